This design comes from an exercise in tuning for small area, a short achievable clock period and few clock cycles on the open sky130 flow, not from production work. RTL that was checked went through simulation tests only; none was proved equivalent to the original. Order is by start time. A run may have started before the one above it ended, and the first run may already hold edits. The series may have gaps, and a smaller design here may also do less where the tests do not look. Function not checked in run 3: the RTL went through the layout flow alone.

File: flow/constraint.sdc
create_clock -name core_clock -period 6.0 [get_ports {clk}]
set_input_delay 1.2000 -clock core_clock [delete_from_list [all_inputs] [get_ports {clk}]]
set_output_delay 1.2000 -clock core_clock [all_outputs]
set_load 0.01 [all_outputs]
File: flow/config.mk
export PLATFORM = sky130hd
export DESIGN_NAME = mvm
export DESIGN_NICKNAME = mvm
export VERILOG_FILES = /design/flow/design.v
export SDC_FILE = /design/flow/constraint.sdc
export NUM_CORES = 4
export LEC_CHECK = 0
export CAP_MARGIN = 20
export CORE_MARGIN = 2
export CORE_UTILIZATION = 45
export PLACE_DENSITY = 0.6
export SLEW_MARGIN = 20
File: flow/run.sh
#!/bin/bash
# synth_recipe.tcl (not shown) runs the flow's synth.tcl, then flattens the netlist and writes it again
# the make line also repeats each setting of config.mk as NAME=value (left out here)
make -C /OpenROAD-flow-scripts/flow DESIGN_CONFIG=/design/flow/config.mk WORK_HOME=/design/flow/orfs CLKGATE_MAP_FILE= SYNTH_SCRIPT=/design/flow/synth_recipe.tcl finish
File: flow/design.v
module MULT_MACRO #(
    parameter DEVICE  = "7SERIES",
    parameter LATENCY = 3,
    parameter WIDTH_A = 18,
    parameter WIDTH_B = 18
)(
    output [WIDTH_A+WIDTH_B-1:0] P,
    input  [WIDTH_A-1:0] A,
    input  [WIDTH_B-1:0] B,
    input  CE,
    input  CLK,
    input  RST
);
logic [LATENCY-1:0][WIDTH_A+WIDTH_B-1:0] pipe;
always_ff @(posedge CLK) begin
    if (RST) begin
        pipe <= '0;
    end else if (CE) begin
        pipe[0] <= $signed(A) * $signed(B);
        for (int k = 1; k < LATENCY; k++) pipe[k] <= pipe[k-1];
    end
end
assign P = pipe[LATENCY-1];
endmodule
module dot8 # (
    parameter IWIDTH = 8,
    parameter OWIDTH = 32
)(
    input clk,
    input rst,
    input signed [8*IWIDTH-1:0] vec0,
    input signed [8*IWIDTH-1:0] vec1,
    input ivalid,
    output signed [OWIDTH-1:0] result,
    output ovalid
);
logic signed [IWIDTH-1:0] a0, a1, a2, a3, a4, a5, a6, a7;
logic signed [IWIDTH-1:0] b0, b1, b2, b3, b4, b5, b6, b7;
logic signed [2*IWIDTH-1:0] r_mul0, r_mul1, r_mul2, r_mul3, r_mul4, r_mul5, r_mul6, r_mul7;
logic signed [2*IWIDTH:0] r0_add0, r0_add1, r0_add2, r0_add3;
logic signed [2*IWIDTH+1:0] r1_add0, r1_add1;
logic signed [2*IWIDTH+2:0] r1p_add0, r1p_add1;
logic signed [OWIDTH-1:0] r2_add0;
logic r_valid0, r_valid1, r_valid2, r_valid3, r_valid4, r_valid5, r_valid6, r_valid7, r_valid8;
always_ff @(posedge clk) begin
    if (rst) begin
        a0 <= 0; a1 <= 0; a2 <= 0; a3 <= 0; 
        a4 <= 0; a5 <= 0; a6 <= 0; a7 <= 0;
        b0 <= 0; b1 <= 0; b2 <= 0; b3 <= 0; 
        b4 <= 0; b5 <= 0; b6 <= 0; b7 <= 0;
        r_valid0 <= 0;
    end else begin
        a0 <= vec0[8*IWIDTH-1:7*IWIDTH];
        a1 <= vec0[7*IWIDTH-1:6*IWIDTH];
        a2 <= vec0[6*IWIDTH-1:5*IWIDTH];
        a3 <= vec0[5*IWIDTH-1:4*IWIDTH];
        a4 <= vec0[4*IWIDTH-1:3*IWIDTH];
        a5 <= vec0[3*IWIDTH-1:2*IWIDTH];
        a6 <= vec0[2*IWIDTH-1:1*IWIDTH];
        a7 <= vec0[1*IWIDTH-1:0];
        b0 <= vec1[8*IWIDTH-1:7*IWIDTH];
        b1 <= vec1[7*IWIDTH-1:6*IWIDTH];
        b2 <= vec1[6*IWIDTH-1:5*IWIDTH];
        b3 <= vec1[5*IWIDTH-1:4*IWIDTH];
        b4 <= vec1[4*IWIDTH-1:3*IWIDTH];
        b5 <= vec1[3*IWIDTH-1:2*IWIDTH];
        b6 <= vec1[2*IWIDTH-1:1*IWIDTH];
        b7 <= vec1[1*IWIDTH-1:0];
        r_valid0 <= ivalid;
    end
end
MULT_MACRO #(
    .DEVICE("7SERIES"),
    .LATENCY(4),
    .WIDTH_A(8),
    .WIDTH_B(8)
) MULT_MACRO_inst0 (
    .P(r_mul0), .A(a0), .B(b0),
    .CE(1'b1), .CLK(clk), .RST(rst)
);
MULT_MACRO #(
    .DEVICE("7SERIES"),
    .LATENCY(4),
    .WIDTH_A(8),
    .WIDTH_B(8)
) MULT_MACRO_inst1 (
    .P(r_mul1), .A(a1), .B(b1),
    .CE(1'b1), .CLK(clk), .RST(rst)
);
MULT_MACRO #(
    .DEVICE("7SERIES"),
    .LATENCY(4),
    .WIDTH_A(8),
    .WIDTH_B(8)
) MULT_MACRO_inst2 (
    .P(r_mul2), .A(a2), .B(b2),
    .CE(1'b1), .CLK(clk), .RST(rst)
);
MULT_MACRO #(
    .DEVICE("7SERIES"),
    .LATENCY(4),
    .WIDTH_A(8),
    .WIDTH_B(8)
) MULT_MACRO_inst3 (
    .P(r_mul3), .A(a3), .B(b3),
    .CE(1'b1), .CLK(clk), .RST(rst)
);
MULT_MACRO #(
    .DEVICE("7SERIES"),
    .LATENCY(4),
    .WIDTH_A(8),
    .WIDTH_B(8)
) MULT_MACRO_inst4 (
    .P(r_mul4), .A(a4), .B(b4),
    .CE(1'b1), .CLK(clk), .RST(rst)
);
MULT_MACRO #(
    .DEVICE("7SERIES"),
    .LATENCY(4),
    .WIDTH_A(8),
    .WIDTH_B(8)
) MULT_MACRO_inst5 (
    .P(r_mul5), .A(a5), .B(b5),
    .CE(1'b1), .CLK(clk), .RST(rst)
);
MULT_MACRO #(
    .DEVICE("7SERIES"),
    .LATENCY(4),
    .WIDTH_A(8),
    .WIDTH_B(8)
) MULT_MACRO_inst6 (
    .P(r_mul6), .A(a6), .B(b6),
    .CE(1'b1), .CLK(clk), .RST(rst)
);
MULT_MACRO #(
    .DEVICE("7SERIES"),
    .LATENCY(4),
    .WIDTH_A(8),
    .WIDTH_B(8)
) MULT_MACRO_inst7 (
    .P(r_mul7), .A(a7), .B(b7),
    .CE(1'b1), .CLK(clk), .RST(rst)
);
always_ff @(posedge clk) begin
    if (rst) begin
        r0_add0 <= 0; r0_add1 <= 0; r0_add2 <= 0; r0_add3 <= 0;
        r1_add0 <= 0; r1_add1 <= 0;
        r1p_add0 <= 0; r1p_add1 <= 0;
        r2_add0 <= 0;
        r_valid1 <= 0; r_valid2 <= 0; r_valid3 <= 0; r_valid4 <= 0; 
        r_valid5 <= 0; r_valid6 <= 0; r_valid7 <= 0; r_valid8 <= 0;
    end else begin
        r_valid1 <= r_valid0;
        r_valid2 <= r_valid1;
        r_valid3 <= r_valid2;
        r_valid4 <= r_valid3;
        r0_add0 <= r_mul0 + r_mul1;
        r0_add1 <= r_mul2 + r_mul3;
        r0_add2 <= r_mul4 + r_mul5;
        r0_add3 <= r_mul6 + r_mul7;
        r_valid5 <= r_valid4;
        r1_add0 <= r0_add0 + r0_add1;
        r1_add1 <= r0_add2 + r0_add3;
        r_valid6 <= r_valid5;
        r1p_add0 <= r1_add0;
        r1p_add1 <= r1_add1;
        r_valid7 <= r_valid6;
        r2_add0 <= r1p_add0 + r1p_add1;
        r_valid8 <= r_valid7;
    end
end
assign result = r2_add0;
assign ovalid = r_valid8;
endmodule
module accum # (
    parameter DATAW = 32,
    parameter ACCUMW = 32
)(
    input  clk,
    input  rst,
    input  signed [DATAW-1:0] data,
    input  ivalid,
    input  first,
    input  last,
    output signed [ACCUMW-1:0] result,
    output ovalid
);
logic signed [ACCUMW-1:0] accum_reg_r;
logic signed [DATAW-1:0] data_r;
logic ivalid_r, first_r, last_r;
logic signed [ACCUMW-1:0] add_result_r;
logic result_valid_r;
logic do_accumulate, do_reset, do_output;
always_ff @(posedge clk) begin
    if (rst) begin
        data_r <= 0;
        ivalid_r <= 0;
        first_r <= 0;
        last_r <= 0;
    end else begin
        data_r <= data;
        ivalid_r <= ivalid;
        first_r <= first;
        last_r <= last;
    end
end
always_comb begin
    do_accumulate = ivalid_r && !first_r;
    do_reset = ivalid_r && first_r;
    do_output = ivalid_r && last_r;
end
always_ff @(posedge clk) begin
    if (rst) begin
        accum_reg_r <= 0;
        add_result_r <= 0;
        result_valid_r <= 0;
    end else begin
        if (do_reset) begin
            accum_reg_r <= {{(ACCUMW-DATAW){data_r[DATAW-1]}}, data_r};
        end else if (do_accumulate) begin
            accum_reg_r <= accum_reg_r + {{(ACCUMW-DATAW){data_r[DATAW-1]}}, data_r};
        end
        if (do_reset) begin
            add_result_r <= {{(ACCUMW-DATAW){data_r[DATAW-1]}}, data_r};
        end else begin
            add_result_r <= accum_reg_r + {{(ACCUMW-DATAW){data_r[DATAW-1]}}, data_r};
        end
        result_valid_r <= do_output;
    end
end
assign result = add_result_r;
assign ovalid = result_valid_r;
endmodule
module ctrl # (
    parameter VEC_ADDRW = 8,
    parameter MAT_ADDRW = 9,
    parameter VEC_SIZEW = VEC_ADDRW + 1,
    parameter MAT_SIZEW = MAT_ADDRW + 1
)(
    input  clk,
    input  rst,
    input  start,
    input  [VEC_ADDRW-1:0] vec_start_addr,
    input  [VEC_SIZEW-1:0] vec_num_words,
    input  [MAT_ADDRW-1:0] mat_start_addr,
    input  [MAT_SIZEW-1:0] mat_num_rows_per_olane,
    output [VEC_ADDRW-1:0] vec_raddr,
    output [MAT_ADDRW-1:0] mat_raddr,
    output accum_first,
    output accum_last,
    output ovalid,
    output busy
);
enum {IDLE, COMPUTE} state, next_state;
logic [VEC_ADDRW-1:0] vec_start_addr_r, vec_raddr_r;
logic [VEC_SIZEW-1:0] vec_num_words_r;
logic [MAT_ADDRW-1:0] mat_start_addr_r, mat_raddr_r;
logic [MAT_SIZEW-1:0] mat_num_rows_per_olane_r;
logic [VEC_SIZEW-1:0] vec_words_remaining;
logic [MAT_SIZEW-1:0] mat_rows_remaining;
logic [VEC_ADDRW-1:0] vec_addr_next;
logic [MAT_ADDRW-1:0] mat_addr_next;
logic [MAT_ADDRW-1:0] mat_row_start_addr;
logic ovalid_r, busy_r;
logic done;
logic [10:0] accum_first_r;
logic [10:0] accum_last_r;
logic ovalid_w, busy_w;
always_ff @(posedge clk) begin
    if (rst) begin
        vec_start_addr_r <= 0;
        vec_num_words_r <= 0;
        mat_start_addr_r <= 0;
        mat_num_rows_per_olane_r <= 0;
        vec_words_remaining <= 0;
        mat_rows_remaining <= 0;
        vec_addr_next <= 0;
        mat_addr_next <= 0;
        mat_row_start_addr <= 0;
        ovalid_r <= 0;
        busy_r <= 0;
        done <= 0;
        vec_raddr_r <= 0;
        mat_raddr_r <= 0;
        state <= IDLE;
        accum_first_r <= '0;
        accum_last_r <= '0;
    end else begin
        state <= next_state;
        if (state == IDLE && start) begin
            vec_start_addr_r <= vec_start_addr;
            mat_start_addr_r <= mat_start_addr;
            vec_num_words_r <= vec_num_words;
            mat_num_rows_per_olane_r <= mat_num_rows_per_olane;
            vec_words_remaining <= vec_num_words;
            mat_rows_remaining <= mat_num_rows_per_olane;
            vec_addr_next <= vec_start_addr;
            mat_addr_next <= mat_start_addr;
            mat_row_start_addr <= mat_start_addr;
        end else if (state == COMPUTE) begin
            if (vec_words_remaining == 1) begin
                vec_words_remaining <= vec_num_words_r;
                vec_addr_next <= vec_start_addr_r;
                if (mat_rows_remaining == 1) begin
                    mat_rows_remaining <= mat_num_rows_per_olane_r;
                    mat_addr_next <= mat_start_addr_r;
                    mat_row_start_addr <= mat_start_addr_r;
                end else begin
                    mat_rows_remaining <= mat_rows_remaining - 1;
                    mat_addr_next <= mat_row_start_addr + vec_num_words_r;
                    mat_row_start_addr <= mat_row_start_addr + vec_num_words_r;
                end
            end else begin
                vec_words_remaining <= vec_words_remaining - 1;
                vec_addr_next <= vec_addr_next + 1;
                mat_addr_next <= mat_addr_next + 1;
            end
        end
        done <= (state == COMPUTE && vec_words_remaining == 1 && mat_rows_remaining == 1);
        vec_raddr_r <= vec_addr_next;
        mat_raddr_r <= mat_addr_next;
        ovalid_r <= ovalid_w;
        busy_r <= busy_w;
        if (state == COMPUTE) begin
            accum_first_r[0] <= (vec_words_remaining == vec_num_words_r);
            accum_last_r[0] <= (vec_words_remaining == 1);
        end else begin
            accum_first_r[0] <= 0;
            accum_last_r[0] <= 0;
        end
        for (int i = 1; i < 11; i++) begin
            accum_first_r[i] <= accum_first_r[i-1];
            accum_last_r[i] <= accum_last_r[i-1];
        end
    end
end
always_comb begin
    case(state)
        IDLE: next_state = start ? COMPUTE : IDLE;
        COMPUTE: next_state = done ? IDLE : COMPUTE;
        default: next_state = IDLE;
    endcase
end
always_comb begin
    ovalid_w = (state == COMPUTE);
    busy_w = (state == COMPUTE);
end
assign vec_raddr = vec_raddr_r;
assign mat_raddr = mat_raddr_r;
assign accum_first = accum_first_r[10];
assign accum_last = accum_last_r[10];
assign ovalid = ovalid_r;
assign busy = busy_w;
endmodule
module mvm # (
    parameter IWIDTH = 8,
    parameter OWIDTH = 32,
    parameter MEM_DATAW = IWIDTH * 8,
    parameter VEC_MEM_DEPTH = 256,
    parameter VEC_ADDRW = $clog2(VEC_MEM_DEPTH),
    parameter MAT_MEM_DEPTH = 512,
    parameter MAT_ADDRW = $clog2(MAT_MEM_DEPTH),
    parameter NUM_OLANES = 8
)(
    input clk,
    input rst,
    output [VEC_ADDRW-1:0] o_vec_raddr,
    input  [MEM_DATAW-1:0] i_vec_rdata,
    output [MAT_ADDRW-1:0] o_mat_raddr,
    input  [NUM_OLANES*MEM_DATAW-1:0] i_mat_rdata,
    input i_start,
    input [VEC_ADDRW-1:0] i_vec_start_addr,
    input [VEC_ADDRW:0] i_vec_num_words,
    input [MAT_ADDRW-1:0] i_mat_start_addr,
    input [MAT_ADDRW:0] i_mat_num_rows_per_olane,
    output o_busy,
    output [NUM_OLANES*OWIDTH-1:0] o_result,
    output o_valid
);
logic [MEM_DATAW-1:0] vec_rdata;
logic [MEM_DATAW-1:0] mat_rdata [NUM_OLANES-1:0];
logic [OWIDTH-1:0] dot8_result [NUM_OLANES-1:0];
logic ovalid_mvm [NUM_OLANES-1:0];
logic [OWIDTH-1:0] accum_result [NUM_OLANES-1:0];
logic ovalid_accum [NUM_OLANES-1:0];
logic [VEC_ADDRW-1:0] vec_raddr;
logic [MAT_ADDRW-1:0] mat_raddr;
logic accum_first, accum_last, ctrl_ovalid;
ctrl # (
    .VEC_ADDRW(VEC_ADDRW), 
    .MAT_ADDRW(MAT_ADDRW), 
    .VEC_SIZEW(VEC_ADDRW+1), 
    .MAT_SIZEW(MAT_ADDRW+1)
) ctrl_inst (
    .clk(clk),
    .rst(rst),
    .start(i_start),
    .vec_start_addr(i_vec_start_addr),
    .vec_num_words(i_vec_num_words),
    .mat_start_addr(i_mat_start_addr),
    .mat_num_rows_per_olane(i_mat_num_rows_per_olane),
    .vec_raddr(vec_raddr),
    .mat_raddr(mat_raddr),
    .accum_first(accum_first),
    .accum_last(accum_last),
    .ovalid(ctrl_ovalid),
    .busy(o_busy) 
);
assign o_vec_raddr = vec_raddr;
assign o_mat_raddr = mat_raddr;
assign vec_rdata = i_vec_rdata;
genvar i;
generate
for (i = 0; i < NUM_OLANES; i = i + 1) begin : compute_lane
    assign mat_rdata[i] = i_mat_rdata[i*MEM_DATAW +: MEM_DATAW];
    dot8 # (
        .IWIDTH(IWIDTH), 
        .OWIDTH(OWIDTH)
    ) dot8_inst (
        .clk(clk),
        .rst(rst),
        .vec0(vec_rdata),
        .vec1(mat_rdata[i]),
        .ivalid(ctrl_ovalid),
        .result(dot8_result[i]),
        .ovalid(ovalid_mvm[i])
    );
    accum # (
        .DATAW(OWIDTH), 
        .ACCUMW(OWIDTH)
    ) accum_inst (
        .clk(clk),
        .rst(rst),
        .data(dot8_result[i]),
        .ivalid(ovalid_mvm[i]),
        .first(accum_first),
        .last(accum_last),
        .result(accum_result[i]),
        .ovalid(ovalid_accum[i])
    );
    assign o_result[i*OWIDTH +: OWIDTH] = accum_result[i];
end
endgenerate
assign o_valid = ovalid_accum[0];
endmodule
==> key figures, run 1 <==
Flow run
  • Max Cap Violations: 0

Setup path
  • Crit Path Class: flip-flop to flip-flop
  • CP Capture Type: flip-flop
  • Required time of the critical path: 7040 ps
  • CP Data Arrival Time: 6340 ps
  • CP Launch Type: flip-flop
  • Reg2Reg Depth: 20
  • Worst-path fanout max: 45

Synth
  • Syn Area/Cell: 9.709 um2
  • Post-synthesis sequential area ratio: roughly a third
  • Synth cell types: 97
  • Synth warnings: 11
  • Ys flop type: dfxtp_1
  • #FFs+latches synth: 6744
  • Synth Cell Area: a little under 400000 um2
  • Ys async rst share: 0%
  • Mapped Cells: 39670
  • Top cells by area, synth: dfxtp_1 35%, fa_1 19%, ha_1 9.9%, nor2b_1 8.4%, inv_1 5.8%
  • Top cell type's share of synthesized area: 35.06%
  • Synth area leader: dfxtp_1
  • EDFF count, synth: 0

Floorplanning
  • Die area: 863200 um2
  • Rows: 339
  • Chip height: 929.1 um
  • Io pins: slightly below 900
  • Core Box Area: 852600 um2
  • Die X: 929.1 um
  • Initial Utilization: between 40% and 50%

Placed design
  • Routability congestion estimate: 0.9052
  • DP Wirelength: 840800 um
  • Dpl cells: between 50000 and 60000
  • DP Area: 406700 um2
  • PortBufs: 889

CTS
  • Clock root buffer: clkbuf_16
  • CTS buffer count: 714
  • Post-CTS Hold Fix Bufs: 0
  • Clk sink count: approximately 6700
  • Maximum clock path buffer count: 4
  • Worst skew pair latency: 1250 ps
  • CTS tree: yes
  • Post-CTS setup buffer count: 0
  • H-tree Lvls: 6
  • CTS clk-pin slew, worst paths: roughly 60 ps
  • Post-CTS Resized: 0

Route
  • DR WL met2: 462800 um
  • # DRC: 0
  • DR vias/cell: 4.935
  • First-pass DRT Iterations: 8
  • Initial DRC count: between 15000 and 20000
  • M1 wire length: 507100 um
  • WL/cell: a little over 20 um
  • Vias: 257400
  • WL final: 1057000 um
  • DR WL met3: 55130 um
  • Top Layer Used: met5
  • DRT antenna net count: 0

Hold path
  • Hold Path Stages: 1
  • Min-Delay Path Class: flip-flop to flip-flop

Global route
  • Initial antenna violation count: 156
  • Vias in the first global route: around 270k
  • GRT overflow: 0
  • First-pass GRT wire length: 1605000 um
  • GRT Overall Usage: 24.21%
  • Largest net degree at the start of global routing: around 210

Timing
  • Pins Over Slew Limit: 0
  • RSZ-0062 raised after global routing: false
  • Hold violation total from the final report: 0
  • Worst-margin pin slew: 1275 ps
  • Hold slack: ~390 ps
  • Slew margin rel.: 14.09%
  • Clock Skew: 78.81 ps
  • Fin crit period: 5304 ps
  • Crit share post-route: between 80 and 90%
  • Fmax: 188.5 MHz
  • Setup Viol. Count Final: 0
  • Final setup TNS: 0 ps

Layout
  • Share of layout cells above drive strength 1: 4.340%
  • Filler cells: 77760
  • Fin nets: 47500
  • Area Overhead vs Synth: 12.22%
  • Post-route insts no fill: 52150
  • Final Instance Area: approximately 430000 um2

Status
  • Run status: finished clean
[metal layers]
layer / up-vias / GRT usage (%)
li1: 123500 / -
met1: 126700 / 35.45
met2: 5809 / 37.80
met3: 1361 / 3.071
met4: 18 / 6.568
met5: - / 0
[cell usage in the layout, fill, tap and decap left out, types with 62 or more instances in the layout]
master | synthesis | final
a31oi_1 | 72 | 72
clkbuf_16 | 0 | 716
nor2_1 | 2334 | 2331
ha_1 | 3046 | 3046
buf_4 | 0 | 253
or3_1 | 70 | 70
nand2b_1 | 307 | 307
clkbuf_1 | 1280 | 100
xnor2_1 | 1321 | 1321
o211ai_1 | 70 | 70
clkinv_2 | 0 | 117
nor3_1 | 563 | 563
nand3_1 | 137 | 137
clkbuf_8 | 0 | 126
and3_1 | 82 | 82
clkdlybuf4s50_1 | 0 | 888
a21boi_0 | 236 | 236
fa_1 | 3585 | 3585
dfxtp_2 | 0 | 62
xor2_1 | 371 | 371
a21o_1 | 332 | 332
o21bai_1 | 324 | 324
nor2b_1 | 5151 | 5144
o21a_1 | 63 | 63
bufinv_16 | 0 | 77
o21ai_0 | 937 | 937
inv_1 | 5967 | 5966
clkinvlp_4 | 0 | 64
a211oi_1 | 255 | 255
buf_12 | 0 | 81
and2_1 | 2756 | 2756
nand2_1 | 1658 | 1657
dfxtp_1 | 6744 | 6681
a21oi_1 | 1243 | 1243
mux2i_1 | 66 | 66
[cell families (layout without fill, tap and decap cells)]
logic type,after synthesis,count (layout),share of synthesized area [%]
AND/OR/NAND/NOR,13250,13250,18.79
other,0,46,0
AO/OA/AOI/OAI,3899,3899,6.292
XOR/XNOR,1692,1692,3.848
flip-flops,6744,6744,35.06
multiplexers,126,126,0.3470
adder cells (fa/ha/maj),6631,6631,28.53
buffers and inverters,7320,8510,7.136
[metrics by stage]
step / util [%] / setup slack (ps)
finish: 50.69 / 695.7
global route: 50.68 / 270.8
global placement: 47.70 / 714.0
CTS: 50.68 / 683.0
floorplan: - / 1299
detailed placement: 47.70 / 736.5
[state kept, by name (all words and copies together), names as in the netlist, 136 cells and up]
register and count:
compute_lane.dot8_inst.MULT_MACRO_inst0.pipe 512, compute_lane.dot8_inst.MULT_MACRO_inst1.pipe 512, compute_lane.dot8_inst.MULT_MACRO_inst2.pipe 512, compute_lane.dot8_inst.MULT_MACRO_inst3.pipe 512, compute_lane.dot8_inst.MULT_MACRO_inst4.pipe 512, compute_lane.dot8_inst.MULT_MACRO_inst5.pipe 512, compute_lane.dot8_inst.MULT_MACRO_inst6.pipe 512, compute_lane.dot8_inst.MULT_MACRO_inst7.pipe 512
compute_lane.accum_inst.accum_reg_r 256, compute_lane.accum_inst.add_result_r 256, compute_lane.accum_inst.data_r 152, compute_lane.dot8_inst.r2_add0 152, compute_lane.dot8_inst.r1_add0 144, compute_lane.dot8_inst.r1_add1 144, compute_lane.dot8_inst.r1p_add0 144, compute_lane.dot8_inst.r1p_add1 144
compute_lane.dot8_inst.r0_add0 136, compute_lane.dot8_inst.r0_add1 136, compute_lane.dot8_inst.r0_add2 136, compute_lane.dot8_inst.r0_add3 136
[cells in the mapped netlist, types with 48 or more instances]
library cell  instances
a211oi_1            255
a21boi_0            236
a21o_1              332
a21oi_1            1243
a311oi_1             52
a31oi_1              72
and2_1             2756
and3_1               82
buf_1                69
clkbuf_1           1280
dfxtp_1            6744
fa_1               3585
ha_1               3046
inv_1              5967
mux2_2               60
mux2i_1              66
nand2_1            1658
nand2b_1            307
nand3_1             137
nor2_1             2334
nor2b_1            5151
nor3_1              563
nor3b_1              48
o211ai_1             70
o21a_1               63
o21ai_0             937
o21bai_1            324
or3_1                70
xnor2_1            1321
xor2_1              371
[final timing paths]
kind	startpoint	end	slack, ps
min reg2reg	flip-flop	flip-flop	390
max reg2reg	compute_lane[5].dot8_inst.a0[0]$_SDFF_PP0_	flip-flop	700
max	compute_lane[5].dot8_inst.a0[0]$_SDFF_PP0_	flip-flop	700
min	flip-flop	flip-flop	390
[final cells by class]
cell class | count | area [um2] | area share, %
Multi-Input combinational cell | 25600 | 222700 | 51.52
Sequential cell | 6744 | 135100 | 31.26
Inverter | 5969 | 22410 | 5.186
Clock buffer | 942 | 20030 | 4.634
Tap cell | 11250 | 14080 | 3.258
Timing Repair Buffer | 1223 | 12440 | 2.878
Clock inverter | 376 | 5345 | 1.237
Antenna cell | 46 | 115.1 | 0.02664
[worst max-delay path, stage by stage, from the launching register on]
cell and delay, ps:
dfxtp_2 1000, nand2b_1 220, fa_1 430, fa_1 490
inv_1 50, fa_1 490, inv_1 60, fa_1 480
inv_1 50, ha_1 280, inv_1 100, o21ai_0 100
a21oi_1 280, o21bai_1 100, a21oi_1 220, o21bai_1 90
a21oi_1 240, o21bai_1 100, a21oi_1 180, xnor2_1 150
nor2_1 60
Testbench counts, summed over its fixed seeds: cycles 29,730.
Power of run 1 is not shown: the default activity estimate is doubtful for this run.
## Run 2: large edit since run 1, in outline
flow/design.v: 445 -> 1899 lines; modules unchanged: 1
  dot8: edited, 150 -> 1722 lines, shown in part
  accum: edited, 59 -> 10 lines
  ctrl: edited, 121 -> 74 lines
  mvm: edited, 91 -> 69 lines
==> module dot8, changes in run 2, first 49 of 1868 lines <==
@@ -1,150 +1,1722 @@
-module dot8 # (
-    parameter IWIDTH = 8,
-    parameter OWIDTH = 32
-)(
+module dot8 (
     input clk,
-    input rst,
-    input signed [8*IWIDTH-1:0] vec0,
-    input signed [8*IWIDTH-1:0] vec1,
-    input ivalid,
-    output signed [OWIDTH-1:0] result,
-    output ovalid
+    input [63:0] v,
+    input [63:0] m,
+    input first,
+    output [26:0] sum_s,
+    output [26:0] sum_c
 );
-logic signed [IWIDTH-1:0] a0, a1, a2, a3, a4, a5, a6, a7;
-logic signed [IWIDTH-1:0] b0, b1, b2, b3, b4, b5, b6, b7;
-logic signed [2*IWIDTH-1:0] r_mul0, r_mul1, r_mul2, r_mul3, r_mul4, r_mul5, r_mul6, r_mul7;
-logic signed [2*IWIDTH:0] r0_add0, r0_add1, r0_add2, r0_add3;
-logic signed [2*IWIDTH+1:0] r1_add0, r1_add1;
-logic signed [2*IWIDTH+2:0] r1p_add0, r1p_add1;
-logic signed [OWIDTH-1:0] r2_add0;
-logic r_valid0, r_valid1, r_valid2, r_valid3, r_valid4, r_valid5, r_valid6, r_valid7, r_valid8;
-always_ff @(posedge clk) begin
-    if (rst) begin
-        a0 <= 0; a1 <= 0; a2 <= 0; a3 <= 0; 
-        a4 <= 0; a5 <= 0; a6 <= 0; a7 <= 0;
-        b0 <= 0; b1 <= 0; b2 <= 0; b3 <= 0; 
-        b4 <= 0; b5 <= 0; b6 <= 0; b7 <= 0;
-        r_valid0 <= 0;
-    end else begin
-        a0 <= vec0[8*IWIDTH-1:7*IWIDTH];
-        a1 <= vec0[7*IWIDTH-1:6*IWIDTH];
-        a2 <= vec0[6*IWIDTH-1:5*IWIDTH];
-        a3 <= vec0[5*IWIDTH-1:4*IWIDTH];
-        a4 <= vec0[4*IWIDTH-1:3*IWIDTH];
-        a5 <= vec0[3*IWIDTH-1:2*IWIDTH];
-        a6 <= vec0[2*IWIDTH-1:1*IWIDTH];
-        a7 <= vec0[1*IWIDTH-1:0];
-        b0 <= vec1[8*IWIDTH-1:7*IWIDTH];
-        b1 <= vec1[7*IWIDTH-1:6*IWIDTH];
-        b2 <= vec1[6*IWIDTH-1:5*IWIDTH];
-        b3 <= vec1[5*IWIDTH-1:4*IWIDTH];
-        b4 <= vec1[4*IWIDTH-1:3*IWIDTH];
-        b5 <= vec1[3*IWIDTH-1:2*IWIDTH];
==> module accum as of run 2 <==
module accum (
    input  clk,
    input  [26:0] sum_s,
    input  [26:0] sum_c,
    output [31:0] result
);
logic [26:0] res_r;
always_ff @(posedge clk) res_r <= sum_s + sum_c;
assign result = {{5{res_r[26]}}, res_r};
endmodule
==> module ctrl as of run 2 <==
module ctrl (
    input  clk,
    input  rst,
    input  start,
    input  [7:0] vec_start_addr,
    input  [8:0] vec_num_words,
    input  [8:0] mat_start_addr,
    input  [9:0] mat_num_rows_per_olane,
    output [7:0] vec_raddr,
    output [8:0] mat_raddr,
    output rd_valid,         
    output rd_first,         
    output rd_last,          
    output busy
);
logic       active, busy_r;
logic [7:0] vaddr, vs_r;
logic [8:0] maddr, w_r, wcnt;
logic [9:0] rcnt;
logic       first_r, wlast_r, rlast_r, w1_r;
wire accept = start && !busy_r;
always_ff @(posedge clk) begin
    if (rst) begin
        active  <= 1'b0;
        busy_r  <= 1'b0;
    end else if (accept) begin
        active  <= 1'b1;
        busy_r  <= !(vec_num_words == 9'd1 && mat_num_rows_per_olane == 10'd1);
    end else if (active) begin
        if (wlast_r && rlast_r) begin
            active <= 1'b0;
            busy_r <= 1'b0;
        end else begin
            busy_r <= !((wlast_r ? w1_r : (wcnt == 9'd2)) &&
                        (wlast_r ? (rcnt == 10'd2) : rlast_r));
        end
    end
end
always_ff @(posedge clk) begin
    if (accept) begin
        vs_r    <= vec_start_addr;
        w_r     <= vec_num_words;
        w1_r    <= (vec_num_words == 9'd1);
        vaddr   <= vec_start_addr;
        maddr   <= mat_start_addr;
        wcnt    <= vec_num_words;
        rcnt    <= mat_num_rows_per_olane;
        first_r <= 1'b1;
        wlast_r <= (vec_num_words == 9'd1);
        rlast_r <= (mat_num_rows_per_olane == 10'd1);
    end else begin
        maddr <= maddr + 9'd1;
        if (wlast_r) begin
            vaddr   <= vs_r;
            wcnt    <= w_r;
            first_r <= 1'b1;
            wlast_r <= w1_r;
            rcnt    <= rcnt - 10'd1;
            rlast_r <= (rcnt == 10'd2);
        end else begin
            vaddr   <= vaddr + 8'd1;
            wcnt    <= wcnt - 9'd1;
            first_r <= 1'b0;
            wlast_r <= (wcnt == 9'd2);
        end
    end
end
assign vec_raddr = vaddr;
assign mat_raddr = maddr;
assign rd_valid  = active;
assign rd_first  = first_r;
assign rd_last   = wlast_r;
assign busy      = busy_r;
endmodule
==> module mvm as of run 2 <==
module mvm #(
    parameter NUM_OLANES = 8
)(
    input clk,
    input rst,
    output [7:0] o_vec_raddr,
    input  [63:0] i_vec_rdata,
    output [8:0] o_mat_raddr,
    input  [NUM_OLANES*64-1:0] i_mat_rdata,
    input i_start,
    input [7:0] i_vec_start_addr,
    input [8:0] i_vec_num_words,
    input [8:0] i_mat_start_addr,
    input [9:0] i_mat_num_rows_per_olane,
    output o_busy,
    output [NUM_OLANES*32-1:0] o_result,
    output o_valid
);
logic rd_valid, rd_first, rd_last;
ctrl ctrl_inst (
    .clk(clk),
    .rst(rst),
    .start(i_start),
    .vec_start_addr(i_vec_start_addr),
    .vec_num_words(i_vec_num_words),
    .mat_start_addr(i_mat_start_addr),
    .mat_num_rows_per_olane(i_mat_num_rows_per_olane),
    .vec_raddr(o_vec_raddr),
    .mat_raddr(o_mat_raddr),
    .rd_valid(rd_valid),
    .rd_first(rd_first),
    .rd_last(rd_last),
    .busy(o_busy)
);
logic [4:0] vl_p;        
logic [2:0] first_p;     
always_ff @(posedge clk) begin
    if (rst) vl_p <= '0;
    else     vl_p <= {vl_p[3:0], rd_valid & rd_last};
end
always_ff @(posedge clk) first_p <= {first_p[1:0], rd_first};
logic [63:0] vec_r;
logic [NUM_OLANES*64-1:0] mat_r;
always_ff @(posedge clk) begin
    vec_r <= i_vec_rdata;
    mat_r <= i_mat_rdata;
end
genvar l;
generate
for (l = 0; l < NUM_OLANES; l = l + 1) begin : lane
    logic [26:0] sum_s, sum_c;
    dot8 dot8_inst (
        .clk(clk),
        .v(vec_r),
        .m(mat_r[l*64 +: 64]),
        .first(first_p[2]),
        .sum_s(sum_s),
        .sum_c(sum_c)
    );
    accum accum_inst (
        .clk(clk),
        .sum_s(sum_s),
        .sum_c(sum_c),
        .result(o_result[l*32 +: 32])
    );
end
endgenerate
assign o_valid = vl_p[4];
endmodule
==> key figures, run 2 <==
CTS
  • CTS buffer count: 275
  • Post-CTS setup buffer count: 0
  • Worst skew pair latency: 980 ps
  • Post-CTS Resized: 0
  • Maximum clock path buffer count: 4
  • Post-CTS Hold Fix Bufs: 0
  • CTS tree: yes
  • Clk sink count: 2211
  • CTS clk-pin slew, worst paths: 60 ps
  • H-tree Lvls: 5
  • Clock root buffer: clkbuf_16

Timing
  • Crit share post-route: a little over two thirds
  • Slew margin rel.: 21.33%
  • Setup Viol. Count Final: 0
  • Worst-margin pin slew: 1180 ps
  • Clock Skew: around 62 ps
  • RSZ-0062 raised after global routing: false
  • Final setup TNS: 0 ps
  • Fin crit period: around 4200 ps
  • Setup slack after layout: 1812 ps
  • Fmax: 238.8 MHz
  • Hold violation total from the final report: 0
  • Pins Over Slew Limit: 0

Floorplanning
  • Rows: 233
  • Core Box Area: roughly 400000 um2
  • Chip height: ~640 um
  • Die X: 639.2 um
  • Initial Utilization: 45.13%
  • Die area: 408600 um2
  • Io pins: approximately 900

Setup path
  • Crit Path Class: flip-flop to flip-flop
  • Worst path bufs/invs: 5
  • Cells along the critical path: buf_4, nor2b_1, fa_1, inv_1, fa_1, inv_1, fa_1, inv_1, fa_1, inv_1, fa_1
  • Worst path max stage delay: 830 ps
  • CP Launch Type: flip-flop
  • Required time of the critical path: between 6000 and 7000 ps
  • Slowest-stage cell, CP: dfxtp_4
  • CP Data Arrival Time: 5020 ps
  • Worst R2R Start: first_p[2]$_DFF_P_
  • Most frequent CP cell: fa_1
  • Delay-heaviest family, CP: adder cells
  • Worst-path fanout max: 45
  • CP Capture Type: flip-flop
  • Crit path launch: first_p[2]$_DFF_P_

Synth
  • #FFs+latches synth: 2211
  • EDFF count, synth: 28
  • Mapped Cells: 17260
  • Synth warnings: 4
  • Synth top cells by count: 4107 x inv_1, 4088 x fa_1, 2399 x and2_1, 2183 x dfxtp_1, 1841 x nand2_1
  • Count leader, synth: inv_1
  • Synth Cell Area: 181600 um2
  • Synth cell types: 82
  • Top cells by area, synth: fa_1 45%, dfxtp_1 24%, inv_1 8.5%, and2_1 8.3%, nand2_1 3.8%
  • Syn Area/Cell: around 11 um2
  • Top cell type's share of synthesized area: 45.08%
  • Ys async rst share: 0%
  • Synth area leader: fa_1
  • Post-synthesis sequential area ratio: about 25%
  • Ys flop type: dfxtp_1

Route
  • DRT antenna net count: 0
  • Initial DRC count: 11980
  • Vias: 122100
  • First-pass DRT Iterations: 5
  • # DRC: 0
  • WL final: between 600000 and 700000 um
  • WL/cell: 27.26 um
  • DR vias/cell: 5.190

Global route
  • GRT overflow: 0
  • Vias in the first global route: 131800
  • Initial antenna violation count: 86
  • Largest net degree at the start of global routing: 69
  • GRT Overall Usage: 31.90%
  • First-pass GRT wire length: 927200 um

Status
  • Run status: finished clean

Placed design
  • PortBufs: 889
  • Pre-CTS WS: 1807 ps
  • DP Wirelength: 496800 um
  • Routability congestion estimate: 0.9539

Layout
  • Fin nets: 23050
  • Commonest non-fill, non-tap cell in the layout: inv_1
  • Filler cells: 36550
  • Area Overhead vs Synth: 13.21%
  • Largest regs: lane.dot8_inst.r0 x920, mat_r x512
  • Max reg flops: 920
  • Top reg by flops: lane.dot8_inst.r0
  • Most frequent cells in the layout: 4106 x inv_1, 4088 x fa_1, 2399 x and2_1
  • Share of layout cells above drive strength 1: approximately 3.6%

Flow run
  • Max Cap Violations: 0

Hold path
  • Critical hold path startpoint: first_p[1]$_DFF_P_
  • Min-Delay Path Class: flip-flop to flip-flop
==> run 2: changes by cell type in the layout (fill, tap and decap cells not counted), moves of 297 or more <==
cell | before | now
inv_1 | 5966 | 4106
xor2_1 | 371 | 68
o21bai_1 | 324 | 27
clkbuf_16 | 716 | 286
a21oi_1 | 1243 | 181
and2_1 | 2756 | 2399
nor2_1 | 2331 | 168
o21ai_0 | 937 | 92
ha_1 | 3046 | 414
xnor2_1 | 1321 | 144
nor2b_1 | 5144 | 150
fa_1 | 3585 | 4088
dfxtp_1 | 6681 | 2118
nor3_1 | 563 | 41
==> run 2: logic make-up after synthesis <==
group,after synthesis,synth area share [%]
mux,7,0.03928
fa+ha+maj,4502,47.93
flops,2211,24.53
compound gates,584,2.098
xor+xnor,212,1.023
simple gates,5042,14.58
buf+inv,4699,9.798
==> run 2: layer usage <==
layer  GRT usage [%]  vias to the layer above  wire length, um
met5         0.07090                        -               81
met4           18.25                       12            43100
met3           8.185                     1739            69560
met2           48.29                     7072           282000
met1           41.68                    62850           246600
li1                -                    50430                -
==> run 2: final timing paths <==
| kind | end | slack, ps | depth (start not counted) |
|---|---|---|---|
| setup / recovery | lane[1].dot8_inst.acc_c[13]$_DFF_P_ | 1810 | 11 |
| hold / removal | first_p[2]$_DFF_P_ | 330 | 0 |
| setup reg to reg | lane[1].dot8_inst.acc_c[13]$_DFF_P_ | 1810 | 11 |
| hold reg to reg | first_p[2]$_DFF_P_ | 330 | 0 |
==> run 2: metrics by stage <==
stage	utilization, %	cell area [um2]	hold WS, ps	cells
2_1_floorplan	-	181600	309.6	17260
3_3_place_gp	48.68	195900	312.7	22940
3_5_place_dp	48.68	195900	312.1	22940
4_1_cts	51.04	205300	325.9	23440
5_1_grt	51.07	205500	338.5	23490
6_report	51.09	205500	325.8	23530
==> run 2: final cells by class <==
| cell class | instances | area (um2) | area share (%) |
|---|---|---|---|
| multi-input combinational | 10350 | 119200 | 58.00 |
| inverter | 4108 | 15420 | 7.502 |
| tap | 5287 | 6615 | 3.218 |
| clock inverter | 135 | 1675 | 0.8151 |
| timing repair buffer | 991 | 9814 | 4.775 |
| antenna | 85 | 212.7 | 0.1035 |
| clock buffer | 362 | 7792 | 3.791 |
| sequential | 2211 | 44790 | 21.79 |
Testbench counts for the RTL of run 2, summed over its fixed seeds: cycles 28,914.
Power of run 2 is not shown: the default activity estimate is doubtful for this run.
==> run 3: too many edits to list; what changed since run 2 <==
flow/design.v: 1899 -> 1339 lines; modules unchanged: 2
  lane_s0: new, 902 lines, shown in part
  lane_s1: new, 98 lines
  lane_acc: new, 147 lines
  fa: new, 4 lines
  ha: new, 4 lines
  lane: new, 25 lines
  mvm: edited, 69 -> 61 lines
  removed: dot8, accum
==> module lane_s0 as of run 3, first 60 of 902 lines <==
module lane_s0 (
    input [63:0] v,
    input [63:0] m,
    output [129:0] y
);
wire [511:0] pp;
wire [763:0] t;
assign pp[0] = ~(v[0] & m[0]);
assign pp[1] = ~(v[0] & m[1]);
assign pp[2] = ~(v[0] & m[2]);
assign pp[3] = ~(v[0] & m[3]);
assign pp[4] = ~(v[0] & m[4]);
assign pp[5] = ~(v[0] & m[5]);
assign pp[6] = ~(v[0] & m[6]);
assign pp[7] = (v[0] & m[7]);
assign pp[8] = ~(v[1] & m[0]);
assign pp[9] = ~(v[1] & m[1]);
assign pp[10] = ~(v[1] & m[2]);
assign pp[11] = ~(v[1] & m[3]);
assign pp[12] = ~(v[1] & m[4]);
assign pp[13] = ~(v[1] & m[5]);
assign pp[14] = ~(v[1] & m[6]);
assign pp[15] = (v[1] & m[7]);
assign pp[16] = ~(v[2] & m[0]);
assign pp[17] = ~(v[2] & m[1]);
assign pp[18] = ~(v[2] & m[2]);
assign pp[19] = ~(v[2] & m[3]);
assign pp[20] = ~(v[2] & m[4]);
assign pp[21] = ~(v[2] & m[5]);
assign pp[22] = ~(v[2] & m[6]);
assign pp[23] = (v[2] & m[7]);
assign pp[24] = ~(v[3] & m[0]);
assign pp[25] = ~(v[3] & m[1]);
assign pp[26] = ~(v[3] & m[2]);
assign pp[27] = ~(v[3] & m[3]);
assign pp[28] = ~(v[3] & m[4]);
assign pp[29] = ~(v[3] & m[5]);
assign pp[30] = ~(v[3] & m[6]);
assign pp[31] = (v[3] & m[7]);
assign pp[32] = ~(v[4] & m[0]);
assign pp[33] = ~(v[4] & m[1]);
assign pp[34] = ~(v[4] & m[2]);
assign pp[35] = ~(v[4] & m[3]);
assign pp[36] = ~(v[4] & m[4]);
assign pp[37] = ~(v[4] & m[5]);
assign pp[38] = ~(v[4] & m[6]);
assign pp[39] = (v[4] & m[7]);
assign pp[40] = ~(v[5] & m[0]);
assign pp[41] = ~(v[5] & m[1]);
assign pp[42] = ~(v[5] & m[2]);
assign pp[43] = ~(v[5] & m[3]);
assign pp[44] = ~(v[5] & m[4]);
assign pp[45] = ~(v[5] & m[5]);
assign pp[46] = ~(v[5] & m[6]);
assign pp[47] = (v[5] & m[7]);
assign pp[48] = ~(v[6] & m[0]);
assign pp[49] = ~(v[6] & m[1]);
assign pp[50] = ~(v[6] & m[2]);
assign pp[51] = ~(v[6] & m[3]);
assign pp[52] = ~(v[6] & m[4]);
==> module lane_s1 as of run 3 <==
module lane_s1 (
    input [129:0] x,
    output [40:0] y
);
wire [177:0] t;
fa u0 (.a(x[3]), .b(x[4]), .c(x[5]), .s(y[3]), .co(t[1]));
fa u1 (.a(x[6]), .b(x[7]), .c(x[8]), .s(y[4]), .co(t[3]));
fa u2 (.a(x[9]), .b(x[10]), .c(t[1]), .s(y[5]), .co(t[5]));
fa u3 (.a(x[11]), .b(x[12]), .c(x[13]), .s(t[6]), .co(t[7]));
fa u4 (.a(x[14]), .b(x[15]), .c(x[16]), .s(t[8]), .co(t[9]));
fa u5 (.a(x[17]), .b(t[3]), .c(t[6]), .s(t[10]), .co(t[11]));
fa u6 (.a(t[8]), .b(t[5]), .c(t[10]), .s(y[6]), .co(t[13]));
fa u7 (.a(x[18]), .b(x[19]), .c(x[20]), .s(t[14]), .co(t[15]));
fa u8 (.a(x[21]), .b(x[22]), .c(x[23]), .s(t[16]), .co(t[17]));
fa u9 (.a(x[24]), .b(x[25]), .c(x[26]), .s(t[18]), .co(t[19]));
fa u10 (.a(t[7]), .b(t[9]), .c(t[14]), .s(t[20]), .co(t[21]));
fa u11 (.a(t[16]), .b(t[18]), .c(t[11]), .s(t[22]), .co(t[23]));
fa u12 (.a(t[20]), .b(t[13]), .c(t[22]), .s(y[7]), .co(y[10]));
fa u13 (.a(x[27]), .b(x[28]), .c(x[29]), .s(t[26]), .co(t[27]));
fa u14 (.a(x[30]), .b(x[31]), .c(x[32]), .s(t[28]), .co(t[29]));
fa u15 (.a(x[33]), .b(x[34]), .c(x[35]), .s(t[30]), .co(t[31]));
fa u16 (.a(x[36]), .b(x[37]), .c(t[15]), .s(t[32]), .co(t[33]));
fa u17 (.a(t[17]), .b(t[19]), .c(t[26]), .s(t[34]), .co(t[35]));
fa u18 (.a(t[28]), .b(t[30]), .c(t[32]), .s(y[8]), .co(t[37]));
fa u19 (.a(t[21]), .b(t[34]), .c(t[23]), .s(y[9]), .co(y[11]));
fa u20 (.a(x[38]), .b(x[39]), .c(x[40]), .s(t[40]), .co(t[41]));
fa u21 (.a(x[41]), .b(x[42]), .c(x[43]), .s(t[42]), .co(t[43]));
fa u22 (.a(x[44]), .b(x[45]), .c(x[46]), .s(t[44]), .co(t[45]));
fa u23 (.a(x[47]), .b(x[48]), .c(x[49]), .s(t[46]), .co(t[47]));
fa u24 (.a(x[50]), .b(t[27]), .c(t[29]), .s(t[48]), .co(t[49]));
fa u25 (.a(t[31]), .b(t[40]), .c(t[42]), .s(t[50]), .co(t[51]));
fa u26 (.a(t[44]), .b(t[46]), .c(t[33]), .s(t[52]), .co(t[53]));
fa u27 (.a(t[35]), .b(t[48]), .c(t[50]), .s(t[54]), .co(y[13]));
fa u28 (.a(t[37]), .b(t[52]), .c(t[54]), .s(y[12]), .co(y[16]));
fa u29 (.a(x[51]), .b(x[52]), .c(x[53]), .s(t[58]), .co(t[59]));
fa u30 (.a(x[54]), .b(x[55]), .c(x[56]), .s(t[60]), .co(t[61]));
fa u31 (.a(x[57]), .b(x[58]), .c(x[59]), .s(t[62]), .co(t[63]));
fa u32 (.a(x[60]), .b(x[61]), .c(x[62]), .s(t[64]), .co(t[65]));
fa u33 (.a(x[63]), .b(t[41]), .c(t[43]), .s(t[66]), .co(t[67]));
fa u34 (.a(t[45]), .b(t[47]), .c(t[58]), .s(t[68]), .co(t[69]));
fa u35 (.a(t[60]), .b(t[62]), .c(t[64]), .s(t[70]), .co(t[71]));
fa u36 (.a(t[49]), .b(t[66]), .c(t[51]), .s(y[14]), .co(t[73]));
fa u37 (.a(t[68]), .b(t[70]), .c(t[53]), .s(y[15]), .co(y[18]));
fa u38 (.a(x[64]), .b(x[65]), .c(x[66]), .s(t[76]), .co(t[77]));
fa u39 (.a(x[67]), .b(x[68]), .c(x[69]), .s(t[78]), .co(t[79]));
fa u40 (.a(x[70]), .b(x[71]), .c(x[72]), .s(t[80]), .co(t[81]));
fa u41 (.a(x[73]), .b(x[74]), .c(x[75]), .s(t[82]), .co(t[83]));
fa u42 (.a(x[76]), .b(x[77]), .c(t[59]), .s(t[84]), .co(t[85]));
fa u43 (.a(t[61]), .b(t[63]), .c(t[65]), .s(t[86]), .co(t[87]));
fa u44 (.a(t[76]), .b(t[78]), .c(t[80]), .s(t[88]), .co(t[89]));
fa u45 (.a(t[82]), .b(t[84]), .c(t[67]), .s(t[90]), .co(t[91]));
fa u46 (.a(t[69]), .b(t[71]), .c(t[86]), .s(y[17]), .co(t[93]));
fa u47 (.a(t[88]), .b(t[90]), .c(t[73]), .s(y[19]), .co(y[21]));
fa u48 (.a(x[78]), .b(x[79]), .c(x[80]), .s(t[96]), .co(t[97]));
fa u49 (.a(x[81]), .b(x[82]), .c(x[83]), .s(t[98]), .co(t[99]));
fa u50 (.a(x[84]), .b(x[85]), .c(x[86]), .s(t[100]), .co(t[101]));
fa u51 (.a(x[87]), .b(x[88]), .c(x[89]), .s(t[102]), .co(t[103]));
fa u52 (.a(x[90]), .b(t[77]), .c(t[79]), .s(t[104]), .co(t[105]));
fa u53 (.a(t[81]), .b(t[83]), .c(t[96]), .s(t[106]), .co(t[107]));
fa u54 (.a(t[98]), .b(t[100]), .c(t[102]), .s(t[108]), .co(t[109]));
fa u55 (.a(t[85]), .b(t[87]), .c(t[104]), .s(t[110]), .co(t[111]));
fa u56 (.a(t[89]), .b(t[106]), .c(t[108]), .s(y[20]), .co(t[113]));
fa u57 (.a(t[91]), .b(t[110]), .c(t[93]), .s(y[22]), .co(y[24]));
fa u58 (.a(x[91]), .b(x[92]), .c(x[93]), .s(t[116]), .co(t[117]));
fa u59 (.a(x[94]), .b(x[95]), .c(x[96]), .s(t[118]), .co(t[119]));
fa u60 (.a(x[97]), .b(x[98]), .c(x[99]), .s(t[120]), .co(t[121]));
fa u61 (.a(x[100]), .b(x[101]), .c(t[97]), .s(t[122]), .co(t[123]));
fa u62 (.a(t[99]), .b(t[101]), .c(t[103]), .s(t[124]), .co(t[125]));
fa u63 (.a(t[116]), .b(t[118]), .c(t[120]), .s(t[126]), .co(t[127]));
fa u64 (.a(t[122]), .b(t[105]), .c(t[107]), .s(t[128]), .co(t[129]));
fa u65 (.a(t[109]), .b(t[124]), .c(t[126]), .s(y[23]), .co(y[27]));
fa u66 (.a(t[111]), .b(t[128]), .c(t[113]), .s(y[25]), .co(y[29]));
fa u67 (.a(x[102]), .b(x[103]), .c(x[104]), .s(t[134]), .co(t[135]));
fa u68 (.a(x[105]), .b(x[106]), .c(x[107]), .s(t[136]), .co(t[137]));
fa u69 (.a(x[108]), .b(x[109]), .c(x[110]), .s(t[138]), .co(t[139]));
fa u70 (.a(t[117]), .b(t[119]), .c(t[121]), .s(t[140]), .co(t[141]));
fa u71 (.a(t[134]), .b(t[136]), .c(t[138]), .s(t[142]), .co(t[143]));
fa u72 (.a(t[123]), .b(t[125]), .c(t[127]), .s(y[26]), .co(t[145]));
fa u73 (.a(t[140]), .b(t[142]), .c(t[129]), .s(y[28]), .co(y[30]));
fa u74 (.a(x[111]), .b(x[112]), .c(x[113]), .s(t[148]), .co(t[149]));
fa u75 (.a(x[114]), .b(x[115]), .c(x[116]), .s(t[150]), .co(t[151]));
fa u76 (.a(x[117]), .b(t[135]), .c(t[137]), .s(t[152]), .co(t[153]));
fa u77 (.a(t[139]), .b(t[148]), .c(t[150]), .s(t[154]), .co(t[155]));
fa u78 (.a(t[141]), .b(t[152]), .c(t[143]), .s(t[156]), .co(y[32]));
fa u79 (.a(t[154]), .b(t[145]), .c(t[156]), .s(y[31]), .co(y[34]));
fa u80 (.a(x[118]), .b(x[119]), .c(x[120]), .s(t[160]), .co(t[161]));
fa u81 (.a(x[121]), .b(x[122]), .c(t[149]), .s(t[162]), .co(t[163]));
fa u82 (.a(t[151]), .b(t[160]), .c(t[162]), .s(t[164]), .co(y[35]));
fa u83 (.a(t[153]), .b(t[155]), .c(t[164]), .s(y[33]), .co(y[37]));
fa u84 (.a(x[123]), .b(x[124]), .c(x[125]), .s(t[168]), .co(t[169]));
fa u85 (.a(x[126]), .b(x[127]), .c(t[161]), .s(t[170]), .co(t[171]));
fa u86 (.a(t[168]), .b(t[163]), .c(t[170]), .s(y[36]), .co(t[173]));
fa u87 (.a(x[128]), .b(x[129]), .c(t[169]), .s(t[174]), .co(y[39]));
fa u88 (.a(t[171]), .b(t[174]), .c(t[173]), .s(y[38]), .co(y[40]));
assign y[0] = x[0];
assign y[1] = x[1];
assign y[2] = x[2];
endmodule
==> module lane_acc as of run 3 <==
module lane_acc (
    input [40:0] x,
    input first,
    input [26:0] acc_s,
    input [26:0] acc_c,
    output [26:0] nxt_s,
    output [26:0] nxt_c
);
wire [185:0] t;
assign t[0] = ~(x[8] ^ x[9]);
assign t[1] = x[8] | x[9];
assign t[2] = ~(x[11] ^ x[12]);
assign t[3] = x[11] | x[12];
fa u0 (.a(x[13]), .b(x[14]), .c(x[15]), .s(t[4]), .co(t[5]));
assign t[6] = ~(x[16] ^ t[3]);
assign t[7] = x[16] | t[3];
fa u1 (.a(x[17]), .b(x[18]), .c(x[19]), .s(t[8]), .co(t[9]));
assign t[10] = ~(t[5] ^ t[8]);
assign t[11] = t[5] | t[8];
fa u2 (.a(x[20]), .b(x[21]), .c(x[22]), .s(t[12]), .co(t[13]));
assign t[14] = ~(t[9] ^ t[12]);
assign t[15] = t[9] | t[12];
ha u3 (.a(x[23]), .b(x[24]), .s(t[16]), .co(t[17]));
fa u4 (.a(x[25]), .b(t[13]), .c(t[16]), .s(t[18]), .co(t[19]));
fa u5 (.a(x[26]), .b(x[27]), .c(x[28]), .s(t[20]), .co(t[21]));
fa u6 (.a(x[29]), .b(t[17]), .c(t[20]), .s(t[22]), .co(t[23]));
fa u7 (.a(x[30]), .b(x[31]), .c(t[21]), .s(t[24]), .co(t[25]));
fa u8 (.a(x[32]), .b(x[33]), .c(x[34]), .s(t[26]), .co(t[27]));
fa u9 (.a(x[35]), .b(x[36]), .c(x[37]), .s(t[28]), .co(t[29]));
fa u10 (.a(x[0]), .b(x[1]), .c(acc_s[0]), .s(t[30]), .co(t[31]));
fa u11 (.a(x[2]), .b(acc_s[1]), .c(acc_c[1]), .s(t[32]), .co(t[33]));
fa u12 (.a(x[3]), .b(acc_s[2]), .c(acc_c[2]), .s(t[34]), .co(t[35]));
fa u13 (.a(x[4]), .b(x[5]), .c(acc_s[3]), .s(t[36]), .co(t[37]));
assign t[38] = ~(acc_c[3] ^ t[35]);
assign t[39] = acc_c[3] | t[35];
fa u14 (.a(x[6]), .b(acc_s[4]), .c(acc_c[4]), .s(t[40]), .co(t[41]));
assign t[42] = ~(t[37] ^ t[40]);
assign t[43] = t[37] | t[40];
fa u15 (.a(x[7]), .b(acc_s[5]), .c(acc_c[5]), .s(t[44]), .co(t[45]));
assign t[46] = ~(t[41] ^ t[44]);
assign t[47] = t[41] | t[44];
fa u16 (.a(x[10]), .b(acc_s[6]), .c(acc_c[6]), .s(t[48]), .co(t[49]));
fa u17 (.a(t[0]), .b(t[45]), .c(t[48]), .s(t[50]), .co(t[51]));
fa u18 (.a(acc_s[7]), .b(acc_c[7]), .c(t[1]), .s(t[52]), .co(t[53]));
fa u19 (.a(t[2]), .b(t[49]), .c(t[52]), .s(t[54]), .co(t[55]));
fa u20 (.a(acc_s[8]), .b(acc_c[8]), .c(t[4]), .s(t[56]), .co(t[57]));
fa u21 (.a(t[6]), .b(t[53]), .c(t[56]), .s(t[58]), .co(t[59]));
fa u22 (.a(acc_s[9]), .b(acc_c[9]), .c(t[7]), .s(t[60]), .co(t[61]));
fa u23 (.a(t[10]), .b(t[57]), .c(t[60]), .s(t[62]), .co(t[63]));
fa u24 (.a(acc_s[10]), .b(acc_c[10]), .c(t[11]), .s(t[64]), .co(t[65]));
fa u25 (.a(t[14]), .b(t[61]), .c(t[64]), .s(t[66]), .co(t[67]));
fa u26 (.a(acc_s[11]), .b(acc_c[11]), .c(t[15]), .s(t[68]), .co(t[69]));
fa u27 (.a(t[18]), .b(t[65]), .c(t[68]), .s(t[70]), .co(t[71]));
fa u28 (.a(acc_s[12]), .b(acc_c[12]), .c(t[19]), .s(t[72]), .co(t[73]));
fa u29 (.a(t[22]), .b(t[69]), .c(t[72]), .s(t[74]), .co(t[75]));
fa u30 (.a(acc_s[13]), .b(acc_c[13]), .c(t[24]), .s(t[76]), .co(t[77]));
fa u31 (.a(t[23]), .b(t[73]), .c(t[76]), .s(t[78]), .co(t[79]));
fa u32 (.a(acc_s[14]), .b(acc_c[14]), .c(t[26]), .s(t[80]), .co(t[81]));
fa u33 (.a(t[25]), .b(t[80]), .c(t[77]), .s(t[82]), .co(t[83]));
fa u34 (.a(acc_s[15]), .b(acc_c[15]), .c(t[27]), .s(t[84]), .co(t[85]));
fa u35 (.a(t[28]), .b(t[84]), .c(t[81]), .s(t[86]), .co(t[87]));
fa u36 (.a(x[38]), .b(acc_s[16]), .c(acc_c[16]), .s(t[88]), .co(t[89]));
fa u37 (.a(t[29]), .b(t[88]), .c(t[85]), .s(t[90]), .co(t[91]));
fa u38 (.a(x[39]), .b(x[40]), .c(acc_s[17]), .s(t[92]), .co(t[93]));
fa u39 (.a(acc_c[17]), .b(t[89]), .c(t[92]), .s(t[94]), .co(t[95]));
ha u40 (.a(acc_s[18]), .b(acc_c[18]), .s(t[96]), .co(t[97]));
assign t[98] = ~(t[93] ^ t[96]);
assign t[99] = t[93] | t[96];
ha u41 (.a(acc_s[19]), .b(acc_c[19]), .s(t[100]), .co(t[101]));
assign t[102] = ~(t[97] ^ t[100]);
assign t[103] = t[97] | t[100];
ha u42 (.a(acc_s[20]), .b(acc_c[20]), .s(t[104]), .co(t[105]));
assign t[106] = ~(t[101] ^ t[104]);
assign t[107] = t[101] | t[104];
ha u43 (.a(acc_s[21]), .b(acc_c[21]), .s(t[108]), .co(t[109]));
assign t[110] = ~(t[105] ^ t[108]);
assign t[111] = t[105] | t[108];
ha u44 (.a(acc_s[22]), .b(acc_c[22]), .s(t[112]), .co(t[113]));
assign t[114] = ~(t[109] ^ t[112]);
assign t[115] = t[109] | t[112];
ha u45 (.a(acc_s[23]), .b(acc_c[23]), .s(t[116]), .co(t[117]));
assign t[118] = ~(t[113] ^ t[116]);
assign t[119] = t[113] | t[116];
ha u46 (.a(acc_s[24]), .b(acc_c[24]), .s(t[120]), .co(t[121]));
assign t[122] = ~(t[117] ^ t[120]);
assign t[123] = t[117] | t[120];
ha u47 (.a(acc_s[25]), .b(acc_c[25]), .s(t[124]), .co(t[125]));
assign t[126] = ~(t[121] ^ t[124]);
assign t[127] = t[121] | t[124];
ha u48 (.a(acc_s[26]), .b(acc_c[26]), .s(t[128]), .co(t[129]));
assign t[130] = ~(t[125] ^ t[128]);
assign t[131] = t[125] | t[128];
assign nxt_s[0] = first ? x[0] : acc_c[0];
assign nxt_c[0] = first ? x[1] : t[30];
assign nxt_s[1] = first ? x[2] : t[31];
assign nxt_c[1] = first ? 1'b1 : t[32];
assign nxt_s[2] = first ? x[3] : t[33];
assign nxt_c[2] = first ? 1'b1 : t[34];
assign nxt_s[3] = first ? x[4] : t[36];
assign nxt_c[3] = first ? x[5] : t[38];
assign nxt_s[4] = first ? x[6] : t[39];
assign nxt_c[4] = first ? 1'b1 : t[42];
assign nxt_s[5] = first ? x[7] : t[43];
assign nxt_c[5] = first ? 1'b1 : t[46];
assign nxt_s[6] = first ? x[10] : t[47];
assign nxt_c[6] = first ? t[0] : t[50];
assign nxt_s[7] = first ? t[1] : t[51];
assign nxt_c[7] = first ? t[2] : t[54];
assign nxt_s[8] = first ? t[4] : t[55];
assign nxt_c[8] = first ? t[6] : t[58];
assign nxt_s[9] = first ? t[7] : t[59];
assign nxt_c[9] = first ? t[10] : t[62];
assign nxt_s[10] = first ? t[11] : t[63];
assign nxt_c[10] = first ? t[14] : t[66];
assign nxt_s[11] = first ? t[15] : t[67];
assign nxt_c[11] = first ? t[18] : t[70];
assign nxt_s[12] = first ? t[19] : t[71];
assign nxt_c[12] = first ? t[22] : t[74];
assign nxt_s[13] = first ? t[24] : t[75];
assign nxt_c[13] = first ? t[23] : t[78];
assign nxt_s[14] = first ? t[26] : t[82];
assign nxt_c[14] = first ? t[25] : t[79];
assign nxt_s[15] = first ? t[27] : t[86];
assign nxt_c[15] = first ? t[28] : t[83];
assign nxt_s[16] = first ? x[38] : t[90];
assign nxt_c[16] = first ? t[29] : t[87];
assign nxt_s[17] = first ? x[39] : t[94];
assign nxt_c[17] = first ? x[40] : t[91];
assign nxt_s[18] = first ? 1'b0 : t[98];
assign nxt_c[18] = first ? 1'b1 : t[95];
assign nxt_s[19] = first ? 1'b0 : t[99];
assign nxt_c[19] = first ? 1'b1 : t[102];
assign nxt_s[20] = first ? 1'b0 : t[103];
assign nxt_c[20] = first ? 1'b1 : t[106];
assign nxt_s[21] = first ? 1'b0 : t[107];
assign nxt_c[21] = first ? 1'b1 : t[110];
assign nxt_s[22] = first ? 1'b0 : t[111];
assign nxt_c[22] = first ? 1'b1 : t[114];
assign nxt_s[23] = first ? 1'b0 : t[115];
assign nxt_c[23] = first ? 1'b1 : t[118];
assign nxt_s[24] = first ? 1'b0 : t[119];
assign nxt_c[24] = first ? 1'b1 : t[122];
assign nxt_s[25] = first ? 1'b0 : t[123];
assign nxt_c[25] = first ? 1'b1 : t[126];
assign nxt_s[26] = first ? 1'b0 : t[127];
assign nxt_c[26] = first ? 1'b1 : t[130];
endmodule
==> module fa as of run 3 <==
module fa (input a, input b, input c, output s, output co);
assign s = a ^ b ^ c;
assign co = (a & b) | (c & (a ^ b));
endmodule
==> module ha as of run 3 <==
module ha (input a, input b, output s, output co);
assign s = a ^ b;
assign co = a & b;
endmodule
==> module lane as of run 3 <==
module lane (
    input clk,
    input [63:0] v,
    input [63:0] m,
    input first,
    output [26:0] sum
);
wire [129:0] y0;
reg  [129:0] r0;
wire [40:0] y1;
reg  [40:0] r1;
wire [26:0] nxt_s, nxt_c;
reg  [26:0] acc_s, acc_c, sum_r;
lane_s0 s0 (.v(v), .m(m), .y(y0));
lane_s1 s1 (.x(r0), .y(y1));
lane_acc sa (.x(r1), .first(first), .acc_s(acc_s), .acc_c(acc_c), .nxt_s(nxt_s), .nxt_c(nxt_c));
always @(posedge clk) begin
    r0 <= y0;
    r1 <= y1;
    acc_s <= nxt_s;
    acc_c <= nxt_c;
    sum_r <= ~(acc_s + acc_c + 1'b1);    
end
assign sum = sum_r;
endmodule
==> module mvm as of run 3 <==
module mvm #(
    parameter NUM_OLANES = 8
)(
    input clk,
    input rst,
    output [7:0] o_vec_raddr,
    input  [63:0] i_vec_rdata,
    output [8:0] o_mat_raddr,
    input  [NUM_OLANES*64-1:0] i_mat_rdata,
    input i_start,
    input [7:0] i_vec_start_addr,
    input [8:0] i_vec_num_words,
    input [8:0] i_mat_start_addr,
    input [9:0] i_mat_num_rows_per_olane,
    output o_busy,
    output [NUM_OLANES*32-1:0] o_result,
    output o_valid
);
localparam NCUT = 2;     
logic rd_valid, rd_first, rd_last;
ctrl ctrl_inst (
    .clk(clk),
    .rst(rst),
    .start(i_start),
    .vec_start_addr(i_vec_start_addr),
    .vec_num_words(i_vec_num_words),
    .mat_start_addr(i_mat_start_addr),
    .mat_num_rows_per_olane(i_mat_num_rows_per_olane),
    .vec_raddr(o_vec_raddr),
    .mat_raddr(o_mat_raddr),
    .rd_valid(rd_valid),
    .rd_first(rd_first),
    .rd_last(rd_last),
    .busy(o_busy)
);
logic [NCUT+2:0] vl_p;       
logic [NCUT:0]   first_p;    
always_ff @(posedge clk) begin
    if (rst) vl_p <= '0;
    else     vl_p <= {vl_p[NCUT+1:0], rd_valid & rd_last};
end
always_ff @(posedge clk) begin
    if (NCUT == 0) first_p <= rd_first;
    else           first_p <= {first_p, rd_first};
end
genvar l;
generate
for (l = 0; l < NUM_OLANES; l = l + 1) begin : lanes
    logic [26:0] sum;
    lane lane_inst (
        .clk(clk),
        .v(i_vec_rdata),
        .m(i_mat_rdata[l*64 +: 64]),
        .first(first_p[NCUT]),
        .sum(sum)
    );
    assign o_result[l*32 +: 32] = {{5{sum[26]}}, sum};
end
endgenerate
assign o_valid = vl_p[NCUT+2];
endmodule
removed: flow/run.sh
==> flow/flow/run.sh (new file) <==
#!/bin/bash
# Layout: the standard flow (standard.sh, unchanged synthesis and steps),
# except that the input and output ports are buffered with plain buffers
# (buf_1, resized later by the flow as timing needs) instead of the delay-type
# buffer the placer picks by default.  make's full output goes to
# standard.log; each ORFS step keeps its own log under orfs/logs/.
set -uo pipefail
export BUFFER_PORTS_ARGS="-buffer_cell sky130_fd_sc_hd__buf_1"
bash standard.sh > standard.log 2>&1
status=$?
tail -n 40 standard.log
exit $status
==> flow/standard.sh (new file) <==
#!/bin/bash
# synth_recipe.tcl (not shown) runs the flow's synth.tcl, then flattens the netlist and writes it again
# the make line also repeats each setting of config.mk as NAME=value (left out here)
make -C /OpenROAD-flow-scripts/flow DESIGN_CONFIG=/design/flow/config.mk WORK_HOME=/design/flow/orfs CLKGATE_MAP_FILE= SYNTH_SCRIPT=/design/flow/synth_recipe.tcl "${@:-finish}"
--- a/flow/config.mk
+++ b/flow/config.mk
@@ -9,4 +9,7 @@
 export CORE_MARGIN = 2
-export CORE_UTILIZATION = 45
-export PLACE_DENSITY = 0.6
+export CORE_UTILIZATION = 65
+export PLACE_DENSITY = 0.75
+export SETUP_SLACK_MARGIN = 3.4
 export SLEW_MARGIN = 20
+export SYNTH_HIERARCHICAL = 1
+export SYNTH_MINIMUM_KEEP_SIZE = 0
==> key figures, run 3 <==
Synth
  • Post-synthesis sequential area ratio: 25.20%
  • EDFF count, synth: 28
  • Synth warnings: 9
  • Ys flop type: dfxtp_1
  • Synth Cell Area: 166600 um2
  • Ys async rst share: 0%
  • Top cells by area, synth: fa_1 49%, dfxtp_1 25%, nand2_1 7.7%, and2_1 3.4%, ha_1 3.2%
  • Synth area leader: fa_1
  • Mapped Cells: between 10000 and 15000
  • Count leader, synth: fa_1
  • Syn Area/Cell: roughly 12 um2
  • #FFs+latches synth: 2083
  • Synth top cells by count: 4088 x fa_1, 3430 x nand2_1, 2055 x dfxtp_1, 904 x and2_1, 552 x buf_4
  • Synth cell types: 68
  • Top cell type's share of synthesized area: between 40% and 50%

Global route
  • GRT Overall Usage: 71.07%
  • Vias in the first global route: 152700
  • First-pass GRT wire length: roughly 1200000 um
  • Largest net degree at the start of global routing: 166
  • GRT overflow: between 90 and 100

Floorplanning
  • Chip height: 510.3 um
  • Initial Utilization: 65.49%
  • Rows: 185
  • Io pins: between 800 and 900
  • Die X: 510.3 um

Placed design
  • DP Wirelength: approximately 460000 um
  • Routability congestion estimate: around 1.0
  • PortBufs: approximately 890

CTS
  • H-tree Lvls: 4
  • Clock root buffer: clkbuf_16
  • Clk sink count: approximately 2100
  • Post-CTS Hold Fix Bufs: 0
  • CTS buffer count: around 230
  • Maximum clock path buffer count: 3

Status
  • Stop Error: [ERROR GRT-0116] Global routing finished with congestion. Check the congestion regions in the DRC Viewer.
  • Stop stage: global routing
  • Run status: did not finish
run 3: cell types whose count changed after synthesis, sizes merged, moves of 33 or more:
| cell | change |
|---|---|
| and2 | -1495 |
| buf | +513 |
| clkbuf | -476 |
| dfxtp | -128 |
| inv | -3690 |
| mux2 | +223 |
| nand2 | +1589 |
| nand2b | -195 |
| nor2 | +51 |
| nor2b | -125 |
| nor3 | +33 |
| o21ai | +47 |
run 3: cell families after synthesis:
logic type      synth area share (%)
fa+ha+maj                      52.30
flops                          25.20
compound gates                 2.871
mux                            1.592
simple gates                   13.29
buf+inv                        3.717
xor+xnor                       1.036
run 3: worst max-delay path by stage:
| stage | startpoint | to | slack, ps | cells after the start |
|---|---|---|---|---|
| 2_1_floorplan | i_mat_rdata[269] | lanes[4].lane_inst.r0[117]$_DFF_P_ | 2640 | 6 |
| 3_3_place_gp | i_vec_rdata[5] | lanes[3].lane_inst.r0[90]$_DFF_P_ | 1260 | 7 |
| 3_5_place_dp | i_vec_rdata[5] | lanes[3].lane_inst.r0[90]$_DFF_P_ | 1250 | 7 |
| 4_1_cts | i_vec_rdata[2] | lanes[4].lane_inst.r0[26]$_DFF_P_ | 3100 | 8 |
run 3: layer usage:
layer / GRT overflow / GRT usage [%]
met3: 2 / 62.19
met2: 52 / 83.98
met1: 2 / 71.49
met5: 0 / 40.59
met4: 41 / 63.44
run 3: timing repair:
item	4_1_cts
cloned	316
setup endpoints to repair	1295
resized for setup	2309
pin swaps	542
setup buffers	451
run 3: Yosys stat by module, one instance, submodules excluded:
module / copies in the design / cell area [um2] / flops+latches / cells
fa: 4080 / 20.02 / 0 / 1
lane_acc: 8 / 869.6 / 0 / 121
lane_s1: 8 / 22.52 / 0 / 3
ctrl: 1 / 2728 / 59 / 276
lane_s0: 8 / 2630 / 0 / 569
mvm: 1 / 505.5 / 8 / 53
lane: 8 / 6563 / 252 / 469
ha: 80 / 12.51 / 0 / 1
run 3: per-stage QoR:
stage / utilization (%) / hold slack [ps] / setup slack (ps) / cell area, um2 / std cells
floorplan: - / 309.6 / 2642 / 181400 / 13790
global placement: 71.99 / 310.8 / 1257 / 183100 / 17550
detailed placement: 72.00 / 311.8 / 1253 / 183200 / 17550
CTS: 82.93 / 290.5 / 3102 / 211000 / 18760
==> run 4, diff against run 3 <==
==> flow/design.v (replaced) <==
module MULT_MACRO #(
    parameter DEVICE  = "7SERIES",
    parameter LATENCY = 3,
    parameter WIDTH_A = 18,
    parameter WIDTH_B = 18
)(
    output [WIDTH_A+WIDTH_B-1:0] P,
    input  [WIDTH_A-1:0] A,
    input  [WIDTH_B-1:0] B,
    input  CE,
    input  CLK,
    input  RST
);
logic [LATENCY-1:0][WIDTH_A+WIDTH_B-1:0] pipe;
always_ff @(posedge CLK) begin
    if (RST) begin
        pipe <= '0;
    end else if (CE) begin
        pipe[0] <= $signed(A) * $signed(B);
        for (int k = 1; k < LATENCY; k++) pipe[k] <= pipe[k-1];
    end
end
assign P = pipe[LATENCY-1];
endmodule
module lane_s0 (
    input [63:0] v,
    input [63:0] m,
    output [143:0] y
);
wire [511:0] pp;
wire [735:0] t;
assign pp[0] = ~(v[0] & m[0]);
assign pp[1] = ~(v[0] & m[1]);
assign pp[2] = ~(v[0] & m[2]);
assign pp[3] = ~(v[0] & m[3]);
assign pp[4] = ~(v[0] & m[4]);
assign pp[5] = ~(v[0] & m[5]);
assign pp[6] = ~(v[0] & m[6]);
assign pp[7] = (v[0] & m[7]);
assign pp[8] = ~(v[1] & m[0]);
assign pp[9] = ~(v[1] & m[1]);
assign pp[10] = ~(v[1] & m[2]);
assign pp[11] = ~(v[1] & m[3]);
assign pp[12] = ~(v[1] & m[4]);
assign pp[13] = ~(v[1] & m[5]);
assign pp[14] = ~(v[1] & m[6]);
assign pp[15] = (v[1] & m[7]);
assign pp[16] = ~(v[2] & m[0]);
assign pp[17] = ~(v[2] & m[1]);
assign pp[18] = ~(v[2] & m[2]);
assign pp[19] = ~(v[2] & m[3]);
assign pp[20] = ~(v[2] & m[4]);
assign pp[21] = ~(v[2] & m[5]);
assign pp[22] = ~(v[2] & m[6]);
assign pp[23] = (v[2] & m[7]);
assign pp[24] = ~(v[3] & m[0]);
assign pp[25] = ~(v[3] & m[1]);
assign pp[26] = ~(v[3] & m[2]);
assign pp[27] = ~(v[3] & m[3]);
assign pp[28] = ~(v[3] & m[4]);
assign pp[29] = ~(v[3] & m[5]);
assign pp[30] = ~(v[3] & m[6]);
assign pp[31] = (v[3] & m[7]);
assign pp[32] = ~(v[4] & m[0]);
assign pp[33] = ~(v[4] & m[1]);
assign pp[34] = ~(v[4] & m[2]);
assign pp[35] = ~(v[4] & m[3]);
assign pp[36] = ~(v[4] & m[4]);
assign pp[37] = ~(v[4] & m[5]);
assign pp[38] = ~(v[4] & m[6]);
assign pp[39] = (v[4] & m[7]);
assign pp[40] = ~(v[5] & m[0]);
assign pp[41] = ~(v[5] & m[1]);
assign pp[42] = ~(v[5] & m[2]);
assign pp[43] = ~(v[5] & m[3]);
assign pp[44] = ~(v[5] & m[4]);
assign pp[45] = ~(v[5] & m[5]);
assign pp[46] = ~(v[5] & m[6]);
assign pp[47] = (v[5] & m[7]);
assign pp[48] = ~(v[6] & m[0]);
assign pp[49] = ~(v[6] & m[1]);
assign pp[50] = ~(v[6] & m[2]);
assign pp[51] = ~(v[6] & m[3]);
assign pp[52] = ~(v[6] & m[4]);
assign pp[53] = ~(v[6] & m[5]);
assign pp[54] = ~(v[6] & m[6]);
assign pp[55] = (v[6] & m[7]);
assign pp[56] = (v[7] & m[0]);
assign pp[57] = (v[7] & m[1]);
assign pp[58] = (v[7] & m[2]);
assign pp[59] = (v[7] & m[3]);
assign pp[60] = (v[7] & m[4]);
assign pp[61] = (v[7] & m[5]);
assign pp[62] = (v[7] & m[6]);
assign pp[63] = ~(v[7] & m[7]);
assign pp[64] = ~(v[8] & m[8]);
assign pp[65] = ~(v[8] & m[9]);
assign pp[66] = ~(v[8] & m[10]);
assign pp[67] = ~(v[8] & m[11]);
assign pp[68] = ~(v[8] & m[12]);
assign pp[69] = ~(v[8] & m[13]);
assign pp[70] = ~(v[8] & m[14]);
assign pp[71] = (v[8] & m[15]);
assign pp[72] = ~(v[9] & m[8]);
assign pp[73] = ~(v[9] & m[9]);
assign pp[74] = ~(v[9] & m[10]);
assign pp[75] = ~(v[9] & m[11]);
assign pp[76] = ~(v[9] & m[12]);
assign pp[77] = ~(v[9] & m[13]);
assign pp[78] = ~(v[9] & m[14]);
assign pp[79] = (v[9] & m[15]);
assign pp[80] = ~(v[10] & m[8]);
assign pp[81] = ~(v[10] & m[9]);
assign pp[82] = ~(v[10] & m[10]);
assign pp[83] = ~(v[10] & m[11]);
assign pp[84] = ~(v[10] & m[12]);
assign pp[85] = ~(v[10] & m[13]);
assign pp[86] = ~(v[10] & m[14]);
assign pp[87] = (v[10] & m[15]);
assign pp[88] = ~(v[11] & m[8]);
assign pp[89] = ~(v[11] & m[9]);
assign pp[90] = ~(v[11] & m[10]);
assign pp[91] = ~(v[11] & m[11]);
assign pp[92] = ~(v[11] & m[12]);
assign pp[93] = ~(v[11] & m[13]);
assign pp[94] = ~(v[11] & m[14]);
assign pp[95] = (v[11] & m[15]);
assign pp[96] = ~(v[12] & m[8]);
assign pp[97] = ~(v[12] & m[9]);
assign pp[98] = ~(v[12] & m[10]);
assign pp[99] = ~(v[12] & m[11]);
assign pp[100] = ~(v[12] & m[12]);
assign pp[101] = ~(v[12] & m[13]);
assign pp[102] = ~(v[12] & m[14]);
assign pp[103] = (v[12] & m[15]);
assign pp[104] = ~(v[13] & m[8]);
assign pp[105] = ~(v[13] & m[9]);
assign pp[106] = ~(v[13] & m[10]);
assign pp[107] = ~(v[13] & m[11]);
assign pp[108] = ~(v[13] & m[12]);
assign pp[109] = ~(v[13] & m[13]);
assign pp[110] = ~(v[13] & m[14]);
assign pp[111] = (v[13] & m[15]);
assign pp[112] = ~(v[14] & m[8]);
assign pp[113] = ~(v[14] & m[9]);
assign pp[114] = ~(v[14] & m[10]);
assign pp[115] = ~(v[14] & m[11]);
assign pp[116] = ~(v[14] & m[12]);
assign pp[117] = ~(v[14] & m[13]);
assign pp[118] = ~(v[14] & m[14]);
assign pp[119] = (v[14] & m[15]);
assign pp[120] = (v[15] & m[8]);
assign pp[121] = (v[15] & m[9]);
assign pp[122] = (v[15] & m[10]);
assign pp[123] = (v[15] & m[11]);
assign pp[124] = (v[15] & m[12]);
assign pp[125] = (v[15] & m[13]);
assign pp[126] = (v[15] & m[14]);
assign pp[127] = ~(v[15] & m[15]);
assign pp[128] = ~(v[16] & m[16]);
assign pp[129] = ~(v[16] & m[17]);
assign pp[130] = ~(v[16] & m[18]);
assign pp[131] = ~(v[16] & m[19]);
assign pp[132] = ~(v[16] & m[20]);
assign pp[133] = ~(v[16] & m[21]);
assign pp[134] = ~(v[16] & m[22]);
assign pp[135] = (v[16] & m[23]);
assign pp[136] = ~(v[17] & m[16]);
assign pp[137] = ~(v[17] & m[17]);
assign pp[138] = ~(v[17] & m[18]);
assign pp[139] = ~(v[17] & m[19]);
assign pp[140] = ~(v[17] & m[20]);
assign pp[141] = ~(v[17] & m[21]);
assign pp[142] = ~(v[17] & m[22]);
assign pp[143] = (v[17] & m[23]);
assign pp[144] = ~(v[18] & m[16]);
assign pp[145] = ~(v[18] & m[17]);
assign pp[146] = ~(v[18] & m[18]);
assign pp[147] = ~(v[18] & m[19]);
assign pp[148] = ~(v[18] & m[20]);
assign pp[149] = ~(v[18] & m[21]);
assign pp[150] = ~(v[18] & m[22]);
assign pp[151] = (v[18] & m[23]);
assign pp[152] = ~(v[19] & m[16]);
assign pp[153] = ~(v[19] & m[17]);
assign pp[154] = ~(v[19] & m[18]);
assign pp[155] = ~(v[19] & m[19]);
assign pp[156] = ~(v[19] & m[20]);
assign pp[157] = ~(v[19] & m[21]);
assign pp[158] = ~(v[19] & m[22]);
assign pp[159] = (v[19] & m[23]);
assign pp[160] = ~(v[20] & m[16]);
assign pp[161] = ~(v[20] & m[17]);
assign pp[162] = ~(v[20] & m[18]);
assign pp[163] = ~(v[20] & m[19]);
assign pp[164] = ~(v[20] & m[20]);
assign pp[165] = ~(v[20] & m[21]);
assign pp[166] = ~(v[20] & m[22]);
assign pp[167] = (v[20] & m[23]);
assign pp[168] = ~(v[21] & m[16]);
assign pp[169] = ~(v[21] & m[17]);
assign pp[170] = ~(v[21] & m[18]);
assign pp[171] = ~(v[21] & m[19]);
assign pp[172] = ~(v[21] & m[20]);
assign pp[173] = ~(v[21] & m[21]);
assign pp[174] = ~(v[21] & m[22]);
assign pp[175] = (v[21] & m[23]);
assign pp[176] = ~(v[22] & m[16]);
assign pp[177] = ~(v[22] & m[17]);
assign pp[178] = ~(v[22] & m[18]);
assign pp[179] = ~(v[22] & m[19]);
assign pp[180] = ~(v[22] & m[20]);
assign pp[181] = ~(v[22] & m[21]);
assign pp[182] = ~(v[22] & m[22]);
assign pp[183] = (v[22] & m[23]);
assign pp[184] = (v[23] & m[16]);
assign pp[185] = (v[23] & m[17]);
assign pp[186] = (v[23] & m[18]);
assign pp[187] = (v[23] & m[19]);
assign pp[188] = (v[23] & m[20]);
assign pp[189] = (v[23] & m[21]);
assign pp[190] = (v[23] & m[22]);
assign pp[191] = ~(v[23] & m[23]);
assign pp[192] = ~(v[24] & m[24]);
assign pp[193] = ~(v[24] & m[25]);
assign pp[194] = ~(v[24] & m[26]);
assign pp[195] = ~(v[24] & m[27]);
assign pp[196] = ~(v[24] & m[28]);
assign pp[197] = ~(v[24] & m[29]);
assign pp[198] = ~(v[24] & m[30]);
assign pp[199] = (v[24] & m[31]);
assign pp[200] = ~(v[25] & m[24]);
assign pp[201] = ~(v[25] & m[25]);
assign pp[202] = ~(v[25] & m[26]);
assign pp[203] = ~(v[25] & m[27]);
assign pp[204] = ~(v[25] & m[28]);
assign pp[205] = ~(v[25] & m[29]);
assign pp[206] = ~(v[25] & m[30]);
assign pp[207] = (v[25] & m[31]);
assign pp[208] = ~(v[26] & m[24]);
assign pp[209] = ~(v[26] & m[25]);
assign pp[210] = ~(v[26] & m[26]);
assign pp[211] = ~(v[26] & m[27]);
assign pp[212] = ~(v[26] & m[28]);
assign pp[213] = ~(v[26] & m[29]);
assign pp[214] = ~(v[26] & m[30]);
assign pp[215] = (v[26] & m[31]);
assign pp[216] = ~(v[27] & m[24]);
assign pp[217] = ~(v[27] & m[25]);
assign pp[218] = ~(v[27] & m[26]);
assign pp[219] = ~(v[27] & m[27]);
assign pp[220] = ~(v[27] & m[28]);
assign pp[221] = ~(v[27] & m[29]);
assign pp[222] = ~(v[27] & m[30]);
assign pp[223] = (v[27] & m[31]);
assign pp[224] = ~(v[28] & m[24]);
assign pp[225] = ~(v[28] & m[25]);
assign pp[226] = ~(v[28] & m[26]);
assign pp[227] = ~(v[28] & m[27]);
assign pp[228] = ~(v[28] & m[28]);
assign pp[229] = ~(v[28] & m[29]);
assign pp[230] = ~(v[28] & m[30]);
assign pp[231] = (v[28] & m[31]);
assign pp[232] = ~(v[29] & m[24]);
assign pp[233] = ~(v[29] & m[25]);
assign pp[234] = ~(v[29] & m[26]);
assign pp[235] = ~(v[29] & m[27]);
assign pp[236] = ~(v[29] & m[28]);
assign pp[237] = ~(v[29] & m[29]);
assign pp[238] = ~(v[29] & m[30]);
assign pp[239] = (v[29] & m[31]);
assign pp[240] = ~(v[30] & m[24]);
assign pp[241] = ~(v[30] & m[25]);
assign pp[242] = ~(v[30] & m[26]);
assign pp[243] = ~(v[30] & m[27]);
assign pp[244] = ~(v[30] & m[28]);
assign pp[245] = ~(v[30] & m[29]);
assign pp[246] = ~(v[30] & m[30]);
assign pp[247] = (v[30] & m[31]);
assign pp[248] = (v[31] & m[24]);
assign pp[249] = (v[31] & m[25]);
assign pp[250] = (v[31] & m[26]);
assign pp[251] = (v[31] & m[27]);
assign pp[252] = (v[31] & m[28]);
assign pp[253] = (v[31] & m[29]);
assign pp[254] = (v[31] & m[30]);
assign pp[255] = ~(v[31] & m[31]);
assign pp[256] = ~(v[32] & m[32]);
assign pp[257] = ~(v[32] & m[33]);
assign pp[258] = ~(v[32] & m[34]);
assign pp[259] = ~(v[32] & m[35]);
assign pp[260] = ~(v[32] & m[36]);
assign pp[261] = ~(v[32] & m[37]);
assign pp[262] = ~(v[32] & m[38]);
assign pp[263] = (v[32] & m[39]);
assign pp[264] = ~(v[33] & m[32]);
assign pp[265] = ~(v[33] & m[33]);
assign pp[266] = ~(v[33] & m[34]);
assign pp[267] = ~(v[33] & m[35]);
assign pp[268] = ~(v[33] & m[36]);
assign pp[269] = ~(v[33] & m[37]);
assign pp[270] = ~(v[33] & m[38]);
assign pp[271] = (v[33] & m[39]);
assign pp[272] = ~(v[34] & m[32]);
assign pp[273] = ~(v[34] & m[33]);
assign pp[274] = ~(v[34] & m[34]);
assign pp[275] = ~(v[34] & m[35]);
assign pp[276] = ~(v[34] & m[36]);
assign pp[277] = ~(v[34] & m[37]);
assign pp[278] = ~(v[34] & m[38]);
assign pp[279] = (v[34] & m[39]);
assign pp[280] = ~(v[35] & m[32]);
assign pp[281] = ~(v[35] & m[33]);
assign pp[282] = ~(v[35] & m[34]);
assign pp[283] = ~(v[35] & m[35]);
assign pp[284] = ~(v[35] & m[36]);
assign pp[285] = ~(v[35] & m[37]);
assign pp[286] = ~(v[35] & m[38]);
assign pp[287] = (v[35] & m[39]);
assign pp[288] = ~(v[36] & m[32]);
assign pp[289] = ~(v[36] & m[33]);
assign pp[290] = ~(v[36] & m[34]);
assign pp[291] = ~(v[36] & m[35]);
assign pp[292] = ~(v[36] & m[36]);
assign pp[293] = ~(v[36] & m[37]);
assign pp[294] = ~(v[36] & m[38]);
assign pp[295] = (v[36] & m[39]);
assign pp[296] = ~(v[37] & m[32]);
assign pp[297] = ~(v[37] & m[33]);
assign pp[298] = ~(v[37] & m[34]);
assign pp[299] = ~(v[37] & m[35]);
assign pp[300] = ~(v[37] & m[36]);
assign pp[301] = ~(v[37] & m[37]);
assign pp[302] = ~(v[37] & m[38]);
assign pp[303] = (v[37] & m[39]);
assign pp[304] = ~(v[38] & m[32]);
assign pp[305] = ~(v[38] & m[33]);
assign pp[306] = ~(v[38] & m[34]);
assign pp[307] = ~(v[38] & m[35]);
assign pp[308] = ~(v[38] & m[36]);
assign pp[309] = ~(v[38] & m[37]);
assign pp[310] = ~(v[38] & m[38]);
assign pp[311] = (v[38] & m[39]);
assign pp[312] = (v[39] & m[32]);
assign pp[313] = (v[39] & m[33]);
assign pp[314] = (v[39] & m[34]);
assign pp[315] = (v[39] & m[35]);
assign pp[316] = (v[39] & m[36]);
assign pp[317] = (v[39] & m[37]);
assign pp[318] = (v[39] & m[38]);
assign pp[319] = ~(v[39] & m[39]);
assign pp[320] = ~(v[40] & m[40]);
assign pp[321] = ~(v[40] & m[41]);
assign pp[322] = ~(v[40] & m[42]);
assign pp[323] = ~(v[40] & m[43]);
assign pp[324] = ~(v[40] & m[44]);
assign pp[325] = ~(v[40] & m[45]);
assign pp[326] = ~(v[40] & m[46]);
assign pp[327] = (v[40] & m[47]);
assign pp[328] = ~(v[41] & m[40]);
assign pp[329] = ~(v[41] & m[41]);
assign pp[330] = ~(v[41] & m[42]);
assign pp[331] = ~(v[41] & m[43]);
assign pp[332] = ~(v[41] & m[44]);
assign pp[333] = ~(v[41] & m[45]);
assign pp[334] = ~(v[41] & m[46]);
assign pp[335] = (v[41] & m[47]);
assign pp[336] = ~(v[42] & m[40]);
assign pp[337] = ~(v[42] & m[41]);
assign pp[338] = ~(v[42] & m[42]);
assign pp[339] = ~(v[42] & m[43]);
assign pp[340] = ~(v[42] & m[44]);
assign pp[341] = ~(v[42] & m[45]);
assign pp[342] = ~(v[42] & m[46]);
assign pp[343] = (v[42] & m[47]);
assign pp[344] = ~(v[43] & m[40]);
assign pp[345] = ~(v[43] & m[41]);
assign pp[346] = ~(v[43] & m[42]);
assign pp[347] = ~(v[43] & m[43]);
assign pp[348] = ~(v[43] & m[44]);
assign pp[349] = ~(v[43] & m[45]);
assign pp[350] = ~(v[43] & m[46]);
assign pp[351] = (v[43] & m[47]);
assign pp[352] = ~(v[44] & m[40]);
assign pp[353] = ~(v[44] & m[41]);
assign pp[354] = ~(v[44] & m[42]);
assign pp[355] = ~(v[44] & m[43]);
assign pp[356] = ~(v[44] & m[44]);
assign pp[357] = ~(v[44] & m[45]);
assign pp[358] = ~(v[44] & m[46]);
assign pp[359] = (v[44] & m[47]);
assign pp[360] = ~(v[45] & m[40]);
assign pp[361] = ~(v[45] & m[41]);
assign pp[362] = ~(v[45] & m[42]);
assign pp[363] = ~(v[45] & m[43]);
assign pp[364] = ~(v[45] & m[44]);
assign pp[365] = ~(v[45] & m[45]);
assign pp[366] = ~(v[45] & m[46]);
assign pp[367] = (v[45] & m[47]);
assign pp[368] = ~(v[46] & m[40]);
assign pp[369] = ~(v[46] & m[41]);
assign pp[370] = ~(v[46] & m[42]);
assign pp[371] = ~(v[46] & m[43]);
assign pp[372] = ~(v[46] & m[44]);
assign pp[373] = ~(v[46] & m[45]);
assign pp[374] = ~(v[46] & m[46]);
assign pp[375] = (v[46] & m[47]);
assign pp[376] = (v[47] & m[40]);
assign pp[377] = (v[47] & m[41]);
assign pp[378] = (v[47] & m[42]);
assign pp[379] = (v[47] & m[43]);
assign pp[380] = (v[47] & m[44]);
assign pp[381] = (v[47] & m[45]);
assign pp[382] = (v[47] & m[46]);
assign pp[383] = ~(v[47] & m[47]);
assign pp[384] = ~(v[48] & m[48]);
assign pp[385] = ~(v[48] & m[49]);
assign pp[386] = ~(v[48] & m[50]);
assign pp[387] = ~(v[48] & m[51]);
assign pp[388] = ~(v[48] & m[52]);
assign pp[389] = ~(v[48] & m[53]);
assign pp[390] = ~(v[48] & m[54]);
assign pp[391] = (v[48] & m[55]);
assign pp[392] = ~(v[49] & m[48]);
assign pp[393] = ~(v[49] & m[49]);
assign pp[394] = ~(v[49] & m[50]);
assign pp[395] = ~(v[49] & m[51]);
assign pp[396] = ~(v[49] & m[52]);
assign pp[397] = ~(v[49] & m[53]);
assign pp[398] = ~(v[49] & m[54]);
assign pp[399] = (v[49] & m[55]);
assign pp[400] = ~(v[50] & m[48]);
assign pp[401] = ~(v[50] & m[49]);
assign pp[402] = ~(v[50] & m[50]);
assign pp[403] = ~(v[50] & m[51]);
assign pp[404] = ~(v[50] & m[52]);
assign pp[405] = ~(v[50] & m[53]);
assign pp[406] = ~(v[50] & m[54]);
assign pp[407] = (v[50] & m[55]);
assign pp[408] = ~(v[51] & m[48]);
assign pp[409] = ~(v[51] & m[49]);
assign pp[410] = ~(v[51] & m[50]);
assign pp[411] = ~(v[51] & m[51]);
assign pp[412] = ~(v[51] & m[52]);
assign pp[413] = ~(v[51] & m[53]);
assign pp[414] = ~(v[51] & m[54]);
assign pp[415] = (v[51] & m[55]);
assign pp[416] = ~(v[52] & m[48]);
assign pp[417] = ~(v[52] & m[49]);
assign pp[418] = ~(v[52] & m[50]);
assign pp[419] = ~(v[52] & m[51]);
assign pp[420] = ~(v[52] & m[52]);
assign pp[421] = ~(v[52] & m[53]);
assign pp[422] = ~(v[52] & m[54]);
assign pp[423] = (v[52] & m[55]);
assign pp[424] = ~(v[53] & m[48]);
assign pp[425] = ~(v[53] & m[49]);
assign pp[426] = ~(v[53] & m[50]);
assign pp[427] = ~(v[53] & m[51]);
assign pp[428] = ~(v[53] & m[52]);
assign pp[429] = ~(v[53] & m[53]);
assign pp[430] = ~(v[53] & m[54]);
assign pp[431] = (v[53] & m[55]);
assign pp[432] = ~(v[54] & m[48]);
assign pp[433] = ~(v[54] & m[49]);
assign pp[434] = ~(v[54] & m[50]);
assign pp[435] = ~(v[54] & m[51]);
assign pp[436] = ~(v[54] & m[52]);
assign pp[437] = ~(v[54] & m[53]);
assign pp[438] = ~(v[54] & m[54]);
assign pp[439] = (v[54] & m[55]);
assign pp[440] = (v[55] & m[48]);
assign pp[441] = (v[55] & m[49]);
assign pp[442] = (v[55] & m[50]);
assign pp[443] = (v[55] & m[51]);
assign pp[444] = (v[55] & m[52]);
assign pp[445] = (v[55] & m[53]);
assign pp[446] = (v[55] & m[54]);
assign pp[447] = ~(v[55] & m[55]);
assign pp[448] = ~(v[56] & m[56]);
assign pp[449] = ~(v[56] & m[57]);
assign pp[450] = ~(v[56] & m[58]);
assign pp[451] = ~(v[56] & m[59]);
assign pp[452] = ~(v[56] & m[60]);
assign pp[453] = ~(v[56] & m[61]);
assign pp[454] = ~(v[56] & m[62]);
assign pp[455] = (v[56] & m[63]);
assign pp[456] = ~(v[57] & m[56]);
assign pp[457] = ~(v[57] & m[57]);
assign pp[458] = ~(v[57] & m[58]);
assign pp[459] = ~(v[57] & m[59]);
assign pp[460] = ~(v[57] & m[60]);
assign pp[461] = ~(v[57] & m[61]);
assign pp[462] = ~(v[57] & m[62]);
assign pp[463] = (v[57] & m[63]);
assign pp[464] = ~(v[58] & m[56]);
assign pp[465] = ~(v[58] & m[57]);
assign pp[466] = ~(v[58] & m[58]);
assign pp[467] = ~(v[58] & m[59]);
assign pp[468] = ~(v[58] & m[60]);
assign pp[469] = ~(v[58] & m[61]);
assign pp[470] = ~(v[58] & m[62]);
assign pp[471] = (v[58] & m[63]);
assign pp[472] = ~(v[59] & m[56]);
assign pp[473] = ~(v[59] & m[57]);
assign pp[474] = ~(v[59] & m[58]);
assign pp[475] = ~(v[59] & m[59]);
assign pp[476] = ~(v[59] & m[60]);
assign pp[477] = ~(v[59] & m[61]);
assign pp[478] = ~(v[59] & m[62]);
assign pp[479] = (v[59] & m[63]);
assign pp[480] = ~(v[60] & m[56]);
assign pp[481] = ~(v[60] & m[57]);
assign pp[482] = ~(v[60] & m[58]);
assign pp[483] = ~(v[60] & m[59]);
assign pp[484] = ~(v[60] & m[60]);
assign pp[485] = ~(v[60] & m[61]);
assign pp[486] = ~(v[60] & m[62]);
assign pp[487] = (v[60] & m[63]);
assign pp[488] = ~(v[61] & m[56]);
assign pp[489] = ~(v[61] & m[57]);
assign pp[490] = ~(v[61] & m[58]);
assign pp[491] = ~(v[61] & m[59]);
assign pp[492] = ~(v[61] & m[60]);
assign pp[493] = ~(v[61] & m[61]);
assign pp[494] = ~(v[61] & m[62]);
assign pp[495] = (v[61] & m[63]);
assign pp[496] = ~(v[62] & m[56]);
assign pp[497] = ~(v[62] & m[57]);
assign pp[498] = ~(v[62] & m[58]);
assign pp[499] = ~(v[62] & m[59]);
assign pp[500] = ~(v[62] & m[60]);
assign pp[501] = ~(v[62] & m[61]);
assign pp[502] = ~(v[62] & m[62]);
assign pp[503] = (v[62] & m[63]);
assign pp[504] = (v[63] & m[56]);
assign pp[505] = (v[63] & m[57]);
assign pp[506] = (v[63] & m[58]);
assign pp[507] = (v[63] & m[59]);
assign pp[508] = (v[63] & m[60]);
assign pp[509] = (v[63] & m[61]);
assign pp[510] = (v[63] & m[62]);
assign pp[511] = ~(v[63] & m[63]);
fa u0 (.a(pp[0]), .b(pp[64]), .c(pp[128]), .s(t[0]), .co(t[1]));
fa u1 (.a(pp[192]), .b(pp[256]), .c(pp[320]), .s(y[0]), .co(t[3]));
fa u2 (.a(pp[384]), .b(pp[448]), .c(t[0]), .s(y[1]), .co(t[5]));
fa u3 (.a(pp[1]), .b(pp[8]), .c(pp[65]), .s(t[6]), .co(t[7]));
fa u4 (.a(pp[72]), .b(pp[129]), .c(pp[136]), .s(t[8]), .co(t[9]));
fa u5 (.a(pp[193]), .b(pp[200]), .c(pp[257]), .s(t[10]), .co(t[11]));
fa u6 (.a(pp[264]), .b(pp[321]), .c(pp[328]), .s(t[12]), .co(t[13]));
fa u7 (.a(pp[385]), .b(pp[392]), .c(pp[449]), .s(t[14]), .co(t[15]));
fa u8 (.a(pp[456]), .b(t[1]), .c(t[3]), .s(t[16]), .co(t[17]));
fa u9 (.a(t[6]), .b(t[8]), .c(t[10]), .s(t[18]), .co(t[19]));
fa u10 (.a(t[12]), .b(t[14]), .c(t[16]), .s(t[20]), .co(t[21]));
fa u11 (.a(t[5]), .b(t[18]), .c(t[20]), .s(y[2]), .co(y[4]));
fa u12 (.a(pp[2]), .b(pp[9]), .c(pp[16]), .s(t[24]), .co(t[25]));
fa u13 (.a(pp[66]), .b(pp[73]), .c(pp[80]), .s(t[26]), .co(t[27]));
fa u14 (.a(pp[130]), .b(pp[137]), .c(pp[144]), .s(t[28]), .co(t[29]));
fa u15 (.a(pp[194]), .b(pp[201]), .c(pp[208]), .s(t[30]), .co(t[31]));
fa u16 (.a(pp[258]), .b(pp[265]), .c(pp[272]), .s(t[32]), .co(t[33]));
fa u17 (.a(pp[322]), .b(pp[329]), .c(pp[336]), .s(t[34]), .co(t[35]));
fa u18 (.a(pp[386]), .b(pp[393]), .c(pp[400]), .s(t[36]), .co(t[37]));
fa u19 (.a(pp[450]), .b(pp[457]), .c(pp[464]), .s(t[38]), .co(t[39]));
fa u20 (.a(t[7]), .b(t[9]), .c(t[11]), .s(t[40]), .co(t[41]));
fa u21 (.a(t[13]), .b(t[15]), .c(t[24]), .s(t[42]), .co(t[43]));
fa u22 (.a(t[26]), .b(t[28]), .c(t[30]), .s(t[44]), .co(t[45]));
fa u23 (.a(t[32]), .b(t[34]), .c(t[36]), .s(t[46]), .co(t[47]));
fa u24 (.a(t[38]), .b(t[17]), .c(t[19]), .s(t[48]), .co(t[49]));
fa u25 (.a(t[40]), .b(t[42]), .c(t[44]), .s(y[3]), .co(y[6]));
fa u26 (.a(t[46]), .b(t[21]), .c(t[48]), .s(y[5]), .co(y[9]));
fa u27 (.a(pp[3]), .b(pp[10]), .c(pp[17]), .s(t[54]), .co(t[55]));
fa u28 (.a(pp[24]), .b(pp[67]), .c(pp[74]), .s(t[56]), .co(t[57]));
fa u29 (.a(pp[81]), .b(pp[88]), .c(pp[131]), .s(t[58]), .co(t[59]));
fa u30 (.a(pp[138]), .b(pp[145]), .c(pp[152]), .s(t[60]), .co(t[61]));
fa u31 (.a(pp[195]), .b(pp[202]), .c(pp[209]), .s(t[62]), .co(t[63]));
fa u32 (.a(pp[216]), .b(pp[259]), .c(pp[266]), .s(t[64]), .co(t[65]));
fa u33 (.a(pp[273]), .b(pp[280]), .c(pp[323]), .s(t[66]), .co(t[67]));
fa u34 (.a(pp[330]), .b(pp[337]), .c(pp[344]), .s(t[68]), .co(t[69]));
fa u35 (.a(pp[387]), .b(pp[394]), .c(pp[401]), .s(t[70]), .co(t[71]));
fa u36 (.a(pp[408]), .b(pp[451]), .c(pp[458]), .s(t[72]), .co(t[73]));
fa u37 (.a(pp[465]), .b(pp[472]), .c(t[25]), .s(t[74]), .co(t[75]));
fa u38 (.a(t[27]), .b(t[29]), .c(t[31]), .s(t[76]), .co(t[77]));
fa u39 (.a(t[33]), .b(t[35]), .c(t[37]), .s(t[78]), .co(t[79]));
fa u40 (.a(t[39]), .b(t[54]), .c(t[56]), .s(t[80]), .co(t[81]));
fa u41 (.a(t[58]), .b(t[60]), .c(t[62]), .s(t[82]), .co(t[83]));
fa u42 (.a(t[64]), .b(t[66]), .c(t[68]), .s(t[84]), .co(t[85]));
fa u43 (.a(t[70]), .b(t[72]), .c(t[74]), .s(t[86]), .co(t[87]));
fa u44 (.a(t[41]), .b(t[43]), .c(t[45]), .s(t[88]), .co(y[11]));
fa u45 (.a(t[47]), .b(t[76]), .c(t[78]), .s(y[7]), .co(y[13]));
fa u46 (.a(t[80]), .b(t[82]), .c(t[84]), .s(y[8]), .co(y[15]));
fa u47 (.a(t[86]), .b(t[49]), .c(t[88]), .s(y[10]), .co(y[19]));
fa u48 (.a(pp[4]), .b(pp[11]), .c(pp[18]), .s(t[96]), .co(t[97]));
fa u49 (.a(pp[25]), .b(pp[32]), .c(pp[68]), .s(t[98]), .co(t[99]));
fa u50 (.a(pp[75]), .b(pp[82]), .c(pp[89]), .s(t[100]), .co(t[101]));
fa u51 (.a(pp[96]), .b(pp[132]), .c(pp[139]), .s(t[102]), .co(t[103]));
fa u52 (.a(pp[146]), .b(pp[153]), .c(pp[160]), .s(t[104]), .co(t[105]));
fa u53 (.a(pp[196]), .b(pp[203]), .c(pp[210]), .s(t[106]), .co(t[107]));
fa u54 (.a(pp[217]), .b(pp[224]), .c(pp[260]), .s(t[108]), .co(t[109]));
fa u55 (.a(pp[267]), .b(pp[274]), .c(pp[281]), .s(t[110]), .co(t[111]));
fa u56 (.a(pp[288]), .b(pp[324]), .c(pp[331]), .s(t[112]), .co(t[113]));
fa u57 (.a(pp[338]), .b(pp[345]), .c(pp[352]), .s(t[114]), .co(t[115]));
fa u58 (.a(pp[388]), .b(pp[395]), .c(pp[402]), .s(t[116]), .co(t[117]));
fa u59 (.a(pp[409]), .b(pp[416]), .c(pp[452]), .s(t[118]), .co(t[119]));
fa u60 (.a(pp[459]), .b(pp[466]), .c(pp[473]), .s(t[120]), .co(t[121]));
fa u61 (.a(pp[480]), .b(t[55]), .c(t[57]), .s(t[122]), .co(t[123]));
fa u62 (.a(t[59]), .b(t[61]), .c(t[63]), .s(t[124]), .co(t[125]));
fa u63 (.a(t[65]), .b(t[67]), .c(t[69]), .s(t[126]), .co(t[127]));
fa u64 (.a(t[71]), .b(t[73]), .c(t[96]), .s(t[128]), .co(t[129]));
fa u65 (.a(t[98]), .b(t[100]), .c(t[102]), .s(t[130]), .co(t[131]));
fa u66 (.a(t[104]), .b(t[106]), .c(t[108]), .s(t[132]), .co(t[133]));
fa u67 (.a(t[110]), .b(t[112]), .c(t[114]), .s(t[134]), .co(t[135]));
fa u68 (.a(t[116]), .b(t[118]), .c(t[120]), .s(t[136]), .co(t[137]));
fa u69 (.a(t[75]), .b(t[77]), .c(t[79]), .s(y[12]), .co(t[139]));
fa u70 (.a(t[122]), .b(t[81]), .c(t[83]), .s(y[14]), .co(y[20]));
fa u71 (.a(t[85]), .b(t[124]), .c(t[126]), .s(y[16]), .co(y[21]));
fa u72 (.a(t[128]), .b(t[130]), .c(t[132]), .s(y[17]), .co(y[23]));
fa u73 (.a(t[134]), .b(t[136]), .c(t[87]), .s(y[18]), .co(y[27]));
fa u74 (.a(pp[5]), .b(pp[12]), .c(pp[19]), .s(t[148]), .co(t[149]));
fa u75 (.a(pp[26]), .b(pp[33]), .c(pp[40]), .s(t[150]), .co(t[151]));
fa u76 (.a(pp[69]), .b(pp[76]), .c(pp[83]), .s(t[152]), .co(t[153]));
fa u77 (.a(pp[90]), .b(pp[97]), .c(pp[104]), .s(t[154]), .co(t[155]));
fa u78 (.a(pp[133]), .b(pp[140]), .c(pp[147]), .s(t[156]), .co(t[157]));
fa u79 (.a(pp[154]), .b(pp[161]), .c(pp[168]), .s(t[158]), .co(t[159]));
fa u80 (.a(pp[197]), .b(pp[204]), .c(pp[211]), .s(t[160]), .co(t[161]));
fa u81 (.a(pp[218]), .b(pp[225]), .c(pp[232]), .s(t[162]), .co(t[163]));
fa u82 (.a(pp[261]), .b(pp[268]), .c(pp[275]), .s(t[164]), .co(t[165]));
fa u83 (.a(pp[282]), .b(pp[289]), .c(pp[296]), .s(t[166]), .co(t[167]));
fa u84 (.a(pp[325]), .b(pp[332]), .c(pp[339]), .s(t[168]), .co(t[169]));
fa u85 (.a(pp[346]), .b(pp[353]), .c(pp[360]), .s(t[170]), .co(t[171]));
fa u86 (.a(pp[389]), .b(pp[396]), .c(pp[403]), .s(t[172]), .co(t[173]));
fa u87 (.a(pp[410]), .b(pp[417]), .c(pp[424]), .s(t[174]), .co(t[175]));
fa u88 (.a(pp[453]), .b(pp[460]), .c(pp[467]), .s(t[176]), .co(t[177]));
fa u89 (.a(pp[474]), .b(pp[481]), .c(pp[488]), .s(t[178]), .co(t[179]));
fa u90 (.a(t[97]), .b(t[99]), .c(t[101]), .s(t[180]), .co(t[181]));
fa u91 (.a(t[103]), .b(t[105]), .c(t[107]), .s(t[182]), .co(t[183]));
fa u92 (.a(t[109]), .b(t[111]), .c(t[113]), .s(t[184]), .co(t[185]));
fa u93 (.a(t[115]), .b(t[117]), .c(t[119]), .s(t[186]), .co(t[187]));
fa u94 (.a(t[121]), .b(t[148]), .c(t[150]), .s(t[188]), .co(t[189]));
fa u95 (.a(t[152]), .b(t[154]), .c(t[156]), .s(t[190]), .co(t[191]));
fa u96 (.a(t[158]), .b(t[160]), .c(t[162]), .s(t[192]), .co(t[193]));
fa u97 (.a(t[164]), .b(t[166]), .c(t[168]), .s(t[194]), .co(t[195]));
fa u98 (.a(t[170]), .b(t[172]), .c(t[174]), .s(t[196]), .co(t[197]));
fa u99 (.a(t[176]), .b(t[178]), .c(t[123]), .s(t[198]), .co(t[199]));
fa u100 (.a(t[125]), .b(t[127]), .c(t[129]), .s(y[22]), .co(t[201]));
fa u101 (.a(t[131]), .b(t[133]), .c(t[135]), .s(y[24]), .co(y[30]));
fa u102 (.a(t[137]), .b(t[180]), .c(t[182]), .s(y[25]), .co(y[31]));
fa u103 (.a(t[184]), .b(t[186]), .c(t[188]), .s(y[26]), .co(y[32]));
fa u104 (.a(t[190]), .b(t[192]), .c(t[194]), .s(y[28]), .co(y[34]));
fa u105 (.a(t[196]), .b(t[198]), .c(t[139]), .s(y[29]), .co(y[38]));
fa u106 (.a(pp[6]), .b(pp[13]), .c(pp[20]), .s(t[212]), .co(t[213]));
fa u107 (.a(pp[27]), .b(pp[34]), .c(pp[41]), .s(t[214]), .co(t[215]));
fa u108 (.a(pp[48]), .b(pp[70]), .c(pp[77]), .s(t[216]), .co(t[217]));
fa u109 (.a(pp[84]), .b(pp[91]), .c(pp[98]), .s(t[218]), .co(t[219]));
fa u110 (.a(pp[105]), .b(pp[112]), .c(pp[134]), .s(t[220]), .co(t[221]));
fa u111 (.a(pp[141]), .b(pp[148]), .c(pp[155]), .s(t[222]), .co(t[223]));
fa u112 (.a(pp[162]), .b(pp[169]), .c(pp[176]), .s(t[224]), .co(t[225]));
fa u113 (.a(pp[198]), .b(pp[205]), .c(pp[212]), .s(t[226]), .co(t[227]));
fa u114 (.a(pp[219]), .b(pp[226]), .c(pp[233]), .s(t[228]), .co(t[229]));
fa u115 (.a(pp[240]), .b(pp[262]), .c(pp[269]), .s(t[230]), .co(t[231]));
fa u116 (.a(pp[276]), .b(pp[283]), .c(pp[290]), .s(t[232]), .co(t[233]));
fa u117 (.a(pp[297]), .b(pp[304]), .c(pp[326]), .s(t[234]), .co(t[235]));
fa u118 (.a(pp[333]), .b(pp[340]), .c(pp[347]), .s(t[236]), .co(t[237]));
fa u119 (.a(pp[354]), .b(pp[361]), .c(pp[368]), .s(t[238]), .co(t[239]));
fa u120 (.a(pp[390]), .b(pp[397]), .c(pp[404]), .s(t[240]), .co(t[241]));
fa u121 (.a(pp[411]), .b(pp[418]), .c(pp[425]), .s(t[242]), .co(t[243]));
fa u122 (.a(pp[432]), .b(pp[454]), .c(pp[461]), .s(t[244]), .co(t[245]));
fa u123 (.a(pp[468]), .b(pp[475]), .c(pp[482]), .s(t[246]), .co(t[247]));
fa u124 (.a(pp[489]), .b(pp[496]), .c(t[149]), .s(t[248]), .co(t[249]));
fa u125 (.a(t[151]), .b(t[153]), .c(t[155]), .s(t[250]), .co(t[251]));
fa u126 (.a(t[157]), .b(t[159]), .c(t[161]), .s(t[252]), .co(t[253]));
fa u127 (.a(t[163]), .b(t[165]), .c(t[167]), .s(t[254]), .co(t[255]));
fa u128 (.a(t[169]), .b(t[171]), .c(t[173]), .s(t[256]), .co(t[257]));
fa u129 (.a(t[175]), .b(t[177]), .c(t[179]), .s(t[258]), .co(t[259]));
fa u130 (.a(t[212]), .b(t[214]), .c(t[216]), .s(t[260]), .co(t[261]));
fa u131 (.a(t[218]), .b(t[220]), .c(t[222]), .s(t[262]), .co(t[263]));
fa u132 (.a(t[224]), .b(t[226]), .c(t[228]), .s(t[264]), .co(t[265]));
fa u133 (.a(t[230]), .b(t[232]), .c(t[234]), .s(t[266]), .co(t[267]));
fa u134 (.a(t[236]), .b(t[238]), .c(t[240]), .s(t[268]), .co(t[269]));
fa u135 (.a(t[242]), .b(t[244]), .c(t[246]), .s(t[270]), .co(t[271]));
fa u136 (.a(t[248]), .b(t[181]), .c(t[183]), .s(t[272]), .co(t[273]));
fa u137 (.a(t[185]), .b(t[187]), .c(t[189]), .s(y[33]), .co(t[275]));
fa u138 (.a(t[191]), .b(t[193]), .c(t[195]), .s(y[35]), .co(t[277]));
fa u139 (.a(t[197]), .b(t[250]), .c(t[252]), .s(y[36]), .co(y[42]));
fa u140 (.a(t[254]), .b(t[256]), .c(t[258]), .s(y[37]), .co(y[43]));
fa u141 (.a(t[260]), .b(t[262]), .c(t[264]), .s(y[39]), .co(y[46]));
fa u142 (.a(t[266]), .b(t[268]), .c(t[270]), .s(y[40]), .co(y[47]));
fa u143 (.a(t[199]), .b(t[201]), .c(t[272]), .s(y[41]), .co(y[54]));
fa u144 (.a(pp[7]), .b(pp[14]), .c(pp[21]), .s(t[288]), .co(t[289]));
fa u145 (.a(pp[28]), .b(pp[35]), .c(pp[42]), .s(t[290]), .co(t[291]));
fa u146 (.a(pp[49]), .b(pp[56]), .c(pp[71]), .s(t[292]), .co(t[293]));
fa u147 (.a(pp[78]), .b(pp[85]), .c(pp[92]), .s(t[294]), .co(t[295]));
fa u148 (.a(pp[99]), .b(pp[106]), .c(pp[113]), .s(t[296]), .co(t[297]));
fa u149 (.a(pp[120]), .b(pp[135]), .c(pp[142]), .s(t[298]), .co(t[299]));
fa u150 (.a(pp[149]), .b(pp[156]), .c(pp[163]), .s(t[300]), .co(t[301]));
fa u151 (.a(pp[170]), .b(pp[177]), .c(pp[184]), .s(t[302]), .co(t[303]));
fa u152 (.a(pp[199]), .b(pp[206]), .c(pp[213]), .s(t[304]), .co(t[305]));
fa u153 (.a(pp[220]), .b(pp[227]), .c(pp[234]), .s(t[306]), .co(t[307]));
fa u154 (.a(pp[241]), .b(pp[248]), .c(pp[263]), .s(t[308]), .co(t[309]));
fa u155 (.a(pp[270]), .b(pp[277]), .c(pp[284]), .s(t[310]), .co(t[311]));
fa u156 (.a(pp[291]), .b(pp[298]), .c(pp[305]), .s(t[312]), .co(t[313]));
fa u157 (.a(pp[312]), .b(pp[327]), .c(pp[334]), .s(t[314]), .co(t[315]));
fa u158 (.a(pp[341]), .b(pp[348]), .c(pp[355]), .s(t[316]), .co(t[317]));
fa u159 (.a(pp[362]), .b(pp[369]), .c(pp[376]), .s(t[318]), .co(t[319]));
fa u160 (.a(pp[391]), .b(pp[398]), .c(pp[405]), .s(t[320]), .co(t[321]));
fa u161 (.a(pp[412]), .b(pp[419]), .c(pp[426]), .s(t[322]), .co(t[323]));
fa u162 (.a(pp[433]), .b(pp[440]), .c(pp[455]), .s(t[324]), .co(t[325]));
fa u163 (.a(pp[462]), .b(pp[469]), .c(pp[476]), .s(t[326]), .co(t[327]));
fa u164 (.a(pp[483]), .b(pp[490]), .c(pp[497]), .s(t[328]), .co(t[329]));
fa u165 (.a(pp[504]), .b(t[213]), .c(t[215]), .s(t[330]), .co(t[331]));
fa u166 (.a(t[217]), .b(t[219]), .c(t[221]), .s(t[332]), .co(t[333]));
fa u167 (.a(t[223]), .b(t[225]), .c(t[227]), .s(t[334]), .co(t[335]));
fa u168 (.a(t[229]), .b(t[231]), .c(t[233]), .s(t[336]), .co(t[337]));
fa u169 (.a(t[235]), .b(t[237]), .c(t[239]), .s(t[338]), .co(t[339]));
fa u170 (.a(t[241]), .b(t[243]), .c(t[245]), .s(t[340]), .co(t[341]));
fa u171 (.a(t[247]), .b(t[288]), .c(t[290]), .s(t[342]), .co(t[343]));
fa u172 (.a(t[292]), .b(t[294]), .c(t[296]), .s(t[344]), .co(t[345]));
fa u173 (.a(t[298]), .b(t[300]), .c(t[302]), .s(t[346]), .co(t[347]));
fa u174 (.a(t[304]), .b(t[306]), .c(t[308]), .s(t[348]), .co(t[349]));
fa u175 (.a(t[310]), .b(t[312]), .c(t[314]), .s(t[350]), .co(t[351]));
fa u176 (.a(t[316]), .b(t[318]), .c(t[320]), .s(t[352]), .co(t[353]));
fa u177 (.a(t[322]), .b(t[324]), .c(t[326]), .s(t[354]), .co(t[355]));
fa u178 (.a(t[328]), .b(t[249]), .c(t[251]), .s(t[356]), .co(t[357]));
fa u179 (.a(t[253]), .b(t[255]), .c(t[257]), .s(y[44]), .co(t[359]));
fa u180 (.a(t[259]), .b(t[330]), .c(t[261]), .s(y[45]), .co(t[361]));
fa u181 (.a(t[263]), .b(t[265]), .c(t[267]), .s(y[48]), .co(y[56]));
fa u182 (.a(t[269]), .b(t[271]), .c(t[332]), .s(y[49]), .co(y[57]));
fa u183 (.a(t[334]), .b(t[336]), .c(t[338]), .s(y[50]), .co(y[58]));
fa u184 (.a(t[340]), .b(t[342]), .c(t[344]), .s(y[51]), .co(y[60]));
fa u185 (.a(t[346]), .b(t[348]), .c(t[350]), .s(y[52]), .co(y[62]));
fa u186 (.a(t[352]), .b(t[354]), .c(t[273]), .s(y[53]), .co(y[67]));
fa u187 (.a(t[356]), .b(t[275]), .c(t[277]), .s(y[55]), .co(y[70]));
fa u188 (.a(pp[15]), .b(pp[22]), .c(pp[29]), .s(t[376]), .co(t[377]));
fa u189 (.a(pp[36]), .b(pp[43]), .c(pp[50]), .s(t[378]), .co(t[379]));
fa u190 (.a(pp[57]), .b(pp[79]), .c(pp[86]), .s(t[380]), .co(t[381]));
fa u191 (.a(pp[93]), .b(pp[100]), .c(pp[107]), .s(t[382]), .co(t[383]));
fa u192 (.a(pp[114]), .b(pp[121]), .c(pp[143]), .s(t[384]), .co(t[385]));
fa u193 (.a(pp[150]), .b(pp[157]), .c(pp[164]), .s(t[386]), .co(t[387]));
fa u194 (.a(pp[171]), .b(pp[178]), .c(pp[185]), .s(t[388]), .co(t[389]));
fa u195 (.a(pp[207]), .b(pp[214]), .c(pp[221]), .s(t[390]), .co(t[391]));
fa u196 (.a(pp[228]), .b(pp[235]), .c(pp[242]), .s(t[392]), .co(t[393]));
fa u197 (.a(pp[249]), .b(pp[271]), .c(pp[278]), .s(t[394]), .co(t[395]));
fa u198 (.a(pp[285]), .b(pp[292]), .c(pp[299]), .s(t[396]), .co(t[397]));
fa u199 (.a(pp[306]), .b(pp[313]), .c(pp[335]), .s(t[398]), .co(t[399]));
fa u200 (.a(pp[342]), .b(pp[349]), .c(pp[356]), .s(t[400]), .co(t[401]));
fa u201 (.a(pp[363]), .b(pp[370]), .c(pp[377]), .s(t[402]), .co(t[403]));
fa u202 (.a(pp[399]), .b(pp[406]), .c(pp[413]), .s(t[404]), .co(t[405]));
fa u203 (.a(pp[420]), .b(pp[427]), .c(pp[434]), .s(t[406]), .co(t[407]));
fa u204 (.a(pp[441]), .b(pp[463]), .c(pp[470]), .s(t[408]), .co(t[409]));
fa u205 (.a(pp[477]), .b(pp[484]), .c(pp[491]), .s(t[410]), .co(t[411]));
fa u206 (.a(pp[498]), .b(pp[505]), .c(t[289]), .s(t[412]), .co(t[413]));
fa u207 (.a(t[291]), .b(t[293]), .c(t[295]), .s(t[414]), .co(t[415]));
fa u208 (.a(t[297]), .b(t[299]), .c(t[301]), .s(t[416]), .co(t[417]));
fa u209 (.a(t[303]), .b(t[305]), .c(t[307]), .s(t[418]), .co(t[419]));
fa u210 (.a(t[309]), .b(t[311]), .c(t[313]), .s(t[420]), .co(t[421]));
fa u211 (.a(t[315]), .b(t[317]), .c(t[319]), .s(t[422]), .co(t[423]));
fa u212 (.a(t[321]), .b(t[323]), .c(t[325]), .s(t[424]), .co(t[425]));
fa u213 (.a(t[327]), .b(t[329]), .c(t[376]), .s(t[426]), .co(t[427]));
fa u214 (.a(t[378]), .b(t[380]), .c(t[382]), .s(t[428]), .co(t[429]));
fa u215 (.a(t[384]), .b(t[386]), .c(t[388]), .s(t[430]), .co(t[431]));
fa u216 (.a(t[390]), .b(t[392]), .c(t[394]), .s(t[432]), .co(t[433]));
fa u217 (.a(t[396]), .b(t[398]), .c(t[400]), .s(t[434]), .co(t[435]));
fa u218 (.a(t[402]), .b(t[404]), .c(t[406]), .s(t[436]), .co(t[437]));
fa u219 (.a(t[408]), .b(t[410]), .c(t[331]), .s(t[438]), .co(t[439]));
fa u220 (.a(t[412]), .b(t[333]), .c(t[335]), .s(t[440]), .co(t[441]));
fa u221 (.a(t[337]), .b(t[339]), .c(t[341]), .s(y[59]), .co(t[443]));
fa u222 (.a(t[343]), .b(t[345]), .c(t[347]), .s(y[61]), .co(t[445]));
fa u223 (.a(t[349]), .b(t[351]), .c(t[353]), .s(y[63]), .co(y[72]));
fa u224 (.a(t[355]), .b(t[414]), .c(t[416]), .s(y[64]), .co(y[73]));
fa u225 (.a(t[418]), .b(t[420]), .c(t[422]), .s(y[65]), .co(y[74]));
fa u226 (.a(t[424]), .b(t[426]), .c(t[428]), .s(y[66]), .co(y[77]));
fa u227 (.a(t[430]), .b(t[432]), .c(t[434]), .s(y[68]), .co(y[78]));
fa u228 (.a(t[436]), .b(t[357]), .c(t[438]), .s(y[69]), .co(y[83]));
fa u229 (.a(t[359]), .b(t[361]), .c(t[440]), .s(y[71]), .co(y[86]));
fa u230 (.a(pp[23]), .b(pp[30]), .c(pp[37]), .s(t[460]), .co(t[461]));
fa u231 (.a(pp[44]), .b(pp[51]), .c(pp[58]), .s(t[462]), .co(t[463]));
fa u232 (.a(pp[87]), .b(pp[94]), .c(pp[101]), .s(t[464]), .co(t[465]));
fa u233 (.a(pp[108]), .b(pp[115]), .c(pp[122]), .s(t[466]), .co(t[467]));
fa u234 (.a(pp[151]), .b(pp[158]), .c(pp[165]), .s(t[468]), .co(t[469]));
fa u235 (.a(pp[172]), .b(pp[179]), .c(pp[186]), .s(t[470]), .co(t[471]));
fa u236 (.a(pp[215]), .b(pp[222]), .c(pp[229]), .s(t[472]), .co(t[473]));
fa u237 (.a(pp[236]), .b(pp[243]), .c(pp[250]), .s(t[474]), .co(t[475]));
fa u238 (.a(pp[279]), .b(pp[286]), .c(pp[293]), .s(t[476]), .co(t[477]));
fa u239 (.a(pp[300]), .b(pp[307]), .c(pp[314]), .s(t[478]), .co(t[479]));
fa u240 (.a(pp[343]), .b(pp[350]), .c(pp[357]), .s(t[480]), .co(t[481]));
fa u241 (.a(pp[364]), .b(pp[371]), .c(pp[378]), .s(t[482]), .co(t[483]));
fa u242 (.a(pp[407]), .b(pp[414]), .c(pp[421]), .s(t[484]), .co(t[485]));
fa u243 (.a(pp[428]), .b(pp[435]), .c(pp[442]), .s(t[486]), .co(t[487]));
fa u244 (.a(pp[471]), .b(pp[478]), .c(pp[485]), .s(t[488]), .co(t[489]));
fa u245 (.a(pp[492]), .b(pp[499]), .c(pp[506]), .s(t[490]), .co(t[491]));
fa u246 (.a(t[377]), .b(t[379]), .c(t[381]), .s(t[492]), .co(t[493]));
fa u247 (.a(t[383]), .b(t[385]), .c(t[387]), .s(t[494]), .co(t[495]));
fa u248 (.a(t[389]), .b(t[391]), .c(t[393]), .s(t[496]), .co(t[497]));
fa u249 (.a(t[395]), .b(t[397]), .c(t[399]), .s(t[498]), .co(t[499]));
fa u250 (.a(t[401]), .b(t[403]), .c(t[405]), .s(t[500]), .co(t[501]));
fa u251 (.a(t[407]), .b(t[409]), .c(t[411]), .s(t[502]), .co(t[503]));
fa u252 (.a(t[460]), .b(t[462]), .c(t[464]), .s(t[504]), .co(t[505]));
fa u253 (.a(t[466]), .b(t[468]), .c(t[470]), .s(t[506]), .co(t[507]));
fa u254 (.a(t[472]), .b(t[474]), .c(t[476]), .s(t[508]), .co(t[509]));
fa u255 (.a(t[478]), .b(t[480]), .c(t[482]), .s(t[510]), .co(t[511]));
fa u256 (.a(t[484]), .b(t[486]), .c(t[488]), .s(t[512]), .co(t[513]));
fa u257 (.a(t[490]), .b(t[413]), .c(t[415]), .s(t[514]), .co(t[515]));
fa u258 (.a(t[417]), .b(t[419]), .c(t[421]), .s(y[75]), .co(t[517]));
fa u259 (.a(t[423]), .b(t[425]), .c(t[427]), .s(y[76]), .co(t[519]));
fa u260 (.a(t[429]), .b(t[431]), .c(t[433]), .s(y[79]), .co(y[88]));
fa u261 (.a(t[435]), .b(t[437]), .c(t[492]), .s(y[80]), .co(y[89]));
fa u262 (.a(t[494]), .b(t[496]), .c(t[498]), .s(y[81]), .co(y[90]));
fa u263 (.a(t[500]), .b(t[502]), .c(t[504]), .s(y[82]), .co(y[94]));
fa u264 (.a(t[506]), .b(t[508]), .c(t[510]), .s(y[84]), .co(y[95]));
fa u265 (.a(t[512]), .b(t[439]), .c(t[441]), .s(y[85]), .co(y[99]));
fa u266 (.a(t[514]), .b(t[443]), .c(t[445]), .s(y[87]), .co(y[101]));
fa u267 (.a(pp[31]), .b(pp[38]), .c(pp[45]), .s(t[534]), .co(t[535]));
fa u268 (.a(pp[52]), .b(pp[59]), .c(pp[95]), .s(t[536]), .co(t[537]));
fa u269 (.a(pp[102]), .b(pp[109]), .c(pp[116]), .s(t[538]), .co(t[539]));
fa u270 (.a(pp[123]), .b(pp[159]), .c(pp[166]), .s(t[540]), .co(t[541]));
fa u271 (.a(pp[173]), .b(pp[180]), .c(pp[187]), .s(t[542]), .co(t[543]));
fa u272 (.a(pp[223]), .b(pp[230]), .c(pp[237]), .s(t[544]), .co(t[545]));
fa u273 (.a(pp[244]), .b(pp[251]), .c(pp[287]), .s(t[546]), .co(t[547]));
fa u274 (.a(pp[294]), .b(pp[301]), .c(pp[308]), .s(t[548]), .co(t[549]));
fa u275 (.a(pp[315]), .b(pp[351]), .c(pp[358]), .s(t[550]), .co(t[551]));
fa u276 (.a(pp[365]), .b(pp[372]), .c(pp[379]), .s(t[552]), .co(t[553]));
fa u277 (.a(pp[415]), .b(pp[422]), .c(pp[429]), .s(t[554]), .co(t[555]));
fa u278 (.a(pp[436]), .b(pp[443]), .c(pp[479]), .s(t[556]), .co(t[557]));
fa u279 (.a(pp[486]), .b(pp[493]), .c(pp[500]), .s(t[558]), .co(t[559]));
fa u280 (.a(pp[507]), .b(t[461]), .c(t[463]), .s(t[560]), .co(t[561]));
fa u281 (.a(t[465]), .b(t[467]), .c(t[469]), .s(t[562]), .co(t[563]));
fa u282 (.a(t[471]), .b(t[473]), .c(t[475]), .s(t[564]), .co(t[565]));
fa u283 (.a(t[477]), .b(t[479]), .c(t[481]), .s(t[566]), .co(t[567]));
fa u284 (.a(t[483]), .b(t[485]), .c(t[487]), .s(t[568]), .co(t[569]));
fa u285 (.a(t[489]), .b(t[491]), .c(t[534]), .s(t[570]), .co(t[571]));
fa u286 (.a(t[536]), .b(t[538]), .c(t[540]), .s(t[572]), .co(t[573]));
fa u287 (.a(t[542]), .b(t[544]), .c(t[546]), .s(t[574]), .co(t[575]));
fa u288 (.a(t[548]), .b(t[550]), .c(t[552]), .s(t[576]), .co(t[577]));
fa u289 (.a(t[554]), .b(t[556]), .c(t[558]), .s(t[578]), .co(t[579]));
fa u290 (.a(t[493]), .b(t[495]), .c(t[497]), .s(y[91]), .co(t[581]));
fa u291 (.a(t[499]), .b(t[501]), .c(t[503]), .s(y[92]), .co(t[583]));
fa u292 (.a(t[560]), .b(t[505]), .c(t[507]), .s(y[93]), .co(t[585]));
fa u293 (.a(t[509]), .b(t[511]), .c(t[513]), .s(y[96]), .co(t[587]));
fa u294 (.a(t[562]), .b(t[564]), .c(t[566]), .s(y[97]), .co(y[103]));
fa u295 (.a(t[568]), .b(t[570]), .c(t[572]), .s(y[98]), .co(y[106]));
fa u296 (.a(t[574]), .b(t[576]), .c(t[578]), .s(y[100]), .co(y[107]));
fa u297 (.a(t[515]), .b(t[517]), .c(t[519]), .s(y[102]), .co(y[111]));
fa u298 (.a(pp[39]), .b(pp[46]), .c(pp[53]), .s(t[596]), .co(t[597]));
fa u299 (.a(pp[60]), .b(pp[103]), .c(pp[110]), .s(t[598]), .co(t[599]));
fa u300 (.a(pp[117]), .b(pp[124]), .c(pp[167]), .s(t[600]), .co(t[601]));
fa u301 (.a(pp[174]), .b(pp[181]), .c(pp[188]), .s(t[602]), .co(t[603]));
fa u302 (.a(pp[231]), .b(pp[238]), .c(pp[245]), .s(t[604]), .co(t[605]));
fa u303 (.a(pp[252]), .b(pp[295]), .c(pp[302]), .s(t[606]), .co(t[607]));
fa u304 (.a(pp[309]), .b(pp[316]), .c(pp[359]), .s(t[608]), .co(t[609]));
fa u305 (.a(pp[366]), .b(pp[373]), .c(pp[380]), .s(t[610]), .co(t[611]));
fa u306 (.a(pp[423]), .b(pp[430]), .c(pp[437]), .s(t[612]), .co(t[613]));
fa u307 (.a(pp[444]), .b(pp[487]), .c(pp[494]), .s(t[614]), .co(t[615]));
fa u308 (.a(pp[501]), .b(pp[508]), .c(t[535]), .s(t[616]), .co(t[617]));
fa u309 (.a(t[537]), .b(t[539]), .c(t[541]), .s(t[618]), .co(t[619]));
fa u310 (.a(t[543]), .b(t[545]), .c(t[547]), .s(t[620]), .co(t[621]));
fa u311 (.a(t[549]), .b(t[551]), .c(t[553]), .s(t[622]), .co(t[623]));
fa u312 (.a(t[555]), .b(t[557]), .c(t[559]), .s(t[624]), .co(t[625]));
fa u313 (.a(t[596]), .b(t[598]), .c(t[600]), .s(t[626]), .co(t[627]));
fa u314 (.a(t[602]), .b(t[604]), .c(t[606]), .s(t[628]), .co(t[629]));
fa u315 (.a(t[608]), .b(t[610]), .c(t[612]), .s(t[630]), .co(t[631]));
fa u316 (.a(t[614]), .b(t[561]), .c(t[616]), .s(t[632]), .co(t[633]));
fa u317 (.a(t[563]), .b(t[565]), .c(t[567]), .s(y[104]), .co(t[635]));
fa u318 (.a(t[569]), .b(t[571]), .c(t[573]), .s(y[105]), .co(t[637]));
fa u319 (.a(t[575]), .b(t[577]), .c(t[579]), .s(y[108]), .co(y[114]));
fa u320 (.a(t[618]), .b(t[620]), .c(t[622]), .s(y[109]), .co(y[115]));
fa u321 (.a(t[624]), .b(t[626]), .c(t[628]), .s(y[110]), .co(y[117]));
fa u322 (.a(t[630]), .b(t[581]), .c(t[583]), .s(y[112]), .co(y[121]));
fa u323 (.a(t[632]), .b(t[585]), .c(t[587]), .s(y[113]), .co(y[122]));
fa u324 (.a(pp[47]), .b(pp[54]), .c(pp[61]), .s(t[648]), .co(t[649]));
fa u325 (.a(pp[111]), .b(pp[118]), .c(pp[125]), .s(t[650]), .co(t[651]));
fa u326 (.a(pp[175]), .b(pp[182]), .c(pp[189]), .s(t[652]), .co(t[653]));
fa u327 (.a(pp[239]), .b(pp[246]), .c(pp[253]), .s(t[654]), .co(t[655]));
fa u328 (.a(pp[303]), .b(pp[310]), .c(pp[317]), .s(t[656]), .co(t[657]));
fa u329 (.a(pp[367]), .b(pp[374]), .c(pp[381]), .s(t[658]), .co(t[659]));
fa u330 (.a(pp[431]), .b(pp[438]), .c(pp[445]), .s(t[660]), .co(t[661]));
fa u331 (.a(pp[495]), .b(pp[502]), .c(pp[509]), .s(t[662]), .co(t[663]));
fa u332 (.a(t[597]), .b(t[599]), .c(t[601]), .s(t[664]), .co(t[665]));
fa u333 (.a(t[603]), .b(t[605]), .c(t[607]), .s(t[666]), .co(t[667]));
fa u334 (.a(t[609]), .b(t[611]), .c(t[613]), .s(t[668]), .co(t[669]));
fa u335 (.a(t[615]), .b(t[648]), .c(t[650]), .s(t[670]), .co(t[671]));
fa u336 (.a(t[652]), .b(t[654]), .c(t[656]), .s(t[672]), .co(t[673]));
fa u337 (.a(t[658]), .b(t[660]), .c(t[662]), .s(t[674]), .co(t[675]));
fa u338 (.a(t[617]), .b(t[619]), .c(t[621]), .s(t[676]), .co(t[677]));
fa u339 (.a(t[623]), .b(t[625]), .c(t[627]), .s(y[116]), .co(t[679]));
fa u340 (.a(t[629]), .b(t[631]), .c(t[664]), .s(y[118]), .co(y[124]));
fa u341 (.a(t[666]), .b(t[668]), .c(t[670]), .s(y[119]), .co(y[125]));
fa u342 (.a(t[672]), .b(t[674]), .c(t[633]), .s(y[120]), .co(y[129]));
fa u343 (.a(t[635]), .b(t[637]), .c(t[676]), .s(y[123]), .co(y[130]));
fa u344 (.a(pp[55]), .b(pp[62]), .c(pp[119]), .s(t[688]), .co(t[689]));
fa u345 (.a(pp[126]), .b(pp[183]), .c(pp[190]), .s(t[690]), .co(t[691]));
fa u346 (.a(pp[247]), .b(pp[254]), .c(pp[311]), .s(t[692]), .co(t[693]));
fa u347 (.a(pp[318]), .b(pp[375]), .c(pp[382]), .s(t[694]), .co(t[695]));
fa u348 (.a(pp[439]), .b(pp[446]), .c(pp[503]), .s(t[696]), .co(t[697]));
fa u349 (.a(pp[510]), .b(t[649]), .c(t[651]), .s(t[698]), .co(t[699]));
fa u350 (.a(t[653]), .b(t[655]), .c(t[657]), .s(t[700]), .co(t[701]));
fa u351 (.a(t[659]), .b(t[661]), .c(t[663]), .s(t[702]), .co(t[703]));
fa u352 (.a(t[688]), .b(t[690]), .c(t[692]), .s(t[704]), .co(t[705]));
fa u353 (.a(t[694]), .b(t[696]), .c(t[665]), .s(t[706]), .co(t[707]));
fa u354 (.a(t[667]), .b(t[669]), .c(t[698]), .s(y[126]), .co(t[709]));
fa u355 (.a(t[671]), .b(t[673]), .c(t[675]), .s(y[127]), .co(y[132]));
fa u356 (.a(t[700]), .b(t[702]), .c(t[704]), .s(y[128]), .co(y[135]));
fa u357 (.a(t[677]), .b(t[706]), .c(t[679]), .s(y[131]), .co(y[136]));
fa u358 (.a(pp[63]), .b(pp[127]), .c(pp[191]), .s(t[716]), .co(t[717]));
fa u359 (.a(pp[255]), .b(pp[319]), .c(pp[383]), .s(t[718]), .co(t[719]));
fa u360 (.a(pp[447]), .b(pp[511]), .c(t[689]), .s(t[720]), .co(t[721]));
fa u361 (.a(t[691]), .b(t[693]), .c(t[695]), .s(t[722]), .co(t[723]));
fa u362 (.a(t[697]), .b(t[716]), .c(t[718]), .s(t[724]), .co(t[725]));
fa u363 (.a(t[699]), .b(t[720]), .c(t[701]), .s(y[133]), .co(y[138]));
fa u364 (.a(t[703]), .b(t[705]), .c(t[722]), .s(y[134]), .co(y[139]));
fa u365 (.a(t[724]), .b(t[707]), .c(t[709]), .s(y[137]), .co(y[141]));
fa u366 (.a(t[717]), .b(t[719]), .c(t[721]), .s(t[732]), .co(y[142]));
fa u367 (.a(t[723]), .b(t[725]), .c(t[732]), .s(y[140]), .co(y[143]));
endmodule
module lane_s1 (
    input [143:0] x,
    output [42:0] y
);
wire [201:0] t;
fa u0 (.a(x[3]), .b(x[4]), .c(x[5]), .s(y[3]), .co(t[1]));
fa u1 (.a(x[6]), .b(x[7]), .c(x[8]), .s(y[4]), .co(t[3]));
fa u2 (.a(x[9]), .b(x[10]), .c(t[1]), .s(y[5]), .co(t[5]));
fa u3 (.a(x[11]), .b(x[12]), .c(x[13]), .s(t[6]), .co(t[7]));
fa u4 (.a(x[14]), .b(x[15]), .c(x[16]), .s(t[8]), .co(t[9]));
fa u5 (.a(x[17]), .b(x[18]), .c(x[19]), .s(t[10]), .co(t[11]));
fa u6 (.a(t[3]), .b(t[6]), .c(t[8]), .s(t[12]), .co(t[13]));
fa u7 (.a(t[10]), .b(t[5]), .c(t[12]), .s(y[6]), .co(t[15]));
fa u8 (.a(x[20]), .b(x[21]), .c(x[22]), .s(t[16]), .co(t[17]));
fa u9 (.a(x[23]), .b(x[24]), .c(x[25]), .s(t[18]), .co(t[19]));
fa u10 (.a(x[26]), .b(x[27]), .c(x[28]), .s(t[20]), .co(t[21]));
fa u11 (.a(x[29]), .b(t[7]), .c(t[9]), .s(t[22]), .co(t[23]));
fa u12 (.a(t[11]), .b(t[16]), .c(t[18]), .s(t[24]), .co(t[25]));
fa u13 (.a(t[20]), .b(t[22]), .c(t[13]), .s(t[26]), .co(t[27]));
fa u14 (.a(t[24]), .b(t[26]), .c(t[15]), .s(y[7]), .co(y[10]));
fa u15 (.a(x[30]), .b(x[31]), .c(x[32]), .s(t[30]), .co(t[31]));
fa u16 (.a(x[33]), .b(x[34]), .c(x[35]), .s(t[32]), .co(t[33]));
fa u17 (.a(x[36]), .b(x[37]), .c(x[38]), .s(t[34]), .co(t[35]));
fa u18 (.a(x[39]), .b(x[40]), .c(x[41]), .s(t[36]), .co(t[37]));
fa u19 (.a(t[17]), .b(t[19]), .c(t[21]), .s(t[38]), .co(t[39]));
fa u20 (.a(t[30]), .b(t[32]), .c(t[34]), .s(t[40]), .co(t[41]));
fa u21 (.a(t[36]), .b(t[23]), .c(t[25]), .s(y[8]), .co(t[43]));
fa u22 (.a(t[38]), .b(t[40]), .c(t[27]), .s(y[9]), .co(y[11]));
fa u23 (.a(x[42]), .b(x[43]), .c(x[44]), .s(t[46]), .co(t[47]));
fa u24 (.a(x[45]), .b(x[46]), .c(x[47]), .s(t[48]), .co(t[49]));
fa u25 (.a(x[48]), .b(x[49]), .c(x[50]), .s(t[50]), .co(t[51]));
fa u26 (.a(x[51]), .b(x[52]), .c(x[53]), .s(t[52]), .co(t[53]));
fa u27 (.a(x[54]), .b(x[55]), .c(t[31]), .s(t[54]), .co(t[55]));
fa u28 (.a(t[33]), .b(t[35]), .c(t[37]), .s(t[56]), .co(t[57]));
fa u29 (.a(t[46]), .b(t[48]), .c(t[50]), .s(t[58]), .co(t[59]));
fa u30 (.a(t[52]), .b(t[54]), .c(t[39]), .s(t[60]), .co(t[61]));
fa u31 (.a(t[41]), .b(t[56]), .c(t[58]), .s(t[62]), .co(y[14]));
fa u32 (.a(t[43]), .b(t[60]), .c(t[62]), .s(y[12]), .co(y[16]));
fa u33 (.a(x[56]), .b(x[57]), .c(x[58]), .s(t[66]), .co(t[67]));
fa u34 (.a(x[59]), .b(x[60]), .c(x[61]), .s(t[68]), .co(t[69]));
fa u35 (.a(x[62]), .b(x[63]), .c(x[64]), .s(t[70]), .co(t[71]));
fa u36 (.a(x[65]), .b(x[66]), .c(x[67]), .s(t[72]), .co(t[73]));
fa u37 (.a(x[68]), .b(x[69]), .c(x[70]), .s(t[74]), .co(t[75]));
fa u38 (.a(x[71]), .b(t[47]), .c(t[49]), .s(t[76]), .co(t[77]));
fa u39 (.a(t[51]), .b(t[53]), .c(t[66]), .s(t[78]), .co(t[79]));
fa u40 (.a(t[68]), .b(t[70]), .c(t[72]), .s(t[80]), .co(t[81]));
fa u41 (.a(t[74]), .b(t[55]), .c(t[57]), .s(t[82]), .co(t[83]));
fa u42 (.a(t[76]), .b(t[59]), .c(t[78]), .s(y[13]), .co(t[85]));
fa u43 (.a(t[80]), .b(t[61]), .c(t[82]), .s(y[15]), .co(y[18]));
fa u44 (.a(x[72]), .b(x[73]), .c(x[74]), .s(t[88]), .co(t[89]));
fa u45 (.a(x[75]), .b(x[76]), .c(x[77]), .s(t[90]), .co(t[91]));
fa u46 (.a(x[78]), .b(x[79]), .c(x[80]), .s(t[92]), .co(t[93]));
fa u47 (.a(x[81]), .b(x[82]), .c(x[83]), .s(t[94]), .co(t[95]));
fa u48 (.a(x[84]), .b(x[85]), .c(x[86]), .s(t[96]), .co(t[97]));
fa u49 (.a(x[87]), .b(t[67]), .c(t[69]), .s(t[98]), .co(t[99]));
fa u50 (.a(t[71]), .b(t[73]), .c(t[75]), .s(t[100]), .co(t[101]));
fa u51 (.a(t[88]), .b(t[90]), .c(t[92]), .s(t[102]), .co(t[103]));
fa u52 (.a(t[94]), .b(t[96]), .c(t[77]), .s(t[104]), .co(t[105]));
fa u53 (.a(t[98]), .b(t[79]), .c(t[81]), .s(t[106]), .co(t[107]));
fa u54 (.a(t[100]), .b(t[102]), .c(t[83]), .s(y[17]), .co(t[109]));
fa u55 (.a(t[104]), .b(t[85]), .c(t[106]), .s(y[19]), .co(y[21]));
fa u56 (.a(x[88]), .b(x[89]), .c(x[90]), .s(t[112]), .co(t[113]));
fa u57 (.a(x[91]), .b(x[92]), .c(x[93]), .s(t[114]), .co(t[115]));
fa u58 (.a(x[94]), .b(x[95]), .c(x[96]), .s(t[116]), .co(t[117]));
fa u59 (.a(x[97]), .b(x[98]), .c(x[99]), .s(t[118]), .co(t[119]));
fa u60 (.a(x[100]), .b(x[101]), .c(x[102]), .s(t[120]), .co(t[121]));
fa u61 (.a(t[89]), .b(t[91]), .c(t[93]), .s(t[122]), .co(t[123]));
fa u62 (.a(t[95]), .b(t[97]), .c(t[112]), .s(t[124]), .co(t[125]));
fa u63 (.a(t[114]), .b(t[116]), .c(t[118]), .s(t[126]), .co(t[127]));
fa u64 (.a(t[120]), .b(t[99]), .c(t[101]), .s(t[128]), .co(t[129]));
fa u65 (.a(t[103]), .b(t[122]), .c(t[124]), .s(t[130]), .co(y[23]));
fa u66 (.a(t[126]), .b(t[105]), .c(t[128]), .s(y[20]), .co(y[25]));
fa u67 (.a(t[107]), .b(t[130]), .c(t[109]), .s(y[22]), .co(y[27]));
fa u68 (.a(x[103]), .b(x[104]), .c(x[105]), .s(t[136]), .co(t[137]));
fa u69 (.a(x[106]), .b(x[107]), .c(x[108]), .s(t[138]), .co(t[139]));
fa u70 (.a(x[109]), .b(x[110]), .c(x[111]), .s(t[140]), .co(t[141]));
fa u71 (.a(x[112]), .b(x[113]), .c(t[113]), .s(t[142]), .co(t[143]));
fa u72 (.a(t[115]), .b(t[117]), .c(t[119]), .s(t[144]), .co(t[145]));
fa u73 (.a(t[121]), .b(t[136]), .c(t[138]), .s(t[146]), .co(t[147]));
fa u74 (.a(t[140]), .b(t[142]), .c(t[123]), .s(t[148]), .co(t[149]));
fa u75 (.a(t[125]), .b(t[127]), .c(t[144]), .s(y[24]), .co(t[151]));
fa u76 (.a(t[146]), .b(t[129]), .c(t[148]), .s(y[26]), .co(y[29]));
fa u77 (.a(x[114]), .b(x[115]), .c(x[116]), .s(t[154]), .co(t[155]));
fa u78 (.a(x[117]), .b(x[118]), .c(x[119]), .s(t[156]), .co(t[157]));
fa u79 (.a(x[120]), .b(x[121]), .c(x[122]), .s(t[158]), .co(t[159]));
fa u80 (.a(x[123]), .b(t[137]), .c(t[139]), .s(t[160]), .co(t[161]));
fa u81 (.a(t[141]), .b(t[154]), .c(t[156]), .s(t[162]), .co(t[163]));
fa u82 (.a(t[158]), .b(t[143]), .c(t[145]), .s(t[164]), .co(t[165]));
fa u83 (.a(t[160]), .b(t[147]), .c(t[162]), .s(y[28]), .co(y[32]));
fa u84 (.a(t[149]), .b(t[164]), .c(t[151]), .s(y[30]), .co(y[34]));
fa u85 (.a(x[124]), .b(x[125]), .c(x[126]), .s(t[170]), .co(t[171]));
fa u86 (.a(x[127]), .b(x[128]), .c(x[129]), .s(t[172]), .co(t[173]));
fa u87 (.a(x[130]), .b(x[131]), .c(t[155]), .s(t[174]), .co(t[175]));
fa u88 (.a(t[157]), .b(t[159]), .c(t[170]), .s(t[176]), .co(t[177]));
fa u89 (.a(t[172]), .b(t[161]), .c(t[174]), .s(y[31]), .co(t[179]));
fa u90 (.a(t[163]), .b(t[176]), .c(t[165]), .s(y[33]), .co(y[35]));
fa u91 (.a(x[132]), .b(x[133]), .c(x[134]), .s(t[182]), .co(t[183]));
fa u92 (.a(x[135]), .b(x[136]), .c(x[137]), .s(t[184]), .co(t[185]));
fa u93 (.a(t[171]), .b(t[173]), .c(t[182]), .s(t[186]), .co(t[187]));
fa u94 (.a(t[184]), .b(t[175]), .c(t[177]), .s(t[188]), .co(y[37]));
fa u95 (.a(t[186]), .b(t[179]), .c(t[188]), .s(y[36]), .co(y[39]));
fa u96 (.a(x[138]), .b(x[139]), .c(x[140]), .s(t[192]), .co(t[193]));
fa u97 (.a(x[141]), .b(t[183]), .c(t[185]), .s(t[194]), .co(t[195]));
fa u98 (.a(t[192]), .b(t[194]), .c(t[187]), .s(y[38]), .co(t[197]));
fa u99 (.a(x[142]), .b(x[143]), .c(t[193]), .s(t[198]), .co(y[41]));
fa u100 (.a(t[195]), .b(t[198]), .c(t[197]), .s(y[40]), .co(y[42]));
assign y[0] = x[0];
assign y[1] = x[1];
assign y[2] = x[2];
endmodule
module lane_s2 (
    input [42:0] x,
    output [40:0] y
);
wire [33:0] t;
assign y[9] = ~(x[8] ^ x[9]);
assign y[10] = x[8] | x[9];
assign y[11] = ~(x[11] ^ x[12]);
assign t[3] = x[11] | x[12];
fa u0 (.a(x[13]), .b(x[14]), .c(x[15]), .s(y[12]), .co(t[5]));
assign y[13] = ~(x[16] ^ t[3]);
assign y[14] = x[16] | t[3];
fa u1 (.a(x[17]), .b(x[18]), .c(x[19]), .s(t[8]), .co(t[9]));
assign y[15] = ~(t[5] ^ t[8]);
assign y[16] = t[5] | t[8];
fa u2 (.a(x[20]), .b(x[21]), .c(x[22]), .s(t[12]), .co(t[13]));
assign y[17] = ~(t[9] ^ t[12]);
assign y[18] = t[9] | t[12];
ha u3 (.a(x[23]), .b(x[24]), .s(t[16]), .co(t[17]));
fa u4 (.a(x[25]), .b(x[26]), .c(x[27]), .s(t[18]), .co(t[19]));
fa u5 (.a(t[13]), .b(t[16]), .c(t[18]), .s(y[19]), .co(y[20]));
fa u6 (.a(x[28]), .b(x[29]), .c(x[30]), .s(t[22]), .co(t[23]));
fa u7 (.a(t[17]), .b(t[19]), .c(t[22]), .s(y[21]), .co(y[22]));
fa u8 (.a(x[31]), .b(x[32]), .c(x[33]), .s(t[26]), .co(t[27]));
fa u9 (.a(x[34]), .b(t[23]), .c(t[26]), .s(y[23]), .co(y[25]));
fa u10 (.a(x[35]), .b(x[36]), .c(t[27]), .s(y[24]), .co(y[27]));
fa u11 (.a(x[37]), .b(x[38]), .c(x[39]), .s(y[26]), .co(y[29]));
assign y[0] = x[0];
assign y[1] = x[1];
assign y[2] = x[2];
assign y[3] = x[3];
assign y[4] = x[4];
assign y[5] = x[5];
assign y[6] = x[6];
assign y[7] = x[7];
assign y[8] = x[10];
assign y[28] = x[40];
assign y[30] = x[41];
assign y[31] = x[42];
assign y[32] = 1'b0;
assign y[33] = 1'b0;
assign y[34] = 1'b0;
assign y[35] = 1'b0;
assign y[36] = 1'b0;
assign y[37] = 1'b0;
assign y[38] = 1'b0;
assign y[39] = 1'b0;
assign y[40] = 1'b0;
endmodule
module lane_acc (
    input [40:0] x,
    input first,
    input [26:0] acc,
    output [26:0] nxt
);
wire [80:0] t;
assign t[0] = first | ~acc[0];
fa u0 (.a(x[0]), .b(x[1]), .c(t[0]), .s(t[1]), .co(t[2]));
assign t[3] = first | ~acc[1];
assign t[4] = ~(x[2] ^ t[3]);
assign t[5] = x[2] | t[3];
assign t[6] = first | ~acc[2];
assign t[7] = ~(x[3] ^ t[6]);
assign t[8] = x[3] | t[6];
assign t[9] = first | ~acc[3];
fa u1 (.a(x[4]), .b(x[5]), .c(t[9]), .s(t[10]), .co(t[11]));
assign t[12] = first | ~acc[4];
assign t[13] = ~(x[6] ^ t[12]);
assign t[14] = x[6] | t[12];
assign t[15] = first | ~acc[5];
assign t[16] = ~(x[7] ^ t[15]);
assign t[17] = x[7] | t[15];
assign t[18] = first | ~acc[6];
fa u2 (.a(x[8]), .b(x[9]), .c(t[18]), .s(t[19]), .co(t[20]));
assign t[21] = first | ~acc[7];
fa u3 (.a(x[10]), .b(x[11]), .c(t[21]), .s(t[22]), .co(t[23]));
assign t[24] = first | ~acc[8];
fa u4 (.a(x[12]), .b(x[13]), .c(t[24]), .s(t[25]), .co(t[26]));
assign t[27] = first | ~acc[9];
fa u5 (.a(x[14]), .b(x[15]), .c(t[27]), .s(t[28]), .co(t[29]));
assign t[30] = first | ~acc[10];
fa u6 (.a(x[16]), .b(x[17]), .c(t[30]), .s(t[31]), .co(t[32]));
assign t[33] = first | ~acc[11];
fa u7 (.a(x[18]), .b(x[19]), .c(t[33]), .s(t[34]), .co(t[35]));
assign t[36] = first | ~acc[12];
fa u8 (.a(x[20]), .b(x[21]), .c(t[36]), .s(t[37]), .co(t[38]));
assign t[39] = first | ~acc[13];
fa u9 (.a(x[22]), .b(x[23]), .c(t[39]), .s(t[40]), .co(t[41]));
assign t[42] = first | ~acc[14];
fa u10 (.a(x[24]), .b(x[25]), .c(t[42]), .s(t[43]), .co(t[44]));
assign t[45] = first | ~acc[15];
fa u11 (.a(x[26]), .b(x[27]), .c(t[45]), .s(t[46]), .co(t[47]));
assign t[48] = first | ~acc[16];
fa u12 (.a(x[28]), .b(x[29]), .c(t[48]), .s(t[49]), .co(t[50]));
assign t[51] = first | ~acc[17];
fa u13 (.a(x[30]), .b(x[31]), .c(t[51]), .s(t[52]), .co(t[53]));
assign t[54] = first | ~acc[18];
assign t[55] = ~(x[32] ^ t[54]);
assign t[56] = x[32] | t[54];
assign t[57] = first | ~acc[19];
assign t[58] = ~(x[33] ^ t[57]);
assign t[59] = x[33] | t[57];
assign t[60] = first | ~acc[20];
assign t[61] = ~(x[34] ^ t[60]);
assign t[62] = x[34] | t[60];
assign t[63] = first | ~acc[21];
assign t[64] = ~(x[35] ^ t[63]);
assign t[65] = x[35] | t[63];
assign t[66] = first | ~acc[22];
assign t[67] = ~(x[36] ^ t[66]);
assign t[68] = x[36] | t[66];
assign t[69] = first | ~acc[23];
assign t[70] = ~(x[37] ^ t[69]);
assign t[71] = x[37] | t[69];
assign t[72] = first | ~acc[24];
assign t[73] = ~(x[38] ^ t[72]);
assign t[74] = x[38] | t[72];
assign t[75] = first | ~acc[25];
assign t[76] = ~(x[39] ^ t[75]);
assign t[77] = x[39] | t[75];
assign t[78] = first | ~acc[26];
assign t[79] = ~(x[40] ^ t[78]);
assign t[80] = x[40] | t[78];
wire [26:0] s = {t[79], t[76], t[73], t[70], t[67], t[64], t[61], t[58], t[55], t[52], t[49], t[46], t[43], t[40], t[37], t[34], t[31], t[28], t[25], t[22], t[19], t[16], t[13], t[10], t[7], t[4], t[1]};
wire [26:0] c = {t[77], t[74], t[71], t[68], t[65], t[62], t[59], t[56], t[53], t[50], t[47], t[44], t[41], t[38], t[35], t[32], t[29], t[26], t[23], t[20], t[17], t[14], t[11], t[8], t[5], t[2], 1'b1};
wire [27:0] sum_p = {s, 1'b1} + {c, 1'b1};    
assign nxt = ~sum_p[27:1];
endmodule
module fa (input a, input b, input c, output s, output co);
assign s = a ^ b ^ c;
assign co = (a & b) | (c & (a ^ b));
endmodule
module ha (input a, input b, output s, output co);
assign s = a ^ b;
assign co = a & b;
endmodule
module lane (
    input clk,
    input [63:0] vin,
    input [63:0] m,
    input first_in,
    output [26:0] sum
);
reg  [63:0] v;
reg  first;
wire [143:0] y0;
reg  [143:0] r0;
wire [42:0] y1;
reg  [42:0] r1;
wire [40:0] y2;
reg  [40:0] r2;
wire [26:0] nxt;
reg  [26:0] acc;
lane_s0 s0 (.v(v), .m(m), .y(y0));
lane_s1 s1 (.x(r0), .y(y1));
lane_s2 s2 (.x(r1), .y(y2));
lane_acc sa (.x(r2), .first(first), .acc(acc), .nxt(nxt));
always @(posedge clk) begin
    v <= vin;
    first <= first_in;
    r0 <= y0;
    r1 <= y1;
    r2 <= y2;
    acc <= nxt;
end
assign sum = acc;
endmodule
module ctrl (
    input  clk,
    input  rst,
    input  start,
    input  [7:0] vec_start_addr,
    input  [8:0] vec_num_words,
    input  [8:0] mat_start_addr,
    input  [9:0] mat_num_rows_per_olane,
    output [7:0] vec_raddr,
    output [8:0] mat_raddr,
    output rd_valid,         
    output rd_first,         
    output rd_last,          
    output busy
);
logic       active, busy_r;
logic [7:0] vaddr, vs_r;
logic [8:0] maddr, w_r, wcnt;
logic [9:0] rcnt;
logic       first_r, wlast_r, rlast_r, w1_r;
wire accept = start && !busy_r;
always_ff @(posedge clk) begin
    if (rst) begin
        active  <= 1'b0;
        busy_r  <= 1'b0;
    end else if (accept) begin
        active  <= 1'b1;
        busy_r  <= !(vec_num_words == 9'd1 && mat_num_rows_per_olane == 10'd1);
    end else if (active) begin
        if (wlast_r && rlast_r) begin
            active <= 1'b0;
            busy_r <= 1'b0;
        end else begin
            busy_r <= !((wlast_r ? w1_r : (wcnt == 9'd2)) &&
                        (wlast_r ? (rcnt == 10'd2) : rlast_r));
        end
    end
end
always_ff @(posedge clk) begin
    if (accept) begin
        vs_r    <= vec_start_addr;
        w_r     <= vec_num_words;
        w1_r    <= (vec_num_words == 9'd1);
        vaddr   <= vec_start_addr;
        maddr   <= mat_start_addr;
        wcnt    <= vec_num_words;
        rcnt    <= mat_num_rows_per_olane;
        first_r <= 1'b1;
        wlast_r <= (vec_num_words == 9'd1);
        rlast_r <= (mat_num_rows_per_olane == 10'd1);
    end else begin
        maddr <= maddr + 9'd1;
        if (wlast_r) begin
            vaddr   <= vs_r;
            wcnt    <= w_r;
            first_r <= 1'b1;
            wlast_r <= w1_r;
            rcnt    <= rcnt - 10'd1;
            rlast_r <= (rcnt == 10'd2);
        end else begin
            vaddr   <= vaddr + 8'd1;
            wcnt    <= wcnt - 9'd1;
            first_r <= 1'b0;
            wlast_r <= (wcnt == 9'd2);
        end
    end
end
assign vec_raddr = vaddr;
assign mat_raddr = maddr;
assign rd_valid  = active;
assign rd_first  = first_r;
assign rd_last   = wlast_r;
assign busy      = busy_r;
endmodule
module mvm #(
    parameter NUM_OLANES = 8
)(
    input clk,
    input rst,
    output [7:0] o_vec_raddr,
    input  [63:0] i_vec_rdata,
    output [8:0] o_mat_raddr,
    input  [NUM_OLANES*64-1:0] i_mat_rdata,
    input i_start,
    input [7:0] i_vec_start_addr,
    input [8:0] i_vec_num_words,
    input [8:0] i_mat_start_addr,
    input [9:0] i_mat_num_rows_per_olane,
    output o_busy,
    output [NUM_OLANES*32-1:0] o_result,
    output o_valid
);
localparam NCUT = 3;     
logic rd_valid, rd_first, rd_last;
logic [8:0] mat_raddr;
ctrl ctrl_inst (
    .clk(clk),
    .rst(rst),
    .start(i_start),
    .vec_start_addr(i_vec_start_addr),
    .vec_num_words(i_vec_num_words),
    .mat_start_addr(i_mat_start_addr),
    .mat_num_rows_per_olane(i_mat_num_rows_per_olane),
    .vec_raddr(o_vec_raddr),
    .mat_raddr(mat_raddr),
    .rd_valid(rd_valid),
    .rd_first(rd_first),
    .rd_last(rd_last),
    .busy(o_busy)
);
logic [8:0] mat_raddr_r;
always_ff @(posedge clk) mat_raddr_r <= mat_raddr;
assign o_mat_raddr = mat_raddr_r;
logic [NCUT+2:0] vl_p;       
logic [NCUT:0]   first_p;    
always_ff @(posedge clk) begin
    if (rst) vl_p <= '0;
    else     vl_p <= {vl_p[NCUT+1:0], rd_valid & rd_last};
end
always_ff @(posedge clk) first_p <= {first_p[NCUT-1:0], rd_first};
genvar l;
generate
for (l = 0; l < NUM_OLANES; l = l + 1) begin : lanes
    logic [26:0] sum;
    lane lane_inst (
        .clk(clk),
        .vin(i_vec_rdata),
        .m(i_mat_rdata[l*64 +: 64]),
        .first_in(first_p[NCUT]),    
        .sum(sum)
    );
    assign o_result[l*32 +: 32] = {{5{sum[26]}}, sum};
end
endgenerate
assign o_valid = vl_p[NCUT+2];
endmodule
--- a/flow/config.mk
+++ b/flow/config.mk
@@ -9,5 +9,5 @@
 export CORE_MARGIN = 2
-export CORE_UTILIZATION = 65
-export PLACE_DENSITY = 0.75
-export SETUP_SLACK_MARGIN = 3.4
+export CORE_UTILIZATION = 50
+export PLACE_DENSITY = 0.65
+export SETUP_SLACK_MARGIN = 3.3
 export SLEW_MARGIN = 20
==> key figures, run 4 <==
Status
  • Run status: finished clean

Global route
  • GRT overflow: 0
  • GRT Overall Usage: 35.85%
  • Largest net degree at the start of global routing: 76
  • Vias in the first global route: 120800
  • Initial antenna violation count: 224
  • First-pass GRT wire length: 872700 um
  • Routing usage on met1: 43.83%
  • M2 GR Usage: 55.10%
  • Gr busiest metal: met2
  • Met3 GRT Util: 10.68%

Timing
  • Slew margin rel.: 15.19%
  • Fmax: 324.7 MHz
  • Pins Over Slew Limit: 0
  • Final setup TNS: 0 ps
  • Hold violation total from the final report: 0
  • Worst-margin pin slew: 1272 ps
  • RSZ-0062 raised after global routing: true
  • Crit share post-route: approximately half
  • Fin crit period: 3080 ps
  • Clock Skew: 42.03 ps
  • Setup Viol. Count Final: 0

Floorplanning
  • Rows: 215
  • Die X: 590.6 um
  • Io pins: 890
  • Initial Utilization: between 50% and 60%
  • Core Box Area: 342700 um2
  • Chip height: between 500 and 600 um
  • Die area: 348800 um2

Setup path
  • Slowest-stage cell, CP: fa_1
  • Required time of the critical path: 6820 ps
  • CP Data Arrival Time: between 3000 and 4000 ps
  • Crit Path Class: flip-flop to flip-flop
  • Crit path launch: lanes[1].lane_inst.first$_DFF_P_
  • Worst-path fanout max: 4
  • CP Capture Type: flip-flop
  • R2R setup slack: about 2900 ps
  • RR Endpoint: lanes[1].lane_inst.acc[21]$_DFF_P_
  • Setup crit end: lanes[1].lane_inst.acc[21]$_DFF_P_
  • CP Launch Type: flip-flop
  • Worst R2R Start: lanes[1].lane_inst.first$_DFF_P_
  • Reg2Reg Depth: 11
  • Worst path max stage delay: 480 ps
  • Cells along the critical path: buf_8, nand2b_4, fa_1, ha_4, a21oi_2, o211ai_1, nand2_2, buf_6, a211oi_4, nor4_1, a211o_1

Layout
  • Commonest non-fill, non-tap cell in the layout: fa_2
  • Max reg flops: about 1200
  • Largest regs: lanes.lane_inst.r0 x1152, lanes.lane_inst.v x512, lanes.lane_inst.r1 x344
  • Fin nets: 19590
  • Area Overhead vs Synth: 19.76%
  • Share of layout cells above drive strength 1: 42.34%
  • Most frequent cells in the layout: 2553 x fa_2, 2396 x nand2_1, 2105 x dfxtp_1
  • Top reg by flops: lanes.lane_inst.r0

CTS
  • CTS buffer count: 306
  • CTS tree: yes
  • Post-CTS Hold Fix Bufs: 0
  • Clk sink count: 2638
  • Worst skew pair latency: 960 ps
  • Maximum clock path buffer count: 4
  • H-tree Lvls: 5
  • Clock root buffer: clkbuf_16
  • CTS clk-pin slew, worst paths: around 60 ps

Synth
  • Ys async rst share: 0%
  • Top cell type's share of synthesized area: 46.08%
  • #FFs+latches synth: 2638
  • Ys flop type: dfxtp_1
  • Syn Area/Cell: ~12 um2
  • Count leader, synth: fa_1
  • Synth area leader: fa_1
  • Top cells by area, synth: fa_1 46%, dfxtp_1 30%, nand2_1 7.4%, and2_1 3.3%, buf_4 3.0%
  • Mapped Cells: 13940
  • Post-synthesis sequential area ratio: 30.86%
  • EDFF count, synth: 28
  • Synth top cells by count: 3960 x fa_1, 3374 x nand2_1, 2610 x dfxtp_1, 920 x and2_1, 688 x buf_4
  • Synth Cell Area: 172000 um2
  • Synth warnings: 9
  • Synth cell types: 66

Route
  • Vias: 111700
  • Initial DRC count: 9701
  • WL/cell: 31.40 um
  • WL final: 620100 um
  • DRT antenna net count: 0
  • DR vias/cell: 5.657
  • First-pass DRT Iterations: 6
  • # DRC: 0

Placed design
  • PortBufs: between 800 and 900
  • DP Wirelength: 493800 um
  • Routability congestion estimate: ~1

Flow run
  • Max Cap Violations: 0

Hold path
  • Min-Delay Path Class: flip-flop to flip-flop
  • Hold Path Stages: 0
[run 4: cell types whose count changed after synthesis, moves of 56 or more]
cell	delta
nor2_1	-120
inv_1	+80
nor2b_1	+96
buf_4	+136
dfxtp_1	+555
nand2_1	-56
fa_1	-128
ha_1	-64
mux2_2	-224
[run 4: kinds of logic (layout without fill, tap and decap cells)]
logic type	after synthesis	count (layout)	synth area share, %
compound gates	639	639	2.466
xor+xnor	213	213	1.084
fa+ha+maj	4318	4318	48.69
buf+inv	1245	2150	4.234
flops	2638	2638	30.86
mux	5	5	0.02909
other cells	8	353	0.01746
simple gates	4875	4875	12.62
[run 4: final cells by class]
cell class	count	area, um2
well taps	4557	5702
inverters	497	1866
diodes	281	703.2
flip-flops and latches	2638	53840
clock inverters	138	1815
clock buffers	419	8666
multi-input cells	10120	126600
repair buffers	1096	6854
fillers	27310	136700
[run 4: layer usage]
metal	vias to the layer above	wire (um)
li1	44430	-
met1	58600	223900
met2	6734	284500
met3	1826	64090
met4	118	46820
met5	-	743
[run 4: Yosys stat by module (local to each module, per instance)]
module,area (um2),flops+latches,times used,cells
ha,12.51,0,8,1
mvm,734.5,19,1,65
fa,20.02,0,3952,1
lane,6406,320,8,320
ctrl,2728,59,1,276
lane_s0,2630,0,8,569
lane_s2,291.5,0,8,45
lane_s1,22.52,0,8,3
lane_acc,1818,0,8,268
[run 4: worst min-delay path by stage]
stage,start,endpoint,slack (ps)
floorplan,ctrl_inst.first_r$_SDFF_PP1_,first_p[0]$_DFF_P_,310
global placement,lanes[6].lane_inst.r1[0]$_DFF_P_,lanes[6].lane_inst.r2[0]$_DFF_P_,310
detailed placement,lanes[7].lane_inst.r1[7]$_DFF_P_,lanes[7].lane_inst.r2[7]$_DFF_P_,310
CTS,lanes[6].lane_inst.r1[10]$_DFF_P_,lanes[6].lane_inst.r2[8]$_DFF_P_,320
global route,lanes[1].lane_inst.r1[7]$_DFF_P_,lanes[1].lane_inst.r2[7]$_DFF_P_,330
finish,lanes[1].lane_inst.r1[4]$_DFF_P_,lanes[1].lane_inst.r2[4]$_DFF_P_,320
[run 4: through the flow]
stage	hold slack [ps]	setup WS [ps]	utilization (%)	instance area, um2	std cells
final	321.1	2920	60.11	206000	19750
after global placement	309.7	1762	54.79	187800	18740
after CTS	324.9	3021	59.15	202700	19380
after floorplan	309.6	2672	-	187400	14010
after global routing	327.1	2924	60.01	205700	19610
after detailed placement	312.1	1782	54.79	187800	18740
[run 4: critical path, delay by kind of cell (launching register included)]
| kind | cells | cell delay (ps) |
|---|---|---|
| buf+inv | 2 | 320 |
| fa+ha+maj | 2 | 780 |
| compound gates | 4 | 1050 |
| simple gates | 3 | 430 |
| flops | 1 | 360 |
[run 4: timing repair]
action                      CTS  global route
setup endpoints to repair   687           281
pin swaps                   118           220
cloned                        0             1
buffers inserted             92            81
gates resized for setup    1519           674
Testbench counts for the RTL of run 4, summed over its fixed seeds: cycles 28,922.
Power of run 4 is not shown: the default activity estimate is doubtful for this run.
==> run 5: too many edits to list; what changed since run 4 <==
flow/design.v: 1325 -> 1340 lines; modules unchanged: 4
  lane_s0: edited, 888 -> 902 lines, shown in part
  lane_s1: edited, 110 -> 98 lines
  lane_acc: edited, 79 -> 147 lines
  lane: edited, 31 -> 26 lines
  mvm: edited, 62 -> 61 lines
  removed: lane_s2
==> module lane_s0, changes in run 5, first 36 of 647 lines <==
@@ -3,6 +3,6 @@
     input [63:0] m,
-    output [143:0] y
+    output [129:0] y
 );
 wire [511:0] pp;
-wire [735:0] t;
+wire [763:0] t;
 assign pp[0] = ~(v[0] & m[0]);
@@ -529,4 +529,4 @@
 fa u9 (.a(t[6]), .b(t[8]), .c(t[10]), .s(t[18]), .co(t[19]));
-fa u10 (.a(t[12]), .b(t[14]), .c(t[16]), .s(t[20]), .co(t[21]));
-fa u11 (.a(t[5]), .b(t[18]), .c(t[20]), .s(y[2]), .co(y[4]));
+fa u10 (.a(t[12]), .b(t[14]), .c(t[5]), .s(t[20]), .co(t[21]));
+fa u11 (.a(t[16]), .b(t[18]), .c(t[20]), .s(y[2]), .co(y[4]));
 fa u12 (.a(pp[2]), .b(pp[9]), .c(pp[16]), .s(t[24]), .co(t[25]));
@@ -544,3 +544,3 @@
 fa u24 (.a(t[38]), .b(t[17]), .c(t[19]), .s(t[48]), .co(t[49]));
-fa u25 (.a(t[40]), .b(t[42]), .c(t[44]), .s(y[3]), .co(y[6]));
+fa u25 (.a(t[40]), .b(t[42]), .c(t[44]), .s(y[3]), .co(t[51]));
 fa u26 (.a(t[46]), .b(t[21]), .c(t[48]), .s(y[5]), .co(y[9]));
@@ -563,6 +563,6 @@
 fa u43 (.a(t[70]), .b(t[72]), .c(t[74]), .s(t[86]), .co(t[87]));
-fa u44 (.a(t[41]), .b(t[43]), .c(t[45]), .s(t[88]), .co(y[11]));
-fa u45 (.a(t[47]), .b(t[76]), .c(t[78]), .s(y[7]), .co(y[13]));
-fa u46 (.a(t[80]), .b(t[82]), .c(t[84]), .s(y[8]), .co(y[15]));
-fa u47 (.a(t[86]), .b(t[49]), .c(t[88]), .s(y[10]), .co(y[19]));
+fa u44 (.a(t[41]), .b(t[43]), .c(t[45]), .s(y[6]), .co(t[89]));
+fa u45 (.a(t[47]), .b(t[76]), .c(t[78]), .s(y[7]), .co(t[91]));
+fa u46 (.a(t[80]), .b(t[82]), .c(t[84]), .s(y[8]), .co(y[12]));
+fa u47 (.a(t[86]), .b(t[49]), .c(t[51]), .s(y[10]), .co(y[16]));
 fa u48 (.a(pp[4]), .b(pp[11]), .c(pp[18]), .s(t[96]), .co(t[97]));
@@ -588,301 +588,315 @@
 fa u68 (.a(t[116]), .b(t[118]), .c(t[120]), .s(t[136]), .co(t[137]));
-fa u69 (.a(t[75]), .b(t[77]), .c(t[79]), .s(y[12]), .co(t[139]));
-fa u70 (.a(t[122]), .b(t[81]), .c(t[83]), .s(y[14]), .co(y[20]));
==> module lane_s1 as of run 5 <==
module lane_s1 (
    input [129:0] x,
    output [40:0] y
);
wire [177:0] t;
fa u0 (.a(x[3]), .b(x[4]), .c(x[5]), .s(y[3]), .co(t[1]));
fa u1 (.a(x[6]), .b(x[7]), .c(x[8]), .s(y[4]), .co(t[3]));
fa u2 (.a(x[9]), .b(x[10]), .c(t[1]), .s(y[5]), .co(t[5]));
fa u3 (.a(x[11]), .b(x[12]), .c(x[13]), .s(t[6]), .co(t[7]));
fa u4 (.a(x[14]), .b(x[15]), .c(x[16]), .s(t[8]), .co(t[9]));
fa u5 (.a(x[17]), .b(t[3]), .c(t[6]), .s(t[10]), .co(t[11]));
fa u6 (.a(t[8]), .b(t[5]), .c(t[10]), .s(y[6]), .co(t[13]));
fa u7 (.a(x[18]), .b(x[19]), .c(x[20]), .s(t[14]), .co(t[15]));
fa u8 (.a(x[21]), .b(x[22]), .c(x[23]), .s(t[16]), .co(t[17]));
fa u9 (.a(x[24]), .b(x[25]), .c(x[26]), .s(t[18]), .co(t[19]));
fa u10 (.a(t[7]), .b(t[9]), .c(t[14]), .s(t[20]), .co(t[21]));
fa u11 (.a(t[16]), .b(t[18]), .c(t[11]), .s(t[22]), .co(t[23]));
fa u12 (.a(t[20]), .b(t[13]), .c(t[22]), .s(y[7]), .co(y[10]));
fa u13 (.a(x[27]), .b(x[28]), .c(x[29]), .s(t[26]), .co(t[27]));
fa u14 (.a(x[30]), .b(x[31]), .c(x[32]), .s(t[28]), .co(t[29]));
fa u15 (.a(x[33]), .b(x[34]), .c(x[35]), .s(t[30]), .co(t[31]));
fa u16 (.a(x[36]), .b(x[37]), .c(t[15]), .s(t[32]), .co(t[33]));
fa u17 (.a(t[17]), .b(t[19]), .c(t[26]), .s(t[34]), .co(t[35]));
fa u18 (.a(t[28]), .b(t[30]), .c(t[32]), .s(y[8]), .co(t[37]));
fa u19 (.a(t[21]), .b(t[34]), .c(t[23]), .s(y[9]), .co(y[11]));
fa u20 (.a(x[38]), .b(x[39]), .c(x[40]), .s(t[40]), .co(t[41]));
fa u21 (.a(x[41]), .b(x[42]), .c(x[43]), .s(t[42]), .co(t[43]));
fa u22 (.a(x[44]), .b(x[45]), .c(x[46]), .s(t[44]), .co(t[45]));
fa u23 (.a(x[47]), .b(x[48]), .c(x[49]), .s(t[46]), .co(t[47]));
fa u24 (.a(x[50]), .b(t[27]), .c(t[29]), .s(t[48]), .co(t[49]));
fa u25 (.a(t[31]), .b(t[40]), .c(t[42]), .s(t[50]), .co(t[51]));
fa u26 (.a(t[44]), .b(t[46]), .c(t[33]), .s(t[52]), .co(t[53]));
fa u27 (.a(t[35]), .b(t[48]), .c(t[50]), .s(t[54]), .co(y[13]));
fa u28 (.a(t[37]), .b(t[52]), .c(t[54]), .s(y[12]), .co(y[16]));
fa u29 (.a(x[51]), .b(x[52]), .c(x[53]), .s(t[58]), .co(t[59]));
fa u30 (.a(x[54]), .b(x[55]), .c(x[56]), .s(t[60]), .co(t[61]));
fa u31 (.a(x[57]), .b(x[58]), .c(x[59]), .s(t[62]), .co(t[63]));
fa u32 (.a(x[60]), .b(x[61]), .c(x[62]), .s(t[64]), .co(t[65]));
fa u33 (.a(x[63]), .b(t[41]), .c(t[43]), .s(t[66]), .co(t[67]));
fa u34 (.a(t[45]), .b(t[47]), .c(t[58]), .s(t[68]), .co(t[69]));
fa u35 (.a(t[60]), .b(t[62]), .c(t[64]), .s(t[70]), .co(t[71]));
fa u36 (.a(t[49]), .b(t[66]), .c(t[51]), .s(y[14]), .co(t[73]));
fa u37 (.a(t[68]), .b(t[70]), .c(t[53]), .s(y[15]), .co(y[18]));
fa u38 (.a(x[64]), .b(x[65]), .c(x[66]), .s(t[76]), .co(t[77]));
fa u39 (.a(x[67]), .b(x[68]), .c(x[69]), .s(t[78]), .co(t[79]));
fa u40 (.a(x[70]), .b(x[71]), .c(x[72]), .s(t[80]), .co(t[81]));
fa u41 (.a(x[73]), .b(x[74]), .c(x[75]), .s(t[82]), .co(t[83]));
fa u42 (.a(x[76]), .b(x[77]), .c(t[59]), .s(t[84]), .co(t[85]));
fa u43 (.a(t[61]), .b(t[63]), .c(t[65]), .s(t[86]), .co(t[87]));
fa u44 (.a(t[76]), .b(t[78]), .c(t[80]), .s(t[88]), .co(t[89]));
fa u45 (.a(t[82]), .b(t[84]), .c(t[67]), .s(t[90]), .co(t[91]));
fa u46 (.a(t[69]), .b(t[71]), .c(t[86]), .s(y[17]), .co(t[93]));
fa u47 (.a(t[88]), .b(t[90]), .c(t[73]), .s(y[19]), .co(y[21]));
fa u48 (.a(x[78]), .b(x[79]), .c(x[80]), .s(t[96]), .co(t[97]));
fa u49 (.a(x[81]), .b(x[82]), .c(x[83]), .s(t[98]), .co(t[99]));
fa u50 (.a(x[84]), .b(x[85]), .c(x[86]), .s(t[100]), .co(t[101]));
fa u51 (.a(x[87]), .b(x[88]), .c(x[89]), .s(t[102]), .co(t[103]));
fa u52 (.a(x[90]), .b(t[77]), .c(t[79]), .s(t[104]), .co(t[105]));
fa u53 (.a(t[81]), .b(t[83]), .c(t[96]), .s(t[106]), .co(t[107]));
fa u54 (.a(t[98]), .b(t[100]), .c(t[102]), .s(t[108]), .co(t[109]));
fa u55 (.a(t[85]), .b(t[87]), .c(t[104]), .s(t[110]), .co(t[111]));
fa u56 (.a(t[89]), .b(t[106]), .c(t[108]), .s(y[20]), .co(t[113]));
fa u57 (.a(t[91]), .b(t[110]), .c(t[93]), .s(y[22]), .co(y[24]));
fa u58 (.a(x[91]), .b(x[92]), .c(x[93]), .s(t[116]), .co(t[117]));
fa u59 (.a(x[94]), .b(x[95]), .c(x[96]), .s(t[118]), .co(t[119]));
fa u60 (.a(x[97]), .b(x[98]), .c(x[99]), .s(t[120]), .co(t[121]));
fa u61 (.a(x[100]), .b(x[101]), .c(t[97]), .s(t[122]), .co(t[123]));
fa u62 (.a(t[99]), .b(t[101]), .c(t[103]), .s(t[124]), .co(t[125]));
fa u63 (.a(t[116]), .b(t[118]), .c(t[120]), .s(t[126]), .co(t[127]));
fa u64 (.a(t[122]), .b(t[105]), .c(t[107]), .s(t[128]), .co(t[129]));
fa u65 (.a(t[109]), .b(t[124]), .c(t[126]), .s(y[23]), .co(y[27]));
fa u66 (.a(t[111]), .b(t[128]), .c(t[113]), .s(y[25]), .co(y[29]));
fa u67 (.a(x[102]), .b(x[103]), .c(x[104]), .s(t[134]), .co(t[135]));
fa u68 (.a(x[105]), .b(x[106]), .c(x[107]), .s(t[136]), .co(t[137]));
fa u69 (.a(x[108]), .b(x[109]), .c(x[110]), .s(t[138]), .co(t[139]));
fa u70 (.a(t[117]), .b(t[119]), .c(t[121]), .s(t[140]), .co(t[141]));
fa u71 (.a(t[134]), .b(t[136]), .c(t[138]), .s(t[142]), .co(t[143]));
fa u72 (.a(t[123]), .b(t[125]), .c(t[127]), .s(y[26]), .co(t[145]));
fa u73 (.a(t[140]), .b(t[142]), .c(t[129]), .s(y[28]), .co(y[30]));
fa u74 (.a(x[111]), .b(x[112]), .c(x[113]), .s(t[148]), .co(t[149]));
fa u75 (.a(x[114]), .b(x[115]), .c(x[116]), .s(t[150]), .co(t[151]));
fa u76 (.a(x[117]), .b(t[135]), .c(t[137]), .s(t[152]), .co(t[153]));
fa u77 (.a(t[139]), .b(t[148]), .c(t[150]), .s(t[154]), .co(t[155]));
fa u78 (.a(t[141]), .b(t[152]), .c(t[143]), .s(t[156]), .co(y[32]));
fa u79 (.a(t[154]), .b(t[145]), .c(t[156]), .s(y[31]), .co(y[34]));
fa u80 (.a(x[118]), .b(x[119]), .c(x[120]), .s(t[160]), .co(t[161]));
fa u81 (.a(x[121]), .b(x[122]), .c(t[149]), .s(t[162]), .co(t[163]));
fa u82 (.a(t[151]), .b(t[160]), .c(t[162]), .s(t[164]), .co(y[35]));
fa u83 (.a(t[153]), .b(t[155]), .c(t[164]), .s(y[33]), .co(y[37]));
fa u84 (.a(x[123]), .b(x[124]), .c(x[125]), .s(t[168]), .co(t[169]));
fa u85 (.a(x[126]), .b(x[127]), .c(t[161]), .s(t[170]), .co(t[171]));
fa u86 (.a(t[168]), .b(t[163]), .c(t[170]), .s(y[36]), .co(t[173]));
fa u87 (.a(x[128]), .b(x[129]), .c(t[169]), .s(t[174]), .co(y[39]));
fa u88 (.a(t[171]), .b(t[174]), .c(t[173]), .s(y[38]), .co(y[40]));
assign y[0] = x[0];
assign y[1] = x[1];
assign y[2] = x[2];
endmodule
==> module lane_acc as of run 5 <==
module lane_acc (
    input [40:0] x,
    input first,
    input [26:0] acc_s,
    input [26:0] acc_c,
    output [26:0] nxt_s,
    output [26:0] nxt_c
);
wire [185:0] t;
assign t[0] = ~(x[8] ^ x[9]);
assign t[1] = x[8] | x[9];
assign t[2] = ~(x[11] ^ x[12]);
assign t[3] = x[11] | x[12];
fa u0 (.a(x[13]), .b(x[14]), .c(x[15]), .s(t[4]), .co(t[5]));
assign t[6] = ~(x[16] ^ t[3]);
assign t[7] = x[16] | t[3];
fa u1 (.a(x[17]), .b(x[18]), .c(x[19]), .s(t[8]), .co(t[9]));
assign t[10] = ~(t[5] ^ t[8]);
assign t[11] = t[5] | t[8];
fa u2 (.a(x[20]), .b(x[21]), .c(x[22]), .s(t[12]), .co(t[13]));
assign t[14] = ~(t[9] ^ t[12]);
assign t[15] = t[9] | t[12];
ha u3 (.a(x[23]), .b(x[24]), .s(t[16]), .co(t[17]));
fa u4 (.a(x[25]), .b(t[13]), .c(t[16]), .s(t[18]), .co(t[19]));
fa u5 (.a(x[26]), .b(x[27]), .c(x[28]), .s(t[20]), .co(t[21]));
fa u6 (.a(x[29]), .b(t[17]), .c(t[20]), .s(t[22]), .co(t[23]));
fa u7 (.a(x[30]), .b(x[31]), .c(t[21]), .s(t[24]), .co(t[25]));
fa u8 (.a(x[32]), .b(x[33]), .c(x[34]), .s(t[26]), .co(t[27]));
fa u9 (.a(x[35]), .b(x[36]), .c(x[37]), .s(t[28]), .co(t[29]));
fa u10 (.a(x[0]), .b(x[1]), .c(acc_s[0]), .s(t[30]), .co(t[31]));
fa u11 (.a(x[2]), .b(acc_s[1]), .c(acc_c[1]), .s(t[32]), .co(t[33]));
fa u12 (.a(x[3]), .b(acc_s[2]), .c(acc_c[2]), .s(t[34]), .co(t[35]));
fa u13 (.a(x[4]), .b(x[5]), .c(acc_s[3]), .s(t[36]), .co(t[37]));
assign t[38] = ~(acc_c[3] ^ t[35]);
assign t[39] = acc_c[3] | t[35];
fa u14 (.a(x[6]), .b(acc_s[4]), .c(acc_c[4]), .s(t[40]), .co(t[41]));
assign t[42] = ~(t[37] ^ t[40]);
assign t[43] = t[37] | t[40];
fa u15 (.a(x[7]), .b(acc_s[5]), .c(acc_c[5]), .s(t[44]), .co(t[45]));
assign t[46] = ~(t[41] ^ t[44]);
assign t[47] = t[41] | t[44];
fa u16 (.a(x[10]), .b(acc_s[6]), .c(acc_c[6]), .s(t[48]), .co(t[49]));
fa u17 (.a(t[0]), .b(t[45]), .c(t[48]), .s(t[50]), .co(t[51]));
fa u18 (.a(acc_s[7]), .b(acc_c[7]), .c(t[1]), .s(t[52]), .co(t[53]));
fa u19 (.a(t[2]), .b(t[49]), .c(t[52]), .s(t[54]), .co(t[55]));
fa u20 (.a(acc_s[8]), .b(acc_c[8]), .c(t[4]), .s(t[56]), .co(t[57]));
fa u21 (.a(t[6]), .b(t[53]), .c(t[56]), .s(t[58]), .co(t[59]));
fa u22 (.a(acc_s[9]), .b(acc_c[9]), .c(t[7]), .s(t[60]), .co(t[61]));
fa u23 (.a(t[10]), .b(t[57]), .c(t[60]), .s(t[62]), .co(t[63]));
fa u24 (.a(acc_s[10]), .b(acc_c[10]), .c(t[11]), .s(t[64]), .co(t[65]));
fa u25 (.a(t[14]), .b(t[61]), .c(t[64]), .s(t[66]), .co(t[67]));
fa u26 (.a(acc_s[11]), .b(acc_c[11]), .c(t[15]), .s(t[68]), .co(t[69]));
fa u27 (.a(t[18]), .b(t[65]), .c(t[68]), .s(t[70]), .co(t[71]));
fa u28 (.a(acc_s[12]), .b(acc_c[12]), .c(t[19]), .s(t[72]), .co(t[73]));
fa u29 (.a(t[22]), .b(t[69]), .c(t[72]), .s(t[74]), .co(t[75]));
fa u30 (.a(acc_s[13]), .b(acc_c[13]), .c(t[24]), .s(t[76]), .co(t[77]));
fa u31 (.a(t[23]), .b(t[73]), .c(t[76]), .s(t[78]), .co(t[79]));
fa u32 (.a(acc_s[14]), .b(acc_c[14]), .c(t[26]), .s(t[80]), .co(t[81]));
fa u33 (.a(t[25]), .b(t[80]), .c(t[77]), .s(t[82]), .co(t[83]));
fa u34 (.a(acc_s[15]), .b(acc_c[15]), .c(t[27]), .s(t[84]), .co(t[85]));
fa u35 (.a(t[28]), .b(t[84]), .c(t[81]), .s(t[86]), .co(t[87]));
fa u36 (.a(x[38]), .b(acc_s[16]), .c(acc_c[16]), .s(t[88]), .co(t[89]));
fa u37 (.a(t[29]), .b(t[88]), .c(t[85]), .s(t[90]), .co(t[91]));
fa u38 (.a(x[39]), .b(x[40]), .c(acc_s[17]), .s(t[92]), .co(t[93]));
fa u39 (.a(acc_c[17]), .b(t[89]), .c(t[92]), .s(t[94]), .co(t[95]));
ha u40 (.a(acc_s[18]), .b(acc_c[18]), .s(t[96]), .co(t[97]));
assign t[98] = ~(t[93] ^ t[96]);
assign t[99] = t[93] | t[96];
ha u41 (.a(acc_s[19]), .b(acc_c[19]), .s(t[100]), .co(t[101]));
assign t[102] = ~(t[97] ^ t[100]);
assign t[103] = t[97] | t[100];
ha u42 (.a(acc_s[20]), .b(acc_c[20]), .s(t[104]), .co(t[105]));
assign t[106] = ~(t[101] ^ t[104]);
assign t[107] = t[101] | t[104];
ha u43 (.a(acc_s[21]), .b(acc_c[21]), .s(t[108]), .co(t[109]));
assign t[110] = ~(t[105] ^ t[108]);
assign t[111] = t[105] | t[108];
ha u44 (.a(acc_s[22]), .b(acc_c[22]), .s(t[112]), .co(t[113]));
assign t[114] = ~(t[109] ^ t[112]);
assign t[115] = t[109] | t[112];
ha u45 (.a(acc_s[23]), .b(acc_c[23]), .s(t[116]), .co(t[117]));
assign t[118] = ~(t[113] ^ t[116]);
assign t[119] = t[113] | t[116];
ha u46 (.a(acc_s[24]), .b(acc_c[24]), .s(t[120]), .co(t[121]));
assign t[122] = ~(t[117] ^ t[120]);
assign t[123] = t[117] | t[120];
ha u47 (.a(acc_s[25]), .b(acc_c[25]), .s(t[124]), .co(t[125]));
assign t[126] = ~(t[121] ^ t[124]);
assign t[127] = t[121] | t[124];
ha u48 (.a(acc_s[26]), .b(acc_c[26]), .s(t[128]), .co(t[129]));
assign t[130] = ~(t[125] ^ t[128]);
assign t[131] = t[125] | t[128];
assign nxt_s[0] = first ? x[0] : acc_c[0];
assign nxt_c[0] = first ? x[1] : t[30];
assign nxt_s[1] = first ? x[2] : t[31];
assign nxt_c[1] = first ? 1'b1 : t[32];
assign nxt_s[2] = first ? x[3] : t[33];
assign nxt_c[2] = first ? 1'b1 : t[34];
assign nxt_s[3] = first ? x[4] : t[36];
assign nxt_c[3] = first ? x[5] : t[38];
assign nxt_s[4] = first ? x[6] : t[39];
assign nxt_c[4] = first ? 1'b1 : t[42];
assign nxt_s[5] = first ? x[7] : t[43];
assign nxt_c[5] = first ? 1'b1 : t[46];
assign nxt_s[6] = first ? x[10] : t[47];
assign nxt_c[6] = first ? t[0] : t[50];
assign nxt_s[7] = first ? t[1] : t[51];
assign nxt_c[7] = first ? t[2] : t[54];
assign nxt_s[8] = first ? t[4] : t[55];
assign nxt_c[8] = first ? t[6] : t[58];
assign nxt_s[9] = first ? t[7] : t[59];
assign nxt_c[9] = first ? t[10] : t[62];
assign nxt_s[10] = first ? t[11] : t[63];
assign nxt_c[10] = first ? t[14] : t[66];
assign nxt_s[11] = first ? t[15] : t[67];
assign nxt_c[11] = first ? t[18] : t[70];
assign nxt_s[12] = first ? t[19] : t[71];
assign nxt_c[12] = first ? t[22] : t[74];
assign nxt_s[13] = first ? t[24] : t[75];
assign nxt_c[13] = first ? t[23] : t[78];
assign nxt_s[14] = first ? t[26] : t[82];
assign nxt_c[14] = first ? t[25] : t[79];
assign nxt_s[15] = first ? t[27] : t[86];
assign nxt_c[15] = first ? t[28] : t[83];
assign nxt_s[16] = first ? x[38] : t[90];
assign nxt_c[16] = first ? t[29] : t[87];
assign nxt_s[17] = first ? x[39] : t[94];
assign nxt_c[17] = first ? x[40] : t[91];
assign nxt_s[18] = first ? 1'b0 : t[98];
assign nxt_c[18] = first ? 1'b1 : t[95];
assign nxt_s[19] = first ? 1'b0 : t[99];
assign nxt_c[19] = first ? 1'b1 : t[102];
assign nxt_s[20] = first ? 1'b0 : t[103];
assign nxt_c[20] = first ? 1'b1 : t[106];
assign nxt_s[21] = first ? 1'b0 : t[107];
assign nxt_c[21] = first ? 1'b1 : t[110];
assign nxt_s[22] = first ? 1'b0 : t[111];
assign nxt_c[22] = first ? 1'b1 : t[114];
assign nxt_s[23] = first ? 1'b0 : t[115];
assign nxt_c[23] = first ? 1'b1 : t[118];
assign nxt_s[24] = first ? 1'b0 : t[119];
assign nxt_c[24] = first ? 1'b1 : t[122];
assign nxt_s[25] = first ? 1'b0 : t[123];
assign nxt_c[25] = first ? 1'b1 : t[126];
assign nxt_s[26] = first ? 1'b0 : t[127];
assign nxt_c[26] = first ? 1'b1 : t[130];
endmodule
==> module lane as of run 5 <==
module lane (
    input clk,
    input [63:0] v,
    input [63:0] m,
    input first,
    output [26:0] sum
);
wire [129:0] y0;
reg  [129:0] r0;
wire [40:0] y1;
reg  [40:0] r1;
wire [26:0] nxt_s, nxt_c;
wire [27:0] sum_p = {acc_s, 1'b1} + {acc_c, 1'b1};
reg  [26:0] acc_s, acc_c, sum_r;
lane_s0 s0 (.v(v), .m(m), .y(y0));
lane_s1 s1 (.x(r0), .y(y1));
lane_acc sa (.x(r1), .first(first), .acc_s(acc_s), .acc_c(acc_c), .nxt_s(nxt_s), .nxt_c(nxt_c));
always @(posedge clk) begin
    r0 <= y0;
    r1 <= y1;
    acc_s <= nxt_s;
    acc_c <= nxt_c;
    sum_r <= ~sum_p[27:1];
end
assign sum = sum_r;
endmodule
==> module mvm, changes in run 5 <==
@@ -18,5 +18,4 @@
 );
-localparam NCUT = 3;     
+localparam NCUT = 2;     
 logic rd_valid, rd_first, rd_last;
-logic [8:0] mat_raddr;
 ctrl ctrl_inst (
@@ -30,3 +29,3 @@
     .vec_raddr(o_vec_raddr),
-    .mat_raddr(mat_raddr),
+    .mat_raddr(o_mat_raddr),
     .rd_valid(rd_valid),
@@ -36,5 +35,2 @@
 );
-logic [8:0] mat_raddr_r;
-always_ff @(posedge clk) mat_raddr_r <= mat_raddr;
-assign o_mat_raddr = mat_raddr_r;
 logic [NCUT+2:0] vl_p;       
@@ -45,3 +41,6 @@
 end
-always_ff @(posedge clk) first_p <= {first_p[NCUT-1:0], rd_first};
+always_ff @(posedge clk) begin
+    if (NCUT == 0) first_p <= rd_first;
+    else           first_p <= {first_p, rd_first};
+end
 genvar l;
@@ -52,5 +51,5 @@
         .clk(clk),
-        .vin(i_vec_rdata),
+        .v(i_vec_rdata),
         .m(i_mat_rdata[l*64 +: 64]),
-        .first_in(first_p[NCUT]),    
+        .first(first_p[NCUT]),
         .sum(sum)
--- a/flow/config.mk
+++ b/flow/config.mk
@@ -11,3 +11,3 @@
 export PLACE_DENSITY = 0.65
-export SETUP_SLACK_MARGIN = 3.3
+export SETUP_SLACK_MARGIN = 3.15
 export SLEW_MARGIN = 20
==> key figures, run 5 <==
Route
  • Initial DRC count: roughly 15000
  • WL/cell: 39.39 um
  • First-pass DRT Iterations: 11
  • # DRC: 0
  • Vias: 125500
  • DRT antenna net count: 0
  • DR vias/cell: 6.343
  • WL final: 779500 um

Synth
  • Top cell type's share of synthesized area: 49.13%
  • Synth cell types: 68
  • Synth warnings: 9
  • Syn Area/Cell: 12.08 um2
  • Post-synthesis sequential area ratio: 25.20%
  • Count leader, synth: fa_1
  • EDFF count, synth: 28
  • Synth Cell Area: 166600 um2
  • Ys flop type: dfxtp_1
  • Synth top cells by count: 4088 x fa_1, 3430 x nand2_1, 2055 x dfxtp_1, 904 x and2_1, 552 x buf_4
  • #FFs+latches synth: 2083
  • Synth area leader: fa_1
  • Mapped Cells: approximately 14000
  • Top cells by area, synth: fa_1 49%, dfxtp_1 25%, nand2_1 7.7%, and2_1 3.4%, ha_1 3.2%
  • Ys async rst share: 0%

Setup path
  • Required time of the critical path: 6960 ps
  • CP Capture Type: flip-flop
  • CP Launch Type: input port
  • Worst path bufs/invs: 1
  • Most frequent CP cell: fa_2
  • Cells along the critical path: clkdlybuf4s15_2, nand2_1, fa_2, fa_2, fa_2, fa_2
  • CP Data Arrival Time: 3970 ps
  • Slowest-stage cell, CP: clkdlybuf4s15_2
  • Crit Path Class: input port to flip-flop
  • Worst path max stage delay: 560 ps
  • Worst-path fanout max: 8
  • Delay-heaviest family, CP: adder cells

Global route
  • Routing usage on met1: 48.74%
  • Initial antenna violation count: 294
  • Met3 GRT Util: 22.63%
  • Vias in the first global route: 128900
  • First-pass GRT wire length: 1011000 um
  • Largest net degree at the start of global routing: roughly 130
  • M2 GR Usage: 61.08%
  • Gr busiest metal: met2
  • GRT overflow: 0
  • GRT Overall Usage: ~44%

Timing
  • Setup slack after layout: 2995 ps
  • Pins Over Slew Limit: 0
  • RSZ-0062 raised after global routing: true
  • Worst-margin pin slew: 857.2 ps
  • Hold violation total from the final report: 0
  • Fmax: 332.8 MHz
  • Slew margin rel.: 42.85%
  • Clock Skew: 63.27 ps
  • Final setup TNS: 0 ps
  • Setup Viol. Count Final: 0
  • Crit share post-route: 50.08%
  • Fin crit period: 3005 ps

Placed design
  • Routability congestion estimate: 0.9886
  • Pre-CTS WS: 1350 ps
  • Dpl cells: 18570
  • PortBufs: between 800 and 900
  • DP Wirelength: 480200 um

Flow run
  • Max Cap Violations: 0

Hold path
  • Min-Delay Path Class: flip-flop to flip-flop

Layout
  • Top reg by flops: lanes.lane_inst.r0
  • Largest regs: lanes.lane_inst.r0 x1040, lanes.lane_inst.r1 x328
  • Most frequent cells in the layout: 2581 x fa_2, 2504 x nand2_1, 2027 x dfxtp_1
  • Post-route insts no fill: just under 20000
  • Filler cells: 25710
  • Share of layout cells above drive strength 1: 37.63%
  • Fin nets: 20020
  • Area Overhead vs Synth: 23.14%
  • Commonest non-fill, non-tap cell in the layout: fa_2
  • Max reg flops: 1040

Floorplanning
  • Die area: 337800 um2
  • Chip height: 581.2 um
  • Initial Utilization: 50.32%
  • Die X: 581.2 um
  • Io pins: a little under 900
  • Core Box Area: 331100 um2
  • Rows: 211

CTS
  • Post-CTS Hold Fix Bufs: 0
  • Maximum clock path buffer count: 4
  • CTS clk-pin slew, worst paths: 60 ps
  • Clk sink count: about 2100
  • Clock root buffer: clkbuf_16
  • Worst skew pair latency: 1040 ps
  • CTS buffer count: between 200 and 250
  • H-tree Lvls: 4
  • CTS tree: yes

Status
  • Run status: finished clean
## run 5: cell types whose count changed after synthesis, sizes merged, moves of 48 or more
cell   change
dfxtp    -555
ha        +64
nand3     -48
nor2b     -96
nand2     +56
inv       -80
mux2     +224
nor2     +120
buf      -120
fa       +128
## run 5: per-module statistics from Yosys, one instance, submodules excluded, a selection
module	flops+latches	area, um2
ctrl	59	2728
ha	0	12.51
lane	252	6563
lane_s0	0	2630
lane_s1	0	22.52
mvm	8	505.5
## run 5: cell families after synthesis
group           count (synthesis)  synth area share (%)
xor+xnor                      197                 1.036
buf+inv                      1045                 3.717
compound gates                711                 2.871
simple gates                 5002                 13.29
flops                        2083                 25.20
mux                           237                 1.592
fa+ha+maj                    4510                 52.30
## run 5: timing repair
action | 4_1_cts | 5_1_grt
pin swaps | 21 | 144
setup endpoints to repair | 1030 | 194
gates resized for setup | 875 | 256
cloned | 138 | 61
setup buffers | 113 | 134
## run 5: per-stage QoR
| step | hold slack [ps] | cell area [um2] | utilization (%) |
|---|---|---|---|
| after floorplan | 309.6 | 180600 | - |
| after global placement | 309.7 | 184100 | 55.61 |
| after detailed placement | 312.1 | 184100 | 55.62 |
| after CTS | 325.5 | 201100 | 60.75 |
| after global routing | 329.4 | 204700 | 61.84 |
| final | 323.5 | 205100 | 61.96 |
## run 5: final cells by class
type	count	area, um2	share of cell area (%)
diodes	318	795.8	0.3879
flip-flops and latches	2083	42050	20.50
well taps	4366	5463	2.663
inverters	417	1565	0.7630
multi-input cells	10660	129700	63.23
clock buffers	331	6987	3.406
repair buffers	1496	16790	8.184
clock inverters	121	1777	0.8661
## run 5: routing by layer
layer	part of all wire, %	vias to the layer above
met5	0.29	-
met4	12	124
met3	16	4390
met2	40	11950
met1	31	63450
li1	-	45610
## run 5: path summary, 6_finish.rpt
kind | slack, ps | cells after the start | startpoint | to
min reg2reg | 320 | 0 | lanes[3].lane_inst.r0[2]$_DFF_P_ | lanes[3].lane_inst.r1[2]$_DFF_P_
max reg2reg | 3150 | 10 | lanes[4].lane_inst.acc_s[0]$_DFF_P_ | lanes[4].lane_inst.sum_r[18]$_DFF_P_
min | 320 | 0 | lanes[3].lane_inst.r0[2]$_DFF_P_ | lanes[3].lane_inst.r1[2]$_DFF_P_
max | 3000 | 6 | i_mat_rdata[170] | lanes[2].lane_inst.r0[26]$_DFF_P_
Testbench counts for the RTL of run 5, summed over its fixed seeds: cycles 28,914.
Power of run 5 is not shown: the default activity estimate is doubtful for this run.
==> run 6, diff against run 5 <==
==> flow/design.v (replaced) <==
module MULT_MACRO #(
    parameter DEVICE  = "7SERIES",
    parameter LATENCY = 3,
    parameter WIDTH_A = 18,
    parameter WIDTH_B = 18
)(
    output [WIDTH_A+WIDTH_B-1:0] P,
    input  [WIDTH_A-1:0] A,
    input  [WIDTH_B-1:0] B,
    input  CE,
    input  CLK,
    input  RST
);
logic [LATENCY-1:0][WIDTH_A+WIDTH_B-1:0] pipe;
always_ff @(posedge CLK) begin
    if (RST) begin
        pipe <= '0;
    end else if (CE) begin
        pipe[0] <= $signed(A) * $signed(B);
        for (int k = 1; k < LATENCY; k++) pipe[k] <= pipe[k-1];
    end
end
assign P = pipe[LATENCY-1];
endmodule
module lane_s0 (
    input [63:0] v,
    input [63:0] m,
    output [143:0] y
);
wire [511:0] pp;
wire [735:0] t;
assign pp[0] = ~(v[0] & m[0]);
assign pp[1] = ~(v[0] & m[1]);
assign pp[2] = ~(v[0] & m[2]);
assign pp[3] = ~(v[0] & m[3]);
assign pp[4] = ~(v[0] & m[4]);
assign pp[5] = ~(v[0] & m[5]);
assign pp[6] = ~(v[0] & m[6]);
assign pp[7] = (v[0] & m[7]);
assign pp[8] = ~(v[1] & m[0]);
assign pp[9] = ~(v[1] & m[1]);
assign pp[10] = ~(v[1] & m[2]);
assign pp[11] = ~(v[1] & m[3]);
assign pp[12] = ~(v[1] & m[4]);
assign pp[13] = ~(v[1] & m[5]);
assign pp[14] = ~(v[1] & m[6]);
assign pp[15] = (v[1] & m[7]);
assign pp[16] = ~(v[2] & m[0]);
assign pp[17] = ~(v[2] & m[1]);
assign pp[18] = ~(v[2] & m[2]);
assign pp[19] = ~(v[2] & m[3]);
assign pp[20] = ~(v[2] & m[4]);
assign pp[21] = ~(v[2] & m[5]);
assign pp[22] = ~(v[2] & m[6]);
assign pp[23] = (v[2] & m[7]);
assign pp[24] = ~(v[3] & m[0]);
assign pp[25] = ~(v[3] & m[1]);
assign pp[26] = ~(v[3] & m[2]);
assign pp[27] = ~(v[3] & m[3]);
assign pp[28] = ~(v[3] & m[4]);
assign pp[29] = ~(v[3] & m[5]);
assign pp[30] = ~(v[3] & m[6]);
assign pp[31] = (v[3] & m[7]);
assign pp[32] = ~(v[4] & m[0]);
assign pp[33] = ~(v[4] & m[1]);
assign pp[34] = ~(v[4] & m[2]);
assign pp[35] = ~(v[4] & m[3]);
assign pp[36] = ~(v[4] & m[4]);
assign pp[37] = ~(v[4] & m[5]);
assign pp[38] = ~(v[4] & m[6]);
assign pp[39] = (v[4] & m[7]);
assign pp[40] = ~(v[5] & m[0]);
assign pp[41] = ~(v[5] & m[1]);
assign pp[42] = ~(v[5] & m[2]);
assign pp[43] = ~(v[5] & m[3]);
assign pp[44] = ~(v[5] & m[4]);
assign pp[45] = ~(v[5] & m[5]);
assign pp[46] = ~(v[5] & m[6]);
assign pp[47] = (v[5] & m[7]);
assign pp[48] = ~(v[6] & m[0]);
assign pp[49] = ~(v[6] & m[1]);
assign pp[50] = ~(v[6] & m[2]);
assign pp[51] = ~(v[6] & m[3]);
assign pp[52] = ~(v[6] & m[4]);
assign pp[53] = ~(v[6] & m[5]);
assign pp[54] = ~(v[6] & m[6]);
assign pp[55] = (v[6] & m[7]);
assign pp[56] = (v[7] & m[0]);
assign pp[57] = (v[7] & m[1]);
assign pp[58] = (v[7] & m[2]);
assign pp[59] = (v[7] & m[3]);
assign pp[60] = (v[7] & m[4]);
assign pp[61] = (v[7] & m[5]);
assign pp[62] = (v[7] & m[6]);
assign pp[63] = ~(v[7] & m[7]);
assign pp[64] = ~(v[8] & m[8]);
assign pp[65] = ~(v[8] & m[9]);
assign pp[66] = ~(v[8] & m[10]);
assign pp[67] = ~(v[8] & m[11]);
assign pp[68] = ~(v[8] & m[12]);
assign pp[69] = ~(v[8] & m[13]);
assign pp[70] = ~(v[8] & m[14]);
assign pp[71] = (v[8] & m[15]);
assign pp[72] = ~(v[9] & m[8]);
assign pp[73] = ~(v[9] & m[9]);
assign pp[74] = ~(v[9] & m[10]);
assign pp[75] = ~(v[9] & m[11]);
assign pp[76] = ~(v[9] & m[12]);
assign pp[77] = ~(v[9] & m[13]);
assign pp[78] = ~(v[9] & m[14]);
assign pp[79] = (v[9] & m[15]);
assign pp[80] = ~(v[10] & m[8]);
assign pp[81] = ~(v[10] & m[9]);
assign pp[82] = ~(v[10] & m[10]);
assign pp[83] = ~(v[10] & m[11]);
assign pp[84] = ~(v[10] & m[12]);
assign pp[85] = ~(v[10] & m[13]);
assign pp[86] = ~(v[10] & m[14]);
assign pp[87] = (v[10] & m[15]);
assign pp[88] = ~(v[11] & m[8]);
assign pp[89] = ~(v[11] & m[9]);
assign pp[90] = ~(v[11] & m[10]);
assign pp[91] = ~(v[11] & m[11]);
assign pp[92] = ~(v[11] & m[12]);
assign pp[93] = ~(v[11] & m[13]);
assign pp[94] = ~(v[11] & m[14]);
assign pp[95] = (v[11] & m[15]);
assign pp[96] = ~(v[12] & m[8]);
assign pp[97] = ~(v[12] & m[9]);
assign pp[98] = ~(v[12] & m[10]);
assign pp[99] = ~(v[12] & m[11]);
assign pp[100] = ~(v[12] & m[12]);
assign pp[101] = ~(v[12] & m[13]);
assign pp[102] = ~(v[12] & m[14]);
assign pp[103] = (v[12] & m[15]);
assign pp[104] = ~(v[13] & m[8]);
assign pp[105] = ~(v[13] & m[9]);
assign pp[106] = ~(v[13] & m[10]);
assign pp[107] = ~(v[13] & m[11]);
assign pp[108] = ~(v[13] & m[12]);
assign pp[109] = ~(v[13] & m[13]);
assign pp[110] = ~(v[13] & m[14]);
assign pp[111] = (v[13] & m[15]);
assign pp[112] = ~(v[14] & m[8]);
assign pp[113] = ~(v[14] & m[9]);
assign pp[114] = ~(v[14] & m[10]);
assign pp[115] = ~(v[14] & m[11]);
assign pp[116] = ~(v[14] & m[12]);
assign pp[117] = ~(v[14] & m[13]);
assign pp[118] = ~(v[14] & m[14]);
assign pp[119] = (v[14] & m[15]);
assign pp[120] = (v[15] & m[8]);
assign pp[121] = (v[15] & m[9]);
assign pp[122] = (v[15] & m[10]);
assign pp[123] = (v[15] & m[11]);
assign pp[124] = (v[15] & m[12]);
assign pp[125] = (v[15] & m[13]);
assign pp[126] = (v[15] & m[14]);
assign pp[127] = ~(v[15] & m[15]);
assign pp[128] = ~(v[16] & m[16]);
assign pp[129] = ~(v[16] & m[17]);
assign pp[130] = ~(v[16] & m[18]);
assign pp[131] = ~(v[16] & m[19]);
assign pp[132] = ~(v[16] & m[20]);
assign pp[133] = ~(v[16] & m[21]);
assign pp[134] = ~(v[16] & m[22]);
assign pp[135] = (v[16] & m[23]);
assign pp[136] = ~(v[17] & m[16]);
assign pp[137] = ~(v[17] & m[17]);
assign pp[138] = ~(v[17] & m[18]);
assign pp[139] = ~(v[17] & m[19]);
assign pp[140] = ~(v[17] & m[20]);
assign pp[141] = ~(v[17] & m[21]);
assign pp[142] = ~(v[17] & m[22]);
assign pp[143] = (v[17] & m[23]);
assign pp[144] = ~(v[18] & m[16]);
assign pp[145] = ~(v[18] & m[17]);
assign pp[146] = ~(v[18] & m[18]);
assign pp[147] = ~(v[18] & m[19]);
assign pp[148] = ~(v[18] & m[20]);
assign pp[149] = ~(v[18] & m[21]);
assign pp[150] = ~(v[18] & m[22]);
assign pp[151] = (v[18] & m[23]);
assign pp[152] = ~(v[19] & m[16]);
assign pp[153] = ~(v[19] & m[17]);
assign pp[154] = ~(v[19] & m[18]);
assign pp[155] = ~(v[19] & m[19]);
assign pp[156] = ~(v[19] & m[20]);
assign pp[157] = ~(v[19] & m[21]);
assign pp[158] = ~(v[19] & m[22]);
assign pp[159] = (v[19] & m[23]);
assign pp[160] = ~(v[20] & m[16]);
assign pp[161] = ~(v[20] & m[17]);
assign pp[162] = ~(v[20] & m[18]);
assign pp[163] = ~(v[20] & m[19]);
assign pp[164] = ~(v[20] & m[20]);
assign pp[165] = ~(v[20] & m[21]);
assign pp[166] = ~(v[20] & m[22]);
assign pp[167] = (v[20] & m[23]);
assign pp[168] = ~(v[21] & m[16]);
assign pp[169] = ~(v[21] & m[17]);
assign pp[170] = ~(v[21] & m[18]);
assign pp[171] = ~(v[21] & m[19]);
assign pp[172] = ~(v[21] & m[20]);
assign pp[173] = ~(v[21] & m[21]);
assign pp[174] = ~(v[21] & m[22]);
assign pp[175] = (v[21] & m[23]);
assign pp[176] = ~(v[22] & m[16]);
assign pp[177] = ~(v[22] & m[17]);
assign pp[178] = ~(v[22] & m[18]);
assign pp[179] = ~(v[22] & m[19]);
assign pp[180] = ~(v[22] & m[20]);
assign pp[181] = ~(v[22] & m[21]);
assign pp[182] = ~(v[22] & m[22]);
assign pp[183] = (v[22] & m[23]);
assign pp[184] = (v[23] & m[16]);
assign pp[185] = (v[23] & m[17]);
assign pp[186] = (v[23] & m[18]);
assign pp[187] = (v[23] & m[19]);
assign pp[188] = (v[23] & m[20]);
assign pp[189] = (v[23] & m[21]);
assign pp[190] = (v[23] & m[22]);
assign pp[191] = ~(v[23] & m[23]);
assign pp[192] = ~(v[24] & m[24]);
assign pp[193] = ~(v[24] & m[25]);
assign pp[194] = ~(v[24] & m[26]);
assign pp[195] = ~(v[24] & m[27]);
assign pp[196] = ~(v[24] & m[28]);
assign pp[197] = ~(v[24] & m[29]);
assign pp[198] = ~(v[24] & m[30]);
assign pp[199] = (v[24] & m[31]);
assign pp[200] = ~(v[25] & m[24]);
assign pp[201] = ~(v[25] & m[25]);
assign pp[202] = ~(v[25] & m[26]);
assign pp[203] = ~(v[25] & m[27]);
assign pp[204] = ~(v[25] & m[28]);
assign pp[205] = ~(v[25] & m[29]);
assign pp[206] = ~(v[25] & m[30]);
assign pp[207] = (v[25] & m[31]);
assign pp[208] = ~(v[26] & m[24]);
assign pp[209] = ~(v[26] & m[25]);
assign pp[210] = ~(v[26] & m[26]);
assign pp[211] = ~(v[26] & m[27]);
assign pp[212] = ~(v[26] & m[28]);
assign pp[213] = ~(v[26] & m[29]);
assign pp[214] = ~(v[26] & m[30]);
assign pp[215] = (v[26] & m[31]);
assign pp[216] = ~(v[27] & m[24]);
assign pp[217] = ~(v[27] & m[25]);
assign pp[218] = ~(v[27] & m[26]);
assign pp[219] = ~(v[27] & m[27]);
assign pp[220] = ~(v[27] & m[28]);
assign pp[221] = ~(v[27] & m[29]);
assign pp[222] = ~(v[27] & m[30]);
assign pp[223] = (v[27] & m[31]);
assign pp[224] = ~(v[28] & m[24]);
assign pp[225] = ~(v[28] & m[25]);
assign pp[226] = ~(v[28] & m[26]);
assign pp[227] = ~(v[28] & m[27]);
assign pp[228] = ~(v[28] & m[28]);
assign pp[229] = ~(v[28] & m[29]);
assign pp[230] = ~(v[28] & m[30]);
assign pp[231] = (v[28] & m[31]);
assign pp[232] = ~(v[29] & m[24]);
assign pp[233] = ~(v[29] & m[25]);
assign pp[234] = ~(v[29] & m[26]);
assign pp[235] = ~(v[29] & m[27]);
assign pp[236] = ~(v[29] & m[28]);
assign pp[237] = ~(v[29] & m[29]);
assign pp[238] = ~(v[29] & m[30]);
assign pp[239] = (v[29] & m[31]);
assign pp[240] = ~(v[30] & m[24]);
assign pp[241] = ~(v[30] & m[25]);
assign pp[242] = ~(v[30] & m[26]);
assign pp[243] = ~(v[30] & m[27]);
assign pp[244] = ~(v[30] & m[28]);
assign pp[245] = ~(v[30] & m[29]);
assign pp[246] = ~(v[30] & m[30]);
assign pp[247] = (v[30] & m[31]);
assign pp[248] = (v[31] & m[24]);
assign pp[249] = (v[31] & m[25]);
assign pp[250] = (v[31] & m[26]);
assign pp[251] = (v[31] & m[27]);
assign pp[252] = (v[31] & m[28]);
assign pp[253] = (v[31] & m[29]);
assign pp[254] = (v[31] & m[30]);
assign pp[255] = ~(v[31] & m[31]);
assign pp[256] = ~(v[32] & m[32]);
assign pp[257] = ~(v[32] & m[33]);
assign pp[258] = ~(v[32] & m[34]);
assign pp[259] = ~(v[32] & m[35]);
assign pp[260] = ~(v[32] & m[36]);
assign pp[261] = ~(v[32] & m[37]);
assign pp[262] = ~(v[32] & m[38]);
assign pp[263] = (v[32] & m[39]);
assign pp[264] = ~(v[33] & m[32]);
assign pp[265] = ~(v[33] & m[33]);
assign pp[266] = ~(v[33] & m[34]);
assign pp[267] = ~(v[33] & m[35]);
assign pp[268] = ~(v[33] & m[36]);
assign pp[269] = ~(v[33] & m[37]);
assign pp[270] = ~(v[33] & m[38]);
assign pp[271] = (v[33] & m[39]);
assign pp[272] = ~(v[34] & m[32]);
assign pp[273] = ~(v[34] & m[33]);
assign pp[274] = ~(v[34] & m[34]);
assign pp[275] = ~(v[34] & m[35]);
assign pp[276] = ~(v[34] & m[36]);
assign pp[277] = ~(v[34] & m[37]);
assign pp[278] = ~(v[34] & m[38]);
assign pp[279] = (v[34] & m[39]);
assign pp[280] = ~(v[35] & m[32]);
assign pp[281] = ~(v[35] & m[33]);
assign pp[282] = ~(v[35] & m[34]);
assign pp[283] = ~(v[35] & m[35]);
assign pp[284] = ~(v[35] & m[36]);
assign pp[285] = ~(v[35] & m[37]);
assign pp[286] = ~(v[35] & m[38]);
assign pp[287] = (v[35] & m[39]);
assign pp[288] = ~(v[36] & m[32]);
assign pp[289] = ~(v[36] & m[33]);
assign pp[290] = ~(v[36] & m[34]);
assign pp[291] = ~(v[36] & m[35]);
assign pp[292] = ~(v[36] & m[36]);
assign pp[293] = ~(v[36] & m[37]);
assign pp[294] = ~(v[36] & m[38]);
assign pp[295] = (v[36] & m[39]);
assign pp[296] = ~(v[37] & m[32]);
assign pp[297] = ~(v[37] & m[33]);
assign pp[298] = ~(v[37] & m[34]);
assign pp[299] = ~(v[37] & m[35]);
assign pp[300] = ~(v[37] & m[36]);
assign pp[301] = ~(v[37] & m[37]);
assign pp[302] = ~(v[37] & m[38]);
assign pp[303] = (v[37] & m[39]);
assign pp[304] = ~(v[38] & m[32]);
assign pp[305] = ~(v[38] & m[33]);
assign pp[306] = ~(v[38] & m[34]);
assign pp[307] = ~(v[38] & m[35]);
assign pp[308] = ~(v[38] & m[36]);
assign pp[309] = ~(v[38] & m[37]);
assign pp[310] = ~(v[38] & m[38]);
assign pp[311] = (v[38] & m[39]);
assign pp[312] = (v[39] & m[32]);
assign pp[313] = (v[39] & m[33]);
assign pp[314] = (v[39] & m[34]);
assign pp[315] = (v[39] & m[35]);
assign pp[316] = (v[39] & m[36]);
assign pp[317] = (v[39] & m[37]);
assign pp[318] = (v[39] & m[38]);
assign pp[319] = ~(v[39] & m[39]);
assign pp[320] = ~(v[40] & m[40]);
assign pp[321] = ~(v[40] & m[41]);
assign pp[322] = ~(v[40] & m[42]);
assign pp[323] = ~(v[40] & m[43]);
assign pp[324] = ~(v[40] & m[44]);
assign pp[325] = ~(v[40] & m[45]);
assign pp[326] = ~(v[40] & m[46]);
assign pp[327] = (v[40] & m[47]);
assign pp[328] = ~(v[41] & m[40]);
assign pp[329] = ~(v[41] & m[41]);
assign pp[330] = ~(v[41] & m[42]);
assign pp[331] = ~(v[41] & m[43]);
assign pp[332] = ~(v[41] & m[44]);
assign pp[333] = ~(v[41] & m[45]);
assign pp[334] = ~(v[41] & m[46]);
assign pp[335] = (v[41] & m[47]);
assign pp[336] = ~(v[42] & m[40]);
assign pp[337] = ~(v[42] & m[41]);
assign pp[338] = ~(v[42] & m[42]);
assign pp[339] = ~(v[42] & m[43]);
assign pp[340] = ~(v[42] & m[44]);
assign pp[341] = ~(v[42] & m[45]);
assign pp[342] = ~(v[42] & m[46]);
assign pp[343] = (v[42] & m[47]);
assign pp[344] = ~(v[43] & m[40]);
assign pp[345] = ~(v[43] & m[41]);
assign pp[346] = ~(v[43] & m[42]);
assign pp[347] = ~(v[43] & m[43]);
assign pp[348] = ~(v[43] & m[44]);
assign pp[349] = ~(v[43] & m[45]);
assign pp[350] = ~(v[43] & m[46]);
assign pp[351] = (v[43] & m[47]);
assign pp[352] = ~(v[44] & m[40]);
assign pp[353] = ~(v[44] & m[41]);
assign pp[354] = ~(v[44] & m[42]);
assign pp[355] = ~(v[44] & m[43]);
assign pp[356] = ~(v[44] & m[44]);
assign pp[357] = ~(v[44] & m[45]);
assign pp[358] = ~(v[44] & m[46]);
assign pp[359] = (v[44] & m[47]);
assign pp[360] = ~(v[45] & m[40]);
assign pp[361] = ~(v[45] & m[41]);
assign pp[362] = ~(v[45] & m[42]);
assign pp[363] = ~(v[45] & m[43]);
assign pp[364] = ~(v[45] & m[44]);
assign pp[365] = ~(v[45] & m[45]);
assign pp[366] = ~(v[45] & m[46]);
assign pp[367] = (v[45] & m[47]);
assign pp[368] = ~(v[46] & m[40]);
assign pp[369] = ~(v[46] & m[41]);
assign pp[370] = ~(v[46] & m[42]);
assign pp[371] = ~(v[46] & m[43]);
assign pp[372] = ~(v[46] & m[44]);
assign pp[373] = ~(v[46] & m[45]);
assign pp[374] = ~(v[46] & m[46]);
assign pp[375] = (v[46] & m[47]);
assign pp[376] = (v[47] & m[40]);
assign pp[377] = (v[47] & m[41]);
assign pp[378] = (v[47] & m[42]);
assign pp[379] = (v[47] & m[43]);
assign pp[380] = (v[47] & m[44]);
assign pp[381] = (v[47] & m[45]);
assign pp[382] = (v[47] & m[46]);
assign pp[383] = ~(v[47] & m[47]);
assign pp[384] = ~(v[48] & m[48]);
assign pp[385] = ~(v[48] & m[49]);
assign pp[386] = ~(v[48] & m[50]);
assign pp[387] = ~(v[48] & m[51]);
assign pp[388] = ~(v[48] & m[52]);
assign pp[389] = ~(v[48] & m[53]);
assign pp[390] = ~(v[48] & m[54]);
assign pp[391] = (v[48] & m[55]);
assign pp[392] = ~(v[49] & m[48]);
assign pp[393] = ~(v[49] & m[49]);
assign pp[394] = ~(v[49] & m[50]);
assign pp[395] = ~(v[49] & m[51]);
assign pp[396] = ~(v[49] & m[52]);
assign pp[397] = ~(v[49] & m[53]);
assign pp[398] = ~(v[49] & m[54]);
assign pp[399] = (v[49] & m[55]);
assign pp[400] = ~(v[50] & m[48]);
assign pp[401] = ~(v[50] & m[49]);
assign pp[402] = ~(v[50] & m[50]);
assign pp[403] = ~(v[50] & m[51]);
assign pp[404] = ~(v[50] & m[52]);
assign pp[405] = ~(v[50] & m[53]);
assign pp[406] = ~(v[50] & m[54]);
assign pp[407] = (v[50] & m[55]);
assign pp[408] = ~(v[51] & m[48]);
assign pp[409] = ~(v[51] & m[49]);
assign pp[410] = ~(v[51] & m[50]);
assign pp[411] = ~(v[51] & m[51]);
assign pp[412] = ~(v[51] & m[52]);
assign pp[413] = ~(v[51] & m[53]);
assign pp[414] = ~(v[51] & m[54]);
assign pp[415] = (v[51] & m[55]);
assign pp[416] = ~(v[52] & m[48]);
assign pp[417] = ~(v[52] & m[49]);
assign pp[418] = ~(v[52] & m[50]);
assign pp[419] = ~(v[52] & m[51]);
assign pp[420] = ~(v[52] & m[52]);
assign pp[421] = ~(v[52] & m[53]);
assign pp[422] = ~(v[52] & m[54]);
assign pp[423] = (v[52] & m[55]);
assign pp[424] = ~(v[53] & m[48]);
assign pp[425] = ~(v[53] & m[49]);
assign pp[426] = ~(v[53] & m[50]);
assign pp[427] = ~(v[53] & m[51]);
assign pp[428] = ~(v[53] & m[52]);
assign pp[429] = ~(v[53] & m[53]);
assign pp[430] = ~(v[53] & m[54]);
assign pp[431] = (v[53] & m[55]);
assign pp[432] = ~(v[54] & m[48]);
assign pp[433] = ~(v[54] & m[49]);
assign pp[434] = ~(v[54] & m[50]);
assign pp[435] = ~(v[54] & m[51]);
assign pp[436] = ~(v[54] & m[52]);
assign pp[437] = ~(v[54] & m[53]);
assign pp[438] = ~(v[54] & m[54]);
assign pp[439] = (v[54] & m[55]);
assign pp[440] = (v[55] & m[48]);
assign pp[441] = (v[55] & m[49]);
assign pp[442] = (v[55] & m[50]);
assign pp[443] = (v[55] & m[51]);
assign pp[444] = (v[55] & m[52]);
assign pp[445] = (v[55] & m[53]);
assign pp[446] = (v[55] & m[54]);
assign pp[447] = ~(v[55] & m[55]);
assign pp[448] = ~(v[56] & m[56]);
assign pp[449] = ~(v[56] & m[57]);
assign pp[450] = ~(v[56] & m[58]);
assign pp[451] = ~(v[56] & m[59]);
assign pp[452] = ~(v[56] & m[60]);
assign pp[453] = ~(v[56] & m[61]);
assign pp[454] = ~(v[56] & m[62]);
assign pp[455] = (v[56] & m[63]);
assign pp[456] = ~(v[57] & m[56]);
assign pp[457] = ~(v[57] & m[57]);
assign pp[458] = ~(v[57] & m[58]);
assign pp[459] = ~(v[57] & m[59]);
assign pp[460] = ~(v[57] & m[60]);
assign pp[461] = ~(v[57] & m[61]);
assign pp[462] = ~(v[57] & m[62]);
assign pp[463] = (v[57] & m[63]);
assign pp[464] = ~(v[58] & m[56]);
assign pp[465] = ~(v[58] & m[57]);
assign pp[466] = ~(v[58] & m[58]);
assign pp[467] = ~(v[58] & m[59]);
assign pp[468] = ~(v[58] & m[60]);
assign pp[469] = ~(v[58] & m[61]);
assign pp[470] = ~(v[58] & m[62]);
assign pp[471] = (v[58] & m[63]);
assign pp[472] = ~(v[59] & m[56]);
assign pp[473] = ~(v[59] & m[57]);
assign pp[474] = ~(v[59] & m[58]);
assign pp[475] = ~(v[59] & m[59]);
assign pp[476] = ~(v[59] & m[60]);
assign pp[477] = ~(v[59] & m[61]);
assign pp[478] = ~(v[59] & m[62]);
assign pp[479] = (v[59] & m[63]);
assign pp[480] = ~(v[60] & m[56]);
assign pp[481] = ~(v[60] & m[57]);
assign pp[482] = ~(v[60] & m[58]);
assign pp[483] = ~(v[60] & m[59]);
assign pp[484] = ~(v[60] & m[60]);
assign pp[485] = ~(v[60] & m[61]);
assign pp[486] = ~(v[60] & m[62]);
assign pp[487] = (v[60] & m[63]);
assign pp[488] = ~(v[61] & m[56]);
assign pp[489] = ~(v[61] & m[57]);
assign pp[490] = ~(v[61] & m[58]);
assign pp[491] = ~(v[61] & m[59]);
assign pp[492] = ~(v[61] & m[60]);
assign pp[493] = ~(v[61] & m[61]);
assign pp[494] = ~(v[61] & m[62]);
assign pp[495] = (v[61] & m[63]);
assign pp[496] = ~(v[62] & m[56]);
assign pp[497] = ~(v[62] & m[57]);
assign pp[498] = ~(v[62] & m[58]);
assign pp[499] = ~(v[62] & m[59]);
assign pp[500] = ~(v[62] & m[60]);
assign pp[501] = ~(v[62] & m[61]);
assign pp[502] = ~(v[62] & m[62]);
assign pp[503] = (v[62] & m[63]);
assign pp[504] = (v[63] & m[56]);
assign pp[505] = (v[63] & m[57]);
assign pp[506] = (v[63] & m[58]);
assign pp[507] = (v[63] & m[59]);
assign pp[508] = (v[63] & m[60]);
assign pp[509] = (v[63] & m[61]);
assign pp[510] = (v[63] & m[62]);
assign pp[511] = ~(v[63] & m[63]);
fa u0 (.a(pp[0]), .b(pp[64]), .c(pp[128]), .s(t[0]), .co(t[1]));
fa u1 (.a(pp[192]), .b(pp[256]), .c(pp[320]), .s(y[0]), .co(t[3]));
fa u2 (.a(pp[384]), .b(pp[448]), .c(t[0]), .s(y[1]), .co(t[5]));
fa u3 (.a(pp[1]), .b(pp[8]), .c(pp[65]), .s(t[6]), .co(t[7]));
fa u4 (.a(pp[72]), .b(pp[129]), .c(pp[136]), .s(t[8]), .co(t[9]));
fa u5 (.a(pp[193]), .b(pp[200]), .c(pp[257]), .s(t[10]), .co(t[11]));
fa u6 (.a(pp[264]), .b(pp[321]), .c(pp[328]), .s(t[12]), .co(t[13]));
fa u7 (.a(pp[385]), .b(pp[392]), .c(pp[449]), .s(t[14]), .co(t[15]));
fa u8 (.a(pp[456]), .b(t[1]), .c(t[3]), .s(t[16]), .co(t[17]));
fa u9 (.a(t[6]), .b(t[8]), .c(t[10]), .s(t[18]), .co(t[19]));
fa u10 (.a(t[12]), .b(t[14]), .c(t[16]), .s(t[20]), .co(t[21]));
fa u11 (.a(t[5]), .b(t[18]), .c(t[20]), .s(y[2]), .co(y[4]));
fa u12 (.a(pp[2]), .b(pp[9]), .c(pp[16]), .s(t[24]), .co(t[25]));
fa u13 (.a(pp[66]), .b(pp[73]), .c(pp[80]), .s(t[26]), .co(t[27]));
fa u14 (.a(pp[130]), .b(pp[137]), .c(pp[144]), .s(t[28]), .co(t[29]));
fa u15 (.a(pp[194]), .b(pp[201]), .c(pp[208]), .s(t[30]), .co(t[31]));
fa u16 (.a(pp[258]), .b(pp[265]), .c(pp[272]), .s(t[32]), .co(t[33]));
fa u17 (.a(pp[322]), .b(pp[329]), .c(pp[336]), .s(t[34]), .co(t[35]));
fa u18 (.a(pp[386]), .b(pp[393]), .c(pp[400]), .s(t[36]), .co(t[37]));
fa u19 (.a(pp[450]), .b(pp[457]), .c(pp[464]), .s(t[38]), .co(t[39]));
fa u20 (.a(t[7]), .b(t[9]), .c(t[11]), .s(t[40]), .co(t[41]));
fa u21 (.a(t[13]), .b(t[15]), .c(t[24]), .s(t[42]), .co(t[43]));
fa u22 (.a(t[26]), .b(t[28]), .c(t[30]), .s(t[44]), .co(t[45]));
fa u23 (.a(t[32]), .b(t[34]), .c(t[36]), .s(t[46]), .co(t[47]));
fa u24 (.a(t[38]), .b(t[17]), .c(t[19]), .s(t[48]), .co(t[49]));
fa u25 (.a(t[40]), .b(t[42]), .c(t[44]), .s(y[3]), .co(y[6]));
fa u26 (.a(t[46]), .b(t[21]), .c(t[48]), .s(y[5]), .co(y[9]));
fa u27 (.a(pp[3]), .b(pp[10]), .c(pp[17]), .s(t[54]), .co(t[55]));
fa u28 (.a(pp[24]), .b(pp[67]), .c(pp[74]), .s(t[56]), .co(t[57]));
fa u29 (.a(pp[81]), .b(pp[88]), .c(pp[131]), .s(t[58]), .co(t[59]));
fa u30 (.a(pp[138]), .b(pp[145]), .c(pp[152]), .s(t[60]), .co(t[61]));
fa u31 (.a(pp[195]), .b(pp[202]), .c(pp[209]), .s(t[62]), .co(t[63]));
fa u32 (.a(pp[216]), .b(pp[259]), .c(pp[266]), .s(t[64]), .co(t[65]));
fa u33 (.a(pp[273]), .b(pp[280]), .c(pp[323]), .s(t[66]), .co(t[67]));
fa u34 (.a(pp[330]), .b(pp[337]), .c(pp[344]), .s(t[68]), .co(t[69]));
fa u35 (.a(pp[387]), .b(pp[394]), .c(pp[401]), .s(t[70]), .co(t[71]));
fa u36 (.a(pp[408]), .b(pp[451]), .c(pp[458]), .s(t[72]), .co(t[73]));
fa u37 (.a(pp[465]), .b(pp[472]), .c(t[25]), .s(t[74]), .co(t[75]));
fa u38 (.a(t[27]), .b(t[29]), .c(t[31]), .s(t[76]), .co(t[77]));
fa u39 (.a(t[33]), .b(t[35]), .c(t[37]), .s(t[78]), .co(t[79]));
fa u40 (.a(t[39]), .b(t[54]), .c(t[56]), .s(t[80]), .co(t[81]));
fa u41 (.a(t[58]), .b(t[60]), .c(t[62]), .s(t[82]), .co(t[83]));
fa u42 (.a(t[64]), .b(t[66]), .c(t[68]), .s(t[84]), .co(t[85]));
fa u43 (.a(t[70]), .b(t[72]), .c(t[74]), .s(t[86]), .co(t[87]));
fa u44 (.a(t[41]), .b(t[43]), .c(t[45]), .s(t[88]), .co(y[11]));
fa u45 (.a(t[47]), .b(t[76]), .c(t[78]), .s(y[7]), .co(y[13]));
fa u46 (.a(t[80]), .b(t[82]), .c(t[84]), .s(y[8]), .co(y[15]));
fa u47 (.a(t[86]), .b(t[49]), .c(t[88]), .s(y[10]), .co(y[19]));
fa u48 (.a(pp[4]), .b(pp[11]), .c(pp[18]), .s(t[96]), .co(t[97]));
fa u49 (.a(pp[25]), .b(pp[32]), .c(pp[68]), .s(t[98]), .co(t[99]));
fa u50 (.a(pp[75]), .b(pp[82]), .c(pp[89]), .s(t[100]), .co(t[101]));
fa u51 (.a(pp[96]), .b(pp[132]), .c(pp[139]), .s(t[102]), .co(t[103]));
fa u52 (.a(pp[146]), .b(pp[153]), .c(pp[160]), .s(t[104]), .co(t[105]));
fa u53 (.a(pp[196]), .b(pp[203]), .c(pp[210]), .s(t[106]), .co(t[107]));
fa u54 (.a(pp[217]), .b(pp[224]), .c(pp[260]), .s(t[108]), .co(t[109]));
fa u55 (.a(pp[267]), .b(pp[274]), .c(pp[281]), .s(t[110]), .co(t[111]));
fa u56 (.a(pp[288]), .b(pp[324]), .c(pp[331]), .s(t[112]), .co(t[113]));
fa u57 (.a(pp[338]), .b(pp[345]), .c(pp[352]), .s(t[114]), .co(t[115]));
fa u58 (.a(pp[388]), .b(pp[395]), .c(pp[402]), .s(t[116]), .co(t[117]));
fa u59 (.a(pp[409]), .b(pp[416]), .c(pp[452]), .s(t[118]), .co(t[119]));
fa u60 (.a(pp[459]), .b(pp[466]), .c(pp[473]), .s(t[120]), .co(t[121]));
fa u61 (.a(pp[480]), .b(t[55]), .c(t[57]), .s(t[122]), .co(t[123]));
fa u62 (.a(t[59]), .b(t[61]), .c(t[63]), .s(t[124]), .co(t[125]));
fa u63 (.a(t[65]), .b(t[67]), .c(t[69]), .s(t[126]), .co(t[127]));
fa u64 (.a(t[71]), .b(t[73]), .c(t[96]), .s(t[128]), .co(t[129]));
fa u65 (.a(t[98]), .b(t[100]), .c(t[102]), .s(t[130]), .co(t[131]));
fa u66 (.a(t[104]), .b(t[106]), .c(t[108]), .s(t[132]), .co(t[133]));
fa u67 (.a(t[110]), .b(t[112]), .c(t[114]), .s(t[134]), .co(t[135]));
fa u68 (.a(t[116]), .b(t[118]), .c(t[120]), .s(t[136]), .co(t[137]));
fa u69 (.a(t[75]), .b(t[77]), .c(t[79]), .s(y[12]), .co(t[139]));
fa u70 (.a(t[122]), .b(t[81]), .c(t[83]), .s(y[14]), .co(y[20]));
fa u71 (.a(t[85]), .b(t[124]), .c(t[126]), .s(y[16]), .co(y[21]));
fa u72 (.a(t[128]), .b(t[130]), .c(t[132]), .s(y[17]), .co(y[23]));
fa u73 (.a(t[134]), .b(t[136]), .c(t[87]), .s(y[18]), .co(y[27]));
fa u74 (.a(pp[5]), .b(pp[12]), .c(pp[19]), .s(t[148]), .co(t[149]));
fa u75 (.a(pp[26]), .b(pp[33]), .c(pp[40]), .s(t[150]), .co(t[151]));
fa u76 (.a(pp[69]), .b(pp[76]), .c(pp[83]), .s(t[152]), .co(t[153]));
fa u77 (.a(pp[90]), .b(pp[97]), .c(pp[104]), .s(t[154]), .co(t[155]));
fa u78 (.a(pp[133]), .b(pp[140]), .c(pp[147]), .s(t[156]), .co(t[157]));
fa u79 (.a(pp[154]), .b(pp[161]), .c(pp[168]), .s(t[158]), .co(t[159]));
fa u80 (.a(pp[197]), .b(pp[204]), .c(pp[211]), .s(t[160]), .co(t[161]));
fa u81 (.a(pp[218]), .b(pp[225]), .c(pp[232]), .s(t[162]), .co(t[163]));
fa u82 (.a(pp[261]), .b(pp[268]), .c(pp[275]), .s(t[164]), .co(t[165]));
fa u83 (.a(pp[282]), .b(pp[289]), .c(pp[296]), .s(t[166]), .co(t[167]));
fa u84 (.a(pp[325]), .b(pp[332]), .c(pp[339]), .s(t[168]), .co(t[169]));
fa u85 (.a(pp[346]), .b(pp[353]), .c(pp[360]), .s(t[170]), .co(t[171]));
fa u86 (.a(pp[389]), .b(pp[396]), .c(pp[403]), .s(t[172]), .co(t[173]));
fa u87 (.a(pp[410]), .b(pp[417]), .c(pp[424]), .s(t[174]), .co(t[175]));
fa u88 (.a(pp[453]), .b(pp[460]), .c(pp[467]), .s(t[176]), .co(t[177]));
fa u89 (.a(pp[474]), .b(pp[481]), .c(pp[488]), .s(t[178]), .co(t[179]));
fa u90 (.a(t[97]), .b(t[99]), .c(t[101]), .s(t[180]), .co(t[181]));
fa u91 (.a(t[103]), .b(t[105]), .c(t[107]), .s(t[182]), .co(t[183]));
fa u92 (.a(t[109]), .b(t[111]), .c(t[113]), .s(t[184]), .co(t[185]));
fa u93 (.a(t[115]), .b(t[117]), .c(t[119]), .s(t[186]), .co(t[187]));
fa u94 (.a(t[121]), .b(t[148]), .c(t[150]), .s(t[188]), .co(t[189]));
fa u95 (.a(t[152]), .b(t[154]), .c(t[156]), .s(t[190]), .co(t[191]));
fa u96 (.a(t[158]), .b(t[160]), .c(t[162]), .s(t[192]), .co(t[193]));
fa u97 (.a(t[164]), .b(t[166]), .c(t[168]), .s(t[194]), .co(t[195]));
fa u98 (.a(t[170]), .b(t[172]), .c(t[174]), .s(t[196]), .co(t[197]));
fa u99 (.a(t[176]), .b(t[178]), .c(t[123]), .s(t[198]), .co(t[199]));
fa u100 (.a(t[125]), .b(t[127]), .c(t[129]), .s(y[22]), .co(t[201]));
fa u101 (.a(t[131]), .b(t[133]), .c(t[135]), .s(y[24]), .co(y[30]));
fa u102 (.a(t[137]), .b(t[180]), .c(t[182]), .s(y[25]), .co(y[31]));
fa u103 (.a(t[184]), .b(t[186]), .c(t[188]), .s(y[26]), .co(y[32]));
fa u104 (.a(t[190]), .b(t[192]), .c(t[194]), .s(y[28]), .co(y[34]));
fa u105 (.a(t[196]), .b(t[198]), .c(t[139]), .s(y[29]), .co(y[38]));
fa u106 (.a(pp[6]), .b(pp[13]), .c(pp[20]), .s(t[212]), .co(t[213]));
fa u107 (.a(pp[27]), .b(pp[34]), .c(pp[41]), .s(t[214]), .co(t[215]));
fa u108 (.a(pp[48]), .b(pp[70]), .c(pp[77]), .s(t[216]), .co(t[217]));
fa u109 (.a(pp[84]), .b(pp[91]), .c(pp[98]), .s(t[218]), .co(t[219]));
fa u110 (.a(pp[105]), .b(pp[112]), .c(pp[134]), .s(t[220]), .co(t[221]));
fa u111 (.a(pp[141]), .b(pp[148]), .c(pp[155]), .s(t[222]), .co(t[223]));
fa u112 (.a(pp[162]), .b(pp[169]), .c(pp[176]), .s(t[224]), .co(t[225]));
fa u113 (.a(pp[198]), .b(pp[205]), .c(pp[212]), .s(t[226]), .co(t[227]));
fa u114 (.a(pp[219]), .b(pp[226]), .c(pp[233]), .s(t[228]), .co(t[229]));
fa u115 (.a(pp[240]), .b(pp[262]), .c(pp[269]), .s(t[230]), .co(t[231]));
fa u116 (.a(pp[276]), .b(pp[283]), .c(pp[290]), .s(t[232]), .co(t[233]));
fa u117 (.a(pp[297]), .b(pp[304]), .c(pp[326]), .s(t[234]), .co(t[235]));
fa u118 (.a(pp[333]), .b(pp[340]), .c(pp[347]), .s(t[236]), .co(t[237]));
fa u119 (.a(pp[354]), .b(pp[361]), .c(pp[368]), .s(t[238]), .co(t[239]));
fa u120 (.a(pp[390]), .b(pp[397]), .c(pp[404]), .s(t[240]), .co(t[241]));
fa u121 (.a(pp[411]), .b(pp[418]), .c(pp[425]), .s(t[242]), .co(t[243]));
fa u122 (.a(pp[432]), .b(pp[454]), .c(pp[461]), .s(t[244]), .co(t[245]));
fa u123 (.a(pp[468]), .b(pp[475]), .c(pp[482]), .s(t[246]), .co(t[247]));
fa u124 (.a(pp[489]), .b(pp[496]), .c(t[149]), .s(t[248]), .co(t[249]));
fa u125 (.a(t[151]), .b(t[153]), .c(t[155]), .s(t[250]), .co(t[251]));
fa u126 (.a(t[157]), .b(t[159]), .c(t[161]), .s(t[252]), .co(t[253]));
fa u127 (.a(t[163]), .b(t[165]), .c(t[167]), .s(t[254]), .co(t[255]));
fa u128 (.a(t[169]), .b(t[171]), .c(t[173]), .s(t[256]), .co(t[257]));
fa u129 (.a(t[175]), .b(t[177]), .c(t[179]), .s(t[258]), .co(t[259]));
fa u130 (.a(t[212]), .b(t[214]), .c(t[216]), .s(t[260]), .co(t[261]));
fa u131 (.a(t[218]), .b(t[220]), .c(t[222]), .s(t[262]), .co(t[263]));
fa u132 (.a(t[224]), .b(t[226]), .c(t[228]), .s(t[264]), .co(t[265]));
fa u133 (.a(t[230]), .b(t[232]), .c(t[234]), .s(t[266]), .co(t[267]));
fa u134 (.a(t[236]), .b(t[238]), .c(t[240]), .s(t[268]), .co(t[269]));
fa u135 (.a(t[242]), .b(t[244]), .c(t[246]), .s(t[270]), .co(t[271]));
fa u136 (.a(t[248]), .b(t[181]), .c(t[183]), .s(t[272]), .co(t[273]));
fa u137 (.a(t[185]), .b(t[187]), .c(t[189]), .s(y[33]), .co(t[275]));
fa u138 (.a(t[191]), .b(t[193]), .c(t[195]), .s(y[35]), .co(t[277]));
fa u139 (.a(t[197]), .b(t[250]), .c(t[252]), .s(y[36]), .co(y[42]));
fa u140 (.a(t[254]), .b(t[256]), .c(t[258]), .s(y[37]), .co(y[43]));
fa u141 (.a(t[260]), .b(t[262]), .c(t[264]), .s(y[39]), .co(y[46]));
fa u142 (.a(t[266]), .b(t[268]), .c(t[270]), .s(y[40]), .co(y[47]));
fa u143 (.a(t[199]), .b(t[201]), .c(t[272]), .s(y[41]), .co(y[54]));
fa u144 (.a(pp[7]), .b(pp[14]), .c(pp[21]), .s(t[288]), .co(t[289]));
fa u145 (.a(pp[28]), .b(pp[35]), .c(pp[42]), .s(t[290]), .co(t[291]));
fa u146 (.a(pp[49]), .b(pp[56]), .c(pp[71]), .s(t[292]), .co(t[293]));
fa u147 (.a(pp[78]), .b(pp[85]), .c(pp[92]), .s(t[294]), .co(t[295]));
fa u148 (.a(pp[99]), .b(pp[106]), .c(pp[113]), .s(t[296]), .co(t[297]));
fa u149 (.a(pp[120]), .b(pp[135]), .c(pp[142]), .s(t[298]), .co(t[299]));
fa u150 (.a(pp[149]), .b(pp[156]), .c(pp[163]), .s(t[300]), .co(t[301]));
fa u151 (.a(pp[170]), .b(pp[177]), .c(pp[184]), .s(t[302]), .co(t[303]));
fa u152 (.a(pp[199]), .b(pp[206]), .c(pp[213]), .s(t[304]), .co(t[305]));
fa u153 (.a(pp[220]), .b(pp[227]), .c(pp[234]), .s(t[306]), .co(t[307]));
fa u154 (.a(pp[241]), .b(pp[248]), .c(pp[263]), .s(t[308]), .co(t[309]));
fa u155 (.a(pp[270]), .b(pp[277]), .c(pp[284]), .s(t[310]), .co(t[311]));
fa u156 (.a(pp[291]), .b(pp[298]), .c(pp[305]), .s(t[312]), .co(t[313]));
fa u157 (.a(pp[312]), .b(pp[327]), .c(pp[334]), .s(t[314]), .co(t[315]));
fa u158 (.a(pp[341]), .b(pp[348]), .c(pp[355]), .s(t[316]), .co(t[317]));
fa u159 (.a(pp[362]), .b(pp[369]), .c(pp[376]), .s(t[318]), .co(t[319]));
fa u160 (.a(pp[391]), .b(pp[398]), .c(pp[405]), .s(t[320]), .co(t[321]));
fa u161 (.a(pp[412]), .b(pp[419]), .c(pp[426]), .s(t[322]), .co(t[323]));
fa u162 (.a(pp[433]), .b(pp[440]), .c(pp[455]), .s(t[324]), .co(t[325]));
fa u163 (.a(pp[462]), .b(pp[469]), .c(pp[476]), .s(t[326]), .co(t[327]));
fa u164 (.a(pp[483]), .b(pp[490]), .c(pp[497]), .s(t[328]), .co(t[329]));
fa u165 (.a(pp[504]), .b(t[213]), .c(t[215]), .s(t[330]), .co(t[331]));
fa u166 (.a(t[217]), .b(t[219]), .c(t[221]), .s(t[332]), .co(t[333]));
fa u167 (.a(t[223]), .b(t[225]), .c(t[227]), .s(t[334]), .co(t[335]));
fa u168 (.a(t[229]), .b(t[231]), .c(t[233]), .s(t[336]), .co(t[337]));
fa u169 (.a(t[235]), .b(t[237]), .c(t[239]), .s(t[338]), .co(t[339]));
fa u170 (.a(t[241]), .b(t[243]), .c(t[245]), .s(t[340]), .co(t[341]));
fa u171 (.a(t[247]), .b(t[288]), .c(t[290]), .s(t[342]), .co(t[343]));
fa u172 (.a(t[292]), .b(t[294]), .c(t[296]), .s(t[344]), .co(t[345]));
fa u173 (.a(t[298]), .b(t[300]), .c(t[302]), .s(t[346]), .co(t[347]));
fa u174 (.a(t[304]), .b(t[306]), .c(t[308]), .s(t[348]), .co(t[349]));
fa u175 (.a(t[310]), .b(t[312]), .c(t[314]), .s(t[350]), .co(t[351]));
fa u176 (.a(t[316]), .b(t[318]), .c(t[320]), .s(t[352]), .co(t[353]));
fa u177 (.a(t[322]), .b(t[324]), .c(t[326]), .s(t[354]), .co(t[355]));
fa u178 (.a(t[328]), .b(t[249]), .c(t[251]), .s(t[356]), .co(t[357]));
fa u179 (.a(t[253]), .b(t[255]), .c(t[257]), .s(y[44]), .co(t[359]));
fa u180 (.a(t[259]), .b(t[330]), .c(t[261]), .s(y[45]), .co(t[361]));
fa u181 (.a(t[263]), .b(t[265]), .c(t[267]), .s(y[48]), .co(y[56]));
fa u182 (.a(t[269]), .b(t[271]), .c(t[332]), .s(y[49]), .co(y[57]));
fa u183 (.a(t[334]), .b(t[336]), .c(t[338]), .s(y[50]), .co(y[58]));
fa u184 (.a(t[340]), .b(t[342]), .c(t[344]), .s(y[51]), .co(y[60]));
fa u185 (.a(t[346]), .b(t[348]), .c(t[350]), .s(y[52]), .co(y[62]));
fa u186 (.a(t[352]), .b(t[354]), .c(t[273]), .s(y[53]), .co(y[67]));
fa u187 (.a(t[356]), .b(t[275]), .c(t[277]), .s(y[55]), .co(y[70]));
fa u188 (.a(pp[15]), .b(pp[22]), .c(pp[29]), .s(t[376]), .co(t[377]));
fa u189 (.a(pp[36]), .b(pp[43]), .c(pp[50]), .s(t[378]), .co(t[379]));
fa u190 (.a(pp[57]), .b(pp[79]), .c(pp[86]), .s(t[380]), .co(t[381]));
fa u191 (.a(pp[93]), .b(pp[100]), .c(pp[107]), .s(t[382]), .co(t[383]));
fa u192 (.a(pp[114]), .b(pp[121]), .c(pp[143]), .s(t[384]), .co(t[385]));
fa u193 (.a(pp[150]), .b(pp[157]), .c(pp[164]), .s(t[386]), .co(t[387]));
fa u194 (.a(pp[171]), .b(pp[178]), .c(pp[185]), .s(t[388]), .co(t[389]));
fa u195 (.a(pp[207]), .b(pp[214]), .c(pp[221]), .s(t[390]), .co(t[391]));
fa u196 (.a(pp[228]), .b(pp[235]), .c(pp[242]), .s(t[392]), .co(t[393]));
fa u197 (.a(pp[249]), .b(pp[271]), .c(pp[278]), .s(t[394]), .co(t[395]));
fa u198 (.a(pp[285]), .b(pp[292]), .c(pp[299]), .s(t[396]), .co(t[397]));
fa u199 (.a(pp[306]), .b(pp[313]), .c(pp[335]), .s(t[398]), .co(t[399]));
fa u200 (.a(pp[342]), .b(pp[349]), .c(pp[356]), .s(t[400]), .co(t[401]));
fa u201 (.a(pp[363]), .b(pp[370]), .c(pp[377]), .s(t[402]), .co(t[403]));
fa u202 (.a(pp[399]), .b(pp[406]), .c(pp[413]), .s(t[404]), .co(t[405]));
fa u203 (.a(pp[420]), .b(pp[427]), .c(pp[434]), .s(t[406]), .co(t[407]));
fa u204 (.a(pp[441]), .b(pp[463]), .c(pp[470]), .s(t[408]), .co(t[409]));
fa u205 (.a(pp[477]), .b(pp[484]), .c(pp[491]), .s(t[410]), .co(t[411]));
fa u206 (.a(pp[498]), .b(pp[505]), .c(t[289]), .s(t[412]), .co(t[413]));
fa u207 (.a(t[291]), .b(t[293]), .c(t[295]), .s(t[414]), .co(t[415]));
fa u208 (.a(t[297]), .b(t[299]), .c(t[301]), .s(t[416]), .co(t[417]));
fa u209 (.a(t[303]), .b(t[305]), .c(t[307]), .s(t[418]), .co(t[419]));
fa u210 (.a(t[309]), .b(t[311]), .c(t[313]), .s(t[420]), .co(t[421]));
fa u211 (.a(t[315]), .b(t[317]), .c(t[319]), .s(t[422]), .co(t[423]));
fa u212 (.a(t[321]), .b(t[323]), .c(t[325]), .s(t[424]), .co(t[425]));
fa u213 (.a(t[327]), .b(t[329]), .c(t[376]), .s(t[426]), .co(t[427]));
fa u214 (.a(t[378]), .b(t[380]), .c(t[382]), .s(t[428]), .co(t[429]));
fa u215 (.a(t[384]), .b(t[386]), .c(t[388]), .s(t[430]), .co(t[431]));
fa u216 (.a(t[390]), .b(t[392]), .c(t[394]), .s(t[432]), .co(t[433]));
fa u217 (.a(t[396]), .b(t[398]), .c(t[400]), .s(t[434]), .co(t[435]));
fa u218 (.a(t[402]), .b(t[404]), .c(t[406]), .s(t[436]), .co(t[437]));
fa u219 (.a(t[408]), .b(t[410]), .c(t[331]), .s(t[438]), .co(t[439]));
fa u220 (.a(t[412]), .b(t[333]), .c(t[335]), .s(t[440]), .co(t[441]));
fa u221 (.a(t[337]), .b(t[339]), .c(t[341]), .s(y[59]), .co(t[443]));
fa u222 (.a(t[343]), .b(t[345]), .c(t[347]), .s(y[61]), .co(t[445]));
fa u223 (.a(t[349]), .b(t[351]), .c(t[353]), .s(y[63]), .co(y[72]));
fa u224 (.a(t[355]), .b(t[414]), .c(t[416]), .s(y[64]), .co(y[73]));
fa u225 (.a(t[418]), .b(t[420]), .c(t[422]), .s(y[65]), .co(y[74]));
fa u226 (.a(t[424]), .b(t[426]), .c(t[428]), .s(y[66]), .co(y[77]));
fa u227 (.a(t[430]), .b(t[432]), .c(t[434]), .s(y[68]), .co(y[78]));
fa u228 (.a(t[436]), .b(t[357]), .c(t[438]), .s(y[69]), .co(y[83]));
fa u229 (.a(t[359]), .b(t[361]), .c(t[440]), .s(y[71]), .co(y[86]));
fa u230 (.a(pp[23]), .b(pp[30]), .c(pp[37]), .s(t[460]), .co(t[461]));
fa u231 (.a(pp[44]), .b(pp[51]), .c(pp[58]), .s(t[462]), .co(t[463]));
fa u232 (.a(pp[87]), .b(pp[94]), .c(pp[101]), .s(t[464]), .co(t[465]));
fa u233 (.a(pp[108]), .b(pp[115]), .c(pp[122]), .s(t[466]), .co(t[467]));
fa u234 (.a(pp[151]), .b(pp[158]), .c(pp[165]), .s(t[468]), .co(t[469]));
fa u235 (.a(pp[172]), .b(pp[179]), .c(pp[186]), .s(t[470]), .co(t[471]));
fa u236 (.a(pp[215]), .b(pp[222]), .c(pp[229]), .s(t[472]), .co(t[473]));
fa u237 (.a(pp[236]), .b(pp[243]), .c(pp[250]), .s(t[474]), .co(t[475]));
fa u238 (.a(pp[279]), .b(pp[286]), .c(pp[293]), .s(t[476]), .co(t[477]));
fa u239 (.a(pp[300]), .b(pp[307]), .c(pp[314]), .s(t[478]), .co(t[479]));
fa u240 (.a(pp[343]), .b(pp[350]), .c(pp[357]), .s(t[480]), .co(t[481]));
fa u241 (.a(pp[364]), .b(pp[371]), .c(pp[378]), .s(t[482]), .co(t[483]));
fa u242 (.a(pp[407]), .b(pp[414]), .c(pp[421]), .s(t[484]), .co(t[485]));
fa u243 (.a(pp[428]), .b(pp[435]), .c(pp[442]), .s(t[486]), .co(t[487]));
fa u244 (.a(pp[471]), .b(pp[478]), .c(pp[485]), .s(t[488]), .co(t[489]));
fa u245 (.a(pp[492]), .b(pp[499]), .c(pp[506]), .s(t[490]), .co(t[491]));
fa u246 (.a(t[377]), .b(t[379]), .c(t[381]), .s(t[492]), .co(t[493]));
fa u247 (.a(t[383]), .b(t[385]), .c(t[387]), .s(t[494]), .co(t[495]));
fa u248 (.a(t[389]), .b(t[391]), .c(t[393]), .s(t[496]), .co(t[497]));
fa u249 (.a(t[395]), .b(t[397]), .c(t[399]), .s(t[498]), .co(t[499]));
fa u250 (.a(t[401]), .b(t[403]), .c(t[405]), .s(t[500]), .co(t[501]));
fa u251 (.a(t[407]), .b(t[409]), .c(t[411]), .s(t[502]), .co(t[503]));
fa u252 (.a(t[460]), .b(t[462]), .c(t[464]), .s(t[504]), .co(t[505]));
fa u253 (.a(t[466]), .b(t[468]), .c(t[470]), .s(t[506]), .co(t[507]));
fa u254 (.a(t[472]), .b(t[474]), .c(t[476]), .s(t[508]), .co(t[509]));
fa u255 (.a(t[478]), .b(t[480]), .c(t[482]), .s(t[510]), .co(t[511]));
fa u256 (.a(t[484]), .b(t[486]), .c(t[488]), .s(t[512]), .co(t[513]));
fa u257 (.a(t[490]), .b(t[413]), .c(t[415]), .s(t[514]), .co(t[515]));
fa u258 (.a(t[417]), .b(t[419]), .c(t[421]), .s(y[75]), .co(t[517]));
fa u259 (.a(t[423]), .b(t[425]), .c(t[427]), .s(y[76]), .co(t[519]));
fa u260 (.a(t[429]), .b(t[431]), .c(t[433]), .s(y[79]), .co(y[88]));
fa u261 (.a(t[435]), .b(t[437]), .c(t[492]), .s(y[80]), .co(y[89]));
fa u262 (.a(t[494]), .b(t[496]), .c(t[498]), .s(y[81]), .co(y[90]));
fa u263 (.a(t[500]), .b(t[502]), .c(t[504]), .s(y[82]), .co(y[94]));
fa u264 (.a(t[506]), .b(t[508]), .c(t[510]), .s(y[84]), .co(y[95]));
fa u265 (.a(t[512]), .b(t[439]), .c(t[441]), .s(y[85]), .co(y[99]));
fa u266 (.a(t[514]), .b(t[443]), .c(t[445]), .s(y[87]), .co(y[101]));
fa u267 (.a(pp[31]), .b(pp[38]), .c(pp[45]), .s(t[534]), .co(t[535]));
fa u268 (.a(pp[52]), .b(pp[59]), .c(pp[95]), .s(t[536]), .co(t[537]));
fa u269 (.a(pp[102]), .b(pp[109]), .c(pp[116]), .s(t[538]), .co(t[539]));
fa u270 (.a(pp[123]), .b(pp[159]), .c(pp[166]), .s(t[540]), .co(t[541]));
fa u271 (.a(pp[173]), .b(pp[180]), .c(pp[187]), .s(t[542]), .co(t[543]));
fa u272 (.a(pp[223]), .b(pp[230]), .c(pp[237]), .s(t[544]), .co(t[545]));
fa u273 (.a(pp[244]), .b(pp[251]), .c(pp[287]), .s(t[546]), .co(t[547]));
fa u274 (.a(pp[294]), .b(pp[301]), .c(pp[308]), .s(t[548]), .co(t[549]));
fa u275 (.a(pp[315]), .b(pp[351]), .c(pp[358]), .s(t[550]), .co(t[551]));
fa u276 (.a(pp[365]), .b(pp[372]), .c(pp[379]), .s(t[552]), .co(t[553]));
fa u277 (.a(pp[415]), .b(pp[422]), .c(pp[429]), .s(t[554]), .co(t[555]));
fa u278 (.a(pp[436]), .b(pp[443]), .c(pp[479]), .s(t[556]), .co(t[557]));
fa u279 (.a(pp[486]), .b(pp[493]), .c(pp[500]), .s(t[558]), .co(t[559]));
fa u280 (.a(pp[507]), .b(t[461]), .c(t[463]), .s(t[560]), .co(t[561]));
fa u281 (.a(t[465]), .b(t[467]), .c(t[469]), .s(t[562]), .co(t[563]));
fa u282 (.a(t[471]), .b(t[473]), .c(t[475]), .s(t[564]), .co(t[565]));
fa u283 (.a(t[477]), .b(t[479]), .c(t[481]), .s(t[566]), .co(t[567]));
fa u284 (.a(t[483]), .b(t[485]), .c(t[487]), .s(t[568]), .co(t[569]));
fa u285 (.a(t[489]), .b(t[491]), .c(t[534]), .s(t[570]), .co(t[571]));
fa u286 (.a(t[536]), .b(t[538]), .c(t[540]), .s(t[572]), .co(t[573]));
fa u287 (.a(t[542]), .b(t[544]), .c(t[546]), .s(t[574]), .co(t[575]));
fa u288 (.a(t[548]), .b(t[550]), .c(t[552]), .s(t[576]), .co(t[577]));
fa u289 (.a(t[554]), .b(t[556]), .c(t[558]), .s(t[578]), .co(t[579]));
fa u290 (.a(t[493]), .b(t[495]), .c(t[497]), .s(y[91]), .co(t[581]));
fa u291 (.a(t[499]), .b(t[501]), .c(t[503]), .s(y[92]), .co(t[583]));
fa u292 (.a(t[560]), .b(t[505]), .c(t[507]), .s(y[93]), .co(t[585]));
fa u293 (.a(t[509]), .b(t[511]), .c(t[513]), .s(y[96]), .co(t[587]));
fa u294 (.a(t[562]), .b(t[564]), .c(t[566]), .s(y[97]), .co(y[103]));
fa u295 (.a(t[568]), .b(t[570]), .c(t[572]), .s(y[98]), .co(y[106]));
fa u296 (.a(t[574]), .b(t[576]), .c(t[578]), .s(y[100]), .co(y[107]));
fa u297 (.a(t[515]), .b(t[517]), .c(t[519]), .s(y[102]), .co(y[111]));
fa u298 (.a(pp[39]), .b(pp[46]), .c(pp[53]), .s(t[596]), .co(t[597]));
fa u299 (.a(pp[60]), .b(pp[103]), .c(pp[110]), .s(t[598]), .co(t[599]));
fa u300 (.a(pp[117]), .b(pp[124]), .c(pp[167]), .s(t[600]), .co(t[601]));
fa u301 (.a(pp[174]), .b(pp[181]), .c(pp[188]), .s(t[602]), .co(t[603]));
fa u302 (.a(pp[231]), .b(pp[238]), .c(pp[245]), .s(t[604]), .co(t[605]));
fa u303 (.a(pp[252]), .b(pp[295]), .c(pp[302]), .s(t[606]), .co(t[607]));
fa u304 (.a(pp[309]), .b(pp[316]), .c(pp[359]), .s(t[608]), .co(t[609]));
fa u305 (.a(pp[366]), .b(pp[373]), .c(pp[380]), .s(t[610]), .co(t[611]));
fa u306 (.a(pp[423]), .b(pp[430]), .c(pp[437]), .s(t[612]), .co(t[613]));
fa u307 (.a(pp[444]), .b(pp[487]), .c(pp[494]), .s(t[614]), .co(t[615]));
fa u308 (.a(pp[501]), .b(pp[508]), .c(t[535]), .s(t[616]), .co(t[617]));
fa u309 (.a(t[537]), .b(t[539]), .c(t[541]), .s(t[618]), .co(t[619]));
fa u310 (.a(t[543]), .b(t[545]), .c(t[547]), .s(t[620]), .co(t[621]));
fa u311 (.a(t[549]), .b(t[551]), .c(t[553]), .s(t[622]), .co(t[623]));
fa u312 (.a(t[555]), .b(t[557]), .c(t[559]), .s(t[624]), .co(t[625]));
fa u313 (.a(t[596]), .b(t[598]), .c(t[600]), .s(t[626]), .co(t[627]));
fa u314 (.a(t[602]), .b(t[604]), .c(t[606]), .s(t[628]), .co(t[629]));
fa u315 (.a(t[608]), .b(t[610]), .c(t[612]), .s(t[630]), .co(t[631]));
fa u316 (.a(t[614]), .b(t[561]), .c(t[616]), .s(t[632]), .co(t[633]));
fa u317 (.a(t[563]), .b(t[565]), .c(t[567]), .s(y[104]), .co(t[635]));
fa u318 (.a(t[569]), .b(t[571]), .c(t[573]), .s(y[105]), .co(t[637]));
fa u319 (.a(t[575]), .b(t[577]), .c(t[579]), .s(y[108]), .co(y[114]));
fa u320 (.a(t[618]), .b(t[620]), .c(t[622]), .s(y[109]), .co(y[115]));
fa u321 (.a(t[624]), .b(t[626]), .c(t[628]), .s(y[110]), .co(y[117]));
fa u322 (.a(t[630]), .b(t[581]), .c(t[583]), .s(y[112]), .co(y[121]));
fa u323 (.a(t[632]), .b(t[585]), .c(t[587]), .s(y[113]), .co(y[122]));
fa u324 (.a(pp[47]), .b(pp[54]), .c(pp[61]), .s(t[648]), .co(t[649]));
fa u325 (.a(pp[111]), .b(pp[118]), .c(pp[125]), .s(t[650]), .co(t[651]));
fa u326 (.a(pp[175]), .b(pp[182]), .c(pp[189]), .s(t[652]), .co(t[653]));
fa u327 (.a(pp[239]), .b(pp[246]), .c(pp[253]), .s(t[654]), .co(t[655]));
fa u328 (.a(pp[303]), .b(pp[310]), .c(pp[317]), .s(t[656]), .co(t[657]));
fa u329 (.a(pp[367]), .b(pp[374]), .c(pp[381]), .s(t[658]), .co(t[659]));
fa u330 (.a(pp[431]), .b(pp[438]), .c(pp[445]), .s(t[660]), .co(t[661]));
fa u331 (.a(pp[495]), .b(pp[502]), .c(pp[509]), .s(t[662]), .co(t[663]));
fa u332 (.a(t[597]), .b(t[599]), .c(t[601]), .s(t[664]), .co(t[665]));
fa u333 (.a(t[603]), .b(t[605]), .c(t[607]), .s(t[666]), .co(t[667]));
fa u334 (.a(t[609]), .b(t[611]), .c(t[613]), .s(t[668]), .co(t[669]));
fa u335 (.a(t[615]), .b(t[648]), .c(t[650]), .s(t[670]), .co(t[671]));
fa u336 (.a(t[652]), .b(t[654]), .c(t[656]), .s(t[672]), .co(t[673]));
fa u337 (.a(t[658]), .b(t[660]), .c(t[662]), .s(t[674]), .co(t[675]));
fa u338 (.a(t[617]), .b(t[619]), .c(t[621]), .s(t[676]), .co(t[677]));
fa u339 (.a(t[623]), .b(t[625]), .c(t[627]), .s(y[116]), .co(t[679]));
fa u340 (.a(t[629]), .b(t[631]), .c(t[664]), .s(y[118]), .co(y[124]));
fa u341 (.a(t[666]), .b(t[668]), .c(t[670]), .s(y[119]), .co(y[125]));
fa u342 (.a(t[672]), .b(t[674]), .c(t[633]), .s(y[120]), .co(y[129]));
fa u343 (.a(t[635]), .b(t[637]), .c(t[676]), .s(y[123]), .co(y[130]));
fa u344 (.a(pp[55]), .b(pp[62]), .c(pp[119]), .s(t[688]), .co(t[689]));
fa u345 (.a(pp[126]), .b(pp[183]), .c(pp[190]), .s(t[690]), .co(t[691]));
fa u346 (.a(pp[247]), .b(pp[254]), .c(pp[311]), .s(t[692]), .co(t[693]));
fa u347 (.a(pp[318]), .b(pp[375]), .c(pp[382]), .s(t[694]), .co(t[695]));
fa u348 (.a(pp[439]), .b(pp[446]), .c(pp[503]), .s(t[696]), .co(t[697]));
fa u349 (.a(pp[510]), .b(t[649]), .c(t[651]), .s(t[698]), .co(t[699]));
fa u350 (.a(t[653]), .b(t[655]), .c(t[657]), .s(t[700]), .co(t[701]));
fa u351 (.a(t[659]), .b(t[661]), .c(t[663]), .s(t[702]), .co(t[703]));
fa u352 (.a(t[688]), .b(t[690]), .c(t[692]), .s(t[704]), .co(t[705]));
fa u353 (.a(t[694]), .b(t[696]), .c(t[665]), .s(t[706]), .co(t[707]));
fa u354 (.a(t[667]), .b(t[669]), .c(t[698]), .s(y[126]), .co(t[709]));
fa u355 (.a(t[671]), .b(t[673]), .c(t[675]), .s(y[127]), .co(y[132]));
fa u356 (.a(t[700]), .b(t[702]), .c(t[704]), .s(y[128]), .co(y[135]));
fa u357 (.a(t[677]), .b(t[706]), .c(t[679]), .s(y[131]), .co(y[136]));
fa u358 (.a(pp[63]), .b(pp[127]), .c(pp[191]), .s(t[716]), .co(t[717]));
fa u359 (.a(pp[255]), .b(pp[319]), .c(pp[383]), .s(t[718]), .co(t[719]));
fa u360 (.a(pp[447]), .b(pp[511]), .c(t[689]), .s(t[720]), .co(t[721]));
fa u361 (.a(t[691]), .b(t[693]), .c(t[695]), .s(t[722]), .co(t[723]));
fa u362 (.a(t[697]), .b(t[716]), .c(t[718]), .s(t[724]), .co(t[725]));
fa u363 (.a(t[699]), .b(t[720]), .c(t[701]), .s(y[133]), .co(y[138]));
fa u364 (.a(t[703]), .b(t[705]), .c(t[722]), .s(y[134]), .co(y[139]));
fa u365 (.a(t[724]), .b(t[707]), .c(t[709]), .s(y[137]), .co(y[141]));
fa u366 (.a(t[717]), .b(t[719]), .c(t[721]), .s(t[732]), .co(y[142]));
fa u367 (.a(t[723]), .b(t[725]), .c(t[732]), .s(y[140]), .co(y[143]));
endmodule
module lane_s1 (
    input [143:0] x,
    output [42:0] y
);
wire [201:0] t;
fa u0 (.a(x[3]), .b(x[4]), .c(x[5]), .s(y[3]), .co(t[1]));
fa u1 (.a(x[6]), .b(x[7]), .c(x[8]), .s(y[4]), .co(t[3]));
fa u2 (.a(x[9]), .b(x[10]), .c(t[1]), .s(y[5]), .co(t[5]));
fa u3 (.a(x[11]), .b(x[12]), .c(x[13]), .s(t[6]), .co(t[7]));
fa u4 (.a(x[14]), .b(x[15]), .c(x[16]), .s(t[8]), .co(t[9]));
fa u5 (.a(x[17]), .b(x[18]), .c(x[19]), .s(t[10]), .co(t[11]));
fa u6 (.a(t[3]), .b(t[6]), .c(t[8]), .s(t[12]), .co(t[13]));
fa u7 (.a(t[10]), .b(t[5]), .c(t[12]), .s(y[6]), .co(t[15]));
fa u8 (.a(x[20]), .b(x[21]), .c(x[22]), .s(t[16]), .co(t[17]));
fa u9 (.a(x[23]), .b(x[24]), .c(x[25]), .s(t[18]), .co(t[19]));
fa u10 (.a(x[26]), .b(x[27]), .c(x[28]), .s(t[20]), .co(t[21]));
fa u11 (.a(x[29]), .b(t[7]), .c(t[9]), .s(t[22]), .co(t[23]));
fa u12 (.a(t[11]), .b(t[16]), .c(t[18]), .s(t[24]), .co(t[25]));
fa u13 (.a(t[20]), .b(t[22]), .c(t[13]), .s(t[26]), .co(t[27]));
fa u14 (.a(t[24]), .b(t[26]), .c(t[15]), .s(y[7]), .co(y[10]));
fa u15 (.a(x[30]), .b(x[31]), .c(x[32]), .s(t[30]), .co(t[31]));
fa u16 (.a(x[33]), .b(x[34]), .c(x[35]), .s(t[32]), .co(t[33]));
fa u17 (.a(x[36]), .b(x[37]), .c(x[38]), .s(t[34]), .co(t[35]));
fa u18 (.a(x[39]), .b(x[40]), .c(x[41]), .s(t[36]), .co(t[37]));
fa u19 (.a(t[17]), .b(t[19]), .c(t[21]), .s(t[38]), .co(t[39]));
fa u20 (.a(t[30]), .b(t[32]), .c(t[34]), .s(t[40]), .co(t[41]));
fa u21 (.a(t[36]), .b(t[23]), .c(t[25]), .s(y[8]), .co(t[43]));
fa u22 (.a(t[38]), .b(t[40]), .c(t[27]), .s(y[9]), .co(y[11]));
fa u23 (.a(x[42]), .b(x[43]), .c(x[44]), .s(t[46]), .co(t[47]));
fa u24 (.a(x[45]), .b(x[46]), .c(x[47]), .s(t[48]), .co(t[49]));
fa u25 (.a(x[48]), .b(x[49]), .c(x[50]), .s(t[50]), .co(t[51]));
fa u26 (.a(x[51]), .b(x[52]), .c(x[53]), .s(t[52]), .co(t[53]));
fa u27 (.a(x[54]), .b(x[55]), .c(t[31]), .s(t[54]), .co(t[55]));
fa u28 (.a(t[33]), .b(t[35]), .c(t[37]), .s(t[56]), .co(t[57]));
fa u29 (.a(t[46]), .b(t[48]), .c(t[50]), .s(t[58]), .co(t[59]));
fa u30 (.a(t[52]), .b(t[54]), .c(t[39]), .s(t[60]), .co(t[61]));
fa u31 (.a(t[41]), .b(t[56]), .c(t[58]), .s(t[62]), .co(y[14]));
fa u32 (.a(t[43]), .b(t[60]), .c(t[62]), .s(y[12]), .co(y[16]));
fa u33 (.a(x[56]), .b(x[57]), .c(x[58]), .s(t[66]), .co(t[67]));
fa u34 (.a(x[59]), .b(x[60]), .c(x[61]), .s(t[68]), .co(t[69]));
fa u35 (.a(x[62]), .b(x[63]), .c(x[64]), .s(t[70]), .co(t[71]));
fa u36 (.a(x[65]), .b(x[66]), .c(x[67]), .s(t[72]), .co(t[73]));
fa u37 (.a(x[68]), .b(x[69]), .c(x[70]), .s(t[74]), .co(t[75]));
fa u38 (.a(x[71]), .b(t[47]), .c(t[49]), .s(t[76]), .co(t[77]));
fa u39 (.a(t[51]), .b(t[53]), .c(t[66]), .s(t[78]), .co(t[79]));
fa u40 (.a(t[68]), .b(t[70]), .c(t[72]), .s(t[80]), .co(t[81]));
fa u41 (.a(t[74]), .b(t[55]), .c(t[57]), .s(t[82]), .co(t[83]));
fa u42 (.a(t[76]), .b(t[59]), .c(t[78]), .s(y[13]), .co(t[85]));
fa u43 (.a(t[80]), .b(t[61]), .c(t[82]), .s(y[15]), .co(y[18]));
fa u44 (.a(x[72]), .b(x[73]), .c(x[74]), .s(t[88]), .co(t[89]));
fa u45 (.a(x[75]), .b(x[76]), .c(x[77]), .s(t[90]), .co(t[91]));
fa u46 (.a(x[78]), .b(x[79]), .c(x[80]), .s(t[92]), .co(t[93]));
fa u47 (.a(x[81]), .b(x[82]), .c(x[83]), .s(t[94]), .co(t[95]));
fa u48 (.a(x[84]), .b(x[85]), .c(x[86]), .s(t[96]), .co(t[97]));
fa u49 (.a(x[87]), .b(t[67]), .c(t[69]), .s(t[98]), .co(t[99]));
fa u50 (.a(t[71]), .b(t[73]), .c(t[75]), .s(t[100]), .co(t[101]));
fa u51 (.a(t[88]), .b(t[90]), .c(t[92]), .s(t[102]), .co(t[103]));
fa u52 (.a(t[94]), .b(t[96]), .c(t[77]), .s(t[104]), .co(t[105]));
fa u53 (.a(t[98]), .b(t[79]), .c(t[81]), .s(t[106]), .co(t[107]));
fa u54 (.a(t[100]), .b(t[102]), .c(t[83]), .s(y[17]), .co(t[109]));
fa u55 (.a(t[104]), .b(t[85]), .c(t[106]), .s(y[19]), .co(y[21]));
fa u56 (.a(x[88]), .b(x[89]), .c(x[90]), .s(t[112]), .co(t[113]));
fa u57 (.a(x[91]), .b(x[92]), .c(x[93]), .s(t[114]), .co(t[115]));
fa u58 (.a(x[94]), .b(x[95]), .c(x[96]), .s(t[116]), .co(t[117]));
fa u59 (.a(x[97]), .b(x[98]), .c(x[99]), .s(t[118]), .co(t[119]));
fa u60 (.a(x[100]), .b(x[101]), .c(x[102]), .s(t[120]), .co(t[121]));
fa u61 (.a(t[89]), .b(t[91]), .c(t[93]), .s(t[122]), .co(t[123]));
fa u62 (.a(t[95]), .b(t[97]), .c(t[112]), .s(t[124]), .co(t[125]));
fa u63 (.a(t[114]), .b(t[116]), .c(t[118]), .s(t[126]), .co(t[127]));
fa u64 (.a(t[120]), .b(t[99]), .c(t[101]), .s(t[128]), .co(t[129]));
fa u65 (.a(t[103]), .b(t[122]), .c(t[124]), .s(t[130]), .co(y[23]));
fa u66 (.a(t[126]), .b(t[105]), .c(t[128]), .s(y[20]), .co(y[25]));
fa u67 (.a(t[107]), .b(t[130]), .c(t[109]), .s(y[22]), .co(y[27]));
fa u68 (.a(x[103]), .b(x[104]), .c(x[105]), .s(t[136]), .co(t[137]));
fa u69 (.a(x[106]), .b(x[107]), .c(x[108]), .s(t[138]), .co(t[139]));
fa u70 (.a(x[109]), .b(x[110]), .c(x[111]), .s(t[140]), .co(t[141]));
fa u71 (.a(x[112]), .b(x[113]), .c(t[113]), .s(t[142]), .co(t[143]));
fa u72 (.a(t[115]), .b(t[117]), .c(t[119]), .s(t[144]), .co(t[145]));
fa u73 (.a(t[121]), .b(t[136]), .c(t[138]), .s(t[146]), .co(t[147]));
fa u74 (.a(t[140]), .b(t[142]), .c(t[123]), .s(t[148]), .co(t[149]));
fa u75 (.a(t[125]), .b(t[127]), .c(t[144]), .s(y[24]), .co(t[151]));
fa u76 (.a(t[146]), .b(t[129]), .c(t[148]), .s(y[26]), .co(y[29]));
fa u77 (.a(x[114]), .b(x[115]), .c(x[116]), .s(t[154]), .co(t[155]));
fa u78 (.a(x[117]), .b(x[118]), .c(x[119]), .s(t[156]), .co(t[157]));
fa u79 (.a(x[120]), .b(x[121]), .c(x[122]), .s(t[158]), .co(t[159]));
fa u80 (.a(x[123]), .b(t[137]), .c(t[139]), .s(t[160]), .co(t[161]));
fa u81 (.a(t[141]), .b(t[154]), .c(t[156]), .s(t[162]), .co(t[163]));
fa u82 (.a(t[158]), .b(t[143]), .c(t[145]), .s(t[164]), .co(t[165]));
fa u83 (.a(t[160]), .b(t[147]), .c(t[162]), .s(y[28]), .co(y[32]));
fa u84 (.a(t[149]), .b(t[164]), .c(t[151]), .s(y[30]), .co(y[34]));
fa u85 (.a(x[124]), .b(x[125]), .c(x[126]), .s(t[170]), .co(t[171]));
fa u86 (.a(x[127]), .b(x[128]), .c(x[129]), .s(t[172]), .co(t[173]));
fa u87 (.a(x[130]), .b(x[131]), .c(t[155]), .s(t[174]), .co(t[175]));
fa u88 (.a(t[157]), .b(t[159]), .c(t[170]), .s(t[176]), .co(t[177]));
fa u89 (.a(t[172]), .b(t[161]), .c(t[174]), .s(y[31]), .co(t[179]));
fa u90 (.a(t[163]), .b(t[176]), .c(t[165]), .s(y[33]), .co(y[35]));
fa u91 (.a(x[132]), .b(x[133]), .c(x[134]), .s(t[182]), .co(t[183]));
fa u92 (.a(x[135]), .b(x[136]), .c(x[137]), .s(t[184]), .co(t[185]));
fa u93 (.a(t[171]), .b(t[173]), .c(t[182]), .s(t[186]), .co(t[187]));
fa u94 (.a(t[184]), .b(t[175]), .c(t[177]), .s(t[188]), .co(y[37]));
fa u95 (.a(t[186]), .b(t[179]), .c(t[188]), .s(y[36]), .co(y[39]));
fa u96 (.a(x[138]), .b(x[139]), .c(x[140]), .s(t[192]), .co(t[193]));
fa u97 (.a(x[141]), .b(t[183]), .c(t[185]), .s(t[194]), .co(t[195]));
fa u98 (.a(t[192]), .b(t[194]), .c(t[187]), .s(y[38]), .co(t[197]));
fa u99 (.a(x[142]), .b(x[143]), .c(t[193]), .s(t[198]), .co(y[41]));
fa u100 (.a(t[195]), .b(t[198]), .c(t[197]), .s(y[40]), .co(y[42]));
assign y[0] = x[0];
assign y[1] = x[1];
assign y[2] = x[2];
endmodule
module lane_s2 (
    input [42:0] x,
    output [40:0] y
);
wire [33:0] t;
assign y[9] = ~(x[8] ^ x[9]);
assign y[10] = x[8] | x[9];
assign y[11] = ~(x[11] ^ x[12]);
assign t[3] = x[11] | x[12];
fa u0 (.a(x[13]), .b(x[14]), .c(x[15]), .s(y[12]), .co(t[5]));
assign y[13] = ~(x[16] ^ t[3]);
assign y[14] = x[16] | t[3];
fa u1 (.a(x[17]), .b(x[18]), .c(x[19]), .s(t[8]), .co(t[9]));
assign y[15] = ~(t[5] ^ t[8]);
assign y[16] = t[5] | t[8];
fa u2 (.a(x[20]), .b(x[21]), .c(x[22]), .s(t[12]), .co(t[13]));
assign y[17] = ~(t[9] ^ t[12]);
assign y[18] = t[9] | t[12];
ha u3 (.a(x[23]), .b(x[24]), .s(t[16]), .co(t[17]));
fa u4 (.a(x[25]), .b(x[26]), .c(x[27]), .s(t[18]), .co(t[19]));
fa u5 (.a(t[13]), .b(t[16]), .c(t[18]), .s(y[19]), .co(y[20]));
fa u6 (.a(x[28]), .b(x[29]), .c(x[30]), .s(t[22]), .co(t[23]));
fa u7 (.a(t[17]), .b(t[19]), .c(t[22]), .s(y[21]), .co(y[22]));
fa u8 (.a(x[31]), .b(x[32]), .c(x[33]), .s(t[26]), .co(t[27]));
fa u9 (.a(x[34]), .b(t[23]), .c(t[26]), .s(y[23]), .co(y[25]));
fa u10 (.a(x[35]), .b(x[36]), .c(t[27]), .s(y[24]), .co(y[27]));
fa u11 (.a(x[37]), .b(x[38]), .c(x[39]), .s(y[26]), .co(y[29]));
assign y[0] = x[0];
assign y[1] = x[1];
assign y[2] = x[2];
assign y[3] = x[3];
assign y[4] = x[4];
assign y[5] = x[5];
assign y[6] = x[6];
assign y[7] = x[7];
assign y[8] = x[10];
assign y[28] = x[40];
assign y[30] = x[41];
assign y[31] = x[42];
assign y[32] = 1'b0;
assign y[33] = 1'b0;
assign y[34] = 1'b0;
assign y[35] = 1'b0;
assign y[36] = 1'b0;
assign y[37] = 1'b0;
assign y[38] = 1'b0;
assign y[39] = 1'b0;
assign y[40] = 1'b0;
endmodule
module lane_acc (
    input [40:0] x,
    input first_nx,
    input [26:0] fb,
    output [26:0] nxt,
    output [26:0] fb_nxt
);
wire [53:0] t;
fa u0 (.a(x[0]), .b(x[1]), .c(fb[0]), .s(t[0]), .co(t[1]));
assign t[2] = ~(x[2] ^ fb[1]);
assign t[3] = x[2] | fb[1];
assign t[4] = ~(x[3] ^ fb[2]);
assign t[5] = x[3] | fb[2];
fa u1 (.a(x[4]), .b(x[5]), .c(fb[3]), .s(t[6]), .co(t[7]));
assign t[8] = ~(x[6] ^ fb[4]);
assign t[9] = x[6] | fb[4];
assign t[10] = ~(x[7] ^ fb[5]);
assign t[11] = x[7] | fb[5];
fa u2 (.a(x[8]), .b(x[9]), .c(fb[6]), .s(t[12]), .co(t[13]));
fa u3 (.a(x[10]), .b(x[11]), .c(fb[7]), .s(t[14]), .co(t[15]));
fa u4 (.a(x[12]), .b(x[13]), .c(fb[8]), .s(t[16]), .co(t[17]));
fa u5 (.a(x[14]), .b(x[15]), .c(fb[9]), .s(t[18]), .co(t[19]));
fa u6 (.a(x[16]), .b(x[17]), .c(fb[10]), .s(t[20]), .co(t[21]));
fa u7 (.a(x[18]), .b(x[19]), .c(fb[11]), .s(t[22]), .co(t[23]));
fa u8 (.a(x[20]), .b(x[21]), .c(fb[12]), .s(t[24]), .co(t[25]));
fa u9 (.a(x[22]), .b(x[23]), .c(fb[13]), .s(t[26]), .co(t[27]));
fa u10 (.a(x[24]), .b(x[25]), .c(fb[14]), .s(t[28]), .co(t[29]));
fa u11 (.a(x[26]), .b(x[27]), .c(fb[15]), .s(t[30]), .co(t[31]));
fa u12 (.a(x[28]), .b(x[29]), .c(fb[16]), .s(t[32]), .co(t[33]));
fa u13 (.a(x[30]), .b(x[31]), .c(fb[17]), .s(t[34]), .co(t[35]));
assign t[36] = ~(x[32] ^ fb[18]);
assign t[37] = x[32] | fb[18];
assign t[38] = ~(x[33] ^ fb[19]);
assign t[39] = x[33] | fb[19];
assign t[40] = ~(x[34] ^ fb[20]);
assign t[41] = x[34] | fb[20];
assign t[42] = ~(x[35] ^ fb[21]);
assign t[43] = x[35] | fb[21];
assign t[44] = ~(x[36] ^ fb[22]);
assign t[45] = x[36] | fb[22];
assign t[46] = ~(x[37] ^ fb[23]);
assign t[47] = x[37] | fb[23];
assign t[48] = ~(x[38] ^ fb[24]);
assign t[49] = x[38] | fb[24];
assign t[50] = ~(x[39] ^ fb[25]);
assign t[51] = x[39] | fb[25];
assign t[52] = ~(x[40] ^ fb[26]);
assign t[53] = x[40] | fb[26];
wire [26:0] s = {t[52], t[50], t[48], t[46], t[44], t[42], t[40], t[38], t[36], t[34], t[32], t[30], t[28], t[26], t[24], t[22], t[20], t[18], t[16], t[14], t[12], t[10], t[8], t[6], t[4], t[2], t[0]};
wire [26:0] c = {t[51], t[49], t[47], t[45], t[43], t[41], t[39], t[37], t[35], t[33], t[31], t[29], t[27], t[25], t[23], t[21], t[19], t[17], t[15], t[13], t[11], t[9], t[7], t[5], t[3], t[1], 1'b1};
wire [27:0] sum_p = {s, 1'b1} + {c, 1'b1};    
assign nxt = ~sum_p[27:1];
assign fb_nxt = sum_p[27:1] | {27{first_nx}};
endmodule
module fa (input a, input b, input c, output s, output co);
assign s = a ^ b ^ c;
assign co = (a & b) | (c & (a ^ b));
endmodule
module ha (input a, input b, output s, output co);
assign s = a ^ b;
assign co = a & b;
endmodule
module lane (
    input clk,
    input [63:0] vin,
    input [63:0] m,
    input first_in,
    output [26:0] sum
);
reg  [63:0] v;
wire [143:0] y0;
reg  [143:0] r0;
wire [42:0] y1;
reg  [42:0] r1;
wire [40:0] y2;
reg  [40:0] r2;
wire [26:0] nxt, fb_nxt;
reg  [26:0] fb;      
reg  [26:0] acc;
lane_s0 s0 (.v(v), .m(m), .y(y0));
lane_s1 s1 (.x(r0), .y(y1));
lane_s2 s2 (.x(r1), .y(y2));
lane_acc sa (.x(r2), .first_nx(first_in), .fb(fb), .nxt(nxt), .fb_nxt(fb_nxt));
always @(posedge clk) begin
    v <= vin;
    r0 <= y0;
    r1 <= y1;
    r2 <= y2;
    acc <= nxt;
    fb <= fb_nxt;
end
assign sum = acc;
endmodule
module ctrl (
    input  clk,
    input  rst,
    input  start,
    input  [7:0] vec_start_addr,
    input  [8:0] vec_num_words,
    input  [8:0] mat_start_addr,
    input  [9:0] mat_num_rows_per_olane,
    output [7:0] vec_raddr,
    output [8:0] mat_raddr,
    output rd_valid,         
    output rd_first,         
    output rd_last,          
    output busy
);
logic       active, busy_r;
logic [7:0] vaddr, vs_r;
logic [8:0] maddr, w_r, wcnt;
logic [9:0] rcnt;
logic       first_r, wlast_r, rlast_r, w1_r;
wire accept = start && !busy_r;
always_ff @(posedge clk) begin
    if (rst) begin
        active  <= 1'b0;
        busy_r  <= 1'b0;
    end else if (accept) begin
        active  <= 1'b1;
        busy_r  <= !(vec_num_words == 9'd1 && mat_num_rows_per_olane == 10'd1);
    end else if (active) begin
        if (wlast_r && rlast_r) begin
            active <= 1'b0;
            busy_r <= 1'b0;
        end else begin
            busy_r <= !((wlast_r ? w1_r : (wcnt == 9'd2)) &&
                        (wlast_r ? (rcnt == 10'd2) : rlast_r));
        end
    end
end
always_ff @(posedge clk) begin
    if (accept) begin
        vs_r    <= vec_start_addr;
        w_r     <= vec_num_words;
        w1_r    <= (vec_num_words == 9'd1);
        vaddr   <= vec_start_addr;
        maddr   <= mat_start_addr;
        wcnt    <= vec_num_words;
        rcnt    <= mat_num_rows_per_olane;
        first_r <= 1'b1;
        wlast_r <= (vec_num_words == 9'd1);
        rlast_r <= (mat_num_rows_per_olane == 10'd1);
    end else begin
        maddr <= maddr + 9'd1;
        if (wlast_r) begin
            vaddr   <= vs_r;
            wcnt    <= w_r;
            first_r <= 1'b1;
            wlast_r <= w1_r;
            rcnt    <= rcnt - 10'd1;
            rlast_r <= (rcnt == 10'd2);
        end else begin
            vaddr   <= vaddr + 8'd1;
            wcnt    <= wcnt - 9'd1;
            first_r <= 1'b0;
            wlast_r <= (wcnt == 9'd2);
        end
    end
end
assign vec_raddr = vaddr;
assign mat_raddr = maddr;
assign rd_valid  = active;
assign rd_first  = first_r;
assign rd_last   = wlast_r;
assign busy      = busy_r;
endmodule
module mvm #(
    parameter NUM_OLANES = 8
)(
    input clk,
    input rst,
    output [7:0] o_vec_raddr,
    input  [63:0] i_vec_rdata,
    output [8:0] o_mat_raddr,
    input  [NUM_OLANES*64-1:0] i_mat_rdata,
    input i_start,
    input [7:0] i_vec_start_addr,
    input [8:0] i_vec_num_words,
    input [8:0] i_mat_start_addr,
    input [9:0] i_mat_num_rows_per_olane,
    output o_busy,
    output [NUM_OLANES*32-1:0] o_result,
    output o_valid
);
localparam NCUT = 3;     
logic rd_valid, rd_first, rd_last;
logic [8:0] mat_raddr;
ctrl ctrl_inst (
    .clk(clk),
    .rst(rst),
    .start(i_start),
    .vec_start_addr(i_vec_start_addr),
    .vec_num_words(i_vec_num_words),
    .mat_start_addr(i_mat_start_addr),
    .mat_num_rows_per_olane(i_mat_num_rows_per_olane),
    .vec_raddr(o_vec_raddr),
    .mat_raddr(mat_raddr),
    .rd_valid(rd_valid),
    .rd_first(rd_first),
    .rd_last(rd_last),
    .busy(o_busy)
);
logic [8:0] mat_raddr_r;
always_ff @(posedge clk) mat_raddr_r <= mat_raddr;
assign o_mat_raddr = mat_raddr_r;
logic [NCUT+2:0] vl_p;       
logic [NCUT:0]   first_p;    
always_ff @(posedge clk) begin
    if (rst) vl_p <= '0;
    else     vl_p <= {vl_p[NCUT+1:0], rd_valid & rd_last};
end
always_ff @(posedge clk) first_p <= {first_p[NCUT-1:0], rd_first};
genvar l;
generate
for (l = 0; l < NUM_OLANES; l = l + 1) begin : lanes
    logic [26:0] sum;
    lane lane_inst (
        .clk(clk),
        .vin(i_vec_rdata),
        .m(i_mat_rdata[l*64 +: 64]),
        .first_in(first_p[NCUT]),    
        .sum(sum)
    );
    assign o_result[l*32 +: 32] = {{5{sum[26]}}, sum};
end
endgenerate
assign o_valid = vl_p[NCUT+2];
endmodule
--- a/flow/config.mk
+++ b/flow/config.mk
@@ -11,3 +11,3 @@
 export PLACE_DENSITY = 0.65
-export SETUP_SLACK_MARGIN = 3.15
+export SETUP_SLACK_MARGIN = 3.3
 export SLEW_MARGIN = 20
==> key figures, run 6 <==
Setup path
  • Crit Path Class: flip-flop to flip-flop
  • Setup crit end: lanes[7].lane_inst.acc[25]$_DFF_P_
  • CP Data Arrival Time: 3800 ps
  • RR Endpoint: lanes[7].lane_inst.acc[25]$_DFF_P_
  • Reg2Reg Depth: 12
  • Required time of the critical path: 6830 ps
  • R2R setup slack: 3030 ps
  • Worst R2R Start: lanes[7].lane_inst.fb[0]$_DFF_P_
  • Worst-path fanout max: 4
  • CP Launch Type: flip-flop
  • Crit path launch: lanes[7].lane_inst.fb[0]$_DFF_P_
  • CP Capture Type: flip-flop

Status
  • Run status: finished with violations
  • Layout Check Failures: antenna violations

Layout
  • Layout Utilization: 59.82%
  • Share of layout cells above drive strength 1: about two fifths
  • Post-route insts no fill: 20450
  • Max reg flops: around 1200
  • Fin nets: 19980
  • Top reg by flops: lanes.lane_inst.r0
  • Commonest non-fill, non-tap cell in the layout: nand2_1
  • Area Overhead vs Synth: 19.22%
  • Filler cells: ~28000
  • Most frequent cells in the layout: 2593 x nand2_1, 2549 x fa_2, 2381 x dfxtp_1
  • Largest regs: lanes.lane_inst.r0 x1152, lanes.lane_inst.v x512, lanes.lane_inst.r1 x344

Global route
  • Initial antenna violation count: 332
  • GRT Overall Usage: 35.97%
  • First-pass GRT wire length: approximately 890000 um
  • Vias in the first global route: 122500
  • GRT overflow: 0
  • Largest net degree at the start of global routing: 52

CTS
  • H-tree Lvls: 5
  • CTS buffer count: 329
  • CTS clk-pin slew, worst paths: about 60 ps
  • Worst skew pair latency: roughly 970 ps
  • Clk sink count: ~2800
  • Clock root buffer: clkbuf_16
  • CTS tree: yes
  • Maximum clock path buffer count: 4
  • Post-CTS Hold Fix Bufs: 0

Synth
  • #FFs+latches synth: 2846
  • Synth cell types: 62
  • Count leader, synth: fa_1
  • Syn Area/Cell: 12.31 um2
  • Synth area leader: fa_1
  • Ys async rst share: 0%
  • EDFF count, synth: 28
  • Synth Cell Area: 176800 um2
  • Ys flop type: dfxtp_1
  • Synth top cells by count: 3960 x fa_1, 3542 x nand2_1, 2818 x dfxtp_1, 912 x and2_1, 688 x buf_4
  • Synth warnings: 9
  • Top cell type's share of synthesized area: 44.83%
  • Mapped Cells: ~14000
  • Top cells by area, synth: fa_1 45%, dfxtp_1 32%, nand2_1 7.5%, and2_1 3.2%, buf_4 2.9%
  • Post-synthesis sequential area ratio: between 30% and 40%

Placed design
  • Routability congestion estimate: 0.9958
  • DP Wirelength: 504500 um
  • Dpl cells: between 15000 and 20000
  • PortBufs: 889

Timing
  • RSZ-0062 raised after global routing: true
  • Worst-margin pin slew: 1258 ps
  • Slew margin rel.: 16.14%
  • Hold violation total from the final report: 0
  • Hold slack: 316.4 ps
  • Fin crit period: between 2000 and 3000 ps
  • Clock Skew: roughly 68 ps
  • Final setup TNS: 0 ps
  • Fmax: 336.9 MHz
  • Pins Over Slew Limit: 0
  • Crit share post-route: 49.47%
  • Setup Viol. Count Final: 0

Route
  • DRT antenna net count: 1
  • Initial DRC count: 11020
  • Vias: 115200
  • WL/cell: around 31 um
  • DR vias/cell: around 5.6
  • WL final: 638700 um
  • # DRC: 0
  • First-pass DRT Iterations: 5

Floorplanning
  • Chip height: 598.7 um
  • Die area: 358400 um2
  • Rows: 218
  • Initial Utilization: 50.18%
  • Core Box Area: 352400 um2
  • Die X: roughly 600 um
  • Io pins: 890

Flow run
  • Max Cap Violations: 0

Hold path
  • Min-Delay Path Class: flip-flop to flip-flop
run 6: what timing repair did:
item / CTS / global route
pin swaps: 129 / 144
endpoints found under the setup margin: 636 / 395
buffers inserted: 82 / 53
gates resized for setup: 1046 / 616
run 6: cell type report:
type / count / area [um2] / share of cell area, %
multi-input cells: 10230 / 126100 / 59.83
flip-flops and latches: 2846 / 57880 / 27.45
clock buffers: 431 / 9265 / 4.395
repair buffers: 1070 / 5993 / 2.843
well taps: 4730 / 5918 / 2.807
clock inverters: 166 / 2455 / 1.164
inverters: 577 / 2166 / 1.027
diodes: 399 / 998.5 / 0.4736
run 6: worst min-delay path by stage:
stage	startpoint	to	slack, ps	cells past startpoint
6_report	first_p[2]$_DFF_P_	first_p[3]$_DFF_P_	320	0
4_1_cts	lanes[6].lane_inst.r0[1]$_DFF_P_	lanes[6].lane_inst.r1[1]$_DFF_P_	320	0
3_5_place_dp	lanes[5].lane_inst.r1[0]$_DFF_P_	lanes[5].lane_inst.r2[0]$_DFF_P_	310	0
3_3_place_gp	lanes[3].lane_inst.r1[10]$_DFF_P_	lanes[3].lane_inst.r2[8]$_DFF_P_	310	0
2_1_floorplan	ctrl_inst.first_r$_SDFF_PP1_	first_p[0]$_DFF_P_	310	0
5_1_grt	first_p[2]$_DFF_P_	first_p[3]$_DFF_P_	330	0
run 6: per-layer routing:
metal | part of all wire (%) | global-route usage (%) | up-vias
met5 | 0.070 | 0 | -
met4 | 7.1 | 26.07 | 72
met3 | 11 | 11.67 | 1816
met2 | 45 | 52.69 | 7670
met1 | 37 | 44.89 | 59810
li1 | - | - | 45810
run 6: modules after synthesis, one instance, submodules excluded:
module	flip-flops and latches	area, um2
lane	346	6927
ctrl	59	2728
lane_s0	0	2630
lane_acc	0	1898
mvm	19	734.5
lane_s2	0	291.5
lane_s1	0	22.52
fa	0	20.02
ha	0	12.51
run 6: worst max-delay path: stages (launching register included):
cell and delay (ps):
dfxtp_2 320, fa_2 380, inv_2 70, ha_4 130, inv_2 40, fa_2 330, a21o_1 200, a221o_2 460
a221oi_4 310, buf_12 180, nor4_4 50, o21a_1 200, or2_1 210
run 6: cells by family (layout without fill, tap and decap cells):
group | Yosys count | in the layout | synth area share, %
simple gates | 4875 | 4875 | 12.08
fa+ha+maj | 4310 | 4310 | 47.31
flops | 2846 | 2846 | 32.38
buf+inv | 1357 | 2244 | 4.385
compound gates | 751 | 751 | 2.733
xor+xnor | 189 | 189 | 0.9361
mux | 29 | 29 | 0.1642
other cells | 8 | 471 | 0.01698
run 6: per-stage QoR:
step           setup WS, ps  instance area [um2]
2_1_floorplan          2672               192000
3_3_place_gp           1933               192600
3_5_place_dp           1915               192600
4_1_cts                3068               207500
5_1_grt                2941               210300
6_report               3032               210800
Testbench counts for the RTL of run 6, summed over its fixed seeds: cycles 28,922.
Power of run 6 is not shown: the default activity estimate is doubtful for this run.
==> run 7, diff against run 6 <==
--- a/flow/design.v
+++ b/flow/design.v
@@ -1121,3 +1121,4 @@
 wire [26:0] c = {t[51], t[49], t[47], t[45], t[43], t[41], t[39], t[37], t[35], t[33], t[31], t[29], t[27], t[25], t[23], t[21], t[19], t[17], t[15], t[13], t[11], t[9], t[7], t[5], t[3], t[1], 1'b1};
-wire [27:0] sum_p = {s, 1'b1} + {c, 1'b1};    
+wire [27:0] sum_p;    
+cpa cpa_inst (.a({s, 1'b1}), .b({c, 1'b1}), .y(sum_p));
 assign nxt = ~sum_p[27:1];
@@ -1125,2 +1126,36 @@
 endmodule
+module cpa (
+    input [27:0] a,
+    input [27:0] b,
+    output [27:0] y
+);
+wire [27:0] p0 = a ^ b;
+wire [27:0] g0 = a & b;
+wire [27:0] g1, p1;
+assign g1[0:0] = g0[0:0];
+assign p1[0:0] = p0[0:0];
+assign g1[27:1] = g0[27:1] | (p0[27:1] & g0[26:0]);
+assign p1[27:1] = p0[27:1] & p0[26:0];
+wire [27:0] g2, p2;
+assign g2[1:0] = g1[1:0];
+assign p2[1:0] = p1[1:0];
+assign g2[27:2] = g1[27:2] | (p1[27:2] & g1[25:0]);
+assign p2[27:2] = p1[27:2] & p1[25:0];
+wire [27:0] g3, p3;
+assign g3[3:0] = g2[3:0];
+assign p3[3:0] = p2[3:0];
+assign g3[27:4] = g2[27:4] | (p2[27:4] & g2[23:0]);
+assign p3[27:4] = p2[27:4] & p2[23:0];
+wire [27:0] g4, p4;
+assign g4[7:0] = g3[7:0];
+assign p4[7:0] = p3[7:0];
+assign g4[27:8] = g3[27:8] | (p3[27:8] & g3[19:0]);
+assign p4[27:8] = p3[27:8] & p3[19:0];
+wire [27:0] g5, p5;
+assign g5[15:0] = g4[15:0];
+assign p5[15:0] = p4[15:0];
+assign g5[27:16] = g4[27:16] | (p4[27:16] & g4[11:0]);
+assign p5[27:16] = p4[27:16] & p4[11:0];
+assign y = p0 ^ {g5[26:0], 1'b0};
+endmodule
 module fa (input a, input b, input c, output s, output co);
==> key figures, run 7 <==
Synth
  • Synth area leader: fa_1
  • Synth Cell Area: 179800 um2
  • Synth warnings: 9
  • Top cells by area, synth: fa_1 44%, dfxtp_1 31%, nand2_1 7.1%, and2_1 3.1%, buf_4 2.9%
  • Ys async rst share: 0%
  • Count leader, synth: fa_1
  • Top cell type's share of synthesized area: 44.10%
  • Post-synthesis sequential area ratio: 31.85%
  • EDFF count, synth: 28
  • Synth top cells by count: 3960 x fa_1, 3406 x nand2_1, 2818 x dfxtp_1, 904 x and2_1, 825 x inv_1
  • Synth cell types: 70
  • Mapped Cells: 14760
  • #FFs+latches synth: 2846
  • Ys flop type: dfxtp_1
  • Syn Area/Cell: 12.18 um2

Timing
  • Slew margin rel.: around an eighth
  • Crit share post-route: about 50%
  • Fmax: ~340 MHz
  • Hold violation total from the final report: 0
  • Final setup TNS: 0 ps
  • Fin crit period: 2958 ps
  • RSZ-0062 raised after global routing: true
  • Setup Viol. Count Final: 0
  • Clock Skew: around 53 ps
  • Pins Over Slew Limit: 0
  • Setup slack after layout: 3042 ps
  • Worst-margin pin slew: roughly 1300 ps

Layout
  • Area Overhead vs Synth: 19.67%
  • Most frequent cells in the layout: 2532 x fa_2, 2447 x nand2_1, 2356 x dfxtp_1
  • Commonest non-fill, non-tap cell in the layout: fa_2
  • Reg area: 57930 um2
  • Largest regs: lanes.lane_inst.r0 x1152, lanes.lane_inst.v x512, lanes.lane_inst.r1 x344
  • Filler cells: 28730
  • Multi-input logic area: 129700 um2
  • Share of layout cells above drive strength 1: 40.23%
  • Fin nets: around 20000
  • Top reg by flops: lanes.lane_inst.r0
  • Max reg flops: 1152

Global route
  • Vias in the first global route: 125100
  • GRT Overall Usage: 34.99%
  • GRT overflow: 0
  • First-pass GRT wire length: 890400 um
  • Initial antenna violation count: 285
  • Largest net degree at the start of global routing: 104

CTS
  • Maximum clock path buffer count: 4
  • Clock root buffer: clkbuf_16
  • CTS tree: yes
  • CTS buffer count: 324
  • H-tree Lvls: 5
  • Post-CTS Hold Fix Bufs: 0
  • Clk sink count: 2846
  • Worst skew pair latency: 960 ps
  • CTS clk-pin slew, worst paths: 60 ps

Route
  • First-pass DRT Iterations: 6
  • # DRC: 0
  • DR vias/cell: 5.598
  • WL final: around 630000 um
  • DRT antenna net count: 0
  • Vias: 116700
  • WL/cell: 30.29 um
  • Initial DRC count: 10300

Floorplanning
  • Initial Utilization: 50.16%
  • Io pins: 890
  • Core Box Area: 358400 um2
  • Chip height: 603.6 um
  • Rows: between 200 and 250
  • Die area: approximately 360000 um2
  • Die X: 603.6 um

Setup path
  • CP Capture Type: flip-flop
  • Required time of the critical path: approximately 7000 ps
  • Crit Path Class: flip-flop to flip-flop
  • CP Launch Type: flip-flop
  • CP Data Arrival Time: 3770 ps
  • Worst-path fanout max: 5
  • Worst path bufs/invs: 0
  • Worst path max stage delay: 580 ps
  • Slowest-stage cell, CP: fa_2
  • Cells along the critical path: fa_2, ha_4, o211ai_2, a21oi_2, o311a_4, a31o_4, and4b_1, or4_4, or2_1
  • Delay-heaviest family, CP: compound AO/OA/AOI/OAI gates

Hold path
  • Min-Delay Path Class: flip-flop to flip-flop

Flow run
  • Max Cap Violations: 0

Placed design
  • PortBufs: 889
  • DP Wirelength: 501400 um
  • Pre-CTS WS: 1908 ps
  • Routability congestion estimate: 0.9933

Status
  • Run status: finished clean
run 7: cell families (layout without fill, tap and decap cells):
family | after synthesis | after routing | share of synthesized area [%]
simple gates | 5003 | 5003 | 12.60
fa+ha+maj | 4326 | 4326 | 46.65
flops | 2846 | 2846 | 31.85
buf+inv | 1605 | 2489 | 4.970
compound gates | 735 | 735 | 2.783
xor+xnor | 205 | 205 | 0.9988
mux | 21 | 21 | 0.1169
other cells | 16 | 449 | 0.03341
run 7: worst paths after layout:
kind | slack (ps) | cells after the start | startpoint | endpoint
worst max-delay path | 3040 | 9 | lanes[3].lane_inst.r2[4]$_DFF_P_ | lanes[3].lane_inst.fb[19]$_DFF_P_
worst min-delay path | 310 | 0 | lanes[6].lane_inst.r1[42]$_DFF_P_ | lanes[6].lane_inst.r2[31]$_DFF_P_
worst max register to register | 3040 | 9 | lanes[3].lane_inst.r2[4]$_DFF_P_ | lanes[3].lane_inst.fb[19]$_DFF_P_
worst min register to register | 310 | 0 | lanes[6].lane_inst.r1[42]$_DFF_P_ | lanes[6].lane_inst.r2[31]$_DFF_P_
run 7: what timing repair did:
action,in CTS,in global routing
buffers inserted,91,71
gates resized for setup,1314,633
pin swaps,214,191
setup endpoints to repair,607,403
run 7: routing by layer:
metal | track usage [%] | up-vias | wire length [um]
li1 | - | 46790 | -
met1 | 42.59 | 60790 | 225300
met2 | 52.12 | 7275 | 288000
met3 | 10.30 | 1801 | 66120
met4 | 27.79 | 54 | 51750
met5 | 0.2775 | - | 335
run 7: Yosys stat by module, one instance, submodules excluded:
module	flip-flops and latches	area, um2	times used
cpa	0	1629	8
ctrl	59	2728	1
fa	0	20.02	3952
ha	0	12.51	8
lane	346	6927	8
lane_acc	0	635.6	8
lane_s0	0	2630	8
lane_s1	0	22.52	8
lane_s2	0	291.5	8
mvm	19	734.5	1
run 7: area by class of cell:
cell class,instances,share of cell area (%)
antenna,345,0.4013
multi-input combinational,10390,60.28
clock inverter,161,1.134
timing repair buffer,1081,2.827
clock buffer,422,4.203
tap,4773,2.776
sequential,2846,26.93
inverter,825,1.449
run 7: metrics by stage:
stage	utilization, %	instance area, um2	hold WS [ps]	std cells
final	60.02	215100	312.3	20850
after global routing	59.92	214800	310.8	20710
after CTS	59.02	211500	307.6	20430
after detailed placement	54.67	195900	312.1	19760
after global placement	54.67	195900	309.7	19760
after floorplan	-	195500	309.6	14850
run 7: worst reg2reg max path, cell delays in order (launching register included):
cell and delay [ps]:
dfxtp_2 330, fa_2 580, ha_4 220, o211ai_2 80, a21oi_2 70, o311a_4 400
a31o_4 290, and4b_1 200, or4_4 430, or2_1 220
Testbench counts for the RTL of run 7, summed over its fixed seeds: cycles 28,922.
Power of run 7 is not shown: the default activity estimate is doubtful for this run.
==> run 8, diff against run 7 <==
==> flow/design.v: back to that of run 5 <==
--- a/flow/config.mk
+++ b/flow/config.mk
@@ -10,4 +10,5 @@
 export CORE_UTILIZATION = 50
+export CTS_BUF_LIST = sky130_fd_sc_hd__clkbuf_8
 export PLACE_DENSITY = 0.65
-export SETUP_SLACK_MARGIN = 3.3
+export SETUP_SLACK_MARGIN = 3.0
 export SLEW_MARGIN = 20
==> key figures, run 8 <==
Status
  • Run status: finished clean

Synth
  • Count leader, synth: fa_1
  • #FFs+latches synth: between 2000 and 2500
  • Top cell type's share of synthesized area: between 40% and 50%
  • Synth warnings: 9
  • Synth Cell Area: 166600 um2
  • Ys flop type: dfxtp_1
  • Synth top cells by count: 4088 x fa_1, 3430 x nand2_1, 2055 x dfxtp_1, 904 x and2_1, 552 x buf_4
  • EDFF count, synth: 28
  • Synth area leader: fa_1
  • Top cells by area, synth: fa_1 49%, dfxtp_1 25%, nand2_1 7.7%, and2_1 3.4%, ha_1 3.2%
  • Ys async rst share: 0%
  • Synth cell types: 68
  • Mapped Cells: 13790
  • Post-synthesis sequential area ratio: around a quarter
  • Syn Area/Cell: 12.08 um2

Layout
  • Top reg by flops: lanes.lane_inst.r0
  • Max reg flops: 1040
  • Filler cells: 27380
  • Fin nets: 19700
  • Multi-input logic area: approximately 130000 um2
  • Largest regs: lanes.lane_inst.r0 x1040, lanes.lane_inst.r1 x328
  • Reg area: 42040 um2
  • Layout Utilization: 57.90%
  • Share of layout cells above drive strength 1: 29.46%
  • Commonest non-fill, non-tap cell in the layout: nand2_1
  • Area Overhead vs Synth: 15.07%
  • Most frequent cells in the layout: 2853 x nand2_1, 2337 x fa_2, 2021 x dfxtp_1

CTS
  • CTS tree: yes
  • CTS clk-pin slew, worst paths: 60 ps
  • Post-CTS Hold Fix Bufs: 0
  • Clock root buffer: clkbuf_8
  • Post-CTS setup buffer count: 0
  • Maximum clock path buffer count: 4
  • H-tree Lvls: 5
  • Clk sink count: 2083
  • Worst skew pair latency: 1180 ps
  • CTS buffer count: 383

Flow run
  • Max Cap Violations: 0

Setup path
  • Required time of the critical path: 7000 ps
  • CP Launch Type: input port
  • CP Capture Type: flip-flop
  • Critical path depth in cells: 6
  • Crit path launch: i_mat_rdata[146]
  • Reg2Reg Depth: 7
  • Worst-path fanout max: 8
  • Worst path bufs/invs: 1
  • Worst R2R Start: lanes[7].lane_inst.acc_s[16]$_DFF_P_
  • Cells along the critical path: clkdlybuf4s15_1, and2_1, fa_2, fa_2, fa_2, fa_2
  • Slowest-stage cell, CP: clkdlybuf4s15_1
  • Most frequent CP cell: fa_2
  • Delay-heaviest family, CP: adder cells
  • Crit Path Class: input port to flip-flop
  • CP Data Arrival Time: 4110 ps
  • Worst path max stage delay: 710 ps

Floorplanning
  • Io pins: between 800 and 900
  • Die X: 581.2 um
  • Die area: 337800 um2
  • Chip height: 581.2 um
  • Initial Utilization: 50.32%
  • Core Box Area: between 300000 and 400000 um2
  • Rows: 211

Route
  • First-pass DRT Iterations: 6
  • WL/cell: roughly 32 um
  • Initial DRC count: 12060
  • WL final: 625700 um
  • DRT antenna net count: 0
  • # DRC: 0
  • DR vias/cell: 5.947
  • Vias: 115300

Timing
  • Worst-margin pin slew: 1179 ps
  • Fin crit period: between 3000 and 4000 ps
  • RSZ-0062 raised after global routing: true
  • Pins Over Slew Limit: 0
  • Slew margin rel.: about a fifth
  • Setup slack after layout: 2899 ps
  • Setup Viol. Count Final: 0
  • Hold slack: 269.7 ps
  • Final setup TNS: 0 ps
  • Clock Skew: 113.9 ps
  • Hold violation total from the final report: 0
  • Fmax: 322.4 MHz
  • Crit share post-route: 51.69%

Global route
  • GRT Overall Usage: a little under two fifths
  • Vias in the first global route: approximately 130k
  • First-pass GRT wire length: 885100 um
  • Largest net degree at the start of global routing: 117
  • Initial antenna violation count: approximately 190
  • GRT overflow: 0

Placed design
  • DP Wirelength: 467000 um
  • Routability congestion estimate: 0.9818
  • Pre-CTS WS: between 1000 and 1500 ps
  • PortBufs: 889

Hold path
  • Min-Delay Path Class: input port to flip-flop
  • Critical hold path startpoint: i_mat_start_addr[1]
  • Hold Path Stages: 3
==> run 8: cell types whose count changed after synthesis, moves of 48 or more <==
| cell | delta |
|---|---|
| dfxtp_1 | -763 |
| ha_1 | +56 |
| nor3_1 | +48 |
| or2_1 | -152 |
| nand2b_1 | +48 |
| mux2_2 | +224 |
| fa_1 | +128 |
| nor2_1 | +96 |
| inv_1 | -408 |
| buf_4 | -152 |
==> run 8: final timing paths <==
| path | endpoint | slack (ps) |
|---|---|---|
| worst max register to register | lanes[7].lane_inst.sum_r[23]$_DFF_P_ | 3150 |
| worst max-delay path | lanes[2].lane_inst.r0[101]$_DFF_P_ | 2900 |
| worst min register to register | first_p[1]$_DFF_P_ | 320 |
| worst min-delay path | ctrl_inst.maddr[1]$_DFF_P_ | 270 |
==> run 8: layout make-up <==
cell class / count / area share [%]
diodes: 145 / 0.1893
clock inverters: 209 / 1.102
well taps: 4366 / 2.850
flip-flops and latches: 2083 / 21.93
multi-input cells: 10660 / 66.37
clock buffers: 474 / 3.403
inverters: 417 / 0.8165
repair buffers: 1029 / 3.335
==> run 8: cell families (layout without fill, tap and decap cells) <==
| group | Yosys count | after routing | share of synthesized area, % |
|---|---|---|---|
| buffers and inverters | 1045 | 2129 | 3.717 |
| AO/OA/AOI/OAI | 711 | 711 | 2.871 |
| flip-flops | 2083 | 2083 | 25.20 |
| multiplexers | 237 | 237 | 1.592 |
| AND/OR/NAND/NOR | 5002 | 5002 | 13.29 |
| other | 0 | 145 | 0 |
| adder cells (fa/ha/maj) | 4510 | 4510 | 52.30 |
| XOR/XNOR | 197 | 197 | 1.036 |
==> run 8: modules after synthesis (local to each module, per instance) <==
module,cell area [um2],cells,times used
lane_acc,869.6,121,8
mvm,505.5,53,1
ctrl,2728,276,1
ha,12.51,1,80
lane_s1,22.52,3,8
lane_s0,2630,569,8
fa,20.02,1,4080
lane,6563,469,8
==> run 8: repair_timing <==
item	4_1_cts	5_1_grt
pin swaps	0	0
gates cloned	0	8
gates resized for setup	121	122
setup endpoints to repair	546	173
==> run 8: routing by layer <==
layer / global-route usage, % / wire, um
met1: 46.20 / 219600
met2: 53.49 / 266300
met3: 13.43 / 84650
met4: 26.93 / 54720
met5: 0.1276 / 485
==> run 8: worst reg2reg max path, delay by kind of cell, from the launching register on <==
| kind | cells | cell delay (ps) |
|---|---|---|
| adders and majority gates | 1 | 470 |
| AOI/OAI and AO/OA | 5 | 1170 |
| xor gates and xnor gates | 1 | 680 |
| DFF | 1 | 320 |
==> run 8: per-stage QoR <==
step                      area, um2  instances
after global routing         191600      19340
final                        191700      19380
after global placement       181600      18540
after detailed placement     181700      18540
after floorplan              177500      13790
after CTS                    190800      19230
Testbench counts for the RTL of run 8, summed over its fixed seeds: cycles 28,914.
Power of run 8 is not shown: the default activity estimate is doubtful for this run.
==> run 9, diff against run 8 <==
--- a/flow/config.mk
+++ b/flow/config.mk
@@ -10,3 +10,2 @@
 export CORE_UTILIZATION = 50
-export CTS_BUF_LIST = sky130_fd_sc_hd__clkbuf_8
 export PLACE_DENSITY = 0.65
==> key figures, run 9 <==
Status
  • Run status: finished clean

CTS
  • Maximum clock path buffer count: 4
  • CTS buffer count: 241
  • Post-CTS Hold Fix Bufs: 0
  • Clk sink count: 2083
  • H-tree Lvls: 4
  • Clock root buffer: clkbuf_16
  • CTS tree: yes
  • Worst skew pair latency: 1010 ps
  • CTS clk-pin slew, worst paths: 60 ps

Timing
  • Fmax: 315.7 MHz
  • Setup Viol. Count Final: 0
  • Pins Over Slew Limit: 0
  • Worst-margin pin slew: 959.8 ps
  • Crit share post-route: between 50% and 60%
  • Setup slack after layout: 2832 ps
  • Clock Skew: 88.02 ps
  • Final setup TNS: 0 ps
  • Fin crit period: 3168 ps
  • Slew margin rel.: between 30% and 40%
  • Hold violation total from the final report: 0
  • RSZ-0062 raised after global routing: true

Synth
  • Synth cell types: 68
  • Synth warnings: 9
  • Synth area leader: fa_1
  • Top cell type's share of synthesized area: about half
  • Count leader, synth: fa_1
  • Ys async rst share: 0%
  • Top cells by area, synth: fa_1 49%, dfxtp_1 25%, nand2_1 7.7%, and2_1 3.4%, ha_1 3.2%
  • Synth top cells by count: 4088 x fa_1, 3430 x nand2_1, 2055 x dfxtp_1, 904 x and2_1, 552 x buf_4
  • Syn Area/Cell: approximately 12 um2
  • EDFF count, synth: 28
  • Synth Cell Area: 166600 um2
  • Post-synthesis sequential area ratio: 25.20%
  • Ys flop type: dfxtp_1
  • Mapped Cells: roughly 14000
  • #FFs+latches synth: 2083

Route
  • WL/cell: 35.47 um
  • DR WL met3: slightly above 100000 um
  • # DRC: 0
  • First-pass DRT Iterations: 8
  • WL final: 685200 um
  • M1 wire length: 229100 um
  • Vias: 118900
  • DR vias/cell: 6.155
  • DRT antenna net count: 0
  • DR WL met2: 282500 um
  • Top Layer Used: met5
  • Initial DRC count: approximately 14000

Placed design
  • PortBufs: 889
  • Pre-CTS WS: 1312 ps
  • DP Wirelength: roughly 470000 um
  • Routability congestion estimate: 0.9818

Setup path
  • Crit Path Class: input port to flip-flop
  • CP Launch Type: input port
  • CP Capture Type: flip-flop
  • Reg2Reg Depth: 11
  • RR Endpoint: lanes[5].lane_inst.sum_r[26]$_DFF_P_
  • CP Data Arrival Time: 4090 ps
  • Worst R2R Start: lanes[5].lane_inst.acc_s[0]$_DFF_P_
  • Worst-path fanout max: 34
  • R2R setup slack: 3180 ps
  • Required time of the critical path: just under 7000 ps

Hold path
  • Min-Delay Path Class: flip-flop to flip-flop
  • Min-Delay Endpoint: lanes[5].lane_inst.r1[0]$_DFF_P_
  • Hold Path Stages: 0
  • Critical hold path startpoint: lanes[5].lane_inst.r0[0]$_DFF_P_

Global route
  • First-pass GRT wire length: 899600 um
  • Vias in the first global route: between 100k and 150k
  • GRT overflow: 0
  • GRT Overall Usage: 37.94%
  • Largest net degree at the start of global routing: roughly 120
  • Initial antenna violation count: 222

Floorplanning
  • Initial Utilization: 50.32%
  • Die X: 581.2 um
  • Rows: about 210
  • Chip height: 581.2 um
  • Io pins: 890
  • Die area: roughly 340000 um2
  • Core Box Area: approximately 330000 um2

Layout
  • Largest regs: lanes.lane_inst.r0 x1040, lanes.lane_inst.r1 x328
  • Share of layout cells above drive strength 1: 29.90%
  • Fin nets: just under 20000
  • Area Overhead vs Synth: 17.08%
  • Commonest non-fill, non-tap cell in the layout: nand2_1
  • Most frequent cells in the layout: 2853 x nand2_1, 2337 x fa_2, 2053 x dfxtp_1
  • Top reg by flops: lanes.lane_inst.r0
  • Max reg flops: approximately 1000

Flow run
  • Max Cap Violations: 0
## run 9: layer usage
layer	track usage, %	vias up
li1	-	44620
met1	46.82	60480
met3	14.05	3268
met5	0.1134	-
met2	54.41	10460
met4	28.50	84
## run 9: what timing repair did
item	in CTS	in global routing
gates resized for setup	305	238
gates cloned	14	63
pin swaps	0	0
buffers inserted	0	21
endpoints found under the setup margin	824	235
hold endpoints to repair	0	0
## run 9: layout make-up
cell class / instances / area [um2]
Antenna cell: 223 / 558.0
Clock buffer: 310 / 6744
Clock inverter: 144 / 1963
Fill cell: 26920 / 136000
Inverter: 417 / 1565
Multi-Input combinational cell: 10660 / 127200
Sequential cell: 2083 / 41990
Tap cell: 4366 / 5463
Timing Repair Buffer: 1118 / 9524
## run 9: stage by stage
step	std cells	utilization (%)	cell area (um2)	hold WS, ps
finish	19320	58.92	195100	320.1
global placement	18540	54.87	181600	310.1
CTS	19010	58.14	192500	319.6
detailed placement	18540	54.87	181700	312.8
global route	19220	58.84	194800	324.9
floorplan	13790	-	177500	309.6
## run 9: critical path, cell delays in order
cell and delay (ps):
clkbuf_4 220, buf_16 340, and2_4 240, fa_2 440
fa_1 570, fa_2 400, fa_2 520
## run 9: kinds of logic after synthesis
kind of cell | Yosys count | share of synthesized area (%)
simple gates | 5002 | 13.29
mux | 237 | 1.592
buf+inv | 1045 | 3.717
fa+ha+maj | 4510 | 52.30
compound gates | 711 | 2.871
flops | 2083 | 25.20
xor+xnor | 197 | 1.036
## run 9: worst max path at each step
| stage | start | end | cells after the start |
|---|---|---|---|
| after floorplan | i_mat_rdata[269] | lanes[4].lane_inst.r0[117]$_DFF_P_ | 6 |
| after CTS | i_vec_rdata[44] | lanes[1].lane_inst.r0[110]$_DFF_P_ | 7 |
| after global routing | i_vec_rdata[7] | lanes[0].lane_inst.r0[122]$_DFF_P_ | 7 |
| final | i_vec_rdata[7] | lanes[3].lane_inst.r0[90]$_DFF_P_ | 7 |
| after global placement | i_vec_rdata[49] | lanes[1].lane_inst.r0[77]$_DFF_P_ | 7 |
| after detailed placement | i_vec_rdata[49] | lanes[1].lane_inst.r0[77]$_DFF_P_ | 7 |
## run 9: Yosys stat by module (local to each module, per instance)
module    cells inside  flops+latches
ctrl               276             59
fa                   1              0
ha                   1              0
lane               469            252
lane_acc           121              0
lane_s0            569              0
lane_s1              3              0
mvm                 53              8
Power of run 9 is not shown: the default activity estimate is doubtful for this run.
==> run 10, diff against run 9 <==
--- a/flow/config.mk
+++ b/flow/config.mk
@@ -10,4 +10,5 @@
 export CORE_UTILIZATION = 50
+export CTS_BUF_LIST = sky130_fd_sc_hd__clkbuf_8
 export PLACE_DENSITY = 0.65
-export SETUP_SLACK_MARGIN = 3.0
+export SETUP_SLACK_MARGIN = 2.7
 export SLEW_MARGIN = 20
==> key figures, run 10 <==
Floorplanning
  • Die area: approximately 340000 um2
  • Die X: 581.2 um
  • Initial Utilization: 50.32%
  • Core Box Area: 331100 um2
  • Rows: 211
  • Io pins: 890
  • Chip height: 581.2 um

Layout
  • Area Overhead vs Synth: 10.73%
  • Share of layout cells above drive strength 1: between 15 and 20%
  • Largest regs: lanes.lane_inst.r0 x1040, lanes.lane_inst.r1 x328
  • Commonest non-fill, non-tap cell in the layout: nand2_1
  • Top reg by flops: lanes.lane_inst.r0
  • Post-route insts no fill: slightly below 20000
  • Fin nets: 19660
  • Final Instance Area: 184500 um2
  • Max reg flops: 1040
  • Most frequent cells in the layout: 3366 x nand2_1, 2998 x fa_1, 2053 x dfxtp_1

Route
  • Top Layer Used: met5
  • Vias: 116000
  • DR WL met3: about 90000 um
  • DR vias/cell: 6.007
  • DR WL met2: 262000 um
  • First-pass DRT Iterations: 6
  • Initial DRC count: 12180
  • DRT antenna net count: 0
  • # DRC: 0
  • WL/cell: 31.81 um
  • WL final: 614000 um
  • M1 wire length: 211600 um

Setup path
  • Cells along the critical path: buf_1, nand2_1, fa_1, fa_1, fa_1, fa_1
  • Crit Path Class: input port to flip-flop
  • RR Endpoint: lanes[6].lane_inst.sum_r[25]$_DFF_P_
  • Worst path bufs/invs: 1
  • R2R setup slack: 2820 ps
  • Most frequent CP cell: fa_1
  • Worst path max stage delay: 940 ps
  • Worst-path fanout max: 8
  • Slowest-stage cell, CP: buf_1
  • CP Data Arrival Time: 4400 ps
  • CP Launch Type: input port
  • CP Capture Type: flip-flop
  • Required time of the critical path: 7010 ps
  • Delay-heaviest family, CP: adder cells
  • Reg2Reg Depth: 7
  • Worst R2R Start: lanes[6].lane_inst.acc_s[2]$_DFF_P_

Timing
  • Fmax: 294.6 MHz
  • Fin crit period: 3394 ps
  • Pins Over Slew Limit: 0
  • Slew margin rel.: 8.351%
  • Setup slack after layout: ~2600 ps
  • Crit share post-route: 56.57%
  • Final setup TNS: 0 ps
  • Setup Viol. Count Final: 0
  • Clock Skew: ~88 ps
  • RSZ-0062 raised after global routing: false
  • Hold violation total from the final report: 0
  • Worst-margin pin slew: 1375 ps

Placed design
  • Pre-CTS WS: 1353 ps
  • Dpl cells: 18520
  • PortBufs: 889
  • DP Area: 175800 um2
  • DP Wirelength: 462900 um
  • Routability congestion estimate: 0.9853

Global route
  • Initial antenna violation count: 175
  • Largest net degree at the start of global routing: about 160
  • GRT overflow: 0
  • Vias in the first global route: approximately 130k
  • GRT Overall Usage: ~37%
  • First-pass GRT wire length: 876800 um

CTS
  • CTS tree: yes
  • Worst skew pair latency: approximately 1200 ps
  • CTS buffer count: 379
  • Post-CTS Hold Fix Bufs: 0
  • Clock root buffer: clkbuf_8
  • H-tree Lvls: 5
  • CTS clk-pin slew, worst paths: 70 ps
  • Clk sink count: 2083
  • Maximum clock path buffer count: 4

Synth
  • Synth area leader: fa_1
  • Top cell type's share of synthesized area: 49.13%
  • Post-synthesis sequential area ratio: 25.20%
  • Ys async rst share: 0%
  • Count leader, synth: fa_1
  • Top cells by area, synth: fa_1 49%, dfxtp_1 25%, nand2_1 7.7%, and2_1 3.4%, ha_1 3.2%
  • EDFF count, synth: 28
  • Synth warnings: 9
  • Synth top cells by count: 4088 x fa_1, 3430 x nand2_1, 2055 x dfxtp_1, 904 x and2_1, 552 x buf_4
  • Ys flop type: dfxtp_1
  • Syn Area/Cell: 12.08 um2
  • #FFs+latches synth: 2083
  • Synth Cell Area: ~170000 um2
  • Mapped Cells: 13790
  • Synth cell types: 68

Hold path
  • Critical hold path startpoint: i_mat_start_addr[5]
  • Min-Delay Endpoint: ctrl_inst.maddr[5]$_DFF_P_
  • Hold Path Stages: 3
  • Min-Delay Path Class: input port to flip-flop

Flow run
  • Max Cap Violations: 0

Status
  • Run status: finished clean
==> run 10: cell count changes in the layout (fill, tap and decap cells not counted), moves of 330 or more <==
cell / change
nand2_2: -378
fa_1: +1247
clkbuf_8: +431
fa_2: -1247
nand2_1: +513
clkbuf_16: -330
==> run 10: metrics by stage <==
| step | utilization [%] | hold WS, ps |
|---|---|---|
| after floorplan | - | 309.6 |
| after global placement | 53.09 | 310.1 |
| after detailed placement | 53.09 | 312.1 |
| after CTS | 55.60 | 160.1 |
| after global routing | 55.68 | 226.2 |
| final | 55.72 | 250.4 |
==> run 10: Yosys stat by module (local to each module, per instance) <==
module	area, um2	flip-flops and latches	times used
ctrl	2728	59	1
lane_s0	2630	0	8
fa	20.02	0	4080
ha	12.51	0	80
lane_acc	869.6	0	8
mvm	505.5	8	1
lane	6563	252	8
lane_s1	22.52	0	8
==> run 10: logic make-up (layout without fill, tap and decap cells) <==
group | count (synthesis) | in the layout | share of synthesized area, %
mux | 237 | 237 | 1.592
buf+inv | 1045 | 2094 | 3.717
fa+ha+maj | 4510 | 4510 | 52.30
flops | 2083 | 2083 | 25.20
compound gates | 711 | 711 | 2.871
simple gates | 5002 | 5002 | 13.29
xor+xnor | 197 | 197 | 1.036
other cells | 0 | 103 | 0
==> run 10: worst min-delay path, cell delays in order <==
cell	delay, ps
buf_1	70
nand2_1	40
o21ai_0	60
==> run 10: layer usage <==
layer | up-vias | global-route usage, %
met5 | - | 0.1701
met4 | 94 | 24.37
met3 | 2778 | 14.96
met2 | 9415 | 53.49
met1 | 59210 | 44.85
li1 | 44460 | -
==> run 10: worst max-delay path by stage <==
stage,start,endpoint,slack (ps),cells after the start
2_1_floorplan,i_mat_rdata[52],lanes[0].lane_inst.r0[122]$_DFF_P_,2630,6
3_3_place_gp,i_vec_rdata[30],lanes[6].lane_inst.r0[63]$_DFF_P_,1240,7
3_5_place_dp,i_vec_rdata[51],lanes[4].lane_inst.r0[63]$_DFF_P_,1350,7
4_1_cts,i_vec_rdata[8],lanes[1].lane_inst.r0[46]$_DFF_P_,2700,7
5_1_grt,lanes[6].lane_inst.acc_s[0]$_DFF_P_,lanes[6].lane_inst.sum_r[16]$_DFF_P_,2700,10
6_report,i_mat_rdata[274],lanes[4].lane_inst.r0[61]$_DFF_P_,2610,6
==> run 10: layout make-up <==
| type | count | area (um2) |
|---|---|---|
| well taps | 4366 | 5463 |
| diodes | 103 | 257.7 |
| repair buffers | 1000 | 5328 |
| multi-input cells | 10660 | 121600 |
| clock inverters | 212 | 1832 |
| flip-flops and latches | 2083 | 41990 |
| clock buffers | 465 | 6400 |
| fillers | 28230 | 146600 |
| inverters | 417 | 1565 |
==> run 10: what timing repair did <==
item	4_1_cts	5_1_grt
hold endpoints to repair	0	0
resized for setup	15	56
endpoints found under the setup margin	90	290
setup buffers	0	0
Power of run 10 is not shown: the default activity estimate is doubtful for this run.

what the ideal ports hide:
The flow's constraints put no driver on any port. The routed layouts listed below were extracted and timed again, unchanged, in two steps.
Step 1 sets driving cells, clkbuf_16 on the clock port and buf_2 on the other inputs (assumed; they add their load-dependent delay and slew).
Step 2 also shifts input and output timing later by t, the mid clock arrival at the registers, as if the neighbouring blocks saw the same clock.
a / b / c = ideal ports / drivers / drivers and shift; a / b = the first two.
run	t (ns)	setup slack, ns	hold slack, ns	worst setup path after step 2	worst slew at a driven data input, ns
run 1	1.319	0.696 / 0.696 / 0.696	0.391 / 0.361 / 0.391	register to register	0.17
run 2	1.077	1.812 / 1.812 / 1.812	0.326 / 0.326 / 0.326	register to register	0.27
run 4	1.056	2.920 / 2.920 / 2.169	0.321 / 0.321 / 0.321	input to register	0.29
run 5	1.127	2.995 / 2.704 / 1.577	0.323 / 0.265 / 0.323	input to register	0.56
run 6	1.067	3.032 / 3.032 / 2.073	0.316 / 0.316 / 0.316	input to register	0.35
run 7	1.056	3.042 / 3.042 / 2.134	0.312 / 0.312 / 0.312	input to register	0.28
run 8	1.233	2.899 / 2.838 / 1.605	0.270 / 0.195 / 0.319	input to register	0.29
run 9	1.090	2.832 / 2.571 / 1.481	0.320 / 0.320 / 0.320	input to register	0.55
run 10	1.224	2.606 / 2.607 / 1.383	0.250 / 0.171 / 0.312	input to register	0.24
The setup slack of run 5, which loses most, moves by -0.291 ns with the drivers and by -1.418 ns with both steps.
